From an optimization exercise on the open Yosys and OpenROAD flow, aimed at small area, a short achievable clock period and few clock cycles per item; shortcuts taken in it are not production practice.
Function was checked by simulation only, so behaviour that the tests miss may differ from the original.
Runs are listed by start time; runs that overlapped did not see each other's results, and the first one shown may already differ from the original design.
Some runs may be left out. An edit can pass the tests and still lose a function that they never use.

==> design.v <==
module Multiply (a, b, result);
  input [31:0] a, b;
  output [31:0] result;
  wire [23:0] c1, c2;
  wire [47:0] temp;
  wire [31:0] re;
  assign re[31] = 0;
  assign re[30:23] = a[30:23] + b[30:23] - 126;
  assign c1[23] = 1;
  assign c1[22:0] = a[22:0];
  assign c2[23] = 1;
  assign c2[22:0] = b[22:0];
  assign temp = c1 * c2;
  assign re[22:0] = temp[46:24];
  assign result = (a == 0 || b == 0) ? 0:re;
endmodule
module Emission_rom (pos, word, emiss_p);
  input [3:0] pos;
  input [6:0] word;
  output reg [31:0] emiss_p;
  always @(*) begin
    case ({pos, word})
      11'd0: emiss_p = 32'h3de353f8;
      11'd7: emiss_p = 32'h3de353f8;
      11'd24: emiss_p = 32'h3de353f8;
      11'd35: emiss_p = 32'h3de353f8;
      11'd46: emiss_p = 32'h3de353f8;
      11'd56: emiss_p = 32'h3de353f8;
      11'd79: emiss_p = 32'h3de353f8;
      11'd93: emiss_p = 32'h3e6353f8;
      11'd128: emiss_p = 32'h3d4ccccd;
      11'd141: emiss_p = 32'h3f0ccccd;
      11'd157: emiss_p = 32'h3e800000;
      11'd179: emiss_p = 32'h3d4ccccd;
      11'd257: emiss_p = 32'h3d1374bc;
      11'd259: emiss_p = 32'h3e126e98;
      11'd271: emiss_p = 32'h3d916873;
      11'd277: emiss_p = 32'h3d1374bc;
      11'd279: emiss_p = 32'h3d1374bc;
      11'd283: emiss_p = 32'h3d1374bc;
      11'd286: emiss_p = 32'h3d1374bc;
      11'd290: emiss_p = 32'h3d1374bc;
      11'd292: emiss_p = 32'h3d916873;
      11'd296: emiss_p = 32'h3d1374bc;
      11'd303: emiss_p = 32'h3d1374bc;
      11'd305: emiss_p = 32'h3d1374bc;
      11'd306: emiss_p = 32'h3d1374bc;
      11'd315: emiss_p = 32'h3d1374bc;
      11'd321: emiss_p = 32'h3ddb22d1;
      11'd332: emiss_p = 32'h3d1374bc;
      11'd334: emiss_p = 32'h3d1374bc;
      11'd339: emiss_p = 32'h3d1374bc;
      11'd341: emiss_p = 32'h3d1374bc;
      11'd346: emiss_p = 32'h3d1374bc;
      11'd348: emiss_p = 32'h3d1374bc;
      11'd404: emiss_p = 32'h3eef1aa0;
      11'd406: emiss_p = 32'h3d89374c;
      11'd409: emiss_p = 32'h3d89374c;
      11'd415: emiss_p = 32'h3d89374c;
      11'd423: emiss_p = 32'h3e4ccccd;
      11'd436: emiss_p = 32'h3d89374c;
      11'd464: emiss_p = 32'h3d89374c;
      11'd516: emiss_p = 32'h3eaa7efa;
      11'd520: emiss_p = 32'h3f2ac083;
      11'd641: emiss_p = 32'h3cfdf3b6;
      11'd645: emiss_p = 32'h3cfdf3b6;
      11'd650: emiss_p = 32'h3cfdf3b6;
      11'd659: emiss_p = 32'h3cfdf3b6;
      11'd661: emiss_p = 32'h3cfdf3b6;
      11'd668: emiss_p = 32'h3cfdf3b6;
      11'd670: emiss_p = 32'h3cfdf3b6;
      11'd677: emiss_p = 32'h3cfdf3b6;
      11'd682: emiss_p = 32'h3d810625;
      11'd683: emiss_p = 32'h3cfdf3b6;
      11'd684: emiss_p = 32'h3cfdf3b6;
      11'd689: emiss_p = 32'h3cfdf3b6;
      11'd694: emiss_p = 32'h3e1fbe77;
      11'd696: emiss_p = 32'h3cfdf3b6;
      11'd700: emiss_p = 32'h3cfdf3b6;
      11'd704: emiss_p = 32'h3cfdf3b6;
      11'd706: emiss_p = 32'h3cfdf3b6;
      11'd709: emiss_p = 32'h3cfdf3b6;
      11'd710: emiss_p = 32'h3cfdf3b6;
      11'd714: emiss_p = 32'h3cfdf3b6;
      11'd715: emiss_p = 32'h3cfdf3b6;
      11'd717: emiss_p = 32'h3cfdf3b6;
      11'd721: emiss_p = 32'h3cfdf3b6;
      11'd722: emiss_p = 32'h3d810625;
      11'd724: emiss_p = 32'h3cfdf3b6;
      11'd729: emiss_p = 32'h3cfdf3b6;
      11'd774: emiss_p = 32'h3d9db22d;
      11'd777: emiss_p = 32'h3d9db22d;
      11'd784: emiss_p = 32'h3d9db22d;
      11'd792: emiss_p = 32'h3d9db22d;
      11'd803: emiss_p = 32'h3d9db22d;
      11'd806: emiss_p = 32'h3d9db22d;
      11'd814: emiss_p = 32'h3d9db22d;
      11'd816: emiss_p = 32'h3d9db22d;
      11'd825: emiss_p = 32'h3d9db22d;
      11'd829: emiss_p = 32'h3d9db22d;
      11'd831: emiss_p = 32'h3d9db22d;
      11'd855: emiss_p = 32'h3d9db22d;
      11'd856: emiss_p = 32'h3d9db22d;
      11'd903: emiss_p = 32'h3df1a9fc;
      11'd928: emiss_p = 32'h3df1a9fc;
      11'd937: emiss_p = 32'h3df1a9fc;
      11'd941: emiss_p = 32'h3df1a9fc;
      11'd949: emiss_p = 32'h3df1a9fc;
      11'd954: emiss_p = 32'h3d71a9fc;
      11'd964: emiss_p = 32'h3df1a9fc;
      11'd969: emiss_p = 32'h3df1a9fc;
      11'd990: emiss_p = 32'h3df1a9fc;
      11'd1035: emiss_p = 32'h3e126e98;
      11'd1038: emiss_p = 32'h3e126e98;
      11'd1042: emiss_p = 32'h3e126e98;
      11'd1050: emiss_p = 32'h3d916873;
      11'd1057: emiss_p = 32'h3d916873;
      11'd1079: emiss_p = 32'h3d916873;
      11'd1091: emiss_p = 32'h3d916873;
      11'd1095: emiss_p = 32'h3d916873;
      11'd1103: emiss_p = 32'h3d916873;
      11'd1110: emiss_p = 32'h3d916873;
      11'd1115: emiss_p = 32'h3d916873;
      11'd1164: emiss_p = 32'h3de353f8;
      11'd1169: emiss_p = 32'h3eaa7efa;
      11'd1214: emiss_p = 32'h3eaa7efa;
      11'd1224: emiss_p = 32'h3e6353f8;
      11'd1282: emiss_p = 32'h3f800000;
      default: emiss_p = 32'h00000000;
    endcase
  end
endmodule
module Transition_rom (previous_POS, current_POS, trans_p);
  input [3:0] previous_POS;
  input [3:0] current_POS;
  output reg [31:0] trans_p;
  always @(*) begin
    case ({previous_POS, current_POS})
      8'd1: trans_p = 32'h3eaa7efa;
      8'd5: trans_p = 32'h3de353f8;
      8'd6: trans_p = 32'h3eaa7efa;
      8'd7: trans_p = 32'h3de353f8;
      8'd8: trans_p = 32'h3de353f8;
      8'd18: trans_p = 32'h3f19999a;
      8'd19: trans_p = 32'h3d4ccccd;
      8'd24: trans_p = 32'h3eb33333;
      8'd33: trans_p = 32'h3d1ba5e3;
      8'd35: trans_p = 32'h3e449ba6;
      8'd36: trans_p = 32'h3d9db22d;
      8'd37: trans_p = 32'h3e9db22d;
      8'd38: trans_p = 32'h3e1db22d;
      8'd39: trans_p = 32'h3d9db22d;
      8'd40: trans_p = 32'h3d1ba5e3;
      8'd41: trans_p = 32'h3deb851f;
      8'd42: trans_p = 32'h3d1ba5e3;
      8'd49: trans_p = 32'h3eaa7efa;
      8'd50: trans_p = 32'h3d89374c;
      8'd53: trans_p = 32'h3eaa7efa;
      8'd55: trans_p = 32'h3e88b439;
      8'd69: trans_p = 32'h3eaa7efa;
      8'd70: trans_p = 32'h3f2ac083;
      8'd81: trans_p = 32'h3e408312;
      8'd82: trans_p = 32'h3e1fbe77;
      8'd83: trans_p = 32'h3e000000;
      8'd85: trans_p = 32'h3dc08312;
      8'd86: trans_p = 32'h3e000000;
      8'd87: trans_p = 32'h3e000000;
      8'd88: trans_p = 32'h3e000000;
      8'd89: trans_p = 32'h3d810625;
      8'd97: trans_p = 32'h3e1db22d;
      8'd99: trans_p = 32'h3e6c8b44;
      8'd101: trans_p = 32'h3ec51eb8;
      8'd103: trans_p = 32'h3e1db22d;
      8'd105: trans_p = 32'h3d9db22d;
      8'd113: trans_p = 32'h3df1a9fc;
      8'd114: trans_p = 32'h3e343958;
      8'd115: trans_p = 32'h3d71a9fc;
      8'd116: trans_p = 32'h3d71a9fc;
      8'd117: trans_p = 32'h3ef126e9;
      8'd118: trans_p = 32'h3d71a9fc;
      8'd120: trans_p = 32'h3d71a9fc;
      8'd129: trans_p = 32'h3d89374c;
      8'd130: trans_p = 32'h3eef1aa0;
      8'd131: trans_p = 32'h3d89374c;
      8'd133: trans_p = 32'h3d89374c;
      8'd134: trans_p = 32'h3d89374c;
      8'd136: trans_p = 32'h3d89374c;
      8'd137: trans_p = 32'h3e4ccccd;
      8'd145: trans_p = 32'h3eaa7efa;
      8'd149: trans_p = 32'h3de353f8;
      8'd150: trans_p = 32'h3de353f8;
      8'd151: trans_p = 32'h3ee353f8;
      8'd162: trans_p = 32'h3f800000;
      default: trans_p = 32'h00000000;
    endcase
  end
endmodule
module Viterbi (clk, reset, in_valid, in_word, in_ready,
                out_valid, out_tag, out_last, error);
    parameter word_num = 16;
    parameter word_num_bit = 4;
    parameter p_size = 32;
    parameter POS_num = 11;
    parameter POS_num_bit = 4;
    input clk, reset;
    input in_valid;
    input [7:0] in_word;
    output in_ready;
    output reg out_valid;
    output reg [POS_num_bit - 1:0] out_tag;
    output reg out_last;
    output reg error;
    localparam S_ACCEPT  = 3'd0,
               S_FIRST   = 3'd1,
               S_COMPUTE = 3'd2,
               S_FINAL   = 3'd3,
               S_BACK    = 3'd4,
               S_EMIT    = 3'd5;
reg [2:0] state;
reg [6:0] word;                               
reg [4:0] count;                              
reg [POS_num_bit - 1:0] i, j;                 
reg [p_size - 1:0] delta [POS_num - 1:0];     
reg [p_size - 1:0] delta_new [POS_num - 1:0];
reg [POS_num_bit - 1:0] back [word_num - 1:1][POS_num - 1:0];    
reg [POS_num_bit - 1:0] path [word_num - 1:0];
reg [p_size - 1:0] best;
reg [POS_num_bit - 1:0] best_j;
reg [POS_num_bit - 1:0] cur;
reg [word_num_bit - 1:0] t;
wire [p_size - 1:0] emiss_p, trans_p, p_et, p_path;
assign in_ready = (state == S_ACCEPT);
Emission_rom er (.pos(i), .word(word), .emiss_p(emiss_p));
Transition_rom tr (.previous_POS((state == S_FIRST) ? 4'd0 : j), .current_POS(i), .trans_p(trans_p));
Multiply m0 (.a(emiss_p), .b(trans_p), .result(p_et));
Multiply m1 (.a(p_et), .b(delta[j]), .result(p_path));
wire take = (j == 0) || (p_path[30:0] > best[30:0]);
wire [p_size - 1:0] best_now = take ? p_path : best;
wire [POS_num_bit - 1:0] best_j_now = take ? j : best_j;
wire take_final = (i == 0) || (delta[i][30:0] > best[30:0]);
integer k;
always @(posedge clk) begin
    out_valid <= 1'b0;
    out_last <= 1'b0;
    error <= 1'b0;
    if (!reset) begin
        state <= S_ACCEPT;
        count <= 0;
        i <= 0;
        j <= 0;
        t <= 0;
        out_tag <= 0;
    end else begin
        case (state)
        S_ACCEPT: begin
            if (in_valid) begin
                i <= 0;
                j <= 0;
                if (in_word == 8'hff) begin
                    if (count == 0)
                        error <= 1'b1;
                    else
                        state <= S_FINAL;
                end else if (in_word >= 8'd95 || count == word_num) begin
                    error <= 1'b1;
                    count <= 0;
                end else begin
                    word <= in_word[6:0];
                    state <= (count == 0) ? S_FIRST : S_COMPUTE;
                end
            end
        end
        S_FIRST: begin
            delta[i] <= p_et;
            if (i == POS_num - 1) begin
                i <= 0;
                count <= count + 1;
                state <= S_ACCEPT;
            end else
                i <= i + 1;
        end
        S_COMPUTE: begin
            best <= best_now;
            best_j <= best_j_now;
            if (j == POS_num - 1) begin
                j <= 0;
                delta_new[i] <= best_now;
                back[count[3:0]][i] <= best_j_now;
                if (i == POS_num - 1) begin
                    i <= 0;
                    for (k = 0; k < POS_num - 1; k = k + 1)
                        delta[k] <= delta_new[k];
                    delta[POS_num - 1] <= best_now;
                    count <= count + 1;
                    state <= S_ACCEPT;
                end else
                    i <= i + 1;
            end else
                j <= j + 1;
        end
        S_FINAL: begin
            if (take_final) begin
                best <= delta[i];
                cur <= i;
            end
            if (i == POS_num - 1) begin
                i <= 0;
                t <= count - 1;
                state <= S_BACK;
            end else
                i <= i + 1;
        end
        S_BACK: begin
            path[t] <= cur;
            if (t == 0) begin
                state <= S_EMIT;
            end else begin
                cur <= back[t][cur];
                t <= t - 1;
            end
        end
        S_EMIT: begin
            out_valid <= 1'b1;
            out_tag <= path[t];
            if (t == count - 1) begin
                out_last <= 1'b1;
                count <= 0;
                t <= 0;
                state <= S_ACCEPT;
            end else
                t <= t + 1;
        end
        default: state <= S_ACCEPT;
        endcase
    end
end
endmodule
==> run.sh <==
#!/bin/bash
# synth_recipe.tcl (not shown) runs the flow's synth.tcl, then flattens the netlist and writes it again
# the make line also repeats each setting of config.mk as NAME=value (left out here)
make -C /OpenROAD-flow-scripts/flow DESIGN_CONFIG=/design/flow/config.mk WORK_HOME=/design/flow/orfs CLKGATE_MAP_FILE= SYNTH_SCRIPT=/design/flow/synth_recipe.tcl finish
==> config.mk <==
export PLATFORM = sky130hd
export DESIGN_NAME = Viterbi
export DESIGN_NICKNAME = Viterbi
export VERILOG_FILES = /design/flow/design.v
export SDC_FILE = /design/flow/constraint.sdc
export NUM_CORES = 4
export LEC_CHECK = 0
export CAP_MARGIN = 20
export CORE_MARGIN = 2
export CORE_UTILIZATION = 40
export PLACE_DENSITY = 0.6
export SLEW_MARGIN = 20
export SYNTH_MEMORY_MAX_BITS = 16384
==> constraint.sdc <==
create_clock -name core_clock -period 22.0 [get_ports {clk}]
set_input_delay 4.4000 -clock core_clock [delete_from_list [all_inputs] [get_ports {clk}]]
set_output_delay 4.4000 -clock core_clock [all_outputs]
set_load 0.01 [all_outputs]
==> impl_results.md, run 1 <==
- Final hold vios: 0
- Critical Path RT: about 23 ns
- I/O pins: 19
- R2R depth: between 70 and 80
- Worst Skew: 0.103 ns
- Post-synthesis simple-gate area fraction: 9.98%
- Synth Instances: ~9100
- Synth cell types: ~110
- CTS Buf Count: 180
- Clk buf depth: 4
- Routed WL: 352000 um
- Stages on the worst setup path: 76
- Slew @ Worst Pin: about 1.1 ns
- CP delay by family, top: adder cells
- Count leader, synth: edfxtp_1
- CTS sink cnt: around 1600
- Drt drc: 0
- Adder-Cell Fraction of Synth Area: roughly 22%
- Setup crit end: back[120][3]$_DFFE_PP_
- Overflow after GRT: 0
- Total Neg Setup Slack: 0 ns
- Synth Flop Type: edfxtp_1
- Class of the worst hold path: reg -> reg
- WP data arrival: 21.58 ns
- Layout area overhead: 10.2%
- Total track usage: 24.6%
- Initial DRC count: about 8000
- Largest family of logic cells by synthesized area: adder cells
- FF-to-FF End: back[120][3]$_DFFE_PP_
- Synth Area in Compound Gates: 6.09%
- Post-synthesis mux area share: ~11%
- Die H: 535 um
- FF/Latch Area: 48900 um2
- Via density: 5.76
- FF-to-FF Start: word[1]$_DFFE_PP_
- Crit path buffers/inverters: 16
- Global-route wire length before repair: 520000 um
- Antenna-violating nets left: 0
- DP Wirelength: 246000 um
- Setup ws final: 0.942 ns
- Chip width: 535 um
- Top cell type by total area after synthesis: edfxtp_1
- Fin. max-slew vios: 0
- Synthesis warning total: 3
- Core Rows: 195
- CP most frequent cell: fa_1
- Initial antenna violation count: 7
- Detailed Routing Iterations Pass 1: 8
- CP max stage cell: or4b_1
- Fmax: between 40 and 50 MHz
- Number of global-route vias before repair: a little under 80000
- RSZ-0062 raised after global routing: no
- Post-Layout Cell Count: 13000
- Post-Syn Area: 113000 um2
- Syn_nets: between 10000 and 15000
- Post-synth top area share: 42.7%
- Minimum clock period: 21.06 ns
- Worst path max stage delay: 0.70 ns
- FF-to-FF setup slack: ~0.94 ns
- Placed insts: 12700
- Register bit total from synthesis: 1638
- PortBufs: 18
- CTS Hold Bufs: 0
- Post-DR wirelength/cell: between 20 and 30 um
- Final setup fails: 0
- Dominant cells by area after synthesis: edfxtp_1 (43%), fa_1 (17%), mux4_2 (11%)
- CP Capture Type: flop
- Initial Util: around two fifths
- Critical path launch point type: flop
- Clock slew at reported path FFs: 0.06 ns
- Worst-Skew Late Latency: 0.90 ns
- Rel. slew slack: 23.4%
- Ratio of cells with drive above 1 in the final layout: 13.8%
- Number of max-cap violations: 0
- Clock Tree Root: clkbuf_16
- Seq/Total Area, Yosys: 43.3%
- Most instantiated cells after synthesis: edfxtp_1 (1603), inv_1 (1285), nand2_1 (1147)
- Status: timing/DRC/antenna clean
- Ys async rst share: 0%
- Hold Path Depth: 1
- Synthesized area per cell: around 12 um2
- EDFF count, synth: 1603
- Routability congestion estimate from global placement: 0.980
- Largest net degree at the start of global routing: 96
- Number of fill cells in the layout: 25600
- Crit path from: word[1]$_DFFE_PP_
- Via count: 74800
- TritonCTS clock tree: yes
- Post-Place Worst Slack: around 0.65 ns
- CTS H-tree depth: 4
- Fin crit share: 95.7%
- CP Class: reg -> reg
- Area of the multi-input gates: approximately 58000 um2
- Final #Nets: 10600
- Die area: approximately 290000 um2
- Total core area: 282000 um2
- Crit-path max FO: 94
- XOR/XNOR share of the synthesized area: 0.729%
worst min path at each step:
stage                              startpoint                       to  slack [ns]
global placement      out_tag[3]$_SDFFE_PN0P_  out_tag[3]$_SDFFE_PN0P_        0.46
CTS                 delta_new[5][5]$_DFFE_PP_    delta[5][5]$_DFFE_PP_        0.44
global route        delta_new[2][5]$_DFFE_PP_    delta[2][5]$_DFFE_PP_        0.46
detailed placement    out_tag[0]$_SDFFE_PN0P_  out_tag[0]$_SDFFE_PN0P_        0.46
floorplan             out_tag[0]$_SDFFE_PN0P_  out_tag[0]$_SDFFE_PN0P_        0.48
finish              delta_new[5][5]$_DFFE_PP_    delta[5][5]$_DFFE_PP_        0.45
what timing repair did:
item	4_1_cts	5_1_grt
setup endpoints to repair	0	952
buffers inserted	0	10
gates resized for setup	0	16
logic make-up after synthesis:
family,Yosys count
and+or+nand+nor,2531
buffers and inverters,1843
DFF,1638
adders and majority gates,1439
AOI/OAI and AO/OA,997
muxes,594
xor gates and xnor gates,94
worst register-to-register path, delay by kind of cell, from the launching register on:
family	cells	cell delay [ns]
xor+xnor	2	0.57
fa+ha+maj	17	7.82
buf+inv	16	2.78
flops	1	0.63
simple gates	14	2.80
compound gates	27	5.96
final cells by class:
class | count | area share (%)
diodes | 6 | 0.0121
clock buffers | 214 | 3.78
clock inverters | 102 | 0.818
inverters | 1312 | 3.97
multi-input cells | 5655 | 46.2
flip-flops and latches | 1638 | 39.3
well taps | 3743 | 3.77
repair buffers | 321 | 2.11
cells in the final DEF, fill, tap and decap left out, drive strengths merged, types with 21 or more instances in the layout:
cell,instances
inv,1297
o21ai,166
nand3,73
nor2b,61
edfxtp,1603
a31oi,32
xnor2,65
or3,21
a211oi,43
ha,458
fa,981
o22ai,27
nor3,90
a22oi,23
o211ai,28
nor2,719
mux2i,48
nor4,34
nand4,50
nand2b,39
xor2,29
o21bai,27
clkbuf,214
dfxtp,35
and3,69
nand2,1147
a21oi,208
and2,111
a21o,264
mux4,535
buf,303
clkinv,85
sequential cells by signal, summed over array words and instances, names as in the netlist, 5 cells and up, named ones only:
signal / cells
word: 7
delta: 512
path: 64
best: 32
delta_new: 320
back: 660
count: 5
metal layers:
layer / GRT usage, % / part of all wire, %
met1: 33.0 / 40
met2: 40.1 / 48
met3: 4.28 / 8.5
met4: 8.85 / 4.0
met5: 0 / 0.0028
stage by stage:
stage	util [%]	area, um2	hold slack, ns
finish	44.2	124000	0.452
CTS	44.1	124000	0.442
global route	44.2	124000	0.463
detailed placement	42.1	118000	0.457
global placement	42.1	118000	0.457
floorplan	-	113000	0.481
Testbench counts, summed over its fixed seeds: cycles 448,208, words 3,918.
Power of run 1 is not shown: the default activity estimate is doubtful for this run.
==> run 2: changes to the inputs <==
==> design.v (replaced) <==
module Multiply (a, b, result);
  input [31:0] a, b;
  output [31:0] result;
  wire [23:0] c1, c2;
  wire [47:0] temp;
  wire [31:0] re;
  assign re[31] = 0;
  assign re[30:23] = a[30:23] + b[30:23] - 126;
  assign c1[23] = 1;
  assign c1[22:0] = a[22:0];
  assign c2[23] = 1;
  assign c2[22:0] = b[22:0];
  assign temp = c1 * c2;
  assign re[22:0] = temp[46:24];
  assign result = (a == 0 || b == 0) ? 0:re;
endmodule
module Emission_rom (word, slots);
  input [6:0] word;
  output reg [15:0] slots;
  always @(*) begin
    case (word)
      7'd0: slots = 16'h0089;
      7'd1: slots = 16'ha991;
      7'd2: slots = 16'h00d1;
      7'd3: slots = 16'h0094;
      7'd4: slots = 16'h00a1;
      7'd5: slots = 16'h00a9;
      7'd6: slots = 16'h00b1;
      7'd7: slots = 16'h00ba;
      7'd8: slots = 16'h00a2;
      7'd9: slots = 16'h00b1;
      7'd10: slots = 16'h00a9;
      7'd11: slots = 16'h00c2;
      7'd12: slots = 16'h00c9;
      7'd13: slots = 16'h008b;
      7'd14: slots = 16'h00c2;
      7'd15: slots = 16'h0092;
      7'd16: slots = 16'h00b1;
      7'd17: slots = 16'h00cb;
      7'd18: slots = 16'h00c2;
      7'd19: slots = 16'h00a9;
      7'd20: slots = 16'h009b;
      7'd21: slots = 16'ha991;
      7'd22: slots = 16'h0099;
      7'd23: slots = 16'h0091;
      7'd24: slots = 16'h00b1;
      7'd25: slots = 16'h0099;
      7'd26: slots = 16'h00c1;
      7'd27: slots = 16'h0091;
      7'd28: slots = 16'h00a9;
      7'd29: slots = 16'h008a;
      7'd30: slots = 16'ha991;
      7'd31: slots = 16'h0099;
      7'd32: slots = 16'h00ba;
      7'd33: slots = 16'h00c1;
      7'd34: slots = 16'h0091;
      7'd35: slots = 16'h00b1;
      7'd36: slots = 16'h0092;
      7'd37: slots = 16'h00a9;
      7'd38: slots = 16'h00b1;
      7'd39: slots = 16'h009a;
      7'd40: slots = 16'h0091;
      7'd41: slots = 16'h00ba;
      7'd42: slots = 16'h00aa;
      7'd43: slots = 16'h00a9;
      7'd44: slots = 16'h00a9;
      7'd45: slots = 16'h00ba;
      7'd46: slots = 16'h00b1;
      7'd47: slots = 16'h0091;
      7'd48: slots = 16'h00b1;
      7'd49: slots = 16'ha991;
      7'd50: slots = 16'h0091;
      7'd51: slots = 16'h0089;
      7'd52: slots = 16'h0099;
      7'd53: slots = 16'h00ba;
      7'd54: slots = 16'h00ab;
      7'd55: slots = 16'h00c1;
      7'd56: slots = 16'h00a9;
      7'd57: slots = 16'h00b1;
      7'd58: slots = 16'h00b9;
      7'd59: slots = 16'h0091;
      7'd60: slots = 16'h00a9;
      7'd61: slots = 16'h00b1;
      7'd62: slots = 16'h00cb;
      7'd63: slots = 16'h00b1;
      7'd64: slots = 16'h00a9;
      7'd65: slots = 16'h0093;
      7'd66: slots = 16'h00a9;
      7'd67: slots = 16'h00c1;
      7'd68: slots = 16'h00ba;
      7'd69: slots = 16'h00a9;
      7'd70: slots = 16'h00a9;
      7'd71: slots = 16'h00c1;
      7'd72: slots = 16'h00ca;
      7'd73: slots = 16'h00ba;
      7'd74: slots = 16'h00a9;
      7'd75: slots = 16'h00a9;
      7'd76: slots = 16'h0091;
      7'd77: slots = 16'h00a9;
      7'd78: slots = 16'h0091;
      7'd79: slots = 16'h00c1;
      7'd80: slots = 16'h0099;
      7'd81: slots = 16'h00a9;
      7'd82: slots = 16'h00aa;
      7'd83: slots = 16'h0091;
      7'd84: slots = 16'h00a9;
      7'd85: slots = 16'h0091;
      7'd86: slots = 16'h00c1;
      7'd87: slots = 16'h00b1;
      7'd88: slots = 16'h00b1;
      7'd89: slots = 16'h00a9;
      7'd90: slots = 16'h0091;
      7'd91: slots = 16'h00c1;
      7'd92: slots = 16'h0091;
      7'd93: slots = 16'h0000;
      7'd94: slots = 16'h00ba;
      default: slots = 16'h0000;
    endcase
  end
endmodule
module Transition_nz (j, i, nz);
  input [3:0] j, i;
  output reg nz;
  always @(*) begin
    case ({j, i})
      8'd1: nz = 1'b1;
      8'd5: nz = 1'b1;
      8'd6: nz = 1'b1;
      8'd7: nz = 1'b1;
      8'd8: nz = 1'b1;
      8'd18: nz = 1'b1;
      8'd19: nz = 1'b1;
      8'd24: nz = 1'b1;
      8'd33: nz = 1'b1;
      8'd35: nz = 1'b1;
      8'd36: nz = 1'b1;
      8'd37: nz = 1'b1;
      8'd38: nz = 1'b1;
      8'd39: nz = 1'b1;
      8'd40: nz = 1'b1;
      8'd41: nz = 1'b1;
      8'd42: nz = 1'b1;
      8'd49: nz = 1'b1;
      8'd50: nz = 1'b1;
      8'd53: nz = 1'b1;
      8'd55: nz = 1'b1;
      8'd69: nz = 1'b1;
      8'd70: nz = 1'b1;
      8'd81: nz = 1'b1;
      8'd82: nz = 1'b1;
      8'd83: nz = 1'b1;
      8'd85: nz = 1'b1;
      8'd86: nz = 1'b1;
      8'd87: nz = 1'b1;
      8'd88: nz = 1'b1;
      8'd89: nz = 1'b1;
      8'd97: nz = 1'b1;
      8'd99: nz = 1'b1;
      8'd101: nz = 1'b1;
      8'd103: nz = 1'b1;
      8'd105: nz = 1'b1;
      8'd113: nz = 1'b1;
      8'd114: nz = 1'b1;
      8'd115: nz = 1'b1;
      8'd116: nz = 1'b1;
      8'd117: nz = 1'b1;
      8'd118: nz = 1'b1;
      8'd120: nz = 1'b1;
      8'd129: nz = 1'b1;
      8'd130: nz = 1'b1;
      8'd131: nz = 1'b1;
      8'd133: nz = 1'b1;
      8'd134: nz = 1'b1;
      8'd136: nz = 1'b1;
      8'd137: nz = 1'b1;
      8'd145: nz = 1'b1;
      8'd149: nz = 1'b1;
      8'd150: nz = 1'b1;
      8'd151: nz = 1'b1;
      8'd162: nz = 1'b1;
      default: nz = 1'b0;
    endcase
  end
endmodule
module Transition_rom (j, i, e, pet);
  input [3:0] j, i;
  input [2:0] e;
  output reg [30:0] pet;
  always @(*) begin
    case ({j, i, e})
      11'd9: pet = 31'h3c886594;
      11'd10: pet = 31'h3e553f7d;
      11'd11: pet = 31'h3eddc5d6;
      11'd41: pet = 31'h3b618266;
      11'd42: pet = 31'h3c7292c4;
      11'd43: pet = 31'h3c8dda49;
      11'd49: pet = 31'h3d690689;
      11'd57: pet = 31'h3bd698fe;
      11'd58: pet = 31'h3c5698fe;
      11'd65: pet = 31'h3c011f4f;
      11'd66: pet = 31'h3c820818;
      11'd145: pet = 31'h3d58793d;
      11'd146: pet = 31'h3dd73eab;
      11'd147: pet = 31'h3d837b4a;
      11'd148: pet = 31'h3e57dbf5;
      11'd153: pet = 31'h3bedc5d6;
      11'd154: pet = 31'h3c23d70a;
      11'd155: pet = 31'h3cbf4880;
      11'd193: pet = 31'h3d65c91d;
      11'd194: pet = 31'h3de6809d;
      11'd265: pet = 31'h3b7c84b5;
      11'd266: pet = 31'h3ccdd2f1;
      11'd267: pet = 31'h3d559b3c;
      11'd281: pet = 31'h3ce961c3;
      11'd282: pet = 31'h3d1d4951;
      11'd283: pet = 31'h3db7a1c2;
      11'd289: pet = 31'h3d690689;
      11'd290: pet = 31'h3de92ee8;
      11'd297: pet = 31'h3c1c6f36;
      11'd298: pet = 31'h3d4f7a91;
      11'd299: pet = 31'h3de266fd;
      11'd305: pet = 31'h3ce12407;
      11'd313: pet = 31'h3b94dd72;
      11'd314: pet = 31'h3c14dd72;
      11'd321: pet = 31'h3bd86876;
      11'd322: pet = 31'h3c5907d9;
      11'd329: pet = 31'h3c51244a;
      11'd330: pet = 31'h3cd1244a;
      11'd331: pet = 31'h3d1cdb38;
      11'd337: pet = 31'h3dcdd2f1;
      11'd393: pet = 31'h3c886594;
      11'd394: pet = 31'h3e553f7d;
      11'd395: pet = 31'h3eddc5d6;
      11'd401: pet = 31'h3bcf0952;
      11'd402: pet = 31'h3c4df04e;
      11'd403: pet = 31'h3c7574f7;
      11'd404: pet = 31'h3cce7cd0;
      11'd425: pet = 31'h3c2921cc;
      11'd426: pet = 31'h3d55ee13;
      11'd427: pet = 31'h3dea63b6;
      11'd441: pet = 31'h3c810c6f;
      11'd442: pet = 31'h3d010c6f;
      11'd553: pet = 31'h3c2921cc;
      11'd554: pet = 31'h3d55ee13;
      11'd555: pet = 31'h3dea63b6;
      11'd561: pet = 31'h3de92ee8;
      11'd649: pet = 31'h3c1a0274;
      11'd650: pet = 31'h3de04189;
      11'd651: pet = 31'h3e69e1b0;
      11'd657: pet = 31'h3c5c0335;
      11'd658: pet = 31'h3cdabc0e;
      11'd659: pet = 31'h3c88bda9;
      11'd660: pet = 31'h3d5b5fa2;
      11'd665: pet = 31'h3cc49ba6;
      11'd666: pet = 31'h3d666666;
      11'd667: pet = 31'h3df78d50;
      11'd681: pet = 31'h3b3ef8ce;
      11'd682: pet = 31'h3c6106aa;
      11'd683: pet = 31'h3cf820a2;
      11'd689: pet = 31'h3cced916;
      11'd697: pet = 31'h3c78d4fe;
      11'd698: pet = 31'h3cf8d4fe;
      11'd705: pet = 31'h3cc8b439;
      11'd706: pet = 31'h3d49374c;
      11'd713: pet = 31'h3c7292c4;
      11'd714: pet = 31'h3cf292c4;
      11'd715: pet = 31'h3d55ee13;
      11'd777: pet = 31'h3c7e2824;
      11'd778: pet = 31'h3dced916;
      11'd779: pet = 31'h3e56bb98;
      11'd793: pet = 31'h3cfec99f;
      11'd794: pet = 31'h3d3d3c36;
      11'd795: pet = 31'h3ddcee9e;
      11'd809: pet = 31'h3c438b04;
      11'd810: pet = 31'h3d635935;
      11'd811: pet = 31'h3dfb00bc;
      11'd825: pet = 31'h3c14dd72;
      11'd826: pet = 31'h3c94dd72;
      11'd841: pet = 31'h3c0c08b7;
      11'd842: pet = 31'h3c8c08b7;
      11'd843: pet = 31'h3d690689;
      11'd905: pet = 31'h3bc154c9;
      11'd906: pet = 31'h3d78d4fe;
      11'd907: pet = 31'h3d84ea4a;
      11'd913: pet = 31'h3c67cf1b;
      11'd914: pet = 31'h3ce65e03;
      11'd915: pet = 31'h3c9a4591;
      11'd916: pet = 31'h3d67168f;
      11'd921: pet = 31'h3b81882b;
      11'd922: pet = 31'h3c4154c9;
      11'd923: pet = 31'h3ce1b6d4;
      11'd929: pet = 31'h3ca0f2bf;
      11'd930: pet = 31'h3d21309c;
      11'd937: pet = 31'h3c6f3907;
      11'd938: pet = 31'h3d798a65;
      11'd939: pet = 31'h3d967a95;
      11'd945: pet = 31'h3b94dd72;
      11'd961: pet = 31'h3b8943e1;
      11'd962: pet = 31'h3c0a3b58;
      11'd1033: pet = 31'h3bedc5d6;
      11'd1034: pet = 31'h3d449ba6;
      11'd1035: pet = 31'h3dcb7803;
      11'd1041: pet = 31'h3c89b951;
      11'd1042: pet = 31'h3d07cfa2;
      11'd1043: pet = 31'h3d4cac4b;
      11'd1044: pet = 31'h3d88c47a;
      11'd1049: pet = 31'h3c498c3b;
      11'd1050: pet = 31'h3cedc5d6;
      11'd1051: pet = 31'h3d0028e5;
      11'd1065: pet = 31'h3b081e47;
      11'd1066: pet = 31'h3c452828;
      11'd1067: pet = 31'h3cd59f6f;
      11'd1073: pet = 31'h3c54866a;
      11'd1089: pet = 31'h3c4df04e;
      11'd1090: pet = 31'h3cce7cd0;
      11'd1097: pet = 31'h3cb5dcc6;
      11'd1098: pet = 31'h3d35dcc6;
      11'd1099: pet = 31'h3d886594;
      11'd1161: pet = 31'h3c886594;
      11'd1162: pet = 31'h3e553f7d;
      11'd1163: pet = 31'h3eddc5d6;
      11'd1193: pet = 31'h3b618266;
      11'd1194: pet = 31'h3c7292c4;
      11'd1195: pet = 31'h3c8dda49;
      11'd1201: pet = 31'h3c0c08b7;
      11'd1209: pet = 31'h3cd698fe;
      11'd1210: pet = 31'h3d5698fe;
      11'd1297: pet = 31'h3dc9ba5e;
      11'd1298: pet = 31'h3e48b439;
      11'd1299: pet = 31'h3e6d9168;
      11'd1300: pet = 31'h3ec9374c;
      default: pet = 31'h0;
    endcase
  end
endmodule
module Viterbi (clk, reset, in_valid, in_word, in_ready,
                out_valid, out_tag, out_last, error);
    input clk, reset;
    input in_valid;
    input [7:0] in_word;
    output in_ready;
    output reg out_valid;
    output reg [3:0] out_tag;
    output reg out_last;
    output reg error;
reg hv, sv;
reg [7:0] hw, sw;
wire pop;
assign in_ready = ~sv;
wire in_acc = in_valid & ~sv;
always @(posedge clk) begin
    if (!reset) begin
        hv <= 1'b0;
        sv <= 1'b0;
    end else begin
        if (sv) begin
            if (pop) begin hw <= sw; sv <= 1'b0; end
        end else if (hv) begin
            if (pop) begin
                hv <= in_acc;
                if (in_acc) hw <= in_word;
            end else if (in_acc) begin
                sw <= in_word; sv <= 1'b1;
            end
        end else if (in_acc) begin
            hw <= in_word; hv <= 1'b1;
        end
    end
end
reg [4:0] wcnt;                
reg [1:0] live;                
reg [3:0] b0, b1;              
reg [1:0] pos;                 
reg tok_started;
reg prev_k;
wire is_ff = (hw == 8'hff);
wire is_word = (hw < 8'd95);
wire mode_err = hv & ((is_word & (wcnt == 5'd16)) | (is_ff & (wcnt == 5'd0)) | (~is_ff & ~is_word));
wire mode_init = hv & is_word & (wcnt == 5'd0);
wire mode_norm = hv & is_word & (wcnt != 5'd0) & (wcnt != 5'd16);
wire mode_fin = hv & is_ff & (wcnt != 5'd0);
wire [15:0] slots;
Emission_rom erom (.word(hw[6:0]), .slots(slots));
wire v0 = slots[7], v1 = slots[15];
wire [3:0] a0 = slots[6:3], a1 = slots[14:11];
wire [2:0] e0 = slots[2:0], e1 = slots[10:8];
wire [3:0] j0 = mode_init ? 4'd0 : b0;
wire nz00, nz01, nz10, nz11;
Transition_nz tz00 (.j(j0), .i(a0), .nz(nz00));
Transition_nz tz01 (.j(b1), .i(a0), .nz(nz01));
Transition_nz tz10 (.j(j0), .i(a1), .nz(nz10));
Transition_nz tz11 (.j(b1), .i(a1), .nz(nz11));
wire l0 = mode_init | live[0];
wire l1 = ~mode_init & live[1];
wire [3:0] mask = {(mode_init | mode_norm) & v1 & l1 & nz11,
                   (mode_init | mode_norm) & v1 & l0 & nz10,
                   (mode_init | mode_norm) & v0 & l1 & nz01,
                   (mode_init | mode_norm) & v0 & l0 & nz00};
wire [3:0] thr = mask & (4'hf << pos);
wire [3:0] thr_low = thr & (~thr + 1'b1);
wire any = |thr;
wire more = |(thr ^ thr_low);
wire sel_k = thr_low[2] | thr_low[3];
wire sel_m = thr_low[1] | thr_low[3];
wire [1:0] newlive = {mask[2] | mask[3], mask[0] | mask[1]};
wire [3:0] sel_j = sel_m ? b1 : j0;
wire [3:0] sel_i = sel_k ? a1 : a0;
wire [2:0] sel_e = sel_k ? e1 : e0;
wire [30:0] sel_pet;
Transition_rom prom (.j(sel_j), .i(sel_i), .e(sel_e), .pet(sel_pet));
reg p0_v;
reg [1:0] p0_op;               
reg p0_first, p0_wend, p0_k, p0_m;
reg [30:0] p0_pet, p0_dval;
reg [4:0] p0_n;
reg [30:0] d0, d1;             
reg [30:0] acc, hold;
reg bj, hbp;
wire [30:0] acc_n;
wire bj_n;
wire s1_wend = p0_v & ~p0_op[1] & p0_wend;
wire [30:0] d0_n = p0_k ? hold : acc_n;
wire [30:0] d0_f = s1_wend ? d0_n : d0;      
wire [30:0] d1_f = s1_wend ? acc_n : d1;
reg em_busy, em_err;
reg [3:0] em_idx;
wire em_soon = ~em_busy | (em_idx <= 4'd1);   
wire marker_ok = em_soon & ~(p0_v & p0_op[1]);
reg issue, popr, iss_first;
reg [1:0] iss_op;
always @(*) begin
    issue = 1'b0; iss_op = 2'd0; popr = 1'b0;
    iss_first = ~tok_started | (sel_k != prev_k);
    if (mode_err) begin
        if (marker_ok) begin issue = 1'b1; iss_op = 2'd3; popr = 1'b1; end
    end else if (mode_init | mode_norm) begin
        if (any) begin issue = 1'b1; iss_op = {1'b0, mode_init}; popr = ~more; end
        else popr = 1'b1;
    end else if (mode_fin) begin
        if (marker_ok) begin issue = 1'b1; iss_op = 2'd2; popr = 1'b1; end
    end
end
assign pop = popr;
always @(posedge clk) begin
    if (!reset) begin
        wcnt <= 5'd0;
        pos <= 2'd0;
        tok_started <= 1'b0;
        p0_v <= 1'b0;
    end else begin
        p0_v <= issue;
        if (issue) begin
            p0_op <= iss_op;
            p0_first <= iss_first;
            p0_wend <= ~more;
            p0_k <= sel_k;
            p0_m <= sel_m;
            p0_n <= wcnt;
            if (mode_fin) begin
                p0_pet <= live[0] ? d0_f : 31'd0;
                p0_dval <= live[1] ? d1_f : 31'd0;
            end else begin
                p0_pet <= sel_pet;
                p0_dval <= sel_m ? d1_f : d0_f;
            end
        end
        if (popr) begin
            pos <= 2'd0;
            tok_started <= 1'b0;
            if (mode_err | mode_fin) wcnt <= 5'd0;
            else begin
                wcnt <= wcnt + 5'd1;
                live <= newlive;
                b0 <= a0;
                b1 <= a1;
            end
        end else if (issue) begin
            pos <= {sel_k, sel_m} + 2'd1;
            tok_started <= 1'b1;
            prev_k <= sel_k;
        end
    end
end
wire [31:0] mres;
Multiply mul (.a({1'b0, p0_pet}), .b({1'b0, p0_dval}), .result(mres));
wire [30:0] cand = (p0_op == 2'd0) ? mres[30:0] : p0_pet;
wire [30:0] acc_e = p0_first ? 31'd0 : acc;
wire bj_e = p0_first ? 1'b0 : bj;
wire take = cand > acc_e;
assign acc_n = take ? cand : acc_e;
assign bj_n = take ? p0_m : bj_e;
wire fin1 = p0_dval > p0_pet;
wire fin0 = ~fin1 & (p0_pet != 31'd0);
reg [3:0] surv0 [0:15];
reg [3:0] surv1 [0:15];
reg [3:0] ebuf [0:15];
wire bp0 = p0_k ? hbp : bj_n;
wire bp1 = bj_n;
integer u;
always @(posedge clk) begin
    if (p0_v && !p0_op[1]) begin
        acc <= acc_n;
        bj <= bj_n;
        if (!p0_k) begin hold <= acc_n; hbp <= bj_n; end
        if (p0_wend) begin
            d0 <= d0_n;
            d1 <= acc_n;
            surv0[0] <= b0;
            surv1[0] <= b1;
            for (u = 1; u < 16; u = u + 1) begin
                surv0[u] <= bp0 ? surv1[u-1] : surv0[u-1];
                surv1[u] <= bp1 ? surv1[u-1] : surv0[u-1];
            end
        end
    end
    if (p0_v && p0_op == 2'd2) begin
        for (u = 0; u < 16; u = u + 1)
            ebuf[u] <= fin1 ? surv1[u] : fin0 ? surv0[u] : 4'd0;
    end
end
always @(posedge clk) begin
    out_valid <= 1'b0;
    out_last <= 1'b0;
    error <= 1'b0;
    if (!reset) begin
        em_busy <= 1'b0;
    end else begin
        if (p0_v && p0_op[1]) begin
            em_busy <= 1'b1;
            em_err <= p0_op[0];
            em_idx <= p0_op[0] ? 4'd0 : (p0_n[3:0] - 4'd1);
        end else if (em_busy) begin
            if (em_idx == 4'd0) em_busy <= 1'b0;
            em_idx <= em_idx - 4'd1;
        end
        if (em_busy) begin
            out_valid <= ~em_err;
            error <= em_err;
            out_tag <= ebuf[em_idx];
            out_last <= (em_idx == 4'd0);
        end
    end
end
endmodule
==> run 2 against run 1 <==
Against the previous run: critical endpoint is now surv0[8][3]$_DFFE_PP_; utilization decreased by 0.31 points; global-route usage increased by 6.4 points; critical path type unchanged; via count decreased by 48%; design area fell by 60%; cell count is 49% lower; setup slack improved by 8.8 ns; sequential cell count decreased by 1194; hold slack improved by 0.0034 ns; register-to-register slack better by 8.8 ns; die area fell by 59%; first-iteration DRC count down 45%; sequential share of layout area down 13 points.
==> impl_results.md, run 2 <==
- EDFF count, synth: 420 (was 1603)
- Dominant cells by area after synthesis: edfxtp_1 (27%), fa_1 (21%), ha_1 (7.6%) (was edfxtp_1 (43%), fa_1 (17%), mux4_2 (11%))
- Total Neg Setup Slack: 0 ns (unchanged)
- Initial Util: 40.4% (was 40.1%)
- Minimum clock period: 12.29 ns (was 21.06 ns)
- Chip width: 344 um (was 535 um)
- WP data arrival: 12.62 ns (was 21.58 ns)
- Final hold vios: 0 (unchanged)
- Post-Layout Cell Count: 6567 (was 13000)
- Fmax: 81.4 MHz (was 47.5 MHz)
- Most instantiated cells after synthesis: inv_1 (756), nand2_1 (681), fa_1 (483) (was edfxtp_1 (1603), inv_1 (1285), nand2_1 (1147))
- CP most frequent cell: fa_1 (unchanged)
- Placed insts: 6469 (was 12700)
- Final #Nets: 5783 (was 10600)
- Largest net degree at the start of global routing: 119 (was 96)
- Synth cell types: 104 (was 112)
- Final setup fails: 0 (unchanged)
- CTS H-tree depth: 2 (was 4)
- I/O pins: 19 (unchanged)
- Post-Syn Area: 46300 um2 (was 113000 um2)
- Die area: 118000 um2 (was 286000 um2)
- Syn_nets: 5847 (was 10600)
- Synthesis warning total: 7 (was 3)
- Detailed Routing Iterations Pass 1: 7 (was 8)
- Synth Instances: 5073 (was 9136)
- Ys async rst share: 0% (unchanged)
- Drt drc: 0 (unchanged)
- Area of the multi-input gates: 29300 um2 (was 57500 um2)
- Synth Flop Type: edfxtp_1 (unchanged)
- DP Wirelength: 136000 um (was 246000 um)
- Synthesized area per cell: 9.12 um2 (was 12.4 um2)
- Clock slew at reported path FFs: 0.06 ns (about the same)
- Rel. slew slack: 14.8% (was 23.4%)
- Total core area: 115000 um2 (was 282000 um2)
- Critical Path RT: 22.33 ns (was 22.52 ns)
- Worst path max stage delay: 0.81 ns (was 0.70 ns)
- Slew @ Worst Pin: 1.27 ns (was 1.15 ns)
- Commonest non-fill, non-tap cells in the layout: inv_1 (754), nand2_1 (680), fa_1 (483) (was edfxtp_1 (1603), inv_1 (1282), nand2_1 (1146))
- Die H: 344 um (was 535 um)
- FF/Latch Area: 13100 um2 (was 48900 um2)
- CP Capture Type: flop (unchanged)
- TritonCTS clock tree: yes (unchanged)
- Core Rows: 124 (was 195)
- Number of fill cells in the layout: 11200 (was 25600)
- CP Class: reg -> reg (unchanged)
- Crit-path max FO: 118 (was 94)
- Cell Area, Placed: 48400 um2 (was 118000 um2)
- Status: timing/DRC/antenna clean (unchanged)
- PortBufs: 18 (unchanged)
- Critical path launch point type: flop (unchanged)
- Top cell type by total area after synthesis: edfxtp_1 (unchanged)
- Most common cell after layout, fill and taps aside: inv_1 (was edfxtp_1)
- RSZ-0062 raised after global routing: no (unchanged)
- Antenna-violating nets left: 0 (unchanged)
- Clk buf depth: 3 (was 4)
- Post-synth top area share: 27.3% (was 42.7%)
- Via density: 5.91 (was 5.76)
- Clock Tree Root: clkbuf_16 (unchanged)
- Routability congestion estimate from global placement: 1.04 (was 0.980)
- Ratio of cells with drive above 1 in the final layout: 6.46% (was 13.8%)
- CTS Hold Bufs: 0 (unchanged)
- Post-DR wirelength/cell: 27.8 um (was 27.1 um)
- CTS Buf Count: 50 (was 180)
- Count leader, synth: inv_1 (was edfxtp_1)
- Fin crit share: 55.9% (was 95.7%)
- Fin. max-slew vios: 0 (unchanged)
- Initial antenna violation count: 9 (was 7)
- Number of global-route vias before repair: 38500 (was 78000)
- Post_cts resized: 0 (unchanged)
- Class of the worst hold path: reg -> reg (unchanged)
- Cell area after layout: 50200 um2 (was 124000 um2)
- Total track usage: 30.9% (was 24.6%)
- Worst-Skew Late Latency: 0.64 ns (was 0.90 ns)
- Routed WL: 183000 um (was 352000 um)
- CTS sink cnt: 444 (was 1638)
- Layout area overhead: 8.56% (was 10.2%)
- Worst Skew: 0.0453 ns (was 0.103 ns)
- Register bit total from synthesis: 444 (was 1638)
- Initial DRC count: 4459 (was 8066)
- Via count: 38800 (was 74800)
- Post-CTS Setup Bufs: 0 (unchanged)
- Global-route wire length before repair: 268000 um (was 520000 um)
- CP max stage cell: edfxtp_1 (was or4b_1)
- Overflow after GRT: 0 (unchanged)
- Number of max-cap violations: 0 (unchanged)
- Seq/Total Area, Yosys: 28.3% (was 43.3%)
run 2: per-layer routing:
metal	GRT usage [%]	wire, um	vias up
met5	0	71	-
met3	5.32	14900	372
met4	11.2	7520	10
li1	-	-	17000
met2	46.4	79300	1649
met1	44.8	81000	19800
run 2: critical path: cells and delay by family (launching register included):
family,cells,cell delay (ns)
adder cells (fa/ha/maj),9,4.15
buffers and inverters,10,2.58
AO/OA/AOI/OAI,10,2.36
multiplexers,1,0.27
flip-flops,1,0.81
AND/OR/NAND/NOR,7,1.71
run 2: cells by family after synthesis:
family	after synthesis	share of synthesized area [%]
muxes	141	3.19
buffers and inverters	1040	8.70
DFF	444	28.3
and+or+nand+nor	1755	18.1
AOI/OAI and AO/OA	897	12.6
xor gates and xnor gates	33	0.625
adders and majority gates	763	28.5
run 2: area by class of cell:
cell class	count	area share [%]
repair buffers	165	2.56
clock buffers	66	2.79
diodes	6	0.0299
inverters	759	5.69
clock inverters	26	0.690
well taps	1512	3.77
flip-flops and latches	444	26.1
multi-input cells	3589	58.4
run 2: metrics by stage:
step                      util [%]  hold slack [ns]  setup slack (ns)
after floorplan                  -            0.404             11.39
after global placement        42.3            0.426              9.69
after detailed placement      42.3            0.435              9.53
after CTS                     43.8            0.452              9.50
after global routing          43.8            0.459              8.90
final                         43.9            0.456              9.71
run 2: path summary, 6_finish.rpt:
| kind | from | endpoint | slack (ns) | cells after the start |
|---|---|---|---|---|
| worst max register to register | p0_pet[18]$_DFFE_PP_ | surv0[8][3]$_DFFE_PP_ | 9.71 | 37 |
| worst min-delay path | slots[13]$_SDFF_PP0_ | b1[0]$_DFFE_PP_ | 0.46 | 0 |
| worst max-delay path | p0_pet[18]$_DFFE_PP_ | surv0[8][3]$_DFFE_PP_ | 9.71 | 37 |
| worst min register to register | slots[13]$_SDFF_PP0_ | b1[0]$_DFFE_PP_ | 0.46 | 0 |
Testbench counts for the RTL of run 2, summed over its fixed seeds: cycles 5,473, words 3,918.
Power of run 2 is not shown: the default activity estimate is doubtful for this run.
==> run 3: changes to the inputs <==
--- a/config.mk
+++ b/config.mk
@@ -7,2 +7,3 @@
 export LEC_CHECK = 0
+export ABC_CLOCK_PERIOD_IN_PS = 5000
 export CAP_MARGIN = 20
==> run 3 against run 2 <==
Against the previous run: fmax is the same; synthesized cell count is the same; die area is the same; non-clock buffer count is the same; cell count is the same; sequential share of layout area is the same; routed wire length is the same; hold slack is the same; critical path type unchanged; largest cell class unchanged; highest routed layer unchanged.
==> impl_results.md, run 3 <==
- Synth Instances: 5073 (unchanged)
- R2R depth: 37 (unchanged)
- Total track usage: 30.9% (unchanged)
- Synthesis warning total: 7 (unchanged)
- CP max stage cell: edfxtp_1 (unchanged)
- FF-to-FF Start: p0_pet[18]$_DFFE_PP_ (unchanged)
- Core Rows: 124 (unchanged)
- Worst-Skew Late Latency: 0.64 ns (about the same)
- I/O pins: 19 (unchanged)
- Syn_nets: 5847 (unchanged)
- Fin crit share: 55.9% (unchanged)
- CP most frequent cell: fa_1 (unchanged)
- Critical path launch point type: flop (unchanged)
- CTS Hold Bufs: 0 (unchanged)
- Fmax: 81.4 MHz (unchanged)
- Critical Path RT: 22.33 ns (about the same)
- Clk buf depth: 3 (unchanged)
- Detailed Routing Iterations Pass 1: 7 (unchanged)
- Fin. max-slew vios: 0 (unchanged)
- Synth cell types: 104 (unchanged)
- Initial Util: 40.4% (unchanged)
- Clock Tree Root: clkbuf_16 (unchanged)
- Count leader, synth: inv_1 (unchanged)
- Cell Area, Placed: 48400 um2 (unchanged)
- Hold path start: slots[13]$_SDFF_PP0_ (unchanged)
- WHS: 0.456 ns (unchanged)
- Most instantiated cells after synthesis: inv_1 (756), nand2_1 (681), fa_1 (483) (unchanged)
- Cell area after layout: 50200 um2 (unchanged)
- Final setup fails: 0 (unchanged)
- Final #Nets: 5783 (unchanged)
- Routed WL: 183000 um (unchanged)
- Minimum clock period: 12.29 ns (unchanged)
- Total core area: 115000 um2 (unchanged)
- Post-DR wirelength/cell: 27.8 um (unchanged)
- Most common cell after layout, fill and taps aside: inv_1 (unchanged)
- TritonCTS clock tree: yes (unchanged)
- DP Wirelength: 136000 um (unchanged)
- Number of global-route vias before repair: 38500 (unchanged)
- FF-to-FF setup slack: 9.71 ns (about the same)
- Ratio of cells with drive above 1 in the final layout: 6.46% (unchanged)
- Worst path max stage delay: 0.81 ns (about the same)
- Worst Skew: 0.0453 ns (unchanged)
- Register bit total from synthesis: 444 (unchanged)
- Clock slew at reported path FFs: 0.06 ns (about the same)
- Crit path from: p0_pet[18]$_DFFE_PP_ (unchanged)
- Metal-1 WL: 81000 um (unchanged)
- RSZ-0062 raised after global routing: no (unchanged)
- Post-synth top area share: 27.3% (unchanged)
- Number of max-cap violations: 0 (unchanged)
- Antenna-violating nets left: 0 (unchanged)
- Seq/Total Area, Yosys: 28.3% (unchanged)
- WP data arrival: 12.62 ns (about the same)
- Routability congestion estimate from global placement: 1.04 (unchanged)
- CTS Buf Count: 50 (unchanged)
- Die area: 118000 um2 (unchanged)
- Via density: 5.91 (unchanged)
- Post_cts resized: 0 (unchanged)
- Crit-path max FO: 118 (unchanged)
- Util after Layout: 43.9% (unchanged)
- CP Capture Type: flop (unchanged)
- Die H: 344 um (unchanged)
- Slew @ Worst Pin: 1.27 ns (unchanged)
- Drt drc: 0 (unchanged)
- Top Layer Used: met5 (unchanged)
- Synthesized area per cell: 9.12 um2 (unchanged)
- Class of the worst hold path: reg -> reg (unchanged)
- Via count: 38800 (unchanged)
- PortBufs: 18 (unchanged)
- Post-CTS Setup Bufs: 0 (unchanged)
- Global-route wire length before repair: 268000 um (unchanged)
- Top cell type by total area after synthesis: edfxtp_1 (unchanged)
- Setup crit end: surv0[8][3]$_DFFE_PP_ (unchanged)
- Total Neg Setup Slack: 0 ns (unchanged)
- Synth Flop Type: edfxtp_1 (unchanged)
- EDFF count, synth: 420 (unchanged)
- Initial antenna violation count: 9 (unchanged)
- Commonest non-fill, non-tap cells in the layout: inv_1 (754), nand2_1 (680), fa_1 (483) (unchanged)
- FF-to-FF End: surv0[8][3]$_DFFE_PP_ (unchanged)
- Chip width: 344 um (unchanged)
- Overflow after GRT: 0 (unchanged)
- Status: timing/DRC/antenna clean (unchanged)
- Largest net degree at the start of global routing: 119 (unchanged)
- Routed wl met2: 79300 um (unchanged)
- Rel. slew slack: 14.8% (unchanged)
- Dominant cells by area after synthesis: edfxtp_1 (27%), fa_1 (21%), ha_1 (7.6%) (unchanged)
- Final hold vios: 0 (unchanged)
- Post-Syn Area: 46300 um2 (unchanged)
- CP Class: reg -> reg (unchanged)
- CTS sink cnt: 444 (unchanged)
- Initial DRC count: 4459 (unchanged)
- Met3 wire len: 14900 um (unchanged)
- Layout area overhead: 8.56% (unchanged)
- CTS H-tree depth: 2 (unchanged)
- Ys async rst share: 0% (unchanged)
## run 3: cell counts after synthesis
No cell type changed its count.
## run 3: how the worst min path moves through the flow
stage,cells after the start,slack (ns),end
2_1_floorplan,1,0.40,out_valid$_SDFF_PN0_
3_3_place_gp,0,0.43,b1[0]$_DFFE_PP_
3_5_place_dp,0,0.43,b1[0]$_DFFE_PP_
4_1_cts,0,0.45,b1[0]$_DFFE_PP_
5_1_grt,0,0.46,b1[0]$_DFFE_PP_
6_report,0,0.46,b1[0]$_DFFE_PP_
## run 3: critical path, delay by kind of cell (launching register included)
kind / cells / cell delay (ns)
AOI/OAI and AO/OA: 10 / 2.36
adders and majority gates: 9 / 4.15
buffers and inverters: 10 / 2.58
DFF: 1 / 0.81
muxes: 1 / 0.27
and+or+nand+nor: 7 / 1.71
## run 3: kinds of logic (layout without fill, tap and decap cells)
logic type	count (synthesis)	in the layout	synth area share, %
fa+ha+maj	763	763	28.5
buf+inv	1040	1016	8.70
xor+xnor	33	33	0.625
compound gates	897	897	12.6
mux	141	141	3.19
flops	444	444	28.3
simple gates	1755	1755	18.1
other cells	0	6	0
## run 3: through the flow
step / setup WS, ns / cells
2_1_floorplan: 11.39 / 5073
3_3_place_gp: 9.69 / 6468
3_5_place_dp: 9.53 / 6469
4_1_cts: 9.50 / 6561
5_1_grt: 8.90 / 6561
6_report: 9.71 / 6567
## run 3: area by class of cell
type	instances	area, um2
Clock inverter	26	347
Multi-Input combinational cell	3589	29300
Timing Repair Buffer	165	1280
Tap cell	1512	1890
Antenna cell	6	15.0
Clock buffer	66	1400
Fill cell	11200	64300
Sequential cell	444	13100
Inverter	759	2860
## run 3: per-layer routing
metal  vias up  track usage [%]
li1      17000                -
met1     19800             44.8
met2      1649             46.4
met3       372             5.32
met4        10             11.2
met5         -                0
Power of run 3 is not shown: the default activity estimate is doubtful for this run.
==> run 4: changes to the inputs <==
--- a/design.v
+++ b/design.v
@@ -412,3 +412,3 @@
 reg [1:0] p0_op;               
-reg p0_first, p0_wend, p0_k, p0_m;
+reg p0_first, p0_kend, p0_wend, p0_k, p0_m;
 reg [30:0] p0_pet, p0_dval;
@@ -416,14 +416,30 @@
 reg [30:0] d0, d1;             
-reg [30:0] acc, hold;
-reg bj, hbp;
-wire [30:0] acc_n;
-wire bj_n;
-wire s1_wend = p0_v & ~p0_op[1] & p0_wend;
-wire [30:0] d0_n = p0_k ? hold : acc_n;
-wire [30:0] d0_f = s1_wend ? d0_n : d0;      
-wire [30:0] d1_f = s1_wend ? acc_n : d1;
-reg em_busy, em_err;
+reg [30:0] acc;                
+reg bj, hbp;                   
+reg fx;                        
+reg [30:0] candr;
+reg fx_m, fx_k, fx_kend, fx_wend;
+wire [30:0] mres_w;
+wire [30:0] cand;
+wire cmp_gt;
+wire wb_v = fx | (p0_v & ~p0_op[1] & p0_first);
+wire [30:0] wb_val = fx ? (cmp_gt ? candr : acc) : cand;
+wire wb_bj = fx ? (cmp_gt ? fx_m : bj) : p0_m;
+wire wb_k = fx ? fx_k : p0_k;
+wire wb_kend = fx ? fx_kend : p0_kend;
+wire wb_wend = fx ? fx_wend : p0_wend;
+wire wb_fwd = wb_v & wb_wend;          
+wire [30:0] d0_f = (wb_fwd & ~wb_k) ? wb_val : d0;
+wire [30:0] d1_f = (wb_fwd & wb_k) ? wb_val : d1;
+reg [1:0] q_cnt;
+reg q_rd, q_wr;
 reg [3:0] em_idx;
-wire em_soon = ~em_busy | (em_idx <= 4'd1);   
-wire marker_ok = em_soon & ~(p0_v & p0_op[1]);
+reg [3:0] eb_len [0:1];
+reg eb_err [0:1];
+wire em_busy = (q_cnt != 2'd0);
+wire em_last = em_busy & (em_idx == 4'd0);
+wire p0_mk = p0_v & p0_op[1];
+wire marker_ok = ({1'b0, q_cnt} + {2'b0, p0_mk} - {2'b0, em_last}) <= 3'd1;
+wire bub = p0_v & ~p0_op[1] & ~p0_first;
+wire sel_kend = sel_k | ~(thr_low[0] & thr[1]);
 reg issue, popr, iss_first;
@@ -433,3 +449,4 @@
     iss_first = ~tok_started | (sel_k != prev_k);
-    if (mode_err) begin
+    if (bub) begin
+    end else if (mode_err) begin
         if (marker_ok) begin issue = 1'b1; iss_op = 2'd3; popr = 1'b1; end
@@ -454,2 +471,3 @@
             p0_first <= iss_first;
+            p0_kend <= sel_kend;
             p0_wend <= ~more;
@@ -485,24 +503,33 @@
 Multiply mul (.a({1'b0, p0_pet}), .b({1'b0, p0_dval}), .result(mres));
-wire [30:0] cand = (p0_op == 2'd0) ? mres[30:0] : p0_pet;
-wire [30:0] acc_e = p0_first ? 31'd0 : acc;
-wire bj_e = p0_first ? 1'b0 : bj;
-wire take = cand > acc_e;
-assign acc_n = take ? cand : acc_e;
-assign bj_n = take ? p0_m : bj_e;
-wire fin1 = p0_dval > p0_pet;
-wire fin0 = ~fin1 & (p0_pet != 31'd0);
+assign cand = (p0_op == 2'd0) ? mres[30:0] : p0_pet;
+wire [30:0] cmp_a = fx ? candr : p0_dval;
+wire [30:0] cmp_b = fx ? acc : p0_pet;
+assign cmp_gt = cmp_a > cmp_b;
+wire fin1 = cmp_gt;
+wire fin0 = ~cmp_gt & (p0_pet != 31'd0);
 reg [3:0] surv0 [0:15];
 reg [3:0] surv1 [0:15];
-reg [3:0] ebuf [0:15];
-wire bp0 = p0_k ? hbp : bj_n;
-wire bp1 = bj_n;
+reg [3:0] eb0 [0:15];
+reg [3:0] eb1 [0:15];
+wire bp0 = wb_k ? hbp : wb_bj;
+wire bp1 = wb_bj;
 integer u;
 always @(posedge clk) begin
-    if (p0_v && !p0_op[1]) begin
-        acc <= acc_n;
-        bj <= bj_n;
-        if (!p0_k) begin hold <= acc_n; hbp <= bj_n; end
-        if (p0_wend) begin
-            d0 <= d0_n;
-            d1 <= acc_n;
+    if (!reset) fx <= 1'b0;
+    else fx <= bub;
+    if (bub) begin
+        candr <= cand;
+        fx_m <= p0_m;
+        fx_k <= p0_k;
+        fx_kend <= p0_kend;
+        fx_wend <= p0_wend;
+    end
+    if (wb_v) begin
+        acc <= wb_val;
+        bj <= wb_bj;
+        if (wb_kend) begin
+            if (wb_k) d1 <= wb_val;
+            else begin d0 <= wb_val; hbp <= wb_bj; end
+        end
+        if (wb_wend) begin
             surv0[0] <= b0;
@@ -516,6 +543,9 @@
     if (p0_v && p0_op == 2'd2) begin
-        for (u = 0; u < 16; u = u + 1)
-            ebuf[u] <= fin1 ? surv1[u] : fin0 ? surv0[u] : 4'd0;
+        for (u = 0; u < 16; u = u + 1) begin
+            if (q_wr) eb1[u] <= fin1 ? surv1[u] : fin0 ? surv0[u] : 4'd0;
+            else eb0[u] <= fin1 ? surv1[u] : fin0 ? surv0[u] : 4'd0;
+        end
     end
 end
+wire [3:0] ld_len = p0_op[0] ? 4'd0 : (p0_n[3:0] - 4'd1);
 always @(posedge clk) begin
@@ -525,17 +555,23 @@
     if (!reset) begin
-        em_busy <= 1'b0;
+        q_cnt <= 2'd0;
+        q_rd <= 1'b0;
+        q_wr <= 1'b0;
     end else begin
-        if (p0_v && p0_op[1]) begin
-            em_busy <= 1'b1;
-            em_err <= p0_op[0];
-            em_idx <= p0_op[0] ? 4'd0 : (p0_n[3:0] - 4'd1);
-        end else if (em_busy) begin
-            if (em_idx == 4'd0) em_busy <= 1'b0;
-            em_idx <= em_idx - 4'd1;
+        q_cnt <= q_cnt + {1'b0, p0_mk} - {1'b0, em_last};
+        if (p0_mk) begin
+            eb_len[q_wr] <= ld_len;
+            eb_err[q_wr] <= p0_op[0];
+            q_wr <= ~q_wr;
         end
+        if (!em_busy || em_last) begin
+            if (em_last) q_rd <= ~q_rd;
+            if (em_last && q_cnt == 2'd2) em_idx <= eb_len[~q_rd];
+            else em_idx <= ld_len;           
+        end else
+            em_idx <= em_idx - 4'd1;
         if (em_busy) begin
-            out_valid <= ~em_err;
-            error <= em_err;
-            out_tag <= ebuf[em_idx];
-            out_last <= (em_idx == 4'd0);
+            out_valid <= ~eb_err[q_rd];
+            error <= eb_err[q_rd];
+            out_tag <= q_rd ? eb1[em_idx] : eb0[em_idx];
+            out_last <= em_last;
         end
--- a/config.mk
+++ b/config.mk
@@ -7,3 +7,2 @@
 export LEC_CHECK = 0
-export ABC_CLOCK_PERIOD_IN_PS = 5000
 export CAP_MARGIN = 20
==> run 4 against run 3 <==
Against the previous run: synthesized cell count fell by 3.4%; critical path depth fell by 10; cell count fell by 0.81%; hold slack got worse by 0.013 ns; routed wire length fell by 0.68%; clock-buffer cell count rose by 1; sequential share of layout area rose by 3.4 points; global-route usage fell by 1.9 points; first-iteration DRC count fell by 9.9%.
==> impl_results.md, run 4 <==
- Synth Instances: 4900 (was 5073)
- Post-DR wirelength/cell: 27.9 um (was 27.8 um)
- CTS H-tree depth: 2 (unchanged)
- Syn_nets: 5624 (was 5847)
- Number of max-cap violations: 0 (unchanged)
- Overflow after GRT: 0 (unchanged)
- CP Capture Type: flop (unchanged)
- Die H: 352 um (was 344 um)
- WP data arrival: 9.80 ns (was 12.62 ns)
- Post-CTS Setup Bufs: 0 (unchanged)
- DP Wirelength: 133000 um (was 136000 um)
- FF-to-FF Start: p0_dval[2]$_DFFE_PP_ (was p0_pet[18]$_DFFE_PP_)
- Largest net degree at the start of global routing: 157 (was 119)
- Setup ws final: 12.68 ns (was 9.71 ns)
- CP max stage cell: edfxtp_1 (unchanged)
- Fin crit share: 42.4% (was 55.9%)
- Number of fill cells in the layout: 11500 (was 11200)
- Slew @ Worst Pin: 1.26 ns (was 1.27 ns)
- Post-Place Worst Slack: 12.50 ns (was 9.53 ns)
- CTS Buf Count: 59 (was 50)
- CP Class: reg -> reg (unchanged)
- Count leader, synth: inv_1 (unchanged)
- Critical Path RT: 22.47 ns (was 22.33 ns)
- Synthesis warning total: 8 (was 7)
- EDFF count, synth: 498 (was 420)
- Final setup fails: 0 (unchanged)
- TritonCTS clock tree: yes (unchanged)
- CTS Hold Bufs: 0 (unchanged)
- Initial Util: 40.4% (about the same)
- PortBufs: 18 (unchanged)
- Post-synth top area share: 30.9% (was 27.3%)
- Worst path max stage delay: 0.80 ns (was 0.81 ns)
- Class of the worst hold path: reg -> reg (unchanged)
- Routability congestion estimate from global placement: 1.06 (was 1.04)
- Via count: 38600 (was 38800)
- Fmax: 107 MHz (was 81.4 MHz)
- Most common cell after layout, fill and taps aside: inv_1 (unchanged)
- FF-to-FF setup slack: 12.68 ns (was 9.71 ns)
- Seq/Total Area, Yosys: 32.1% (was 28.3%)
- Post-Syn Area: 48400 um2 (was 46300 um2)
- Synthesized area per cell: 9.88 um2 (was 9.12 um2)
- Total Neg Setup Slack: 0 ns (unchanged)
- Layout area overhead: 9.00% (was 8.56%)
- I/O pins: 19 (unchanged)
- Critical path launch point type: flop (unchanged)
- Chip width: 352 um (was 344 um)
- Commonest non-fill, non-tap cells in the layout: inv_1 (657), nand2_1 (630), edfxtp_1 (498) (was inv_1 (754), nand2_1 (680), fa_1 (483))
- Antenna-violating nets left: 0 (unchanged)
- Total track usage: 29.0% (was 30.9%)
- Detailed Routing Iterations Pass 1: 7 (unchanged)
- Drt drc: 0 (unchanged)
- Die area: 124000 um2 (was 118000 um2)
- Via density: 5.92 (was 5.91)
- Crit-path max FO: 17 (was 118)
- Worst-Skew Late Latency: 0.68 ns (was 0.64 ns)
- Total core area: 120000 um2 (was 115000 um2)
- Dominant cells by area after synthesis: edfxtp_1 (31%), fa_1 (20%), ha_1 (5.9%) (was edfxtp_1 (27%), fa_1 (21%), ha_1 (7.6%))
- Global-route wire length before repair: 267000 um (was 268000 um)
- Rel. slew slack: 15.3% (was 14.8%)
- Synth Flop Type: edfxtp_1 (unchanged)
- Initial antenna violation count: 8 (was 9)
- Register bit total from synthesis: 527 (was 444)
- Final #Nets: 5572 (was 5783)
- Hold path start: p0_kend$_DFFE_PP_ (was slots[13]$_SDFF_PP0_)
- Final hold vios: 0 (unchanged)
- Number of global-route vias before repair: 38600 (was 38500)
- Clock Tree Root: clkbuf_16 (unchanged)
- FF-to-FF End: p0_pet[16]$_DFFE_PP_ (was surv0[8][3]$_DFFE_PP_)
- Fin. max-slew vios: 0 (unchanged)
- Top cell type by total area after synthesis: edfxtp_1 (unchanged)
- Ratio of cells with drive above 1 in the final layout: 9.90% (was 6.46%)
- Minimum clock period: 9.32 ns (was 12.29 ns)
- Hold Path Depth: 0 (unchanged)
- Clock slew at reported path FFs: 0.07 ns (was 0.06 ns)
- Core Rows: 127 (was 124)
- Routed WL: 182000 um (was 183000 um)
- Most instantiated cells after synthesis: inv_1 (659), nand2_1 (631), edfxtp_1 (498) (was inv_1 (756), nand2_1 (681), fa_1 (483))
- Clk buf depth: 3 (unchanged)
- CP most frequent cell: fa_1 (unchanged)
- Post_cts resized: 0 (unchanged)
- Status: timing/DRC/antenna clean (unchanged)
- RSZ-0062 raised after global routing: no (unchanged)
- R2R depth: 27 (was 37)
- CTS sink cnt: 527 (was 444)
- Hold EP: fx_kend$_DFFE_PP_ (was b1[0]$_DFFE_PP_)
- Ys async rst share: 0% (unchanged)
- Worst Skew: 0.0711 ns (was 0.0453 ns)
- Synth cell types: 104 (unchanged)
- Initial DRC count: 4018 (was 4459)
-- run 4: per-stage QoR --
stage	instance area [um2]	std cells	util [%]	hold slack, ns
detailed placement	50900	6399	42.4	0.426
global placement	50800	6399	42.4	0.428
floorplan	48400	4900	-	0.409
finish	52800	6514	44.0	0.442
CTS	52700	6510	44.0	0.442
global route	52800	6510	44.0	0.453
-- run 4: worst max path at each step --
| stage | startpoint | end | slack (ns) | cells after the start |
|---|---|---|---|---|
| after global placement | p0_dval[8]$_DFFE_PP_ | p0_dval[21]$_DFFE_PP_ | 12.83 | 29 |
| final | p0_dval[2]$_DFFE_PP_ | p0_pet[16]$_DFFE_PP_ | 12.68 | 27 |
| after CTS | p0_dval[8]$_DFFE_PP_ | p0_dval[21]$_DFFE_PP_ | 12.43 | 29 |
| after global routing | p0_dval[8]$_DFFE_PP_ | p0_dval[21]$_DFFE_PP_ | 12.27 | 29 |
| after detailed placement | p0_dval[8]$_DFFE_PP_ | p0_dval[21]$_DFFE_PP_ | 12.50 | 29 |
| after floorplan | p0_dval[4]$_DFFE_PP_ | p0_dval[21]$_DFFE_PP_ | 14.50 | 31 |
-- run 4: kinds of logic after synthesis --
group                      after synthesis  synth area share, %
buffers and inverters                  944                 7.47
adders and majority gates              713                 25.9
DFF                                    527                 32.1
muxes                                  272                 6.10
and+or+nand+nor                       1549                 15.6
AOI/OAI and AO/OA                      849                 12.0
xor gates and xnor gates                46                0.832
-- run 4: area by class of cell --
cell class | count | area [um2] | share of cell area (%)
tap | 1612 | 2020 | 3.82
antenna | 4 | 10.0 | 0.0190
multi-input combinational | 3429 | 29500 | 55.9
clock buffer | 67 | 1510 | 2.85
clock inverter | 44 | 384 | 0.728
sequential | 527 | 15500 | 29.4
inverter | 664 | 2490 | 4.73
timing repair buffer | 167 | 1310 | 2.48
-- run 4: layer usage --
metal  wire length (um)  GRT usage, %  part of all wire, %  up-vias
met1              76800          39.8                   42    19600
met5                 17             0               0.0094        -
li1                   -             -                    -    16800
met3              13400          4.41                  7.4      450
met4              10100          14.1                  5.6        2
met2              81200          44.8                   45     1727
-- run 4: worst max-delay path: cells and delay by family (launching register included) --
family | cells | cell delay (ns)
muxes | 1 | 0.21
and+or+nand+nor | 5 | 0.75
buffers and inverters | 5 | 0.79
xor gates and xnor gates | 1 | 0.17
AOI/OAI and AO/OA | 7 | 2.65
adders and majority gates | 8 | 3.75
DFF | 1 | 0.80
Testbench counts for the RTL of run 4, summed over its fixed seeds: cycles 4,871, words 3,918.
Power of run 4 is not shown: the default activity estimate is doubtful for this run.
==> run 5: changes to the inputs <==
--- a/design.v
+++ b/design.v
@@ -3,3 +3,2 @@
   output [31:0] result;
-  wire [23:0] c1, c2;
   wire [47:0] temp;
@@ -8,7 +7,3 @@
   assign re[30:23] = a[30:23] + b[30:23] - 126;
-  assign c1[23] = 1;
-  assign c1[22:0] = a[22:0];
-  assign c2[23] = 1;
-  assign c2[22:0] = b[22:0];
-  assign temp = c1 * c2;
+  Mant_mul mm (.x({1'b1, a[22:0]}), .y({1'b1, b[22:0]}), .p(temp));
   assign re[22:0] = temp[46:24];
@@ -16,2 +11,941 @@
 endmodule
+module Mant_mul (x, y, p);
+  input [23:0] x, y;
+  output [47:0] p;
+  wire neg0 = y[1];
+  wire one0 = y[0] ^ 1'b0;
+  wire two0 = (y[1] & ~y[0] & ~1'b0) | (~y[1] & y[0] & 1'b0);
+  wire pp0_0 = neg0 ^ ((one0 & x[0]) | (two0 & 1'b0));
+  wire pp0_1 = neg0 ^ ((one0 & x[1]) | (two0 & x[0]));
+  wire pp0_2 = neg0 ^ ((one0 & x[2]) | (two0 & x[1]));
+  wire pp0_3 = neg0 ^ ((one0 & x[3]) | (two0 & x[2]));
+  wire pp0_4 = neg0 ^ ((one0 & x[4]) | (two0 & x[3]));
+  wire pp0_5 = neg0 ^ ((one0 & x[5]) | (two0 & x[4]));
+  wire pp0_6 = neg0 ^ ((one0 & x[6]) | (two0 & x[5]));
+  wire pp0_7 = neg0 ^ ((one0 & x[7]) | (two0 & x[6]));
+  wire pp0_8 = neg0 ^ ((one0 & x[8]) | (two0 & x[7]));
+  wire pp0_9 = neg0 ^ ((one0 & x[9]) | (two0 & x[8]));
+  wire pp0_10 = neg0 ^ ((one0 & x[10]) | (two0 & x[9]));
+  wire pp0_11 = neg0 ^ ((one0 & x[11]) | (two0 & x[10]));
+  wire pp0_12 = neg0 ^ ((one0 & x[12]) | (two0 & x[11]));
+  wire pp0_13 = neg0 ^ ((one0 & x[13]) | (two0 & x[12]));
+  wire pp0_14 = neg0 ^ ((one0 & x[14]) | (two0 & x[13]));
+  wire pp0_15 = neg0 ^ ((one0 & x[15]) | (two0 & x[14]));
+  wire pp0_16 = neg0 ^ ((one0 & x[16]) | (two0 & x[15]));
+  wire pp0_17 = neg0 ^ ((one0 & x[17]) | (two0 & x[16]));
+  wire pp0_18 = neg0 ^ ((one0 & x[18]) | (two0 & x[17]));
+  wire pp0_19 = neg0 ^ ((one0 & x[19]) | (two0 & x[18]));
+  wire pp0_20 = neg0 ^ ((one0 & x[20]) | (two0 & x[19]));
+  wire pp0_21 = neg0 ^ ((one0 & x[21]) | (two0 & x[20]));
+  wire pp0_22 = neg0 ^ ((one0 & x[22]) | (two0 & x[21]));
+  wire pp0_23 = neg0 ^ ((one0 & x[23]) | (two0 & x[22]));
+  wire pp0_24 = neg0 ^ ((one0 & 1'b0) | (two0 & x[23]));
+  wire neg1 = y[3];
+  wire one1 = y[2] ^ y[1];
+  wire two1 = (y[3] & ~y[2] & ~y[1]) | (~y[3] & y[2] & y[1]);
+  wire pp1_0 = neg1 ^ ((one1 & x[0]) | (two1 & 1'b0));
+  wire pp1_1 = neg1 ^ ((one1 & x[1]) | (two1 & x[0]));
+  wire pp1_2 = neg1 ^ ((one1 & x[2]) | (two1 & x[1]));
+  wire pp1_3 = neg1 ^ ((one1 & x[3]) | (two1 & x[2]));
+  wire pp1_4 = neg1 ^ ((one1 & x[4]) | (two1 & x[3]));
+  wire pp1_5 = neg1 ^ ((one1 & x[5]) | (two1 & x[4]));
+  wire pp1_6 = neg1 ^ ((one1 & x[6]) | (two1 & x[5]));
+  wire pp1_7 = neg1 ^ ((one1 & x[7]) | (two1 & x[6]));
+  wire pp1_8 = neg1 ^ ((one1 & x[8]) | (two1 & x[7]));
+  wire pp1_9 = neg1 ^ ((one1 & x[9]) | (two1 & x[8]));
+  wire pp1_10 = neg1 ^ ((one1 & x[10]) | (two1 & x[9]));
+  wire pp1_11 = neg1 ^ ((one1 & x[11]) | (two1 & x[10]));
+  wire pp1_12 = neg1 ^ ((one1 & x[12]) | (two1 & x[11]));
+  wire pp1_13 = neg1 ^ ((one1 & x[13]) | (two1 & x[12]));
+  wire pp1_14 = neg1 ^ ((one1 & x[14]) | (two1 & x[13]));
+  wire pp1_15 = neg1 ^ ((one1 & x[15]) | (two1 & x[14]));
+  wire pp1_16 = neg1 ^ ((one1 & x[16]) | (two1 & x[15]));
+  wire pp1_17 = neg1 ^ ((one1 & x[17]) | (two1 & x[16]));
+  wire pp1_18 = neg1 ^ ((one1 & x[18]) | (two1 & x[17]));
+  wire pp1_19 = neg1 ^ ((one1 & x[19]) | (two1 & x[18]));
+  wire pp1_20 = neg1 ^ ((one1 & x[20]) | (two1 & x[19]));
+  wire pp1_21 = neg1 ^ ((one1 & x[21]) | (two1 & x[20]));
+  wire pp1_22 = neg1 ^ ((one1 & x[22]) | (two1 & x[21]));
+  wire pp1_23 = neg1 ^ ((one1 & x[23]) | (two1 & x[22]));
+  wire pp1_24 = neg1 ^ ((one1 & 1'b0) | (two1 & x[23]));
+  wire neg2 = y[5];
+  wire one2 = y[4] ^ y[3];
+  wire two2 = (y[5] & ~y[4] & ~y[3]) | (~y[5] & y[4] & y[3]);
+  wire pp2_0 = neg2 ^ ((one2 & x[0]) | (two2 & 1'b0));
+  wire pp2_1 = neg2 ^ ((one2 & x[1]) | (two2 & x[0]));
+  wire pp2_2 = neg2 ^ ((one2 & x[2]) | (two2 & x[1]));
+  wire pp2_3 = neg2 ^ ((one2 & x[3]) | (two2 & x[2]));
+  wire pp2_4 = neg2 ^ ((one2 & x[4]) | (two2 & x[3]));
+  wire pp2_5 = neg2 ^ ((one2 & x[5]) | (two2 & x[4]));
+  wire pp2_6 = neg2 ^ ((one2 & x[6]) | (two2 & x[5]));
+  wire pp2_7 = neg2 ^ ((one2 & x[7]) | (two2 & x[6]));
+  wire pp2_8 = neg2 ^ ((one2 & x[8]) | (two2 & x[7]));
+  wire pp2_9 = neg2 ^ ((one2 & x[9]) | (two2 & x[8]));
+  wire pp2_10 = neg2 ^ ((one2 & x[10]) | (two2 & x[9]));
+  wire pp2_11 = neg2 ^ ((one2 & x[11]) | (two2 & x[10]));
+  wire pp2_12 = neg2 ^ ((one2 & x[12]) | (two2 & x[11]));
+  wire pp2_13 = neg2 ^ ((one2 & x[13]) | (two2 & x[12]));
+  wire pp2_14 = neg2 ^ ((one2 & x[14]) | (two2 & x[13]));
+  wire pp2_15 = neg2 ^ ((one2 & x[15]) | (two2 & x[14]));
+  wire pp2_16 = neg2 ^ ((one2 & x[16]) | (two2 & x[15]));
+  wire pp2_17 = neg2 ^ ((one2 & x[17]) | (two2 & x[16]));
+  wire pp2_18 = neg2 ^ ((one2 & x[18]) | (two2 & x[17]));
+  wire pp2_19 = neg2 ^ ((one2 & x[19]) | (two2 & x[18]));
+  wire pp2_20 = neg2 ^ ((one2 & x[20]) | (two2 & x[19]));
+  wire pp2_21 = neg2 ^ ((one2 & x[21]) | (two2 & x[20]));
+  wire pp2_22 = neg2 ^ ((one2 & x[22]) | (two2 & x[21]));
+  wire pp2_23 = neg2 ^ ((one2 & x[23]) | (two2 & x[22]));
+  wire pp2_24 = neg2 ^ ((one2 & 1'b0) | (two2 & x[23]));
+  wire neg3 = y[7];
+  wire one3 = y[6] ^ y[5];
+  wire two3 = (y[7] & ~y[6] & ~y[5]) | (~y[7] & y[6] & y[5]);
+  wire pp3_0 = neg3 ^ ((one3 & x[0]) | (two3 & 1'b0));
+  wire pp3_1 = neg3 ^ ((one3 & x[1]) | (two3 & x[0]));
+  wire pp3_2 = neg3 ^ ((one3 & x[2]) | (two3 & x[1]));
+  wire pp3_3 = neg3 ^ ((one3 & x[3]) | (two3 & x[2]));
+  wire pp3_4 = neg3 ^ ((one3 & x[4]) | (two3 & x[3]));
+  wire pp3_5 = neg3 ^ ((one3 & x[5]) | (two3 & x[4]));
+  wire pp3_6 = neg3 ^ ((one3 & x[6]) | (two3 & x[5]));
+  wire pp3_7 = neg3 ^ ((one3 & x[7]) | (two3 & x[6]));
+  wire pp3_8 = neg3 ^ ((one3 & x[8]) | (two3 & x[7]));
+  wire pp3_9 = neg3 ^ ((one3 & x[9]) | (two3 & x[8]));
+  wire pp3_10 = neg3 ^ ((one3 & x[10]) | (two3 & x[9]));
+  wire pp3_11 = neg3 ^ ((one3 & x[11]) | (two3 & x[10]));
+  wire pp3_12 = neg3 ^ ((one3 & x[12]) | (two3 & x[11]));
+  wire pp3_13 = neg3 ^ ((one3 & x[13]) | (two3 & x[12]));
+  wire pp3_14 = neg3 ^ ((one3 & x[14]) | (two3 & x[13]));
+  wire pp3_15 = neg3 ^ ((one3 & x[15]) | (two3 & x[14]));
+  wire pp3_16 = neg3 ^ ((one3 & x[16]) | (two3 & x[15]));
+  wire pp3_17 = neg3 ^ ((one3 & x[17]) | (two3 & x[16]));
+  wire pp3_18 = neg3 ^ ((one3 & x[18]) | (two3 & x[17]));
+  wire pp3_19 = neg3 ^ ((one3 & x[19]) | (two3 & x[18]));
+  wire pp3_20 = neg3 ^ ((one3 & x[20]) | (two3 & x[19]));
+  wire pp3_21 = neg3 ^ ((one3 & x[21]) | (two3 & x[20]));
+  wire pp3_22 = neg3 ^ ((one3 & x[22]) | (two3 & x[21]));
+  wire pp3_23 = neg3 ^ ((one3 & x[23]) | (two3 & x[22]));
+  wire pp3_24 = neg3 ^ ((one3 & 1'b0) | (two3 & x[23]));
+  wire neg4 = y[9];
+  wire one4 = y[8] ^ y[7];
+  wire two4 = (y[9] & ~y[8] & ~y[7]) | (~y[9] & y[8] & y[7]);
+  wire pp4_0 = neg4 ^ ((one4 & x[0]) | (two4 & 1'b0));
+  wire pp4_1 = neg4 ^ ((one4 & x[1]) | (two4 & x[0]));
+  wire pp4_2 = neg4 ^ ((one4 & x[2]) | (two4 & x[1]));
+  wire pp4_3 = neg4 ^ ((one4 & x[3]) | (two4 & x[2]));
+  wire pp4_4 = neg4 ^ ((one4 & x[4]) | (two4 & x[3]));
+  wire pp4_5 = neg4 ^ ((one4 & x[5]) | (two4 & x[4]));
+  wire pp4_6 = neg4 ^ ((one4 & x[6]) | (two4 & x[5]));
+  wire pp4_7 = neg4 ^ ((one4 & x[7]) | (two4 & x[6]));
+  wire pp4_8 = neg4 ^ ((one4 & x[8]) | (two4 & x[7]));
+  wire pp4_9 = neg4 ^ ((one4 & x[9]) | (two4 & x[8]));
+  wire pp4_10 = neg4 ^ ((one4 & x[10]) | (two4 & x[9]));
+  wire pp4_11 = neg4 ^ ((one4 & x[11]) | (two4 & x[10]));
+  wire pp4_12 = neg4 ^ ((one4 & x[12]) | (two4 & x[11]));
+  wire pp4_13 = neg4 ^ ((one4 & x[13]) | (two4 & x[12]));
+  wire pp4_14 = neg4 ^ ((one4 & x[14]) | (two4 & x[13]));
+  wire pp4_15 = neg4 ^ ((one4 & x[15]) | (two4 & x[14]));
+  wire pp4_16 = neg4 ^ ((one4 & x[16]) | (two4 & x[15]));
+  wire pp4_17 = neg4 ^ ((one4 & x[17]) | (two4 & x[16]));
+  wire pp4_18 = neg4 ^ ((one4 & x[18]) | (two4 & x[17]));
+  wire pp4_19 = neg4 ^ ((one4 & x[19]) | (two4 & x[18]));
+  wire pp4_20 = neg4 ^ ((one4 & x[20]) | (two4 & x[19]));
+  wire pp4_21 = neg4 ^ ((one4 & x[21]) | (two4 & x[20]));
+  wire pp4_22 = neg4 ^ ((one4 & x[22]) | (two4 & x[21]));
+  wire pp4_23 = neg4 ^ ((one4 & x[23]) | (two4 & x[22]));
+  wire pp4_24 = neg4 ^ ((one4 & 1'b0) | (two4 & x[23]));
+  wire neg5 = y[11];
+  wire one5 = y[10] ^ y[9];
+  wire two5 = (y[11] & ~y[10] & ~y[9]) | (~y[11] & y[10] & y[9]);
+  wire pp5_0 = neg5 ^ ((one5 & x[0]) | (two5 & 1'b0));
+  wire pp5_1 = neg5 ^ ((one5 & x[1]) | (two5 & x[0]));
+  wire pp5_2 = neg5 ^ ((one5 & x[2]) | (two5 & x[1]));
+  wire pp5_3 = neg5 ^ ((one5 & x[3]) | (two5 & x[2]));
+  wire pp5_4 = neg5 ^ ((one5 & x[4]) | (two5 & x[3]));
+  wire pp5_5 = neg5 ^ ((one5 & x[5]) | (two5 & x[4]));
+  wire pp5_6 = neg5 ^ ((one5 & x[6]) | (two5 & x[5]));
+  wire pp5_7 = neg5 ^ ((one5 & x[7]) | (two5 & x[6]));
+  wire pp5_8 = neg5 ^ ((one5 & x[8]) | (two5 & x[7]));
+  wire pp5_9 = neg5 ^ ((one5 & x[9]) | (two5 & x[8]));
+  wire pp5_10 = neg5 ^ ((one5 & x[10]) | (two5 & x[9]));
+  wire pp5_11 = neg5 ^ ((one5 & x[11]) | (two5 & x[10]));
+  wire pp5_12 = neg5 ^ ((one5 & x[12]) | (two5 & x[11]));
+  wire pp5_13 = neg5 ^ ((one5 & x[13]) | (two5 & x[12]));
+  wire pp5_14 = neg5 ^ ((one5 & x[14]) | (two5 & x[13]));
+  wire pp5_15 = neg5 ^ ((one5 & x[15]) | (two5 & x[14]));
+  wire pp5_16 = neg5 ^ ((one5 & x[16]) | (two5 & x[15]));
+  wire pp5_17 = neg5 ^ ((one5 & x[17]) | (two5 & x[16]));
+  wire pp5_18 = neg5 ^ ((one5 & x[18]) | (two5 & x[17]));
+  wire pp5_19 = neg5 ^ ((one5 & x[19]) | (two5 & x[18]));
+  wire pp5_20 = neg5 ^ ((one5 & x[20]) | (two5 & x[19]));
+  wire pp5_21 = neg5 ^ ((one5 & x[21]) | (two5 & x[20]));
+  wire pp5_22 = neg5 ^ ((one5 & x[22]) | (two5 & x[21]));
+  wire pp5_23 = neg5 ^ ((one5 & x[23]) | (two5 & x[22]));
+  wire pp5_24 = neg5 ^ ((one5 & 1'b0) | (two5 & x[23]));
+  wire neg6 = y[13];
+  wire one6 = y[12] ^ y[11];
+  wire two6 = (y[13] & ~y[12] & ~y[11]) | (~y[13] & y[12] & y[11]);
+  wire pp6_0 = neg6 ^ ((one6 & x[0]) | (two6 & 1'b0));
+  wire pp6_1 = neg6 ^ ((one6 & x[1]) | (two6 & x[0]));
+  wire pp6_2 = neg6 ^ ((one6 & x[2]) | (two6 & x[1]));
+  wire pp6_3 = neg6 ^ ((one6 & x[3]) | (two6 & x[2]));
+  wire pp6_4 = neg6 ^ ((one6 & x[4]) | (two6 & x[3]));
+  wire pp6_5 = neg6 ^ ((one6 & x[5]) | (two6 & x[4]));
+  wire pp6_6 = neg6 ^ ((one6 & x[6]) | (two6 & x[5]));
+  wire pp6_7 = neg6 ^ ((one6 & x[7]) | (two6 & x[6]));
+  wire pp6_8 = neg6 ^ ((one6 & x[8]) | (two6 & x[7]));
+  wire pp6_9 = neg6 ^ ((one6 & x[9]) | (two6 & x[8]));
+  wire pp6_10 = neg6 ^ ((one6 & x[10]) | (two6 & x[9]));
+  wire pp6_11 = neg6 ^ ((one6 & x[11]) | (two6 & x[10]));
+  wire pp6_12 = neg6 ^ ((one6 & x[12]) | (two6 & x[11]));
+  wire pp6_13 = neg6 ^ ((one6 & x[13]) | (two6 & x[12]));
+  wire pp6_14 = neg6 ^ ((one6 & x[14]) | (two6 & x[13]));
+  wire pp6_15 = neg6 ^ ((one6 & x[15]) | (two6 & x[14]));
+  wire pp6_16 = neg6 ^ ((one6 & x[16]) | (two6 & x[15]));
+  wire pp6_17 = neg6 ^ ((one6 & x[17]) | (two6 & x[16]));
+  wire pp6_18 = neg6 ^ ((one6 & x[18]) | (two6 & x[17]));
+  wire pp6_19 = neg6 ^ ((one6 & x[19]) | (two6 & x[18]));
+  wire pp6_20 = neg6 ^ ((one6 & x[20]) | (two6 & x[19]));
+  wire pp6_21 = neg6 ^ ((one6 & x[21]) | (two6 & x[20]));
+  wire pp6_22 = neg6 ^ ((one6 & x[22]) | (two6 & x[21]));
+  wire pp6_23 = neg6 ^ ((one6 & x[23]) | (two6 & x[22]));
+  wire pp6_24 = neg6 ^ ((one6 & 1'b0) | (two6 & x[23]));
+  wire neg7 = y[15];
+  wire one7 = y[14] ^ y[13];
+  wire two7 = (y[15] & ~y[14] & ~y[13]) | (~y[15] & y[14] & y[13]);
+  wire pp7_0 = neg7 ^ ((one7 & x[0]) | (two7 & 1'b0));
+  wire pp7_1 = neg7 ^ ((one7 & x[1]) | (two7 & x[0]));
+  wire pp7_2 = neg7 ^ ((one7 & x[2]) | (two7 & x[1]));
+  wire pp7_3 = neg7 ^ ((one7 & x[3]) | (two7 & x[2]));
+  wire pp7_4 = neg7 ^ ((one7 & x[4]) | (two7 & x[3]));
+  wire pp7_5 = neg7 ^ ((one7 & x[5]) | (two7 & x[4]));
+  wire pp7_6 = neg7 ^ ((one7 & x[6]) | (two7 & x[5]));
+  wire pp7_7 = neg7 ^ ((one7 & x[7]) | (two7 & x[6]));
+  wire pp7_8 = neg7 ^ ((one7 & x[8]) | (two7 & x[7]));
+  wire pp7_9 = neg7 ^ ((one7 & x[9]) | (two7 & x[8]));
+  wire pp7_10 = neg7 ^ ((one7 & x[10]) | (two7 & x[9]));
+  wire pp7_11 = neg7 ^ ((one7 & x[11]) | (two7 & x[10]));
+  wire pp7_12 = neg7 ^ ((one7 & x[12]) | (two7 & x[11]));
+  wire pp7_13 = neg7 ^ ((one7 & x[13]) | (two7 & x[12]));
+  wire pp7_14 = neg7 ^ ((one7 & x[14]) | (two7 & x[13]));
+  wire pp7_15 = neg7 ^ ((one7 & x[15]) | (two7 & x[14]));
+  wire pp7_16 = neg7 ^ ((one7 & x[16]) | (two7 & x[15]));
+  wire pp7_17 = neg7 ^ ((one7 & x[17]) | (two7 & x[16]));
+  wire pp7_18 = neg7 ^ ((one7 & x[18]) | (two7 & x[17]));
+  wire pp7_19 = neg7 ^ ((one7 & x[19]) | (two7 & x[18]));
+  wire pp7_20 = neg7 ^ ((one7 & x[20]) | (two7 & x[19]));
+  wire pp7_21 = neg7 ^ ((one7 & x[21]) | (two7 & x[20]));
+  wire pp7_22 = neg7 ^ ((one7 & x[22]) | (two7 & x[21]));
+  wire pp7_23 = neg7 ^ ((one7 & x[23]) | (two7 & x[22]));
+  wire pp7_24 = neg7 ^ ((one7 & 1'b0) | (two7 & x[23]));
+  wire neg8 = y[17];
+  wire one8 = y[16] ^ y[15];
+  wire two8 = (y[17] & ~y[16] & ~y[15]) | (~y[17] & y[16] & y[15]);
+  wire pp8_0 = neg8 ^ ((one8 & x[0]) | (two8 & 1'b0));
+  wire pp8_1 = neg8 ^ ((one8 & x[1]) | (two8 & x[0]));
+  wire pp8_2 = neg8 ^ ((one8 & x[2]) | (two8 & x[1]));
+  wire pp8_3 = neg8 ^ ((one8 & x[3]) | (two8 & x[2]));
+  wire pp8_4 = neg8 ^ ((one8 & x[4]) | (two8 & x[3]));
+  wire pp8_5 = neg8 ^ ((one8 & x[5]) | (two8 & x[4]));
+  wire pp8_6 = neg8 ^ ((one8 & x[6]) | (two8 & x[5]));
+  wire pp8_7 = neg8 ^ ((one8 & x[7]) | (two8 & x[6]));
+  wire pp8_8 = neg8 ^ ((one8 & x[8]) | (two8 & x[7]));
+  wire pp8_9 = neg8 ^ ((one8 & x[9]) | (two8 & x[8]));
+  wire pp8_10 = neg8 ^ ((one8 & x[10]) | (two8 & x[9]));
+  wire pp8_11 = neg8 ^ ((one8 & x[11]) | (two8 & x[10]));
+  wire pp8_12 = neg8 ^ ((one8 & x[12]) | (two8 & x[11]));
+  wire pp8_13 = neg8 ^ ((one8 & x[13]) | (two8 & x[12]));
+  wire pp8_14 = neg8 ^ ((one8 & x[14]) | (two8 & x[13]));
+  wire pp8_15 = neg8 ^ ((one8 & x[15]) | (two8 & x[14]));
+  wire pp8_16 = neg8 ^ ((one8 & x[16]) | (two8 & x[15]));
+  wire pp8_17 = neg8 ^ ((one8 & x[17]) | (two8 & x[16]));
+  wire pp8_18 = neg8 ^ ((one8 & x[18]) | (two8 & x[17]));
+  wire pp8_19 = neg8 ^ ((one8 & x[19]) | (two8 & x[18]));
+  wire pp8_20 = neg8 ^ ((one8 & x[20]) | (two8 & x[19]));
+  wire pp8_21 = neg8 ^ ((one8 & x[21]) | (two8 & x[20]));
+  wire pp8_22 = neg8 ^ ((one8 & x[22]) | (two8 & x[21]));
+  wire pp8_23 = neg8 ^ ((one8 & x[23]) | (two8 & x[22]));
+  wire pp8_24 = neg8 ^ ((one8 & 1'b0) | (two8 & x[23]));
+  wire neg9 = y[19];
+  wire one9 = y[18] ^ y[17];
+  wire two9 = (y[19] & ~y[18] & ~y[17]) | (~y[19] & y[18] & y[17]);
+  wire pp9_0 = neg9 ^ ((one9 & x[0]) | (two9 & 1'b0));
+  wire pp9_1 = neg9 ^ ((one9 & x[1]) | (two9 & x[0]));
+  wire pp9_2 = neg9 ^ ((one9 & x[2]) | (two9 & x[1]));
+  wire pp9_3 = neg9 ^ ((one9 & x[3]) | (two9 & x[2]));
+  wire pp9_4 = neg9 ^ ((one9 & x[4]) | (two9 & x[3]));
+  wire pp9_5 = neg9 ^ ((one9 & x[5]) | (two9 & x[4]));
+  wire pp9_6 = neg9 ^ ((one9 & x[6]) | (two9 & x[5]));
+  wire pp9_7 = neg9 ^ ((one9 & x[7]) | (two9 & x[6]));
+  wire pp9_8 = neg9 ^ ((one9 & x[8]) | (two9 & x[7]));
+  wire pp9_9 = neg9 ^ ((one9 & x[9]) | (two9 & x[8]));
+  wire pp9_10 = neg9 ^ ((one9 & x[10]) | (two9 & x[9]));
+  wire pp9_11 = neg9 ^ ((one9 & x[11]) | (two9 & x[10]));
+  wire pp9_12 = neg9 ^ ((one9 & x[12]) | (two9 & x[11]));
+  wire pp9_13 = neg9 ^ ((one9 & x[13]) | (two9 & x[12]));
+  wire pp9_14 = neg9 ^ ((one9 & x[14]) | (two9 & x[13]));
+  wire pp9_15 = neg9 ^ ((one9 & x[15]) | (two9 & x[14]));
+  wire pp9_16 = neg9 ^ ((one9 & x[16]) | (two9 & x[15]));
+  wire pp9_17 = neg9 ^ ((one9 & x[17]) | (two9 & x[16]));
+  wire pp9_18 = neg9 ^ ((one9 & x[18]) | (two9 & x[17]));
+  wire pp9_19 = neg9 ^ ((one9 & x[19]) | (two9 & x[18]));
+  wire pp9_20 = neg9 ^ ((one9 & x[20]) | (two9 & x[19]));
+  wire pp9_21 = neg9 ^ ((one9 & x[21]) | (two9 & x[20]));
+  wire pp9_22 = neg9 ^ ((one9 & x[22]) | (two9 & x[21]));
+  wire pp9_23 = neg9 ^ ((one9 & x[23]) | (two9 & x[22]));
+  wire pp9_24 = neg9 ^ ((one9 & 1'b0) | (two9 & x[23]));
+  wire neg10 = y[21];
+  wire one10 = y[20] ^ y[19];
+  wire two10 = (y[21] & ~y[20] & ~y[19]) | (~y[21] & y[20] & y[19]);
+  wire pp10_0 = neg10 ^ ((one10 & x[0]) | (two10 & 1'b0));
+  wire pp10_1 = neg10 ^ ((one10 & x[1]) | (two10 & x[0]));
+  wire pp10_2 = neg10 ^ ((one10 & x[2]) | (two10 & x[1]));
+  wire pp10_3 = neg10 ^ ((one10 & x[3]) | (two10 & x[2]));
+  wire pp10_4 = neg10 ^ ((one10 & x[4]) | (two10 & x[3]));
+  wire pp10_5 = neg10 ^ ((one10 & x[5]) | (two10 & x[4]));
+  wire pp10_6 = neg10 ^ ((one10 & x[6]) | (two10 & x[5]));
+  wire pp10_7 = neg10 ^ ((one10 & x[7]) | (two10 & x[6]));
+  wire pp10_8 = neg10 ^ ((one10 & x[8]) | (two10 & x[7]));
+  wire pp10_9 = neg10 ^ ((one10 & x[9]) | (two10 & x[8]));
+  wire pp10_10 = neg10 ^ ((one10 & x[10]) | (two10 & x[9]));
+  wire pp10_11 = neg10 ^ ((one10 & x[11]) | (two10 & x[10]));
+  wire pp10_12 = neg10 ^ ((one10 & x[12]) | (two10 & x[11]));
+  wire pp10_13 = neg10 ^ ((one10 & x[13]) | (two10 & x[12]));
+  wire pp10_14 = neg10 ^ ((one10 & x[14]) | (two10 & x[13]));
+  wire pp10_15 = neg10 ^ ((one10 & x[15]) | (two10 & x[14]));
+  wire pp10_16 = neg10 ^ ((one10 & x[16]) | (two10 & x[15]));
+  wire pp10_17 = neg10 ^ ((one10 & x[17]) | (two10 & x[16]));
+  wire pp10_18 = neg10 ^ ((one10 & x[18]) | (two10 & x[17]));
+  wire pp10_19 = neg10 ^ ((one10 & x[19]) | (two10 & x[18]));
+  wire pp10_20 = neg10 ^ ((one10 & x[20]) | (two10 & x[19]));
+  wire pp10_21 = neg10 ^ ((one10 & x[21]) | (two10 & x[20]));
+  wire pp10_22 = neg10 ^ ((one10 & x[22]) | (two10 & x[21]));
+  wire pp10_23 = neg10 ^ ((one10 & x[23]) | (two10 & x[22]));
+  wire pp10_24 = neg10 ^ ((one10 & 1'b0) | (two10 & x[23]));
+  wire neg11 = y[23];
+  wire one11 = y[22] ^ y[21];
+  wire two11 = (y[23] & ~y[22] & ~y[21]) | (~y[23] & y[22] & y[21]);
+  wire pp11_0 = neg11 ^ ((one11 & x[0]) | (two11 & 1'b0));
+  wire pp11_1 = neg11 ^ ((one11 & x[1]) | (two11 & x[0]));
+  wire pp11_2 = neg11 ^ ((one11 & x[2]) | (two11 & x[1]));
+  wire pp11_3 = neg11 ^ ((one11 & x[3]) | (two11 & x[2]));
+  wire pp11_4 = neg11 ^ ((one11 & x[4]) | (two11 & x[3]));
+  wire pp11_5 = neg11 ^ ((one11 & x[5]) | (two11 & x[4]));
+  wire pp11_6 = neg11 ^ ((one11 & x[6]) | (two11 & x[5]));
+  wire pp11_7 = neg11 ^ ((one11 & x[7]) | (two11 & x[6]));
+  wire pp11_8 = neg11 ^ ((one11 & x[8]) | (two11 & x[7]));
+  wire pp11_9 = neg11 ^ ((one11 & x[9]) | (two11 & x[8]));
+  wire pp11_10 = neg11 ^ ((one11 & x[10]) | (two11 & x[9]));
+  wire pp11_11 = neg11 ^ ((one11 & x[11]) | (two11 & x[10]));
+  wire pp11_12 = neg11 ^ ((one11 & x[12]) | (two11 & x[11]));
+  wire pp11_13 = neg11 ^ ((one11 & x[13]) | (two11 & x[12]));
+  wire pp11_14 = neg11 ^ ((one11 & x[14]) | (two11 & x[13]));
+  wire pp11_15 = neg11 ^ ((one11 & x[15]) | (two11 & x[14]));
+  wire pp11_16 = neg11 ^ ((one11 & x[16]) | (two11 & x[15]));
+  wire pp11_17 = neg11 ^ ((one11 & x[17]) | (two11 & x[16]));
+  wire pp11_18 = neg11 ^ ((one11 & x[18]) | (two11 & x[17]));
+  wire pp11_19 = neg11 ^ ((one11 & x[19]) | (two11 & x[18]));
+  wire pp11_20 = neg11 ^ ((one11 & x[20]) | (two11 & x[19]));
+  wire pp11_21 = neg11 ^ ((one11 & x[21]) | (two11 & x[20]));
+  wire pp11_22 = neg11 ^ ((one11 & x[22]) | (two11 & x[21]));
+  wire pp11_23 = neg11 ^ ((one11 & x[23]) | (two11 & x[22]));
+  wire pp11_24 = neg11 ^ ((one11 & 1'b0) | (two11 & x[23]));
+  wire t1 = ~neg0 ^ pp1_23;
+  wire t2 = ~neg0 & pp1_23;
+  wire t3 = pp1_24 ^ pp2_22;
+  wire t4 = pp1_24 & pp2_22;
+  wire t5 = pp0_16 ^ pp1_14;
+  wire t6 = pp0_16 & pp1_14;
+  wire t7 = pp0_17 ^ pp1_15;
+  wire t8 = pp0_17 & pp1_15;
+  wire t9 = pp0_18 ^ pp1_16 ^ pp2_14;
+  wire t10 = (pp0_18 & pp1_16) | (pp0_18 & pp2_14) | (pp1_16 & pp2_14);
+  wire t11 = pp3_12 ^ pp4_10;
+  wire t12 = pp3_12 & pp4_10;
+  wire t13 = pp0_19 ^ pp1_17 ^ pp2_15;
+  wire t14 = (pp0_19 & pp1_17) | (pp0_19 & pp2_15) | (pp1_17 & pp2_15);
+  wire t15 = pp3_13 ^ pp4_11;
+  wire t16 = pp3_13 & pp4_11;
+  wire t17 = pp0_20 ^ pp1_18 ^ pp2_16;
+  wire t18 = (pp0_20 & pp1_18) | (pp0_20 & pp2_16) | (pp1_18 & pp2_16);
+  wire t19 = pp3_14 ^ pp4_12 ^ pp5_10;
+  wire t20 = (pp3_14 & pp4_12) | (pp3_14 & pp5_10) | (pp4_12 & pp5_10);
+  wire t21 = pp6_8 ^ pp7_6;
+  wire t22 = pp6_8 & pp7_6;
+  wire t23 = pp0_21 ^ pp1_19 ^ pp2_17;
+  wire t24 = (pp0_21 & pp1_19) | (pp0_21 & pp2_17) | (pp1_19 & pp2_17);
+  wire t25 = pp3_15 ^ pp4_13 ^ pp5_11;
+  wire t26 = (pp3_15 & pp4_13) | (pp3_15 & pp5_11) | (pp4_13 & pp5_11);
+  wire t27 = pp6_9 ^ pp7_7;
+  wire t28 = pp6_9 & pp7_7;
+  wire t29 = pp0_22 ^ pp1_20 ^ pp2_18;
+  wire t30 = (pp0_22 & pp1_20) | (pp0_22 & pp2_18) | (pp1_20 & pp2_18);
+  wire t31 = pp3_16 ^ pp4_14 ^ pp5_12;
+  wire t32 = (pp3_16 & pp4_14) | (pp3_16 & pp5_12) | (pp4_14 & pp5_12);
+  wire t33 = pp6_10 ^ pp7_8 ^ pp8_6;
+  wire t34 = (pp6_10 & pp7_8) | (pp6_10 & pp8_6) | (pp7_8 & pp8_6);
+  wire t35 = pp9_4 ^ pp10_2;
+  wire t36 = pp9_4 & pp10_2;
+  wire t37 = pp0_23 ^ pp1_21 ^ pp2_19;
+  wire t38 = (pp0_23 & pp1_21) | (pp0_23 & pp2_19) | (pp1_21 & pp2_19);
+  wire t39 = pp3_17 ^ pp4_15 ^ pp5_13;
+  wire t40 = (pp3_17 & pp4_15) | (pp3_17 & pp5_13) | (pp4_15 & pp5_13);
+  wire t41 = pp6_11 ^ pp7_9 ^ pp8_7;
+  wire t42 = (pp6_11 & pp7_9) | (pp6_11 & pp8_7) | (pp7_9 & pp8_7);
+  wire t43 = pp9_5 ^ pp10_3;
+  wire t44 = pp9_5 & pp10_3;
+  wire t45 = pp0_24 ^ pp1_22 ^ pp2_20;
+  wire t46 = (pp0_24 & pp1_22) | (pp0_24 & pp2_20) | (pp1_22 & pp2_20);
+  wire t47 = pp3_18 ^ pp4_16 ^ pp5_14;
+  wire t48 = (pp3_18 & pp4_16) | (pp3_18 & pp5_14) | (pp4_16 & pp5_14);
+  wire t49 = pp6_12 ^ pp7_10 ^ pp8_8;
+  wire t50 = (pp6_12 & pp7_10) | (pp6_12 & pp8_8) | (pp7_10 & pp8_8);
+  wire t51 = pp9_6 ^ pp10_4 ^ pp11_2;
+  wire t52 = (pp9_6 & pp10_4) | (pp9_6 & pp11_2) | (pp10_4 & pp11_2);
+  wire t53 = pp2_21 ^ pp3_19 ^ pp4_17;
+  wire t54 = (pp2_21 & pp3_19) | (pp2_21 & pp4_17) | (pp3_19 & pp4_17);
+  wire t55 = pp5_15 ^ pp6_13 ^ pp7_11;
+  wire t56 = (pp5_15 & pp6_13) | (pp5_15 & pp7_11) | (pp6_13 & pp7_11);
+  wire t57 = pp8_9 ^ pp9_7 ^ pp10_5;
+  wire t58 = (pp8_9 & pp9_7) | (pp8_9 & pp10_5) | (pp9_7 & pp10_5);
+  wire t59 = pp11_3 ^ x[1] ^ 1'b1;
+  wire t60 = (pp11_3 & x[1]) | (pp11_3 & 1'b1) | (x[1] & 1'b1);
+  wire t61 = pp3_20 ^ pp4_18 ^ pp5_16;
+  wire t62 = (pp3_20 & pp4_18) | (pp3_20 & pp5_16) | (pp4_18 & pp5_16);
+  wire t63 = pp6_14 ^ pp7_12 ^ pp8_10;
+  wire t64 = (pp6_14 & pp7_12) | (pp6_14 & pp8_10) | (pp7_12 & pp8_10);
+  wire t65 = pp9_8 ^ pp10_6 ^ pp11_4;
+  wire t66 = (pp9_8 & pp10_6) | (pp9_8 & pp11_4) | (pp10_6 & pp11_4);
+  wire t67 = x[2] ^ 1'b1 ^ t2;
+  wire t68 = (x[2] & 1'b1) | (x[2] & t2) | (1'b1 & t2);
+  wire t69 = ~neg1 ^ pp2_23 ^ pp3_21;
+  wire t70 = (~neg1 & pp2_23) | (~neg1 & pp3_21) | (pp2_23 & pp3_21);
+  wire t71 = pp4_19 ^ pp5_17 ^ pp6_15;
+  wire t72 = (pp4_19 & pp5_17) | (pp4_19 & pp6_15) | (pp5_17 & pp6_15);
+  wire t73 = pp7_13 ^ pp8_11 ^ pp9_9;
+  wire t74 = (pp7_13 & pp8_11) | (pp7_13 & pp9_9) | (pp8_11 & pp9_9);
+  wire t75 = pp10_7 ^ pp11_5 ^ x[3];
+  wire t76 = (pp10_7 & pp11_5) | (pp10_7 & x[3]) | (pp11_5 & x[3]);
+  wire t77 = pp2_24 ^ pp3_22 ^ pp4_20;
+  wire t78 = (pp2_24 & pp3_22) | (pp2_24 & pp4_20) | (pp3_22 & pp4_20);
+  wire t79 = pp5_18 ^ pp6_16 ^ pp7_14;
+  wire t80 = (pp5_18 & pp6_16) | (pp5_18 & pp7_14) | (pp6_16 & pp7_14);
+  wire t81 = pp8_12 ^ pp9_10 ^ pp10_8;
+  wire t82 = (pp8_12 & pp9_10) | (pp8_12 & pp10_8) | (pp9_10 & pp10_8);
+  wire t83 = pp11_6 ^ x[4];
+  wire t84 = pp11_6 & x[4];
+  wire t85 = ~neg2 ^ pp3_23 ^ pp4_21;
+  wire t86 = (~neg2 & pp3_23) | (~neg2 & pp4_21) | (pp3_23 & pp4_21);
+  wire t87 = pp5_19 ^ pp6_17 ^ pp7_15;
+  wire t88 = (pp5_19 & pp6_17) | (pp5_19 & pp7_15) | (pp6_17 & pp7_15);
+  wire t89 = pp8_13 ^ pp9_11 ^ pp10_9;
+  wire t90 = (pp8_13 & pp9_11) | (pp8_13 & pp10_9) | (pp9_11 & pp10_9);
+  wire t91 = pp3_24 ^ pp4_22 ^ pp5_20;
+  wire t92 = (pp3_24 & pp4_22) | (pp3_24 & pp5_20) | (pp4_22 & pp5_20);
+  wire t93 = pp6_18 ^ pp7_16 ^ pp8_14;
+  wire t94 = (pp6_18 & pp7_16) | (pp6_18 & pp8_14) | (pp7_16 & pp8_14);
+  wire t95 = pp9_12 ^ pp10_10;
+  wire t96 = pp9_12 & pp10_10;
+  wire t97 = ~neg3 ^ pp4_23 ^ pp5_21;
+  wire t98 = (~neg3 & pp4_23) | (~neg3 & pp5_21) | (pp4_23 & pp5_21);
+  wire t99 = pp6_19 ^ pp7_17 ^ pp8_15;
+  wire t100 = (pp6_19 & pp7_17) | (pp6_19 & pp8_15) | (pp7_17 & pp8_15);
+  wire t101 = pp4_24 ^ pp5_22 ^ pp6_20;
+  wire t102 = (pp4_24 & pp5_22) | (pp4_24 & pp6_20) | (pp5_22 & pp6_20);
+  wire t103 = pp7_18 ^ pp8_16;
+  wire t104 = pp7_18 & pp8_16;
+  wire t105 = ~neg4 ^ pp5_23 ^ pp6_21;
+  wire t106 = (~neg4 & pp5_23) | (~neg4 & pp6_21) | (pp5_23 & pp6_21);
+  wire t107 = pp5_24 ^ pp6_22;
+  wire t108 = pp5_24 & pp6_22;
+  wire t109 = pp0_10 ^ pp1_8;
+  wire t110 = pp0_10 & pp1_8;
+  wire t111 = pp0_11 ^ pp1_9;
+  wire t112 = pp0_11 & pp1_9;
+  wire t113 = pp0_12 ^ pp1_10 ^ pp2_8;
+  wire t114 = (pp0_12 & pp1_10) | (pp0_12 & pp2_8) | (pp1_10 & pp2_8);
+  wire t115 = pp3_6 ^ pp4_4;
+  wire t116 = pp3_6 & pp4_4;
+  wire t117 = pp0_13 ^ pp1_11 ^ pp2_9;
+  wire t118 = (pp0_13 & pp1_11) | (pp0_13 & pp2_9) | (pp1_11 & pp2_9);
+  wire t119 = pp3_7 ^ pp4_5;
+  wire t120 = pp3_7 & pp4_5;
+  wire t121 = pp0_14 ^ pp1_12 ^ pp2_10;
+  wire t122 = (pp0_14 & pp1_12) | (pp0_14 & pp2_10) | (pp1_12 & pp2_10);
+  wire t123 = pp3_8 ^ pp4_6 ^ pp5_4;
+  wire t124 = (pp3_8 & pp4_6) | (pp3_8 & pp5_4) | (pp4_6 & pp5_4);
+  wire t125 = pp6_2 ^ pp7_0;
+  wire t126 = pp6_2 & pp7_0;
+  wire t127 = pp0_15 ^ pp1_13 ^ pp2_11;
+  wire t128 = (pp0_15 & pp1_13) | (pp0_15 & pp2_11) | (pp1_13 & pp2_11);
+  wire t129 = pp3_9 ^ pp4_7 ^ pp5_5;
+  wire t130 = (pp3_9 & pp4_7) | (pp3_9 & pp5_5) | (pp4_7 & pp5_5);
+  wire t131 = pp6_3 ^ pp7_1;
+  wire t132 = pp6_3 & pp7_1;
+  wire t133 = pp2_12 ^ pp3_10 ^ pp4_8;
+  wire t134 = (pp2_12 & pp3_10) | (pp2_12 & pp4_8) | (pp3_10 & pp4_8);
+  wire t135 = pp5_6 ^ pp6_4 ^ pp7_2;
+  wire t136 = (pp5_6 & pp6_4) | (pp5_6 & pp7_2) | (pp6_4 & pp7_2);
+  wire t137 = pp8_0 ^ neg8 ^ t5;
+  wire t138 = (pp8_0 & neg8) | (pp8_0 & t5) | (neg8 & t5);
+  wire t139 = pp2_13 ^ pp3_11 ^ pp4_9;
+  wire t140 = (pp2_13 & pp3_11) | (pp2_13 & pp4_9) | (pp3_11 & pp4_9);
+  wire t141 = pp5_7 ^ pp6_5 ^ pp7_3;
+  wire t142 = (pp5_7 & pp6_5) | (pp5_7 & pp7_3) | (pp6_5 & pp7_3);
+  wire t143 = pp8_1 ^ t6 ^ t7;
+  wire t144 = (pp8_1 & t6) | (pp8_1 & t7) | (t6 & t7);
+  wire t145 = pp5_8 ^ pp6_6 ^ pp7_4;
+  wire t146 = (pp5_8 & pp6_6) | (pp5_8 & pp7_4) | (pp6_6 & pp7_4);
+  wire t147 = pp8_2 ^ pp9_0 ^ neg9;
+  wire t148 = (pp8_2 & pp9_0) | (pp8_2 & neg9) | (pp9_0 & neg9);
+  wire t149 = t8 ^ t9 ^ t11;
+  wire t150 = (t8 & t9) | (t8 & t11) | (t9 & t11);
+  wire t151 = pp5_9 ^ pp6_7 ^ pp7_5;
+  wire t152 = (pp5_9 & pp6_7) | (pp5_9 & pp7_5) | (pp6_7 & pp7_5);
+  wire t153 = pp8_3 ^ pp9_1 ^ t10;
+  wire t154 = (pp8_3 & pp9_1) | (pp8_3 & t10) | (pp9_1 & t10);
+  wire t155 = t12 ^ t13 ^ t15;
+  wire t156 = (t12 & t13) | (t12 & t15) | (t13 & t15);
+  wire t157 = pp8_4 ^ pp9_2 ^ pp10_0;
+  wire t158 = (pp8_4 & pp9_2) | (pp8_4 & pp10_0) | (pp9_2 & pp10_0);
+  wire t159 = neg10 ^ t14 ^ t16;
+  wire t160 = (neg10 & t14) | (neg10 & t16) | (t14 & t16);
+  wire t161 = t17 ^ t19 ^ t21;
+  wire t162 = (t17 & t19) | (t17 & t21) | (t19 & t21);
+  wire t163 = pp8_5 ^ pp9_3 ^ pp10_1;
+  wire t164 = (pp8_5 & pp9_3) | (pp8_5 & pp10_1) | (pp9_3 & pp10_1);
+  wire t165 = t18 ^ t20 ^ t22;
+  wire t166 = (t18 & t20) | (t18 & t22) | (t20 & t22);
+  wire t167 = t23 ^ t25 ^ t27;
+  wire t168 = (t23 & t25) | (t23 & t27) | (t25 & t27);
+  wire t169 = pp11_0 ^ neg11 ^ t24;
+  wire t170 = (pp11_0 & neg11) | (pp11_0 & t24) | (neg11 & t24);
+  wire t171 = t26 ^ t28 ^ t29;
+  wire t172 = (t26 & t28) | (t26 & t29) | (t28 & t29);
+  wire t173 = t31 ^ t33 ^ t35;
+  wire t174 = (t31 & t33) | (t31 & t35) | (t33 & t35);
+  wire t175 = pp11_1 ^ t30 ^ t32;
+  wire t176 = (pp11_1 & t30) | (pp11_1 & t32) | (t30 & t32);
+  wire t177 = t34 ^ t36 ^ t37;
+  wire t178 = (t34 & t36) | (t34 & t37) | (t36 & t37);
+  wire t179 = t39 ^ t41 ^ t43;
+  wire t180 = (t39 & t41) | (t39 & t43) | (t41 & t43);
+  wire t181 = x[0] ^ t38 ^ t40;
+  wire t182 = (x[0] & t38) | (x[0] & t40) | (t38 & t40);
+  wire t183 = t42 ^ t44 ^ t45;
+  wire t184 = (t42 & t44) | (t42 & t45) | (t44 & t45);
+  wire t185 = t47 ^ t49 ^ t51;
+  wire t186 = (t47 & t49) | (t47 & t51) | (t49 & t51);
+  wire t187 = t1 ^ t46 ^ t48;
+  wire t188 = (t1 & t46) | (t1 & t48) | (t46 & t48);
+  wire t189 = t50 ^ t52 ^ t53;
+  wire t190 = (t50 & t52) | (t50 & t53) | (t52 & t53);
+  wire t191 = t55 ^ t57 ^ t59;
+  wire t192 = (t55 & t57) | (t55 & t59) | (t57 & t59);
+  wire t193 = t3 ^ t54 ^ t56;
+  wire t194 = (t3 & t54) | (t3 & t56) | (t54 & t56);
+  wire t195 = t58 ^ t60 ^ t61;
+  wire t196 = (t58 & t60) | (t58 & t61) | (t60 & t61);
+  wire t197 = t63 ^ t65 ^ t67;
+  wire t198 = (t63 & t65) | (t63 & t67) | (t65 & t67);
+  wire t199 = t4 ^ t62 ^ t64;
+  wire t200 = (t4 & t62) | (t4 & t64) | (t62 & t64);
+  wire t201 = t66 ^ t68 ^ t69;
+  wire t202 = (t66 & t68) | (t66 & t69) | (t68 & t69);
+  wire t203 = t71 ^ t73 ^ t75;
+  wire t204 = (t71 & t73) | (t71 & t75) | (t73 & t75);
+  wire t205 = 1'b1 ^ t70 ^ t72;
+  wire t206 = (1'b1 & t70) | (1'b1 & t72) | (t70 & t72);
+  wire t207 = t74 ^ t76 ^ t77;
+  wire t208 = (t74 & t76) | (t74 & t77) | (t76 & t77);
+  wire t209 = t79 ^ t81 ^ t83;
+  wire t210 = (t79 & t81) | (t79 & t83) | (t81 & t83);
+  wire t211 = pp11_7 ^ x[5] ^ t78;
+  wire t212 = (pp11_7 & x[5]) | (pp11_7 & t78) | (x[5] & t78);
+  wire t213 = t80 ^ t82 ^ t84;
+  wire t214 = (t80 & t82) | (t80 & t84) | (t82 & t84);
+  wire t215 = t85 ^ t87 ^ t89;
+  wire t216 = (t85 & t87) | (t85 & t89) | (t87 & t89);
+  wire t217 = pp11_8 ^ x[6] ^ 1'b1;
+  wire t218 = (pp11_8 & x[6]) | (pp11_8 & 1'b1) | (x[6] & 1'b1);
+  wire t219 = t86 ^ t88 ^ t90;
+  wire t220 = (t86 & t88) | (t86 & t90) | (t88 & t90);
+  wire t221 = t91 ^ t93 ^ t95;
+  wire t222 = (t91 & t93) | (t91 & t95) | (t93 & t95);
+  wire t223 = pp9_13 ^ pp10_11 ^ pp11_9;
+  wire t224 = (pp9_13 & pp10_11) | (pp9_13 & pp11_9) | (pp10_11 & pp11_9);
+  wire t225 = x[7] ^ t92 ^ t94;
+  wire t226 = (x[7] & t92) | (x[7] & t94) | (t92 & t94);
+  wire t227 = t96 ^ t97 ^ t99;
+  wire t228 = (t96 & t97) | (t96 & t99) | (t97 & t99);
+  wire t229 = pp9_14 ^ pp10_12 ^ pp11_10;
+  wire t230 = (pp9_14 & pp10_12) | (pp9_14 & pp11_10) | (pp10_12 & pp11_10);
+  wire t231 = x[8] ^ 1'b1 ^ t98;
+  wire t232 = (x[8] & 1'b1) | (x[8] & t98) | (1'b1 & t98);
+  wire t233 = t100 ^ t101 ^ t103;
+  wire t234 = (t100 & t101) | (t100 & t103) | (t101 & t103);
+  wire t235 = pp7_19 ^ pp8_17 ^ pp9_15;
+  wire t236 = (pp7_19 & pp8_17) | (pp7_19 & pp9_15) | (pp8_17 & pp9_15);
+  wire t237 = pp10_13 ^ pp11_11 ^ x[9];
+  wire t238 = (pp10_13 & pp11_11) | (pp10_13 & x[9]) | (pp11_11 & x[9]);
+  wire t239 = t102 ^ t104 ^ t105;
+  wire t240 = (t102 & t104) | (t102 & t105) | (t104 & t105);
+  wire t241 = pp7_20 ^ pp8_18 ^ pp9_16;
+  wire t242 = (pp7_20 & pp8_18) | (pp7_20 & pp9_16) | (pp8_18 & pp9_16);
+  wire t243 = pp10_14 ^ pp11_12 ^ x[10];
+  wire t244 = (pp10_14 & pp11_12) | (pp10_14 & x[10]) | (pp11_12 & x[10]);
+  wire t245 = 1'b1 ^ t106 ^ t107;
+  wire t246 = (1'b1 & t106) | (1'b1 & t107) | (t106 & t107);
+  wire t247 = ~neg5 ^ pp6_23 ^ pp7_21;
+  wire t248 = (~neg5 & pp6_23) | (~neg5 & pp7_21) | (pp6_23 & pp7_21);
+  wire t249 = pp8_19 ^ pp9_17 ^ pp10_15;
+  wire t250 = (pp8_19 & pp9_17) | (pp8_19 & pp10_15) | (pp9_17 & pp10_15);
+  wire t251 = pp11_13 ^ x[11] ^ t108;
+  wire t252 = (pp11_13 & x[11]) | (pp11_13 & t108) | (x[11] & t108);
+  wire t253 = pp6_24 ^ pp7_22 ^ pp8_20;
+  wire t254 = (pp6_24 & pp7_22) | (pp6_24 & pp8_20) | (pp7_22 & pp8_20);
+  wire t255 = pp9_18 ^ pp10_16 ^ pp11_14;
+  wire t256 = (pp9_18 & pp10_16) | (pp9_18 & pp11_14) | (pp10_16 & pp11_14);
+  wire t257 = x[12] ^ 1'b1;
+  wire t258 = x[12] & 1'b1;
+  wire t259 = ~neg6 ^ pp7_23 ^ pp8_21;
+  wire t260 = (~neg6 & pp7_23) | (~neg6 & pp8_21) | (pp7_23 & pp8_21);
+  wire t261 = pp9_19 ^ pp10_17 ^ pp11_15;
+  wire t262 = (pp9_19 & pp10_17) | (pp9_19 & pp11_15) | (pp10_17 & pp11_15);
+  wire t263 = pp7_24 ^ pp8_22 ^ pp9_20;
+  wire t264 = (pp7_24 & pp8_22) | (pp7_24 & pp9_20) | (pp8_22 & pp9_20);
+  wire t265 = pp10_18 ^ pp11_16;
+  wire t266 = pp10_18 & pp11_16;
+  wire t267 = ~neg7 ^ pp8_23 ^ pp9_21;
+  wire t268 = (~neg7 & pp8_23) | (~neg7 & pp9_21) | (pp8_23 & pp9_21);
+  wire t269 = pp8_24 ^ pp9_22;
+  wire t270 = pp8_24 & pp9_22;
+  wire t271 = pp0_6 ^ pp1_4;
+  wire t272 = pp0_6 & pp1_4;
+  wire t273 = pp0_7 ^ pp1_5;
+  wire t274 = pp0_7 & pp1_5;
+  wire t275 = pp0_8 ^ pp1_6 ^ pp2_4;
+  wire t276 = (pp0_8 & pp1_6) | (pp0_8 & pp2_4) | (pp1_6 & pp2_4);
+  wire t277 = pp3_2 ^ pp4_0;
+  wire t278 = pp3_2 & pp4_0;
+  wire t279 = pp0_9 ^ pp1_7 ^ pp2_5;
+  wire t280 = (pp0_9 & pp1_7) | (pp0_9 & pp2_5) | (pp1_7 & pp2_5);
+  wire t281 = pp3_3 ^ pp4_1;
+  wire t282 = pp3_3 & pp4_1;
+  wire t283 = pp2_6 ^ pp3_4 ^ pp4_2;
+  wire t284 = (pp2_6 & pp3_4) | (pp2_6 & pp4_2) | (pp3_4 & pp4_2);
+  wire t285 = pp5_0 ^ neg5 ^ t109;
+  wire t286 = (pp5_0 & neg5) | (pp5_0 & t109) | (neg5 & t109);
+  wire t287 = pp2_7 ^ pp3_5 ^ pp4_3;
+  wire t288 = (pp2_7 & pp3_5) | (pp2_7 & pp4_3) | (pp3_5 & pp4_3);
+  wire t289 = pp5_1 ^ t110 ^ t111;
+  wire t290 = (pp5_1 & t110) | (pp5_1 & t111) | (t110 & t111);
+  wire t291 = pp5_2 ^ pp6_0 ^ neg6;
+  wire t292 = (pp5_2 & pp6_0) | (pp5_2 & neg6) | (pp6_0 & neg6);
+  wire t293 = t112 ^ t113 ^ t115;
+  wire t294 = (t112 & t113) | (t112 & t115) | (t113 & t115);
+  wire t295 = pp5_3 ^ pp6_1 ^ t114;
+  wire t296 = (pp5_3 & pp6_1) | (pp5_3 & t114) | (pp6_1 & t114);
+  wire t297 = t116 ^ t117 ^ t119;
+  wire t298 = (t116 & t117) | (t116 & t119) | (t117 & t119);
+  wire t299 = neg7 ^ t118 ^ t120;
+  wire t300 = (neg7 & t118) | (neg7 & t120) | (t118 & t120);
+  wire t301 = t121 ^ t123 ^ t125;
+  wire t302 = (t121 & t123) | (t121 & t125) | (t123 & t125);
+  wire t303 = t122 ^ t124 ^ t126;
+  wire t304 = (t122 & t124) | (t122 & t126) | (t124 & t126);
+  wire t305 = t127 ^ t129 ^ t131;
+  wire t306 = (t127 & t129) | (t127 & t131) | (t129 & t131);
+  wire t307 = t128 ^ t130 ^ t132;
+  wire t308 = (t128 & t130) | (t128 & t132) | (t130 & t132);
+  wire t309 = t133 ^ t135 ^ t137;
+  wire t310 = (t133 & t135) | (t133 & t137) | (t135 & t137);
+  wire t311 = t134 ^ t136 ^ t138;
+  wire t312 = (t134 & t136) | (t134 & t138) | (t136 & t138);
+  wire t313 = t139 ^ t141 ^ t143;
+  wire t314 = (t139 & t141) | (t139 & t143) | (t141 & t143);
+  wire t315 = t140 ^ t142 ^ t144;
+  wire t316 = (t140 & t142) | (t140 & t144) | (t142 & t144);
+  wire t317 = t145 ^ t147 ^ t149;
+  wire t318 = (t145 & t147) | (t145 & t149) | (t147 & t149);
+  wire t319 = t146 ^ t148 ^ t150;
+  wire t320 = (t146 & t148) | (t146 & t150) | (t148 & t150);
+  wire t321 = t151 ^ t153 ^ t155;
+  wire t322 = (t151 & t153) | (t151 & t155) | (t153 & t155);
+  wire t323 = t152 ^ t154 ^ t156;
+  wire t324 = (t152 & t154) | (t152 & t156) | (t154 & t156);
+  wire t325 = t157 ^ t159 ^ t161;
+  wire t326 = (t157 & t159) | (t157 & t161) | (t159 & t161);
+  wire t327 = t158 ^ t160 ^ t162;
+  wire t328 = (t158 & t160) | (t158 & t162) | (t160 & t162);
+  wire t329 = t163 ^ t165 ^ t167;
+  wire t330 = (t163 & t165) | (t163 & t167) | (t165 & t167);
+  wire t331 = t164 ^ t166 ^ t168;
+  wire t332 = (t164 & t166) | (t164 & t168) | (t166 & t168);
+  wire t333 = t169 ^ t171 ^ t173;
+  wire t334 = (t169 & t171) | (t169 & t173) | (t171 & t173);
+  wire t335 = t170 ^ t172 ^ t174;
+  wire t336 = (t170 & t172) | (t170 & t174) | (t172 & t174);
+  wire t337 = t175 ^ t177 ^ t179;
+  wire t338 = (t175 & t177) | (t175 & t179) | (t177 & t179);
+  wire t339 = t176 ^ t178 ^ t180;
+  wire t340 = (t176 & t178) | (t176 & t180) | (t178 & t180);
+  wire t341 = t181 ^ t183 ^ t185;
+  wire t342 = (t181 & t183) | (t181 & t185) | (t183 & t185);
+  wire t343 = t182 ^ t184 ^ t186;
+  wire t344 = (t182 & t184) | (t182 & t186) | (t184 & t186);
+  wire t345 = t187 ^ t189 ^ t191;
+  wire t346 = (t187 & t189) | (t187 & t191) | (t189 & t191);
+  wire t347 = t188 ^ t190 ^ t192;
+  wire t348 = (t188 & t190) | (t188 & t192) | (t190 & t192);
+  wire t349 = t193 ^ t195 ^ t197;
+  wire t350 = (t193 & t195) | (t193 & t197) | (t195 & t197);
+  wire t351 = t194 ^ t196 ^ t198;
+  wire t352 = (t194 & t196) | (t194 & t198) | (t196 & t198);
+  wire t353 = t199 ^ t201 ^ t203;
+  wire t354 = (t199 & t201) | (t199 & t203) | (t201 & t203);
+  wire t355 = t200 ^ t202 ^ t204;
+  wire t356 = (t200 & t202) | (t200 & t204) | (t202 & t204);
+  wire t357 = t205 ^ t207 ^ t209;
+  wire t358 = (t205 & t207) | (t205 & t209) | (t207 & t209);
+  wire t359 = t206 ^ t208 ^ t210;
+  wire t360 = (t206 & t208) | (t206 & t210) | (t208 & t210);
+  wire t361 = t211 ^ t213 ^ t215;
+  wire t362 = (t211 & t213) | (t211 & t215) | (t213 & t215);
+  wire t363 = t212 ^ t214 ^ t216;
+  wire t364 = (t212 & t214) | (t212 & t216) | (t214 & t216);
+  wire t365 = t217 ^ t219 ^ t221;
+  wire t366 = (t217 & t219) | (t217 & t221) | (t219 & t221);
+  wire t367 = t218 ^ t220 ^ t222;
+  wire t368 = (t218 & t220) | (t218 & t222) | (t220 & t222);
+  wire t369 = t223 ^ t225 ^ t227;
+  wire t370 = (t223 & t225) | (t223 & t227) | (t225 & t227);
+  wire t371 = t224 ^ t226 ^ t228;
+  wire t372 = (t224 & t226) | (t224 & t228) | (t226 & t228);
+  wire t373 = t229 ^ t231 ^ t233;
+  wire t374 = (t229 & t231) | (t229 & t233) | (t231 & t233);
+  wire t375 = t230 ^ t232 ^ t234;
+  wire t376 = (t230 & t232) | (t230 & t234) | (t232 & t234);
+  wire t377 = t235 ^ t237 ^ t239;
+  wire t378 = (t235 & t237) | (t235 & t239) | (t237 & t239);
+  wire t379 = t236 ^ t238 ^ t240;
+  wire t380 = (t236 & t238) | (t236 & t240) | (t238 & t240);
+  wire t381 = t241 ^ t243 ^ t245;
+  wire t382 = (t241 & t243) | (t241 & t245) | (t243 & t245);
+  wire t383 = t242 ^ t244 ^ t246;
+  wire t384 = (t242 & t244) | (t242 & t246) | (t244 & t246);
+  wire t385 = t247 ^ t249 ^ t251;
+  wire t386 = (t247 & t249) | (t247 & t251) | (t249 & t251);
+  wire t387 = t248 ^ t250 ^ t252;
+  wire t388 = (t248 & t250) | (t248 & t252) | (t250 & t252);
+  wire t389 = t253 ^ t255 ^ t257;
+  wire t390 = (t253 & t255) | (t253 & t257) | (t255 & t257);
+  wire t391 = x[13] ^ t254 ^ t256;
+  wire t392 = (x[13] & t254) | (x[13] & t256) | (t254 & t256);
+  wire t393 = t258 ^ t259 ^ t261;
+  wire t394 = (t258 & t259) | (t258 & t261) | (t259 & t261);
+  wire t395 = x[14] ^ 1'b1 ^ t260;
+  wire t396 = (x[14] & 1'b1) | (x[14] & t260) | (1'b1 & t260);
+  wire t397 = t262 ^ t263 ^ t265;
+  wire t398 = (t262 & t263) | (t262 & t265) | (t263 & t265);
+  wire t399 = pp10_19 ^ pp11_17 ^ x[15];
+  wire t400 = (pp10_19 & pp11_17) | (pp10_19 & x[15]) | (pp11_17 & x[15]);
+  wire t401 = t264 ^ t266 ^ t267;
+  wire t402 = (t264 & t266) | (t264 & t267) | (t266 & t267);
+  wire t403 = pp10_20 ^ pp11_18 ^ x[16];
+  wire t404 = (pp10_20 & pp11_18) | (pp10_20 & x[16]) | (pp11_18 & x[16]);
+  wire t405 = 1'b1 ^ t268 ^ t269;
+  wire t406 = (1'b1 & t268) | (1'b1 & t269) | (t268 & t269);
+  wire t407 = ~neg8 ^ pp9_23 ^ pp10_21;
+  wire t408 = (~neg8 & pp9_23) | (~neg8 & pp10_21) | (pp9_23 & pp10_21);
+  wire t409 = pp11_19 ^ x[17] ^ t270;
+  wire t410 = (pp11_19 & x[17]) | (pp11_19 & t270) | (x[17] & t270);
+  wire t411 = pp9_24 ^ pp10_22 ^ pp11_20;
+  wire t412 = (pp9_24 & pp10_22) | (pp9_24 & pp11_20) | (pp10_22 & pp11_20);
+  wire t413 = x[18] ^ 1'b1;
+  wire t414 = x[18] & 1'b1;
+  wire t415 = ~neg9 ^ pp10_23 ^ pp11_21;
+  wire t416 = (~neg9 & pp10_23) | (~neg9 & pp11_21) | (pp10_23 & pp11_21);
+  wire t417 = pp10_24 ^ pp11_22;
+  wire t418 = pp10_24 & pp11_22;
+  wire t419 = pp0_4 ^ pp1_2;
+  wire t420 = pp0_4 & pp1_2;
+  wire t421 = pp0_5 ^ pp1_3;
+  wire t422 = pp0_5 & pp1_3;
+  wire t423 = pp2_2 ^ pp3_0 ^ neg3;
+  wire t424 = (pp2_2 & pp3_0) | (pp2_2 & neg3) | (pp3_0 & neg3);
+  wire t425 = pp2_3 ^ pp3_1 ^ t272;
+  wire t426 = (pp2_3 & pp3_1) | (pp2_3 & t272) | (pp3_1 & t272);
+  wire t427 = neg4 ^ t274 ^ t275;
+  wire t428 = (neg4 & t274) | (neg4 & t275) | (t274 & t275);
+  wire t429 = t276 ^ t278 ^ t279;
+  wire t430 = (t276 & t278) | (t276 & t279) | (t278 & t279);
+  wire t431 = t280 ^ t282 ^ t283;
+  wire t432 = (t280 & t282) | (t280 & t283) | (t282 & t283);
+  wire t433 = t284 ^ t286 ^ t287;
+  wire t434 = (t284 & t286) | (t284 & t287) | (t286 & t287);
+  wire t435 = t288 ^ t290 ^ t291;
+  wire t436 = (t288 & t290) | (t288 & t291) | (t290 & t291);
+  wire t437 = t292 ^ t294 ^ t295;
+  wire t438 = (t292 & t294) | (t292 & t295) | (t294 & t295);
+  wire t439 = t296 ^ t298 ^ t299;
+  wire t440 = (t296 & t298) | (t296 & t299) | (t298 & t299);
+  wire t441 = t300 ^ t302 ^ t303;
+  wire t442 = (t300 & t302) | (t300 & t303) | (t302 & t303);
+  wire t443 = t304 ^ t306 ^ t307;
+  wire t444 = (t304 & t306) | (t304 & t307) | (t306 & t307);
+  wire t445 = t308 ^ t310 ^ t311;
+  wire t446 = (t308 & t310) | (t308 & t311) | (t310 & t311);
+  wire t447 = t312 ^ t314 ^ t315;
+  wire t448 = (t312 & t314) | (t312 & t315) | (t314 & t315);
+  wire t449 = t316 ^ t318 ^ t319;
+  wire t450 = (t316 & t318) | (t316 & t319) | (t318 & t319);
+  wire t451 = t320 ^ t322 ^ t323;
+  wire t452 = (t320 & t322) | (t320 & t323) | (t322 & t323);
+  wire t453 = t324 ^ t326 ^ t327;
+  wire t454 = (t324 & t326) | (t324 & t327) | (t326 & t327);
+  wire t455 = t328 ^ t330 ^ t331;
+  wire t456 = (t328 & t330) | (t328 & t331) | (t330 & t331);
+  wire t457 = t332 ^ t334 ^ t335;
+  wire t458 = (t332 & t334) | (t332 & t335) | (t334 & t335);
+  wire t459 = t336 ^ t338 ^ t339;
+  wire t460 = (t336 & t338) | (t336 & t339) | (t338 & t339);
+  wire t461 = t340 ^ t342 ^ t343;
+  wire t462 = (t340 & t342) | (t340 & t343) | (t342 & t343);
+  wire t463 = t344 ^ t346 ^ t347;
+  wire t464 = (t344 & t346) | (t344 & t347) | (t346 & t347);
+  wire t465 = t348 ^ t350 ^ t351;
+  wire t466 = (t348 & t350) | (t348 & t351) | (t350 & t351);
+  wire t467 = t352 ^ t354 ^ t355;
+  wire t468 = (t352 & t354) | (t352 & t355) | (t354 & t355);
+  wire t469 = t356 ^ t358 ^ t359;
+  wire t470 = (t356 & t358) | (t356 & t359) | (t358 & t359);
+  wire t471 = t360 ^ t362 ^ t363;
+  wire t472 = (t360 & t362) | (t360 & t363) | (t362 & t363);
+  wire t473 = t364 ^ t366 ^ t367;
+  wire t474 = (t364 & t366) | (t364 & t367) | (t366 & t367);
+  wire t475 = t368 ^ t370 ^ t371;
+  wire t476 = (t368 & t370) | (t368 & t371) | (t370 & t371);
+  wire t477 = t372 ^ t374 ^ t375;
+  wire t478 = (t372 & t374) | (t372 & t375) | (t374 & t375);
+  wire t479 = t376 ^ t378 ^ t379;
+  wire t480 = (t376 & t378) | (t376 & t379) | (t378 & t379);
+  wire t481 = t380 ^ t382 ^ t383;
+  wire t482 = (t380 & t382) | (t380 & t383) | (t382 & t383);
+  wire t483 = t384 ^ t386 ^ t387;
+  wire t484 = (t384 & t386) | (t384 & t387) | (t386 & t387);
+  wire t485 = t388 ^ t390 ^ t391;
+  wire t486 = (t388 & t390) | (t388 & t391) | (t390 & t391);
+  wire t487 = t392 ^ t394 ^ t395;
+  wire t488 = (t392 & t394) | (t392 & t395) | (t394 & t395);
+  wire t489 = t396 ^ t398 ^ t399;
+  wire t490 = (t396 & t398) | (t396 & t399) | (t398 & t399);
+  wire t491 = t400 ^ t402 ^ t403;
+  wire t492 = (t400 & t402) | (t400 & t403) | (t402 & t403);
+  wire t493 = t404 ^ t406 ^ t407;
+  wire t494 = (t404 & t406) | (t404 & t407) | (t406 & t407);
+  wire t495 = t408 ^ t410 ^ t411;
+  wire t496 = (t408 & t410) | (t408 & t411) | (t410 & t411);
+  wire t497 = x[19] ^ t412 ^ t414;
+  wire t498 = (x[19] & t412) | (x[19] & t414) | (t412 & t414);
+  wire t499 = x[20] ^ 1'b1 ^ t416;
+  wire t500 = (x[20] & 1'b1) | (x[20] & t416) | (1'b1 & t416);
+  wire t501 = ~neg10 ^ pp11_23 ^ x[21];
+  wire t502 = (~neg10 & pp11_23) | (~neg10 & x[21]) | (pp11_23 & x[21]);
+  wire t503 = pp11_24 ^ x[22];
+  wire t504 = pp11_24 & x[22];
+  wire t505 = pp0_2 ^ pp1_0;
+  wire t506 = pp0_2 & pp1_0;
+  wire t507 = pp0_3 ^ pp1_1;
+  wire t508 = pp0_3 & pp1_1;
+  wire t509 = pp2_0 ^ neg2 ^ t419;
+  wire t510 = (pp2_0 & neg2) | (pp2_0 & t419) | (neg2 & t419);
+  wire t511 = pp2_1 ^ t420 ^ t421;
+  wire t512 = (pp2_1 & t420) | (pp2_1 & t421) | (t420 & t421);
+  wire t513 = t271 ^ t422 ^ t423;
+  wire t514 = (t271 & t422) | (t271 & t423) | (t422 & t423);
+  wire t515 = t273 ^ t424 ^ t425;
+  wire t516 = (t273 & t424) | (t273 & t425) | (t424 & t425);
+  wire t517 = t277 ^ t426 ^ t427;
+  wire t518 = (t277 & t426) | (t277 & t427) | (t426 & t427);
+  wire t519 = t281 ^ t428 ^ t429;
+  wire t520 = (t281 & t428) | (t281 & t429) | (t428 & t429);
+  wire t521 = t285 ^ t430 ^ t431;
+  wire t522 = (t285 & t430) | (t285 & t431) | (t430 & t431);
+  wire t523 = t289 ^ t432 ^ t433;
+  wire t524 = (t289 & t432) | (t289 & t433) | (t432 & t433);
+  wire t525 = t293 ^ t434 ^ t435;
+  wire t526 = (t293 & t434) | (t293 & t435) | (t434 & t435);
+  wire t527 = t297 ^ t436 ^ t437;
+  wire t528 = (t297 & t436) | (t297 & t437) | (t436 & t437);
+  wire t529 = t301 ^ t438 ^ t439;
+  wire t530 = (t301 & t438) | (t301 & t439) | (t438 & t439);
+  wire t531 = t305 ^ t440 ^ t441;
+  wire t532 = (t305 & t440) | (t305 & t441) | (t440 & t441);
+  wire t533 = t309 ^ t442 ^ t443;
+  wire t534 = (t309 & t442) | (t309 & t443) | (t442 & t443);
+  wire t535 = t313 ^ t444 ^ t445;
+  wire t536 = (t313 & t444) | (t313 & t445) | (t444 & t445);
+  wire t537 = t317 ^ t446 ^ t447;
+  wire t538 = (t317 & t446) | (t317 & t447) | (t446 & t447);
+  wire t539 = t321 ^ t448 ^ t449;
+  wire t540 = (t321 & t448) | (t321 & t449) | (t448 & t449);
+  wire t541 = t325 ^ t450 ^ t451;
+  wire t542 = (t325 & t450) | (t325 & t451) | (t450 & t451);
+  wire t543 = t329 ^ t452 ^ t453;
+  wire t544 = (t329 & t452) | (t329 & t453) | (t452 & t453);
+  wire t545 = t333 ^ t454 ^ t455;
+  wire t546 = (t333 & t454) | (t333 & t455) | (t454 & t455);
+  wire t547 = t337 ^ t456 ^ t457;
+  wire t548 = (t337 & t456) | (t337 & t457) | (t456 & t457);
+  wire t549 = t341 ^ t458 ^ t459;
+  wire t550 = (t341 & t458) | (t341 & t459) | (t458 & t459);
+  wire t551 = t345 ^ t460 ^ t461;
+  wire t552 = (t345 & t460) | (t345 & t461) | (t460 & t461);
+  wire t553 = t349 ^ t462 ^ t463;
+  wire t554 = (t349 & t462) | (t349 & t463) | (t462 & t463);
+  wire t555 = t353 ^ t464 ^ t465;
+  wire t556 = (t353 & t464) | (t353 & t465) | (t464 & t465);
+  wire t557 = t357 ^ t466 ^ t467;
+  wire t558 = (t357 & t466) | (t357 & t467) | (t466 & t467);
+  wire t559 = t361 ^ t468 ^ t469;
+  wire t560 = (t361 & t468) | (t361 & t469) | (t468 & t469);
+  wire t561 = t365 ^ t470 ^ t471;
+  wire t562 = (t365 & t470) | (t365 & t471) | (t470 & t471);
+  wire t563 = t369 ^ t472 ^ t473;
+  wire t564 = (t369 & t472) | (t369 & t473) | (t472 & t473);
+  wire t565 = t373 ^ t474 ^ t475;
+  wire t566 = (t373 & t474) | (t373 & t475) | (t474 & t475);
+  wire t567 = t377 ^ t476 ^ t477;
+  wire t568 = (t377 & t476) | (t377 & t477) | (t476 & t477);
+  wire t569 = t381 ^ t478 ^ t479;
+  wire t570 = (t381 & t478) | (t381 & t479) | (t478 & t479);
+  wire t571 = t385 ^ t480 ^ t481;
+  wire t572 = (t385 & t480) | (t385 & t481) | (t480 & t481);
+  wire t573 = t389 ^ t482 ^ t483;
+  wire t574 = (t389 & t482) | (t389 & t483) | (t482 & t483);
+  wire t575 = t393 ^ t484 ^ t485;
+  wire t576 = (t393 & t484) | (t393 & t485) | (t484 & t485);
+  wire t577 = t397 ^ t486 ^ t487;
+  wire t578 = (t397 & t486) | (t397 & t487) | (t486 & t487);
+  wire t579 = t401 ^ t488 ^ t489;
+  wire t580 = (t401 & t488) | (t401 & t489) | (t488 & t489);
+  wire t581 = t405 ^ t490 ^ t491;
+  wire t582 = (t405 & t490) | (t405 & t491) | (t490 & t491);
+  wire t583 = t409 ^ t492 ^ t493;
+  wire t584 = (t409 & t492) | (t409 & t493) | (t492 & t493);
+  wire t585 = t413 ^ t494 ^ t495;
+  wire t586 = (t413 & t494) | (t413 & t495) | (t494 & t495);
+  wire t587 = t415 ^ t496 ^ t497;
+  wire t588 = (t415 & t496) | (t415 & t497) | (t496 & t497);
+  wire t589 = t417 ^ t498 ^ t499;
+  wire t590 = (t417 & t498) | (t417 & t499) | (t498 & t499);
+  wire t591 = t418 ^ t500 ^ t501;
+  wire t592 = (t418 & t500) | (t418 & t501) | (t500 & t501);
+  wire t593 = 1'b1 ^ t502 ^ t503;
+  wire t594 = (1'b1 & t502) | (1'b1 & t503) | (t502 & t503);
+  wire t595 = ~neg11 ^ x[23] ^ t504;
+  wire t596 = (~neg11 & x[23]) | (~neg11 & t504) | (x[23] & t504);
+  wire [47:0] r0 = {t594, t592, t590, t588, t586, t584, t582, t580, t578, t576, t574, t572, t570, t568, t566, t564, t562, t560, t558, t556, t554, t552, t550, t548, t546, t544, t542, t540, t538, t536, t534, t532, t530, t528, t526, t524, t522, t520, t518, t516, t514, t512, t510, t508, t506, neg1, pp0_1, pp0_0};
+  wire [47:0] r1 = {t595, t593, t591, t589, t587, t585, t583, t581, t579, t577, t575, t573, t571, t569, t567, t565, t563, t561, t559, t557, t555, t553, t551, t549, t547, t545, t543, t541, t539, t537, t535, t533, t531, t529, t527, t525, t523, t521, t519, t517, t515, t513, t511, t509, t507, t505, 1'b0, neg0};
+  assign p = r0 + r1;
+endmodule
 module Emission_rom (word, slots);
==> run 5 against run 4 <==
Against the previous run: still clean; sequential share of layout area up 0.55 points; routed wire length up 8.2%; sequential cell count unchanged; clock skew down 0.019 ns; clock-buffer cell count up 10; design area down 1.8%; highest routed layer unchanged.
==> impl_results.md, run 5 <==
- Worst path max stage delay: 0.88 ns (was 0.80 ns)
- Clock slew at reported path FFs: 0.06 ns (was 0.07 ns)
- Crit path cell chain: buf_4, nand2_1, and3_1, a221oi_1, fa_1, inv_1, fa_1, inv_1, fa_1, fa_1, fa_1, ha_1, a21o_1, a211o_1, nor3_1, a21oi_1, buf_4, o41ai_1, o21ai_0, xor2_1, a221o_1, nand4_1, and3_1, a21oi_1
- Synthesized area per cell: 8.71 um2 (was 9.88 um2)
- Status: timing/DRC/antenna clean (unchanged)
- Fin. max-slew vios: 0 (unchanged)
- Routability congestion estimate from global placement: 1.12 (was 1.06)
- Synthesis warning total: 8 (unchanged)
- I/O pins: 19 (unchanged)
- Final setup fails: 0 (unchanged)
- Core Rows: 127 (unchanged)
- Worst-Skew Late Latency: 0.65 ns (was 0.68 ns)
- Seq/Total Area, Yosys: 32.2% (was 32.1%)
- Die H: 352 um (about the same)
- Total Neg Setup Slack: 0 ns (unchanged)
- Post-Place Worst Slack: 13.54 ns (was 12.50 ns)
- Worst Skew: 0.0520 ns (was 0.0711 ns)
- CP Class: reg -> reg (unchanged)
- Register bit total from synthesis: 527 (unchanged)
- Most instantiated cells after synthesis: nand2_1 (537), edfxtp_1 (498), nor2_1 (474) (was inv_1 (659), nand2_1 (631), edfxtp_1 (498))
- Post-synth top area share: 31.0% (was 30.9%)
- Largest net degree at the start of global routing: 156 (was 157)
- Post-Syn Area: 48300 um2 (was 48400 um2)
- DP Wirelength: 136000 um (was 133000 um)
- CTS H-tree depth: 2 (unchanged)
- Drt drc: 0 (unchanged)
- PortBufs: 18 (unchanged)
- Post_cts resized: 0 (unchanged)
- Chip width: 352 um (about the same)
- CTS sink cnt: 527 (unchanged)
- Detailed Routing Iterations Pass 1: 8 (was 7)
- Initial DRC count: 6435 (was 4018)
- Via density: 6.51 (was 5.92)
- Number of max-cap violations: 0 (unchanged)
- CP most frequent cell: fa_1 (unchanged)
- Commonest non-fill, non-tap cells in the layout: nand2_1 (537), edfxtp_1 (498), nor2_1 (461) (was inv_1 (657), nand2_1 (630), edfxtp_1 (498))
- Setup ws final: 13.38 ns (was 12.68 ns)
- CP Capture Type: flop (unchanged)
- Layout area overhead: 7.28% (was 9.00%)
- CP max stage cell: and3_1 (was edfxtp_1)
- Die area: 124000 um2 (about the same)
- RSZ-0062 raised after global routing: no (unchanged)
- Post-CTS Setup Bufs: 0 (unchanged)
- Count leader, synth: nand2_1 (was inv_1)
- Routed WL: 196000 um (was 182000 um)
- Critical Path RT: 22.34 ns (was 22.47 ns)
- Synth Instances: 5545 (was 4900)
- Initial Util: 40.3% (was 40.4%)
- Crit-path max FO: 51 (was 17)
- Synth Flop Type: edfxtp_1 (unchanged)
- Ys async rst share: 0% (unchanged)
- Crit path buffers/inverters: 4 (was 5)
- Number of global-route vias before repair: 42500 (was 38600)
- Clk buf depth: 3 (unchanged)
- EDFF count, synth: 498 (unchanged)
- Clock Tree Root: clkbuf_16 (unchanged)
- Fin crit share: 39.2% (was 42.4%)
- Total core area: 120000 um2 (about the same)
- Overflow after GRT: 0 (unchanged)
- Global-route wire length before repair: 290000 um (was 267000 um)
- Dominant cells by area after synthesis: edfxtp_1 (31%), fa_1 (10%), a21oi_1 (4.3%) (was edfxtp_1 (31%), fa_1 (20%), ha_1 (5.9%))
- CP delay by family, top: adder cells (unchanged)
- Syn_nets: 5955 (was 5624)
- Fmax: 116 MHz (was 107 MHz)
- Final #Nets: 5690 (was 5572)
- CTS Buf Count: 56 (was 59)
- Synth cell types: 98 (was 104)
- CTS Hold Bufs: 0 (unchanged)
- Via count: 45200 (was 38600)
- Top cell type by total area after synthesis: edfxtp_1 (unchanged)
- Most common cell after layout, fill and taps aside: nand2_1 (was inv_1)
- Antenna-violating nets left: 0 (unchanged)
- Rel. slew slack: 14.3% (was 15.3%)
- Critical path launch point type: flop (unchanged)
- Final hold vios: 0 (unchanged)
- WP data arrival: 8.96 ns (was 9.80 ns)
- TritonCTS clock tree: yes (unchanged)
- Initial antenna violation count: 3 (was 8)
- Total track usage: 31.2% (was 29.0%)
- Minimum clock period: 8.62 ns (was 9.32 ns)
- Slew @ Worst Pin: 1.27 ns (was 1.26 ns)
- FF-to-FF setup slack: 13.38 ns (was 12.68 ns)
- Class of the worst hold path: reg -> reg (unchanged)
- Ratio of cells with drive above 1 in the final layout: 9.48% (was 9.90%)
- Post-DR wirelength/cell: 28.3 um (was 27.9 um)
run 5: cell types whose count changed in the layout (fill, tap and decap cells not counted), moves of 95 or more:
cell,previous run,this run
fa_1,484,248
a21oi_1,156,415
o21ai_0,198,408
a22oi_1,21,116
nor2_1,212,461
inv_1,657,419
a221oi_1,23,155
and2_1,256,32
run 5: logic make-up after synthesis:
family	after synthesis	synth area share (%)
xor gates and xnor gates	55	0.997
buffers and inverters	943	7.48
adders and majority gates	431	14.9
and+or+nand+nor	1606	15.2
DFF	527	32.2
AOI/OAI and AO/OA	1692	22.8
muxes	291	6.47
run 5: layout make-up:
class	instances	area (um2)
Antenna cell	2	5.00
Clock buffer	77	1520
Clock inverter	26	304
Fill cell	11800	68000
Inverter	429	1610
Multi-Input combinational cell	4075	29300
Sequential cell	527	15500
Tap cell	1612	2020
Timing Repair Buffer	191	1490
run 5: worst paths after layout:
check / start / endpoint / depth (start not counted)
max: p0_dval[11]$_DFFE_PP_ / p0_pet[14]$_DFFE_PP_ / 24
min: p0_m$_DFFE_PP_ / fx_m$_DFFE_PP_ / 0
max reg2reg: p0_dval[11]$_DFFE_PP_ / p0_pet[14]$_DFFE_PP_ / 24
min reg2reg: p0_m$_DFFE_PP_ / fx_m$_DFFE_PP_ / 0
run 5: layer usage:
metal / vias to the layer above / GRT usage, % / routed length [um]
li1: 19800 / - / -
met1: 22000 / 42.6 / 80700
met2: 2746 / 47.4 / 85300
met3: 575 / 6.21 / 19700
met4: 2 / 14.4 / 10700
met5: - / 0.353 / 11
run 5: worst reg2reg max path: cells and delay by family, from the launching register on:
kind / cells / cell delay, ns
fa+ha+maj: 6 / 2.83
buf+inv: 4 / 0.63
simple gates: 5 / 1.97
compound gates: 8 / 2.35
flops: 1 / 0.35
xor+xnor: 1 / 0.23
run 5: per-stage QoR:
step	cell area, um2	util [%]	instances	hold WS [ns]
final	51800	43.2	6939	0.427
after global routing	51800	43.2	6938	0.443
after CTS	51800	43.2	6937	0.420
after detailed placement	50000	41.7	6834	0.425
after global placement	50000	41.7	6833	0.434
after floorplan	48300	-	5545	0.403
Testbench counts for the RTL of run 5, summed over its fixed seeds: cycles 4,871, words 3,918.
Power of run 5 is not shown: the default activity estimate is doubtful for this run.
==> run 6: changes to the inputs <==
--- a/design.v
+++ b/design.v
@@ -3,2 +3,3 @@
   output [31:0] result;
+  wire [23:0] c1, c2;
   wire [47:0] temp;
@@ -7,3 +8,7 @@
   assign re[30:23] = a[30:23] + b[30:23] - 126;
-  Mant_mul mm (.x({1'b1, a[22:0]}), .y({1'b1, b[22:0]}), .p(temp));
+  assign c1[23] = 1;
+  assign c1[22:0] = a[22:0];
+  assign c2[23] = 1;
+  assign c2[22:0] = b[22:0];
+  assign temp = c1 * c2;
   assign re[22:0] = temp[46:24];
@@ -11,8 +16,18 @@
 endmodule
-module Mant_mul (x, y, p);
-  input [23:0] x, y;
-  output [47:0] p;
-  wire neg0 = y[1];
-  wire one0 = y[0] ^ 1'b0;
-  wire two0 = (y[1] & ~y[0] & ~1'b0) | (~y[1] & y[0] & 1'b0);
+module Multiply_booth (a_enc, b, result);
+  input [43:0] a_enc;
+  input [30:0] b;
+  output [30:0] result;
+  wire [22:0] mant;
+  wire [7:0] ex = a_enc[43:36] + b[30:23] - 8'd126;
+  Mant_mul mm (.x({1'b1, b[22:0]}), .bd(a_enc[35:0]), .s(mant));
+  assign result = (b == 31'd0) ? 31'd0 : {ex, mant};
+endmodule
+module Mant_mul (x, bd, s);
+  input [23:0] x;
+  input [35:0] bd;
+  output [22:0] s;
+  wire one0 = bd[0];
+  wire two0 = bd[1];
+  wire neg0 = bd[2];
   wire pp0_0 = neg0 ^ ((one0 & x[0]) | (two0 & 1'b0));
@@ -42,5 +57,5 @@
   wire pp0_24 = neg0 ^ ((one0 & 1'b0) | (two0 & x[23]));
-  wire neg1 = y[3];
-  wire one1 = y[2] ^ y[1];
-  wire two1 = (y[3] & ~y[2] & ~y[1]) | (~y[3] & y[2] & y[1]);
+  wire one1 = bd[3];
+  wire two1 = bd[4];
+  wire neg1 = bd[5];
   wire pp1_0 = neg1 ^ ((one1 & x[0]) | (two1 & 1'b0));
@@ -70,5 +85,5 @@
   wire pp1_24 = neg1 ^ ((one1 & 1'b0) | (two1 & x[23]));
-  wire neg2 = y[5];
-  wire one2 = y[4] ^ y[3];
-  wire two2 = (y[5] & ~y[4] & ~y[3]) | (~y[5] & y[4] & y[3]);
+  wire one2 = bd[6];
+  wire two2 = bd[7];
+  wire neg2 = bd[8];
   wire pp2_0 = neg2 ^ ((one2 & x[0]) | (two2 & 1'b0));
@@ -98,5 +113,5 @@
   wire pp2_24 = neg2 ^ ((one2 & 1'b0) | (two2 & x[23]));
-  wire neg3 = y[7];
-  wire one3 = y[6] ^ y[5];
-  wire two3 = (y[7] & ~y[6] & ~y[5]) | (~y[7] & y[6] & y[5]);
+  wire one3 = bd[9];
+  wire two3 = bd[10];
+  wire neg3 = bd[11];
   wire pp3_0 = neg3 ^ ((one3 & x[0]) | (two3 & 1'b0));
@@ -126,5 +141,5 @@
   wire pp3_24 = neg3 ^ ((one3 & 1'b0) | (two3 & x[23]));
-  wire neg4 = y[9];
-  wire one4 = y[8] ^ y[7];
-  wire two4 = (y[9] & ~y[8] & ~y[7]) | (~y[9] & y[8] & y[7]);
+  wire one4 = bd[12];
+  wire two4 = bd[13];
+  wire neg4 = bd[14];
   wire pp4_0 = neg4 ^ ((one4 & x[0]) | (two4 & 1'b0));
@@ -154,5 +169,5 @@
   wire pp4_24 = neg4 ^ ((one4 & 1'b0) | (two4 & x[23]));
-  wire neg5 = y[11];
-  wire one5 = y[10] ^ y[9];
-  wire two5 = (y[11] & ~y[10] & ~y[9]) | (~y[11] & y[10] & y[9]);
+  wire one5 = bd[15];
+  wire two5 = bd[16];
+  wire neg5 = bd[17];
   wire pp5_0 = neg5 ^ ((one5 & x[0]) | (two5 & 1'b0));
@@ -182,5 +197,5 @@
   wire pp5_24 = neg5 ^ ((one5 & 1'b0) | (two5 & x[23]));
-  wire neg6 = y[13];
-  wire one6 = y[12] ^ y[11];
-  wire two6 = (y[13] & ~y[12] & ~y[11]) | (~y[13] & y[12] & y[11]);
+  wire one6 = bd[18];
+  wire two6 = bd[19];
+  wire neg6 = bd[20];
   wire pp6_0 = neg6 ^ ((one6 & x[0]) | (two6 & 1'b0));
@@ -210,5 +225,5 @@
   wire pp6_24 = neg6 ^ ((one6 & 1'b0) | (two6 & x[23]));
-  wire neg7 = y[15];
-  wire one7 = y[14] ^ y[13];
-  wire two7 = (y[15] & ~y[14] & ~y[13]) | (~y[15] & y[14] & y[13]);
+  wire one7 = bd[21];
+  wire two7 = bd[22];
+  wire neg7 = bd[23];
   wire pp7_0 = neg7 ^ ((one7 & x[0]) | (two7 & 1'b0));
@@ -238,5 +253,5 @@
   wire pp7_24 = neg7 ^ ((one7 & 1'b0) | (two7 & x[23]));
-  wire neg8 = y[17];
-  wire one8 = y[16] ^ y[15];
-  wire two8 = (y[17] & ~y[16] & ~y[15]) | (~y[17] & y[16] & y[15]);
+  wire one8 = bd[24];
+  wire two8 = bd[25];
+  wire neg8 = bd[26];
   wire pp8_0 = neg8 ^ ((one8 & x[0]) | (two8 & 1'b0));
@@ -266,5 +281,5 @@
   wire pp8_24 = neg8 ^ ((one8 & 1'b0) | (two8 & x[23]));
-  wire neg9 = y[19];
-  wire one9 = y[18] ^ y[17];
-  wire two9 = (y[19] & ~y[18] & ~y[17]) | (~y[19] & y[18] & y[17]);
+  wire one9 = bd[27];
+  wire two9 = bd[28];
+  wire neg9 = bd[29];
   wire pp9_0 = neg9 ^ ((one9 & x[0]) | (two9 & 1'b0));
@@ -294,5 +309,5 @@
   wire pp9_24 = neg9 ^ ((one9 & 1'b0) | (two9 & x[23]));
-  wire neg10 = y[21];
-  wire one10 = y[20] ^ y[19];
-  wire two10 = (y[21] & ~y[20] & ~y[19]) | (~y[21] & y[20] & y[19]);
+  wire one10 = bd[30];
+  wire two10 = bd[31];
+  wire neg10 = bd[32];
   wire pp10_0 = neg10 ^ ((one10 & x[0]) | (two10 & 1'b0));
@@ -322,5 +337,5 @@
   wire pp10_24 = neg10 ^ ((one10 & 1'b0) | (two10 & x[23]));
-  wire neg11 = y[23];
-  wire one11 = y[22] ^ y[21];
-  wire two11 = (y[23] & ~y[22] & ~y[21]) | (~y[23] & y[22] & y[21]);
+  wire one11 = bd[33];
+  wire two11 = bd[34];
+  wire neg11 = bd[35];
   wire pp11_0 = neg11 ^ ((one11 & x[0]) | (two11 & 1'b0));
@@ -948,3 +963,252 @@
   wire [47:0] r1 = {t595, t593, t591, t589, t587, t585, t583, t581, t579, t577, t575, t573, t571, t569, t567, t565, t563, t561, t559, t557, t555, t553, t551, t549, t547, t545, t543, t541, t539, t537, t535, t533, t531, t529, t527, t525, t523, t521, t519, t517, t515, t513, t511, t509, t507, t505, 1'b0, neg0};
-  assign p = r0 + r1;
+  wire [47:0] g = r0 & r1;
+  wire [47:0] pr = r0 ^ r1;
+  wire lg1 = g[1] | (pr[1] & g[0]);
+  wire lp1 = pr[1] & pr[0];
+  wire lg2 = g[3] | (pr[3] & g[2]);
+  wire lp2 = pr[3] & pr[2];
+  wire lg3 = g[5] | (pr[5] & g[4]);
+  wire lp3 = pr[5] & pr[4];
+  wire lg4 = g[7] | (pr[7] & g[6]);
+  wire lp4 = pr[7] & pr[6];
+  wire lg5 = g[9] | (pr[9] & g[8]);
+  wire lp5 = pr[9] & pr[8];
+  wire lg6 = g[11] | (pr[11] & g[10]);
+  wire lp6 = pr[11] & pr[10];
+  wire lg7 = g[13] | (pr[13] & g[12]);
+  wire lp7 = pr[13] & pr[12];
+  wire lg8 = g[15] | (pr[15] & g[14]);
+  wire lp8 = pr[15] & pr[14];
+  wire lg9 = g[17] | (pr[17] & g[16]);
+  wire lp9 = pr[17] & pr[16];
+  wire lg10 = g[19] | (pr[19] & g[18]);
+  wire lp10 = pr[19] & pr[18];
+  wire lg11 = g[21] | (pr[21] & g[20]);
+  wire lp11 = pr[21] & pr[20];
+  wire lg12 = g[23] | (pr[23] & g[22]);
+  wire lp12 = pr[23] & pr[22];
+  wire lg13 = lg2 | (lp2 & lg1);
+  wire lp13 = lp2 & lp1;
+  wire lg14 = lg4 | (lp4 & lg3);
+  wire lp14 = lp4 & lp3;
+  wire lg15 = lg6 | (lp6 & lg5);
+  wire lp15 = lp6 & lp5;
+  wire lg16 = lg8 | (lp8 & lg7);
+  wire lp16 = lp8 & lp7;
+  wire lg17 = lg10 | (lp10 & lg9);
+  wire lp17 = lp10 & lp9;
+  wire lg18 = lg12 | (lp12 & lg11);
+  wire lp18 = lp12 & lp11;
+  wire lg19 = lg14 | (lp14 & lg13);
+  wire lp19 = lp14 & lp13;
+  wire lg20 = lg16 | (lp16 & lg15);
+  wire lp20 = lp16 & lp15;
+  wire lg21 = lg18 | (lp18 & lg17);
+  wire lp21 = lp18 & lp17;
+  wire lg22 = lg20 | (lp20 & lg19);
+  wire lp22 = lp20 & lp19;
+  wire lg23 = lg21 | (lp21 & lg22);
+  wire lp23 = lp21 & lp22;
+  wire c24 = lg23;
+  wire ks1_24_g = g[24] | (pr[24] & c24);
+  wire ks1_24_p = pr[24] & 1'b0;
+  wire ks1_25_g = g[25] | (pr[25] & g[24]);
+  wire ks1_25_p = pr[25] & pr[24];
+  wire ks1_26_g = g[26] | (pr[26] & g[25]);
+  wire ks1_26_p = pr[26] & pr[25];
+  wire ks1_27_g = g[27] | (pr[27] & g[26]);
+  wire ks1_27_p = pr[27] & pr[26];
+  wire ks1_28_g = g[28] | (pr[28] & g[27]);
+  wire ks1_28_p = pr[28] & pr[27];
+  wire ks1_29_g = g[29] | (pr[29] & g[28]);
+  wire ks1_29_p = pr[29] & pr[28];
+  wire ks1_30_g = g[30] | (pr[30] & g[29]);
+  wire ks1_30_p = pr[30] & pr[29];
+  wire ks1_31_g = g[31] | (pr[31] & g[30]);
+  wire ks1_31_p = pr[31] & pr[30];
+  wire ks1_32_g = g[32] | (pr[32] & g[31]);
+  wire ks1_32_p = pr[32] & pr[31];
+  wire ks1_33_g = g[33] | (pr[33] & g[32]);
+  wire ks1_33_p = pr[33] & pr[32];
+  wire ks1_34_g = g[34] | (pr[34] & g[33]);
+  wire ks1_34_p = pr[34] & pr[33];
+  wire ks1_35_g = g[35] | (pr[35] & g[34]);
+  wire ks1_35_p = pr[35] & pr[34];
+  wire ks1_36_g = g[36] | (pr[36] & g[35]);
+  wire ks1_36_p = pr[36] & pr[35];
+  wire ks1_37_g = g[37] | (pr[37] & g[36]);
+  wire ks1_37_p = pr[37] & pr[36];
+  wire ks1_38_g = g[38] | (pr[38] & g[37]);
+  wire ks1_38_p = pr[38] & pr[37];
+  wire ks1_39_g = g[39] | (pr[39] & g[38]);
+  wire ks1_39_p = pr[39] & pr[38];
+  wire ks1_40_g = g[40] | (pr[40] & g[39]);
+  wire ks1_40_p = pr[40] & pr[39];
+  wire ks1_41_g = g[41] | (pr[41] & g[40]);
+  wire ks1_41_p = pr[41] & pr[40];
+  wire ks1_42_g = g[42] | (pr[42] & g[41]);
+  wire ks1_42_p = pr[42] & pr[41];
+  wire ks1_43_g = g[43] | (pr[43] & g[42]);
+  wire ks1_43_p = pr[43] & pr[42];
+  wire ks1_44_g = g[44] | (pr[44] & g[43]);
+  wire ks1_44_p = pr[44] & pr[43];
+  wire ks1_45_g = g[45] | (pr[45] & g[44]);
+  wire ks1_45_p = pr[45] & pr[44];
+  wire ks1_46_g = g[46] | (pr[46] & g[45]);
+  wire ks1_46_p = pr[46] & pr[45];
+  wire ks2_25_g = ks1_25_g | (ks1_25_p & c24);
+  wire ks2_25_p = ks1_25_p & 1'b0;
+  wire ks2_26_g = ks1_26_g | (ks1_26_p & ks1_24_g);
+  wire ks2_26_p = ks1_26_p & ks1_24_p;
+  wire ks2_27_g = ks1_27_g | (ks1_27_p & ks1_25_g);
+  wire ks2_27_p = ks1_27_p & ks1_25_p;
+  wire ks2_28_g = ks1_28_g | (ks1_28_p & ks1_26_g);
+  wire ks2_28_p = ks1_28_p & ks1_26_p;
+  wire ks2_29_g = ks1_29_g | (ks1_29_p & ks1_27_g);
+  wire ks2_29_p = ks1_29_p & ks1_27_p;
+  wire ks2_30_g = ks1_30_g | (ks1_30_p & ks1_28_g);
+  wire ks2_30_p = ks1_30_p & ks1_28_p;
+  wire ks2_31_g = ks1_31_g | (ks1_31_p & ks1_29_g);
+  wire ks2_31_p = ks1_31_p & ks1_29_p;
+  wire ks2_32_g = ks1_32_g | (ks1_32_p & ks1_30_g);
+  wire ks2_32_p = ks1_32_p & ks1_30_p;
+  wire ks2_33_g = ks1_33_g | (ks1_33_p & ks1_31_g);
+  wire ks2_33_p = ks1_33_p & ks1_31_p;
+  wire ks2_34_g = ks1_34_g | (ks1_34_p & ks1_32_g);
+  wire ks2_34_p = ks1_34_p & ks1_32_p;
+  wire ks2_35_g = ks1_35_g | (ks1_35_p & ks1_33_g);
+  wire ks2_35_p = ks1_35_p & ks1_33_p;
+  wire ks2_36_g = ks1_36_g | (ks1_36_p & ks1_34_g);
+  wire ks2_36_p = ks1_36_p & ks1_34_p;
+  wire ks2_37_g = ks1_37_g | (ks1_37_p & ks1_35_g);
+  wire ks2_37_p = ks1_37_p & ks1_35_p;
+  wire ks2_38_g = ks1_38_g | (ks1_38_p & ks1_36_g);
+  wire ks2_38_p = ks1_38_p & ks1_36_p;
+  wire ks2_39_g = ks1_39_g | (ks1_39_p & ks1_37_g);
+  wire ks2_39_p = ks1_39_p & ks1_37_p;
+  wire ks2_40_g = ks1_40_g | (ks1_40_p & ks1_38_g);
+  wire ks2_40_p = ks1_40_p & ks1_38_p;
+  wire ks2_41_g = ks1_41_g | (ks1_41_p & ks1_39_g);
+  wire ks2_41_p = ks1_41_p & ks1_39_p;
+  wire ks2_42_g = ks1_42_g | (ks1_42_p & ks1_40_g);
+  wire ks2_42_p = ks1_42_p & ks1_40_p;
+  wire ks2_43_g = ks1_43_g | (ks1_43_p & ks1_41_g);
+  wire ks2_43_p = ks1_43_p & ks1_41_p;
+  wire ks2_44_g = ks1_44_g | (ks1_44_p & ks1_42_g);
+  wire ks2_44_p = ks1_44_p & ks1_42_p;
+  wire ks2_45_g = ks1_45_g | (ks1_45_p & ks1_43_g);
+  wire ks2_45_p = ks1_45_p & ks1_43_p;
+  wire ks2_46_g = ks1_46_g | (ks1_46_p & ks1_44_g);
+  wire ks2_46_p = ks1_46_p & ks1_44_p;
+  wire ks3_27_g = ks2_27_g | (ks2_27_p & c24);
+  wire ks3_27_p = ks2_27_p & 1'b0;
+  wire ks3_28_g = ks2_28_g | (ks2_28_p & ks1_24_g);
+  wire ks3_28_p = ks2_28_p & ks1_24_p;
+  wire ks3_29_g = ks2_29_g | (ks2_29_p & ks2_25_g);
+  wire ks3_29_p = ks2_29_p & ks2_25_p;
+  wire ks3_30_g = ks2_30_g | (ks2_30_p & ks2_26_g);
+  wire ks3_30_p = ks2_30_p & ks2_26_p;
+  wire ks3_31_g = ks2_31_g | (ks2_31_p & ks2_27_g);
+  wire ks3_31_p = ks2_31_p & ks2_27_p;
+  wire ks3_32_g = ks2_32_g | (ks2_32_p & ks2_28_g);
+  wire ks3_32_p = ks2_32_p & ks2_28_p;
+  wire ks3_33_g = ks2_33_g | (ks2_33_p & ks2_29_g);
+  wire ks3_33_p = ks2_33_p & ks2_29_p;
+  wire ks3_34_g = ks2_34_g | (ks2_34_p & ks2_30_g);
+  wire ks3_34_p = ks2_34_p & ks2_30_p;
+  wire ks3_35_g = ks2_35_g | (ks2_35_p & ks2_31_g);
+  wire ks3_35_p = ks2_35_p & ks2_31_p;
+  wire ks3_36_g = ks2_36_g | (ks2_36_p & ks2_32_g);
+  wire ks3_36_p = ks2_36_p & ks2_32_p;
+  wire ks3_37_g = ks2_37_g | (ks2_37_p & ks2_33_g);
+  wire ks3_37_p = ks2_37_p & ks2_33_p;
+  wire ks3_38_g = ks2_38_g | (ks2_38_p & ks2_34_g);
+  wire ks3_38_p = ks2_38_p & ks2_34_p;
+  wire ks3_39_g = ks2_39_g | (ks2_39_p & ks2_35_g);
+  wire ks3_39_p = ks2_39_p & ks2_35_p;
+  wire ks3_40_g = ks2_40_g | (ks2_40_p & ks2_36_g);
+  wire ks3_40_p = ks2_40_p & ks2_36_p;
+  wire ks3_41_g = ks2_41_g | (ks2_41_p & ks2_37_g);
+  wire ks3_41_p = ks2_41_p & ks2_37_p;
+  wire ks3_42_g = ks2_42_g | (ks2_42_p & ks2_38_g);
+  wire ks3_42_p = ks2_42_p & ks2_38_p;
+  wire ks3_43_g = ks2_43_g | (ks2_43_p & ks2_39_g);
+  wire ks3_43_p = ks2_43_p & ks2_39_p;
+  wire ks3_44_g = ks2_44_g | (ks2_44_p & ks2_40_g);
+  wire ks3_44_p = ks2_44_p & ks2_40_p;
+  wire ks3_45_g = ks2_45_g | (ks2_45_p & ks2_41_g);
+  wire ks3_45_p = ks2_45_p & ks2_41_p;
+  wire ks3_46_g = ks2_46_g | (ks2_46_p & ks2_42_g);
+  wire ks3_46_p = ks2_46_p & ks2_42_p;
+  wire ks4_31_g = ks3_31_g | (ks3_31_p & c24);
+  wire ks4_31_p = ks3_31_p & 1'b0;
+  wire ks4_32_g = ks3_32_g | (ks3_32_p & ks1_24_g);
+  wire ks4_32_p = ks3_32_p & ks1_24_p;
+  wire ks4_33_g = ks3_33_g | (ks3_33_p & ks2_25_g);
+  wire ks4_33_p = ks3_33_p & ks2_25_p;
+  wire ks4_34_g = ks3_34_g | (ks3_34_p & ks2_26_g);
+  wire ks4_34_p = ks3_34_p & ks2_26_p;
+  wire ks4_35_g = ks3_35_g | (ks3_35_p & ks3_27_g);
+  wire ks4_35_p = ks3_35_p & ks3_27_p;
+  wire ks4_36_g = ks3_36_g | (ks3_36_p & ks3_28_g);
+  wire ks4_36_p = ks3_36_p & ks3_28_p;
+  wire ks4_37_g = ks3_37_g | (ks3_37_p & ks3_29_g);
+  wire ks4_37_p = ks3_37_p & ks3_29_p;
+  wire ks4_38_g = ks3_38_g | (ks3_38_p & ks3_30_g);
+  wire ks4_38_p = ks3_38_p & ks3_30_p;
+  wire ks4_39_g = ks3_39_g | (ks3_39_p & ks3_31_g);
+  wire ks4_39_p = ks3_39_p & ks3_31_p;
+  wire ks4_40_g = ks3_40_g | (ks3_40_p & ks3_32_g);
+  wire ks4_40_p = ks3_40_p & ks3_32_p;
+  wire ks4_41_g = ks3_41_g | (ks3_41_p & ks3_33_g);
+  wire ks4_41_p = ks3_41_p & ks3_33_p;
+  wire ks4_42_g = ks3_42_g | (ks3_42_p & ks3_34_g);
+  wire ks4_42_p = ks3_42_p & ks3_34_p;
+  wire ks4_43_g = ks3_43_g | (ks3_43_p & ks3_35_g);
+  wire ks4_43_p = ks3_43_p & ks3_35_p;
+  wire ks4_44_g = ks3_44_g | (ks3_44_p & ks3_36_g);
+  wire ks4_44_p = ks3_44_p & ks3_36_p;
+  wire ks4_45_g = ks3_45_g | (ks3_45_p & ks3_37_g);
+  wire ks4_45_p = ks3_45_p & ks3_37_p;
+  wire ks4_46_g = ks3_46_g | (ks3_46_p & ks3_38_g);
+  wire ks4_46_p = ks3_46_p & ks3_38_p;
+  wire ks5_39_g = ks4_39_g | (ks4_39_p & c24);
+  wire ks5_39_p = ks4_39_p & 1'b0;
+  wire ks5_40_g = ks4_40_g | (ks4_40_p & ks1_24_g);
+  wire ks5_40_p = ks4_40_p & ks1_24_p;
+  wire ks5_41_g = ks4_41_g | (ks4_41_p & ks2_25_g);
+  wire ks5_41_p = ks4_41_p & ks2_25_p;
+  wire ks5_42_g = ks4_42_g | (ks4_42_p & ks2_26_g);
+  wire ks5_42_p = ks4_42_p & ks2_26_p;
+  wire ks5_43_g = ks4_43_g | (ks4_43_p & ks3_27_g);
+  wire ks5_43_p = ks4_43_p & ks3_27_p;
+  wire ks5_44_g = ks4_44_g | (ks4_44_p & ks3_28_g);
+  wire ks5_44_p = ks4_44_p & ks3_28_p;
+  wire ks5_45_g = ks4_45_g | (ks4_45_p & ks3_29_g);
+  wire ks5_45_p = ks4_45_p & ks3_29_p;
+  wire ks5_46_g = ks4_46_g | (ks4_46_p & ks3_30_g);
+  wire ks5_46_p = ks4_46_p & ks3_30_p;
+  assign s[0] = pr[24] ^ c24;
+  assign s[1] = pr[25] ^ ks1_24_g;
+  assign s[2] = pr[26] ^ ks2_25_g;
+  assign s[3] = pr[27] ^ ks2_26_g;
+  assign s[4] = pr[28] ^ ks3_27_g;
+  assign s[5] = pr[29] ^ ks3_28_g;
+  assign s[6] = pr[30] ^ ks3_29_g;
+  assign s[7] = pr[31] ^ ks3_30_g;
+  assign s[8] = pr[32] ^ ks4_31_g;
+  assign s[9] = pr[33] ^ ks4_32_g;
+  assign s[10] = pr[34] ^ ks4_33_g;
+  assign s[11] = pr[35] ^ ks4_34_g;
+  assign s[12] = pr[36] ^ ks4_35_g;
+  assign s[13] = pr[37] ^ ks4_36_g;
+  assign s[14] = pr[38] ^ ks4_37_g;
+  assign s[15] = pr[39] ^ ks4_38_g;
+  assign s[16] = pr[40] ^ ks5_39_g;
+  assign s[17] = pr[41] ^ ks5_40_g;
+  assign s[18] = pr[42] ^ ks5_41_g;
+  assign s[19] = pr[43] ^ ks5_42_g;
+  assign s[20] = pr[44] ^ ks5_43_g;
+  assign s[21] = pr[45] ^ ks5_44_g;
+  assign s[22] = pr[46] ^ ks5_45_g;
 endmodule
@@ -1121,147 +1385,147 @@
   input [2:0] e;
-  output reg [30:0] pet;
+  output reg [43:0] pet;
   always @(*) begin
     case ({j, i, e})
-      11'd9: pet = 31'h3c886594;
-      11'd10: pet = 31'h3e553f7d;
-      11'd11: pet = 31'h3eddc5d6;
-      11'd41: pet = 31'h3b618266;
-      11'd42: pet = 31'h3c7292c4;
-      11'd43: pet = 31'h3c8dda49;
-      11'd49: pet = 31'h3d690689;
-      11'd57: pet = 31'h3bd698fe;
-      11'd58: pet = 31'h3c5698fe;
-      11'd65: pet = 31'h3c011f4f;
-      11'd66: pet = 31'h3c820818;
-      11'd145: pet = 31'h3d58793d;
-      11'd146: pet = 31'h3dd73eab;
-      11'd147: pet = 31'h3d837b4a;
-      11'd148: pet = 31'h3e57dbf5;
-      11'd153: pet = 31'h3bedc5d6;
-      11'd154: pet = 31'h3c23d70a;
-      11'd155: pet = 31'h3cbf4880;
-      11'd193: pet = 31'h3d65c91d;
-      11'd194: pet = 31'h3de6809d;
-      11'd265: pet = 31'h3b7c84b5;
-      11'd266: pet = 31'h3ccdd2f1;
-      11'd267: pet = 31'h3d559b3c;
-      11'd281: pet = 31'h3ce961c3;
-      11'd282: pet = 31'h3d1d4951;
-      11'd283: pet = 31'h3db7a1c2;
-      11'd289: pet = 31'h3d690689;
-      11'd290: pet = 31'h3de92ee8;
-      11'd297: pet = 31'h3c1c6f36;
-      11'd298: pet = 31'h3d4f7a91;
-      11'd299: pet = 31'h3de266fd;
-      11'd305: pet = 31'h3ce12407;
-      11'd313: pet = 31'h3b94dd72;
-      11'd314: pet = 31'h3c14dd72;
-      11'd321: pet = 31'h3bd86876;
-      11'd322: pet = 31'h3c5907d9;
-      11'd329: pet = 31'h3c51244a;
-      11'd330: pet = 31'h3cd1244a;
-      11'd331: pet = 31'h3d1cdb38;
-      11'd337: pet = 31'h3dcdd2f1;
-      11'd393: pet = 31'h3c886594;
-      11'd394: pet = 31'h3e553f7d;
-      11'd395: pet = 31'h3eddc5d6;
-      11'd401: pet = 31'h3bcf0952;
-      11'd402: pet = 31'h3c4df04e;
-      11'd403: pet = 31'h3c7574f7;
-      11'd404: pet = 31'h3cce7cd0;
-      11'd425: pet = 31'h3c2921cc;
-      11'd426: pet = 31'h3d55ee13;
-      11'd427: pet = 31'h3dea63b6;
-      11'd441: pet = 31'h3c810c6f;
-      11'd442: pet = 31'h3d010c6f;
-      11'd553: pet = 31'h3c2921cc;
-      11'd554: pet = 31'h3d55ee13;
-      11'd555: pet = 31'h3dea63b6;
-      11'd561: pet = 31'h3de92ee8;
-      11'd649: pet = 31'h3c1a0274;
-      11'd650: pet = 31'h3de04189;
-      11'd651: pet = 31'h3e69e1b0;
-      11'd657: pet = 31'h3c5c0335;
-      11'd658: pet = 31'h3cdabc0e;
-      11'd659: pet = 31'h3c88bda9;
-      11'd660: pet = 31'h3d5b5fa2;
-      11'd665: pet = 31'h3cc49ba6;
-      11'd666: pet = 31'h3d666666;
-      11'd667: pet = 31'h3df78d50;
-      11'd681: pet = 31'h3b3ef8ce;
-      11'd682: pet = 31'h3c6106aa;
-      11'd683: pet = 31'h3cf820a2;
-      11'd689: pet = 31'h3cced916;
-      11'd697: pet = 31'h3c78d4fe;
-      11'd698: pet = 31'h3cf8d4fe;
-      11'd705: pet = 31'h3cc8b439;
-      11'd706: pet = 31'h3d49374c;
-      11'd713: pet = 31'h3c7292c4;
-      11'd714: pet = 31'h3cf292c4;
-      11'd715: pet = 31'h3d55ee13;
-      11'd777: pet = 31'h3c7e2824;
-      11'd778: pet = 31'h3dced916;
-      11'd779: pet = 31'h3e56bb98;
-      11'd793: pet = 31'h3cfec99f;
-      11'd794: pet = 31'h3d3d3c36;
-      11'd795: pet = 31'h3ddcee9e;
-      11'd809: pet = 31'h3c438b04;
-      11'd810: pet = 31'h3d635935;
-      11'd811: pet = 31'h3dfb00bc;
-      11'd825: pet = 31'h3c14dd72;
-      11'd826: pet = 31'h3c94dd72;
-      11'd841: pet = 31'h3c0c08b7;
-      11'd842: pet = 31'h3c8c08b7;
-      11'd843: pet = 31'h3d690689;
-      11'd905: pet = 31'h3bc154c9;
-      11'd906: pet = 31'h3d78d4fe;
-      11'd907: pet = 31'h3d84ea4a;
-      11'd913: pet = 31'h3c67cf1b;
-      11'd914: pet = 31'h3ce65e03;
-      11'd915: pet = 31'h3c9a4591;
-      11'd916: pet = 31'h3d67168f;
-      11'd921: pet = 31'h3b81882b;
-      11'd922: pet = 31'h3c4154c9;
-      11'd923: pet = 31'h3ce1b6d4;
-      11'd929: pet = 31'h3ca0f2bf;
-      11'd930: pet = 31'h3d21309c;
-      11'd937: pet = 31'h3c6f3907;
-      11'd938: pet = 31'h3d798a65;
-      11'd939: pet = 31'h3d967a95;
-      11'd945: pet = 31'h3b94dd72;
-      11'd961: pet = 31'h3b8943e1;
-      11'd962: pet = 31'h3c0a3b58;
-      11'd1033: pet = 31'h3bedc5d6;
-      11'd1034: pet = 31'h3d449ba6;
-      11'd1035: pet = 31'h3dcb7803;
-      11'd1041: pet = 31'h3c89b951;
-      11'd1042: pet = 31'h3d07cfa2;
-      11'd1043: pet = 31'h3d4cac4b;
-      11'd1044: pet = 31'h3d88c47a;
-      11'd1049: pet = 31'h3c498c3b;
-      11'd1050: pet = 31'h3cedc5d6;
-      11'd1051: pet = 31'h3d0028e5;
-      11'd1065: pet = 31'h3b081e47;
-      11'd1066: pet = 31'h3c452828;
-      11'd1067: pet = 31'h3cd59f6f;
-      11'd1073: pet = 31'h3c54866a;
-      11'd1089: pet = 31'h3c4df04e;
-      11'd1090: pet = 31'h3cce7cd0;
-      11'd1097: pet = 31'h3cb5dcc6;
-      11'd1098: pet = 31'h3d35dcc6;
-      11'd1099: pet = 31'h3d886594;
-      11'd1161: pet = 31'h3c886594;
-      11'd1162: pet = 31'h3e553f7d;
-      11'd1163: pet = 31'h3eddc5d6;
-      11'd1193: pet = 31'h3b618266;
-      11'd1194: pet = 31'h3c7292c4;
-      11'd1195: pet = 31'h3c8dda49;
-      11'd1201: pet = 31'h3c0c08b7;
-      11'd1209: pet = 31'h3cd698fe;
-      11'd1210: pet = 31'h3d5698fe;
-      11'd1297: pet = 31'h3dc9ba5e;
-      11'd1298: pet = 31'h3e48b439;
-      11'd1299: pet = 31'h3e6d9168;
-      11'd1300: pet = 31'h3ec9374c;
-      default: pet = 31'h0;
+      11'd9: pet = 44'h0003c886594;
+      11'd10: pet = 44'h0003e553f7d;
+      11'd11: pet = 44'h0003eddc5d6;
+      11'd41: pet = 44'h0003b618266;
+      11'd42: pet = 44'h0003c7292c4;
+      11'd43: pet = 44'h0003c8dda49;
+      11'd49: pet = 44'h0003d690689;
+      11'd57: pet = 44'h0003bd698fe;
+      11'd58: pet = 44'h0003c5698fe;
+      11'd65: pet = 44'h0003c011f4f;
+      11'd66: pet = 44'h0003c820818;
+      11'd145: pet = 44'h7aab0431229;
+      11'd146: pet = 44'h7ba55205b6d;
+      11'd147: pet = 44'h7bc0d42d26e;
+      11'd148: pet = 44'h7ca50aa8149;
+      11'd153: pet = 44'h7716aa0aa56;
+      11'd154: pet = 44'h78b88a5506e;
+      11'd155: pet = 44'h79a05271c00;
+      11'd193: pet = 44'h7a18aa710a9;
+      11'd194: pet = 44'h7b195c01ca9;
+      11'd265: pet = 44'h76029c09b49;
+      11'd266: pet = 44'h79a6aa4d141;
+      11'd267: pet = 44'h7aa4acad228;
+      11'd281: pet = 44'h79171582a0d;
+      11'd282: pet = 44'h7aca9271241;
+      11'd283: pet = 44'h7bb50b82a0e;
+      11'd289: pet = 44'h7a171015c71;
+      11'd290: pet = 44'h7b171345170;
+      11'd297: pet = 44'h78ca8545356;
+      11'd298: pet = 44'h7aa4542dc41;
+      11'd299: pet = 44'h7b18e595029;
+      11'd305: pet = 44'h79181388015;
+      11'd313: pet = 44'h77c49aa954e;
+      11'd314: pet = 44'h78c49aa954e;
+      11'd321: pet = 44'h77ab0570556;
+      11'd322: pet = 44'h78ab1010ab1;
+      11'd329: pet = 44'h78a4138826e;
+      11'd330: pet = 44'h79a4138826e;
+      11'd331: pet = 44'h7aca9aad230;
+      11'd337: pet = 44'h7ba6aa4d141;
+      11'd393: pet = 44'h79c7058ac48;
+      11'd394: pet = 44'h7ca49205429;
+      11'd395: pet = 44'h7daaaa0aa56;
+      11'd401: pet = 44'h77a4507124e;
+      11'd402: pet = 44'h78a6a140246;
+      11'd403: pet = 44'h78149549155;
+      11'd404: pet = 44'h79a46429a40;
+      11'd425: pet = 44'h78b71382a68;
+      11'd426: pet = 44'h7aa4a14604d;
+      11'd427: pet = 44'h7b16e588b56;
+      11'd441: pet = 44'h79c01068545;
+      11'd442: pet = 44'h7ac01068545;
+      11'd553: pet = 44'h78b71382a68;
+      11'd554: pet = 44'h7aa4a14604d;
+      11'd555: pet = 44'h7b16e588b56;
+      11'd561: pet = 44'h7b171345170;
+      11'd649: pet = 44'h78cae00e548;
+      11'd650: pet = 44'h7b180202c71;
+      11'd651: pet = 44'h7c172182b40;
+      11'd657: pet = 44'h78aa800d349;
+      11'd658: pet = 44'h79aada28046;
+      11'd659: pet = 44'h79c71a2ab71;
+      11'd660: pet = 44'h7aaad280b8e;
+      11'd665: pet = 44'h79a09ca8b96;
+      11'd666: pet = 44'h7a196596596;
+      11'd667: pet = 44'h7b150c69240;
+      11'd681: pet = 44'h76a05031a46;
+      11'd682: pet = 44'h78181015b6e;
+      11'd683: pet = 44'h79030381b8e;
+      11'd689: pet = 44'h79a45ab1056;
+      11'd697: pet = 44'h78031a49006;
+      11'd698: pet = 44'h79031a49006;
+      11'd705: pet = 44'h79a71b48231;
+      11'd706: pet = 44'h7aa71355268;
+      11'd713: pet = 44'h7814dc4da08;
+      11'd714: pet = 44'h7914dc4da08;
+      11'd715: pet = 44'h7aa4a14604d;
+      11'd777: pet = 44'h78006370388;
+      11'd778: pet = 44'h7ba45ab1056;
+      11'd779: pet = 44'h7ca55a28cb0;
+      11'd793: pet = 44'h79005a72c85;
+      11'd794: pet = 44'h7aa29228356;
+      11'd795: pet = 44'h7baa9145c86;
+      11'd809: pet = 44'h78a08c6d008;
+      11'd810: pet = 44'h7a18d2b1349;
+      11'd811: pet = 44'h7b02d001a28;
+      11'd825: pet = 44'h78c49aa954e;
+      11'd826: pet = 44'h79c49aa954e;
+      11'd841: pet = 44'h78c68071b55;
+      11'd842: pet = 44'h79c68071b55;
+      11'd843: pet = 44'h7a171015c71;
+      11'd905: pet = 44'h77a01249a71;
+      11'd906: pet = 44'h7a031a49006;
+      11'd907: pet = 44'h7bc0916e26e;
+      11'd913: pet = 44'h78190a450ad;
+      11'd914: pet = 44'h7919628600d;
+      11'd915: pet = 44'h79cae20ac41;
+      11'd916: pet = 44'h7a195055c45;
+      11'd921: pet = 44'h77c02c7036d;
+      11'd922: pet = 44'h78a01249a71;
+      11'd923: pet = 44'h79182b55a48;
+      11'd929: pet = 44'h79b8114da05;
+      11'd930: pet = 44'h7ab81341ca8;
+      11'd937: pet = 44'h78145231015;
+      11'd938: pet = 44'h7a032c6e589;
+      11'd939: pet = 44'h7bc5642dc49;
+      11'd945: pet = 44'h77c49aa954e;
+      11'd961: pet = 44'h77c71208181;
+      11'd962: pet = 44'h78c6e22d2b0;
+      11'd1033: pet = 44'h7716aa0aa56;
+      11'd1034: pet = 44'h7aa09ca8b96;
+      11'd1035: pet = 44'h7ba6d43000d;
+      11'd1041: pet = 44'h79c72a31241;
+      11'd1042: pet = 44'h7ac10a40b8e;
+      11'd1043: pet = 44'h7aa69b6826d;
+      11'd1044: pet = 44'h7bc71a0842e;
+      11'd1049: pet = 44'h78a72c6822d;
+      11'd1050: pet = 44'h7916aa0aa56;
+      11'd1051: pet = 44'h7ac00371189;
+      11'd1065: pet = 44'h76c70086215;
+      11'd1066: pet = 44'h78a09370370;
+      11'd1067: pet = 44'h79a4ac85545;
+      11'd1073: pet = 44'h78a49c1656e;
+      11'd1089: pet = 44'h78a6a140246;
+      11'd1090: pet = 44'h79a46429a40;
+      11'd1097: pet = 44'h79b4aaa9a16;
+      11'd1098: pet = 44'h7ab4aaa9a16;
+      11'd1099: pet = 44'h7bc7058ac48;
+      11'd1161: pet = 44'h79c7058ac48;
+      11'd1162: pet = 44'h7ca49205429;
+      11'd1163: pet = 44'h7daaaa0aa56;
+      11'd1193: pet = 44'h76182c0e596;
+      11'd1194: pet = 44'h7814dc4da08;
+      11'd1195: pet = 44'h79c6aaae271;
+      11'd1201: pet = 44'h78c68071b55;
+      11'd1209: pet = 44'h79a55cb1006;
+      11'd1210: pet = 44'h7aa55cb1006;
+      11'd1297: pet = 44'h7ba72a2e286;
+      11'd1298: pet = 44'h7ca71b48231;
+      11'd1299: pet = 44'h7c16ac41570;
+      11'd1300: pet = 44'h7da71355268;
+      default: pet = 44'h0;
     endcase
@@ -1305,3 +1569,4 @@
 reg [1:0] live;                
-reg [3:0] b0, b1;              
+reg [3:0] b0;                  
+localparam [3:0] A1 = 4'd5;   
 reg [1:0] pos;                 
@@ -1318,3 +1583,5 @@
 wire v0 = slots[7], v1 = slots[15];
-wire [3:0] a0 = slots[6:3], a1 = slots[14:11];
+wire [3:0] a0 = slots[6:3];
+wire [3:0] a1 = A1;
+wire [3:0] b1 = A1;
 wire [2:0] e0 = slots[2:0], e1 = slots[10:8];
@@ -1342,3 +1609,3 @@
 wire [2:0] sel_e = sel_k ? e1 : e0;
-wire [30:0] sel_pet;
+wire [43:0] sel_pet;
 Transition_rom prom (.j(sel_j), .i(sel_i), .e(sel_e), .pet(sel_pet));
@@ -1347,3 +1614,4 @@
 reg p0_first, p0_kend, p0_wend, p0_k, p0_m;
-reg [30:0] p0_pet, p0_dval;
+reg [43:0] p0_pet;               
+reg [30:0] p0_dval;              
 reg [4:0] p0_n;
@@ -1411,3 +1679,3 @@
             if (mode_fin) begin
-                p0_pet <= live[0] ? d0_f : 31'd0;
+                p0_pet <= {13'd0, (live[0] ? d0_f : 31'd0)};
                 p0_dval <= live[1] ? d1_f : 31'd0;
@@ -1415,3 +1683,3 @@
                 p0_pet <= sel_pet;
-                p0_dval <= sel_m ? d1_f : d0_f;
+                p0_dval <= mode_init ? sel_pet[30:0] : sel_m ? d1_f : d0_f;
             end
@@ -1426,3 +1694,2 @@
                 b0 <= a0;
-                b1 <= a1;
             end
@@ -1435,12 +1702,12 @@
 end
-wire [31:0] mres;
-Multiply mul (.a({1'b0, p0_pet}), .b({1'b0, p0_dval}), .result(mres));
-assign cand = (p0_op == 2'd0) ? mres[30:0] : p0_pet;
+wire [30:0] mres;
+Multiply_booth mul (.a_enc(p0_pet), .b(p0_dval), .result(mres));
+assign cand = (p0_op == 2'd0) ? mres : p0_dval;
 wire [30:0] cmp_a = fx ? candr : p0_dval;
-wire [30:0] cmp_b = fx ? acc : p0_pet;
+wire [30:0] cmp_b = fx ? acc : p0_pet[30:0];
 assign cmp_gt = cmp_a > cmp_b;
 wire fin1 = cmp_gt;
-wire fin0 = ~cmp_gt & (p0_pet != 31'd0);
-reg [3:0] surv0 [0:15];
-reg [3:0] surv1 [0:15];
+wire fin0 = ~cmp_gt & (p0_pet[30:0] != 31'd0);
+reg [3:0] sa0 [0:15];
+reg [15:0] sb0, sb1;
 reg [3:0] eb0 [0:15];
@@ -1449,2 +1716,3 @@
 wire bp1 = wb_bj;
+wire [15:0] fbits = fin1 ? sb1 : sb0;
 integer u;
@@ -1468,8 +1736,6 @@
         if (wb_wend) begin
-            surv0[0] <= b0;
-            surv1[0] <= b1;
-            for (u = 1; u < 16; u = u + 1) begin
-                surv0[u] <= bp0 ? surv1[u-1] : surv0[u-1];
-                surv1[u] <= bp1 ? surv1[u-1] : surv0[u-1];
-            end
+            sa0[0] <= b0;
+            for (u = 1; u < 16; u = u + 1) sa0[u] <= sa0[u-1];
+            sb0 <= {(bp0 ? sb1[14:0] : sb0[14:0]), 1'b0};
+            sb1 <= {(bp1 ? sb1[14:0] : sb0[14:0]), 1'b1};
         end
@@ -1478,4 +1744,4 @@
         for (u = 0; u < 16; u = u + 1) begin
-            if (q_wr) eb1[u] <= fin1 ? surv1[u] : fin0 ? surv0[u] : 4'd0;
-            else eb0[u] <= fin1 ? surv1[u] : fin0 ? surv0[u] : 4'd0;
+            if (q_wr) eb1[u] <= (fin1 | fin0) ? (fbits[u] ? A1 : sa0[u]) : 4'd0;
+            else eb0[u] <= (fin1 | fin0) ? (fbits[u] ? A1 : sa0[u]) : 4'd0;
         end
==> run 6 against run 5 <==
Against the previous run: still clean on timing, DRC and antenna; non-clock buffer count is 28 higher; register-to-register slack got worse by 0.66 ns; sequential cell count decreased by 22; utilization rose by 1.2 points; critical path depth up 6; global-route usage rose by 5.4 points; fmax down 7.1%; setup slack lost 0.66 ns; highest routed layer unchanged.
==> impl_results.md, run 6 <==
- Synth Flop Type: edfxtp_1 (unchanged)
- Ys async rst share: 0% (unchanged)
- Count leader, synth: edfxtp_1 (was nand2_1)
- Total core area: 107000 um2 (was 120000 um2)
- Die area: 111000 um2 (was 124000 um2)
- FF-to-FF setup slack: 12.72 ns (was 13.38 ns)
- CTS H-tree depth: 2 (unchanged)
- Routability congestion estimate from global placement: 1.09 (was 1.12)
- Synth Instances: 4541 (was 5545)
- DP Wirelength: 152000 um (was 136000 um)
- CTS sink cnt: 505 (was 527)
- Hold EP: sa0[3][1]$_DFFE_PP_ (was fx_m$_DFFE_PP_)
- Clock slew at reported path FFs: 0.06 ns (about the same)
- FF-to-FF End: p0_dval[21]$_DFFE_PP_ (was p0_pet[14]$_DFFE_PP_)
- Status: timing/DRC/antenna clean (unchanged)
- Worst-Skew Late Latency: 0.68 ns (was 0.65 ns)
- Worst Skew: 0.101 ns (was 0.0520 ns)
- Critical Path RT: 22.34 ns (about the same)
- Dominant cells by area after synthesis: edfxtp_1 (33%), fa_1 (12%), xnor2_1 (5.9%) (was edfxtp_1 (31%), fa_1 (10%), a21oi_1 (4.3%))
- Seq/Total Area, Yosys: 34.3% (was 32.2%)
- Synthesized area per cell: 9.54 um2 (was 8.71 um2)
- Initial antenna violation count: 16 (was 3)
- Clock Tree Root: clkbuf_16 (unchanged)
- I/O pins: 19 (unchanged)
- CP Capture Type: flop (unchanged)
- Routed WL: 205000 um (was 196000 um)
- Syn_nets: 4956 (was 5955)
- Register bit total from synthesis: 505 (was 527)
- Post_cts resized: 0 (unchanged)
- Minimum clock period: 9.28 ns (was 8.62 ns)
- Synthesis warning total: 7 (was 8)
- Synth cell types: 96 (was 98)
- Fin crit share: 42.2% (was 39.2%)
- TritonCTS clock tree: yes (unchanged)
- Drt drc: 0 (unchanged)
- Rel. slew slack: 18.2% (was 14.3%)
- CP max stage cell: edfxtp_1 (was and3_1)
- Total Neg Setup Slack: 0 ns (unchanged)
- Class of the worst hold path: reg -> reg (unchanged)
- Slew @ Worst Pin: 1.22 ns (was 1.27 ns)
- R2R depth: 30 (was 24)
- RSZ-0062 raised after global routing: no (unchanged)
- Initial Util: 40.4% (was 40.3%)
- Most common cell after layout, fill and taps aside: edfxtp_1 (was nand2_1)
- CP Class: reg -> reg (unchanged)
- CP most frequent cell: fa_1 (unchanged)
- Most instantiated cells after synthesis: edfxtp_1 (476), inv_1 (394), xnor2_1 (294) (was nand2_1 (537), edfxtp_1 (498), nor2_1 (474))
- Final #Nets: 4892 (was 5690)
- Layout area overhead: 10.0% (was 7.28%)
- Core Rows: 120 (was 127)
- Post-CTS Setup Bufs: 0 (unchanged)
- CTS Buf Count: 56 (unchanged)
- Number of global-route vias before repair: 38000 (was 42500)
- FF-to-FF Start: mul.a_enc[8]$_DFFE_PP_ (was p0_dval[11]$_DFFE_PP_)
- Chip width: 333 um (was 352 um)
- Detailed Routing Iterations Pass 1: 8 (unchanged)
- Post-Syn Area: 43300 um2 (was 48300 um2)
- PortBufs: 18 (unchanged)
- Crit-path max FO: 20 (was 51)
- Antenna-violating nets left: 0 (unchanged)
- Worst path max stage delay: 1.07 ns (was 0.88 ns)
- Via density: 6.52 (was 6.51)
- Hold path start: sa0[2][1]$_DFFE_PP_ (was p0_m$_DFFE_PP_)
- Fin. max-slew vios: 0 (unchanged)
- Hold Path Depth: 0 (unchanged)
- Die H: 333 um (was 352 um)
- WP data arrival: 9.62 ns (was 8.96 ns)
- Critical path launch point type: flop (unchanged)
- Largest net degree at the start of global routing: 75 (was 156)
- Total track usage: 36.5% (was 31.2%)
- Initial DRC count: 5083 (was 6435)
- Fmax: 108 MHz (was 116 MHz)
- Post-DR wirelength/cell: 34.5 um (was 28.3 um)
- Via count: 38700 (was 45200)
- Number of max-cap violations: 0 (unchanged)
- Post-synth top area share: 33.0% (was 31.0%)
- EDFF count, synth: 476 (was 498)
- Top cell type by total area after synthesis: edfxtp_1 (unchanged)
- Clk buf depth: 3 (unchanged)
- Ratio of cells with drive above 1 in the final layout: 10.3% (was 9.48%)
- Final hold vios: 0 (unchanged)
- CTS Hold Bufs: 0 (unchanged)
- Overflow after GRT: 0 (unchanged)
- Global-route wire length before repair: 292000 um (was 290000 um)
- Commonest non-fill, non-tap cells in the layout: edfxtp_1 (476), inv_1 (393), xnor2_1 (294) (was nand2_1 (537), edfxtp_1 (498), nor2_1 (461))
- Final setup fails: 0 (unchanged)
run 6: critical path: cells and delay by family, from the launching register on:
kind / cells / cell delay, ns
AOI/OAI and AO/OA: 11 / 2.77
xor gates and xnor gates: 2 / 0.40
adders and majority gates: 7 / 2.99
buffers and inverters: 6 / 0.80
DFF: 1 / 1.07
and+or+nand+nor: 4 / 0.93
run 6: cell families after synthesis:
logic type               share of synthesized area (%)
buffers and inverters                             6.59
AO/OA/AOI/OAI                                     17.3
XOR/XNOR                                          6.75
multiplexers                                      5.24
flip-flops                                        34.3
adder cells (fa/ha/maj)                           16.0
AND/OR/NAND/NOR                                   13.8
run 6: cell type report:
class	instances	area, um2
tap	1403	1760
multi-input combinational	3288	25900
clock buffer	60	1420
inverter	407	1530
timing repair buffer	219	1690
fill	10500	59500
sequential	505	14900
antenna	8	20.0
clock inverter	43	469
run 6: worst max-delay path by stage:
stage,start,end,slack [ns],cells after the start
2_1_floorplan,p0_op[1]$_SDFFCE_PP0P_,mul.a_enc[12]$_DFFE_PP_,12.34,8
3_3_place_gp,reset,erom.slots[1]$_DFF_P_,13.00,13
3_5_place_dp,mul.a_enc[8]$_DFFE_PP_,p0_dval[21]$_DFFE_PP_,12.88,30
4_1_cts,mul.a_enc[8]$_DFFE_PP_,p0_dval[21]$_DFFE_PP_,12.77,30
5_1_grt,mul.a_enc[8]$_DFFE_PP_,p0_dval[21]$_DFFE_PP_,12.19,30
6_report,mul.a_enc[8]$_DFFE_PP_,p0_dval[21]$_DFFE_PP_,12.72,30
run 6: metal layers:
| metal | vias up | track usage (%) | part of all wire, % |
|---|---|---|---|
| li1 | 16300 | - | - |
| met1 | 19300 | 45.4 | 38 |
| met2 | 2331 | 57.9 | 45 |
| met3 | 717 | 7.59 | 8.7 |
| met4 | 18 | 23.3 | 7.8 |
| met5 | - | 0 | 0.055 |
run 6: per-stage QoR:
stage	util [%]	std cells	setup slack (ns)	area [um2]	hold slack, ns
after global routing	44.4	5925	12.19	47600	0.441
after CTS	44.4	5924	12.77	47600	0.435
after detailed placement	42.6	5821	12.88	45700	0.425
final	44.5	5933	12.72	47700	0.432
after floorplan	-	4541	12.34	43300	0.403
after global placement	42.6	5821	13.00	45700	0.422
Testbench counts for the RTL of run 6, summed over its fixed seeds: cycles 4,871, words 3,918.
Power of run 6 is not shown: the default activity estimate is doubtful for this run.
==> run 7: changes to the inputs <==
--- a/design.v
+++ b/design.v
@@ -1621,4 +1621,2 @@
 reg fx;                        
-reg [30:0] candr;
-reg fx_m, fx_k, fx_kend, fx_wend;
 wire [30:0] mres_w;
@@ -1627,7 +1625,7 @@
 wire wb_v = fx | (p0_v & ~p0_op[1] & p0_first);
-wire [30:0] wb_val = fx ? (cmp_gt ? candr : acc) : cand;
-wire wb_bj = fx ? (cmp_gt ? fx_m : bj) : p0_m;
-wire wb_k = fx ? fx_k : p0_k;
-wire wb_kend = fx ? fx_kend : p0_kend;
-wire wb_wend = fx ? fx_wend : p0_wend;
+wire [30:0] wb_val = fx ? (cmp_gt ? p0_dval : acc) : cand;
+wire wb_bj = fx ? (cmp_gt ? p0_m : bj) : p0_m;
+wire wb_k = p0_k;
+wire wb_kend = p0_kend;
+wire wb_wend = p0_wend;
 wire wb_fwd = wb_v & wb_wend;          
@@ -1685,3 +1683,4 @@
             end
-        end
+        end else if (bub)
+            p0_dval <= cand;
         if (popr) begin
@@ -1705,3 +1704,3 @@
 assign cand = (p0_op == 2'd0) ? mres : p0_dval;
-wire [30:0] cmp_a = fx ? candr : p0_dval;
+wire [30:0] cmp_a = p0_dval;
 wire [30:0] cmp_b = fx ? acc : p0_pet[30:0];
@@ -1721,9 +1720,2 @@
     else fx <= bub;
-    if (bub) begin
-        candr <= cand;
-        fx_m <= p0_m;
-        fx_k <= p0_k;
-        fx_kend <= p0_kend;
-        fx_wend <= p0_wend;
-    end
     if (wb_v) begin
==> run 7 against run 6 <==
Against the previous run: still clean on timing, DRC and antenna; synthesized cell count shrank 0.53%; clock skew decreased by 0.046 ns; utilization is 0.23 points lower; register-to-register slack better by 0.53 ns; routed wire length increased by 1.0%; sequential cell count down 35.
==> impl_results.md, run 7 <==
- CTS Hold Bufs: 0 (unchanged)
- Post_cts resized: 0 (unchanged)
- Die area: 109000 um2 (was 111000 um2)
- CP Class: reg -> reg (unchanged)
- PortBufs: 18 (unchanged)
- CP Capture Type: flop (unchanged)
- Critical path launch point type: flop (unchanged)
- Post-DR wirelength/cell: 35.1 um (was 34.5 um)
- FF/Latch Area: 13800 um2 (was 14900 um2)
- Routability congestion estimate from global placement: 1.11 (was 1.09)
- Layout area overhead: 9.60% (was 10.0%)
- Worst-Skew Late Latency: 0.64 ns (was 0.68 ns)
- Seq/Total Area, Yosys: 32.5% (was 34.3%)
- Ratio of cells with drive above 1 in the final layout: 9.72% (was 10.3%)
- FF-to-FF setup slack: 13.25 ns (was 12.72 ns)
- Antenna-violating nets left: 0 (unchanged)
- Hold path start: sa0[1][3]$_DFFE_PP_ (was sa0[2][1]$_DFFE_PP_)
- Final hold vios: 0 (unchanged)
- Hold EP: sa0[2][3]$_DFFE_PP_ (was sa0[3][1]$_DFFE_PP_)
- Synthesized area per cell: 9.41 um2 (was 9.54 um2)
- Total track usage: 37.7% (was 36.5%)
- Drt drc: 0 (unchanged)
- Post-Syn Area: 42500 um2 (was 43300 um2)
- Fin. max-slew vios: 0 (unchanged)
- Commonest non-fill, non-tap cells in the layout: edfxtp_1 (441), inv_1 (394), nand2_1 (336) (was edfxtp_1 (476), inv_1 (393), xnor2_1 (294))
- Clock Tree Root: clkbuf_16 (unchanged)
- CTS sink cnt: 470 (was 505)
- Initial DRC count: 5219 (was 5083)
- Global-route wire length before repair: 292000 um (about the same)
- Chip width: 330 um (was 333 um)
- Via density: 6.62 (was 6.52)
- Total Neg Setup Slack: 0 ns (unchanged)
- Ys async rst share: 0% (unchanged)
- RSZ-0062 raised after global routing: no (unchanged)
- Critical Path RT: 22.32 ns (was 22.34 ns)
- Dominant cells by area after synthesis: edfxtp_1 (31%), fa_1 (12%), xnor2_1 (6.1%) (was edfxtp_1 (33%), fa_1 (12%), xnor2_1 (5.9%))
- Detailed Routing Iterations Pass 1: 8 (unchanged)
- TritonCTS clock tree: yes (unchanged)
- Die H: 330 um (was 333 um)
- Placed insts: 5790 (was 5821)
- FF-to-FF End: p0_dval[15]$_DFFE_PP_ (was p0_dval[21]$_DFFE_PP_)
- Final #Nets: 4872 (was 4892)
- Clock slew at reported path FFs: 0.06 ns (about the same)
- Area of the multi-input gates: 26100 um2 (was 25900 um2)
- CP max stage cell: edfxtp_1 (unchanged)
- CP most frequent cell: fa_1 (unchanged)
- Number of fill cells in the layout: 10200 (was 10500)
- FF-to-FF Start: mul.a_enc[4]$_DFFE_PP_ (was mul.a_enc[8]$_DFFE_PP_)
- EDFF count, synth: 441 (was 476)
- Clk buf depth: 3 (unchanged)
- I/O pins: 19 (unchanged)
- Post-synth top area share: 31.2% (was 33.0%)
- Number of global-route vias before repair: 37600 (was 38000)
- Synthesis warning total: 7 (unchanged)
- Crit-path max FO: 25 (was 20)
- CTS Buf Count: 52 (was 56)
- Register bit total from synthesis: 470 (was 505)
- Worst Skew: 0.0551 ns (was 0.101 ns)
- Fin crit share: 39.8% (was 42.2%)
- Most instantiated cells after synthesis: edfxtp_1 (441), inv_1 (394), nand2_1 (336) (was edfxtp_1 (476), inv_1 (394), xnor2_1 (294))
- Total core area: 105000 um2 (was 107000 um2)
- Routed WL: 207000 um (was 205000 um)
- Core Rows: 119 (was 120)
- Worst path max stage delay: 0.97 ns (was 1.07 ns)
- Syn_nets: 4932 (was 4956)
- Slew @ Worst Pin: 1.26 ns (was 1.22 ns)
- Initial antenna violation count: 14 (was 16)
- Top cell type by total area after synthesis: edfxtp_1 (unchanged)
- Post-Layout Cell Count: 5894 (was 5933)
- Count leader, synth: edfxtp_1 (unchanged)
- Most common cell after layout, fill and taps aside: edfxtp_1 (unchanged)
- Final setup fails: 0 (unchanged)
- Fmax: 114 MHz (was 108 MHz)
- Number of max-cap violations: 0 (unchanged)
- Status: timing/DRC/antenna clean (unchanged)
- R2R depth: 31 (was 30)
- CTS H-tree depth: 2 (unchanged)
- Hold Path Depth: 0 (unchanged)
- Synth cell types: 107 (was 96)
- Minimum clock period: 8.75 ns (was 9.28 ns)
- Initial Util: 40.4% (about the same)
- Post-CTS Setup Bufs: 0 (unchanged)
- WP data arrival: 9.07 ns (was 9.62 ns)
- Class of the worst hold path: reg -> reg (unchanged)
- Largest net degree at the start of global routing: 65 (was 75)
- Overflow after GRT: 0 (unchanged)
- Synth Flop Type: edfxtp_1 (unchanged)
- Synth Instances: 4517 (was 4541)
- DP Wirelength: 151000 um (was 152000 um)
- Rel. slew slack: 15.1% (was 18.2%)
- Via count: 39000 (was 38700)
-- run 7: cell count changes after synthesis, sizes merged, moves of 21 or more --
cell    previous run  this run
nand4             61        89
a21oi            263       239
edfxtp           476       441
nor2             293       263
nor2b             56        18
nand2            294       337
mux2              69        39
a22oi            284       312
a211oi            22        43
o21ai            218       160
and2              25        55
a221oi            14        39
-- run 7: worst max-delay path by stage --
stage,cells after the start,to,from
finish,31,p0_dval[15]$_DFFE_PP_,mul.a_enc[4]$_DFFE_PP_
global route,31,p0_dval[15]$_DFFE_PP_,mul.a_enc[4]$_DFFE_PP_
CTS,31,p0_dval[15]$_DFFE_PP_,mul.a_enc[4]$_DFFE_PP_
detailed placement,31,p0_dval[15]$_DFFE_PP_,mul.a_enc[4]$_DFFE_PP_
global placement,29,p0_dval[15]$_DFFE_PP_,mul.a_enc[4]$_DFFE_PP_
floorplan,30,p0_dval[15]$_DFFE_PP_,mul.a_enc[8]$_DFFE_PP_
-- run 7: worst max-delay path: cells and delay by family (launching register included) --
family	cells	cell delay (ns)
flip-flops	1	0.97
AND/OR/NAND/NOR	3	0.30
buffers and inverters	4	0.21
multiplexers	2	0.43
AO/OA/AOI/OAI	13	3.21
XOR/XNOR	2	0.37
adder cells (fa/ha/maj)	7	2.96
-- run 7: per-stage QoR --
| step | setup WS, ns | instance area (um2) | util, % | hold slack (ns) |
|---|---|---|---|---|
| after CTS | 13.39 | 46500 | 44.2 | 0.410 |
| after detailed placement | 13.41 | 44800 | 42.6 | 0.425 |
| after global placement | 13.55 | 44800 | 42.5 | 0.421 |
| after global routing | 12.82 | 46500 | 44.2 | 0.428 |
| after floorplan | 14.32 | 42500 | - | 0.415 |
| final | 13.25 | 46600 | 44.2 | 0.423 |
-- run 7: area by class of cell --
type / count / area share (%)
diodes: 6 / 0.0322
clock buffers: 59 / 2.85
clock inverters: 35 / 0.755
inverters: 405 / 3.26
multi-input cells: 3305 / 56.0
flip-flops and latches: 470 / 29.7
well taps: 1391 / 3.74
repair buffers: 223 / 3.69
-- run 7: kinds of logic (layout without fill, tap and decap cells) --
kind of cell    count (synthesis)  count (layout)  synth area share [%]
mux                           181             181                  4.47
simple gates                 1281            1281                  15.1
xor+xnor                      333             333                  6.86
flops                         470             470                  32.5
other cells                     0               6                     0
fa+ha+maj                     404             404                  16.3
compound gates               1106            1106                  18.0
buf+inv                       742             722                  6.77
-- run 7: metal layers --
layer / part of all wire (%) / global-route usage [%] / up-vias / routed length [um]
met3: 9.1 / 7.83 / 768 / 18700
met5: 0.019 / 0 / - / 40
li1: - / - / 16400 / -
met4: 8.9 / 26.2 / 6 / 18400
met2: 45 / 59.4 / 2513 / 92700
met1: 37 / 46.4 / 19400 / 77000
Testbench counts for the RTL of run 7, summed over its fixed seeds: cycles 4,871, words 3,918.
Power of run 7 is not shown: default switching activity piles up to over one toggle a cycle in this logic, so the estimate is an artifact.
==> run 8: changes to the inputs <==
==> flow/run.sh (new file) <==
#!/bin/bash
# Standard ORFS layout (standard.sh), with the post-CTS and post-route
# timing repair aiming for a setup slack of 16 ns at the design's clock period.
set -euo pipefail
bash standard.sh SETUP_SLACK_MARGIN=16 finish > flow_make.log 2>&1
==> standard.sh (new file) <==
#!/bin/bash
# synth_recipe.tcl (not shown) runs the flow's synth.tcl, then flattens the netlist and writes it again
# the make line also repeats each setting of config.mk as NAME=value (left out here)
make -C /OpenROAD-flow-scripts/flow DESIGN_CONFIG=/design/flow/config.mk WORK_HOME=/design/flow/orfs CLKGATE_MAP_FILE= SYNTH_SCRIPT=/design/flow/synth_recipe.tcl "${@:-finish}"
removed: run.sh
==> run 8 against run 7 <==
Against the previous run: global-route usage increased by 2.8 points; via count grew 4.4%; setup slack better by 1.3 ns; non-clock buffer count rose by 255; die area stayed put; synthesized area did not move; synthesized cell count is the same.
==> impl_results.md, run 8 <==
- Status: timing/DRC/antenna clean (unchanged)
- Rel. slew slack: 9.44% (was 15.1%)
- CTS Hold Bufs: 0 (unchanged)
- Met2 usage: 64.3% (was 59.4%)
- Synthesis warning total: 7 (unchanged)
- Setup ws final: 14.56 ns (was 13.25 ns)
- Critical path launch point type: flop (unchanged)
- Ratio of cells with drive above 1 in the final layout: 21.1% (was 9.72%)
- Post-DR wirelength/cell: 36.6 um (was 35.1 um)
- Crit-path max FO: 26 (was 25)
- Clock Tree Root: clkbuf_16 (unchanged)
- Initial DRC count: 5238 (was 5219)
- Die H: 330 um (unchanged)
- EDFF count, synth: 441 (unchanged)
- Synth Instances: 4517 (unchanged)
- Initial Util: 40.4% (unchanged)
- Die area: 109000 um2 (unchanged)
- Fmax: 134 MHz (was 114 MHz)
- TritonCTS clock tree: yes (unchanged)
- Syn_nets: 4932 (unchanged)
- DP Wirelength: 159000 um (was 151000 um)
- I/O pins: 19 (unchanged)
- Worst path max stage delay: 0.51 ns (was 0.97 ns)
- Antenna-violating nets left: 0 (unchanged)
- Top cell type by total area after synthesis: edfxtp_1 (unchanged)
- CTS H-tree depth: 2 (unchanged)
- Via count: 40700 (was 39000)
- Worst-Skew Late Latency: 0.63 ns (was 0.64 ns)
- Ys async rst share: 0% (unchanged)
- Minimum clock period: 7.44 ns (was 8.75 ns)
- CP Class: reg -> reg (unchanged)
- Count leader, synth: edfxtp_1 (unchanged)
- Synthesized area per cell: 9.41 um2 (unchanged)
- Final hold vios: 0 (unchanged)
- Layout area overhead: 21.1% (was 9.60%)
- WHS: 0.408 ns (was 0.423 ns)
- Number of max-cap violations: 0 (unchanged)
- Register bit total from synthesis: 470 (unchanged)
- Overflow after GRT: 0 (unchanged)
- Fin crit share: 33.8% (was 39.8%)
- Clock slew at reported path FFs: 0.06 ns (about the same)
- CP Capture Type: flop (unchanged)
- Most common cell after layout, fill and taps aside: edfxtp_1 (unchanged)
- Global-route wire length before repair: 311000 um (was 292000 um)
- Final #Nets: 5127 (was 4872)
- PortBufs: 18 (unchanged)
- Chip width: 330 um (unchanged)
- Slew @ Worst Pin: 1.34 ns (was 1.26 ns)
- Detailed Routing Iterations Pass 1: 6 (was 8)
- Critical Path RT: 22.36 ns (was 22.32 ns)
- CTS sink cnt: 470 (unchanged)
- Dominant cells by area after synthesis: edfxtp_1 (31%), fa_1 (12%), xnor2_1 (6.1%) (unchanged)
- Class of the worst hold path: reg -> reg (unchanged)
- Most Used Layer, Global Route: met2 (unchanged)
- Final setup fails: 0 (unchanged)
- Routed WL: 225000 um (was 207000 um)
- Total core area: 105000 um2 (unchanged)
- Commonest non-fill, non-tap cells in the layout: edfxtp_1 (441), inv_1 (378), buf_4 (348) (was edfxtp_1 (441), inv_1 (394), nand2_1 (336))
- Util after Layout: 48.9% (was 44.2%)
- Grt met3 use: 8.41% (was 7.83%)
- Synth Flop Type: edfxtp_1 (unchanged)
- Clk buf depth: 3 (unchanged)
- Met1 Resource Use GR: 49.3% (was 46.4%)
- Number of global-route vias before repair: 39400 (was 37600)
- WP data arrival: 7.81 ns (was 9.07 ns)
- Total Neg Setup Slack: 0 ns (unchanged)
- Initial antenna violation count: 6 (was 14)
- Core Rows: 119 (unchanged)
- Fin. max-slew vios: 0 (unchanged)
- Seq/Total Area, Yosys: 32.5% (unchanged)
- Post-synth top area share: 31.2% (unchanged)
- Via density: 6.63 (was 6.62)
- CTS Buf Count: 51 (was 52)
- Crit path buffers/inverters: 4 (unchanged)
- Total track usage: 40.6% (was 37.7%)
- Synth cell types: 107 (unchanged)
- Largest net degree at the start of global routing: 65 (unchanged)
- Routability congestion estimate from global placement: 1.09 (was 1.11)
- Post-Syn Area: 42500 um2 (unchanged)
- RSZ-0062 raised after global routing: yes (was no)
- CP max stage cell: fa_1 (was edfxtp_1)
- Post-Place Worst Slack: 14.00 ns (was 13.41 ns)
- CP most frequent cell: fa_1 (unchanged)
- CP delay by family, top: adder cells (was compound AO/OA/AOI/OAI gates)
- Drt drc: 0 (unchanged)
- Most instantiated cells after synthesis: edfxtp_1 (441), inv_1 (394), nand2_1 (336) (unchanged)
- Worst Skew: 0.0606 ns (was 0.0551 ns)
run 8: cell counts after synthesis:
No cell type changed its count.
run 8: path summary, 6_finish.rpt:
path                           endpoint  cells past startpoint                     from  slack, ns
hold / removal     sa0[10][3]$_DFFE_PP_                      0      sa0[9][3]$_DFFE_PP_       0.41
setup / recovery  p0_dval[15]$_DFFE_PP_                     30  mul.a_enc[15]$_DFFE_PP_      14.56
hold reg to reg    sa0[10][3]$_DFFE_PP_                      0      sa0[9][3]$_DFFE_PP_       0.41
setup reg to reg  p0_dval[15]$_DFFE_PP_                     30  mul.a_enc[15]$_DFFE_PP_      14.56
run 8: metrics by stage:
stage / cells / instance area, um2
finish: 6149 / 51400
global route: 6145 / 51400
CTS: 6086 / 50000
detailed placement: 5792 / 45200
global placement: 5792 / 45100
floorplan: 4517 / 43200
run 8: routing by layer:
| layer | up-vias | part of all wire [%] |
|---|---|---|
| met1 | 20500 | 37 |
| met3 | 765 | 9.0 |
| met2 | 2611 | 45 |
| met5 | - | 0.035 |
| met4 | 10 | 9.0 |
| li1 | 16900 | - |
run 8: logic make-up (layout without fill, tap and decap cells):
logic type / count (synthesis) / in the layout / synth area share, %
adders and majority gates: 404 / 404 / 16.3
muxes: 181 / 182 / 4.47
xor gates and xnor gates: 333 / 333 / 6.86
buffers and inverters: 742 / 978 / 6.77
DFF: 470 / 470 / 32.5
AOI/OAI and AO/OA: 1106 / 1106 / 18.0
other: 0 / 4 / 0
and+or+nand+nor: 1281 / 1281 / 15.1
run 8: what timing repair did:
action,in CTS,in global routing
endpoints found under the setup margin,166,221
gates cloned,15,1
pin swaps,113,99
gates resized for setup,326,209
setup buffers,184,56
run 8: cell type report:
class	instances	area [um2]
flip-flops and latches	470	13800
fillers	9730	53800
multi-input cells	3306	28100
diodes	4	10.0
clock inverters	25	246
well taps	1391	1740
repair buffers	478	4610
clock buffers	70	1360
inverters	405	1580
Power of run 8 is left out for the same reason.
==> run 9: too many edits to list; what changed since run 8 <==
design.v: 1772 -> 1859 lines; modules unchanged: 2
  Multiply_booth: edited, 9 -> 9 lines
  Emission_rom: edited, 104 -> 115 lines
  Transition_nz: edited, 64 -> 61 lines
  Transition_rom: edited, 151 -> 190 lines, shown in part
  Viterbi: edited, 239 -> 279 lines
==> module Multiply_booth, changes in run 9 <==
@@ -7,3 +7,3 @@
   Mant_mul mm (.x({1'b1, b[22:0]}), .bd(a_enc[35:0]), .s(mant));
-  assign result = (b == 31'd0) ? 31'd0 : {ex, mant};
+  assign result = {ex, mant};
 endmodule
==> module Emission_rom as of run 9 <==
module Emission_rom (word, slots);
  input [6:0] word;
  output [15:0] slots;
  wire [93:0] hit;
  assign hit[0] = (word == 7'd0);
  assign hit[1] = (word == 7'd1);
  assign hit[2] = (word == 7'd2);
  assign hit[3] = (word == 7'd3);
  assign hit[4] = (word == 7'd4);
  assign hit[5] = (word == 7'd5);
  assign hit[6] = (word == 7'd6);
  assign hit[7] = (word == 7'd7);
  assign hit[8] = (word == 7'd8);
  assign hit[9] = (word == 7'd9);
  assign hit[10] = (word == 7'd10);
  assign hit[11] = (word == 7'd11);
  assign hit[12] = (word == 7'd12);
  assign hit[13] = (word == 7'd13);
  assign hit[14] = (word == 7'd14);
  assign hit[15] = (word == 7'd15);
  assign hit[16] = (word == 7'd16);
  assign hit[17] = (word == 7'd17);
  assign hit[18] = (word == 7'd18);
  assign hit[19] = (word == 7'd19);
  assign hit[20] = (word == 7'd20);
  assign hit[21] = (word == 7'd21);
  assign hit[22] = (word == 7'd22);
  assign hit[23] = (word == 7'd23);
  assign hit[24] = (word == 7'd24);
  assign hit[25] = (word == 7'd25);
  assign hit[26] = (word == 7'd26);
  assign hit[27] = (word == 7'd27);
  assign hit[28] = (word == 7'd28);
  assign hit[29] = (word == 7'd29);
  assign hit[30] = (word == 7'd30);
  assign hit[31] = (word == 7'd31);
  assign hit[32] = (word == 7'd32);
  assign hit[33] = (word == 7'd33);
  assign hit[34] = (word == 7'd34);
  assign hit[35] = (word == 7'd35);
  assign hit[36] = (word == 7'd36);
  assign hit[37] = (word == 7'd37);
  assign hit[38] = (word == 7'd38);
  assign hit[39] = (word == 7'd39);
  assign hit[40] = (word == 7'd40);
  assign hit[41] = (word == 7'd41);
  assign hit[42] = (word == 7'd42);
  assign hit[43] = (word == 7'd43);
  assign hit[44] = (word == 7'd44);
  assign hit[45] = (word == 7'd45);
  assign hit[46] = (word == 7'd46);
  assign hit[47] = (word == 7'd47);
  assign hit[48] = (word == 7'd48);
  assign hit[49] = (word == 7'd49);
  assign hit[50] = (word == 7'd50);
  assign hit[51] = (word == 7'd51);
  assign hit[52] = (word == 7'd52);
  assign hit[53] = (word == 7'd53);
  assign hit[54] = (word == 7'd54);
  assign hit[55] = (word == 7'd55);
  assign hit[56] = (word == 7'd56);
  assign hit[57] = (word == 7'd57);
  assign hit[58] = (word == 7'd58);
  assign hit[59] = (word == 7'd59);
  assign hit[60] = (word == 7'd60);
  assign hit[61] = (word == 7'd61);
  assign hit[62] = (word == 7'd62);
  assign hit[63] = (word == 7'd63);
  assign hit[64] = (word == 7'd64);
  assign hit[65] = (word == 7'd65);
  assign hit[66] = (word == 7'd66);
  assign hit[67] = (word == 7'd67);
  assign hit[68] = (word == 7'd68);
  assign hit[69] = (word == 7'd69);
  assign hit[70] = (word == 7'd70);
  assign hit[71] = (word == 7'd71);
  assign hit[72] = (word == 7'd72);
  assign hit[73] = (word == 7'd73);
  assign hit[74] = (word == 7'd74);
  assign hit[75] = (word == 7'd75);
  assign hit[76] = (word == 7'd76);
  assign hit[77] = (word == 7'd77);
  assign hit[78] = (word == 7'd78);
  assign hit[79] = (word == 7'd79);
  assign hit[80] = (word == 7'd80);
  assign hit[81] = (word == 7'd81);
  assign hit[82] = (word == 7'd82);
  assign hit[83] = (word == 7'd83);
  assign hit[84] = (word == 7'd84);
  assign hit[85] = (word == 7'd85);
  assign hit[86] = (word == 7'd86);
  assign hit[87] = (word == 7'd87);
  assign hit[88] = (word == 7'd88);
  assign hit[89] = (word == 7'd89);
  assign hit[90] = (word == 7'd90);
  assign hit[91] = (word == 7'd91);
  assign hit[92] = (word == 7'd92);
  assign hit[93] = (word == 7'd94);
  assign slots[0] = hit[0] | hit[1] | hit[2] | hit[4] | hit[5] | hit[6] | hit[9] | hit[10] | hit[12] | hit[13] | hit[16] | hit[17] | hit[19] | hit[20] | hit[21] | hit[22] | hit[23] | hit[24] | hit[25] | hit[26] | hit[27] | hit[28] | hit[30] | hit[31] | hit[33] | hit[34] | hit[35] | hit[37] | hit[38] | hit[40] | hit[43] | hit[44] | hit[46] | hit[47] | hit[48] | hit[49] | hit[50] | hit[51] | hit[52] | hit[54] | hit[55] | hit[56] | hit[57] | hit[58] | hit[59] | hit[60] | hit[61] | hit[62] | hit[63] | hit[64] | hit[65] | hit[66] | hit[67] | hit[69] | hit[70] | hit[71] | hit[74] | hit[75] | hit[76] | hit[77] | hit[78] | hit[79] | hit[80] | hit[81] | hit[83] | hit[84] | hit[85] | hit[86] | hit[87] | hit[88] | hit[89] | hit[90] | hit[91] | hit[92];
  assign slots[1] = hit[7] | hit[8] | hit[11] | hit[13] | hit[14] | hit[15] | hit[17] | hit[18] | hit[20] | hit[29] | hit[32] | hit[36] | hit[39] | hit[41] | hit[42] | hit[45] | hit[53] | hit[54] | hit[62] | hit[65] | hit[68] | hit[72] | hit[73] | hit[82] | hit[93];
  assign slots[2] = hit[3];
  assign slots[3] = hit[0] | hit[5] | hit[7] | hit[10] | hit[12] | hit[13] | hit[17] | hit[19] | hit[20] | hit[22] | hit[25] | hit[28] | hit[29] | hit[31] | hit[32] | hit[37] | hit[39] | hit[41] | hit[42] | hit[43] | hit[44] | hit[45] | hit[51] | hit[52] | hit[53] | hit[54] | hit[56] | hit[58] | hit[60] | hit[62] | hit[64] | hit[66] | hit[68] | hit[69] | hit[70] | hit[72] | hit[73] | hit[74] | hit[75] | hit[77] | hit[80] | hit[81] | hit[82] | hit[84] | hit[89] | hit[93];
  assign slots[4] = hit[1] | hit[2] | hit[3] | hit[6] | hit[7] | hit[9] | hit[15] | hit[16] | hit[20] | hit[21] | hit[22] | hit[23] | hit[24] | hit[25] | hit[27] | hit[30] | hit[31] | hit[32] | hit[34] | hit[35] | hit[36] | hit[38] | hit[39] | hit[40] | hit[41] | hit[45] | hit[46] | hit[47] | hit[48] | hit[49] | hit[50] | hit[52] | hit[53] | hit[57] | hit[58] | hit[59] | hit[61] | hit[63] | hit[65] | hit[68] | hit[73] | hit[76] | hit[78] | hit[80] | hit[83] | hit[85] | hit[87] | hit[88] | hit[90] | hit[92] | hit[93];
  assign slots[5] = hit[4] | hit[5] | hit[6] | hit[7] | hit[8] | hit[9] | hit[10] | hit[16] | hit[19] | hit[24] | hit[28] | hit[32] | hit[35] | hit[37] | hit[38] | hit[41] | hit[42] | hit[43] | hit[44] | hit[45] | hit[46] | hit[48] | hit[53] | hit[54] | hit[56] | hit[57] | hit[58] | hit[60] | hit[61] | hit[63] | hit[64] | hit[66] | hit[68] | hit[69] | hit[70] | hit[73] | hit[74] | hit[75] | hit[77] | hit[81] | hit[82] | hit[84] | hit[87] | hit[88] | hit[89] | hit[93];
  assign slots[6] = hit[2] | hit[11] | hit[12] | hit[14] | hit[17] | hit[18] | hit[26] | hit[33] | hit[55] | hit[62] | hit[67] | hit[71] | hit[72] | hit[79] | hit[86] | hit[91];
  assign slots[7] = hit[0] | hit[1] | hit[2] | hit[3] | hit[4] | hit[5] | hit[6] | hit[7] | hit[8] | hit[9] | hit[10] | hit[11] | hit[12] | hit[13] | hit[14] | hit[15] | hit[16] | hit[17] | hit[18] | hit[19] | hit[20] | hit[21] | hit[22] | hit[23] | hit[24] | hit[25] | hit[26] | hit[27] | hit[28] | hit[29] | hit[30] | hit[31] | hit[32] | hit[33] | hit[34] | hit[35] | hit[36] | hit[37] | hit[38] | hit[39] | hit[40] | hit[41] | hit[42] | hit[43] | hit[44] | hit[45] | hit[46] | hit[47] | hit[48] | hit[49] | hit[50] | hit[51] | hit[52] | hit[53] | hit[54] | hit[55] | hit[56] | hit[57] | hit[58] | hit[59] | hit[60] | hit[61] | hit[62] | hit[63] | hit[64] | hit[65] | hit[66] | hit[67] | hit[68] | hit[69] | hit[70] | hit[71] | hit[72] | hit[73] | hit[74] | hit[75] | hit[76] | hit[77] | hit[78] | hit[79] | hit[80] | hit[81] | hit[82] | hit[83] | hit[84] | hit[85] | hit[86] | hit[87] | hit[88] | hit[89] | hit[90] | hit[91] | hit[92] | hit[93];
  assign slots[8] = hit[1] | hit[21] | hit[30] | hit[49];
  assign slots[9] = 1'b0;
  assign slots[10] = 1'b0;
  assign slots[11] = hit[1] | hit[21] | hit[30] | hit[49];
  assign slots[12] = 1'b0;
  assign slots[13] = hit[1] | hit[21] | hit[30] | hit[49];
  assign slots[14] = 1'b0;
  assign slots[15] = hit[1] | hit[21] | hit[30] | hit[49];
endmodule
==> module Transition_nz as of run 9 <==
module Transition_nz (ji, nz);
  input [7:0] ji;
  output [0:0] nz;
  wire [54:0] hit;
  assign hit[0] = (ji == 8'd1);
  assign hit[1] = (ji == 8'd5);
  assign hit[2] = (ji == 8'd6);
  assign hit[3] = (ji == 8'd7);
  assign hit[4] = (ji == 8'd8);
  assign hit[5] = (ji == 8'd18);
  assign hit[6] = (ji == 8'd19);
  assign hit[7] = (ji == 8'd24);
  assign hit[8] = (ji == 8'd33);
  assign hit[9] = (ji == 8'd35);
  assign hit[10] = (ji == 8'd36);
  assign hit[11] = (ji == 8'd37);
  assign hit[12] = (ji == 8'd38);
  assign hit[13] = (ji == 8'd39);
  assign hit[14] = (ji == 8'd40);
  assign hit[15] = (ji == 8'd41);
  assign hit[16] = (ji == 8'd42);
  assign hit[17] = (ji == 8'd49);
  assign hit[18] = (ji == 8'd50);
  assign hit[19] = (ji == 8'd53);
  assign hit[20] = (ji == 8'd55);
  assign hit[21] = (ji == 8'd69);
  assign hit[22] = (ji == 8'd70);
  assign hit[23] = (ji == 8'd81);
  assign hit[24] = (ji == 8'd82);
  assign hit[25] = (ji == 8'd83);
  assign hit[26] = (ji == 8'd85);
  assign hit[27] = (ji == 8'd86);
  assign hit[28] = (ji == 8'd87);
  assign hit[29] = (ji == 8'd88);
  assign hit[30] = (ji == 8'd89);
  assign hit[31] = (ji == 8'd97);
  assign hit[32] = (ji == 8'd99);
  assign hit[33] = (ji == 8'd101);
  assign hit[34] = (ji == 8'd103);
  assign hit[35] = (ji == 8'd105);
  assign hit[36] = (ji == 8'd113);
  assign hit[37] = (ji == 8'd114);
  assign hit[38] = (ji == 8'd115);
  assign hit[39] = (ji == 8'd116);
  assign hit[40] = (ji == 8'd117);
  assign hit[41] = (ji == 8'd118);
  assign hit[42] = (ji == 8'd120);
  assign hit[43] = (ji == 8'd129);
  assign hit[44] = (ji == 8'd130);
  assign hit[45] = (ji == 8'd131);
  assign hit[46] = (ji == 8'd133);
  assign hit[47] = (ji == 8'd134);
  assign hit[48] = (ji == 8'd136);
  assign hit[49] = (ji == 8'd137);
  assign hit[50] = (ji == 8'd145);
  assign hit[51] = (ji == 8'd149);
  assign hit[52] = (ji == 8'd150);
  assign hit[53] = (ji == 8'd151);
  assign hit[54] = (ji == 8'd162);
  assign nz[0] = hit[0] | hit[1] | hit[2] | hit[3] | hit[4] | hit[5] | hit[6] | hit[7] | hit[8] | hit[9] | hit[10] | hit[11] | hit[12] | hit[13] | hit[14] | hit[15] | hit[16] | hit[17] | hit[18] | hit[19] | hit[20] | hit[21] | hit[22] | hit[23] | hit[24] | hit[25] | hit[26] | hit[27] | hit[28] | hit[29] | hit[30] | hit[31] | hit[32] | hit[33] | hit[34] | hit[35] | hit[36] | hit[37] | hit[38] | hit[39] | hit[40] | hit[41] | hit[42] | hit[43] | hit[44] | hit[45] | hit[46] | hit[47] | hit[48] | hit[49] | hit[50] | hit[51] | hit[52] | hit[53] | hit[54];
endmodule
==> module Transition_rom as of run 9, first 50 of 190 lines <==
module Transition_rom (idx, pet);
  input [10:0] idx;
  output [43:0] pet;
  wire [140:0] hit;
  assign hit[0] = (idx == 11'd9);
  assign hit[1] = (idx == 11'd10);
  assign hit[2] = (idx == 11'd11);
  assign hit[3] = (idx == 11'd41);
  assign hit[4] = (idx == 11'd42);
  assign hit[5] = (idx == 11'd43);
  assign hit[6] = (idx == 11'd49);
  assign hit[7] = (idx == 11'd57);
  assign hit[8] = (idx == 11'd58);
  assign hit[9] = (idx == 11'd65);
  assign hit[10] = (idx == 11'd66);
  assign hit[11] = (idx == 11'd145);
  assign hit[12] = (idx == 11'd146);
  assign hit[13] = (idx == 11'd147);
  assign hit[14] = (idx == 11'd148);
  assign hit[15] = (idx == 11'd153);
  assign hit[16] = (idx == 11'd154);
  assign hit[17] = (idx == 11'd155);
  assign hit[18] = (idx == 11'd193);
  assign hit[19] = (idx == 11'd194);
  assign hit[20] = (idx == 11'd265);
  assign hit[21] = (idx == 11'd266);
  assign hit[22] = (idx == 11'd267);
  assign hit[23] = (idx == 11'd281);
  assign hit[24] = (idx == 11'd282);
  assign hit[25] = (idx == 11'd283);
  assign hit[26] = (idx == 11'd289);
  assign hit[27] = (idx == 11'd290);
  assign hit[28] = (idx == 11'd297);
  assign hit[29] = (idx == 11'd298);
  assign hit[30] = (idx == 11'd299);
  assign hit[31] = (idx == 11'd305);
  assign hit[32] = (idx == 11'd313);
  assign hit[33] = (idx == 11'd314);
  assign hit[34] = (idx == 11'd321);
  assign hit[35] = (idx == 11'd322);
  assign hit[36] = (idx == 11'd329);
  assign hit[37] = (idx == 11'd330);
  assign hit[38] = (idx == 11'd331);
  assign hit[39] = (idx == 11'd337);
  assign hit[40] = (idx == 11'd393);
  assign hit[41] = (idx == 11'd394);
  assign hit[42] = (idx == 11'd395);
  assign hit[43] = (idx == 11'd401);
  assign hit[44] = (idx == 11'd402);
  assign hit[45] = (idx == 11'd403);
==> module Viterbi as of run 9 <==
module Viterbi (clk, reset, in_valid, in_word, in_ready,
                out_valid, out_tag, out_last, error);
    input clk, reset;
    input in_valid;
    input [7:0] in_word;
    output in_ready;
    output reg out_valid;
    output reg [3:0] out_tag;
    output reg out_last;
    output reg error;
reg hv, sv;
reg [7:0] hw, sw;
reg rdy;                       
wire pop;
assign in_ready = rdy;
wire in_acc = in_valid & rdy;
wire sv_next = sv ? ~pop : (hv & ~pop & in_acc);
always @(posedge clk) begin
    if (!reset) begin
        hv <= 1'b0;
        sv <= 1'b0;
        rdy <= 1'b1;
    end else begin
        rdy <= ~sv_next;
        sv <= sv_next;
        if (sv) begin
            if (pop) hw <= sw;
        end else if (hv) begin
            if (pop) begin
                hv <= in_acc;
                if (in_acc) hw <= in_word;
            end else if (in_acc)
                sw <= in_word;
        end else if (in_acc) begin
            hw <= in_word; hv <= 1'b1;
        end
    end
end
reg [4:0] wcnt;                
reg [1:0] live;                
reg [3:0] b0;                  
localparam [3:0] A1 = 4'd5;   
reg [1:0] pos;                 
reg tok_started;
reg prev_k;
wire is_ff = (hw == 8'hff);
wire is_word = (hw < 8'd95);
wire mode_err = hv & ((is_word & (wcnt == 5'd16)) | (is_ff & (wcnt == 5'd0)) | (~is_ff & ~is_word));
wire mode_init = hv & is_word & (wcnt == 5'd0);
wire mode_norm = hv & is_word & (wcnt != 5'd0) & (wcnt != 5'd16);
wire mode_fin = hv & is_ff & (wcnt != 5'd0);
wire [15:0] slots;
Emission_rom erom (.word(hw[6:0]), .slots(slots));
wire v0 = slots[7], v1 = slots[15];
wire [3:0] a0 = slots[6:3];
wire [2:0] e0 = slots[2:0], e1 = slots[10:8];
wire [3:0] j0 = mode_init ? 4'd0 : b0;
wire nz00, nz01, nz10, nz11;
Transition_nz tz00 (.ji({j0, a0}), .nz(nz00));
Transition_nz tz01 (.ji({A1, a0}), .nz(nz01));
Transition_nz tz10 (.ji({j0, A1}), .nz(nz10));
Transition_nz tz11 (.ji({A1, A1}), .nz(nz11));
wire l0 = mode_init | live[0];
wire l1 = ~mode_init & live[1];
wire [3:0] mask = {(mode_init | mode_norm) & v1 & l1 & nz11,
                   (mode_init | mode_norm) & v1 & l0 & nz10,
                   (mode_init | mode_norm) & v0 & l1 & nz01,
                   (mode_init | mode_norm) & v0 & l0 & nz00};
wire [3:0] thr = mask & (4'hf << pos);
wire [3:0] thr_low = thr & (~thr + 1'b1);
wire any = |thr;
wire more = |(thr ^ thr_low);
wire sel_k = thr_low[2] | thr_low[3];
wire sel_m = thr_low[1] | thr_low[3];
wire [1:0] newlive = {mask[2] | mask[3], mask[0] | mask[1]};
wire sel_kend = sel_k | ~(thr_low[0] & thr[1]);
wire [3:0] sel_j = sel_m ? A1 : j0;
wire [3:0] sel_i = sel_k ? A1 : a0;
wire [2:0] sel_e = sel_k ? e1 : e0;
reg r_v;
reg [1:0] r_op;                
reg r_first, r_kend, r_wend, r_k, r_m;
reg [10:0] r_idx;              
reg [4:0] r_n;                 
reg [3:0] r_a0;                
reg [1:0] r_live;              
reg p0_v;
reg [1:0] p0_op;
reg p0_first, p0_kend, p0_wend, p0_k, p0_m;
reg [43:0] p0_pet;             
reg [30:0] p0_dval;            
reg [4:0] p0_n;
reg [3:0] p0_a0;
reg [30:0] d0, d1;             
reg [30:0] acc;                
reg bj, hbp;                   
reg fx;                        
wire [30:0] mval;              
wire mz = (p0_dval == 31'd0);  
wire cmp_gt;
wire s1m = p0_v & (p0_op == 2'd0);        
wire wb_v = fx | (p0_v & ~p0_op[1] & p0_first);
wire wbm = ~fx & s1m;                     
wire [30:0] wbv_nm = fx ? (cmp_gt ? p0_dval : acc) : p0_dval;    
wire [30:0] wb_val = (wbm & ~mz) ? mval : (wbm ? 31'd0 : wbv_nm);
wire wb_bj = fx ? (cmp_gt ? p0_m : bj) : p0_m;
wire wb_k = p0_k;
wire wb_kend = p0_kend;
wire wb_wend = p0_wend;
wire wb_fwd = wb_v & wb_wend;          
wire fwd0 = wb_fwd & ~wb_k;
wire fwd1 = wb_fwd & wb_k;
wire [30:0] d0_fn = fwd0 ? wbv_nm : d0;   
wire [30:0] d1_fn = fwd1 ? wbv_nm : d1;
wire use0 = fwd0 & wbm;
wire use1 = fwd1 & wbm;
reg [1:0] q_cnt;
reg q_rd, q_wr;
reg [3:0] em_idx;
reg [3:0] eb_len [0:1];
reg eb_err [0:1];
wire em_busy = (q_cnt != 2'd0);
wire em_last = em_busy & (em_idx == 4'd0);
wire p0_mk = p0_v & p0_op[1];
wire r_mk = r_v & r_op[1];
wire marker_ok = ({1'b0, q_cnt} + {2'b0, p0_mk} + {2'b0, r_mk} - {2'b0, em_last}) <= 3'd1;
wire bub = p0_v & ~p0_op[1] & ~p0_first;
wire hold_a = bub & r_v;
reg issue, popr, iss_first;
reg [1:0] iss_op;
always @(*) begin
    issue = 1'b0; iss_op = 2'd0; popr = 1'b0;
    iss_first = ~tok_started | (sel_k != prev_k);
    if (hold_a) begin
    end else if (mode_err) begin
        if (marker_ok) begin issue = 1'b1; iss_op = 2'd3; popr = 1'b1; end
    end else if (mode_init | mode_norm) begin
        if (any) begin issue = 1'b1; iss_op = {1'b0, mode_init}; popr = ~more; end
        else popr = 1'b1;
    end else if (mode_fin) begin
        if (marker_ok) begin issue = 1'b1; iss_op = 2'd2; popr = 1'b1; end
    end
end
assign pop = popr;
always @(posedge clk) begin
    if (!reset) begin
        wcnt <= 5'd0;
        pos <= 2'd0;
        tok_started <= 1'b0;
        r_v <= 1'b0;
    end else begin
        if (!hold_a) r_v <= issue;
        if (popr) begin
            pos <= 2'd0;
            tok_started <= 1'b0;
            if (mode_err | mode_fin) wcnt <= 5'd0;
            else wcnt <= wcnt + 5'd1;
        end else if (issue) begin
            pos <= {sel_k, sel_m} + 2'd1;
            tok_started <= 1'b1;
        end
    end
end
always @(posedge clk) begin
    if (issue) begin
        r_op <= iss_op;
        r_first <= iss_first;
        r_kend <= sel_kend;
        r_wend <= ~more;
        r_k <= sel_k;
        r_m <= sel_m;
        r_idx <= {sel_j, sel_i, sel_e};
        r_n <= wcnt;
        r_a0 <= a0;
        r_live <= live;
    end
    if (popr & ~mode_err & ~mode_fin) begin
        live <= newlive;
        b0 <= a0;
    end
    if (~popr & issue) prev_k <= sel_k;
end
wire [43:0] r_pet;
Transition_rom prom (.idx(r_idx), .pet(r_pet));
wire r_fin = (r_op == 2'd2);
wire du_m = bub ? 1'b1 : r_fin ? (r_live[1] & use1) : (r_op == 2'd1) ? 1'b0 : (r_m ? use1 : use0);
wire [30:0] du_rest = bub ? 31'd0 : r_fin ? (r_live[1] ? d1_fn : 31'd0) : (r_op == 2'd1) ? r_pet[30:0]
                    : (r_m ? d1_fn : d0_fn);
wire pu_m = r_live[0] & use0;
wire [30:0] pu_rest = r_live[0] ? d0_fn : 31'd0;
always @(posedge clk) begin
    if (!reset) p0_v <= 1'b0;
    else p0_v <= ~bub & r_v;
end
always @(posedge clk) begin
    begin
        if (!bub) begin
            p0_op <= r_op;
            p0_first <= r_first;
            p0_kend <= r_kend;
            p0_wend <= r_wend;
            p0_k <= r_k;
            p0_m <= r_m;
            p0_n <= r_n;
            p0_a0 <= r_a0;
            p0_pet <= r_fin ? {13'd0, ((pu_m & ~mz) ? mval : (pu_m ? 31'd0 : pu_rest))} : r_pet;
        end
        p0_dval <= (du_m & ~mz) ? mval : (du_m ? 31'd0 : du_rest);
    end
end
Multiply_booth mul (.a_enc(p0_pet), .b(p0_dval), .result(mval));
wire [30:0] cmp_a = p0_dval;
wire [30:0] cmp_b = fx ? acc : p0_pet[30:0];
assign cmp_gt = cmp_a > cmp_b;
wire fin1 = cmp_gt;
wire fin0 = ~cmp_gt & (p0_pet[30:0] != 31'd0);
reg [3:0] sa0 [0:15];
reg [15:0] sb0, sb1;
reg [3:0] eb0 [0:15];
reg [3:0] eb1 [0:15];
wire bp0 = wb_k ? hbp : wb_bj;
wire bp1 = wb_bj;
wire [15:0] fbits = fin1 ? sb1 : sb0;
integer u;
always @(posedge clk) begin
    if (!reset) fx <= 1'b0;
    else fx <= bub;
    if (wb_v) begin
        acc <= wb_val;
        bj <= wb_bj;
        if (wb_kend) begin
            if (wb_k) d1 <= wb_val;
            else begin d0 <= wb_val; hbp <= wb_bj; end
        end
        if (wb_wend) begin
            sa0[0] <= p0_a0;
            for (u = 1; u < 16; u = u + 1) sa0[u] <= sa0[u-1];
            sb0 <= {(bp0 ? sb1[14:0] : sb0[14:0]), 1'b0};
            sb1 <= {(bp1 ? sb1[14:0] : sb0[14:0]), 1'b1};
        end
    end
    if (p0_v && p0_op == 2'd2) begin
        for (u = 0; u < 16; u = u + 1) begin
            if (q_wr) eb1[u] <= (fin1 | fin0) ? (fbits[u] ? A1 : sa0[u]) : 4'd0;
            else eb0[u] <= (fin1 | fin0) ? (fbits[u] ? A1 : sa0[u]) : 4'd0;
        end
    end
end
wire [3:0] ld_len = p0_op[0] ? 4'd0 : (p0_n[3:0] - 4'd1);
always @(posedge clk) begin
    out_valid <= 1'b0;
    out_last <= 1'b0;
    error <= 1'b0;
    if (!reset) begin
        q_cnt <= 2'd0;
        q_rd <= 1'b0;
        q_wr <= 1'b0;
    end else begin
        q_cnt <= q_cnt + {1'b0, p0_mk} - {1'b0, em_last};
        if (p0_mk) begin
            eb_len[q_wr] <= ld_len;
            eb_err[q_wr] <= p0_op[0];
            q_wr <= ~q_wr;
        end
        if (!em_busy || em_last) begin
            if (em_last) q_rd <= ~q_rd;
            if (em_last && q_cnt == 2'd2) em_idx <= eb_len[~q_rd];
            else em_idx <= ld_len;           
        end else
            em_idx <= em_idx - 4'd1;
        if (em_busy) begin
            out_valid <= ~eb_err[q_rd];
            error <= eb_err[q_rd];
            out_tag <= q_rd ? eb1[em_idx] : eb0[em_idx];
            out_last <= em_last;
        end
    end
end
endmodule
removed: flow/run.sh
removed: standard.sh
==> run.sh (new file) <==
#!/bin/bash
# synth_recipe.tcl (not shown) runs the flow's synth.tcl, then flattens the netlist and writes it again
# the make line also repeats each setting of config.mk as NAME=value (left out here)
make -C /OpenROAD-flow-scripts/flow DESIGN_CONFIG=/design/flow/config.mk WORK_HOME=/design/flow/orfs CLKGATE_MAP_FILE= SYNTH_SCRIPT=/design/flow/synth_recipe.tcl finish
==> run 9 against run 8 <==
Against the previous run: sequential share of layout area increased by 3.9 points; design area decreased by 9.4%; die area about the same; critical endpoint is now p0_pet[17]$_DFFE_PN_; sequential cell count increased by 25; first-iteration DRC count decreased by 7.4%; cell count decreased by 4.6%; via count decreased by 5.6%; fmax decreased by 13%; largest cell class unchanged; setup slack got worse by 1.1 ns.
==> impl_results.md, run 9 <==
- Status: timing/DRC/antenna clean (unchanged)
- Fmax: 117 MHz (was 134 MHz)
- PortBufs: 18 (unchanged)
- Post-CTS Setup Bufs: 0 (was 184)
- CP Class: reg -> reg (unchanged)
- Final hold vios: 0 (unchanged)
- Die H: 330 um (about the same)
- Synthesis warning total: 4 (was 7)
- Worst path max stage delay: 0.85 ns (was 0.51 ns)
- CP max stage cell: clkinv_1 (was fa_1)
- FF-to-FF Start: p0_pet[5]$_DFFE_PN_ (was mul.a_enc[15]$_DFFE_PP_)
- Most common cell after layout, fill and taps aside: edfxtp_1 (unchanged)
- Final setup fails: 0 (unchanged)
- Class of the worst hold path: reg -> reg (unchanged)
- EDFF count, synth: 442 (was 441)
- Most instantiated cells after synthesis: edfxtp_1 (442), nor2_1 (361), inv_1 (346) (was edfxtp_1 (441), inv_1 (394), nand2_1 (336))
- Met2 usage: 59.4% (was 64.3%)
- Post_cts resized: 0 (was 326)
- Initial antenna violation count: 4 (was 6)
- FF-to-FF End: p0_pet[17]$_DFFE_PN_ (was p0_dval[15]$_DFFE_PP_)
- Hold Path Depth: 0 (unchanged)
- Post-Syn Area: 42500 um2 (about the same)
- Critical path launch point type: flop (unchanged)
- Number of global-route vias before repair: 37200 (was 39400)
- Overflow after GRT: 0 (unchanged)
- Total Neg Setup Slack: 0 ns (unchanged)
- Crit-path max FO: 15 (was 26)
- Met1 Resource Use GR: 48.7% (was 49.3%)
- Clk buf depth: 3 (unchanged)
- Syn_nets: 4917 (was 4932)
- Worst-Skew Late Latency: 0.66 ns (was 0.63 ns)
- Via density: 6.56 (was 6.63)
- CTS Buf Count: 56 (was 51)
- Slew @ Worst Pin: 1.31 ns (was 1.34 ns)
- Worst Skew: 0.0670 ns (was 0.0606 ns)
- CTS sink cnt: 495 (was 470)
- Post-synth top area share: 31.2% (about the same)
- TritonCTS clock tree: yes (unchanged)
- I/O pins: 19 (unchanged)
- Synth Flop Type: edfxtp_1 (unchanged)
- Via count: 38500 (was 40700)
- Synth Instances: 4513 (was 4517)
- Final #Nets: 4827 (was 5127)
- Most Used Layer, Global Route: met2 (unchanged)
- Core Rows: 119 (unchanged)
- Chip width: 330 um (about the same)
- Dominant cells by area after synthesis: edfxtp_1 (31%), fa_1 (12%), xnor2_1 (6.0%) (was edfxtp_1 (31%), fa_1 (12%), xnor2_1 (6.1%))
- Commonest non-fill, non-tap cells in the layout: edfxtp_1 (442), nor2_1 (356), inv_1 (344) (was edfxtp_1 (441), inv_1 (378), buf_4 (348))
- Post-DR wirelength/cell: 35.2 um (was 36.6 um)
- CTS Hold Bufs: 0 (unchanged)
- Minimum clock period: 8.58 ns (was 7.44 ns)
- Fin. max-slew vios: 0 (unchanged)
- Cell Area, Placed: 44600 um2 (was 45200 um2)
- Seq/Total Area, Yosys: 33.7% (was 32.5%)
- Number of fill cells in the layout: 10200 (was 9730)
- FF-to-FF setup slack: 13.42 ns (was 14.56 ns)
- Largest net degree at the start of global routing: 66 (was 65)
- Crit path buffers/inverters: 2 (was 4)
- Detailed Routing Iterations Pass 1: 8 (was 6)
- Critical Path RT: 22.36 ns (about the same)
- Hold EP: sa0[2][1]$_DFFE_PP_ (was sa0[10][3]$_DFFE_PP_)
- Clock slew at reported path FFs: 0.06 ns (about the same)
- Clock Tree Root: clkbuf_16 (unchanged)
- R2R depth: 26 (was 30)
- Grt met3 use: 6.39% (was 8.41%)
- Post-Layout Cell Count: 5866 (was 6149)
- Die area: 109000 um2 (about the same)
- Placed insts: 5753 (was 5792)
- Top cell type by total area after synthesis: edfxtp_1 (unchanged)
- CP delay by family, top: adder cells (unchanged)
- Initial DRC count: 4852 (was 5238)
- Antenna-violating nets left: 0 (unchanged)
- Layout area overhead: 9.66% (was 21.1%)
- Initial Util: 40.4% (about the same)
- Synth cell types: 96 (was 107)
- Drt drc: 0 (unchanged)
- DP Wirelength: 150000 um (was 159000 um)
- Ratio of cells with drive above 1 in the final layout: 9.17% (was 21.1%)
- Global-route wire length before repair: 292000 um (was 311000 um)
- Total core area: 105000 um2 (unchanged)
- Total track usage: 37.6% (was 40.6%)
- RSZ-0062 raised after global routing: no (was yes)
- Routed WL: 207000 um (was 225000 um)
- CP Capture Type: flop (unchanged)
- Fin crit share: 39.0% (was 33.8%)
- Synthesized area per cell: 9.42 um2 (was 9.41 um2)
- Ys async rst share: 0% (unchanged)
- Count leader, synth: edfxtp_1 (unchanged)
- Hold path start: sa0[1][1]$_DFFE_PP_ (was sa0[9][3]$_DFFE_PP_)
- Register bit total from synthesis: 495 (was 470)
- Number of max-cap violations: 0 (unchanged)
- WP data arrival: 8.94 ns (was 7.81 ns)
- CP most frequent cell: fa_1 (unchanged)
- CTS H-tree depth: 2 (unchanged)
- Routability congestion estimate from global placement: 1.13 (was 1.09)
- Cell area after layout: 46600 um2 (was 51400 um2)
- Rel. slew slack: 12.0% (was 9.44%)
==> run 9: cell type report <==
cell class                      count  area, um2  area share (%)
Tap cell                         1391       1740            3.74
Multi-Input combinational cell   3300      25600            55.0
Clock buffer                       66       1450            3.11
Clock inverter                     40        454           0.975
Sequential cell                   495      14300            30.8
Timing Repair Buffer              211       1630            3.50
Antenna cell                        4       10.0          0.0215
Inverter                          359       1350            2.89
==> run 9: worst max path at each step <==
stage / cells after the start / endpoint / startpoint
6_report: 26 / p0_pet[17]$_DFFE_PN_ / p0_pet[5]$_DFFE_PN_
5_1_grt: 26 / p0_pet[17]$_DFFE_PN_ / p0_pet[5]$_DFFE_PN_
4_1_cts: 26 / p0_pet[17]$_DFFE_PN_ / p0_pet[5]$_DFFE_PN_
3_5_place_dp: 26 / p0_pet[17]$_DFFE_PN_ / p0_pet[5]$_DFFE_PN_
3_3_place_gp: 26 / p0_pet[17]$_DFFE_PN_ / p0_pet[5]$_DFFE_PN_
2_1_floorplan: 10 / p0_pet[23]$_DFFE_PN_ / p0_op[1]$_DFFE_PN_
==> run 9: cells by family after synthesis <==
group / after synthesis / synth area share, %
buffers and inverters: 718 / 6.63
AOI/OAI and AO/OA: 1063 / 17.0
muxes: 150 / 3.68
adders and majority gates: 394 / 16.0
xor gates and xnor gates: 338 / 6.97
DFF: 495 / 33.7
and+or+nand+nor: 1355 / 15.9
==> run 9: routing by layer <==
layer | vias to the layer above | wire length, um
li1 | 16200 | -
met1 | 19300 | 80300
met5 | - | 11
met4 | 2 | 15000
met2 | 2402 | 93600
met3 | 533 | 17800
==> run 9: worst register-to-register path, cell delays in order (launching register included) <==
cell and delay [ns]:
edfxtp_1 0.83, clkinv_1 0.86, xnor2_1 0.48, fa_1 0.45
inv_1 0.08, fa_1 0.43, fa_1 0.41, fa_1 0.53
fa_1 0.44, ha_1 0.31, o21ai_0 0.08, o21bai_1 0.08
a211oi_1 0.24, o21bai_1 0.09, a211o_1 0.39, fa_1 0.43
a21o_1 0.17, a21oi_1 0.31, o21a_1 0.21, o31ai_1 0.09
a21oi_1 0.29, o2111ai_1 0.19, a31oi_1 0.24, xor2_1 0.33
o21ai_0 0.14, a21oi_1 0.15, nor2_1 0.05
==> run 9: metrics by stage <==
step | util [%] | hold slack, ns | setup WS, ns
3_5_place_dp | 42.4 | 0.405 | 13.48
2_1_floorplan | - | 0.400 | 14.59
6_report | 44.3 | 0.389 | 13.42
4_1_cts | 44.2 | 0.387 | 13.46
3_3_place_gp | 42.4 | 0.402 | 13.58
5_1_grt | 44.3 | 0.402 | 12.93
Testbench counts for the RTL of run 9, summed over its fixed seeds: cycles 4,915, words 3,918.
Power of run 9 is left out for the same reason.
==> run 10: changes to the inputs <==
==> flow/run.sh (new file) <==
#!/bin/bash
# Standard ORFS layout (standard.sh), with the post-CTS and post-route
# timing repair aiming for a setup slack of 15 ns at the design's clock period.
set -euo pipefail
bash standard.sh SETUP_SLACK_MARGIN=15 finish > flow_make.log 2>&1
==> standard.sh (new file) <==
#!/bin/bash
# synth_recipe.tcl (not shown) runs the flow's synth.tcl, then flattens the netlist and writes it again
# the make line also repeats each setting of config.mk as NAME=value (left out here)
make -C /OpenROAD-flow-scripts/flow DESIGN_CONFIG=/design/flow/config.mk WORK_HOME=/design/flow/orfs CLKGATE_MAP_FILE= SYNTH_SCRIPT=/design/flow/synth_recipe.tcl "${@:-finish}"
removed: run.sh
==> run 10 against run 9 <==
Against the previous run: register-to-register slack better by 1.7 ns; via count up 1.5%; sequential cell count unchanged; critical path depth down 6; global-route usage up 1.3 points; design area up 2.0%; cell count up 0.78%; synthesized area unchanged; non-clock buffer count up 50; setup slack better by 1.7 ns; utilization up 0.90 points.
==> impl_results.md, run 10 <==
- Status: timing/DRC/antenna clean (unchanged)
- Synth Instances: 4513 (unchanged)
- Final hold vios: 0 (unchanged)
- Detailed Routing Iterations Pass 1: 8 (unchanged)
- Hold path start: sa0[2][3]$_DFFE_PP_ (was sa0[1][1]$_DFFE_PP_)
- FF-to-FF Start: p0_dval[21]$_DFF_P_ (was p0_pet[5]$_DFFE_PN_)
- Clock slew at reported path FFs: 0.06 ns (about the same)
- Count leader, synth: edfxtp_1 (unchanged)
- Critical path launch point type: flop (unchanged)
- TritonCTS clock tree: yes (unchanged)
- FF/Latch Area: 14400 um2 (was 14300 um2)
- Worst path max stage delay: 0.59 ns (was 0.85 ns)
- Initial Util: 40.4% (unchanged)
- Top cell type by total area after synthesis: edfxtp_1 (unchanged)
- Area of the multi-input gates: 25900 um2 (was 25600 um2)
- CTS Buf Count: 53 (was 56)
- Slew @ Worst Pin: 1.33 ns (was 1.31 ns)
- Most common cell after layout, fill and taps aside: edfxtp_1 (unchanged)
- Chip width: 330 um (unchanged)
- Seq/Total Area, Yosys: 33.7% (unchanged)
- CTS H-tree depth: 2 (unchanged)
- Synthesis warning total: 4 (unchanged)
- Rel. slew slack: 10.6% (was 12.0%)
- CTS sink cnt: 495 (unchanged)
- Ys async rst share: 0% (unchanged)
- CP max stage cell: fa_1 (was clkinv_1)
- Final #Nets: 4874 (was 4827)
- EDFF count, synth: 442 (unchanged)
- Total core area: 105000 um2 (unchanged)
- CTS Hold Bufs: 0 (unchanged)
- Clock Tree Root: clkbuf_16 (unchanged)
- Number of global-route vias before repair: 37600 (was 37200)
- Worst-Skew Late Latency: 0.63 ns (was 0.66 ns)
- Minimum clock period: 6.90 ns (was 8.58 ns)
- Most instantiated cells after synthesis: edfxtp_1 (442), nor2_1 (361), inv_1 (346) (unchanged)
- Syn_nets: 4917 (unchanged)
- Core Rows: 119 (unchanged)
- Antenna-violating nets left: 0 (unchanged)
- FF-to-FF setup slack: 15.10 ns (was 13.42 ns)
- Worst Skew: 0.0570 ns (was 0.0670 ns)
- Via count: 39100 (was 38500)
- Fmax: 145 MHz (was 117 MHz)
- WP data arrival: 7.15 ns (was 8.94 ns)
- CP Capture Type: flop (unchanged)
- Initial DRC count: 5078 (was 4852)
- Overflow after GRT: 0 (unchanged)
- Critical Path RT: 22.25 ns (was 22.36 ns)
- Hold EP: sa0[3][3]$_DFFE_PP_ (was sa0[2][1]$_DFFE_PP_)
- CP delay by family, top: adder cells (unchanged)
- Die H: 330 um (unchanged)
- Fin crit share: 31.4% (was 39.0%)
- CP Class: reg -> reg (unchanged)
- Post-synth top area share: 31.2% (unchanged)
- Number of max-cap violations: 0 (unchanged)
- Die area: 109000 um2 (unchanged)
- Clk buf depth: 3 (unchanged)
- RSZ-0062 raised after global routing: yes (was no)
- I/O pins: 19 (unchanged)
- Via density: 6.61 (was 6.56)
- Crit-path max FO: 26 (was 15)
- Largest net degree at the start of global routing: 66 (unchanged)
- Synth cell types: 96 (unchanged)
- Initial antenna violation count: 13 (was 4)
- Total track usage: 39.0% (was 37.6%)
- Register bit total from synthesis: 495 (unchanged)
- PortBufs: 18 (unchanged)
- Class of the worst hold path: reg -> reg (unchanged)
- Total Neg Setup Slack: 0 ns (unchanged)
- Synth Flop Type: edfxtp_1 (unchanged)
- Drt drc: 0 (unchanged)
- FF-to-FF End: d0[18]$_DFFE_PP_ (was p0_pet[17]$_DFFE_PN_)
- Ratio of cells with drive above 1 in the final layout: 11.6% (was 9.17%)
- R2R depth: 20 (was 26)
- Commonest non-fill, non-tap cells in the layout: edfxtp_1 (442), nor2_1 (357), inv_1 (339) (was edfxtp_1 (442), nor2_1 (356), inv_1 (344))
- Number of fill cells in the layout: 10100 (was 10200)
- Routed WL: 215000 um (was 207000 um)
- Crit path buffers/inverters: 3 (was 2)
- CP most frequent cell: fa_1 (unchanged)
- Layout area overhead: 11.9% (was 9.66%)
- Dominant cells by area after synthesis: edfxtp_1 (31%), fa_1 (12%), xnor2_1 (6.0%) (unchanged)
- Routability congestion estimate from global placement: 1.10 (was 1.13)
- Post-DR wirelength/cell: 36.3 um (was 35.2 um)
- Hold Path Depth: 0 (unchanged)
- Final setup fails: 0 (unchanged)
- Crit path cell chain: buf_8, a22oi_1, xnor2_1, fa_1, inv_1, fa_1, inv_1, fa_1, fa_1, fa_1, ha_1, a21oi_2, o21bai_1, a21oi_1, nor3_1, o41ai_1, o21ai_1, a31oi_1, xor2_1, o22ai_1
- DP Wirelength: 157000 um (was 150000 um)
- Fin. max-slew vios: 0 (unchanged)
- Global-route wire length before repair: 298000 um (was 292000 um)
- Synthesized area per cell: 9.42 um2 (unchanged)
- Post-Syn Area: 42500 um2 (unchanged)
## run 10: cell counts after synthesis
Identical to the previous run, type by type.
## run 10: layer usage
metal,GRT usage (%),wire length [um]
met2,62.0,96600
met1,48.5,81200
met5,0,38
met3,7.22,18600
met4,25.8,18300
## run 10: worst max-delay path by stage
stage	startpoint	end	cells after the start
floorplan	p0_dval[18]$_DFF_P_	p0_pet[15]$_DFFE_PN_	29
global placement	p0_pet[5]$_DFFE_PN_	p0_pet[17]$_DFFE_PN_	28
detailed placement	p0_pet[5]$_DFFE_PN_	p0_pet[17]$_DFFE_PN_	26
CTS	p0_pet[29]$_DFFE_PN_	d1[22]$_DFFE_PP_	20
global route	p0_pet[3]$_DFFE_PN_	p0_pet[19]$_DFFE_PN_	26
finish	p0_dval[21]$_DFF_P_	d0[18]$_DFFE_PP_	20
## run 10: per-stage QoR
step	hold WS [ns]	utilization (%)	std cells	setup WS [ns]	cell area (um2)
global placement	0.401	42.5	5767	13.65	44700
global route	0.404	45.1	5907	14.79	47500
finish	0.394	45.2	5912	15.10	47500
detailed placement	0.405	42.5	5768	13.60	44700
CTS	0.390	44.6	5887	15.01	46900
floorplan	0.400	-	4513	15.03	42500
## run 10: final cells by class
cell class	instances	area share [%]
sequential	495	30.2
timing repair buffer	261	4.80
inverter	359	2.97
antenna	7	0.0368
clock buffer	63	2.91
tap	1391	3.66
multi-input combinational	3300	54.5
clock inverter	36	0.953
## run 10: cell families after synthesis
kind of cell    share of synthesized area (%)
buf+inv                                  6.63
flops                                    33.7
fa+ha+maj                                16.0
mux                                      3.68
simple gates                             15.9
compound gates                           17.0
xor+xnor                                 6.97
## run 10: repair_timing
action,4_1_cts,5_1_grt
buffers inserted,19,16
endpoints found under the setup margin,102,45
pin swaps,5,18
resized for setup,58,103
gates cloned,1,0
Power of run 10 is left out for the same reason.
==> run 11: changes to the inputs <==
--- a/design.v
+++ b/design.v
@@ -16,5 +16,7 @@
 endmodule
-module Multiply_booth (a_enc, b, result);
+module Multiply_booth (a_enc, b, bdn, xn, result);
   input [43:0] a_enc;
   input [30:0] b;
+  input [35:0] bdn;
+  input [22:0] xn;
   output [30:0] result;
@@ -22,8 +24,8 @@
   wire [7:0] ex = a_enc[43:36] + b[30:23] - 8'd126;
-  Mant_mul mm (.x({1'b1, b[22:0]}), .bd(a_enc[35:0]), .s(mant));
+  Mant_mul mm (.x({1'b1, b[22:0]}), .bd(a_enc[35:0]), .xn({1'b0, xn}), .bdn(bdn), .s(mant));
   assign result = {ex, mant};
 endmodule
-module Mant_mul (x, bd, s);
-  input [23:0] x;
-  input [35:0] bd;
+module Mant_mul (x, bd, xn, bdn, s);
+  input [23:0] x, xn;
+  input [35:0] bd, bdn;
   output [22:0] s;
@@ -32,2 +34,5 @@
   wire neg0 = bd[2];
+  wire onh0 = ~bdn[0];
+  wire twh0 = ~bdn[1];
+  wire ngh0 = ~bdn[2];
   wire pp0_0 = neg0 ^ ((one0 & x[0]) | (two0 & 1'b0));
@@ -45,14 +50,14 @@
   wire pp0_12 = neg0 ^ ((one0 & x[12]) | (two0 & x[11]));
-  wire pp0_13 = neg0 ^ ((one0 & x[13]) | (two0 & x[12]));
-  wire pp0_14 = neg0 ^ ((one0 & x[14]) | (two0 & x[13]));
-  wire pp0_15 = neg0 ^ ((one0 & x[15]) | (two0 & x[14]));
-  wire pp0_16 = neg0 ^ ((one0 & x[16]) | (two0 & x[15]));
-  wire pp0_17 = neg0 ^ ((one0 & x[17]) | (two0 & x[16]));
-  wire pp0_18 = neg0 ^ ((one0 & x[18]) | (two0 & x[17]));
-  wire pp0_19 = neg0 ^ ((one0 & x[19]) | (two0 & x[18]));
-  wire pp0_20 = neg0 ^ ((one0 & x[20]) | (two0 & x[19]));
-  wire pp0_21 = neg0 ^ ((one0 & x[21]) | (two0 & x[20]));
-  wire pp0_22 = neg0 ^ ((one0 & x[22]) | (two0 & x[21]));
-  wire pp0_23 = neg0 ^ ((one0 & x[23]) | (two0 & x[22]));
-  wire pp0_24 = neg0 ^ ((one0 & 1'b0) | (two0 & x[23]));
+  wire pp0_13 = ngh0 ^ ((onh0 & ~xn[13]) | (twh0 & ~xn[12]));
+  wire pp0_14 = ngh0 ^ ((onh0 & ~xn[14]) | (twh0 & ~xn[13]));
+  wire pp0_15 = ngh0 ^ ((onh0 & ~xn[15]) | (twh0 & ~xn[14]));
+  wire pp0_16 = ngh0 ^ ((onh0 & ~xn[16]) | (twh0 & ~xn[15]));
+  wire pp0_17 = ngh0 ^ ((onh0 & ~xn[17]) | (twh0 & ~xn[16]));
+  wire pp0_18 = ngh0 ^ ((onh0 & ~xn[18]) | (twh0 & ~xn[17]));
+  wire pp0_19 = ngh0 ^ ((onh0 & ~xn[19]) | (twh0 & ~xn[18]));
+  wire pp0_20 = ngh0 ^ ((onh0 & ~xn[20]) | (twh0 & ~xn[19]));
+  wire pp0_21 = ngh0 ^ ((onh0 & ~xn[21]) | (twh0 & ~xn[20]));
+  wire pp0_22 = ngh0 ^ ((onh0 & ~xn[22]) | (twh0 & ~xn[21]));
+  wire pp0_23 = ngh0 ^ ((onh0 & ~xn[23]) | (twh0 & ~xn[22]));
+  wire pp0_24 = ngh0 ^ ((onh0 & 1'b0) | (twh0 & ~xn[23]));
   wire one1 = bd[3];
@@ -60,2 +65,5 @@
   wire neg1 = bd[5];
+  wire onh1 = ~bdn[3];
+  wire twh1 = ~bdn[4];
+  wire ngh1 = ~bdn[5];
   wire pp1_0 = neg1 ^ ((one1 & x[0]) | (two1 & 1'b0));
@@ -73,14 +81,14 @@
   wire pp1_12 = neg1 ^ ((one1 & x[12]) | (two1 & x[11]));
-  wire pp1_13 = neg1 ^ ((one1 & x[13]) | (two1 & x[12]));
-  wire pp1_14 = neg1 ^ ((one1 & x[14]) | (two1 & x[13]));
-  wire pp1_15 = neg1 ^ ((one1 & x[15]) | (two1 & x[14]));
-  wire pp1_16 = neg1 ^ ((one1 & x[16]) | (two1 & x[15]));
-  wire pp1_17 = neg1 ^ ((one1 & x[17]) | (two1 & x[16]));
-  wire pp1_18 = neg1 ^ ((one1 & x[18]) | (two1 & x[17]));
-  wire pp1_19 = neg1 ^ ((one1 & x[19]) | (two1 & x[18]));
-  wire pp1_20 = neg1 ^ ((one1 & x[20]) | (two1 & x[19]));
-  wire pp1_21 = neg1 ^ ((one1 & x[21]) | (two1 & x[20]));
-  wire pp1_22 = neg1 ^ ((one1 & x[22]) | (two1 & x[21]));
-  wire pp1_23 = neg1 ^ ((one1 & x[23]) | (two1 & x[22]));
-  wire pp1_24 = neg1 ^ ((one1 & 1'b0) | (two1 & x[23]));
+  wire pp1_13 = ngh1 ^ ((onh1 & ~xn[13]) | (twh1 & ~xn[12]));
+  wire pp1_14 = ngh1 ^ ((onh1 & ~xn[14]) | (twh1 & ~xn[13]));
+  wire pp1_15 = ngh1 ^ ((onh1 & ~xn[15]) | (twh1 & ~xn[14]));
+  wire pp1_16 = ngh1 ^ ((onh1 & ~xn[16]) | (twh1 & ~xn[15]));
+  wire pp1_17 = ngh1 ^ ((onh1 & ~xn[17]) | (twh1 & ~xn[16]));
+  wire pp1_18 = ngh1 ^ ((onh1 & ~xn[18]) | (twh1 & ~xn[17]));
+  wire pp1_19 = ngh1 ^ ((onh1 & ~xn[19]) | (twh1 & ~xn[18]));
+  wire pp1_20 = ngh1 ^ ((onh1 & ~xn[20]) | (twh1 & ~xn[19]));
+  wire pp1_21 = ngh1 ^ ((onh1 & ~xn[21]) | (twh1 & ~xn[20]));
+  wire pp1_22 = ngh1 ^ ((onh1 & ~xn[22]) | (twh1 & ~xn[21]));
+  wire pp1_23 = ngh1 ^ ((onh1 & ~xn[23]) | (twh1 & ~xn[22]));
+  wire pp1_24 = ngh1 ^ ((onh1 & 1'b0) | (twh1 & ~xn[23]));
   wire one2 = bd[6];
@@ -88,2 +96,5 @@
   wire neg2 = bd[8];
+  wire onh2 = ~bdn[6];
+  wire twh2 = ~bdn[7];
+  wire ngh2 = ~bdn[8];
   wire pp2_0 = neg2 ^ ((one2 & x[0]) | (two2 & 1'b0));
@@ -101,14 +112,14 @@
   wire pp2_12 = neg2 ^ ((one2 & x[12]) | (two2 & x[11]));
-  wire pp2_13 = neg2 ^ ((one2 & x[13]) | (two2 & x[12]));
-  wire pp2_14 = neg2 ^ ((one2 & x[14]) | (two2 & x[13]));
-  wire pp2_15 = neg2 ^ ((one2 & x[15]) | (two2 & x[14]));
-  wire pp2_16 = neg2 ^ ((one2 & x[16]) | (two2 & x[15]));
-  wire pp2_17 = neg2 ^ ((one2 & x[17]) | (two2 & x[16]));
-  wire pp2_18 = neg2 ^ ((one2 & x[18]) | (two2 & x[17]));
-  wire pp2_19 = neg2 ^ ((one2 & x[19]) | (two2 & x[18]));
-  wire pp2_20 = neg2 ^ ((one2 & x[20]) | (two2 & x[19]));
-  wire pp2_21 = neg2 ^ ((one2 & x[21]) | (two2 & x[20]));
-  wire pp2_22 = neg2 ^ ((one2 & x[22]) | (two2 & x[21]));
-  wire pp2_23 = neg2 ^ ((one2 & x[23]) | (two2 & x[22]));
-  wire pp2_24 = neg2 ^ ((one2 & 1'b0) | (two2 & x[23]));
+  wire pp2_13 = ngh2 ^ ((onh2 & ~xn[13]) | (twh2 & ~xn[12]));
+  wire pp2_14 = ngh2 ^ ((onh2 & ~xn[14]) | (twh2 & ~xn[13]));
+  wire pp2_15 = ngh2 ^ ((onh2 & ~xn[15]) | (twh2 & ~xn[14]));
+  wire pp2_16 = ngh2 ^ ((onh2 & ~xn[16]) | (twh2 & ~xn[15]));
+  wire pp2_17 = ngh2 ^ ((onh2 & ~xn[17]) | (twh2 & ~xn[16]));
+  wire pp2_18 = ngh2 ^ ((onh2 & ~xn[18]) | (twh2 & ~xn[17]));
+  wire pp2_19 = ngh2 ^ ((onh2 & ~xn[19]) | (twh2 & ~xn[18]));
+  wire pp2_20 = ngh2 ^ ((onh2 & ~xn[20]) | (twh2 & ~xn[19]));
+  wire pp2_21 = ngh2 ^ ((onh2 & ~xn[21]) | (twh2 & ~xn[20]));
+  wire pp2_22 = ngh2 ^ ((onh2 & ~xn[22]) | (twh2 & ~xn[21]));
+  wire pp2_23 = ngh2 ^ ((onh2 & ~xn[23]) | (twh2 & ~xn[22]));
+  wire pp2_24 = ngh2 ^ ((onh2 & 1'b0) | (twh2 & ~xn[23]));
   wire one3 = bd[9];
@@ -116,2 +127,5 @@
   wire neg3 = bd[11];
+  wire onh3 = ~bdn[9];
+  wire twh3 = ~bdn[10];
+  wire ngh3 = ~bdn[11];
   wire pp3_0 = neg3 ^ ((one3 & x[0]) | (two3 & 1'b0));
@@ -129,14 +143,14 @@
   wire pp3_12 = neg3 ^ ((one3 & x[12]) | (two3 & x[11]));
-  wire pp3_13 = neg3 ^ ((one3 & x[13]) | (two3 & x[12]));
-  wire pp3_14 = neg3 ^ ((one3 & x[14]) | (two3 & x[13]));
-  wire pp3_15 = neg3 ^ ((one3 & x[15]) | (two3 & x[14]));
-  wire pp3_16 = neg3 ^ ((one3 & x[16]) | (two3 & x[15]));
-  wire pp3_17 = neg3 ^ ((one3 & x[17]) | (two3 & x[16]));
-  wire pp3_18 = neg3 ^ ((one3 & x[18]) | (two3 & x[17]));
-  wire pp3_19 = neg3 ^ ((one3 & x[19]) | (two3 & x[18]));
-  wire pp3_20 = neg3 ^ ((one3 & x[20]) | (two3 & x[19]));
-  wire pp3_21 = neg3 ^ ((one3 & x[21]) | (two3 & x[20]));
-  wire pp3_22 = neg3 ^ ((one3 & x[22]) | (two3 & x[21]));
-  wire pp3_23 = neg3 ^ ((one3 & x[23]) | (two3 & x[22]));
-  wire pp3_24 = neg3 ^ ((one3 & 1'b0) | (two3 & x[23]));
+  wire pp3_13 = ngh3 ^ ((onh3 & ~xn[13]) | (twh3 & ~xn[12]));
+  wire pp3_14 = ngh3 ^ ((onh3 & ~xn[14]) | (twh3 & ~xn[13]));
+  wire pp3_15 = ngh3 ^ ((onh3 & ~xn[15]) | (twh3 & ~xn[14]));
+  wire pp3_16 = ngh3 ^ ((onh3 & ~xn[16]) | (twh3 & ~xn[15]));
+  wire pp3_17 = ngh3 ^ ((onh3 & ~xn[17]) | (twh3 & ~xn[16]));
+  wire pp3_18 = ngh3 ^ ((onh3 & ~xn[18]) | (twh3 & ~xn[17]));
+  wire pp3_19 = ngh3 ^ ((onh3 & ~xn[19]) | (twh3 & ~xn[18]));
+  wire pp3_20 = ngh3 ^ ((onh3 & ~xn[20]) | (twh3 & ~xn[19]));
+  wire pp3_21 = ngh3 ^ ((onh3 & ~xn[21]) | (twh3 & ~xn[20]));
+  wire pp3_22 = ngh3 ^ ((onh3 & ~xn[22]) | (twh3 & ~xn[21]));
+  wire pp3_23 = ngh3 ^ ((onh3 & ~xn[23]) | (twh3 & ~xn[22]));
+  wire pp3_24 = ngh3 ^ ((onh3 & 1'b0) | (twh3 & ~xn[23]));
   wire one4 = bd[12];
@@ -144,2 +158,5 @@
   wire neg4 = bd[14];
+  wire onh4 = ~bdn[12];
+  wire twh4 = ~bdn[13];
+  wire ngh4 = ~bdn[14];
   wire pp4_0 = neg4 ^ ((one4 & x[0]) | (two4 & 1'b0));
@@ -157,14 +174,14 @@
   wire pp4_12 = neg4 ^ ((one4 & x[12]) | (two4 & x[11]));
-  wire pp4_13 = neg4 ^ ((one4 & x[13]) | (two4 & x[12]));
-  wire pp4_14 = neg4 ^ ((one4 & x[14]) | (two4 & x[13]));
-  wire pp4_15 = neg4 ^ ((one4 & x[15]) | (two4 & x[14]));
-  wire pp4_16 = neg4 ^ ((one4 & x[16]) | (two4 & x[15]));
-  wire pp4_17 = neg4 ^ ((one4 & x[17]) | (two4 & x[16]));
-  wire pp4_18 = neg4 ^ ((one4 & x[18]) | (two4 & x[17]));
-  wire pp4_19 = neg4 ^ ((one4 & x[19]) | (two4 & x[18]));
-  wire pp4_20 = neg4 ^ ((one4 & x[20]) | (two4 & x[19]));
-  wire pp4_21 = neg4 ^ ((one4 & x[21]) | (two4 & x[20]));
-  wire pp4_22 = neg4 ^ ((one4 & x[22]) | (two4 & x[21]));
-  wire pp4_23 = neg4 ^ ((one4 & x[23]) | (two4 & x[22]));
-  wire pp4_24 = neg4 ^ ((one4 & 1'b0) | (two4 & x[23]));
+  wire pp4_13 = ngh4 ^ ((onh4 & ~xn[13]) | (twh4 & ~xn[12]));
+  wire pp4_14 = ngh4 ^ ((onh4 & ~xn[14]) | (twh4 & ~xn[13]));
+  wire pp4_15 = ngh4 ^ ((onh4 & ~xn[15]) | (twh4 & ~xn[14]));
+  wire pp4_16 = ngh4 ^ ((onh4 & ~xn[16]) | (twh4 & ~xn[15]));
+  wire pp4_17 = ngh4 ^ ((onh4 & ~xn[17]) | (twh4 & ~xn[16]));
+  wire pp4_18 = ngh4 ^ ((onh4 & ~xn[18]) | (twh4 & ~xn[17]));
+  wire pp4_19 = ngh4 ^ ((onh4 & ~xn[19]) | (twh4 & ~xn[18]));
+  wire pp4_20 = ngh4 ^ ((onh4 & ~xn[20]) | (twh4 & ~xn[19]));
+  wire pp4_21 = ngh4 ^ ((onh4 & ~xn[21]) | (twh4 & ~xn[20]));
+  wire pp4_22 = ngh4 ^ ((onh4 & ~xn[22]) | (twh4 & ~xn[21]));
+  wire pp4_23 = ngh4 ^ ((onh4 & ~xn[23]) | (twh4 & ~xn[22]));
+  wire pp4_24 = ngh4 ^ ((onh4 & 1'b0) | (twh4 & ~xn[23]));
   wire one5 = bd[15];
@@ -172,2 +189,5 @@
   wire neg5 = bd[17];
+  wire onh5 = ~bdn[15];
+  wire twh5 = ~bdn[16];
+  wire ngh5 = ~bdn[17];
   wire pp5_0 = neg5 ^ ((one5 & x[0]) | (two5 & 1'b0));
@@ -185,14 +205,14 @@
   wire pp5_12 = neg5 ^ ((one5 & x[12]) | (two5 & x[11]));
-  wire pp5_13 = neg5 ^ ((one5 & x[13]) | (two5 & x[12]));
-  wire pp5_14 = neg5 ^ ((one5 & x[14]) | (two5 & x[13]));
-  wire pp5_15 = neg5 ^ ((one5 & x[15]) | (two5 & x[14]));
-  wire pp5_16 = neg5 ^ ((one5 & x[16]) | (two5 & x[15]));
-  wire pp5_17 = neg5 ^ ((one5 & x[17]) | (two5 & x[16]));
-  wire pp5_18 = neg5 ^ ((one5 & x[18]) | (two5 & x[17]));
-  wire pp5_19 = neg5 ^ ((one5 & x[19]) | (two5 & x[18]));
-  wire pp5_20 = neg5 ^ ((one5 & x[20]) | (two5 & x[19]));
-  wire pp5_21 = neg5 ^ ((one5 & x[21]) | (two5 & x[20]));
-  wire pp5_22 = neg5 ^ ((one5 & x[22]) | (two5 & x[21]));
-  wire pp5_23 = neg5 ^ ((one5 & x[23]) | (two5 & x[22]));
-  wire pp5_24 = neg5 ^ ((one5 & 1'b0) | (two5 & x[23]));
+  wire pp5_13 = ngh5 ^ ((onh5 & ~xn[13]) | (twh5 & ~xn[12]));
+  wire pp5_14 = ngh5 ^ ((onh5 & ~xn[14]) | (twh5 & ~xn[13]));
+  wire pp5_15 = ngh5 ^ ((onh5 & ~xn[15]) | (twh5 & ~xn[14]));
+  wire pp5_16 = ngh5 ^ ((onh5 & ~xn[16]) | (twh5 & ~xn[15]));
+  wire pp5_17 = ngh5 ^ ((onh5 & ~xn[17]) | (twh5 & ~xn[16]));
+  wire pp5_18 = ngh5 ^ ((onh5 & ~xn[18]) | (twh5 & ~xn[17]));
+  wire pp5_19 = ngh5 ^ ((onh5 & ~xn[19]) | (twh5 & ~xn[18]));
+  wire pp5_20 = ngh5 ^ ((onh5 & ~xn[20]) | (twh5 & ~xn[19]));
+  wire pp5_21 = ngh5 ^ ((onh5 & ~xn[21]) | (twh5 & ~xn[20]));
+  wire pp5_22 = ngh5 ^ ((onh5 & ~xn[22]) | (twh5 & ~xn[21]));
+  wire pp5_23 = ngh5 ^ ((onh5 & ~xn[23]) | (twh5 & ~xn[22]));
+  wire pp5_24 = ngh5 ^ ((onh5 & 1'b0) | (twh5 & ~xn[23]));
   wire one6 = bd[18];
@@ -200,2 +220,5 @@
   wire neg6 = bd[20];
+  wire onh6 = ~bdn[18];
+  wire twh6 = ~bdn[19];
+  wire ngh6 = ~bdn[20];
   wire pp6_0 = neg6 ^ ((one6 & x[0]) | (two6 & 1'b0));
@@ -213,14 +236,14 @@
   wire pp6_12 = neg6 ^ ((one6 & x[12]) | (two6 & x[11]));
-  wire pp6_13 = neg6 ^ ((one6 & x[13]) | (two6 & x[12]));
-  wire pp6_14 = neg6 ^ ((one6 & x[14]) | (two6 & x[13]));
-  wire pp6_15 = neg6 ^ ((one6 & x[15]) | (two6 & x[14]));
-  wire pp6_16 = neg6 ^ ((one6 & x[16]) | (two6 & x[15]));
-  wire pp6_17 = neg6 ^ ((one6 & x[17]) | (two6 & x[16]));
-  wire pp6_18 = neg6 ^ ((one6 & x[18]) | (two6 & x[17]));
-  wire pp6_19 = neg6 ^ ((one6 & x[19]) | (two6 & x[18]));
-  wire pp6_20 = neg6 ^ ((one6 & x[20]) | (two6 & x[19]));
-  wire pp6_21 = neg6 ^ ((one6 & x[21]) | (two6 & x[20]));
-  wire pp6_22 = neg6 ^ ((one6 & x[22]) | (two6 & x[21]));
-  wire pp6_23 = neg6 ^ ((one6 & x[23]) | (two6 & x[22]));
-  wire pp6_24 = neg6 ^ ((one6 & 1'b0) | (two6 & x[23]));
+  wire pp6_13 = ngh6 ^ ((onh6 & ~xn[13]) | (twh6 & ~xn[12]));
+  wire pp6_14 = ngh6 ^ ((onh6 & ~xn[14]) | (twh6 & ~xn[13]));
+  wire pp6_15 = ngh6 ^ ((onh6 & ~xn[15]) | (twh6 & ~xn[14]));
+  wire pp6_16 = ngh6 ^ ((onh6 & ~xn[16]) | (twh6 & ~xn[15]));
+  wire pp6_17 = ngh6 ^ ((onh6 & ~xn[17]) | (twh6 & ~xn[16]));
+  wire pp6_18 = ngh6 ^ ((onh6 & ~xn[18]) | (twh6 & ~xn[17]));
+  wire pp6_19 = ngh6 ^ ((onh6 & ~xn[19]) | (twh6 & ~xn[18]));
+  wire pp6_20 = ngh6 ^ ((onh6 & ~xn[20]) | (twh6 & ~xn[19]));
+  wire pp6_21 = ngh6 ^ ((onh6 & ~xn[21]) | (twh6 & ~xn[20]));
+  wire pp6_22 = ngh6 ^ ((onh6 & ~xn[22]) | (twh6 & ~xn[21]));
+  wire pp6_23 = ngh6 ^ ((onh6 & ~xn[23]) | (twh6 & ~xn[22]));
+  wire pp6_24 = ngh6 ^ ((onh6 & 1'b0) | (twh6 & ~xn[23]));
   wire one7 = bd[21];
@@ -228,2 +251,5 @@
   wire neg7 = bd[23];
+  wire onh7 = ~bdn[21];
+  wire twh7 = ~bdn[22];
+  wire ngh7 = ~bdn[23];
   wire pp7_0 = neg7 ^ ((one7 & x[0]) | (two7 & 1'b0));
@@ -241,14 +267,14 @@
   wire pp7_12 = neg7 ^ ((one7 & x[12]) | (two7 & x[11]));
-  wire pp7_13 = neg7 ^ ((one7 & x[13]) | (two7 & x[12]));
-  wire pp7_14 = neg7 ^ ((one7 & x[14]) | (two7 & x[13]));
-  wire pp7_15 = neg7 ^ ((one7 & x[15]) | (two7 & x[14]));
-  wire pp7_16 = neg7 ^ ((one7 & x[16]) | (two7 & x[15]));
-  wire pp7_17 = neg7 ^ ((one7 & x[17]) | (two7 & x[16]));
-  wire pp7_18 = neg7 ^ ((one7 & x[18]) | (two7 & x[17]));
-  wire pp7_19 = neg7 ^ ((one7 & x[19]) | (two7 & x[18]));
-  wire pp7_20 = neg7 ^ ((one7 & x[20]) | (two7 & x[19]));
-  wire pp7_21 = neg7 ^ ((one7 & x[21]) | (two7 & x[20]));
-  wire pp7_22 = neg7 ^ ((one7 & x[22]) | (two7 & x[21]));
-  wire pp7_23 = neg7 ^ ((one7 & x[23]) | (two7 & x[22]));
-  wire pp7_24 = neg7 ^ ((one7 & 1'b0) | (two7 & x[23]));
+  wire pp7_13 = ngh7 ^ ((onh7 & ~xn[13]) | (twh7 & ~xn[12]));
+  wire pp7_14 = ngh7 ^ ((onh7 & ~xn[14]) | (twh7 & ~xn[13]));
+  wire pp7_15 = ngh7 ^ ((onh7 & ~xn[15]) | (twh7 & ~xn[14]));
+  wire pp7_16 = ngh7 ^ ((onh7 & ~xn[16]) | (twh7 & ~xn[15]));
+  wire pp7_17 = ngh7 ^ ((onh7 & ~xn[17]) | (twh7 & ~xn[16]));
+  wire pp7_18 = ngh7 ^ ((onh7 & ~xn[18]) | (twh7 & ~xn[17]));
+  wire pp7_19 = ngh7 ^ ((onh7 & ~xn[19]) | (twh7 & ~xn[18]));
+  wire pp7_20 = ngh7 ^ ((onh7 & ~xn[20]) | (twh7 & ~xn[19]));
+  wire pp7_21 = ngh7 ^ ((onh7 & ~xn[21]) | (twh7 & ~xn[20]));
+  wire pp7_22 = ngh7 ^ ((onh7 & ~xn[22]) | (twh7 & ~xn[21]));
+  wire pp7_23 = ngh7 ^ ((onh7 & ~xn[23]) | (twh7 & ~xn[22]));
+  wire pp7_24 = ngh7 ^ ((onh7 & 1'b0) | (twh7 & ~xn[23]));
   wire one8 = bd[24];
@@ -256,2 +282,5 @@
   wire neg8 = bd[26];
+  wire onh8 = ~bdn[24];
+  wire twh8 = ~bdn[25];
+  wire ngh8 = ~bdn[26];
   wire pp8_0 = neg8 ^ ((one8 & x[0]) | (two8 & 1'b0));
@@ -269,14 +298,14 @@
   wire pp8_12 = neg8 ^ ((one8 & x[12]) | (two8 & x[11]));
-  wire pp8_13 = neg8 ^ ((one8 & x[13]) | (two8 & x[12]));
-  wire pp8_14 = neg8 ^ ((one8 & x[14]) | (two8 & x[13]));
-  wire pp8_15 = neg8 ^ ((one8 & x[15]) | (two8 & x[14]));
-  wire pp8_16 = neg8 ^ ((one8 & x[16]) | (two8 & x[15]));
-  wire pp8_17 = neg8 ^ ((one8 & x[17]) | (two8 & x[16]));
-  wire pp8_18 = neg8 ^ ((one8 & x[18]) | (two8 & x[17]));
-  wire pp8_19 = neg8 ^ ((one8 & x[19]) | (two8 & x[18]));
-  wire pp8_20 = neg8 ^ ((one8 & x[20]) | (two8 & x[19]));
-  wire pp8_21 = neg8 ^ ((one8 & x[21]) | (two8 & x[20]));
-  wire pp8_22 = neg8 ^ ((one8 & x[22]) | (two8 & x[21]));
-  wire pp8_23 = neg8 ^ ((one8 & x[23]) | (two8 & x[22]));
-  wire pp8_24 = neg8 ^ ((one8 & 1'b0) | (two8 & x[23]));
+  wire pp8_13 = ngh8 ^ ((onh8 & ~xn[13]) | (twh8 & ~xn[12]));
+  wire pp8_14 = ngh8 ^ ((onh8 & ~xn[14]) | (twh8 & ~xn[13]));
+  wire pp8_15 = ngh8 ^ ((onh8 & ~xn[15]) | (twh8 & ~xn[14]));
+  wire pp8_16 = ngh8 ^ ((onh8 & ~xn[16]) | (twh8 & ~xn[15]));
+  wire pp8_17 = ngh8 ^ ((onh8 & ~xn[17]) | (twh8 & ~xn[16]));
+  wire pp8_18 = ngh8 ^ ((onh8 & ~xn[18]) | (twh8 & ~xn[17]));
+  wire pp8_19 = ngh8 ^ ((onh8 & ~xn[19]) | (twh8 & ~xn[18]));
+  wire pp8_20 = ngh8 ^ ((onh8 & ~xn[20]) | (twh8 & ~xn[19]));
+  wire pp8_21 = ngh8 ^ ((onh8 & ~xn[21]) | (twh8 & ~xn[20]));
+  wire pp8_22 = ngh8 ^ ((onh8 & ~xn[22]) | (twh8 & ~xn[21]));
+  wire pp8_23 = ngh8 ^ ((onh8 & ~xn[23]) | (twh8 & ~xn[22]));
+  wire pp8_24 = ngh8 ^ ((onh8 & 1'b0) | (twh8 & ~xn[23]));
   wire one9 = bd[27];
@@ -284,2 +313,5 @@
   wire neg9 = bd[29];
+  wire onh9 = ~bdn[27];
+  wire twh9 = ~bdn[28];
+  wire ngh9 = ~bdn[29];
   wire pp9_0 = neg9 ^ ((one9 & x[0]) | (two9 & 1'b0));
@@ -297,14 +329,14 @@
   wire pp9_12 = neg9 ^ ((one9 & x[12]) | (two9 & x[11]));
-  wire pp9_13 = neg9 ^ ((one9 & x[13]) | (two9 & x[12]));
-  wire pp9_14 = neg9 ^ ((one9 & x[14]) | (two9 & x[13]));
-  wire pp9_15 = neg9 ^ ((one9 & x[15]) | (two9 & x[14]));
-  wire pp9_16 = neg9 ^ ((one9 & x[16]) | (two9 & x[15]));
-  wire pp9_17 = neg9 ^ ((one9 & x[17]) | (two9 & x[16]));
-  wire pp9_18 = neg9 ^ ((one9 & x[18]) | (two9 & x[17]));
-  wire pp9_19 = neg9 ^ ((one9 & x[19]) | (two9 & x[18]));
-  wire pp9_20 = neg9 ^ ((one9 & x[20]) | (two9 & x[19]));
-  wire pp9_21 = neg9 ^ ((one9 & x[21]) | (two9 & x[20]));
-  wire pp9_22 = neg9 ^ ((one9 & x[22]) | (two9 & x[21]));
-  wire pp9_23 = neg9 ^ ((one9 & x[23]) | (two9 & x[22]));
-  wire pp9_24 = neg9 ^ ((one9 & 1'b0) | (two9 & x[23]));
+  wire pp9_13 = ngh9 ^ ((onh9 & ~xn[13]) | (twh9 & ~xn[12]));
+  wire pp9_14 = ngh9 ^ ((onh9 & ~xn[14]) | (twh9 & ~xn[13]));
+  wire pp9_15 = ngh9 ^ ((onh9 & ~xn[15]) | (twh9 & ~xn[14]));
+  wire pp9_16 = ngh9 ^ ((onh9 & ~xn[16]) | (twh9 & ~xn[15]));
+  wire pp9_17 = ngh9 ^ ((onh9 & ~xn[17]) | (twh9 & ~xn[16]));
+  wire pp9_18 = ngh9 ^ ((onh9 & ~xn[18]) | (twh9 & ~xn[17]));
+  wire pp9_19 = ngh9 ^ ((onh9 & ~xn[19]) | (twh9 & ~xn[18]));
+  wire pp9_20 = ngh9 ^ ((onh9 & ~xn[20]) | (twh9 & ~xn[19]));
+  wire pp9_21 = ngh9 ^ ((onh9 & ~xn[21]) | (twh9 & ~xn[20]));
+  wire pp9_22 = ngh9 ^ ((onh9 & ~xn[22]) | (twh9 & ~xn[21]));
+  wire pp9_23 = ngh9 ^ ((onh9 & ~xn[23]) | (twh9 & ~xn[22]));
+  wire pp9_24 = ngh9 ^ ((onh9 & 1'b0) | (twh9 & ~xn[23]));
   wire one10 = bd[30];
@@ -312,2 +344,5 @@
   wire neg10 = bd[32];
+  wire onh10 = ~bdn[30];
+  wire twh10 = ~bdn[31];
+  wire ngh10 = ~bdn[32];
   wire pp10_0 = neg10 ^ ((one10 & x[0]) | (two10 & 1'b0));
@@ -325,14 +360,14 @@
   wire pp10_12 = neg10 ^ ((one10 & x[12]) | (two10 & x[11]));
-  wire pp10_13 = neg10 ^ ((one10 & x[13]) | (two10 & x[12]));
-  wire pp10_14 = neg10 ^ ((one10 & x[14]) | (two10 & x[13]));
-  wire pp10_15 = neg10 ^ ((one10 & x[15]) | (two10 & x[14]));
-  wire pp10_16 = neg10 ^ ((one10 & x[16]) | (two10 & x[15]));
-  wire pp10_17 = neg10 ^ ((one10 & x[17]) | (two10 & x[16]));
-  wire pp10_18 = neg10 ^ ((one10 & x[18]) | (two10 & x[17]));
-  wire pp10_19 = neg10 ^ ((one10 & x[19]) | (two10 & x[18]));
-  wire pp10_20 = neg10 ^ ((one10 & x[20]) | (two10 & x[19]));
-  wire pp10_21 = neg10 ^ ((one10 & x[21]) | (two10 & x[20]));
-  wire pp10_22 = neg10 ^ ((one10 & x[22]) | (two10 & x[21]));
-  wire pp10_23 = neg10 ^ ((one10 & x[23]) | (two10 & x[22]));
-  wire pp10_24 = neg10 ^ ((one10 & 1'b0) | (two10 & x[23]));
+  wire pp10_13 = ngh10 ^ ((onh10 & ~xn[13]) | (twh10 & ~xn[12]));
+  wire pp10_14 = ngh10 ^ ((onh10 & ~xn[14]) | (twh10 & ~xn[13]));
+  wire pp10_15 = ngh10 ^ ((onh10 & ~xn[15]) | (twh10 & ~xn[14]));
+  wire pp10_16 = ngh10 ^ ((onh10 & ~xn[16]) | (twh10 & ~xn[15]));
+  wire pp10_17 = ngh10 ^ ((onh10 & ~xn[17]) | (twh10 & ~xn[16]));
+  wire pp10_18 = ngh10 ^ ((onh10 & ~xn[18]) | (twh10 & ~xn[17]));
+  wire pp10_19 = ngh10 ^ ((onh10 & ~xn[19]) | (twh10 & ~xn[18]));
+  wire pp10_20 = ngh10 ^ ((onh10 & ~xn[20]) | (twh10 & ~xn[19]));
+  wire pp10_21 = ngh10 ^ ((onh10 & ~xn[21]) | (twh10 & ~xn[20]));
+  wire pp10_22 = ngh10 ^ ((onh10 & ~xn[22]) | (twh10 & ~xn[21]));
+  wire pp10_23 = ngh10 ^ ((onh10 & ~xn[23]) | (twh10 & ~xn[22]));
+  wire pp10_24 = ngh10 ^ ((onh10 & 1'b0) | (twh10 & ~xn[23]));
   wire one11 = bd[33];
@@ -340,2 +375,5 @@
   wire neg11 = bd[35];
+  wire onh11 = ~bdn[33];
+  wire twh11 = ~bdn[34];
+  wire ngh11 = ~bdn[35];
   wire pp11_0 = neg11 ^ ((one11 & x[0]) | (two11 & 1'b0));
@@ -353,16 +391,16 @@
   wire pp11_12 = neg11 ^ ((one11 & x[12]) | (two11 & x[11]));
-  wire pp11_13 = neg11 ^ ((one11 & x[13]) | (two11 & x[12]));
-  wire pp11_14 = neg11 ^ ((one11 & x[14]) | (two11 & x[13]));
-  wire pp11_15 = neg11 ^ ((one11 & x[15]) | (two11 & x[14]));
-  wire pp11_16 = neg11 ^ ((one11 & x[16]) | (two11 & x[15]));
-  wire pp11_17 = neg11 ^ ((one11 & x[17]) | (two11 & x[16]));
-  wire pp11_18 = neg11 ^ ((one11 & x[18]) | (two11 & x[17]));
-  wire pp11_19 = neg11 ^ ((one11 & x[19]) | (two11 & x[18]));
-  wire pp11_20 = neg11 ^ ((one11 & x[20]) | (two11 & x[19]));
-  wire pp11_21 = neg11 ^ ((one11 & x[21]) | (two11 & x[20]));
-  wire pp11_22 = neg11 ^ ((one11 & x[22]) | (two11 & x[21]));
-  wire pp11_23 = neg11 ^ ((one11 & x[23]) | (two11 & x[22]));
-  wire pp11_24 = neg11 ^ ((one11 & 1'b0) | (two11 & x[23]));
-  wire t1 = ~neg0 ^ pp1_23;
-  wire t2 = ~neg0 & pp1_23;
+  wire pp11_13 = ngh11 ^ ((onh11 & ~xn[13]) | (twh11 & ~xn[12]));
+  wire pp11_14 = ngh11 ^ ((onh11 & ~xn[14]) | (twh11 & ~xn[13]));
+  wire pp11_15 = ngh11 ^ ((onh11 & ~xn[15]) | (twh11 & ~xn[14]));
+  wire pp11_16 = ngh11 ^ ((onh11 & ~xn[16]) | (twh11 & ~xn[15]));
+  wire pp11_17 = ngh11 ^ ((onh11 & ~xn[17]) | (twh11 & ~xn[16]));
+  wire pp11_18 = ngh11 ^ ((onh11 & ~xn[18]) | (twh11 & ~xn[17]));
+  wire pp11_19 = ngh11 ^ ((onh11 & ~xn[19]) | (twh11 & ~xn[18]));
+  wire pp11_20 = ngh11 ^ ((onh11 & ~xn[20]) | (twh11 & ~xn[19]));
+  wire pp11_21 = ngh11 ^ ((onh11 & ~xn[21]) | (twh11 & ~xn[20]));
+  wire pp11_22 = ngh11 ^ ((onh11 & ~xn[22]) | (twh11 & ~xn[21]));
+  wire pp11_23 = ngh11 ^ ((onh11 & ~xn[23]) | (twh11 & ~xn[22]));
+  wire pp11_24 = ngh11 ^ ((onh11 & 1'b0) | (twh11 & ~xn[23]));
+  wire t1 = bdn[2] ^ pp1_23;
+  wire t2 = bdn[2] & pp1_23;
   wire t3 = pp1_24 ^ pp2_22;
@@ -433,4 +471,4 @@
   wire t68 = (x[2] & 1'b1) | (x[2] & t2) | (1'b1 & t2);
-  wire t69 = ~neg1 ^ pp2_23 ^ pp3_21;
-  wire t70 = (~neg1 & pp2_23) | (~neg1 & pp3_21) | (pp2_23 & pp3_21);
+  wire t69 = bdn[5] ^ pp2_23 ^ pp3_21;
+  wire t70 = (bdn[5] & pp2_23) | (bdn[5] & pp3_21) | (pp2_23 & pp3_21);
   wire t71 = pp4_19 ^ pp5_17 ^ pp6_15;
@@ -449,4 +487,4 @@
   wire t84 = pp11_6 & x[4];
-  wire t85 = ~neg2 ^ pp3_23 ^ pp4_21;
-  wire t86 = (~neg2 & pp3_23) | (~neg2 & pp4_21) | (pp3_23 & pp4_21);
+  wire t85 = bdn[8] ^ pp3_23 ^ pp4_21;
+  wire t86 = (bdn[8] & pp3_23) | (bdn[8] & pp4_21) | (pp3_23 & pp4_21);
   wire t87 = pp5_19 ^ pp6_17 ^ pp7_15;
@@ -461,4 +499,4 @@
   wire t96 = pp9_12 & pp10_10;
-  wire t97 = ~neg3 ^ pp4_23 ^ pp5_21;
-  wire t98 = (~neg3 & pp4_23) | (~neg3 & pp5_21) | (pp4_23 & pp5_21);
+  wire t97 = bdn[11] ^ pp4_23 ^ pp5_21;
+  wire t98 = (bdn[11] & pp4_23) | (bdn[11] & pp5_21) | (pp4_23 & pp5_21);
   wire t99 = pp6_19 ^ pp7_17 ^ pp8_15;
@@ -469,4 +507,4 @@
   wire t104 = pp7_18 & pp8_16;
-  wire t105 = ~neg4 ^ pp5_23 ^ pp6_21;
-  wire t106 = (~neg4 & pp5_23) | (~neg4 & pp6_21) | (pp5_23 & pp6_21);
+  wire t105 = bdn[14] ^ pp5_23 ^ pp6_21;
+  wire t106 = (bdn[14] & pp5_23) | (bdn[14] & pp6_21) | (pp5_23 & pp6_21);
   wire t107 = pp5_24 ^ pp6_22;
@@ -611,4 +649,4 @@
   wire t246 = (1'b1 & t106) | (1'b1 & t107) | (t106 & t107);
-  wire t247 = ~neg5 ^ pp6_23 ^ pp7_21;
-  wire t248 = (~neg5 & pp6_23) | (~neg5 & pp7_21) | (pp6_23 & pp7_21);
+  wire t247 = bdn[17] ^ pp6_23 ^ pp7_21;
+  wire t248 = (bdn[17] & pp6_23) | (bdn[17] & pp7_21) | (pp6_23 & pp7_21);
   wire t249 = pp8_19 ^ pp9_17 ^ pp10_15;
@@ -621,6 +659,6 @@
   wire t256 = (pp9_18 & pp10_16) | (pp9_18 & pp11_14) | (pp10_16 & pp11_14);
-  wire t257 = x[12] ^ 1'b1;
-  wire t258 = x[12] & 1'b1;
-  wire t259 = ~neg6 ^ pp7_23 ^ pp8_21;
-  wire t260 = (~neg6 & pp7_23) | (~neg6 & pp8_21) | (pp7_23 & pp8_21);
+  wire t257 = ~xn[12] ^ 1'b1;
+  wire t258 = ~xn[12] & 1'b1;
+  wire t259 = bdn[20] ^ pp7_23 ^ pp8_21;
+  wire t260 = (bdn[20] & pp7_23) | (bdn[20] & pp8_21) | (pp7_23 & pp8_21);
   wire t261 = pp9_19 ^ pp10_17 ^ pp11_15;
@@ -631,4 +669,4 @@
   wire t266 = pp10_18 & pp11_16;
-  wire t267 = ~neg7 ^ pp8_23 ^ pp9_21;
-  wire t268 = (~neg7 & pp8_23) | (~neg7 & pp9_21) | (pp8_23 & pp9_21);
+  wire t267 = bdn[23] ^ pp8_23 ^ pp9_21;
+  wire t268 = (bdn[23] & pp8_23) | (bdn[23] & pp9_21) | (pp8_23 & pp9_21);
   wire t269 = pp8_24 ^ pp9_22;
@@ -755,28 +793,28 @@
   wire t390 = (t253 & t255) | (t253 & t257) | (t255 & t257);
-  wire t391 = x[13] ^ t254 ^ t256;
-  wire t392 = (x[13] & t254) | (x[13] & t256) | (t254 & t256);
+  wire t391 = ~xn[13] ^ t254 ^ t256;
+  wire t392 = (~xn[13] & t254) | (~xn[13] & t256) | (t254 & t256);
   wire t393 = t258 ^ t259 ^ t261;
   wire t394 = (t258 & t259) | (t258 & t261) | (t259 & t261);
-  wire t395 = x[14] ^ 1'b1 ^ t260;
-  wire t396 = (x[14] & 1'b1) | (x[14] & t260) | (1'b1 & t260);
+  wire t395 = ~xn[14] ^ 1'b1 ^ t260;
+  wire t396 = (~xn[14] & 1'b1) | (~xn[14] & t260) | (1'b1 & t260);
   wire t397 = t262 ^ t263 ^ t265;
   wire t398 = (t262 & t263) | (t262 & t265) | (t263 & t265);
-  wire t399 = pp10_19 ^ pp11_17 ^ x[15];
-  wire t400 = (pp10_19 & pp11_17) | (pp10_19 & x[15]) | (pp11_17 & x[15]);
+  wire t399 = pp10_19 ^ pp11_17 ^ ~xn[15];
+  wire t400 = (pp10_19 & pp11_17) | (pp10_19 & ~xn[15]) | (pp11_17 & ~xn[15]);
   wire t401 = t264 ^ t266 ^ t267;
   wire t402 = (t264 & t266) | (t264 & t267) | (t266 & t267);
-  wire t403 = pp10_20 ^ pp11_18 ^ x[16];
-  wire t404 = (pp10_20 & pp11_18) | (pp10_20 & x[16]) | (pp11_18 & x[16]);
+  wire t403 = pp10_20 ^ pp11_18 ^ ~xn[16];
+  wire t404 = (pp10_20 & pp11_18) | (pp10_20 & ~xn[16]) | (pp11_18 & ~xn[16]);
   wire t405 = 1'b1 ^ t268 ^ t269;
   wire t406 = (1'b1 & t268) | (1'b1 & t269) | (t268 & t269);
-  wire t407 = ~neg8 ^ pp9_23 ^ pp10_21;
-  wire t408 = (~neg8 & pp9_23) | (~neg8 & pp10_21) | (pp9_23 & pp10_21);
-  wire t409 = pp11_19 ^ x[17] ^ t270;
-  wire t410 = (pp11_19 & x[17]) | (pp11_19 & t270) | (x[17] & t270);
+  wire t407 = bdn[26] ^ pp9_23 ^ pp10_21;
+  wire t408 = (bdn[26] & pp9_23) | (bdn[26] & pp10_21) | (pp9_23 & pp10_21);
+  wire t409 = pp11_19 ^ ~xn[17] ^ t270;
+  wire t410 = (pp11_19 & ~xn[17]) | (pp11_19 & t270) | (~xn[17] & t270);
   wire t411 = pp9_24 ^ pp10_22 ^ pp11_20;
   wire t412 = (pp9_24 & pp10_22) | (pp9_24 & pp11_20) | (pp10_22 & pp11_20);
-  wire t413 = x[18] ^ 1'b1;
-  wire t414 = x[18] & 1'b1;
-  wire t415 = ~neg9 ^ pp10_23 ^ pp11_21;
-  wire t416 = (~neg9 & pp10_23) | (~neg9 & pp11_21) | (pp10_23 & pp11_21);
+  wire t413 = ~xn[18] ^ 1'b1;
+  wire t414 = ~xn[18] & 1'b1;
+  wire t415 = bdn[29] ^ pp10_23 ^ pp11_21;
+  wire t416 = (bdn[29] & pp10_23) | (bdn[29] & pp11_21) | (pp10_23 & pp11_21);
   wire t417 = pp10_24 ^ pp11_22;
@@ -861,10 +899,10 @@
   wire t496 = (t408 & t410) | (t408 & t411) | (t410 & t411);
-  wire t497 = x[19] ^ t412 ^ t414;
-  wire t498 = (x[19] & t412) | (x[19] & t414) | (t412 & t414);
-  wire t499 = x[20] ^ 1'b1 ^ t416;
-  wire t500 = (x[20] & 1'b1) | (x[20] & t416) | (1'b1 & t416);
-  wire t501 = ~neg10 ^ pp11_23 ^ x[21];
-  wire t502 = (~neg10 & pp11_23) | (~neg10 & x[21]) | (pp11_23 & x[21]);
-  wire t503 = pp11_24 ^ x[22];
-  wire t504 = pp11_24 & x[22];
+  wire t497 = ~xn[19] ^ t412 ^ t414;
+  wire t498 = (~xn[19] & t412) | (~xn[19] & t414) | (t412 & t414);
+  wire t499 = ~xn[20] ^ 1'b1 ^ t416;
+  wire t500 = (~xn[20] & 1'b1) | (~xn[20] & t416) | (1'b1 & t416);
+  wire t501 = bdn[32] ^ pp11_23 ^ ~xn[21];
+  wire t502 = (bdn[32] & pp11_23) | (bdn[32] & ~xn[21]) | (pp11_23 & ~xn[21]);
+  wire t503 = pp11_24 ^ ~xn[22];
+  wire t504 = pp11_24 & ~xn[22];
   wire t505 = pp0_2 ^ pp1_0;
@@ -959,256 +997,8 @@
   wire t594 = (1'b1 & t502) | (1'b1 & t503) | (t502 & t503);
-  wire t595 = ~neg11 ^ x[23] ^ t504;
-  wire t596 = (~neg11 & x[23]) | (~neg11 & t504) | (x[23] & t504);
+  wire t595 = bdn[35] ^ ~xn[23] ^ t504;
+  wire t596 = (bdn[35] & ~xn[23]) | (bdn[35] & t504) | (~xn[23] & t504);
   wire [47:0] r0 = {t594, t592, t590, t588, t586, t584, t582, t580, t578, t576, t574, t572, t570, t568, t566, t564, t562, t560, t558, t556, t554, t552, t550, t548, t546, t544, t542, t540, t538, t536, t534, t532, t530, t528, t526, t524, t522, t520, t518, t516, t514, t512, t510, t508, t506, neg1, pp0_1, pp0_0};
   wire [47:0] r1 = {t595, t593, t591, t589, t587, t585, t583, t581, t579, t577, t575, t573, t571, t569, t567, t565, t563, t561, t559, t557, t555, t553, t551, t549, t547, t545, t543, t541, t539, t537, t535, t533, t531, t529, t527, t525, t523, t521, t519, t517, t515, t513, t511, t509, t507, t505, 1'b0, neg0};
-  wire [47:0] g = r0 & r1;
-  wire [47:0] pr = r0 ^ r1;
-  wire lg1 = g[1] | (pr[1] & g[0]);
-  wire lp1 = pr[1] & pr[0];
-  wire lg2 = g[3] | (pr[3] & g[2]);
-  wire lp2 = pr[3] & pr[2];
-  wire lg3 = g[5] | (pr[5] & g[4]);
-  wire lp3 = pr[5] & pr[4];
-  wire lg4 = g[7] | (pr[7] & g[6]);
-  wire lp4 = pr[7] & pr[6];
-  wire lg5 = g[9] | (pr[9] & g[8]);
-  wire lp5 = pr[9] & pr[8];
-  wire lg6 = g[11] | (pr[11] & g[10]);
-  wire lp6 = pr[11] & pr[10];
-  wire lg7 = g[13] | (pr[13] & g[12]);
-  wire lp7 = pr[13] & pr[12];
-  wire lg8 = g[15] | (pr[15] & g[14]);
-  wire lp8 = pr[15] & pr[14];
-  wire lg9 = g[17] | (pr[17] & g[16]);
-  wire lp9 = pr[17] & pr[16];
-  wire lg10 = g[19] | (pr[19] & g[18]);
-  wire lp10 = pr[19] & pr[18];
-  wire lg11 = g[21] | (pr[21] & g[20]);
-  wire lp11 = pr[21] & pr[20];
-  wire lg12 = g[23] | (pr[23] & g[22]);
-  wire lp12 = pr[23] & pr[22];
-  wire lg13 = lg2 | (lp2 & lg1);
-  wire lp13 = lp2 & lp1;
-  wire lg14 = lg4 | (lp4 & lg3);
-  wire lp14 = lp4 & lp3;
-  wire lg15 = lg6 | (lp6 & lg5);
-  wire lp15 = lp6 & lp5;
-  wire lg16 = lg8 | (lp8 & lg7);
-  wire lp16 = lp8 & lp7;
-  wire lg17 = lg10 | (lp10 & lg9);
-  wire lp17 = lp10 & lp9;
-  wire lg18 = lg12 | (lp12 & lg11);
-  wire lp18 = lp12 & lp11;
-  wire lg19 = lg14 | (lp14 & lg13);
-  wire lp19 = lp14 & lp13;
-  wire lg20 = lg16 | (lp16 & lg15);
-  wire lp20 = lp16 & lp15;
-  wire lg21 = lg18 | (lp18 & lg17);
-  wire lp21 = lp18 & lp17;
-  wire lg22 = lg20 | (lp20 & lg19);
-  wire lp22 = lp20 & lp19;
-  wire lg23 = lg21 | (lp21 & lg22);
-  wire lp23 = lp21 & lp22;
-  wire c24 = lg23;
-  wire ks1_24_g = g[24] | (pr[24] & c24);
-  wire ks1_24_p = pr[24] & 1'b0;
-  wire ks1_25_g = g[25] | (pr[25] & g[24]);
-  wire ks1_25_p = pr[25] & pr[24];
-  wire ks1_26_g = g[26] | (pr[26] & g[25]);
-  wire ks1_26_p = pr[26] & pr[25];
-  wire ks1_27_g = g[27] | (pr[27] & g[26]);
-  wire ks1_27_p = pr[27] & pr[26];
-  wire ks1_28_g = g[28] | (pr[28] & g[27]);
-  wire ks1_28_p = pr[28] & pr[27];
-  wire ks1_29_g = g[29] | (pr[29] & g[28]);
-  wire ks1_29_p = pr[29] & pr[28];
-  wire ks1_30_g = g[30] | (pr[30] & g[29]);
-  wire ks1_30_p = pr[30] & pr[29];
-  wire ks1_31_g = g[31] | (pr[31] & g[30]);
-  wire ks1_31_p = pr[31] & pr[30];
-  wire ks1_32_g = g[32] | (pr[32] & g[31]);
-  wire ks1_32_p = pr[32] & pr[31];
-  wire ks1_33_g = g[33] | (pr[33] & g[32]);
-  wire ks1_33_p = pr[33] & pr[32];
-  wire ks1_34_g = g[34] | (pr[34] & g[33]);
-  wire ks1_34_p = pr[34] & pr[33];
-  wire ks1_35_g = g[35] | (pr[35] & g[34]);
-  wire ks1_35_p = pr[35] & pr[34];
-  wire ks1_36_g = g[36] | (pr[36] & g[35]);
-  wire ks1_36_p = pr[36] & pr[35];
-  wire ks1_37_g = g[37] | (pr[37] & g[36]);
-  wire ks1_37_p = pr[37] & pr[36];
-  wire ks1_38_g = g[38] | (pr[38] & g[37]);
-  wire ks1_38_p = pr[38] & pr[37];
-  wire ks1_39_g = g[39] | (pr[39] & g[38]);
-  wire ks1_39_p = pr[39] & pr[38];
-  wire ks1_40_g = g[40] | (pr[40] & g[39]);
-  wire ks1_40_p = pr[40] & pr[39];
-  wire ks1_41_g = g[41] | (pr[41] & g[40]);
-  wire ks1_41_p = pr[41] & pr[40];
-  wire ks1_42_g = g[42] | (pr[42] & g[41]);
-  wire ks1_42_p = pr[42] & pr[41];
-  wire ks1_43_g = g[43] | (pr[43] & g[42]);
-  wire ks1_43_p = pr[43] & pr[42];
-  wire ks1_44_g = g[44] | (pr[44] & g[43]);
-  wire ks1_44_p = pr[44] & pr[43];
-  wire ks1_45_g = g[45] | (pr[45] & g[44]);
-  wire ks1_45_p = pr[45] & pr[44];
-  wire ks1_46_g = g[46] | (pr[46] & g[45]);
-  wire ks1_46_p = pr[46] & pr[45];
-  wire ks2_25_g = ks1_25_g | (ks1_25_p & c24);
-  wire ks2_25_p = ks1_25_p & 1'b0;
-  wire ks2_26_g = ks1_26_g | (ks1_26_p & ks1_24_g);
-  wire ks2_26_p = ks1_26_p & ks1_24_p;
-  wire ks2_27_g = ks1_27_g | (ks1_27_p & ks1_25_g);
-  wire ks2_27_p = ks1_27_p & ks1_25_p;
-  wire ks2_28_g = ks1_28_g | (ks1_28_p & ks1_26_g);
-  wire ks2_28_p = ks1_28_p & ks1_26_p;
-  wire ks2_29_g = ks1_29_g | (ks1_29_p & ks1_27_g);
-  wire ks2_29_p = ks1_29_p & ks1_27_p;
-  wire ks2_30_g = ks1_30_g | (ks1_30_p & ks1_28_g);
-  wire ks2_30_p = ks1_30_p & ks1_28_p;
-  wire ks2_31_g = ks1_31_g | (ks1_31_p & ks1_29_g);
-  wire ks2_31_p = ks1_31_p & ks1_29_p;
-  wire ks2_32_g = ks1_32_g | (ks1_32_p & ks1_30_g);
-  wire ks2_32_p = ks1_32_p & ks1_30_p;
-  wire ks2_33_g = ks1_33_g | (ks1_33_p & ks1_31_g);
-  wire ks2_33_p = ks1_33_p & ks1_31_p;
-  wire ks2_34_g = ks1_34_g | (ks1_34_p & ks1_32_g);
-  wire ks2_34_p = ks1_34_p & ks1_32_p;
-  wire ks2_35_g = ks1_35_g | (ks1_35_p & ks1_33_g);
-  wire ks2_35_p = ks1_35_p & ks1_33_p;
-  wire ks2_36_g = ks1_36_g | (ks1_36_p & ks1_34_g);
-  wire ks2_36_p = ks1_36_p & ks1_34_p;
-  wire ks2_37_g = ks1_37_g | (ks1_37_p & ks1_35_g);
-  wire ks2_37_p = ks1_37_p & ks1_35_p;
-  wire ks2_38_g = ks1_38_g | (ks1_38_p & ks1_36_g);
-  wire ks2_38_p = ks1_38_p & ks1_36_p;
-  wire ks2_39_g = ks1_39_g | (ks1_39_p & ks1_37_g);
-  wire ks2_39_p = ks1_39_p & ks1_37_p;
-  wire ks2_40_g = ks1_40_g | (ks1_40_p & ks1_38_g);
-  wire ks2_40_p = ks1_40_p & ks1_38_p;
-  wire ks2_41_g = ks1_41_g | (ks1_41_p & ks1_39_g);
-  wire ks2_41_p = ks1_41_p & ks1_39_p;
-  wire ks2_42_g = ks1_42_g | (ks1_42_p & ks1_40_g);
-  wire ks2_42_p = ks1_42_p & ks1_40_p;
-  wire ks2_43_g = ks1_43_g | (ks1_43_p & ks1_41_g);
-  wire ks2_43_p = ks1_43_p & ks1_41_p;
-  wire ks2_44_g = ks1_44_g | (ks1_44_p & ks1_42_g);
-  wire ks2_44_p = ks1_44_p & ks1_42_p;
-  wire ks2_45_g = ks1_45_g | (ks1_45_p & ks1_43_g);
-  wire ks2_45_p = ks1_45_p & ks1_43_p;
-  wire ks2_46_g = ks1_46_g | (ks1_46_p & ks1_44_g);
-  wire ks2_46_p = ks1_46_p & ks1_44_p;
-  wire ks3_27_g = ks2_27_g | (ks2_27_p & c24);
-  wire ks3_27_p = ks2_27_p & 1'b0;
-  wire ks3_28_g = ks2_28_g | (ks2_28_p & ks1_24_g);
-  wire ks3_28_p = ks2_28_p & ks1_24_p;
-  wire ks3_29_g = ks2_29_g | (ks2_29_p & ks2_25_g);
-  wire ks3_29_p = ks2_29_p & ks2_25_p;
-  wire ks3_30_g = ks2_30_g | (ks2_30_p & ks2_26_g);
-  wire ks3_30_p = ks2_30_p & ks2_26_p;
-  wire ks3_31_g = ks2_31_g | (ks2_31_p & ks2_27_g);
-  wire ks3_31_p = ks2_31_p & ks2_27_p;
-  wire ks3_32_g = ks2_32_g | (ks2_32_p & ks2_28_g);
-  wire ks3_32_p = ks2_32_p & ks2_28_p;
-  wire ks3_33_g = ks2_33_g | (ks2_33_p & ks2_29_g);
-  wire ks3_33_p = ks2_33_p & ks2_29_p;
-  wire ks3_34_g = ks2_34_g | (ks2_34_p & ks2_30_g);
-  wire ks3_34_p = ks2_34_p & ks2_30_p;
-  wire ks3_35_g = ks2_35_g | (ks2_35_p & ks2_31_g);
-  wire ks3_35_p = ks2_35_p & ks2_31_p;
-  wire ks3_36_g = ks2_36_g | (ks2_36_p & ks2_32_g);
-  wire ks3_36_p = ks2_36_p & ks2_32_p;
-  wire ks3_37_g = ks2_37_g | (ks2_37_p & ks2_33_g);
-  wire ks3_37_p = ks2_37_p & ks2_33_p;
-  wire ks3_38_g = ks2_38_g | (ks2_38_p & ks2_34_g);
-  wire ks3_38_p = ks2_38_p & ks2_34_p;
-  wire ks3_39_g = ks2_39_g | (ks2_39_p & ks2_35_g);
-  wire ks3_39_p = ks2_39_p & ks2_35_p;
-  wire ks3_40_g = ks2_40_g | (ks2_40_p & ks2_36_g);
-  wire ks3_40_p = ks2_40_p & ks2_36_p;
-  wire ks3_41_g = ks2_41_g | (ks2_41_p & ks2_37_g);
-  wire ks3_41_p = ks2_41_p & ks2_37_p;
-  wire ks3_42_g = ks2_42_g | (ks2_42_p & ks2_38_g);
-  wire ks3_42_p = ks2_42_p & ks2_38_p;
-  wire ks3_43_g = ks2_43_g | (ks2_43_p & ks2_39_g);
-  wire ks3_43_p = ks2_43_p & ks2_39_p;
-  wire ks3_44_g = ks2_44_g | (ks2_44_p & ks2_40_g);
-  wire ks3_44_p = ks2_44_p & ks2_40_p;
-  wire ks3_45_g = ks2_45_g | (ks2_45_p & ks2_41_g);
-  wire ks3_45_p = ks2_45_p & ks2_41_p;
-  wire ks3_46_g = ks2_46_g | (ks2_46_p & ks2_42_g);
-  wire ks3_46_p = ks2_46_p & ks2_42_p;
-  wire ks4_31_g = ks3_31_g | (ks3_31_p & c24);
-  wire ks4_31_p = ks3_31_p & 1'b0;
-  wire ks4_32_g = ks3_32_g | (ks3_32_p & ks1_24_g);
-  wire ks4_32_p = ks3_32_p & ks1_24_p;
-  wire ks4_33_g = ks3_33_g | (ks3_33_p & ks2_25_g);
-  wire ks4_33_p = ks3_33_p & ks2_25_p;
-  wire ks4_34_g = ks3_34_g | (ks3_34_p & ks2_26_g);
-  wire ks4_34_p = ks3_34_p & ks2_26_p;
-  wire ks4_35_g = ks3_35_g | (ks3_35_p & ks3_27_g);
-  wire ks4_35_p = ks3_35_p & ks3_27_p;
-  wire ks4_36_g = ks3_36_g | (ks3_36_p & ks3_28_g);
-  wire ks4_36_p = ks3_36_p & ks3_28_p;
-  wire ks4_37_g = ks3_37_g | (ks3_37_p & ks3_29_g);
-  wire ks4_37_p = ks3_37_p & ks3_29_p;
-  wire ks4_38_g = ks3_38_g | (ks3_38_p & ks3_30_g);
-  wire ks4_38_p = ks3_38_p & ks3_30_p;
-  wire ks4_39_g = ks3_39_g | (ks3_39_p & ks3_31_g);
-  wire ks4_39_p = ks3_39_p & ks3_31_p;
-  wire ks4_40_g = ks3_40_g | (ks3_40_p & ks3_32_g);
-  wire ks4_40_p = ks3_40_p & ks3_32_p;
-  wire ks4_41_g = ks3_41_g | (ks3_41_p & ks3_33_g);
-  wire ks4_41_p = ks3_41_p & ks3_33_p;
-  wire ks4_42_g = ks3_42_g | (ks3_42_p & ks3_34_g);
-  wire ks4_42_p = ks3_42_p & ks3_34_p;
-  wire ks4_43_g = ks3_43_g | (ks3_43_p & ks3_35_g);
-  wire ks4_43_p = ks3_43_p & ks3_35_p;
-  wire ks4_44_g = ks3_44_g | (ks3_44_p & ks3_36_g);
-  wire ks4_44_p = ks3_44_p & ks3_36_p;
-  wire ks4_45_g = ks3_45_g | (ks3_45_p & ks3_37_g);
-  wire ks4_45_p = ks3_45_p & ks3_37_p;
-  wire ks4_46_g = ks3_46_g | (ks3_46_p & ks3_38_g);
-  wire ks4_46_p = ks3_46_p & ks3_38_p;
-  wire ks5_39_g = ks4_39_g | (ks4_39_p & c24);
-  wire ks5_39_p = ks4_39_p & 1'b0;
-  wire ks5_40_g = ks4_40_g | (ks4_40_p & ks1_24_g);
-  wire ks5_40_p = ks4_40_p & ks1_24_p;
-  wire ks5_41_g = ks4_41_g | (ks4_41_p & ks2_25_g);
-  wire ks5_41_p = ks4_41_p & ks2_25_p;
-  wire ks5_42_g = ks4_42_g | (ks4_42_p & ks2_26_g);
-  wire ks5_42_p = ks4_42_p & ks2_26_p;
-  wire ks5_43_g = ks4_43_g | (ks4_43_p & ks3_27_g);
-  wire ks5_43_p = ks4_43_p & ks3_27_p;
-  wire ks5_44_g = ks4_44_g | (ks4_44_p & ks3_28_g);
-  wire ks5_44_p = ks4_44_p & ks3_28_p;
-  wire ks5_45_g = ks4_45_g | (ks4_45_p & ks3_29_g);
-  wire ks5_45_p = ks4_45_p & ks3_29_p;
-  wire ks5_46_g = ks4_46_g | (ks4_46_p & ks3_30_g);
-  wire ks5_46_p = ks4_46_p & ks3_30_p;
-  assign s[0] = pr[24] ^ c24;
-  assign s[1] = pr[25] ^ ks1_24_g;
-  assign s[2] = pr[26] ^ ks2_25_g;
-  assign s[3] = pr[27] ^ ks2_26_g;
-  assign s[4] = pr[28] ^ ks3_27_g;
-  assign s[5] = pr[29] ^ ks3_28_g;
-  assign s[6] = pr[30] ^ ks3_29_g;
-  assign s[7] = pr[31] ^ ks3_30_g;
-  assign s[8] = pr[32] ^ ks4_31_g;
-  assign s[9] = pr[33] ^ ks4_32_g;
-  assign s[10] = pr[34] ^ ks4_33_g;
-  assign s[11] = pr[35] ^ ks4_34_g;
-  assign s[12] = pr[36] ^ ks4_35_g;
-  assign s[13] = pr[37] ^ ks4_36_g;
-  assign s[14] = pr[38] ^ ks4_37_g;
-  assign s[15] = pr[39] ^ ks4_38_g;
-  assign s[16] = pr[40] ^ ks5_39_g;
-  assign s[17] = pr[41] ^ ks5_40_g;
-  assign s[18] = pr[42] ^ ks5_41_g;
-  assign s[19] = pr[43] ^ ks5_42_g;
-  assign s[20] = pr[44] ^ ks5_43_g;
-  assign s[21] = pr[45] ^ ks5_44_g;
-  assign s[22] = pr[46] ^ ks5_45_g;
+  wire [47:0] full = r0 + r1;
+  assign s = full[46:24];
 endmodule
@@ -1671,2 +1461,4 @@
 reg [30:0] p0_dval;            
+reg [35:0] p0_bdn;
+reg [22:0] p0_xn;
 reg [4:0] p0_n;
@@ -1705,3 +1497,4 @@
 wire r_mk = r_v & r_op[1];
-wire marker_ok = ({1'b0, q_cnt} + {2'b0, p0_mk} + {2'b0, r_mk} - {2'b0, em_last}) <= 3'd1;
+wire em_ends = em_busy & (em_idx <= 4'd2);
+wire marker_ok = ({1'b0, q_cnt} + {2'b0, p0_mk} + {2'b0, r_mk} - {2'b0, em_ends}) <= 3'd1;
 wire bub = p0_v & ~p0_op[1] & ~p0_first;
@@ -1770,2 +1563,4 @@
 wire [30:0] pu_rest = r_live[0] ? d0_fn : 31'd0;
+wire [43:0] p0_pet_d = r_fin ? {13'd0, ((pu_m & ~mz) ? mval : (pu_m ? 31'd0 : pu_rest))} : r_pet;
+wire [30:0] p0_dval_d = (du_m & ~mz) ? mval : (du_m ? 31'd0 : du_rest);
 always @(posedge clk) begin
@@ -1785,8 +1580,10 @@
             p0_a0 <= r_a0;
-            p0_pet <= r_fin ? {13'd0, ((pu_m & ~mz) ? mval : (pu_m ? 31'd0 : pu_rest))} : r_pet;
+            p0_pet <= p0_pet_d;
+            p0_bdn <= ~p0_pet_d[35:0];
         end
-        p0_dval <= (du_m & ~mz) ? mval : (du_m ? 31'd0 : du_rest);
+        p0_dval <= p0_dval_d;
+        p0_xn <= ~p0_dval_d[22:0];
     end
 end
-Multiply_booth mul (.a_enc(p0_pet), .b(p0_dval), .result(mval));
+Multiply_booth mul (.a_enc(p0_pet), .b(p0_dval), .bdn(p0_bdn), .xn(p0_xn), .result(mval));
 wire [30:0] cmp_a = p0_dval;
==> run.sh (new file) <==
#!/bin/bash
# synth_recipe.tcl (not shown) runs the flow's synth.tcl, then flattens the netlist and writes it again
# the make line also repeats each setting of config.mk as NAME=value (left out here)
make -C /OpenROAD-flow-scripts/flow DESIGN_CONFIG=/design/flow/config.mk WORK_HOME=/design/flow/orfs CLKGATE_MAP_FILE= SYNTH_SCRIPT=/design/flow/synth_recipe.tcl finish
removed: flow/run.sh
removed: standard.sh
==> run 11 against run 10 <==
Against the previous run: hold slack gained 0.026 ns; sequential cell count grew 47; sequential share of layout area grew 2.0 points; clock-buffer cell count grew 8; synthesized area grew 4.0%; synthesized cell count grew 3.8%; global-route usage shrank 0.44 points; first-iteration DRC count grew 18%; utilization shrank 0.73 points; register-to-register slack lost 0.76 ns; via count grew 2.6%; critical path depth is the same; critical endpoint is now p0_bdn[11]$_DFFE_PN_; largest cell class unchanged.
==> impl_results.md, run 11 <==
- Adder-Cell Fraction of Synth Area: 15.2% (was 16.0%)
- Total Neg Setup Slack: 0 ns (unchanged)
- Synthesis warning total: 4 (unchanged)
- Clk buf depth: 3 (unchanged)
- Crit-path max FO: 25 (was 26)
- Post-synthesis simple-gate area fraction: 16.0% (was 15.9%)
- Number of global-route vias before repair: 38600 (was 37600)
- Drt drc: 0 (unchanged)
- Fin crit share: 34.8% (was 31.4%)
- Slew @ Worst Pin: 1.31 ns (was 1.33 ns)
- Final hold vios: 0 (unchanged)
- Largest family of logic cells by synthesized area: compound AO/OA/AOI/OAI gates (unchanged)
- Ys async rst share: 0% (unchanged)
- Fmax: 131 MHz (was 145 MHz)
- Dominant cells by area after synthesis: edfxtp_1 (32%), fa_1 (11%), ha_1 (3.9%) (was edfxtp_1 (31%), fa_1 (12%), xnor2_1 (6.0%))
- Commonest non-fill, non-tap cells in the layout: edfxtp_1 (478), inv_1 (404), nor2_1 (336) (was edfxtp_1 (442), nor2_1 (357), inv_1 (339))
- Worst-Skew Late Latency: 0.66 ns (was 0.63 ns)
- Critical Path RT: 22.39 ns (was 22.25 ns)
- Syn_nets: 5084 (was 4917)
- Initial antenna violation count: 12 (was 13)
- CP Class: reg -> reg (unchanged)
- Rel. slew slack: 12.5% (was 10.6%)
- Overflow after GRT: 0 (unchanged)
- XOR/XNOR share of the synthesized area: 6.82% (was 6.97%)
- Top cell type by total area after synthesis: edfxtp_1 (unchanged)
- Worst Skew: 0.0220 ns (was 0.0570 ns)
- Minimum clock period: 7.66 ns (was 6.90 ns)
- Cell Area, Placed: 46400 um2 (was 44700 um2)
- Synth Flop Type: edfxtp_1 (unchanged)
- Clock Tree Root: clkbuf_16 (unchanged)
- Register bit total from synthesis: 542 (was 495)
- Fin. max-slew vios: 0 (unchanged)
- CP Capture Type: flop (unchanged)
- Chip width: 336 um (was 330 um)
- Post-CTS Setup Bufs: 0 (was 19)
- Via density: 6.55 (was 6.61)
- Global-route wire length before repair: 307000 um (was 298000 um)
- Util after Layout: 44.4% (was 45.2%)
- Clock slew at reported path FFs: 0.06 ns (about the same)
- CTS sink cnt: 542 (was 495)
- I/O pins: 19 (unchanged)
- Synth cell types: 96 (unchanged)
- Largest net degree at the start of global routing: 65 (was 66)
- Most instantiated cells after synthesis: edfxtp_1 (478), inv_1 (405), nor2_1 (353) (was edfxtp_1 (442), nor2_1 (361), inv_1 (346))
- Final setup fails: 0 (unchanged)
- Crit path from: p0_xn[13]$_DFF_P_ (was p0_dval[21]$_DFF_P_)
- WP data arrival: 8.05 ns (was 7.15 ns)
- Antenna-violating nets left: 0 (unchanged)
- Critical path launch point type: flop (unchanged)
- Routability congestion estimate from global placement: 1.10 (about the same)
- Post-Syn Area: 44200 um2 (was 42500 um2)
- Ratio of cells with drive above 1 in the final layout: 9.29% (was 11.6%)
- Initial DRC count: 5974 (was 5078)
- Most common cell after layout, fill and taps aside: edfxtp_1 (unchanged)
- Total core area: 109000 um2 (was 105000 um2)
- Layout area overhead: 9.74% (was 11.9%)
- Synthesized area per cell: 9.43 um2 (was 9.42 um2)
- Post-synthesis mux area share: 3.54% (was 3.68%)
- Die H: 336 um (was 330 um)
- Status: timing/DRC/antenna clean (unchanged)
- Via count: 40100 (was 39100)
- Hold path start: r_n[1]$_DFFE_PP_ (was sa0[2][3]$_DFFE_PP_)
- DP Wirelength: 164000 um (was 157000 um)
- Final #Nets: 4986 (was 4874)
- Class of the worst hold path: reg -> reg (unchanged)
- Initial Util: 40.5% (was 40.4%)
- EDFF count, synth: 478 (was 442)
- WHS: 0.420 ns (was 0.394 ns)
- Routed WL: 220000 um (was 215000 um)
- CTS Buf Count: 61 (was 53)
- RSZ-0062 raised after global routing: no (was yes)
- Cell area after layout: 48500 um2 (was 47500 um2)
- PortBufs: 18 (unchanged)
- Detailed Routing Iterations Pass 1: 6 (was 8)
- Synth Area in Compound Gates: 16.5% (was 17.0%)
- CTS H-tree depth: 2 (unchanged)
- CTS Hold Bufs: 0 (unchanged)
- Count leader, synth: edfxtp_1 (unchanged)
- FF-to-FF setup slack: 14.34 ns (was 15.10 ns)
- Core Rows: 121 (was 119)
- Post-synth top area share: 32.5% (was 31.2%)
- Synth Instances: 4686 (was 4513)
- Die area: 113000 um2 (was 109000 um2)
- Post_cts resized: 0 (was 58)
- FF-to-FF Start: p0_xn[13]$_DFF_P_ (was p0_dval[21]$_DFF_P_)
- Number of max-cap violations: 0 (unchanged)
- Post-DR wirelength/cell: 36.0 um (was 36.3 um)
- TritonCTS clock tree: yes (unchanged)
- Seq/Total Area, Yosys: 35.4% (was 33.7%)
- Total track usage: 38.5% (was 39.0%)
[run 11: cell types whose count changed in the layout (fill, tap and decap cells not counted), moves of 51 or more]
cell and change:
xor2_1 +133, inv_1 +65, a22oi_1 -94, o21ai_0 +51, xnor2_1 -121, o22ai_1 +134
[run 11: final cells by class]
type / instances / area, um2
sequential: 542 / 15600
timing repair buffer: 179 / 1390
antenna: 6 / 15.0
clock inverter: 44 / 479
fill: 10500 / 60700
tap: 1476 / 1850
clock buffer: 71 / 1620
multi-input combinational: 3387 / 25900
inverter: 417 / 1570
[run 11: final timing paths]
check / to / cells past startpoint
max: p0_bdn[11]$_DFFE_PN_ / 20
min: p0_n[1]$_DFFE_PN_ / 0
max reg2reg: p0_bdn[11]$_DFFE_PN_ / 20
min reg2reg: p0_n[1]$_DFFE_PN_ / 0
[run 11: metrics by stage]
step	setup slack, ns	instances
finish	14.34	6122
global route	14.04	6117
CTS	14.44	6116
detailed placement	14.45	6001
global placement	14.44	6001
floorplan	15.62	4686
[run 11: critical path: stages (launching register included)]
cell and delay, ns:
dfxtp_1 1.11, o22ai_1 0.24, xor2_1 0.21, fa_1 0.54, inv_1 0.05, fa_1 0.50
fa_1 0.41, fa_1 0.55, fa_1 0.44, ha_1 0.33, nand3_1 0.09, nor3_1 0.26
o2111ai_1 0.15, o211ai_1 0.35, a21oi_1 0.34, o21a_1 0.29, o21ai_0 0.26, xor2_1 0.54
a221oi_1 0.18, nor2_1 0.47, inv_1 0.08
[run 11: kinds of logic after synthesis]
logic type               count (synthesis)
AND/OR/NAND/NOR                       1404
AO/OA/AOI/OAI                         1102
buffers and inverters                  757
flip-flops                             542
adder cells (fa/ha/maj)                388
XOR/XNOR                               344
multiplexers                           149
[run 11: layer usage]
layer  vias to the layer above  GRT usage [%]  part of all wire [%]
met4                         6           24.5                   7.9
met2                      2682           58.6                    43
met1                     20000           50.4                    39
met5                         -              0                 0.014
li1                      16800              -                     -
met3                       668           7.20                   9.3
Testbench counts for the RTL of run 11, summed over its fixed seeds: cycles 4,834, words 3,918.
Power of run 11 is left out for the same reason.
==> run 12: changes to the inputs <==
==> flow/run.sh (new file) <==
#!/bin/bash
# The standard ORFS layout (standard.sh, which logs each step under
# orfs/logs/), with the timing repair steps (floorplan, post-CTS, post-route)
# aiming for a setup slack of 16 ns at the design's clock period and
# constraints, instead of 0. The make output goes to flow_make.log.
set -euo pipefail
bash standard.sh SETUP_SLACK_MARGIN=16 finish > flow_make.log 2>&1
==> standard.sh (new file) <==
#!/bin/bash
# synth_recipe.tcl (not shown) runs the flow's synth.tcl, then flattens the netlist and writes it again
# the make line also repeats each setting of config.mk as NAME=value (left out here)
make -C /OpenROAD-flow-scripts/flow DESIGN_CONFIG=/design/flow/config.mk WORK_HOME=/design/flow/orfs CLKGATE_MAP_FILE= SYNTH_SCRIPT=/design/flow/synth_recipe.tcl "${@:-finish}"
removed: run.sh
==> run 12 against run 11 <==
Against the previous run: now fails the layout checks on max-capacitance violations, max-slew violations; utilization rose by 2.2 points; die area stayed put; routed wire length down 2.2%; cell count up 2.2%; synthesized area is the same; hold slack worse by 0.0024 ns; via count is 1.6% higher; first-iteration DRC count down 7.9%; critical path depth up 4; clock-buffer cell count up 13; largest cell class unchanged; highest routed layer unchanged.
==> impl_results.md, run 12 <==
- Initial DRC count: 5502 (was 5974)
- Critical path launch point type: flop (unchanged)
- Detailed Routing Iterations Pass 1: 6 (unchanged)
- Synth Flop Type: edfxtp_1 (unchanged)
- Count leader, synth: edfxtp_1 (unchanged)
- Antenna-violating nets left: 0 (unchanged)
- Post-Syn Area: 44200 um2 (unchanged)
- Layout area overhead: 15.2% (was 9.74%)
- Via density: 6.51 (was 6.55)
- Status: failed layout checks (was timing/DRC/antenna clean)
- Die H: 336 um (unchanged)
- WP data arrival: 6.67 ns (was 8.05 ns)
- CTS sink cnt: 542 (unchanged)
- WHS: 0.418 ns (was 0.420 ns)
- Worst-Skew Late Latency: 0.66 ns (about the same)
- Number of fill cells in the layout: 10400 (was 10500)
- Routability congestion estimate from global placement: 1.12 (was 1.10)
- Routed WL: 215000 um (was 220000 um)
- Ratio of cells with drive above 1 in the final layout: 14.6% (was 9.29%)
- Fmax: 158 MHz (was 131 MHz)
- CP Capture Type: flop (unchanged)
- Final setup fails: 0 (unchanged)
- CTS H-tree depth: 2 (unchanged)
- Synth Area in Compound Gates: 16.5% (unchanged)
- Die area: 113000 um2 (unchanged)
- Setup ws final: 15.67 ns (was 14.34 ns)
- I/O pins: 19 (unchanged)
- Register bit total from synthesis: 542 (unchanged)
- XOR/XNOR share of the synthesized area: 6.82% (unchanged)
- Post-Layout Cell Count: 6255 (was 6122)
- Commonest non-fill, non-tap cells in the layout: edfxtp_1 (478), inv_1 (398), nor2_1 (333) (was edfxtp_1 (478), inv_1 (404), nor2_1 (336))
- Synthesis warning total: 4 (unchanged)
- CTS Hold Bufs: 0 (unchanged)
- Post-synthesis mux area share: 3.54% (unchanged)
- Most instantiated cells after synthesis: edfxtp_1 (478), inv_1 (405), nor2_1 (353) (unchanged)
- Minimum clock period: 6.33 ns (was 7.66 ns)
- Rel. slew slack: -3.02% (was 12.5%)
- Post-synth top area share: 32.5% (unchanged)
- Chip width: 336 um (unchanged)
- Overflow after GRT: 0 (unchanged)
- Worst Skew: 0.0522 ns (was 0.0220 ns)
- Final hold vios: 0 (unchanged)
- Total Neg Setup Slack: 0 ns (unchanged)
- Post-Place Worst Slack: 14.68 ns (was 14.45 ns)
- Drt drc: 0 (unchanged)
- Synthesized area per cell: 9.43 um2 (unchanged)
- Clk buf depth: 3 (unchanged)
- Total track usage: 37.5% (was 38.5%)
- Crit path buffers/inverters: 4 (was 2)
- CTS Buf Count: 59 (was 61)
- Initial antenna violation count: 14 (was 12)
- Total core area: 109000 um2 (unchanged)
- Synth cell types: 96 (unchanged)
- Fin. max-slew vios: 19 (was 0)
- Fin crit share: 28.8% (was 34.8%)
- CP max stage cell: fa_1 (was dfxtp_1)
- Crit path cell chain: buf_8, a22oi_2, xor2_2, fa_1, inv_1, fa_1, fa_1, fa_1, fa_1, ha_4, nand3_2, nor3_2, o2111ai_1, o211ai_1, a21oi_2, buf_6, o21a_4, or2_4, o21ai_4, buf_6, xnor2_4, nor2_2, a211oi_2, a21oi_1 (was o22ai_1, xor2_1, fa_1, inv_1, fa_1, fa_1, fa_1, fa_1, ha_1, nand3_1, nor3_1, o2111ai_1, o211ai_1, a21oi_1, o21a_1, o21ai_0, xor2_1, a221oi_1, nor2_1, inv_1)
- Dominant cells by area after synthesis: edfxtp_1 (32%), fa_1 (11%), ha_1 (3.9%) (unchanged)
- Synth Instances: 4686 (unchanged)
- CP delay by family, top: adder cells (unchanged)
- Top cell type by total area after synthesis: edfxtp_1 (unchanged)
- Initial Util: 40.5% (unchanged)
- Placed insts: 5992 (was 6001)
- Largest family of logic cells by synthesized area: compound AO/OA/AOI/OAI gates (unchanged)
- CP most frequent cell: fa_1 (unchanged)
- EDFF count, synth: 478 (unchanged)
- Number of global-route vias before repair: 39500 (was 38600)
- Via count: 40700 (was 40100)
- Seq/Total Area, Yosys: 35.4% (unchanged)
- Number of max-cap violations: 1 (was 0)
- Post-synthesis simple-gate area fraction: 16.0% (unchanged)
- Post-DR wirelength/cell: 34.4 um (was 36.0 um)
- Clock slew at reported path FFs: 0.06 ns (about the same)
- Critical Path RT: 22.35 ns (was 22.39 ns)
- Syn_nets: 5084 (unchanged)
- Slew @ Worst Pin: 1.54 ns (was 1.31 ns)
- Final #Nets: 5127 (was 4986)
- Worst path max stage delay: 0.55 ns (was 1.11 ns)
- CP Class: reg -> reg (unchanged)
- Crit-path max FO: 28 (was 25)
- Ys async rst share: 0% (unchanged)
- Class of the worst hold path: reg -> reg (unchanged)
- Core Rows: 121 (unchanged)
- DP Wirelength: 154000 um (was 164000 um)
- N_diodes: 0 (was 6)
- Most common cell after layout, fill and taps aside: edfxtp_1 (unchanged)
- Global-route wire length before repair: 302000 um (was 307000 um)
- Adder-Cell Fraction of Synth Area: 15.2% (unchanged)
- Clock Tree Root: clkbuf_16 (unchanged)
- Largest net degree at the start of global routing: 65 (unchanged)
- TritonCTS clock tree: yes (unchanged)
- Failed Checks: max-capacitance violations, max-slew violations
- RSZ-0062 raised after global routing: yes (was no)
- PortBufs: 18 (unchanged)
## run 12: layer usage
metal	part of all wire, %	GRT usage (%)
met4	8.0	23.9
met3	9.8	8.23
met2	44	57.9
met5	0.039	0
met1	38	47.7
## run 12: repair_timing
| action | CTS | global route |
|---|---|---|
| gates resized for setup | 147 | 127 |
| setup endpoints to repair | 154 | 148 |
| pin swaps | 66 | 69 |
| cloned | 3 | 1 |
| setup buffers | 112 | 33 |
| hold endpoints to repair | 0 | 0 |
## run 12: cell type report
type	instances	area [um2]	area share (%)
clock inverters	27	370	0.727
well taps	1476	1850	3.63
inverters	417	1580	3.11
repair buffers	322	2930	5.76
flip-flops and latches	542	15700	30.8
multi-input cells	3387	26900	52.9
clock buffers	84	1600	3.14
## run 12: path summary, 6_finish.rpt
check	startpoint	end	slack [ns]	depth (start not counted)
max	p0_dval[10]$_DFF_P_	p0_pet[16]$_DFFE_PN_	15.67	24
min	r_a0[2]$_DFFE_PP_	p0_a0[2]$_DFFE_PN_	0.42	0
max reg2reg	p0_dval[10]$_DFF_P_	p0_pet[16]$_DFFE_PN_	15.67	24
min reg2reg	r_a0[2]$_DFFE_PP_	p0_a0[2]$_DFFE_PN_	0.42	0
## run 12: through the flow
step	utilization, %	area [um2]
2_1_floorplan	-	44300
3_3_place_gp	42.4	46300
3_5_place_dp	42.4	46300
4_1_cts	45.7	49900
5_1_grt	46.7	50900
6_report	46.7	50900
## run 12: kinds of logic (layout without fill, tap and decap cells)
kind of cell / after synthesis / in the layout
buffers and inverters: 757 / 850
XOR/XNOR: 344 / 344
flip-flops: 542 / 542
AND/OR/NAND/NOR: 1404 / 1404
multiplexers: 149 / 149
AO/OA/AOI/OAI: 1102 / 1102
adder cells (fa/ha/maj): 388 / 388
## run 12: worst register-to-register path, stage by stage (launching register included)
cell and delay (ns):
dfxtp_1 0.34, buf_8 0.26, a22oi_2 0.18, xor2_2 0.18, fa_1 0.52, inv_1 0.06, fa_1 0.50, fa_1 0.41
fa_1 0.55, fa_1 0.46, ha_4 0.30, nand3_2 0.08, nor3_2 0.21, o2111ai_1 0.13, o211ai_1 0.31, a21oi_2 0.11
buf_6 0.15, o21a_4 0.21, or2_4 0.24, o21ai_4 0.16, buf_6 0.14, xnor2_4 0.13, nor2_2 0.06, a211oi_2 0.27
a21oi_1 0.10
Power of run 12 is left out for the same reason.
==> run 13: changes to the inputs <==
==> flow/run.sh (replaced) <==
#!/bin/bash
# The standard ORFS layout (standard.sh, which logs each step under
# orfs/logs/), with the timing repair steps (floorplan, post-CTS, post-route)
# aiming for a setup slack of 15 ns at the design's clock period and
# constraints, instead of 0. The make output goes to flow_make.log.
set -euo pipefail
bash standard.sh SETUP_SLACK_MARGIN=15 finish > flow_make.log 2>&1
==> run 13 against run 12 <==
Against the previous run: the run now finishes clean; fmax decreased by 7.2%; synthesized area unchanged; synthesized cell count unchanged; non-clock buffer count decreased by 101; cell count decreased by 1.4%; via count decreased by 1.3%.
==> impl_results.md, run 13 <==
- Status: timing/DRC/antenna clean (was failed layout checks)
- Number of fill cells in the layout: 10500 (was 10400)
- Ys async rst share: 0% (unchanged)
- Number of global-route vias before repair: 38800 (was 39500)
- Final setup fails: 0 (unchanged)
- Minimum clock period: 6.82 ns (was 6.33 ns)
- Antenna-violating nets left: 0 (unchanged)
- Fin crit share: 31.0% (was 28.8%)
- FF-to-FF setup slack: 15.18 ns (was 15.67 ns)
- Post-synth top area share: 32.5% (unchanged)
- CTS Hold Bufs: 0 (unchanged)
- Number of max-cap violations: 0 (was 1)
- Most Used Layer, Global Route: met2 (unchanged)
- Rel. slew slack: 10.4% (was -3.02%)
- Synth Instances: 4686 (unchanged)
- Critical Path RT: 22.40 ns (was 22.35 ns)
- I/O pins: 19 (unchanged)
- Post-Place Worst Slack: 14.45 ns (was 14.68 ns)
- Syn_nets: 5084 (unchanged)
- Initial DRC count: 5848 (was 5502)
- Clk buf depth: 3 (unchanged)
- Fin. max-slew vios: 0 (was 19)
- Met1 Resource Use GR: 50.4% (was 47.7%)
- Die area: 113000 um2 (unchanged)
- Initial Util: 40.5% (unchanged)
- Global-route wire length before repair: 308000 um (was 302000 um)
- Commonest non-fill, non-tap cells in the layout: edfxtp_1 (478), inv_1 (404), nor2_1 (336) (was edfxtp_1 (478), inv_1 (398), nor2_1 (333))
- Routability congestion estimate from global placement: 1.10 (was 1.12)
- Fmax: 147 MHz (was 158 MHz)
- Total core area: 109000 um2 (unchanged)
- Worst-Skew Late Latency: 0.66 ns (about the same)
- RSZ-0062 raised after global routing: no (was yes)
- Drt drc: 0 (unchanged)
- Detailed Routing Iterations Pass 1: 6 (unchanged)
- Worst Skew: 0.0256 ns (was 0.0522 ns)
- Seq/Total Area, Yosys: 35.4% (unchanged)
- Die H: 336 um (unchanged)
- Ratio of cells with drive above 1 in the final layout: 10.3% (was 14.6%)
- Final hold vios: 0 (unchanged)
- TritonCTS clock tree: yes (unchanged)
- Grt met3 use: 7.38% (was 8.23%)
- Dominant cells by area after synthesis: edfxtp_1 (32%), fa_1 (11%), ha_1 (3.9%) (unchanged)
- Critical path launch point type: flop (unchanged)
- CP Class: reg -> reg (unchanged)
- Most instantiated cells after synthesis: edfxtp_1 (478), inv_1 (405), nor2_1 (353) (unchanged)
- Synth cell types: 96 (unchanged)
- Setup ws final: 15.18 ns (was 15.67 ns)
- Synth Flop Type: edfxtp_1 (unchanged)
- Total Neg Setup Slack: 0 ns (unchanged)
- Post-Syn Area: 44200 um2 (unchanged)
- Routed WL: 222000 um (was 215000 um)
- Slew @ Worst Pin: 1.34 ns (was 1.54 ns)
- Overflow after GRT: 0 (unchanged)
- Core Rows: 121 (unchanged)
- Final #Nets: 5028 (was 5127)
- Chip width: 336 um (unchanged)
- Cell Area, Placed: 46400 um2 (was 46300 um2)
- CTS Buf Count: 61 (was 59)
- Total track usage: 38.7% (was 37.5%)
- Crit-path max FO: 25 (was 28)
- Via count: 40200 (was 40700)
- Via density: 6.52 (was 6.51)
- DP Wirelength: 164000 um (was 154000 um)
- Initial antenna violation count: 13 (was 14)
- Cell area after layout: 49000 um2 (was 50900 um2)
- Clock slew at reported path FFs: 0.06 ns (about the same)
- Top cell type by total area after synthesis: edfxtp_1 (unchanged)
- Layout area overhead: 10.8% (was 15.2%)
- WP data arrival: 7.22 ns (was 6.67 ns)
- Class of the worst hold path: reg -> reg (unchanged)
- PortBufs: 18 (unchanged)
- CTS sink cnt: 542 (unchanged)
- CTS H-tree depth: 2 (unchanged)
- Count leader, synth: edfxtp_1 (unchanged)
- Post-DR wirelength/cell: 36.0 um (was 34.4 um)
- Most common cell after layout, fill and taps aside: edfxtp_1 (unchanged)
- Met2 usage: 59.1% (was 57.9%)
- CP Capture Type: flop (unchanged)
- Clock Tree Root: clkbuf_16 (unchanged)
- Register bit total from synthesis: 542 (unchanged)
- Synthesis warning total: 4 (unchanged)
- EDFF count, synth: 478 (unchanged)
- Synthesized area per cell: 9.43 um2 (unchanged)
- Largest net degree at the start of global routing: 65 (unchanged)
-- run 13: per-stage QoR --
stage / util (%) / cells / hold WS (ns)
finish: 44.9 / 6165 / 0.420
global route: 44.9 / 6159 / 0.423
CTS: 44.6 / 6135 / 0.417
detailed placement: 42.5 / 6001 / 0.405
global placement: 42.5 / 6001 / 0.403
floorplan: - / 4686 / 0.400
-- run 13: cells by family (layout without fill, tap and decap cells) --
logic type | count (synthesis) | in the layout | synth area share (%)
multiplexers | 149 | 149 | 3.54
adder cells (fa/ha/maj) | 388 | 388 | 15.2
AO/OA/AOI/OAI | 1102 | 1102 | 16.5
other | 0 | 7 | 0
XOR/XNOR | 344 | 344 | 6.82
AND/OR/NAND/NOR | 1404 | 1404 | 16.0
buffers and inverters | 757 | 753 | 6.58
flip-flops | 542 | 542 | 35.4
-- run 13: critical path, cell delays in order, from the launching register on --
cell	delay [ns]
dfxtp_2	0.73
o22ai_1	0.20
xor2_1	0.19
fa_1	0.54
inv_1	0.06
fa_1	0.50
fa_1	0.44
fa_1	0.55
fa_1	0.42
ha_1	0.31
nand3_1	0.09
nor3_1	0.27
o2111ai_1	0.15
o211ai_1	0.21
buf_4	0.16
buf_4	0.11
a21oi_1	0.09
o21bai_1	0.21
xor2_1	0.82
a21oi_1	0.20
a21o_1	0.29
-- run 13: layout make-up --
cell class | count | area, um2 | area share (%)
well taps | 1476 | 1850 | 3.77
clock inverters | 44 | 479 | 0.978
inverters | 417 | 1570 | 3.21
clock buffers | 71 | 1620 | 3.30
flip-flops and latches | 542 | 15600 | 31.9
multi-input cells | 3387 | 26000 | 53.1
repair buffers | 221 | 1810 | 3.69
diodes | 7 | 17.5 | 0.0358
-- run 13: metal layers --
| layer | up-vias | wire (um) |
|---|---|---|
| met5 | - | 56 |
| met4 | 10 | 17100 |
| met3 | 665 | 21000 |
| met2 | 2640 | 96400 |
| met1 | 20000 | 87000 |
| li1 | 16900 | - |
-- run 13: path summary, 6_finish.rpt --
| kind | start | endpoint | cells after the start |
|---|---|---|---|
| worst min-delay path | r_n[1]$_DFFE_PP_ | p0_n[1]$_DFFE_PN_ | 0 |
| worst max register to register | p0_xn[14]$_DFF_P_ | p0_bdn[2]$_DFFE_PN_ | 20 |
| worst max-delay path | p0_xn[14]$_DFF_P_ | p0_bdn[2]$_DFFE_PN_ | 20 |
| worst min register to register | r_n[1]$_DFFE_PP_ | p0_n[1]$_DFFE_PN_ | 0 |
-- run 13: what timing repair did --
item                                    4_1_cts  5_1_grt
endpoints found under the setup margin       99       64
hold endpoints to repair                      0        0
resized for setup                             7       11
pin swaps                                     0        2
buffers inserted                             19       23
Power of run 13 is left out for the same reason.
==> run 14: changes to the inputs <==
--- a/design.v
+++ b/design.v
@@ -1465,2 +1465,3 @@
 reg [3:0] p0_a0;
+reg [1:0] p0_live;            
 reg [30:0] d0, d1;             
@@ -1557,9 +1558,5 @@
 Transition_rom prom (.idx(r_idx), .pet(r_pet));
-wire r_fin = (r_op == 2'd2);
-wire du_m = bub ? 1'b1 : r_fin ? (r_live[1] & use1) : (r_op == 2'd1) ? 1'b0 : (r_m ? use1 : use0);
-wire [30:0] du_rest = bub ? 31'd0 : r_fin ? (r_live[1] ? d1_fn : 31'd0) : (r_op == 2'd1) ? r_pet[30:0]
-                    : (r_m ? d1_fn : d0_fn);
-wire pu_m = r_live[0] & use0;
-wire [30:0] pu_rest = r_live[0] ? d0_fn : 31'd0;
-wire [43:0] p0_pet_d = r_fin ? {13'd0, ((pu_m & ~mz) ? mval : (pu_m ? 31'd0 : pu_rest))} : r_pet;
+wire du_m = bub ? 1'b1 : (r_op != 2'd0) ? 1'b0 : (r_m ? use1 : use0);
+wire [30:0] du_rest = bub ? 31'd0 : (r_op != 2'd0) ? r_pet[30:0] : (r_m ? d1_fn : d0_fn);
+wire [43:0] p0_pet_d = r_pet;
 wire [30:0] p0_dval_d = (du_m & ~mz) ? mval : (du_m ? 31'd0 : du_rest);
@@ -1580,2 +1577,3 @@
             p0_a0 <= r_a0;
+            p0_live <= r_live;
             p0_pet <= p0_pet_d;
@@ -1588,7 +1586,9 @@
 Multiply_booth mul (.a_enc(p0_pet), .b(p0_dval), .bdn(p0_bdn), .xn(p0_xn), .result(mval));
-wire [30:0] cmp_a = p0_dval;
-wire [30:0] cmp_b = fx ? acc : p0_pet[30:0];
+wire [30:0] d0m = p0_live[0] ? d0 : 31'd0;
+wire [30:0] d1m = p0_live[1] ? d1 : 31'd0;
+wire [30:0] cmp_a = fx ? p0_dval : d1m;
+wire [30:0] cmp_b = fx ? acc : d0m;
 assign cmp_gt = cmp_a > cmp_b;
 wire fin1 = cmp_gt;
-wire fin0 = ~cmp_gt & (p0_pet[30:0] != 31'd0);
+wire fin0 = ~cmp_gt & (d0m != 31'd0);
 reg [3:0] sa0 [0:15];
==> run.sh (new file) <==
#!/bin/bash
# synth_recipe.tcl (not shown) runs the flow's synth.tcl, then flattens the netlist and writes it again
# the make line also repeats each setting of config.mk as NAME=value (left out here)
make -C /OpenROAD-flow-scripts/flow DESIGN_CONFIG=/design/flow/config.mk WORK_HOME=/design/flow/orfs CLKGATE_MAP_FILE= SYNTH_SCRIPT=/design/flow/synth_recipe.tcl finish
removed: flow/run.sh
removed: standard.sh
==> run 14 against run 13 <==
Against the previous run: still clean on timing, DRC and antenna; hold slack worse by 0.0058 ns; register-to-register slack worse by 0.65 ns; via count down 7.8%; design area down 4.6%.
==> impl_results.md, run 14 <==
- Status: timing/DRC/antenna clean (unchanged)
- Ratio of cells with drive above 1 in the final layout: 8.66% (was 10.3%)
- Post_cts resized: 0 (was 7)
- Worst Skew: 0.0475 ns (was 0.0256 ns)
- Post-synth top area share: 33.6% (was 32.5%)
- Final #Nets: 4690 (was 5028)
- Total Neg Setup Slack: 0 ns (unchanged)
- Hold Path Depth: 0 (unchanged)
- CP Capture Type: flop (unchanged)
- Rel. slew slack: 14.6% (was 10.4%)
- Global-route wire length before repair: 284000 um (was 308000 um)
- Synth Instances: 4384 (was 4686)
- RSZ-0062 raised after global routing: no (unchanged)
- Number of fill cells in the layout: 10400 (was 10500)
- CTS Buf Count: 59 (was 61)
- Critical path launch point type: flop (unchanged)
- Dominant cells by area after synthesis: edfxtp_1 (34%), fa_1 (12%), ha_1 (4.0%) (was edfxtp_1 (32%), fa_1 (11%), ha_1 (3.9%))
- Minimum clock period: 7.47 ns (was 6.82 ns)
- Post-CTS Setup Bufs: 0 (was 19)
- DP Wirelength: 155000 um (was 164000 um)
- Most instantiated cells after synthesis: edfxtp_1 (480), inv_1 (353), nand2_1 (299) (was edfxtp_1 (478), inv_1 (405), nor2_1 (353))
- Worst path max stage delay: 0.62 ns (was 0.82 ns)
- EDFF count, synth: 480 (was 478)
- CTS Hold Bufs: 0 (unchanged)
- I/O pins: 19 (unchanged)
- Post-DR wirelength/cell: 35.3 um (was 36.0 um)
- Crit-path max FO: 25 (unchanged)
- Worst-Skew Late Latency: 0.67 ns (was 0.66 ns)
- Post-Syn Area: 42900 um2 (was 44200 um2)
- PortBufs: 18 (unchanged)
- Most common cell after layout, fill and taps aside: edfxtp_1 (unchanged)
- Crit path buffers/inverters: 2 (was 3)
- Clk buf depth: 3 (unchanged)
- WP data arrival: 7.80 ns (was 7.22 ns)
- Clock slew at reported path FFs: 0.06 ns (about the same)
- Drt drc: 0 (unchanged)
- Area of the multi-input gates: 24700 um2 (was 26000 um2)
- Number of max-cap violations: 0 (unchanged)
- Count leader, synth: edfxtp_1 (unchanged)
- Critical Path RT: 22.33 ns (was 22.40 ns)
- CP delay by family, top: compound AO/OA/AOI/OAI gates (was adder cells)
- Final hold vios: 0 (unchanged)
- Top cell type by total area after synthesis: edfxtp_1 (unchanged)
- Total core area: 107000 um2 (was 109000 um2)
- Seq/Total Area, Yosys: 36.6% (was 35.4%)
- Number of global-route vias before repair: 36500 (was 38800)
- CTS H-tree depth: 2 (unchanged)
- Die area: 110000 um2 (was 113000 um2)
- Synthesized area per cell: 9.78 um2 (was 9.43 um2)
- Commonest non-fill, non-tap cells in the layout: edfxtp_1 (480), inv_1 (352), nand2_1 (298) (was edfxtp_1 (478), inv_1 (404), nor2_1 (336))
- R2R depth: 21 (was 20)
- Clock Tree Root: clkbuf_16 (unchanged)
- FF-to-FF setup slack: 14.53 ns (was 15.18 ns)
- Routability congestion estimate from global placement: 1.08 (was 1.10)
- Layout area overhead: 8.96% (was 10.8%)
- CP most frequent cell: fa_1 (unchanged)
- CTS sink cnt: 544 (was 542)
- Hold path start: p0_a0[3]$_DFFE_PN_ (was r_n[1]$_DFFE_PP_)
- Die H: 331 um (was 336 um)
- Ys async rst share: 0% (unchanged)
- Total track usage: 36.3% (was 38.7%)
- Synthesis warning total: 4 (unchanged)
- FF/Latch Area: 15700 um2 (was 15600 um2)
- Final setup fails: 0 (unchanged)
- Initial antenna violation count: 7 (was 13)
- Overflow after GRT: 0 (unchanged)
- Register bit total from synthesis: 544 (was 542)
- Detailed Routing Iterations Pass 1: 6 (unchanged)
- FF-to-FF End: d0[22]$_DFFE_PP_ (was p0_bdn[2]$_DFFE_PN_)
- Hold EP: sa0[0][3]$_DFFE_PP_ (was p0_n[1]$_DFFE_PN_)
- FF-to-FF Start: p0_xn[15]$_DFF_P_ (was p0_xn[14]$_DFF_P_)
- Largest net degree at the start of global routing: 82 (was 65)
- TritonCTS clock tree: yes (unchanged)
- Via count: 37100 (was 40200)
- Via density: 6.45 (was 6.52)
- Slew @ Worst Pin: 1.27 ns (was 1.34 ns)
- CP max stage cell: a221oi_1 (was xor2_1)
- Antenna-violating nets left: 0 (unchanged)
- Initial Util: 40.2% (was 40.5%)
- Core Rows: 120 (was 121)
- Chip width: 331 um (was 336 um)
- Syn_nets: 4782 (was 5084)
- Initial DRC count: 4783 (was 5848)
- Fin. max-slew vios: 0 (unchanged)
- Routed WL: 203000 um (was 222000 um)
- Fmax: 134 MHz (was 147 MHz)
- CP Class: reg -> reg (unchanged)
- Class of the worst hold path: reg -> reg (unchanged)
- Synth Flop Type: edfxtp_1 (unchanged)
- Fin crit share: 33.9% (was 31.0%)
- Crit path cell chain: buf_4, o22ai_1, xor2_1, fa_1, inv_1, fa_1, fa_1, fa_1, fa_1, ha_1, and3_1, and2_1, a221o_1, a221oi_1, a21oi_1, o21ai_0, a21oi_1, a41oi_1, a21oi_1, xnor2_1, o22ai_1 (was o22ai_1, xor2_1, fa_1, inv_1, fa_1, fa_1, fa_1, fa_1, ha_1, nand3_1, nor3_1, o2111ai_1, o211ai_1, buf_4, buf_4, a21oi_1, o21bai_1, xor2_1, a21oi_1, a21o_1)
- Synth cell types: 101 (was 96)
==> run 14: metal layers <==
layer  up-vias  GRT usage, %  part of all wire (%)
li1      15800             -                     -
met1     18600          45.6                    39
met2      2049          57.8                    45
met3       566          6.31                   7.6
met4         4          23.9                   8.1
met5         -             0                 0.013
==> run 14: cell families (layout without fill, tap and decap cells) <==
family,count (synthesis),count (layout),synth area share [%]
compound gates,994,994,15.7
xor+xnor,343,343,7.00
fa+ha+maj,387,387,15.6
buf+inv,679,636,6.29
flops,544,544,36.6
mux,117,117,2.88
other cells,0,4,0
simple gates,1320,1320,15.9
==> run 14: cell type report <==
| cell class | instances | share of cell area, % |
|---|---|---|
| flip-flops and latches | 544 | 33.6 |
| repair buffers | 162 | 2.70 |
| diodes | 4 | 0.0214 |
| clock buffers | 76 | 3.45 |
| clock inverters | 34 | 0.616 |
| inverters | 364 | 2.93 |
| multi-input cells | 3161 | 52.9 |
| well taps | 1403 | 3.76 |
==> run 14: how the worst max path moves through the flow <==
stage | start | end | slack (ns) | cells after the start
floorplan | p0_xn[18]$_DFF_P_ | acc[22]$_DFFE_PN_ | 15.73 | 21
global placement | p0_xn[18]$_DFF_P_ | acc[22]$_DFFE_PN_ | 14.81 | 23
detailed placement | p0_bdn[5]$_DFFE_PN_ | acc[22]$_DFFE_PN_ | 14.74 | 19
CTS | p0_dval[8]$_DFF_P_ | acc[22]$_DFFE_PN_ | 14.70 | 20
global route | p0_xn[15]$_DFF_P_ | acc[22]$_DFFE_PN_ | 14.14 | 21
finish | p0_xn[15]$_DFF_P_ | d0[22]$_DFFE_PP_ | 14.53 | 21
==> run 14: through the flow <==
step	cells	hold WS (ns)	setup slack (ns)	utilization (%)	area, um2
global route	5744	0.428	14.14	43.8	46700
global placement	5632	0.401	14.81	42.0	44800
finish	5748	0.414	14.53	43.8	46700
detailed placement	5633	0.405	14.74	42.0	44800
floorplan	4384	0.400	15.73	-	42900
CTS	5743	0.418	14.70	43.8	46700
Testbench counts for the RTL of run 14, summed over its fixed seeds: cycles 4,834, words 3,918.
Power of run 14 is not shown: the default activity estimate is doubtful for this run.
==> run 15: changes to the inputs <==
==> flow/run.sh (new file) <==
#!/bin/bash
# Own layout flow: the standard ORFS layout (standard.sh), with the timing
# repair steps (after floorplan, CTS and global route) aiming for a larger setup
# slack than 0 at the design's own clock period and constraints. If the
# finished layout comes within 3% of a max-slew or max-capacitance limit, the
# layout is made again with the next, smaller margin. Each attempt's make output
# is in flow_make_m<margin>.log and its ORFS logs and reports under
# orfs_m<margin>/ (the last attempt's stay in orfs/).
set -uo pipefail
MARGINS="16 15"
fits() {
  local r=orfs/reports/sky130hd/Viterbi/base/6_finish.rpt
  [[ -f $r && -f out/final.def ]] || return 1
  awk '
    /finish max_slew_check_slack_limit/ {getline; getline; s=$1}
    /finish max_capacitance_check_slack_limit/ {getline; getline; c=$1}
    END { exit !(s != "" && c != "" && s+0 >= 0.03 && c+0 >= 0.03) }' "$r"
}
last=""
for m in $MARGINS; do
  if [[ -n $last ]]; then
    mv orfs "orfs_m$last"
    rm -f out/final.def
  fi
  last=$m
  if bash standard.sh "SETUP_SLACK_MARGIN=$m" finish > "flow_make_m$m.log" 2>&1 && fits; then
    exit 0
  fi
done
[[ -f out/final.def ]]
==> standard.sh (new file) <==
#!/bin/bash
# synth_recipe.tcl (not shown) runs the flow's synth.tcl, then flattens the netlist and writes it again
# the make line also repeats each setting of config.mk as NAME=value (left out here)
make -C /OpenROAD-flow-scripts/flow DESIGN_CONFIG=/design/flow/config.mk WORK_HOME=/design/flow/orfs CLKGATE_MAP_FILE= SYNTH_SCRIPT=/design/flow/synth_recipe.tcl "${@:-finish}"
removed: run.sh
==> run 15 against run 14 <==
Against the previous run: routed wire length rose by 3.9%; still clean on timing, DRC and antenna; clock skew rose by 0.028 ns; utilization rose by 2.6 points; design area rose by 5.9%; clock-buffer cell count fell by 9; critical endpoint is now acc[6]$_DFFE_PN_; global-route usage rose by 1.3 points; critical path depth did not move; sequential cell count did not move.
==> impl_results.md, run 15 <==
- Overflow after GRT: 0 (unchanged)
- Slew @ Worst Pin: 1.32 ns (was 1.27 ns)
- Die area: 110000 um2 (unchanged)
- Post-Syn Area: 42900 um2 (unchanged)
- Layout area overhead: 15.4% (was 8.96%)
- Total Neg Setup Slack: 0 ns (unchanged)
- CP Capture Type: flop (unchanged)
- Die H: 331 um (unchanged)
- Initial DRC count: 4698 (was 4783)
- Number of max-cap violations: 0 (unchanged)
- Post-synth top area share: 33.6% (unchanged)
- Via count: 38400 (was 37100)
- Number of fill cells in the layout: 10000 (was 10400)
- Ratio of cells with drive above 1 in the final layout: 14.9% (was 8.66%)
- Clock slew at reported path FFs: 0.07 ns (was 0.06 ns)
- DP Wirelength: 155000 um (about the same)
- CTS H-tree depth: 2 (unchanged)
- Routed WL: 211000 um (was 203000 um)
- Final setup fails: 0 (unchanged)
- Top cell type by total area after synthesis: edfxtp_1 (unchanged)
- Antenna-violating nets left: 0 (unchanged)
- RSZ-0062 raised after global routing: yes (was no)
- Synth Instances: 4384 (unchanged)
- Total track usage: 37.7% (was 36.3%)
- CP Class: reg -> reg (unchanged)
- Synth Flop Type: edfxtp_1 (unchanged)
- Clock Tree Root: clkbuf_16 (unchanged)
- Routability congestion estimate from global placement: 1.06 (was 1.08)
- Count leader, synth: edfxtp_1 (unchanged)
- Fmax: 164 MHz (was 134 MHz)
- Worst path max stage delay: 0.53 ns (was 0.62 ns)
- EDFF count, synth: 480 (unchanged)
- Minimum clock period: 6.09 ns (was 7.47 ns)
- Fin. max-slew vios: 0 (unchanged)
- Worst-Skew Late Latency: 0.69 ns (was 0.67 ns)
- Most common cell after layout, fill and taps aside: edfxtp_1 (unchanged)
- CP max stage cell: fa_1 (was a221oi_1)
- Post-DR wirelength/cell: 35.7 um (was 35.3 um)
- Synthesis warning total: 4 (unchanged)
- Post-Layout Cell Count: 5912 (was 5748)
- Cell area after layout: 49500 um2 (was 46700 um2)
- CP most frequent cell: fa_1 (unchanged)
- Worst Skew: 0.0753 ns (was 0.0475 ns)
- Critical Path RT: 22.47 ns (was 22.33 ns)
- Clk buf depth: 3 (unchanged)
- Cell Area, Placed: 44800 um2 (about the same)
- Status: timing/DRC/antenna clean (unchanged)
- CTS Buf Count: 59 (unchanged)
- Ys async rst share: 0% (unchanged)
- I/O pins: 19 (unchanged)
- Hold Path Depth: 0 (unchanged)
- Number of global-route vias before repair: 37700 (was 36500)
- R2R depth: 21 (unchanged)
- Dominant cells by area after synthesis: edfxtp_1 (34%), fa_1 (12%), ha_1 (4.0%) (unchanged)
- Fin crit share: 27.7% (was 33.9%)
- Synth cell types: 101 (unchanged)
- Placed insts: 5639 (was 5633)
- Initial Util: 40.2% (unchanged)
- Drt drc: 0 (unchanged)
- Final #Nets: 4855 (was 4690)
- Crit-path max FO: 3 (was 25)
- WHS: 0.398 ns (was 0.414 ns)
- Chip width: 331 um (unchanged)
- Detailed Routing Iterations Pass 1: 7 (was 6)
- CTS sink cnt: 544 (unchanged)
- Commonest non-fill, non-tap cells in the layout: edfxtp_1 (480), inv_1 (347), nand2_1 (296) (was edfxtp_1 (480), inv_1 (352), nand2_1 (298))
- Via density: 6.50 (was 6.45)
- Crit path cell chain: buf_4, o22ai_2, xnor2_1, fa_1, inv_2, fa_2, fa_2, fa_1, fa_1, ha_4, and3_4, and2_4, a221o_1, a221oi_4, buf_6, nand2_2, a21boi_2, o21bai_1, xor2_2, nand2_1, mux2i_1 (was buf_4, o22ai_1, xor2_1, fa_1, inv_1, fa_1, fa_1, fa_1, fa_1, ha_1, and3_1, and2_1, a221o_1, a221oi_1, a21oi_1, o21ai_0, a21oi_1, a41oi_1, a21oi_1, xnor2_1, o22ai_1)
- Seq/Total Area, Yosys: 36.6% (unchanged)
- Core Rows: 120 (unchanged)
- Largest net degree at the start of global routing: 69 (was 82)
- Initial antenna violation count: 12 (was 7)
- Total core area: 107000 um2 (unchanged)
- Critical path launch point type: flop (unchanged)
- TritonCTS clock tree: yes (unchanged)
- Synthesized area per cell: 9.78 um2 (unchanged)
- Final hold vios: 0 (unchanged)
- Syn_nets: 4782 (unchanged)
- Class of the worst hold path: reg -> reg (unchanged)
- Register bit total from synthesis: 544 (unchanged)
- Most instantiated cells after synthesis: edfxtp_1 (480), inv_1 (353), nand2_1 (299) (unchanged)
- WP data arrival: 6.56 ns (was 7.80 ns)
- Rel. slew slack: 11.3% (was 14.6%)
- Global-route wire length before repair: 294000 um (was 284000 um)
- PortBufs: 18 (unchanged)
[run 15: cell counts after synthesis]
Identical to the previous run, type by type.
[run 15: through the flow]
stage	util [%]	setup slack, ns
2_1_floorplan	-	16.02
3_3_place_gp	42.0	14.99
3_5_place_dp	42.0	14.93
4_1_cts	45.7	16.00
5_1_grt	46.4	15.78
6_report	46.4	15.91
[run 15: final cells by class]
type | instances | area (um2) | share of cell area [%]
multi-input cells | 3161 | 25600 | 51.6
flip-flops and latches | 544 | 15700 | 31.8
repair buffers | 327 | 3040 | 6.15
well taps | 1403 | 1760 | 3.55
clock buffers | 67 | 1510 | 3.04
inverters | 364 | 1380 | 2.78
clock inverters | 43 | 551 | 1.11
diodes | 3 | 7.51 | 0.0152
[run 15: final timing paths]
| path | slack, ns | end | startpoint |
|---|---|---|---|
| min | 0.40 | sa0[0][0]$_DFFE_PP_ | p0_a0[0]$_DFFE_PN_ |
| min reg2reg | 0.40 | sa0[0][0]$_DFFE_PP_ | p0_a0[0]$_DFFE_PN_ |
| max | 15.91 | acc[6]$_DFFE_PN_ | p0_bdn[7]$_DFFE_PN_ |
| max reg2reg | 15.91 | acc[6]$_DFFE_PN_ | p0_bdn[7]$_DFFE_PN_ |
[run 15: logic make-up (layout without fill, tap and decap cells)]
group	count (synthesis)	after routing	share of synthesized area (%)
xor gates and xnor gates	343	343	7.00
other	0	3	0
DFF	544	544	36.6
buffers and inverters	679	801	6.29
adders and majority gates	387	387	15.6
muxes	117	117	2.88
and+or+nand+nor	1320	1320	15.9
AOI/OAI and AO/OA	994	994	15.7
[run 15: worst max-delay path, delay by kind of cell (launching register included)]
family | cells | cell delay (ns)
fa+ha+maj | 6 | 2.51
compound gates | 5 | 1.13
simple gates | 4 | 0.58
xor+xnor | 2 | 0.46
buf+inv | 3 | 0.42
flops | 1 | 0.40
mux | 1 | 0.34
[run 15: timing repair]
action / CTS / global route
gates cloned: 5 / 1
endpoints found under the setup margin: 124 / 139
buffers inserted: 114 / 38
pin swaps: 47 / 35
hold buffers: 0 / 0
gates resized for setup: 130 / 82
[run 15: routing by layer]
layer	vias up	GRT usage [%]	wire length (um)
met1	19300	47.6	80900
li1	16200	-	-
met5	-	0	40
met3	655	6.00	17100
met4	6	26.8	19100
met2	2351	58.9	93900
Power of run 15 is not shown: the default activity estimate is doubtful for this run.
==> run 16: changes to the inputs <==
--- a/design.v
+++ b/design.v
@@ -16,7 +16,5 @@
 endmodule
-module Multiply_booth (a_enc, b, bdn, xn, result);
+module Multiply_booth (a_enc, b, result);
   input [43:0] a_enc;
   input [30:0] b;
-  input [35:0] bdn;
-  input [22:0] xn;
   output [30:0] result;
@@ -24,8 +22,8 @@
   wire [7:0] ex = a_enc[43:36] + b[30:23] - 8'd126;
-  Mant_mul mm (.x({1'b1, b[22:0]}), .bd(a_enc[35:0]), .xn({1'b0, xn}), .bdn(bdn), .s(mant));
+  Mant_mul mm (.x({1'b1, b[22:0]}), .bd(a_enc[35:0]), .s(mant));
   assign result = {ex, mant};
 endmodule
-module Mant_mul (x, bd, xn, bdn, s);
-  input [23:0] x, xn;
-  input [35:0] bd, bdn;
+module Mant_mul (x, bd, s);
+  input [23:0] x;
+  input [35:0] bd;
   output [22:0] s;
@@ -34,5 +32,2 @@
   wire neg0 = bd[2];
-  wire onh0 = ~bdn[0];
-  wire twh0 = ~bdn[1];
-  wire ngh0 = ~bdn[2];
   wire pp0_0 = neg0 ^ ((one0 & x[0]) | (two0 & 1'b0));
@@ -50,14 +45,14 @@
   wire pp0_12 = neg0 ^ ((one0 & x[12]) | (two0 & x[11]));
-  wire pp0_13 = ngh0 ^ ((onh0 & ~xn[13]) | (twh0 & ~xn[12]));
-  wire pp0_14 = ngh0 ^ ((onh0 & ~xn[14]) | (twh0 & ~xn[13]));
-  wire pp0_15 = ngh0 ^ ((onh0 & ~xn[15]) | (twh0 & ~xn[14]));
-  wire pp0_16 = ngh0 ^ ((onh0 & ~xn[16]) | (twh0 & ~xn[15]));
-  wire pp0_17 = ngh0 ^ ((onh0 & ~xn[17]) | (twh0 & ~xn[16]));
-  wire pp0_18 = ngh0 ^ ((onh0 & ~xn[18]) | (twh0 & ~xn[17]));
-  wire pp0_19 = ngh0 ^ ((onh0 & ~xn[19]) | (twh0 & ~xn[18]));
-  wire pp0_20 = ngh0 ^ ((onh0 & ~xn[20]) | (twh0 & ~xn[19]));
-  wire pp0_21 = ngh0 ^ ((onh0 & ~xn[21]) | (twh0 & ~xn[20]));
-  wire pp0_22 = ngh0 ^ ((onh0 & ~xn[22]) | (twh0 & ~xn[21]));
-  wire pp0_23 = ngh0 ^ ((onh0 & ~xn[23]) | (twh0 & ~xn[22]));
-  wire pp0_24 = ngh0 ^ ((onh0 & 1'b0) | (twh0 & ~xn[23]));
+  wire pp0_13 = neg0 ^ ((one0 & x[13]) | (two0 & x[12]));
+  wire pp0_14 = neg0 ^ ((one0 & x[14]) | (two0 & x[13]));
+  wire pp0_15 = neg0 ^ ((one0 & x[15]) | (two0 & x[14]));
+  wire pp0_16 = neg0 ^ ((one0 & x[16]) | (two0 & x[15]));
+  wire pp0_17 = neg0 ^ ((one0 & x[17]) | (two0 & x[16]));
+  wire pp0_18 = neg0 ^ ((one0 & x[18]) | (two0 & x[17]));
+  wire pp0_19 = neg0 ^ ((one0 & x[19]) | (two0 & x[18]));
+  wire pp0_20 = neg0 ^ ((one0 & x[20]) | (two0 & x[19]));
+  wire pp0_21 = neg0 ^ ((one0 & x[21]) | (two0 & x[20]));
+  wire pp0_22 = neg0 ^ ((one0 & x[22]) | (two0 & x[21]));
+  wire pp0_23 = neg0 ^ ((one0 & x[23]) | (two0 & x[22]));
+  wire pp0_24 = neg0 ^ ((one0 & 1'b0) | (two0 & x[23]));
   wire one1 = bd[3];
@@ -65,5 +60,2 @@
   wire neg1 = bd[5];
-  wire onh1 = ~bdn[3];
-  wire twh1 = ~bdn[4];
-  wire ngh1 = ~bdn[5];
   wire pp1_0 = neg1 ^ ((one1 & x[0]) | (two1 & 1'b0));
@@ -81,14 +73,14 @@
   wire pp1_12 = neg1 ^ ((one1 & x[12]) | (two1 & x[11]));
-  wire pp1_13 = ngh1 ^ ((onh1 & ~xn[13]) | (twh1 & ~xn[12]));
-  wire pp1_14 = ngh1 ^ ((onh1 & ~xn[14]) | (twh1 & ~xn[13]));
-  wire pp1_15 = ngh1 ^ ((onh1 & ~xn[15]) | (twh1 & ~xn[14]));
-  wire pp1_16 = ngh1 ^ ((onh1 & ~xn[16]) | (twh1 & ~xn[15]));
-  wire pp1_17 = ngh1 ^ ((onh1 & ~xn[17]) | (twh1 & ~xn[16]));
-  wire pp1_18 = ngh1 ^ ((onh1 & ~xn[18]) | (twh1 & ~xn[17]));
-  wire pp1_19 = ngh1 ^ ((onh1 & ~xn[19]) | (twh1 & ~xn[18]));
-  wire pp1_20 = ngh1 ^ ((onh1 & ~xn[20]) | (twh1 & ~xn[19]));
-  wire pp1_21 = ngh1 ^ ((onh1 & ~xn[21]) | (twh1 & ~xn[20]));
-  wire pp1_22 = ngh1 ^ ((onh1 & ~xn[22]) | (twh1 & ~xn[21]));
-  wire pp1_23 = ngh1 ^ ((onh1 & ~xn[23]) | (twh1 & ~xn[22]));
-  wire pp1_24 = ngh1 ^ ((onh1 & 1'b0) | (twh1 & ~xn[23]));
+  wire pp1_13 = neg1 ^ ((one1 & x[13]) | (two1 & x[12]));
+  wire pp1_14 = neg1 ^ ((one1 & x[14]) | (two1 & x[13]));
+  wire pp1_15 = neg1 ^ ((one1 & x[15]) | (two1 & x[14]));
+  wire pp1_16 = neg1 ^ ((one1 & x[16]) | (two1 & x[15]));
+  wire pp1_17 = neg1 ^ ((one1 & x[17]) | (two1 & x[16]));
+  wire pp1_18 = neg1 ^ ((one1 & x[18]) | (two1 & x[17]));
+  wire pp1_19 = neg1 ^ ((one1 & x[19]) | (two1 & x[18]));
+  wire pp1_20 = neg1 ^ ((one1 & x[20]) | (two1 & x[19]));
+  wire pp1_21 = neg1 ^ ((one1 & x[21]) | (two1 & x[20]));
+  wire pp1_22 = neg1 ^ ((one1 & x[22]) | (two1 & x[21]));
+  wire pp1_23 = neg1 ^ ((one1 & x[23]) | (two1 & x[22]));
+  wire pp1_24 = neg1 ^ ((one1 & 1'b0) | (two1 & x[23]));
   wire one2 = bd[6];
@@ -96,5 +88,2 @@
   wire neg2 = bd[8];
-  wire onh2 = ~bdn[6];
-  wire twh2 = ~bdn[7];
-  wire ngh2 = ~bdn[8];
   wire pp2_0 = neg2 ^ ((one2 & x[0]) | (two2 & 1'b0));
@@ -112,14 +101,14 @@
   wire pp2_12 = neg2 ^ ((one2 & x[12]) | (two2 & x[11]));
-  wire pp2_13 = ngh2 ^ ((onh2 & ~xn[13]) | (twh2 & ~xn[12]));
-  wire pp2_14 = ngh2 ^ ((onh2 & ~xn[14]) | (twh2 & ~xn[13]));
-  wire pp2_15 = ngh2 ^ ((onh2 & ~xn[15]) | (twh2 & ~xn[14]));
-  wire pp2_16 = ngh2 ^ ((onh2 & ~xn[16]) | (twh2 & ~xn[15]));
-  wire pp2_17 = ngh2 ^ ((onh2 & ~xn[17]) | (twh2 & ~xn[16]));
-  wire pp2_18 = ngh2 ^ ((onh2 & ~xn[18]) | (twh2 & ~xn[17]));
-  wire pp2_19 = ngh2 ^ ((onh2 & ~xn[19]) | (twh2 & ~xn[18]));
-  wire pp2_20 = ngh2 ^ ((onh2 & ~xn[20]) | (twh2 & ~xn[19]));
-  wire pp2_21 = ngh2 ^ ((onh2 & ~xn[21]) | (twh2 & ~xn[20]));
-  wire pp2_22 = ngh2 ^ ((onh2 & ~xn[22]) | (twh2 & ~xn[21]));
-  wire pp2_23 = ngh2 ^ ((onh2 & ~xn[23]) | (twh2 & ~xn[22]));
-  wire pp2_24 = ngh2 ^ ((onh2 & 1'b0) | (twh2 & ~xn[23]));
+  wire pp2_13 = neg2 ^ ((one2 & x[13]) | (two2 & x[12]));
+  wire pp2_14 = neg2 ^ ((one2 & x[14]) | (two2 & x[13]));
+  wire pp2_15 = neg2 ^ ((one2 & x[15]) | (two2 & x[14]));
+  wire pp2_16 = neg2 ^ ((one2 & x[16]) | (two2 & x[15]));
+  wire pp2_17 = neg2 ^ ((one2 & x[17]) | (two2 & x[16]));
+  wire pp2_18 = neg2 ^ ((one2 & x[18]) | (two2 & x[17]));
+  wire pp2_19 = neg2 ^ ((one2 & x[19]) | (two2 & x[18]));
+  wire pp2_20 = neg2 ^ ((one2 & x[20]) | (two2 & x[19]));
+  wire pp2_21 = neg2 ^ ((one2 & x[21]) | (two2 & x[20]));
+  wire pp2_22 = neg2 ^ ((one2 & x[22]) | (two2 & x[21]));
+  wire pp2_23 = neg2 ^ ((one2 & x[23]) | (two2 & x[22]));
+  wire pp2_24 = neg2 ^ ((one2 & 1'b0) | (two2 & x[23]));
   wire one3 = bd[9];
@@ -127,5 +116,2 @@
   wire neg3 = bd[11];
-  wire onh3 = ~bdn[9];
-  wire twh3 = ~bdn[10];
-  wire ngh3 = ~bdn[11];
   wire pp3_0 = neg3 ^ ((one3 & x[0]) | (two3 & 1'b0));
@@ -143,14 +129,14 @@
   wire pp3_12 = neg3 ^ ((one3 & x[12]) | (two3 & x[11]));
-  wire pp3_13 = ngh3 ^ ((onh3 & ~xn[13]) | (twh3 & ~xn[12]));
-  wire pp3_14 = ngh3 ^ ((onh3 & ~xn[14]) | (twh3 & ~xn[13]));
-  wire pp3_15 = ngh3 ^ ((onh3 & ~xn[15]) | (twh3 & ~xn[14]));
-  wire pp3_16 = ngh3 ^ ((onh3 & ~xn[16]) | (twh3 & ~xn[15]));
-  wire pp3_17 = ngh3 ^ ((onh3 & ~xn[17]) | (twh3 & ~xn[16]));
-  wire pp3_18 = ngh3 ^ ((onh3 & ~xn[18]) | (twh3 & ~xn[17]));
-  wire pp3_19 = ngh3 ^ ((onh3 & ~xn[19]) | (twh3 & ~xn[18]));
-  wire pp3_20 = ngh3 ^ ((onh3 & ~xn[20]) | (twh3 & ~xn[19]));
-  wire pp3_21 = ngh3 ^ ((onh3 & ~xn[21]) | (twh3 & ~xn[20]));
-  wire pp3_22 = ngh3 ^ ((onh3 & ~xn[22]) | (twh3 & ~xn[21]));
-  wire pp3_23 = ngh3 ^ ((onh3 & ~xn[23]) | (twh3 & ~xn[22]));
-  wire pp3_24 = ngh3 ^ ((onh3 & 1'b0) | (twh3 & ~xn[23]));
+  wire pp3_13 = neg3 ^ ((one3 & x[13]) | (two3 & x[12]));
+  wire pp3_14 = neg3 ^ ((one3 & x[14]) | (two3 & x[13]));
+  wire pp3_15 = neg3 ^ ((one3 & x[15]) | (two3 & x[14]));
+  wire pp3_16 = neg3 ^ ((one3 & x[16]) | (two3 & x[15]));
+  wire pp3_17 = neg3 ^ ((one3 & x[17]) | (two3 & x[16]));
+  wire pp3_18 = neg3 ^ ((one3 & x[18]) | (two3 & x[17]));
+  wire pp3_19 = neg3 ^ ((one3 & x[19]) | (two3 & x[18]));
+  wire pp3_20 = neg3 ^ ((one3 & x[20]) | (two3 & x[19]));
+  wire pp3_21 = neg3 ^ ((one3 & x[21]) | (two3 & x[20]));
+  wire pp3_22 = neg3 ^ ((one3 & x[22]) | (two3 & x[21]));
+  wire pp3_23 = neg3 ^ ((one3 & x[23]) | (two3 & x[22]));
+  wire pp3_24 = neg3 ^ ((one3 & 1'b0) | (two3 & x[23]));
   wire one4 = bd[12];
@@ -158,5 +144,2 @@
   wire neg4 = bd[14];
-  wire onh4 = ~bdn[12];
-  wire twh4 = ~bdn[13];
-  wire ngh4 = ~bdn[14];
   wire pp4_0 = neg4 ^ ((one4 & x[0]) | (two4 & 1'b0));
@@ -174,14 +157,14 @@
   wire pp4_12 = neg4 ^ ((one4 & x[12]) | (two4 & x[11]));
-  wire pp4_13 = ngh4 ^ ((onh4 & ~xn[13]) | (twh4 & ~xn[12]));
-  wire pp4_14 = ngh4 ^ ((onh4 & ~xn[14]) | (twh4 & ~xn[13]));
-  wire pp4_15 = ngh4 ^ ((onh4 & ~xn[15]) | (twh4 & ~xn[14]));
-  wire pp4_16 = ngh4 ^ ((onh4 & ~xn[16]) | (twh4 & ~xn[15]));
-  wire pp4_17 = ngh4 ^ ((onh4 & ~xn[17]) | (twh4 & ~xn[16]));
-  wire pp4_18 = ngh4 ^ ((onh4 & ~xn[18]) | (twh4 & ~xn[17]));
-  wire pp4_19 = ngh4 ^ ((onh4 & ~xn[19]) | (twh4 & ~xn[18]));
-  wire pp4_20 = ngh4 ^ ((onh4 & ~xn[20]) | (twh4 & ~xn[19]));
-  wire pp4_21 = ngh4 ^ ((onh4 & ~xn[21]) | (twh4 & ~xn[20]));
-  wire pp4_22 = ngh4 ^ ((onh4 & ~xn[22]) | (twh4 & ~xn[21]));
-  wire pp4_23 = ngh4 ^ ((onh4 & ~xn[23]) | (twh4 & ~xn[22]));
-  wire pp4_24 = ngh4 ^ ((onh4 & 1'b0) | (twh4 & ~xn[23]));
+  wire pp4_13 = neg4 ^ ((one4 & x[13]) | (two4 & x[12]));
+  wire pp4_14 = neg4 ^ ((one4 & x[14]) | (two4 & x[13]));
+  wire pp4_15 = neg4 ^ ((one4 & x[15]) | (two4 & x[14]));
+  wire pp4_16 = neg4 ^ ((one4 & x[16]) | (two4 & x[15]));
+  wire pp4_17 = neg4 ^ ((one4 & x[17]) | (two4 & x[16]));
+  wire pp4_18 = neg4 ^ ((one4 & x[18]) | (two4 & x[17]));
+  wire pp4_19 = neg4 ^ ((one4 & x[19]) | (two4 & x[18]));
+  wire pp4_20 = neg4 ^ ((one4 & x[20]) | (two4 & x[19]));
+  wire pp4_21 = neg4 ^ ((one4 & x[21]) | (two4 & x[20]));
+  wire pp4_22 = neg4 ^ ((one4 & x[22]) | (two4 & x[21]));
+  wire pp4_23 = neg4 ^ ((one4 & x[23]) | (two4 & x[22]));
+  wire pp4_24 = neg4 ^ ((one4 & 1'b0) | (two4 & x[23]));
   wire one5 = bd[15];
@@ -189,5 +172,2 @@
   wire neg5 = bd[17];
-  wire onh5 = ~bdn[15];
-  wire twh5 = ~bdn[16];
-  wire ngh5 = ~bdn[17];
   wire pp5_0 = neg5 ^ ((one5 & x[0]) | (two5 & 1'b0));
@@ -205,14 +185,14 @@
   wire pp5_12 = neg5 ^ ((one5 & x[12]) | (two5 & x[11]));
-  wire pp5_13 = ngh5 ^ ((onh5 & ~xn[13]) | (twh5 & ~xn[12]));
-  wire pp5_14 = ngh5 ^ ((onh5 & ~xn[14]) | (twh5 & ~xn[13]));
-  wire pp5_15 = ngh5 ^ ((onh5 & ~xn[15]) | (twh5 & ~xn[14]));
-  wire pp5_16 = ngh5 ^ ((onh5 & ~xn[16]) | (twh5 & ~xn[15]));
-  wire pp5_17 = ngh5 ^ ((onh5 & ~xn[17]) | (twh5 & ~xn[16]));
-  wire pp5_18 = ngh5 ^ ((onh5 & ~xn[18]) | (twh5 & ~xn[17]));
-  wire pp5_19 = ngh5 ^ ((onh5 & ~xn[19]) | (twh5 & ~xn[18]));
-  wire pp5_20 = ngh5 ^ ((onh5 & ~xn[20]) | (twh5 & ~xn[19]));
-  wire pp5_21 = ngh5 ^ ((onh5 & ~xn[21]) | (twh5 & ~xn[20]));
-  wire pp5_22 = ngh5 ^ ((onh5 & ~xn[22]) | (twh5 & ~xn[21]));
-  wire pp5_23 = ngh5 ^ ((onh5 & ~xn[23]) | (twh5 & ~xn[22]));
-  wire pp5_24 = ngh5 ^ ((onh5 & 1'b0) | (twh5 & ~xn[23]));
+  wire pp5_13 = neg5 ^ ((one5 & x[13]) | (two5 & x[12]));
+  wire pp5_14 = neg5 ^ ((one5 & x[14]) | (two5 & x[13]));
+  wire pp5_15 = neg5 ^ ((one5 & x[15]) | (two5 & x[14]));
+  wire pp5_16 = neg5 ^ ((one5 & x[16]) | (two5 & x[15]));
+  wire pp5_17 = neg5 ^ ((one5 & x[17]) | (two5 & x[16]));
+  wire pp5_18 = neg5 ^ ((one5 & x[18]) | (two5 & x[17]));
+  wire pp5_19 = neg5 ^ ((one5 & x[19]) | (two5 & x[18]));
+  wire pp5_20 = neg5 ^ ((one5 & x[20]) | (two5 & x[19]));
+  wire pp5_21 = neg5 ^ ((one5 & x[21]) | (two5 & x[20]));
+  wire pp5_22 = neg5 ^ ((one5 & x[22]) | (two5 & x[21]));
+  wire pp5_23 = neg5 ^ ((one5 & x[23]) | (two5 & x[22]));
+  wire pp5_24 = neg5 ^ ((one5 & 1'b0) | (two5 & x[23]));
   wire one6 = bd[18];
@@ -220,5 +200,2 @@
   wire neg6 = bd[20];
-  wire onh6 = ~bdn[18];
-  wire twh6 = ~bdn[19];
-  wire ngh6 = ~bdn[20];
   wire pp6_0 = neg6 ^ ((one6 & x[0]) | (two6 & 1'b0));
@@ -236,14 +213,14 @@
   wire pp6_12 = neg6 ^ ((one6 & x[12]) | (two6 & x[11]));
-  wire pp6_13 = ngh6 ^ ((onh6 & ~xn[13]) | (twh6 & ~xn[12]));
-  wire pp6_14 = ngh6 ^ ((onh6 & ~xn[14]) | (twh6 & ~xn[13]));
-  wire pp6_15 = ngh6 ^ ((onh6 & ~xn[15]) | (twh6 & ~xn[14]));
-  wire pp6_16 = ngh6 ^ ((onh6 & ~xn[16]) | (twh6 & ~xn[15]));
-  wire pp6_17 = ngh6 ^ ((onh6 & ~xn[17]) | (twh6 & ~xn[16]));
-  wire pp6_18 = ngh6 ^ ((onh6 & ~xn[18]) | (twh6 & ~xn[17]));
-  wire pp6_19 = ngh6 ^ ((onh6 & ~xn[19]) | (twh6 & ~xn[18]));
-  wire pp6_20 = ngh6 ^ ((onh6 & ~xn[20]) | (twh6 & ~xn[19]));
-  wire pp6_21 = ngh6 ^ ((onh6 & ~xn[21]) | (twh6 & ~xn[20]));
-  wire pp6_22 = ngh6 ^ ((onh6 & ~xn[22]) | (twh6 & ~xn[21]));
-  wire pp6_23 = ngh6 ^ ((onh6 & ~xn[23]) | (twh6 & ~xn[22]));
-  wire pp6_24 = ngh6 ^ ((onh6 & 1'b0) | (twh6 & ~xn[23]));
+  wire pp6_13 = neg6 ^ ((one6 & x[13]) | (two6 & x[12]));
+  wire pp6_14 = neg6 ^ ((one6 & x[14]) | (two6 & x[13]));
+  wire pp6_15 = neg6 ^ ((one6 & x[15]) | (two6 & x[14]));
+  wire pp6_16 = neg6 ^ ((one6 & x[16]) | (two6 & x[15]));
+  wire pp6_17 = neg6 ^ ((one6 & x[17]) | (two6 & x[16]));
+  wire pp6_18 = neg6 ^ ((one6 & x[18]) | (two6 & x[17]));
+  wire pp6_19 = neg6 ^ ((one6 & x[19]) | (two6 & x[18]));
+  wire pp6_20 = neg6 ^ ((one6 & x[20]) | (two6 & x[19]));
+  wire pp6_21 = neg6 ^ ((one6 & x[21]) | (two6 & x[20]));
+  wire pp6_22 = neg6 ^ ((one6 & x[22]) | (two6 & x[21]));
+  wire pp6_23 = neg6 ^ ((one6 & x[23]) | (two6 & x[22]));
+  wire pp6_24 = neg6 ^ ((one6 & 1'b0) | (two6 & x[23]));
   wire one7 = bd[21];
@@ -251,5 +228,2 @@
   wire neg7 = bd[23];
-  wire onh7 = ~bdn[21];
-  wire twh7 = ~bdn[22];
-  wire ngh7 = ~bdn[23];
   wire pp7_0 = neg7 ^ ((one7 & x[0]) | (two7 & 1'b0));
@@ -267,14 +241,14 @@
   wire pp7_12 = neg7 ^ ((one7 & x[12]) | (two7 & x[11]));
-  wire pp7_13 = ngh7 ^ ((onh7 & ~xn[13]) | (twh7 & ~xn[12]));
-  wire pp7_14 = ngh7 ^ ((onh7 & ~xn[14]) | (twh7 & ~xn[13]));
-  wire pp7_15 = ngh7 ^ ((onh7 & ~xn[15]) | (twh7 & ~xn[14]));
-  wire pp7_16 = ngh7 ^ ((onh7 & ~xn[16]) | (twh7 & ~xn[15]));
-  wire pp7_17 = ngh7 ^ ((onh7 & ~xn[17]) | (twh7 & ~xn[16]));
-  wire pp7_18 = ngh7 ^ ((onh7 & ~xn[18]) | (twh7 & ~xn[17]));
-  wire pp7_19 = ngh7 ^ ((onh7 & ~xn[19]) | (twh7 & ~xn[18]));
-  wire pp7_20 = ngh7 ^ ((onh7 & ~xn[20]) | (twh7 & ~xn[19]));
-  wire pp7_21 = ngh7 ^ ((onh7 & ~xn[21]) | (twh7 & ~xn[20]));
-  wire pp7_22 = ngh7 ^ ((onh7 & ~xn[22]) | (twh7 & ~xn[21]));
-  wire pp7_23 = ngh7 ^ ((onh7 & ~xn[23]) | (twh7 & ~xn[22]));
-  wire pp7_24 = ngh7 ^ ((onh7 & 1'b0) | (twh7 & ~xn[23]));
+  wire pp7_13 = neg7 ^ ((one7 & x[13]) | (two7 & x[12]));
+  wire pp7_14 = neg7 ^ ((one7 & x[14]) | (two7 & x[13]));
+  wire pp7_15 = neg7 ^ ((one7 & x[15]) | (two7 & x[14]));
+  wire pp7_16 = neg7 ^ ((one7 & x[16]) | (two7 & x[15]));
+  wire pp7_17 = neg7 ^ ((one7 & x[17]) | (two7 & x[16]));
+  wire pp7_18 = neg7 ^ ((one7 & x[18]) | (two7 & x[17]));
+  wire pp7_19 = neg7 ^ ((one7 & x[19]) | (two7 & x[18]));
+  wire pp7_20 = neg7 ^ ((one7 & x[20]) | (two7 & x[19]));
+  wire pp7_21 = neg7 ^ ((one7 & x[21]) | (two7 & x[20]));
+  wire pp7_22 = neg7 ^ ((one7 & x[22]) | (two7 & x[21]));
+  wire pp7_23 = neg7 ^ ((one7 & x[23]) | (two7 & x[22]));
+  wire pp7_24 = neg7 ^ ((one7 & 1'b0) | (two7 & x[23]));
   wire one8 = bd[24];
@@ -282,5 +256,2 @@
   wire neg8 = bd[26];
-  wire onh8 = ~bdn[24];
-  wire twh8 = ~bdn[25];
-  wire ngh8 = ~bdn[26];
   wire pp8_0 = neg8 ^ ((one8 & x[0]) | (two8 & 1'b0));
@@ -298,14 +269,14 @@
   wire pp8_12 = neg8 ^ ((one8 & x[12]) | (two8 & x[11]));
-  wire pp8_13 = ngh8 ^ ((onh8 & ~xn[13]) | (twh8 & ~xn[12]));
-  wire pp8_14 = ngh8 ^ ((onh8 & ~xn[14]) | (twh8 & ~xn[13]));
-  wire pp8_15 = ngh8 ^ ((onh8 & ~xn[15]) | (twh8 & ~xn[14]));
-  wire pp8_16 = ngh8 ^ ((onh8 & ~xn[16]) | (twh8 & ~xn[15]));
-  wire pp8_17 = ngh8 ^ ((onh8 & ~xn[17]) | (twh8 & ~xn[16]));
-  wire pp8_18 = ngh8 ^ ((onh8 & ~xn[18]) | (twh8 & ~xn[17]));
-  wire pp8_19 = ngh8 ^ ((onh8 & ~xn[19]) | (twh8 & ~xn[18]));
-  wire pp8_20 = ngh8 ^ ((onh8 & ~xn[20]) | (twh8 & ~xn[19]));
-  wire pp8_21 = ngh8 ^ ((onh8 & ~xn[21]) | (twh8 & ~xn[20]));
-  wire pp8_22 = ngh8 ^ ((onh8 & ~xn[22]) | (twh8 & ~xn[21]));
-  wire pp8_23 = ngh8 ^ ((onh8 & ~xn[23]) | (twh8 & ~xn[22]));
-  wire pp8_24 = ngh8 ^ ((onh8 & 1'b0) | (twh8 & ~xn[23]));
+  wire pp8_13 = neg8 ^ ((one8 & x[13]) | (two8 & x[12]));
+  wire pp8_14 = neg8 ^ ((one8 & x[14]) | (two8 & x[13]));
+  wire pp8_15 = neg8 ^ ((one8 & x[15]) | (two8 & x[14]));
+  wire pp8_16 = neg8 ^ ((one8 & x[16]) | (two8 & x[15]));
+  wire pp8_17 = neg8 ^ ((one8 & x[17]) | (two8 & x[16]));
+  wire pp8_18 = neg8 ^ ((one8 & x[18]) | (two8 & x[17]));
+  wire pp8_19 = neg8 ^ ((one8 & x[19]) | (two8 & x[18]));
+  wire pp8_20 = neg8 ^ ((one8 & x[20]) | (two8 & x[19]));
+  wire pp8_21 = neg8 ^ ((one8 & x[21]) | (two8 & x[20]));
+  wire pp8_22 = neg8 ^ ((one8 & x[22]) | (two8 & x[21]));
+  wire pp8_23 = neg8 ^ ((one8 & x[23]) | (two8 & x[22]));
+  wire pp8_24 = neg8 ^ ((one8 & 1'b0) | (two8 & x[23]));
   wire one9 = bd[27];
@@ -313,5 +284,2 @@
   wire neg9 = bd[29];
-  wire onh9 = ~bdn[27];
-  wire twh9 = ~bdn[28];
-  wire ngh9 = ~bdn[29];
   wire pp9_0 = neg9 ^ ((one9 & x[0]) | (two9 & 1'b0));
@@ -329,14 +297,14 @@
   wire pp9_12 = neg9 ^ ((one9 & x[12]) | (two9 & x[11]));
-  wire pp9_13 = ngh9 ^ ((onh9 & ~xn[13]) | (twh9 & ~xn[12]));
-  wire pp9_14 = ngh9 ^ ((onh9 & ~xn[14]) | (twh9 & ~xn[13]));
-  wire pp9_15 = ngh9 ^ ((onh9 & ~xn[15]) | (twh9 & ~xn[14]));
-  wire pp9_16 = ngh9 ^ ((onh9 & ~xn[16]) | (twh9 & ~xn[15]));
-  wire pp9_17 = ngh9 ^ ((onh9 & ~xn[17]) | (twh9 & ~xn[16]));
-  wire pp9_18 = ngh9 ^ ((onh9 & ~xn[18]) | (twh9 & ~xn[17]));
-  wire pp9_19 = ngh9 ^ ((onh9 & ~xn[19]) | (twh9 & ~xn[18]));
-  wire pp9_20 = ngh9 ^ ((onh9 & ~xn[20]) | (twh9 & ~xn[19]));
-  wire pp9_21 = ngh9 ^ ((onh9 & ~xn[21]) | (twh9 & ~xn[20]));
-  wire pp9_22 = ngh9 ^ ((onh9 & ~xn[22]) | (twh9 & ~xn[21]));
-  wire pp9_23 = ngh9 ^ ((onh9 & ~xn[23]) | (twh9 & ~xn[22]));
-  wire pp9_24 = ngh9 ^ ((onh9 & 1'b0) | (twh9 & ~xn[23]));
+  wire pp9_13 = neg9 ^ ((one9 & x[13]) | (two9 & x[12]));
+  wire pp9_14 = neg9 ^ ((one9 & x[14]) | (two9 & x[13]));
+  wire pp9_15 = neg9 ^ ((one9 & x[15]) | (two9 & x[14]));
+  wire pp9_16 = neg9 ^ ((one9 & x[16]) | (two9 & x[15]));
+  wire pp9_17 = neg9 ^ ((one9 & x[17]) | (two9 & x[16]));
+  wire pp9_18 = neg9 ^ ((one9 & x[18]) | (two9 & x[17]));
+  wire pp9_19 = neg9 ^ ((one9 & x[19]) | (two9 & x[18]));
+  wire pp9_20 = neg9 ^ ((one9 & x[20]) | (two9 & x[19]));
+  wire pp9_21 = neg9 ^ ((one9 & x[21]) | (two9 & x[20]));
+  wire pp9_22 = neg9 ^ ((one9 & x[22]) | (two9 & x[21]));
+  wire pp9_23 = neg9 ^ ((one9 & x[23]) | (two9 & x[22]));
+  wire pp9_24 = neg9 ^ ((one9 & 1'b0) | (two9 & x[23]));
   wire one10 = bd[30];
@@ -344,5 +312,2 @@
   wire neg10 = bd[32];
-  wire onh10 = ~bdn[30];
-  wire twh10 = ~bdn[31];
-  wire ngh10 = ~bdn[32];
   wire pp10_0 = neg10 ^ ((one10 & x[0]) | (two10 & 1'b0));
@@ -360,14 +325,14 @@
   wire pp10_12 = neg10 ^ ((one10 & x[12]) | (two10 & x[11]));
-  wire pp10_13 = ngh10 ^ ((onh10 & ~xn[13]) | (twh10 & ~xn[12]));
-  wire pp10_14 = ngh10 ^ ((onh10 & ~xn[14]) | (twh10 & ~xn[13]));
-  wire pp10_15 = ngh10 ^ ((onh10 & ~xn[15]) | (twh10 & ~xn[14]));
-  wire pp10_16 = ngh10 ^ ((onh10 & ~xn[16]) | (twh10 & ~xn[15]));
-  wire pp10_17 = ngh10 ^ ((onh10 & ~xn[17]) | (twh10 & ~xn[16]));
-  wire pp10_18 = ngh10 ^ ((onh10 & ~xn[18]) | (twh10 & ~xn[17]));
-  wire pp10_19 = ngh10 ^ ((onh10 & ~xn[19]) | (twh10 & ~xn[18]));
-  wire pp10_20 = ngh10 ^ ((onh10 & ~xn[20]) | (twh10 & ~xn[19]));
-  wire pp10_21 = ngh10 ^ ((onh10 & ~xn[21]) | (twh10 & ~xn[20]));
-  wire pp10_22 = ngh10 ^ ((onh10 & ~xn[22]) | (twh10 & ~xn[21]));
-  wire pp10_23 = ngh10 ^ ((onh10 & ~xn[23]) | (twh10 & ~xn[22]));
-  wire pp10_24 = ngh10 ^ ((onh10 & 1'b0) | (twh10 & ~xn[23]));
+  wire pp10_13 = neg10 ^ ((one10 & x[13]) | (two10 & x[12]));
+  wire pp10_14 = neg10 ^ ((one10 & x[14]) | (two10 & x[13]));
+  wire pp10_15 = neg10 ^ ((one10 & x[15]) | (two10 & x[14]));
+  wire pp10_16 = neg10 ^ ((one10 & x[16]) | (two10 & x[15]));
+  wire pp10_17 = neg10 ^ ((one10 & x[17]) | (two10 & x[16]));
+  wire pp10_18 = neg10 ^ ((one10 & x[18]) | (two10 & x[17]));
+  wire pp10_19 = neg10 ^ ((one10 & x[19]) | (two10 & x[18]));
+  wire pp10_20 = neg10 ^ ((one10 & x[20]) | (two10 & x[19]));
+  wire pp10_21 = neg10 ^ ((one10 & x[21]) | (two10 & x[20]));
+  wire pp10_22 = neg10 ^ ((one10 & x[22]) | (two10 & x[21]));
+  wire pp10_23 = neg10 ^ ((one10 & x[23]) | (two10 & x[22]));
+  wire pp10_24 = neg10 ^ ((one10 & 1'b0) | (two10 & x[23]));
   wire one11 = bd[33];
@@ -375,5 +340,2 @@
   wire neg11 = bd[35];
-  wire onh11 = ~bdn[33];
-  wire twh11 = ~bdn[34];
-  wire ngh11 = ~bdn[35];
   wire pp11_0 = neg11 ^ ((one11 & x[0]) | (two11 & 1'b0));
@@ -391,16 +353,16 @@
   wire pp11_12 = neg11 ^ ((one11 & x[12]) | (two11 & x[11]));
-  wire pp11_13 = ngh11 ^ ((onh11 & ~xn[13]) | (twh11 & ~xn[12]));
-  wire pp11_14 = ngh11 ^ ((onh11 & ~xn[14]) | (twh11 & ~xn[13]));
-  wire pp11_15 = ngh11 ^ ((onh11 & ~xn[15]) | (twh11 & ~xn[14]));
-  wire pp11_16 = ngh11 ^ ((onh11 & ~xn[16]) | (twh11 & ~xn[15]));
-  wire pp11_17 = ngh11 ^ ((onh11 & ~xn[17]) | (twh11 & ~xn[16]));
-  wire pp11_18 = ngh11 ^ ((onh11 & ~xn[18]) | (twh11 & ~xn[17]));
-  wire pp11_19 = ngh11 ^ ((onh11 & ~xn[19]) | (twh11 & ~xn[18]));
-  wire pp11_20 = ngh11 ^ ((onh11 & ~xn[20]) | (twh11 & ~xn[19]));
-  wire pp11_21 = ngh11 ^ ((onh11 & ~xn[21]) | (twh11 & ~xn[20]));
-  wire pp11_22 = ngh11 ^ ((onh11 & ~xn[22]) | (twh11 & ~xn[21]));
-  wire pp11_23 = ngh11 ^ ((onh11 & ~xn[23]) | (twh11 & ~xn[22]));
-  wire pp11_24 = ngh11 ^ ((onh11 & 1'b0) | (twh11 & ~xn[23]));
-  wire t1 = bdn[2] ^ pp1_23;
-  wire t2 = bdn[2] & pp1_23;
+  wire pp11_13 = neg11 ^ ((one11 & x[13]) | (two11 & x[12]));
+  wire pp11_14 = neg11 ^ ((one11 & x[14]) | (two11 & x[13]));
+  wire pp11_15 = neg11 ^ ((one11 & x[15]) | (two11 & x[14]));
+  wire pp11_16 = neg11 ^ ((one11 & x[16]) | (two11 & x[15]));
+  wire pp11_17 = neg11 ^ ((one11 & x[17]) | (two11 & x[16]));
+  wire pp11_18 = neg11 ^ ((one11 & x[18]) | (two11 & x[17]));
+  wire pp11_19 = neg11 ^ ((one11 & x[19]) | (two11 & x[18]));
+  wire pp11_20 = neg11 ^ ((one11 & x[20]) | (two11 & x[19]));
+  wire pp11_21 = neg11 ^ ((one11 & x[21]) | (two11 & x[20]));
+  wire pp11_22 = neg11 ^ ((one11 & x[22]) | (two11 & x[21]));
+  wire pp11_23 = neg11 ^ ((one11 & x[23]) | (two11 & x[22]));
+  wire pp11_24 = neg11 ^ ((one11 & 1'b0) | (two11 & x[23]));
+  wire t1 = ~neg0 ^ pp1_23;
+  wire t2 = ~neg0 & pp1_23;
   wire t3 = pp1_24 ^ pp2_22;
@@ -471,4 +433,4 @@
   wire t68 = (x[2] & 1'b1) | (x[2] & t2) | (1'b1 & t2);
-  wire t69 = bdn[5] ^ pp2_23 ^ pp3_21;
-  wire t70 = (bdn[5] & pp2_23) | (bdn[5] & pp3_21) | (pp2_23 & pp3_21);
+  wire t69 = ~neg1 ^ pp2_23 ^ pp3_21;
+  wire t70 = (~neg1 & pp2_23) | (~neg1 & pp3_21) | (pp2_23 & pp3_21);
   wire t71 = pp4_19 ^ pp5_17 ^ pp6_15;
@@ -487,4 +449,4 @@
   wire t84 = pp11_6 & x[4];
-  wire t85 = bdn[8] ^ pp3_23 ^ pp4_21;
-  wire t86 = (bdn[8] & pp3_23) | (bdn[8] & pp4_21) | (pp3_23 & pp4_21);
+  wire t85 = ~neg2 ^ pp3_23 ^ pp4_21;
+  wire t86 = (~neg2 & pp3_23) | (~neg2 & pp4_21) | (pp3_23 & pp4_21);
   wire t87 = pp5_19 ^ pp6_17 ^ pp7_15;
@@ -499,4 +461,4 @@
   wire t96 = pp9_12 & pp10_10;
-  wire t97 = bdn[11] ^ pp4_23 ^ pp5_21;
-  wire t98 = (bdn[11] & pp4_23) | (bdn[11] & pp5_21) | (pp4_23 & pp5_21);
+  wire t97 = ~neg3 ^ pp4_23 ^ pp5_21;
+  wire t98 = (~neg3 & pp4_23) | (~neg3 & pp5_21) | (pp4_23 & pp5_21);
   wire t99 = pp6_19 ^ pp7_17 ^ pp8_15;
@@ -507,4 +469,4 @@
   wire t104 = pp7_18 & pp8_16;
-  wire t105 = bdn[14] ^ pp5_23 ^ pp6_21;
-  wire t106 = (bdn[14] & pp5_23) | (bdn[14] & pp6_21) | (pp5_23 & pp6_21);
+  wire t105 = ~neg4 ^ pp5_23 ^ pp6_21;
+  wire t106 = (~neg4 & pp5_23) | (~neg4 & pp6_21) | (pp5_23 & pp6_21);
   wire t107 = pp5_24 ^ pp6_22;
@@ -649,4 +611,4 @@
   wire t246 = (1'b1 & t106) | (1'b1 & t107) | (t106 & t107);
-  wire t247 = bdn[17] ^ pp6_23 ^ pp7_21;
-  wire t248 = (bdn[17] & pp6_23) | (bdn[17] & pp7_21) | (pp6_23 & pp7_21);
+  wire t247 = ~neg5 ^ pp6_23 ^ pp7_21;
+  wire t248 = (~neg5 & pp6_23) | (~neg5 & pp7_21) | (pp6_23 & pp7_21);
   wire t249 = pp8_19 ^ pp9_17 ^ pp10_15;
@@ -659,6 +621,6 @@
   wire t256 = (pp9_18 & pp10_16) | (pp9_18 & pp11_14) | (pp10_16 & pp11_14);
-  wire t257 = ~xn[12] ^ 1'b1;
-  wire t258 = ~xn[12] & 1'b1;
-  wire t259 = bdn[20] ^ pp7_23 ^ pp8_21;
-  wire t260 = (bdn[20] & pp7_23) | (bdn[20] & pp8_21) | (pp7_23 & pp8_21);
+  wire t257 = x[12] ^ 1'b1;
+  wire t258 = x[12] & 1'b1;
+  wire t259 = ~neg6 ^ pp7_23 ^ pp8_21;
+  wire t260 = (~neg6 & pp7_23) | (~neg6 & pp8_21) | (pp7_23 & pp8_21);
   wire t261 = pp9_19 ^ pp10_17 ^ pp11_15;
@@ -669,4 +631,4 @@
   wire t266 = pp10_18 & pp11_16;
-  wire t267 = bdn[23] ^ pp8_23 ^ pp9_21;
-  wire t268 = (bdn[23] & pp8_23) | (bdn[23] & pp9_21) | (pp8_23 & pp9_21);
+  wire t267 = ~neg7 ^ pp8_23 ^ pp9_21;
+  wire t268 = (~neg7 & pp8_23) | (~neg7 & pp9_21) | (pp8_23 & pp9_21);
   wire t269 = pp8_24 ^ pp9_22;
@@ -793,28 +755,28 @@
   wire t390 = (t253 & t255) | (t253 & t257) | (t255 & t257);
-  wire t391 = ~xn[13] ^ t254 ^ t256;
-  wire t392 = (~xn[13] & t254) | (~xn[13] & t256) | (t254 & t256);
+  wire t391 = x[13] ^ t254 ^ t256;
+  wire t392 = (x[13] & t254) | (x[13] & t256) | (t254 & t256);
   wire t393 = t258 ^ t259 ^ t261;
   wire t394 = (t258 & t259) | (t258 & t261) | (t259 & t261);
-  wire t395 = ~xn[14] ^ 1'b1 ^ t260;
-  wire t396 = (~xn[14] & 1'b1) | (~xn[14] & t260) | (1'b1 & t260);
+  wire t395 = x[14] ^ 1'b1 ^ t260;
+  wire t396 = (x[14] & 1'b1) | (x[14] & t260) | (1'b1 & t260);
   wire t397 = t262 ^ t263 ^ t265;
   wire t398 = (t262 & t263) | (t262 & t265) | (t263 & t265);
-  wire t399 = pp10_19 ^ pp11_17 ^ ~xn[15];
-  wire t400 = (pp10_19 & pp11_17) | (pp10_19 & ~xn[15]) | (pp11_17 & ~xn[15]);
+  wire t399 = pp10_19 ^ pp11_17 ^ x[15];
+  wire t400 = (pp10_19 & pp11_17) | (pp10_19 & x[15]) | (pp11_17 & x[15]);
   wire t401 = t264 ^ t266 ^ t267;
   wire t402 = (t264 & t266) | (t264 & t267) | (t266 & t267);
-  wire t403 = pp10_20 ^ pp11_18 ^ ~xn[16];
-  wire t404 = (pp10_20 & pp11_18) | (pp10_20 & ~xn[16]) | (pp11_18 & ~xn[16]);
+  wire t403 = pp10_20 ^ pp11_18 ^ x[16];
+  wire t404 = (pp10_20 & pp11_18) | (pp10_20 & x[16]) | (pp11_18 & x[16]);
   wire t405 = 1'b1 ^ t268 ^ t269;
   wire t406 = (1'b1 & t268) | (1'b1 & t269) | (t268 & t269);
-  wire t407 = bdn[26] ^ pp9_23 ^ pp10_21;
-  wire t408 = (bdn[26] & pp9_23) | (bdn[26] & pp10_21) | (pp9_23 & pp10_21);
-  wire t409 = pp11_19 ^ ~xn[17] ^ t270;
-  wire t410 = (pp11_19 & ~xn[17]) | (pp11_19 & t270) | (~xn[17] & t270);
+  wire t407 = ~neg8 ^ pp9_23 ^ pp10_21;
+  wire t408 = (~neg8 & pp9_23) | (~neg8 & pp10_21) | (pp9_23 & pp10_21);
+  wire t409 = pp11_19 ^ x[17] ^ t270;
+  wire t410 = (pp11_19 & x[17]) | (pp11_19 & t270) | (x[17] & t270);
   wire t411 = pp9_24 ^ pp10_22 ^ pp11_20;
   wire t412 = (pp9_24 & pp10_22) | (pp9_24 & pp11_20) | (pp10_22 & pp11_20);
-  wire t413 = ~xn[18] ^ 1'b1;
-  wire t414 = ~xn[18] & 1'b1;
-  wire t415 = bdn[29] ^ pp10_23 ^ pp11_21;
-  wire t416 = (bdn[29] & pp10_23) | (bdn[29] & pp11_21) | (pp10_23 & pp11_21);
+  wire t413 = x[18] ^ 1'b1;
+  wire t414 = x[18] & 1'b1;
+  wire t415 = ~neg9 ^ pp10_23 ^ pp11_21;
+  wire t416 = (~neg9 & pp10_23) | (~neg9 & pp11_21) | (pp10_23 & pp11_21);
   wire t417 = pp10_24 ^ pp11_22;
@@ -899,10 +861,10 @@
   wire t496 = (t408 & t410) | (t408 & t411) | (t410 & t411);
-  wire t497 = ~xn[19] ^ t412 ^ t414;
-  wire t498 = (~xn[19] & t412) | (~xn[19] & t414) | (t412 & t414);
-  wire t499 = ~xn[20] ^ 1'b1 ^ t416;
-  wire t500 = (~xn[20] & 1'b1) | (~xn[20] & t416) | (1'b1 & t416);
-  wire t501 = bdn[32] ^ pp11_23 ^ ~xn[21];
-  wire t502 = (bdn[32] & pp11_23) | (bdn[32] & ~xn[21]) | (pp11_23 & ~xn[21]);
-  wire t503 = pp11_24 ^ ~xn[22];
-  wire t504 = pp11_24 & ~xn[22];
+  wire t497 = x[19] ^ t412 ^ t414;
+  wire t498 = (x[19] & t412) | (x[19] & t414) | (t412 & t414);
+  wire t499 = x[20] ^ 1'b1 ^ t416;
+  wire t500 = (x[20] & 1'b1) | (x[20] & t416) | (1'b1 & t416);
+  wire t501 = ~neg10 ^ pp11_23 ^ x[21];
+  wire t502 = (~neg10 & pp11_23) | (~neg10 & x[21]) | (pp11_23 & x[21]);
+  wire t503 = pp11_24 ^ x[22];
+  wire t504 = pp11_24 & x[22];
   wire t505 = pp0_2 ^ pp1_0;
@@ -997,4 +959,4 @@
   wire t594 = (1'b1 & t502) | (1'b1 & t503) | (t502 & t503);
-  wire t595 = bdn[35] ^ ~xn[23] ^ t504;
-  wire t596 = (bdn[35] & ~xn[23]) | (bdn[35] & t504) | (~xn[23] & t504);
+  wire t595 = ~neg11 ^ x[23] ^ t504;
+  wire t596 = (~neg11 & x[23]) | (~neg11 & t504) | (x[23] & t504);
   wire [47:0] r0 = {t594, t592, t590, t588, t586, t584, t582, t580, t578, t576, t574, t572, t570, t568, t566, t564, t562, t560, t558, t556, t554, t552, t550, t548, t546, t544, t542, t540, t538, t536, t534, t532, t530, t528, t526, t524, t522, t520, t518, t516, t514, t512, t510, t508, t506, neg1, pp0_1, pp0_0};
@@ -1461,4 +1423,2 @@
 reg [30:0] p0_dval;            
-reg [35:0] p0_bdn;
-reg [22:0] p0_xn;
 reg [4:0] p0_n;
@@ -1579,9 +1539,7 @@
             p0_pet <= p0_pet_d;
-            p0_bdn <= ~p0_pet_d[35:0];
         end
         p0_dval <= p0_dval_d;
-        p0_xn <= ~p0_dval_d[22:0];
     end
 end
-Multiply_booth mul (.a_enc(p0_pet), .b(p0_dval), .bdn(p0_bdn), .xn(p0_xn), .result(mval));
+Multiply_booth mul (.a_enc(p0_pet), .b(p0_dval), .result(mval));
 wire [30:0] d0m = p0_live[0] ? d0 : 31'd0;
==> run 16 against run 15 <==
Against the previous run: still clean; register-to-register slack worse by 0.32 ns; non-clock buffer count fell by 48; design area fell by 3.9%; first-iteration DRC count up 8.8%; routed wire length fell by 0.52%; sequential cell count down 47; critical endpoint is now acc[22]$_DFFE_PN_; highest routed layer is now met4.
==> impl_results.md, run 16 <==
- Status: timing/DRC/antenna clean (unchanged)
- Synth Flop Type: edfxtp_1 (unchanged)
- CP Capture Type: flop (unchanged)
- EDFF count, synth: 444 (was 480)
- Synth Instances: 4312 (was 4384)
- CP Class: reg -> reg (unchanged)
- Initial DRC count: 5113 (was 4698)
- Synth Area in Compound Gates: 17.3% (was 15.7%)
- Count leader, synth: edfxtp_1 (unchanged)
- Worst Skew: 0.0635 ns (was 0.0753 ns)
- Initial antenna violation count: 4 (was 12)
- Via density: 6.59 (was 6.50)
- CTS sink cnt: 497 (was 544)
- Global-route wire length before repair: 291000 um (was 294000 um)
- Class of the worst hold path: reg -> reg (unchanged)
- Critical path launch point type: flop (unchanged)
- Cell Area, Placed: 43600 um2 (was 44800 um2)
- Final setup fails: 0 (unchanged)
- Syn_nets: 4710 (was 4782)
- Post-synth top area share: 32.2% (was 33.6%)
- Synthesis warning total: 4 (unchanged)
- Total core area: 103000 um2 (was 107000 um2)
- Final #Nets: 4734 (was 4855)
- Post-synthesis simple-gate area fraction: 15.5% (was 15.9%)
- Routed WL: 210000 um (was 211000 um)
- Number of global-route vias before repair: 36600 (was 37700)
- Via count: 38000 (was 38400)
- Final hold vios: 0 (unchanged)
- Minimum clock period: 6.41 ns (was 6.09 ns)
- CTS Buf Count: 56 (was 59)
- Fin crit share: 29.1% (was 27.7%)
- Crit-path max FO: 26 (was 3)
- Synthesized area per cell: 9.60 um2 (was 9.78 um2)
- Ys async rst share: 0% (unchanged)
- Chip width: 326 um (was 331 um)
- Initial Util: 40.2% (about the same)
- Layout area overhead: 15.0% (was 15.4%)
- RSZ-0062 raised after global routing: yes (unchanged)
- Most instantiated cells after synthesis: edfxtp_1 (444), nand2_1 (368), inv_1 (330) (was edfxtp_1 (480), inv_1 (353), nand2_1 (299))
- Clock Tree Root: clkbuf_16 (unchanged)
- Clock slew at reported path FFs: 0.06 ns (was 0.07 ns)
- Fin. max-slew vios: 0 (unchanged)
- Rel. slew slack: 14.3% (was 11.3%)
- Total track usage: 38.6% (was 37.7%)
- Register bit total from synthesis: 497 (was 544)
- Largest net degree at the start of global routing: 65 (was 69)
- Routability congestion estimate from global placement: 1.06 (about the same)
- Overflow after GRT: 0 (unchanged)
- Synth cell types: 96 (was 101)
- Top cell type by total area after synthesis: edfxtp_1 (unchanged)
- WP data arrival: 6.80 ns (was 6.56 ns)
- Critical Path RT: 22.39 ns (was 22.47 ns)
- Dominant cells by area after synthesis: edfxtp_1 (32%), fa_1 (12%), a22oi_1 (5.7%) (was edfxtp_1 (34%), fa_1 (12%), ha_1 (4.0%))
- Core Rows: 118 (was 120)
- Slew @ Worst Pin: 1.27 ns (was 1.32 ns)
- Most common cell after layout, fill and taps aside: edfxtp_1 (unchanged)
- Adder-Cell Fraction of Synth Area: 16.2% (was 15.6%)
- I/O pins: 19 (unchanged)
- Antenna-violating nets left: 0 (unchanged)
- Cell area after layout: 47600 um2 (was 49500 um2)
- PortBufs: 18 (unchanged)
- Largest family of logic cells by synthesized area: compound AO/OA/AOI/OAI gates (was simple AND/OR/NAND/NOR gates)
- Post-Syn Area: 41400 um2 (was 42900 um2)
- Die H: 326 um (was 331 um)
- Drt drc: 0 (unchanged)
- Post-synthesis mux area share: 2.88% (about the same)
- Seq/Total Area, Yosys: 34.8% (was 36.6%)
- XOR/XNOR share of the synthesized area: 7.26% (was 7.00%)
- Die area: 106000 um2 (was 110000 um2)
- Post-DR wirelength/cell: 36.4 um (was 35.7 um)
- Total Neg Setup Slack: 0 ns (unchanged)
- Commonest non-fill, non-tap cells in the layout: edfxtp_1 (444), nand2_1 (366), inv_1 (308) (was edfxtp_1 (480), inv_1 (347), nand2_1 (296))
- Worst-Skew Late Latency: 0.69 ns (about the same)
- CTS H-tree depth: 2 (unchanged)
- Clk buf depth: 3 (unchanged)
- Fmax: 156 MHz (was 164 MHz)
- DP Wirelength: 150000 um (was 155000 um)
- Number of max-cap violations: 0 (unchanged)
- Ratio of cells with drive above 1 in the final layout: 14.3% (was 14.9%)
- TritonCTS clock tree: yes (unchanged)
- Detailed Routing Iterations Pass 1: 7 (unchanged)
[run 16: layout make-up]
cell class | instances | area (um2)
clock buffer | 63 | 1430
fill | 9871 | 55400
timing repair inverter | 1 | 8.76
clock inverter | 43 | 439
sequential | 497 | 14400
inverter | 340 | 1330
multi-input combinational | 3161 | 25500
tap | 1380 | 1730
antenna | 3 | 7.51
timing repair buffer | 279 | 2800
[run 16: cells by family after synthesis]
| group | Yosys count |
|---|---|
| AOI/OAI and AO/OA | 1050 |
| xor gates and xnor gates | 343 |
| adders and majority gates | 387 |
| buffers and inverters | 654 |
| DFF | 497 |
| muxes | 111 |
| and+or+nand+nor | 1270 |
[run 16: critical path, cell delays in order (launching register included)]
cell and delay (ns):
dfxtp_1 0.44, buf_4 0.44, a22oi_1 0.15, xnor2_1 0.16, ha_1 0.32, fa_2 0.39
inv_2 0.07, fa_1 0.41, inv_1 0.08, fa_1 0.43, fa_1 0.60, ha_4 0.22
buf_4 0.13, a21o_1 0.17, a21o_1 0.18, a21oi_2 0.13, o21ai_2 0.12, a41o_1 0.29
nor2_2 0.20, o31a_1 0.29, o21ai_2 0.11, a211oi_2 0.27, o21bai_1 0.12, xnor2_1 0.21
o22ai_1 0.15
[run 16: routing by layer]
layer | vias up | routed length, um | track usage [%]
met1 | 19000 | 80100 | 50.1
met5 | - | 0 | 0
met3 | 678 | 19600 | 6.92
li1 | 15700 | - | -
met4 | 0 | 17500 | 24.6
met2 | 2563 | 92700 | 59.5
[run 16: worst paths after layout]
| path | from | to | slack [ns] | cells after the start |
|---|---|---|---|---|
| worst min-delay path | sa0[5][3]$_DFFE_PP_ | sa0[6][3]$_DFFE_PP_ | 0.41 | 0 |
| worst max-delay path | p0_dval[2]$_DFF_P_ | acc[22]$_DFFE_PN_ | 15.59 | 24 |
| worst max register to register | p0_dval[2]$_DFF_P_ | acc[22]$_DFFE_PN_ | 15.59 | 24 |
| worst min register to register | sa0[5][3]$_DFFE_PP_ | sa0[6][3]$_DFFE_PP_ | 0.41 | 0 |
[run 16: repair_timing]
action,4_1_cts,5_1_grt
pin swaps,63,77
hold buffers,0,0
setup endpoints to repair,113,87
cloned,8,4
buffers inserted,51,25
gates resized for setup,198,111
[run 16: per-stage QoR]
step	util, %	instances	hold WS, ns	worst slack (ns)
floorplan	-	4312	0.400	16.00
global placement	42.3	5568	0.402	14.36
detailed placement	42.3	5568	0.405	14.19
CTS	45.4	5733	0.387	15.69
global route	46.2	5764	0.400	15.42
finish	46.2	5767	0.410	15.59
Testbench counts for the RTL of run 16, summed over its fixed seeds: cycles 4,834, words 3,918.
Power of run 16 is not shown: the default activity estimate is doubtful for this run.
==> run 17: changes to the inputs <==
==> design.v: back to that of run 14 <==
==> flow/run.sh (replaced) <==
#!/bin/bash
# Own layout flow: the standard ORFS layout (standard.sh) at the design's
# own clock period and constraints, with two changes in how it is made:
#  - the port buffers that buffer_ports inserts on every input and output are
#    sky130_fd_sc_hd__buf_4 instead of the library's delay buffer, and
#  - the timing repair steps (after floorplan, CTS and global route) aim for a
#    setup slack larger than 0.
# If the finished layout comes within 3% of a max-slew or max-capacitance
# limit, it is made again with the next, smaller repair margin. Each attempt's
# make output is in flow_make_m<margin>.log, and its ORFS logs and reports are
# under orfs_m<margin>/ (the last attempt's stay in orfs/).
set -uo pipefail
MARGINS="16.3 16 15"
PORTBUF="BUFFER_PORTS_ARGS=-buffer_cell sky130_fd_sc_hd__buf_4"
fits() {
  local r=orfs/reports/sky130hd/Viterbi/base/6_finish.rpt
  [[ -f $r && -f out/final.def ]] || return 1
  awk '
    /finish max_slew_check_slack_limit/ {getline; getline; s=$1}
    /finish max_capacitance_check_slack_limit/ {getline; getline; c=$1}
    END { exit !(s != "" && c != "" && s+0 >= 0.03 && c+0 >= 0.03) }' "$r"
}
last=""
for m in $MARGINS; do
  if [[ -n $last ]]; then
    mv orfs "orfs_m$last"
    rm -f out/final.def
  fi
  last=$m
  if bash standard.sh "$PORTBUF" "SETUP_SLACK_MARGIN=$m" finish > "flow_make_m$m.log" 2>&1 && fits; then
    exit 0
  fi
done
[[ -f out/final.def ]]
==> run 17 against run 16 <==
Against the previous run: still clean on timing, DRC and antenna; global-route usage fell by 0.99 points; fmax increased by 2.1%; cell count increased by 2.5%.
==> impl_results.md, run 17 <==
- Most Used Layer, Global Route: met2 (unchanged)
- Detailed Routing Iterations Pass 1: 10 (was 7)
- Met2 usage: 58.8% (was 59.5%)
- Overflow after GRT: 0 (unchanged)
- Ratio of cells with drive above 1 in the final layout: 15.1% (was 14.3%)
- Fin crit share: 28.5% (was 29.1%)
- Core Rows: 120 (was 118)
- Dominant cells by area after synthesis: edfxtp_1 (34%), fa_1 (12%), ha_1 (4.0%) (was edfxtp_1 (32%), fa_1 (12%), a22oi_1 (5.7%))
- Layout area overhead: 14.5% (was 15.0%)
- Antenna-violating nets left: 0 (unchanged)
- Worst-Skew Late Latency: 0.69 ns (about the same)
- Final setup fails: 0 (unchanged)
- Number of max-cap violations: 0 (unchanged)
- Rel. slew slack: 18.0% (was 14.3%)
- Grt met3 use: 7.09% (was 6.92%)
- Synthesis warning total: 4 (unchanged)
- Ys async rst share: 0% (unchanged)
- R2R depth: 21 (was 24)
- I/O pins: 19 (unchanged)
- Clock slew at reported path FFs: 0.06 ns (about the same)
- TritonCTS clock tree: yes (unchanged)
- Clk buf depth: 3 (unchanged)
- Clock Tree Root: clkbuf_16 (unchanged)
- Class of the worst hold path: reg -> reg (unchanged)
- Slew @ Worst Pin: 1.22 ns (was 1.27 ns)
- CTS sink cnt: 544 (was 497)
- Die area: 110000 um2 (was 106000 um2)
- Seq/Total Area, Yosys: 36.6% (was 34.8%)
- CP max stage cell: fa_1 (unchanged)
- Minimum clock period: 6.27 ns (was 6.41 ns)
- Total track usage: 37.6% (was 38.6%)
- Register bit total from synthesis: 544 (was 497)
- Syn_nets: 4782 (was 4710)
- Total Neg Setup Slack: 0 ns (unchanged)
- CP most frequent cell: fa_2 (was fa_1)
- CTS H-tree depth: 2 (unchanged)
- DP Wirelength: 156000 um (was 150000 um)
- Total core area: 107000 um2 (was 103000 um2)
- Crit path cell chain: buf_6, o22ai_4, xor2_2, fa_2, inv_2, fa_2, fa_2, fa_1, fa_1, ha_4, and3_4, and2_4, a221o_1, a221oi_4, a21oi_4, o21ai_4, a21oi_4, a41oi_2, a21oi_2, xnor2_2, o22ai_2 (was buf_4, a22oi_1, xnor2_1, ha_1, fa_2, inv_2, fa_1, inv_1, fa_1, fa_1, ha_4, buf_4, a21o_1, a21o_1, a21oi_2, o21ai_2, a41o_1, nor2_2, o31a_1, o21ai_2, a211oi_2, o21bai_1, xnor2_1, o22ai_1)
- Critical path launch point type: flop (unchanged)
- CTS Buf Count: 60 (was 56)
- Via density: 6.47 (was 6.59)
- CTS Hold Bufs: 0 (unchanged)
- Critical Path RT: 22.32 ns (was 22.39 ns)
- RSZ-0062 raised after global routing: yes (unchanged)
- Top cell type by total area after synthesis: edfxtp_1 (unchanged)
- Status: timing/DRC/antenna clean (unchanged)
- Crit-path max FO: 5 (was 26)
- Initial DRC count: 5108 (was 5113)
- Fmax: 159 MHz (was 156 MHz)
- CP Class: reg -> reg (unchanged)
- Routed WL: 210000 um (about the same)
- Final #Nets: 4850 (was 4734)
- Most instantiated cells after synthesis: edfxtp_1 (480), inv_1 (353), nand2_1 (299) (was edfxtp_1 (444), nand2_1 (368), inv_1 (330))
- Post-synth top area share: 33.6% (was 32.2%)
- Initial antenna violation count: 11 (was 4)
- Worst Skew: 0.0806 ns (was 0.0635 ns)
- Post-DR wirelength/cell: 35.6 um (was 36.4 um)
- Most common cell after layout, fill and taps aside: edfxtp_1 (unchanged)
- Number of global-route vias before repair: 37400 (was 36600)
- Commonest non-fill, non-tap cells in the layout: edfxtp_1 (480), inv_1 (347), nand2_1 (294) (was edfxtp_1 (444), nand2_1 (366), inv_1 (308))
- Synth cell types: 101 (was 96)
- Chip width: 331 um (was 326 um)
- PortBufs: 18 (unchanged)
- Hold Path Depth: 0 (unchanged)
- Final hold vios: 0 (unchanged)
- Worst path max stage delay: 0.53 ns (was 0.60 ns)
- Die H: 331 um (was 326 um)
- Synth Instances: 4384 (was 4312)
- CP Capture Type: flop (unchanged)
- Initial Util: 40.2% (about the same)
- Largest net degree at the start of global routing: 67 (was 65)
- Drt drc: 0 (unchanged)
- Fin. max-slew vios: 0 (unchanged)
- Post-Syn Area: 42900 um2 (was 41400 um2)
- Global-route wire length before repair: 294000 um (was 291000 um)
- EDFF count, synth: 480 (was 444)
- Routability congestion estimate from global placement: 1.08 (was 1.06)
- Synthesized area per cell: 9.78 um2 (was 9.60 um2)
- Synth Flop Type: edfxtp_1 (unchanged)
- Count leader, synth: edfxtp_1 (unchanged)
- Via count: 38200 (was 38000)
- WP data arrival: 6.60 ns (was 6.80 ns)
- Met1 Resource Use GR: 47.8% (was 50.1%)
-- run 17: worst paths after layout --
check	from	to	slack, ns
worst max-delay path	p0_bdn[4]$_DFFE_PN_	acc[22]$_DFFE_PN_	15.73
worst min-delay path	r_n[0]$_DFFE_PP_	p0_n[0]$_DFFE_PN_	0.42
worst max register to register	p0_bdn[4]$_DFFE_PN_	acc[22]$_DFFE_PN_	15.73
worst min register to register	r_n[0]$_DFFE_PP_	p0_n[0]$_DFFE_PN_	0.42
-- run 17: stage by stage --
step | worst slack [ns] | utilization (%) | instance area, um2 | instances | hold slack, ns
6_report | 15.73 | 46.0 | 49100 | 5909 | 0.416
5_1_grt | 15.61 | 46.0 | 49100 | 5901 | 0.425
4_1_cts | 15.82 | 45.3 | 48400 | 5854 | 0.413
3_5_place_dp | 15.19 | 42.0 | 44800 | 5632 | 0.405
3_3_place_gp | 15.21 | 42.0 | 44800 | 5632 | 0.402
2_1_floorplan | 16.26 | - | 43000 | 4384 | 0.400
-- run 17: routing by layer --
layer  vias up  wire (um)  share of wire (%)
met4         4      17000                8.1
met5         -         24              0.011
met1     19200      81800                 39
li1      16200          -                  -
met2      2323      94000                 45
met3       591      17500                8.3
-- run 17: critical path: cells and delay by family (launching register included) --
family	cells	cell delay (ns)
AO/OA/AOI/OAI	9	1.95
flip-flops	1	0.46
XOR/XNOR	2	0.46
adder cells (fa/ha/maj)	6	2.52
AND/OR/NAND/NOR	2	0.31
buffers and inverters	2	0.24
-- run 17: cells by family after synthesis --
| kind of cell | after synthesis | synth area share [%] |
|---|---|---|
| AOI/OAI and AO/OA | 994 | 15.7 |
| xor gates and xnor gates | 343 | 7.00 |
| adders and majority gates | 387 | 15.6 |
| buffers and inverters | 679 | 6.29 |
| DFF | 544 | 36.6 |
| muxes | 117 | 2.88 |
| and+or+nand+nor | 1320 | 15.9 |
-- run 17: what timing repair did --
action                     4_1_cts  5_1_grt
pin swaps                       38       42
gates resized for setup        127       66
gates cloned                     5        0
buffers inserted               110       46
setup endpoints to repair      114      111
-- run 17: cell type report --
type	count	area, um2
clock buffers	77	1600
clock inverters	30	258
repair buffers	321	2840
flip-flops and latches	544	15700
inverters	364	1380
well taps	1403	1760
diodes	9	22.5
multi-input cells	3161	25500
fillers	10100	57600
Testbench counts for the RTL of run 17, summed over its fixed seeds: cycles 4,834, words 3,918.
Power of run 17 is not shown: the default activity estimate is doubtful for this run.
==> run 18: changes to the inputs <==
--- a/flow/run.sh
+++ b/flow/run.sh
@@ -12,3 +12,3 @@
 set -uo pipefail
-MARGINS="16.3 16 15"
+MARGINS="16 15"
 PORTBUF="BUFFER_PORTS_ARGS=-buffer_cell sky130_fd_sc_hd__buf_4"
--- a/config.mk
+++ b/config.mk
@@ -9,4 +9,4 @@
 export CORE_MARGIN = 2
-export CORE_UTILIZATION = 40
-export PLACE_DENSITY = 0.6
+export CORE_UTILIZATION = 50
+export PLACE_DENSITY = 0.7
 export SLEW_MARGIN = 20
==> run 18 against run 17 <==
Against the previous run: still clean; clock skew shrank 0.034 ns; setup slack lost 0.27 ns; die area shrank 20%; cell count shrank 4.6%; first-iteration DRC count grew 23%; fmax shrank 4.2%; synthesized cell count is the same; register-to-register slack lost 0.27 ns; utilization grew 11 points; critical path type unchanged; critical endpoint is now d0[21]$_DFFE_PP_; highest routed layer unchanged.
==> impl_results.md, run 18 <==
- Status: timing/DRC/antenna clean (unchanged)
- Rel. slew slack: 16.3% (was 18.0%)
- Seq/Total Area, Yosys: 36.6% (unchanged)
- Hold EP: p0_a0[0]$_DFFE_PN_ (was p0_n[0]$_DFFE_PN_)
- Detailed Routing Iterations Pass 1: 7 (was 10)
- Fin. max-slew vios: 0 (unchanged)
- Area of the multi-input gates: 25500 um2 (about the same)
- Global-route wire length before repair: 278000 um (was 294000 um)
- Initial DRC count: 6301 (was 5108)
- Number of max-cap violations: 0 (unchanged)
- Most common cell after layout, fill and taps aside: edfxtp_1 (unchanged)
- Largest net degree at the start of global routing: 70 (was 67)
- Register bit total from synthesis: 544 (unchanged)
- DP Wirelength: 139000 um (was 156000 um)
- Core Rows: 107 (was 120)
- FF-to-FF End: d0[21]$_DFFE_PP_ (was acc[22]$_DFFE_PN_)
- Post-synth top area share: 33.6% (unchanged)
- FF-to-FF Start: p0_xn[22]$_DFF_P_ (was p0_bdn[4]$_DFFE_PN_)
- Chip width: 297 um (was 331 um)
- Final setup fails: 0 (unchanged)
- Drt drc: 0 (unchanged)
- Synthesis warning total: 4 (unchanged)
- Routability congestion estimate from global placement: 1.15 (was 1.08)
- I/O pins: 19 (unchanged)
- Syn_nets: 4782 (unchanged)
- Hold path start: r_a0[0]$_DFFE_PP_ (was r_n[0]$_DFFE_PP_)
- WP data arrival: 7.00 ns (was 6.60 ns)
- Number of global-route vias before repair: 38400 (was 37400)
- Die H: 297 um (was 331 um)
- Critical Path RT: 22.45 ns (was 22.32 ns)
- Minimum clock period: 6.55 ns (was 6.27 ns)
- Hold Path Depth: 0 (unchanged)
- Critical path launch point type: flop (unchanged)
- CTS sink cnt: 544 (unchanged)
- CTS Hold Bufs: 0 (unchanged)
- Class of the worst hold path: reg -> reg (unchanged)
- Final hold vios: 0 (unchanged)
- Die area: 88200 um2 (was 110000 um2)
- Worst Skew: 0.0461 ns (was 0.0806 ns)
- Count leader, synth: edfxtp_1 (unchanged)
- TritonCTS clock tree: yes (unchanged)
- Slew @ Worst Pin: 1.25 ns (was 1.22 ns)
- Clock slew at reported path FFs: 0.06 ns (about the same)
- PortBufs: 18 (unchanged)
- Routed WL: 197000 um (was 210000 um)
- Initial antenna violation count: 18 (was 11)
- Final #Nets: 4834 (was 4850)
- Synthesized area per cell: 9.78 um2 (unchanged)
- EDFF count, synth: 480 (unchanged)
- Fmax: 153 MHz (was 159 MHz)
- Total track usage: 43.4% (was 37.6%)
- Via density: 7.08 (was 6.47)
- Layout area overhead: 13.8% (was 14.5%)
- RSZ-0062 raised after global routing: yes (unchanged)
- Via count: 39900 (was 38200)
- Clock Tree Root: clkbuf_16 (unchanged)
- Top cell type by total area after synthesis: edfxtp_1 (unchanged)
- CP Capture Type: flop (unchanged)
- Most instantiated cells after synthesis: edfxtp_1 (480), inv_1 (353), nand2_1 (299) (unchanged)
- Commonest non-fill, non-tap cells in the layout: edfxtp_1 (480), inv_1 (347), nand2_1 (297) (was edfxtp_1 (480), inv_1 (347), nand2_1 (294))
- Ratio of cells with drive above 1 in the final layout: 15.0% (was 15.1%)
- Initial Util: 50.4% (was 40.2%)
- Post-Syn Area: 42900 um2 (unchanged)
- Total core area: 85100 um2 (was 107000 um2)
- Ys async rst share: 0% (unchanged)
- Synth cell types: 101 (unchanged)
- Total Neg Setup Slack: 0 ns (unchanged)
- Synth Instances: 4384 (unchanged)
- R2R depth: 20 (was 21)
- CTS H-tree depth: 2 (unchanged)
- Number of fill cells in the layout: 7070 (was 10100)
- Fin crit share: 29.8% (was 28.5%)
- CTS Buf Count: 56 (was 60)
- Dominant cells by area after synthesis: edfxtp_1 (34%), fa_1 (12%), ha_1 (4.0%) (unchanged)
- Worst-Skew Late Latency: 0.65 ns (was 0.69 ns)
- Antenna-violating nets left: 0 (unchanged)
- Clk buf depth: 3 (unchanged)
- FF-to-FF setup slack: 15.45 ns (was 15.73 ns)
- Crit-path max FO: 25 (was 5)
- Synth Flop Type: edfxtp_1 (unchanged)
- Overflow after GRT: 0 (unchanged)
- FF/Latch Area: 15700 um2 (about the same)
- Post-DR wirelength/cell: 35.0 um (was 35.6 um)
- CP Class: reg -> reg (unchanged)
run 18: cell counts after synthesis:
No cell type changed its count.
run 18: logic make-up (layout without fill, tap and decap cells):
| kind of cell | Yosys count | in the layout | share of synthesized area (%) |
|---|---|---|---|
| AOI/OAI and AO/OA | 994 | 994 | 15.7 |
| xor gates and xnor gates | 343 | 343 | 7.00 |
| adders and majority gates | 387 | 387 | 15.6 |
| buffers and inverters | 679 | 777 | 6.29 |
| DFF | 544 | 544 | 36.6 |
| muxes | 117 | 117 | 2.88 |
| other | 0 | 11 | 0 |
| and+or+nand+nor | 1320 | 1321 | 15.9 |
run 18: per-layer routing:
| layer | vias to the layer above | GRT usage [%] | wire length, um |
|---|---|---|---|
| met2 | 3284 | 66.0 | 85100 |
| li1 | 16100 | - | - |
| met3 | 1072 | 11.8 | 23600 |
| met4 | 18 | 31.7 | 19900 |
| met5 | - | 0 | 113 |
| met1 | 19400 | 53.2 | 68800 |
run 18: what timing repair did:
item / CTS / global route
setup endpoints to repair: 102 / 116
resized for setup: 101 / 102
endpoints found under the hold margin: 0 / 0
pin swaps: 33 / 45
setup buffers: 116 / 43
cloned: 3 / 1
run 18: worst max-delay path, cell delays in order, from the launching register on:
cell       delay, ns
dfxtp_4         0.54
o21ai_0         0.23
xnor2_1         0.56
ha_1            0.34
inv_1           0.07
ha_1            0.20
inv_1           0.07
fa_1            0.44
fa_1            0.42
fa_1            0.56
fa_2            0.41
ha_4            0.34
nand4_1         0.17
or3_1           0.44
a21oi_2         0.24
o21ai_2         0.15
a21oi_4         0.34
a41oi_4         0.19
a21oi_2         0.19
xor2_2          0.28
o2bb2ai_2       0.16
run 18: area by class of cell:
cell class / count / share of cell area (%)
Clock inverter: 33 / 0.869
Inverter: 364 / 2.82
Clock buffer: 72 / 3.16
Multi-Input combinational cell: 3162 / 52.2
Timing Repair Buffer: 308 / 5.66
Tap cell: 1144 / 2.93
Sequential cell: 544 / 32.3
Antenna cell: 11 / 0.0564
run 18: stage by stage:
stage / util [%] / hold WS (ns) / instance area, um2 / worst slack [ns] / std cells
2_1_floorplan: - / 0.400 / 42900 / 16.02 / 4384
3_3_place_gp: 52.0 / 0.401 / 44200 / 14.97 / 5354
3_5_place_dp: 52.0 / 0.405 / 44300 / 14.88 / 5355
4_1_cts: 56.2 / 0.419 / 47800 / 16.00 / 5579
5_1_grt: 57.3 / 0.420 / 48800 / 15.32 / 5627
6_report: 57.3 / 0.418 / 48800 / 15.45 / 5638
run 18: how the worst max path moves through the flow:
stage,endpoint,start,slack [ns]
floorplan,acc[16]$_DFFE_PN_,p0_bdn[1]$_DFFE_PN_,16.02
global placement,acc[22]$_DFFE_PN_,p0_xn[14]$_DFF_P_,14.97
global route,d0[21]$_DFFE_PP_,p0_xn[22]$_DFF_P_,15.32
detailed placement,acc[21]$_DFFE_PN_,p0_xn[22]$_DFF_P_,14.88
CTS,d0[21]$_DFFE_PP_,p0_xn[13]$_DFF_P_,16.00
finish,d0[21]$_DFFE_PP_,p0_xn[22]$_DFF_P_,15.45
Power of run 18 is not shown: the default activity estimate is doubtful for this run.
## Run 19: large edit since run 18, in outline
design.v: 1656 -> 1650 lines; modules unchanged: 6
  Mant_mul: edited, 977 -> 971 lines, shown in part
==> module Mant_mul as of run 19, first 39 of 971 lines <==
module Mant_mul (x, bd, xn, bdn, s);
  input [23:0] x, xn;
  input [35:0] bd, bdn;
  output [22:0] s;
  wire one0 = bd[0];
  wire two0 = bd[1];
  wire neg0 = bd[2];
  wire onh0 = ~bdn[0];
  wire twh0 = ~bdn[1];
  wire ngh0 = ~bdn[2];
  wire pp0_0 = neg0 ^ ((one0 & x[0]) | (two0 & 1'b0));
  wire pp0_1 = neg0 ^ ((one0 & x[1]) | (two0 & x[0]));
  wire pp0_2 = neg0 ^ ((one0 & x[2]) | (two0 & x[1]));
  wire pp0_3 = neg0 ^ ((one0 & x[3]) | (two0 & x[2]));
  wire pp0_4 = neg0 ^ ((one0 & x[4]) | (two0 & x[3]));
  wire pp0_5 = neg0 ^ ((one0 & x[5]) | (two0 & x[4]));
  wire pp0_6 = neg0 ^ ((one0 & x[6]) | (two0 & x[5]));
  wire pp0_7 = neg0 ^ ((one0 & x[7]) | (two0 & x[6]));
  wire pp0_8 = neg0 ^ ((one0 & x[8]) | (two0 & x[7]));
  wire pp0_9 = neg0 ^ ((one0 & x[9]) | (two0 & x[8]));
  wire pp0_10 = neg0 ^ ((one0 & x[10]) | (two0 & x[9]));
  wire pp0_11 = neg0 ^ ((one0 & x[11]) | (two0 & x[10]));
  wire pp0_12 = neg0 ^ ((one0 & x[12]) | (two0 & x[11]));
  wire pp0_13 = ngh0 ^ ((onh0 & ~xn[13]) | (twh0 & ~xn[12]));
  wire pp0_14 = ngh0 ^ ((onh0 & ~xn[14]) | (twh0 & ~xn[13]));
  wire pp0_15 = ngh0 ^ ((onh0 & ~xn[15]) | (twh0 & ~xn[14]));
  wire pp0_16 = ngh0 ^ ((onh0 & ~xn[16]) | (twh0 & ~xn[15]));
  wire pp0_17 = ngh0 ^ ((onh0 & ~xn[17]) | (twh0 & ~xn[16]));
  wire pp0_18 = ngh0 ^ ((onh0 & ~xn[18]) | (twh0 & ~xn[17]));
  wire pp0_19 = ngh0 ^ ((onh0 & ~xn[19]) | (twh0 & ~xn[18]));
  wire pp0_20 = ngh0 ^ ((onh0 & ~xn[20]) | (twh0 & ~xn[19]));
  wire pp0_21 = ngh0 ^ ((onh0 & ~xn[21]) | (twh0 & ~xn[20]));
  wire pp0_22 = ngh0 ^ ((onh0 & ~xn[22]) | (twh0 & ~xn[21]));
  wire pp0_23 = ngh0 ^ ((onh0 & ~xn[23]) | (twh0 & ~xn[22]));
  wire pp0_24 = ngh0 ^ ((onh0 & 1'b0) | (twh0 & ~xn[23]));
  wire one1 = bd[3];
  wire two1 = bd[4];
  wire neg1 = bd[5];
  wire onh1 = ~bdn[3];
==> flow/run.sh (replaced) <==
#!/bin/bash
# Own layout flow: the standard ORFS layout (standard.sh), with the timing
# repair steps (after floorplan, CTS and global route) aiming for a larger setup
# slack than 0 at the design's own clock period and constraints. If the
# finished layout comes within 3% of a max-slew or max-capacitance limit, the
# layout is made again with the next, smaller margin. Each attempt's make output
# is in flow_make_m<margin>.log and its ORFS logs and reports under
# orfs_m<margin>/ (the last attempt's stay in orfs/).
set -uo pipefail
MARGINS="16 15"
fits() {
  local r=orfs/reports/sky130hd/Viterbi/base/6_finish.rpt
  [[ -f $r && -f out/final.def ]] || return 1
  awk '
    /finish max_slew_check_slack_limit/ {getline; getline; s=$1}
    /finish max_capacitance_check_slack_limit/ {getline; getline; c=$1}
    END { exit !(s != "" && c != "" && s+0 >= 0.03 && c+0 >= 0.03) }' "$r"
}
last=""
for m in $MARGINS; do
  if [[ -n $last ]]; then
    mv orfs "orfs_m$last"
    rm -f out/final.def
  fi
  last=$m
  if bash standard.sh "SETUP_SLACK_MARGIN=$m" finish > "flow_make_m$m.log" 2>&1 && fits; then
    exit 0
  fi
done
[[ -f out/final.def ]]
--- a/config.mk
+++ b/config.mk
@@ -9,4 +9,4 @@
 export CORE_MARGIN = 2
-export CORE_UTILIZATION = 50
-export PLACE_DENSITY = 0.7
+export CORE_UTILIZATION = 40
+export PLACE_DENSITY = 0.6
 export SLEW_MARGIN = 20
==> run 19 against run 18 <==
Against the previous run: routed wire length grew 6.9%; sequential cell count did not move; largest cell class unchanged; utilization fell by 11 points; sequential share of layout area shrank 0.33 points.
==> impl_results.md, run 19 <==
- CTS H-tree depth: 2 (unchanged)
- CTS Hold Bufs: 0 (unchanged)
- Final setup fails: 0 (unchanged)
- Synthesized area per cell: 9.72 um2 (was 9.78 um2)
- CTS Buf Count: 61 (was 56)
- FF-to-FF Start: mul.a_enc[28]$_DFFE_PN_ (was p0_xn[22]$_DFF_P_)
- Via count: 38200 (was 39900)
- Detailed Routing Iterations Pass 1: 8 (was 7)
- Die H: 332 um (was 297 um)
- Fmax: 152 MHz (was 153 MHz)
- DP Wirelength: 159000 um (was 139000 um)
- Commonest non-fill, non-tap cells in the layout: edfxtp_1 (480), inv_1 (341), nand2_1 (298) (was edfxtp_1 (480), inv_1 (347), nand2_1 (297))
- Count leader, synth: edfxtp_1 (unchanged)
- Slew @ Worst Pin: 1.24 ns (was 1.25 ns)
- Clk buf depth: 3 (unchanged)
- Number of global-route vias before repair: 38200 (was 38400)
- Dominant cells by area after synthesis: edfxtp_1 (34%), fa_1 (12%), xnor2_1 (3.9%) (was edfxtp_1 (34%), fa_1 (12%), ha_1 (4.0%))
- Fin crit share: 29.9% (was 29.8%)
- Total core area: 107000 um2 (was 85100 um2)
- Core Rows: 120 (was 107)
- Ratio of cells with drive above 1 in the final layout: 14.3% (was 15.0%)
- Synth Flop Type: edfxtp_1 (unchanged)
- FF-to-FF End: acc[19]$_DFFE_PN_ (was d0[21]$_DFFE_PP_)
- FF-to-FF setup slack: 15.41 ns (was 15.45 ns)
- Die area: 110000 um2 (was 88200 um2)
- Total Neg Setup Slack: 0 ns (unchanged)
- Via density: 6.44 (was 7.08)
- Clock slew at reported path FFs: 0.06 ns (about the same)
- Placed insts: 5681 (was 5355)
- Setup crit end: acc[19]$_DFFE_PN_ (was d0[21]$_DFFE_PP_)
- Seq/Total Area, Yosys: 36.5% (was 36.6%)
- PortBufs: 18 (unchanged)
- Critical path launch point type: flop (unchanged)
- Final hold vios: 0 (unchanged)
- Global-route wire length before repair: 295000 um (was 278000 um)
- CP Class: reg -> reg (unchanged)
- Synth Instances: 4417 (was 4384)
- CTS sink cnt: 544 (unchanged)
- Antenna-violating nets left: 0 (unchanged)
- Critical Path RT: 22.36 ns (was 22.45 ns)
- Total track usage: 37.7% (was 43.4%)
- TritonCTS clock tree: yes (unchanged)
- Rel. slew slack: 16.5% (was 16.3%)
- Fin. max-slew vios: 0 (unchanged)
- Clock Tree Root: clkbuf_16 (unchanged)
- Drt drc: 0 (unchanged)
- Crit path from: mul.a_enc[28]$_DFFE_PN_ (was p0_xn[22]$_DFF_P_)
- Most instantiated cells after synthesis: edfxtp_1 (480), inv_1 (347), nand2_1 (303) (was edfxtp_1 (480), inv_1 (353), nand2_1 (299))
- Layout area overhead: 14.8% (was 13.8%)
- Initial antenna violation count: 6 (was 18)
- Post-synth top area share: 33.6% (about the same)
- Syn_nets: 4813 (was 4782)
- Final #Nets: 4873 (was 4834)
- Chip width: 332 um (was 297 um)
- Post-Layout Cell Count: 5937 (was 5638)
- Synthesis warning total: 4 (unchanged)
- Worst-Skew Late Latency: 0.68 ns (was 0.65 ns)
- Post-DR wirelength/cell: 35.6 um (was 35.0 um)
- I/O pins: 19 (unchanged)
- Crit-path max FO: 4 (was 25)
- CP Capture Type: flop (unchanged)
- Routability congestion estimate from global placement: 1.09 (was 1.15)
- Most common cell after layout, fill and taps aside: edfxtp_1 (unchanged)
- EDFF count, synth: 480 (unchanged)
- Ys async rst share: 0% (unchanged)
- Number of max-cap violations: 0 (unchanged)
- Worst Skew: 0.0458 ns (was 0.0461 ns)
- Largest net degree at the start of global routing: 69 (was 70)
- WHS: 0.414 ns (was 0.418 ns)
- Hold Path Depth: 0 (unchanged)
- RSZ-0062 raised after global routing: yes (unchanged)
- R2R depth: 22 (was 20)
- Routed WL: 211000 um (was 197000 um)
- Synth cell types: 96 (was 101)
- Initial Util: 40.2% (was 50.4%)
- WP data arrival: 6.95 ns (was 7.00 ns)
- Overflow after GRT: 0 (unchanged)
- Status: timing/DRC/antenna clean (unchanged)
- Initial DRC count: 4883 (was 6301)
- Register bit total from synthesis: 544 (unchanged)
- Top cell type by total area after synthesis: edfxtp_1 (unchanged)
- Post-Syn Area: 43000 um2 (was 42900 um2)
- Minimum clock period: 6.59 ns (was 6.55 ns)
- Class of the worst hold path: reg -> reg (unchanged)
run 19: cell types whose count changed after synthesis, sizes merged, moves of 17 or more:
cell,change
nand3,-18
xnor2,+20
and2,+34
o21ai,+36
a21oi,+19
o22ai,+17
xor2,-22
run 19: kinds of logic (layout without fill, tap and decap cells):
group / after synthesis / after routing / synth area share, %
fa+ha+maj: 385 / 385 / 15.6
buf+inv: 671 / 784 / 6.14
mux: 127 / 127 / 3.15
flops: 544 / 544 / 36.5
other cells: 0 / 4 / 0
compound gates: 1066 / 1066 / 16.6
simple gates: 1283 / 1283 / 15.0
xor+xnor: 341 / 341 / 6.95
run 19: how the worst min path moves through the flow:
stage,to,startpoint
2_1_floorplan,p0_a0[0]$_DFFE_PN_,r_a0[0]$_DFFE_PP_
3_3_place_gp,p0_n[1]$_DFFE_PN_,r_n[1]$_DFFE_PP_
3_5_place_dp,p0_n[0]$_DFFE_PN_,r_n[0]$_DFFE_PP_
4_1_cts,sa0[0][2]$_DFFE_PP_,p0_a0[2]$_DFFE_PN_
5_1_grt,p0_n[2]$_DFFE_PN_,r_n[2]$_DFFE_PP_
6_report,sa0[0][2]$_DFFE_PP_,p0_a0[2]$_DFFE_PN_
run 19: final cells by class:
class,instances,area [um2]
clock inverters,41,602
inverters,360,1370
fillers,10100,57500
clock buffers,75,1630
well taps,1403,1760
repair buffers,308,2660
multi-input cells,3202,25500
flip-flops and latches,544,15700
diodes,4,10.0
run 19: per-layer routing:
metal / global-route usage, % / up-vias / wire length [um]
li1: - / 16200 / -
met1: 46.2 / 19200 / 79900
met2: 59.7 / 2184 / 95100
met3: 6.61 / 644 / 16300
met4: 28.3 / 8 / 19700
met5: 0 / - / 54
run 19: worst max-delay path: stages, from the launching register on:
cell and delay (ns):
edfxtp_1 0.56, buf_6 0.20, a22oi_1 0.18, xor2_1 0.20
fa_1 0.47, fa_1 0.52, inv_1 0.05, fa_1 0.39
fa_1 0.48, fa_1 0.54, ha_4 0.23, a21o_1 0.18
a21o_1 0.18, a21o_1 0.17, a221o_1 0.42, o21ai_2 0.19
a21oi_2 0.09, or4b_4 0.55, and2_4 0.19, buf_12 0.13
xor2_4 0.16, a21oi_2 0.16, a21oi_2 0.07
run 19: per-stage QoR:
stage	instance area [um2]	utilization [%]	setup slack (ns)
after floorplan	43300	-	15.81
after global placement	45000	42.2	14.61
after detailed placement	45000	42.2	14.89
after CTS	48900	45.8	15.48
after global routing	49300	46.2	15.21
final	49300	46.2	15.41
run 19: what timing repair did:
item                       CTS  global route
cloned                       2             0
setup endpoints to repair  152           106
pin swaps                   41            18
resized for setup          149            51
buffers inserted           120            13
Testbench counts for the RTL of run 19, summed over its fixed seeds: cycles 4,834, words 3,918.
Power of run 19 is not shown: the default activity estimate is doubtful for this run.
==> run 20: changes to the inputs <==
==> run.sh (new file) <==
#!/bin/bash
# synth_recipe.tcl (not shown) runs the flow's synth.tcl, then flattens the netlist and writes it again
# the make line also repeats each setting of config.mk as NAME=value (left out here)
make -C /OpenROAD-flow-scripts/flow DESIGN_CONFIG=/design/flow/config.mk WORK_HOME=/design/flow/orfs CLKGATE_MAP_FILE= SYNTH_SCRIPT=/design/flow/synth_recipe.tcl finish
removed: flow/run.sh
removed: standard.sh
==> run 20 against run 19 <==
Against the previous run: routed wire length shrank 2.1%; utilization shrank 2.2 points; critical path depth is the same; synthesized cell count is the same; via count shrank 1.8%; fmax shrank 12%; critical endpoint is now d0[22]$_DFFE_PP_; largest cell class unchanged.
==> impl_results.md, run 20 <==
- Worst path max stage delay: 0.68 ns (was 0.56 ns)
- CP Class: reg -> reg (unchanged)
- Clock Tree Root: clkbuf_16 (unchanged)
- Crit path cell chain: buf_4, a22oi_1, xor2_1, fa_1, fa_1, inv_1, fa_1, fa_1, fa_1, ha_1, a21o_1, a21o_1, a21o_1, a21o_1, a221o_1, o21ai_0, a21oi_1, or4b_2, and2_1, a211oi_1, xnor2_1, o22ai_1 (was buf_6, a22oi_1, xor2_1, fa_1, fa_1, inv_1, fa_1, fa_1, fa_1, ha_4, a21o_1, a21o_1, a21o_1, a221o_1, o21ai_2, a21oi_2, or4b_4, and2_4, buf_12, xor2_4, a21oi_2, a21oi_2)
- Crit path buffers/inverters: 2 (was 3)
- Clk buf depth: 3 (unchanged)
- Synthesis warning total: 4 (unchanged)
- Chip width: 332 um (unchanged)
- Layout area overhead: 9.38% (was 14.8%)
- Clock slew at reported path FFs: 0.06 ns (about the same)
- CTS H-tree depth: 2 (unchanged)
- Die H: 332 um (unchanged)
- RSZ-0062 raised after global routing: no (was yes)
- Number of max-cap violations: 0 (unchanged)
- Antenna-violating nets left: 0 (unchanged)
- Status: timing/DRC/antenna clean (unchanged)
- Die area: 110000 um2 (unchanged)
- Fin crit share: 33.9% (was 29.9%)
- Ys async rst share: 0% (unchanged)
- Worst Skew: 0.0690 ns (was 0.0458 ns)
- CP Capture Type: flop (unchanged)
- CP most frequent cell: fa_1 (unchanged)
- TritonCTS clock tree: yes (unchanged)
- CP delay by family, top: adder cells (unchanged)
- Largest net degree at the start of global routing: 69 (unchanged)
- Initial DRC count: 4808 (was 4883)
- XOR/XNOR share of the synthesized area: 6.95% (unchanged)
- Via count: 37600 (was 38200)
- Total core area: 107000 um2 (unchanged)
- Synth cell types: 96 (unchanged)
- Fin. max-slew vios: 0 (unchanged)
- Post_cts resized: 0 (was 149)
- Detailed Routing Iterations Pass 1: 6 (was 8)
- Total track usage: 37.0% (was 37.7%)
- Post-synthesis simple-gate area fraction: 15.0% (unchanged)
- Worst-Skew Late Latency: 0.68 ns (about the same)
- Critical Path RT: 22.34 ns (was 22.36 ns)
- Adder-Cell Fraction of Synth Area: 15.6% (unchanged)
- CP max stage cell: or4b_2 (was edfxtp_1)
- DP Wirelength: 158000 um (was 159000 um)
- Dominant cells by area after synthesis: edfxtp_1 (34%), fa_1 (12%), xnor2_1 (3.9%) (unchanged)
- Global-route wire length before repair: 289000 um (was 295000 um)
- Top cell type by total area after synthesis: edfxtp_1 (unchanged)
- Crit-path max FO: 19 (was 4)
- Initial Util: 40.2% (unchanged)
- Count leader, synth: edfxtp_1 (unchanged)
- Final #Nets: 4728 (was 4873)
- Syn_nets: 4813 (unchanged)
- Minimum clock period: 7.47 ns (was 6.59 ns)
- Post-synth top area share: 33.6% (unchanged)
- EDFF count, synth: 480 (unchanged)
- Synth Instances: 4417 (unchanged)
- Routability congestion estimate from global placement: 1.09 (about the same)
- Core Rows: 120 (unchanged)
- Post-CTS Setup Bufs: 0 (was 120)
- Most common cell after layout, fill and taps aside: edfxtp_1 (unchanged)
- PortBufs: 18 (unchanged)
- Drt drc: 0 (unchanged)
- Number of global-route vias before repair: 36900 (was 38200)
- CTS Buf Count: 59 (was 61)
- Critical path launch point type: flop (unchanged)
- Register bit total from synthesis: 544 (unchanged)
- Synth Area in Compound Gates: 16.6% (unchanged)
- Routed WL: 207000 um (was 211000 um)
- Total Neg Setup Slack: 0 ns (unchanged)
- Seq/Total Area, Yosys: 36.5% (unchanged)
- Ratio of cells with drive above 1 in the final layout: 8.93% (was 14.3%)
- Post-Syn Area: 43000 um2 (unchanged)
- Synth Flop Type: edfxtp_1 (unchanged)
- Rel. slew slack: 11.4% (was 16.5%)
- Initial antenna violation count: 4 (was 6)
- Class of the worst hold path: reg -> reg (unchanged)
- Fmax: 134 MHz (was 152 MHz)
- Via density: 6.49 (was 6.44)
- I/O pins: 19 (unchanged)
- Synthesized area per cell: 9.72 um2 (unchanged)
- Overflow after GRT: 0 (unchanged)
- Post-synthesis mux area share: 3.15% (unchanged)
- WP data arrival: 7.81 ns (was 6.95 ns)
- CTS sink cnt: 544 (unchanged)
- Slew @ Worst Pin: 1.32 ns (was 1.24 ns)
- Most instantiated cells after synthesis: edfxtp_1 (480), inv_1 (347), nand2_1 (303) (unchanged)
- Final setup fails: 0 (unchanged)
- Final hold vios: 0 (unchanged)
- Post-DR wirelength/cell: 35.7 um (was 35.6 um)
- Commonest non-fill, non-tap cells in the layout: edfxtp_1 (480), inv_1 (346), nand2_1 (299) (was edfxtp_1 (480), inv_1 (341), nand2_1 (298))
- CTS Hold Bufs: 0 (unchanged)
- Largest family of logic cells by synthesized area: compound AO/OA/AOI/OAI gates (unchanged)
[run 20: final cells by class]
type                            count  area [um2]
Clock buffer                       76        1660
Multi-Input combinational cell   3202       24900
Tap cell                         1403        1760
Timing Repair Buffer              165        1290
Fill cell                       10300       59800
Antenna cell                        4        10.0
Clock inverter                     33         358
Inverter                          360        1360
Sequential cell                   544       15700
[run 20: kinds of logic (layout without fill, tap and decap cells)]
group,after synthesis,count (layout)
simple gates,1283,1283
fa+ha+maj,385,385
mux,127,127
xor+xnor,341,341
buf+inv,671,634
other cells,0,4
flops,544,544
compound gates,1066,1066
[run 20: layer usage]
layer  share of wire, %  GRT usage (%)
met1                 39           46.4
met2                 46           59.1
met3                7.3           5.50
met4                8.3           25.4
met5              0.011              0
[run 20: stage by stage]
step                      setup slack (ns)  util, %  hold slack (ns)  std cells  cell area (um2)
after floorplan                      15.17        -            0.400       4417            43000
after global placement               14.36     42.1            0.402       5673            44900
after detailed placement             14.30     42.1            0.405       5673            44900
after CTS                            14.28     44.0            0.387       5782            46900
after global routing                 14.18     44.0            0.396       5783            47000
final                                14.53     44.0            0.392       5787            47000
[run 20: worst paths after layout]
path,cells after the start,startpoint,to,slack (ns)
min,0,sa0[3][1]$_DFFE_PP_,sa0[4][1]$_DFFE_PP_,0.39
max reg2reg,22,p0_dval[6]$_DFF_P_,d0[22]$_DFFE_PP_,14.53
max,22,p0_dval[6]$_DFF_P_,d0[22]$_DFFE_PP_,14.53
min reg2reg,0,sa0[3][1]$_DFFE_PP_,sa0[4][1]$_DFFE_PP_,0.39
Power of run 20 is not shown: the default activity estimate is doubtful for this run.
==> run 21: changes to the inputs <==
==> design.v: back to that of run 14 <==
==> flow/run.sh (new file) <==
#!/bin/bash
# Own layout flow: the standard ORFS layout (standard.sh), with the timing
# repair steps (after floorplan, CTS and global route) aiming for a larger setup
# slack than 0 at the design's own clock period and constraints. If the
# finished layout comes within 3% of a max-slew or max-capacitance limit, the
# layout is made again with the next, smaller margin. Each attempt's make output
# is in flow_make_m<margin>.log and its ORFS logs and reports under
# orfs_m<margin>/ (the last attempt's stay in orfs/).
set -uo pipefail
MARGINS="16 15"
fits() {
  local r=orfs/reports/sky130hd/Viterbi/base/6_finish.rpt
  [[ -f $r && -f out/final.def ]] || return 1
  awk '
    /finish max_slew_check_slack_limit/ {getline; getline; s=$1}
    /finish max_capacitance_check_slack_limit/ {getline; getline; c=$1}
    END { exit !(s != "" && c != "" && s+0 >= 0.03 && c+0 >= 0.03) }' "$r"
}
last=""
for m in $MARGINS; do
  if [[ -n $last ]]; then
    mv orfs "orfs_m$last"
    rm -f out/final.def
  fi
  last=$m
  if bash standard.sh "SETUP_SLACK_MARGIN=$m" finish > "flow_make_m$m.log" 2>&1 && fits; then
    exit 0
  fi
done
[[ -f out/final.def ]]
==> standard.sh (new file) <==
#!/bin/bash
# synth_recipe.tcl (not shown) runs the flow's synth.tcl, then flattens the netlist and writes it again
# the make line also repeats each setting of config.mk as NAME=value (left out here)
make -C /OpenROAD-flow-scripts/flow DESIGN_CONFIG=/design/flow/config.mk WORK_HOME=/design/flow/orfs CLKGATE_MAP_FILE= SYNTH_SCRIPT=/design/flow/synth_recipe.tcl "${@:-finish}"
--- a/config.mk
+++ b/config.mk
@@ -7,3 +7,3 @@
 export LEC_CHECK = 0
-export CAP_MARGIN = 20
+export CAP_MARGIN = 50
 export CORE_MARGIN = 2
@@ -11,3 +11,3 @@
 export PLACE_DENSITY = 0.6
-export SLEW_MARGIN = 20
+export SLEW_MARGIN = 75
 export SYNTH_MEMORY_MAX_BITS = 16384
removed: run.sh
==> run 21 against run 20 <==
Against the previous run: clock-buffer cell count down 7; synthesized cell count decreased by 0.75%; routed wire length up 1.4%; cell count increased by 6.6%; fmax increased by 19%; sequential share of layout area down 4.0 points; synthesized area shrank 0.13%; register-to-register slack improved by 1.2 ns; global-route usage increased by 0.38 points; sequential cell count did not move; hold slack better by 0.0099 ns; critical path depth rose by 1; critical endpoint is now d1[15]$_DFFE_PP_; largest cell class unchanged.
==> impl_results.md, run 21 <==
- Total core area: 107000 um2 (unchanged)
- Core Rows: 120 (unchanged)
- Chip width: 331 um (was 332 um)
- Dominant cells by area after synthesis: edfxtp_1 (34%), fa_1 (12%), ha_1 (4.0%) (was edfxtp_1 (34%), fa_1 (12%), xnor2_1 (3.9%))
- CP max stage cell: fa_1 (was or4b_2)
- CTS Hold Bufs: 0 (unchanged)
- Synth Flop Type: edfxtp_1 (unchanged)
- Via count: 39200 (was 37600)
- FF-to-FF Start: p0_bdn[4]$_DFFE_PN_ (was p0_dval[6]$_DFF_P_)
- Number of max-cap violations: 0 (unchanged)
- Post-Syn Area: 42900 um2 (was 43000 um2)
- Rel. slew slack: 72.4% (was 11.4%)
- Antenna-violating nets left: 0 (unchanged)
- Crit path cell chain: buf_6, o22ai_2, xnor2_1, ha_1, fa_1, fa_1, fa_1, fa_1, ha_1, a21o_1, a21o_1, a221o_1, a221oi_4, buf_6, a21oi_4, o21ai_4, a21oi_4, buf_12, buf_4, a21oi_4, nor2b_2, o31ai_4, o22ai_2 (was buf_4, a22oi_1, xor2_1, fa_1, fa_1, inv_1, fa_1, fa_1, fa_1, ha_1, a21o_1, a21o_1, a21o_1, a21o_1, a221o_1, o21ai_0, a21oi_1, or4b_2, and2_1, a211oi_1, xnor2_1, o22ai_1)
- Count leader, synth: edfxtp_1 (unchanged)
- Critical Path RT: 22.41 ns (was 22.34 ns)
- Synthesized area per cell: 9.78 um2 (was 9.72 um2)
- Slew @ Worst Pin: 0.409 ns (was 1.32 ns)
- WP data arrival: 6.67 ns (was 7.81 ns)
- Top cell type by total area after synthesis: edfxtp_1 (unchanged)
- CP Class: reg -> reg (unchanged)
- Class of the worst hold path: reg -> reg (unchanged)
- Hold Path Depth: 0 (unchanged)
- Critical path launch point type: flop (unchanged)
- Final #Nets: 5109 (was 4728)
- Ys async rst share: 0% (unchanged)
- Initial antenna violation count: 9 (was 4)
- Detailed Routing Iterations Pass 1: 6 (unchanged)
- Post-Layout Cell Count: 6171 (was 5787)
- Crit-path max FO: 10 (was 19)
- Fmax: 160 MHz (was 134 MHz)
- Register bit total from synthesis: 544 (unchanged)
- Layout area overhead: 24.5% (was 9.38%)
- CP most frequent cell: fa_1 (unchanged)
- CTS H-tree depth: 2 (unchanged)
- PortBufs: 18 (unchanged)
- I/O pins: 19 (unchanged)
- Total Neg Setup Slack: 0 ns (unchanged)
- Initial DRC count: 4637 (was 4808)
- DP Wirelength: 161000 um (was 158000 um)
- Clk buf depth: 3 (unchanged)
- Synth cell types: 101 (was 96)
- WHS: 0.402 ns (was 0.392 ns)
- Synth Area in Compound Gates: 15.7% (was 16.6%)
- Post-synthesis simple-gate area fraction: 15.9% (was 15.0%)
- Hold path start: p0_a0[0]$_DFFE_PN_ (was sa0[3][1]$_DFFE_PP_)
- TritonCTS clock tree: yes (unchanged)
- Adder-Cell Fraction of Synth Area: 15.6% (about the same)
- Synthesis warning total: 4 (unchanged)
- Most common cell after layout, fill and taps aside: edfxtp_1 (unchanged)
- Global-route wire length before repair: 294000 um (was 289000 um)
- Post-synthesis mux area share: 2.88% (was 3.15%)
- RSZ-0062 raised after global routing: yes (was no)
- Status: timing/DRC/antenna clean (unchanged)
- Worst-Skew Late Latency: 0.69 ns (was 0.68 ns)
- Total track usage: 37.4% (was 37.0%)
- Die area: 110000 um2 (about the same)
- Clock slew at reported path FFs: 0.06 ns (about the same)
- CTS sink cnt: 544 (unchanged)
- Clock Tree Root: clkbuf_16 (unchanged)
- Post-DR wirelength/cell: 33.9 um (was 35.7 um)
- FF-to-FF End: d1[15]$_DFFE_PP_ (was d0[22]$_DFFE_PP_)
- Ratio of cells with drive above 1 in the final layout: 26.7% (was 8.93%)
- Worst path max stage delay: 0.53 ns (was 0.68 ns)
- Setup ws final: 15.75 ns (was 14.53 ns)
- Seq/Total Area, Yosys: 36.6% (was 36.5%)
- Initial Util: 40.2% (about the same)
- Final setup fails: 0 (unchanged)
- Post-Place Worst Slack: 15.22 ns (was 14.30 ns)
- R2R depth: 23 (was 22)
- FF-to-FF setup slack: 15.75 ns (was 14.53 ns)
- Fin crit share: 28.4% (was 33.9%)
- CP Capture Type: flop (unchanged)
- CTS Buf Count: 60 (was 59)
- Placed insts: 5981 (was 5673)
- Final hold vios: 0 (unchanged)
- Most instantiated cells after synthesis: edfxtp_1 (480), inv_1 (353), nand2_1 (299) (was edfxtp_1 (480), inv_1 (347), nand2_1 (303))
- Commonest non-fill, non-tap cells in the layout: edfxtp_1 (480), inv_1 (345), nand2_1 (246) (was edfxtp_1 (480), inv_1 (346), nand2_1 (299))
- Via density: 6.35 (was 6.49)
- Syn_nets: 4782 (was 4813)
- Largest net degree at the start of global routing: 55 (was 69)
- Minimum clock period: 6.25 ns (was 7.47 ns)
- Hold EP: sa0[0][0]$_DFFE_PP_ (was sa0[4][1]$_DFFE_PP_)
- Overflow after GRT: 0 (unchanged)
- Die H: 331 um (was 332 um)
- Drt drc: 0 (unchanged)
- Routability congestion estimate from global placement: 1.06 (was 1.09)
- Number of global-route vias before repair: 38900 (was 36900)
- Worst Skew: 0.0802 ns (was 0.0690 ns)
- Routed WL: 209000 um (was 207000 um)
- Fin. max-slew vios: 0 (unchanged)
- Largest family of logic cells by synthesized area: simple AND/OR/NAND/NOR gates (was compound AO/OA/AOI/OAI gates)
- XOR/XNOR share of the synthesized area: 7.00% (was 6.95%)
- Synth Instances: 4384 (was 4417)
- Post-synth top area share: 33.6% (about the same)
- EDFF count, synth: 480 (unchanged)
-- run 21: cell count changes in the layout (fill, tap and decap cells not counted), sizes merged, moves of 10 or more --
cell,before,now
xnor2,192,172
and2,56,22
nand3,121,139
o22a,1,16
or3,8,21
nor2b,46,58
xor2,149,171
nand4,85,95
buf,147,537
a21oi,230,211
o22ai,171,154
mux2i,75,64
o21ai,153,117
-- run 21: repair_timing --
action                                  in CTS  in global routing
buffers inserted                            47                 15
gates cloned                                 0                  2
endpoints found under the setup margin      94                 87
gates resized for setup                    169                 75
pin swaps                                   76                 37
-- run 21: layout make-up --
type                       count  area, um2
inverter                     364       1390
antenna                        7       17.5
clock inverter                43        475
fill                        9691      53400
tap                         1403       1760
clock buffer                  69       1540
sequential                   544      15700
timing repair buffer         580       4440
multi-input combinational   3161      28100
-- run 21: critical path, delay by kind of cell (launching register included) --
| kind | cells | cell delay [ns] |
|---|---|---|
| compound gates | 11 | 2.17 |
| xor+xnor | 1 | 0.16 |
| fa+ha+maj | 6 | 2.45 |
| buf+inv | 4 | 0.63 |
| flops | 1 | 0.49 |
| simple gates | 1 | 0.07 |
-- run 21: routing by layer --
metal / share of wire, % / wire, um / global-route usage (%) / vias to the layer above
met5: 0.020 / 42 / 0 / -
met4: 8.9 / 18600 / 25.8 / 6
met3: 7.5 / 15700 / 5.80 / 647
met2: 45 / 94400 / 59.6 / 2223
met1: 39 / 80700 / 46.8 / 19600
li1: - / - / - / 16700
-- run 21: worst max-delay path by stage --
stage | start | to | slack [ns] | cells past startpoint
final | p0_bdn[4]$_DFFE_PN_ | d1[15]$_DFFE_PP_ | 15.75 | 23
after global routing | p0_bdn[4]$_DFFE_PN_ | p0_dval[20]$_DFF_P_ | 15.63 | 24
after CTS | p0_bdn[7]$_DFFE_PN_ | p0_dval[20]$_DFF_P_ | 15.98 | 24
after detailed placement | p0_bdn[2]$_DFFE_PN_ | acc[8]$_DFFE_PN_ | 15.22 | 21
after global placement | p0_xn[18]$_DFF_P_ | acc[22]$_DFFE_PN_ | 14.99 | 23
after floorplan | p0_bdn[1]$_DFFE_PN_ | acc[16]$_DFFE_PN_ | 16.02 | 21
-- run 21: metrics by stage --
stage | cell area, um2 | util (%)
2_1_floorplan | 42900 | -
3_3_place_gp | 44800 | 42.0
3_5_place_dp | 49300 | 46.2
4_1_cts | 52400 | 49.1
5_1_grt | 53400 | 50.0
6_report | 53400 | 50.0
-- run 21: cell families after synthesis --
logic type	after synthesis
AOI/OAI and AO/OA	994
xor gates and xnor gates	343
adders and majority gates	387
buffers and inverters	679
DFF	544
muxes	117
and+or+nand+nor	1320
Testbench counts for the RTL of run 21, summed over its fixed seeds: cycles 4,834, words 3,918.
Power of run 21 is not shown: the default activity estimate is doubtful for this run.
==> run 22: changes to the inputs <==
==> run.sh (new file) <==
#!/bin/bash
# synth_recipe.tcl (not shown) runs the flow's synth.tcl, then flattens the netlist and writes it again
# the make line also repeats each setting of config.mk as NAME=value (left out here)
make -C /OpenROAD-flow-scripts/flow DESIGN_CONFIG=/design/flow/config.mk WORK_HOME=/design/flow/orfs CLKGATE_MAP_FILE= SYNTH_SCRIPT=/design/flow/synth_recipe.tcl finish
removed: flow/run.sh
removed: standard.sh
==> run 22 against run 21 <==
Against the previous run: sequential share of layout area grew 0.77 points; critical path depth is 1 lower; hold slack gained 0.015 ns; highest routed layer unchanged.
==> impl_results.md, run 22 <==
- Count leader, synth: edfxtp_1 (unchanged)
- CTS sink cnt: 544 (unchanged)
- TritonCTS clock tree: yes (unchanged)
- Routability congestion estimate from global placement: 1.08 (was 1.06)
- I/O pins: 19 (unchanged)
- R2R depth: 22 (was 23)
- Top cell type by total area after synthesis: edfxtp_1 (unchanged)
- RSZ-0062 raised after global routing: no (was yes)
- Initial antenna violation count: 8 (was 9)
- EDFF count, synth: 480 (unchanged)
- Dominant cells by area after synthesis: edfxtp_1 (34%), fa_1 (12%), ha_1 (4.0%) (unchanged)
- Class of the worst hold path: reg -> reg (unchanged)
- Clock Tree Root: clkbuf_16 (unchanged)
- Crit path buffers/inverters: 3 (was 4)
- Syn_nets: 4782 (unchanged)
- Slew @ Worst Pin: 0.423 ns (was 0.409 ns)
- CTS Hold Bufs: 0 (unchanged)
- Fin crit share: 31.7% (was 28.4%)
- Ys async rst share: 0% (unchanged)
- Post-CTS Setup Bufs: 0 (was 47)
- Post-Syn Area: 42900 um2 (unchanged)
- Clock slew at reported path FFs: 0.07 ns (was 0.06 ns)
- CP Capture Type: flop (unchanged)
- Final setup fails: 0 (unchanged)
- CP most frequent cell: fa_1 (unchanged)
- Final hold vios: 0 (unchanged)
- Post-synth top area share: 33.6% (unchanged)
- Area of the multi-input gates: 27300 um2 (was 28100 um2)
- PortBufs: 18 (unchanged)
- Synth cell types: 101 (unchanged)
- Register bit total from synthesis: 544 (unchanged)
- CTS Buf Count: 60 (unchanged)
- Synthesis warning total: 4 (unchanged)
- FF/Latch Area: 15700 um2 (about the same)
- Die H: 331 um (unchanged)
- Worst path max stage delay: 0.54 ns (was 0.53 ns)
- Worst Skew: 0.0665 ns (was 0.0802 ns)
- Core Rows: 120 (unchanged)
- Total Neg Setup Slack: 0 ns (unchanged)
- Crit path cell chain: buf_4, o22ai_1, xor2_1, fa_1, inv_1, fa_1, fa_1, fa_1, fa_1, ha_1, and3_1, and2_1, a221o_1, a221oi_2, buf_1, nand2_1, a21oi_2, o21ai_1, a311oi_2, xnor2_2, a21oi_1, a21oi_1 (was buf_6, o22ai_2, xnor2_1, ha_1, fa_1, fa_1, fa_1, fa_1, ha_1, a21o_1, a21o_1, a221o_1, a221oi_4, buf_6, a21oi_4, o21ai_4, a21oi_4, buf_12, buf_4, a21oi_4, nor2b_2, o31ai_4, o22ai_2)
- Setup ws final: 15.03 ns (was 15.75 ns)
- Initial DRC count: 4709 (was 4637)
- Rel. slew slack: 71.8% (was 72.4%)
- Overflow after GRT: 0 (unchanged)
- Commonest non-fill, non-tap cells in the layout: edfxtp_1 (480), inv_1 (350), fa_1 (249) (was edfxtp_1 (480), inv_1 (345), nand2_1 (246))
- Synthesized area per cell: 9.78 um2 (unchanged)
- Drt drc: 0 (unchanged)
- Minimum clock period: 6.97 ns (was 6.25 ns)
- Chip width: 331 um (unchanged)
- Status: timing/DRC/antenna clean (unchanged)
- Fmax: 143 MHz (was 160 MHz)
- Synth Flop Type: edfxtp_1 (unchanged)
- Crit-path max FO: 25 (was 10)
- Post-Place Worst Slack: 15.25 ns (was 15.22 ns)
- Ratio of cells with drive above 1 in the final layout: 22.9% (was 26.7%)
- Via count: 38500 (was 39200)
- Total track usage: 37.1% (was 37.4%)
- WHS: 0.417 ns (was 0.402 ns)
- Seq/Total Area, Yosys: 36.6% (unchanged)
- Number of max-cap violations: 0 (unchanged)
- Via density: 6.28 (was 6.35)
- Most common cell after layout, fill and taps aside: edfxtp_1 (unchanged)
- Post-DR wirelength/cell: 33.6 um (was 33.9 um)
- Fin. max-slew vios: 0 (unchanged)
- Cell area after layout: 52000 um2 (was 53400 um2)
- Global-route wire length before repair: 292000 um (was 294000 um)
- Post_cts resized: 0 (was 169)
- CP Class: reg -> reg (unchanged)
- Total core area: 107000 um2 (unchanged)
- Most instantiated cells after synthesis: edfxtp_1 (480), inv_1 (353), nand2_1 (299) (unchanged)
- Largest net degree at the start of global routing: 55 (unchanged)
- Initial Util: 40.2% (unchanged)
- Number of fill cells in the layout: 9927 (was 9691)
- Clk buf depth: 3 (unchanged)
- CTS H-tree depth: 2 (unchanged)
- DP Wirelength: 161000 um (about the same)
- Number of global-route vias before repair: 38400 (was 38900)
- Detailed Routing Iterations Pass 1: 8 (was 6)
- Stages on the worst setup path: 22 (was 23)
- Critical path launch point type: flop (unchanged)
- CP delay by family, top: adder cells (unchanged)
- Cell Area, Placed: 49400 um2 (was 49300 um2)
- Layout area overhead: 21.3% (was 24.5%)
- WP data arrival: 7.39 ns (was 6.67 ns)
- Hold Path Depth: 0 (unchanged)
- Worst-Skew Late Latency: 0.67 ns (was 0.69 ns)
- Critical Path RT: 22.42 ns (was 22.41 ns)
- Final #Nets: 5077 (was 5109)
- Die area: 110000 um2 (unchanged)
- Routed WL: 206000 um (was 209000 um)
- Antenna-violating nets left: 0 (unchanged)
- CP max stage cell: fa_1 (unchanged)
- Synth Instances: 4384 (unchanged)
## run 22: final cells by class
| type | instances | share of cell area, % |
|---|---|---|
| diodes | 3 | 0.0144 |
| clock buffers | 74 | 3.11 |
| multi-input cells | 3161 | 52.4 |
| repair buffers | 548 | 7.25 |
| inverters | 364 | 2.66 |
| flip-flops and latches | 544 | 30.2 |
| clock inverters | 40 | 0.969 |
| well taps | 1403 | 3.37 |
## run 22: worst paths after layout
| path | slack, ns | to | from |
|---|---|---|---|
| max | 15.03 | acc[8]$_DFFE_PN_ | p0_xn[17]$_DFF_P_ |
| min | 0.42 | p0_a0[3]$_DFFE_PN_ | r_a0[3]$_DFFE_PP_ |
| max reg2reg | 15.03 | acc[8]$_DFFE_PN_ | p0_xn[17]$_DFF_P_ |
| min reg2reg | 0.42 | p0_a0[3]$_DFFE_PN_ | r_a0[3]$_DFFE_PP_ |
## run 22: worst register-to-register path: stages, from the launching register on
cell and delay (ns):
dfxtp_1 0.31, buf_4 0.30, o22ai_1 0.17, xor2_1 0.18, fa_1 0.54, inv_1 0.07, fa_1 0.49, fa_1 0.41
fa_1 0.53, fa_1 0.41, ha_1 0.33, and3_1 0.23, and2_1 0.16, a221o_1 0.33, a221oi_2 0.27, buf_1 0.26
nand2_1 0.23, a21oi_2 0.34, o21ai_1 0.19, a311oi_2 0.36, xnor2_2 0.23, a21oi_1 0.13, a21oi_1 0.25
## run 22: stage by stage
stage	utilization, %	std cells
after floorplan	-	4384
after global placement	42.0	5632
after detailed placement	46.3	6003
after CTS	48.3	6117
after global routing	48.7	6134
final	48.7	6137
## run 22: per-layer routing
| layer | up-vias | track usage, % | wire length [um] |
|---|---|---|---|
| met3 | 564 | 5.97 | 16100 |
| met1 | 19200 | 47.0 | 79800 |
| met5 | - | 0 | 41 |
| met4 | 6 | 23.5 | 17000 |
| li1 | 16600 | - | - |
| met2 | 2115 | 59.1 | 93000 |
## run 22: kinds of logic after synthesis
kind of cell / count (synthesis) / synth area share [%]
AOI/OAI and AO/OA: 994 / 15.7
xor gates and xnor gates: 343 / 7.00
DFF: 544 / 36.6
buffers and inverters: 679 / 6.29
muxes: 117 / 2.88
and+or+nand+nor: 1320 / 15.9
adders and majority gates: 387 / 15.6
Power of run 22 is not shown: the default activity estimate is doubtful for this run.

==> separate check: timing with driven ports <==
The results above use ideal ports. As a check the final layouts listed here were re-extracted and re-timed, cells and wires unchanged.
Step 1 assumes that a clkbuf_16 drives the clock port and a buf_2 every other input.
Step 2 adds t to the input delays and takes it off the output delays; t is the mean of the earliest and latest rising clock arrival at the registers after step 1. Input paths then give back, and output paths get back, about the clock's delay inside the block.
Slacks: ideal ports / drivers / drivers and shift; pairs: ideal ports / drivers.
run	t, ns	setup slack, ns	hold WS [ns]	worst setup path after step 2	pins driven straight from the clock port
run 1	0.952	0.942 / 0.942 / 0.942	0.452 / 0.452 / 0.452	register to register	1
run 2	0.686	9.711 / 9.711 / 9.711	0.456 / 0.456 / 0.456	register to register	1
run 3	0.686	9.711 / 9.711 / 9.711	0.456 / 0.456 / 0.456	register to register	1
run 4	0.710	12.677 / 12.677 / 12.677	0.442 / 0.442 / 0.442	register to register	1
run 5	0.688	13.381 / 13.381 / 13.381	0.427 / 0.427 / 0.427	register to register	1
run 6	0.693	12.718 / 12.718 / 12.718	0.432 / 0.432 / 0.432	register to register	1
run 7	0.678	13.245 / 13.245 / 13.245	0.423 / 0.423 / 0.423	register to register	1
run 8	0.671	14.558 / 14.558 / 14.558	0.408 / 0.408 / 0.408	register to register	1
run 9	0.713	13.419 / 13.419 / 13.419	0.389 / 0.389 / 0.389	register to register	1
run 10	0.670	15.097 / 15.097 / 15.097	0.394 / 0.394 / 0.394	register to register	1
run 11	0.718	14.340 / 14.340 / 14.340	0.420 / 0.420 / 0.420	register to register	1
run 12	0.704	15.674 / 15.674 / 15.674	0.418 / 0.418 / 0.418	register to register	1
run 13	0.723	15.181 / 15.181 / 15.181	0.420 / 0.420 / 0.420	register to register	1
run 14	0.711	14.534 / 14.534 / 14.534	0.414 / 0.414 / 0.414	register to register	1
run 15	0.716	15.910 / 15.910 / 15.474	0.398 / 0.398 / 0.398	input to register	1
run 16	0.720	15.594 / 15.594 / 15.594	0.410 / 0.410 / 0.410	register to register	1
run 17	0.717	15.728 / 15.728 / 15.728	0.416 / 0.416 / 0.416	register to register	1
run 18	0.690	15.455 / 15.455 / 15.455	0.418 / 0.418 / 0.418	register to register	1
run 19	0.716	15.413 / 15.413 / 15.413	0.414 / 0.414 / 0.414	register to register	1
run 20	0.715	14.534 / 14.534 / 14.534	0.392 / 0.392 / 0.392	register to register	1
run 21	0.718	15.745 / 15.745 / 15.738	0.402 / 0.402 / 0.402	input to register	1
run 22	0.701	15.028 / 15.028 / 15.028	0.417 / 0.417 / 0.417	register to register	1
The setup slack of run 15, which loses most, moves by 0.000 ns with the drivers and by -0.436 ns with both steps.
